What follows belongs to an exercise in optimizing a design on an open flow for small area and a short achievable clock period; a production flow would make more cautious choices.
At most, simulation tests tie the RTL to the original design; equivalence was not proved.
Order is by start time. A run may have started before the one above it ended, and the first run may already hold edits.
Not every run is shown, and edits may drop behaviour that the tests do not exercise.
No functional check of the RTL was part of runs 2 to 7.

===== flow/design.v =====
module Float8Mac16_3stage #(
    parameter int unsigned N_WAY  = 16,
    parameter int unsigned PADBIT = 10
)(
    input  logic               clk,
    input  logic               rst_n,
    input  logic [8*N_WAY-1:0] din_X,
    input  logic [8*N_WAY-1:0] din_W,
    input  logic               din_valid,
    output logic [15:0]        dout,
    output logic               dout_valid
);
    localparam int unsigned S_BIT       = PADBIT + 9;
    localparam int unsigned F_BIT       = S_BIT + $clog2(N_WAY);
    localparam int unsigned FIRST_BIT   = $clog2(F_BIT);
    localparam int unsigned ROUND_BIT   = (F_BIT-1)-8;
    logic        i_sign[N_WAY-1:0];
    logic [7:0]  i_exp [N_WAY-1:0];
    logic [7:0]  i_man [N_WAY-1:0];
    logic        zero_x[N_WAY-1:0];
    logic        zero_w[N_WAY-1:0];
    logic        sub_normal_flag_X[N_WAY-1:0];
    logic        sub_normal_flag_W[N_WAY-1:0];
    logic [3:0]  first[N_WAY-1:0];
    logic [7:0]  m_exp[N_WAY-1:0];
    logic [7:0]  m_man[N_WAY-1:0];
    logic [7:0]  max;
    logic        f_sign;
    logic [7:0]  f_exp;
    logic [FIRST_BIT-1:0]   f_first;
    logic signed [S_BIT-1:0] s_man [N_WAY-1:0];
    logic signed [F_BIT-1:0] f_man;
    logic         dout_valid_buf;
    logic         i_sign_buf[N_WAY-1:0];
    logic [7:0]  i_exp_buf [N_WAY-1:0];
    logic [7:0]  i_man_buf [N_WAY-1:0];
    logic         zero_x_buf[N_WAY-1:0];
    logic         zero_w_buf[N_WAY-1:0];
    logic signed [S_BIT-1:0] s_man_buf [N_WAY-1:0];
    logic         dout_valid_buf_1;
    logic [7:0]  max_buf;
    logic [15:0] dout_buf;
    genvar K;
    generate 
        for (K = 0; K < N_WAY; K = K + 1) begin : gen_mul
            assign sub_normal_flag_X[K] = (din_X[8*K+6:8*K+3] == 4'd0 & din_X[8*K+2:8*K] != 3'd0) ? 1'b1 : 1'b0;  
            assign sub_normal_flag_W[K] = (din_W[8*K+6:8*K+3] == 4'd0 & din_W[8*K+2:8*K] != 3'd0) ? 1'b1 : 1'b0;  
            assign zero_x[K] = (din_X[8*K+6:8*K] == 7'd0 | din_valid == 1'b0) ? 1'b1 : 1'b0;   
            assign zero_w[K] = (din_W[8*K+6:8*K] == 7'd0 | din_valid == 1'b0) ? 1'b1 : 1'b0;   
            assign i_sign[K] = (din_X[8*K+7] ^ din_W[8*K+7]);
            assign i_exp[K]  = (sub_normal_flag_X[K] | sub_normal_flag_W[K]) ? (sub_normal_flag_X[K] & sub_normal_flag_W[K]) ?
            (din_X[8*K+6:8*K+3] + din_W[8*K+6:8*K+3] - 'd7 + 'd2 + 'd120) :  
            (din_X[8*K+6:8*K+3] + din_W[8*K+6:8*K+3] - 'd7 + 'd1 + 'd120) :  
            (din_X[8*K+6:8*K+3] + din_W[8*K+6:8*K+3] - 'd7 + 'd120);         
            assign i_man[K]  = {|{din_X[8*K+6:8*K+3]},din_X[8*K+2:8*K]} * {|{din_W[8*K+6:8*K+3]},din_W[8*K+2:8*K]};
        end
    endgenerate
    generate
        for (K = 0; K < N_WAY; K = K + 1) begin : gen_first
            always_comb begin
                first[K] = 'd0;
                for (int unsigned i = 0; i < 8; i = i + 1) begin
                    if (i_man_buf[K][i]) begin
                        first[K] = i;
                    end
                end
                if (zero_x_buf[K] | zero_w_buf[K]) begin
                    m_exp[K] = 'd0;
                    m_man[K] = 'd0;
                end
                else begin
                    m_exp[K] = i_exp_buf[K] + first[K] - 'd6;
                    m_man[K] = i_man_buf[K] << ('d7 - first[K]);
                end
            end
        end
    endgenerate
    always_comb begin   
        max = 'd0;
        for (int unsigned i = 0; i < N_WAY; i = i + 1) begin
            if (m_exp[i] > max) begin
                max = m_exp[i];
            end
        end
    end
    generate 
        for (K = 0; K < N_WAY; K = K + 1) begin : gen_s_man
            always_comb begin
                s_man[K] = ({|{m_exp[K]},m_man[K][6:0],{PADBIT{1'b0}}} >> (max - m_exp[K]));
                if (i_sign_buf[K]) begin
                    s_man[K] = -s_man[K];
                end
            end
        end
    endgenerate
    always_comb begin
        f_man   = 'd0;
        f_first = 'd0;
        for (int unsigned i = 0; i < N_WAY; i = i + 1) begin
            f_man = f_man + s_man_buf[i];
        end
        if (f_man < 0) begin
            f_sign = 1'b1;
            f_man  = -f_man;
        end
        else begin
            f_sign = 1'b0;
        end
        for (int unsigned i = 0; i < F_BIT; i = i + 1) begin
            if (f_man[i]) begin
                f_first = i;
            end
        end
        f_man = f_man << ((F_BIT-1) - f_first);
        if (f_man == {F_BIT{1'b0}}) begin
            f_exp = 8'd0;
        end else begin
            f_exp = max_buf + f_first - ((F_BIT-1)-($clog2(N_WAY)+1));
        end
        if (f_man[ROUND_BIT]) begin
            if (|f_man[ROUND_BIT-1:0]) begin
                if (&f_man[ROUND_BIT+7:ROUND_BIT+1]) begin
                    f_man[ROUND_BIT+8:ROUND_BIT+1] = 8'b10000000;  
                    f_exp = f_exp + 1; 
                end
                else begin
                    f_man[ROUND_BIT+8:ROUND_BIT+1] = f_man[ROUND_BIT+8:ROUND_BIT+1] + 1'b1;
                end
            end
            else begin
                if (f_man[ROUND_BIT+1]) begin
                    if (&f_man[ROUND_BIT+7:ROUND_BIT+1]) begin
                        f_man[ROUND_BIT+8:ROUND_BIT+1] = 8'b10000000;
                        f_exp = f_exp + 1;
                    end
                    else begin
                        f_man[ROUND_BIT+8:ROUND_BIT+1] = f_man[ROUND_BIT+8:ROUND_BIT+1] + 1'b1;
                    end
                end
            end
        end
    end
    assign dout_buf = {f_sign, f_exp, f_man[ROUND_BIT+7:ROUND_BIT+1]};
    always_ff @(posedge clk or negedge rst_n) begin 
        if (rst_n == 1'b0) begin
            dout_valid_buf    <= 1'b0;
            for (int unsigned i = 0; i < N_WAY; i = i + 1) begin
                i_sign_buf[i] <= 1'b0;
                i_exp_buf[i]  <= 'd0;
                i_man_buf[i]  <= 'd0;
                zero_x_buf[i] <= 1'b0;
                zero_w_buf[i] <= 1'b0;
            end
        end
        else begin
            dout_valid_buf    <= din_valid;
            for (int unsigned i = 0; i < N_WAY; i = i + 1) begin
                i_sign_buf[i] <= i_sign[i];
                i_exp_buf[i]  <= i_exp[i];
                i_man_buf[i]  <= i_man[i];
                zero_x_buf[i] <= zero_x[i];
                zero_w_buf[i] <= zero_w[i];
            end
        end
    end
    always_ff @(posedge clk or negedge rst_n) begin 
        if (rst_n == 1'b0) begin
            dout_valid_buf_1  <= 1'b0;
            max_buf           <= 'd0;
            for (int unsigned i = 0; i < N_WAY; i = i + 1) begin
                s_man_buf[i]  <= 'd0;
            end
        end
        else begin
            dout_valid_buf_1  <= dout_valid_buf;
            max_buf           <= max;
            for (int unsigned i = 0; i < N_WAY; i = i + 1) begin
                s_man_buf[i]  <= s_man[i];
            end
        end 
    end
    always_ff @(posedge clk or negedge rst_n) begin 
        if (rst_n == 1'b0) begin
            dout_valid <= 1'b0;
            dout       <= 16'd0;
        end
        else begin
            dout_valid <= dout_valid_buf_1;
            dout       <= dout_buf;
        end
    end
endmodule

===== flow/run.sh =====
#!/bin/bash
# synth_recipe.tcl (not shown) runs the flow's synth.tcl, then flattens the netlist and writes it again
# the make line also repeats each setting of config.mk as NAME=value (left out here)
make -C /OpenROAD-flow-scripts/flow DESIGN_CONFIG=/design/flow/config.mk WORK_HOME=/design/flow/orfs CLKGATE_MAP_FILE= SYNTH_SCRIPT=/design/flow/synth_recipe.tcl finish

===== flow/config.mk =====
export PLATFORM = sky130hd
export DESIGN_NAME = Float8Mac16_3stage
export DESIGN_NICKNAME = Float8Mac16_3stage
export VERILOG_FILES = /design/flow/design.v
export SDC_FILE = /design/flow/constraint.sdc
export NUM_CORES = 4
export LEC_CHECK = 0
export CAP_MARGIN = 20
export CORE_MARGIN = 2
export CORE_UTILIZATION = 40
export PLACE_DENSITY = 0.6
export SLEW_MARGIN = 20

===== flow/constraint.sdc =====
create_clock -name core_clock -period 44.0 [get_ports {clk}]
set_input_delay 8.8000 -clock core_clock [delete_from_list [all_inputs] [get_ports {clk}]]
set_output_delay 8.8000 -clock core_clock [all_outputs]
set_load 0.01 [all_outputs]

==> results of run 1 <==
through the flow:
step / util (%) / worst slack (ps) / hold slack (ps) / area, µm²
CTS: 44.51 / 2648 / 349.0 / 84460
floorplan: - / 7211 / 331.2 / 76190
global route: 44.54 / 135.1 / 366.9 / 84530
global placement: 43.06 / 3812 / 332.0 / 81720
finish: 44.55 / 3002 / 346.5 / 84540
detailed placement: 43.06 / 2854 / 336.4 / 81720
repair_timing:
| action | CTS | global route |
|---|---|---|
| resized for setup | 0 | 6 |
| setup endpoints to repair | 0 | 159 |
| setup buffers | 0 | 0 |
kinds of logic after synthesis:
| group | share of synthesized area [%] |
|---|---|
| DFF | 20.85 |
| AOI/OAI and AO/OA | 18.13 |
| muxes | 3.785 |
| adders and majority gates | 23.76 |
| buffers and inverters | 6.401 |
| and+or+nand+nor | 18.87 |
| xor gates and xnor gates | 8.196 |
state kept, by name (all words and copies together) (netlist names):
register / cells
dout: 16
dout_valid: 1
dout_valid_buf: 1
dout_valid_buf_1: 1
i_exp_buf: 128
i_man_buf: 128
i_sign_buf: 16
max_buf: 8
s_man_buf: 304
zero_w_buf: 16
zero_x_buf: 16
cell usage in the layout, fill, tap and decap left out, types with 31 or more instances in the layout:
cell type        count
inv_1             1054
nand2_1            954
ha_1               828
nor2_1             742
dfrtp_1            635
a21oi_1            519
o21ai_0            506
xnor2_1            417
fa_1               387
xor2_1             293
clkdlybuf4s50_1    273
a21o_1             231
and2_1             229
nor3_1             223
nand3_1            182
mux2i_1            169
nand2b_1           117
a31oi_1            105
mux2_2              97
nor2b_1             87
clkbuf_16           82
o22ai_1             78
nor4_1              73
o211ai_1            70
o31ai_1             68
or3_1               57
nand4_1             53
o21bai_1            53
buf_4               53
o21ai_1             49
and3_1              49
a211oi_1            46
or4_1               44
or2_2               36
o41ai_1             36
a32oi_1             35
o21a_1              31
per-layer routing:
layer  global-route usage (%)  up-vias  part of all wire, %
li1                         -    32300                    -
met1                    33.86    32190                   46
met2                    38.72     1974                   44
met3                    4.458      366                  6.9
met4                    7.239        2                  3.2
met5                        0        -               0.0054
worst register-to-register path, delay by kind of cell, from the launching register on:
kind,cells,cell delay (ps)
AO/OA/AOI/OAI,74,19600
AND/OR/NAND/NOR,57,10370
adder cells (fa/ha/maj),20,6140
multiplexers,11,3450
buffers and inverters,3,540
XOR/XNOR,2,420
flip-flops,1,380
cell type report:
| type | instances | share of cell area, % |
|---|---|---|
| tap | 2511 | 3.716 |
| timing repair buffer | 329 | 3.750 |
| sequential | 635 | 18.80 |
| clock inverter | 42 | 0.6083 |
| multi-input combinational | 7323 | 65.75 |
| clock buffer | 104 | 2.643 |
| inverter | 1065 | 4.729 |
| antenna | 2 | 0.005920 |
worst paths after layout:
path	cells after the start	endpoint
worst min-delay path	0	dout_valid_buf_1$_DFF_PN0_
worst min register to register	0	dout_valid_buf_1$_DFF_PN0_
worst max register to register	167	s_man_buf[13][15]$_DFF_PN0_
max in group asynchronous	3	i_man_buf[4][0]$_DFF_PN0_
min in group asynchronous	1	i_sign_buf[10]$_DFF_PN0_
worst max-delay path	167	s_man_buf[13][15]$_DFF_PN0_
==> impl_metrics.ini, run 1 <==
[grt]
antenna_found_initial = 3
grt_usage_pct = 24.45
grt-ovfl-total = 0
grt_max_degree = 149
grt_pass1_wl_mm = 370.8
grt_pass1_vias = 64510

[cts]
clock-sinks = 635
cts-root-buf = clkbuf_16
clk_latency_ps = 740
clkSlewWorstSetupHoldPaths_ps = 60
postCtsHoldBufs = 0
cts_tree = yes
cts_buffer_depth = 3
htreeDepth = 3
numCtsBuffers = 80

[sta]
period_share_pct = 93.18
clock_skew_ps = 39.42
fin_tns_setup_ps = 0
timing.fmax_ghz = 0.02439
setup_violations = 0
hold_viol_final = 0
drv_slew = 0
worst_pin_slew_ps = 1252
rsz0062_at_grt = no
relSlewSlack_pct = 16.53
layout_min_cycle_time_ps = 41000

[cells_and_area]
stdcell_count = 12010
area_delta_synth_final_pct = 10.95
seqCellArea_um2 = 15890
nets = 10910
n_fill_cell = 18890
multi_input_area_um2 = 55590
drive_gt1_share_pct = 4.622

[die]
core_um2 = 189800
row_count = 160
initial_core_util_pct = 40.15
die_h_um = 440.4
pin_count = 276
die_x_um = 440.4
dieArea_um2 = 194000

[detailed_routing]
wl_per_cell_um = 20.07
drc = 0
detail_route.first_pass.iterations = 8
vias = 66840
finalWirelength_mm = 241.0
ant_nets = 0
drt_iter0_drc = 5521
viasPerCell = 5.565

[min_path]
hp-class = register to register
min_from = dout_valid_buf$_DFF_PN0_

[placement]
port-buffer-count = 275
gp_congestion = 1.003
dp_hpwl_mm = 198.1
place_inst = 11860

[logic_synthesis]
synthTopCellsByArea = dfrtp_1 (21%), ha_1 (14%), fa_1 (10%)
synth_top_cell_by_area = dfrtp_1
synth_edf_count = 0
synth.most_common_cell = inv_1
yosys.area.top_type_share_pct = 20.85
synth_common_cells = inv_1 (1054), nand2_1 (955), ha_1 (828)
ys_types = 128
synth.avg_cell_area_um2 = 8.241
synth_seq_cells = 635
synth_area_um2 = 76190
yosys_warnings = 18
async_flop_share_pct = 100.0
ys_seq_area_share_pct = 20.85
synthCells = 9246
synthesis.nets = 10720
ys.flop_type = dfrtp_1

[worst_setup_path]
timing.critical_path.buf_inv = 3
startpoint_type = register
critPathMaxFanout = 16
crit_slowest_cell = a21boi_0
crit_family = compound AO/OA/AOI/OAI gates
r2r_start = i_man_buf[0][2]$_DFF_PN0_
cp-end-kind = register
cp-startpoint = i_man_buf[0][2]$_DFF_PN0_
max_stage_delay_ps = 760
worst_path_most_repeated_cell = ha_1
critPathKind = register to register
crit_arrival_ps = 41580
required_ps = 44580
reg2reg_slack_ps = 3000

[outcome]
status = finished clean

[flow_run]
maxCapViolCount = 0
Power of run 1 is left out: the tool's default activity adds up to more than one toggle a clock period on the data nets, which glitch-free logic cannot reach.
==> inputs of run 2 (changes only) <==
==> flow/design.v (replaced) <==
module Float8Mac16_3stage #(
    parameter int unsigned N_WAY  = 16,
    parameter int unsigned PADBIT = 10
)(
    input  logic               clk,
    input  logic               rst_n,
    input  logic [8*N_WAY-1:0] din_X,
    input  logic [8*N_WAY-1:0] din_W,
    input  logic               din_valid,
    output logic [15:0]        dout,
    output logic               dout_valid
);
    logic [7:0] p   [N_WAY-1:0];    
    logic [4:0] e   [N_WAY-1:0];    
    logic       sg  [N_WAY-1:0];    
    logic [5:0] g   [N_WAY-1:0];    
    genvar K;
    generate
        for (K = 0; K < N_WAY; K = K + 1) begin : gen_lane
            wire [3:0] ex = din_X[8*K+6:8*K+3];
            wire [3:0] ew = din_W[8*K+6:8*K+3];
            wire       hx = |ex;
            wire       hw = |ew;
            assign p[K]  = {hx, din_X[8*K+2:8*K]} * {hw, din_W[8*K+2:8*K]};
            assign e[K]  = {1'b0, ex[3:1], ex[0] | ~hx} + {1'b0, ew[3:1], ew[0] | ~hw};
            assign sg[K] = din_X[8*K+7] ^ din_W[8*K+7];
        end
    endgenerate
    logic [7:0] p_r  [N_WAY-1:0];
    logic [4:0] e_r  [N_WAY-1:0];
    logic       sg_r [N_WAY-1:0];
    logic       v1;
    always_ff @(posedge clk) begin
        for (int i = 0; i < N_WAY; i = i + 1) begin
            p_r[i]  <= p[i];
            e_r[i]  <= e[i];
            sg_r[i] <= sg[i];
        end
    end
    always_ff @(posedge clk or negedge rst_n) begin
        if (!rst_n) v1 <= 1'b0;
        else        v1 <= din_valid;
    end
    generate
        for (K = 0; K < N_WAY; K = K + 1) begin : gen_g
            always_comb begin
                logic [2:0] f;
                f = 3'd0;
                for (int i = 0; i < 8; i = i + 1)
                    if (p_r[K][i]) f = i[2:0];
                g[K] = (|p_r[K]) ? ({1'b0, e_r[K]} + {3'b0, f}) : 6'd0;
            end
        end
    endgenerate
    logic [5:0] mt [2*N_WAY-2:0];
    generate
        for (K = 0; K < N_WAY; K = K + 1) begin : gen_mleaf
            assign mt[N_WAY-1+K] = g[K];
        end
        for (K = N_WAY-2; K >= 0; K = K - 1) begin : gen_mnode
            assign mt[K] = (mt[2*K+1] > mt[2*K+2]) ? mt[2*K+1] : mt[2*K+2];
        end
    endgenerate
    logic [5:0] mx;
    assign mx = mt[0];
    logic [17:0] a  [N_WAY-1:0];
    logic [18:0] r  [N_WAY-1:0];
    logic [4:0]  nneg;
    logic [22:0] sum;
    always_comb begin
        for (int i = 0; i < N_WAY; i = i + 1) begin
            logic [6:0]  t;
            logic [31:0] sh;
            t = {2'b0, e_r[i]} + 7'd24 - {1'b0, mx};
            sh = {24'd0, p_r[i]} << t[4:0];
            a[i] = t[6] ? 18'd0 : sh[24:7];
            r[i] = {~sg_r[i], a[i] ^ {18{sg_r[i]}}};
        end
    end
    assign sum = r[0] + r[1] + r[2] + r[3] + r[4] + r[5] + r[6] + r[7]
               + r[8] + r[9] + r[10] + r[11] + r[12] + r[13] + r[14] + r[15]
               + sg_r[0] + sg_r[1] + sg_r[2] + sg_r[3] + sg_r[4] + sg_r[5] + sg_r[6] + sg_r[7]
               + sg_r[8] + sg_r[9] + sg_r[10] + sg_r[11] + sg_r[12] + sg_r[13] + sg_r[14] + sg_r[15]
               + 23'h400000;
    logic [22:0] sum_r;
    logic [5:0]  mx_r;
    logic        v2;
    always_ff @(posedge clk) begin
        sum_r <= sum;
        mx_r  <= mx;
    end
    always_ff @(posedge clk or negedge rst_n) begin
        if (!rst_n) v2 <= 1'b0;
        else        v2 <= v1;
    end
    logic        f_sign;
    logic [21:0] mag;
    logic [4:0]  lead;
    logic [21:0] nrm;
    logic [14:0] em;
    logic        rnd;
    always_comb begin
        f_sign = sum_r[22];
        mag    = f_sign ? -sum_r[21:0] : sum_r[21:0];
        lead   = 5'd0;
        for (int i = 0; i < 22; i = i + 1)
            if (mag[i]) lead = i[4:0];
        nrm = mag << (5'd21 - lead);
        rnd = nrm[13] & ((|nrm[12:0]) | nrm[14]);
        em  = {({2'b0, mx_r} + 8'd90 + {3'b0, lead}), nrm[20:14]} + {14'd0, rnd};
        dout = (|mag) ? {f_sign, em} : 16'd0;
    end
    assign dout_valid = v2;
endmodule
==> impl_metrics.ini, run 2 <==
[outcome]
status = finished clean

[grt]
grt_pass1_wl_mm = 202.9
grt_pass1_vias = 38270
grt_max_degree = 35
grt_usage_pct = 21.18
antenna_found_initial = 1
grt-ovfl-total = 0

[cts]
cts_buffer_depth = 3
clock-sinks = 255
clkSlewWorstSetupHoldPaths_ps = 70
cts_resized = 0
cts-root-buf = clkbuf_16
cts_setup_buffers = 0
cts_tree = yes
clk_latency_ps = 640
numCtsBuffers = 31
htreeDepth = 1
postCtsHoldBufs = 0

[die]
die_h_um = 344.1
pin_count = 276
initial_core_util_pct = 40.42
row_count = 124
dieArea_um2 = 118400
die_x_um = 344.1
core_um2 = 114500

[cells_and_area]
area_delta_synth_final_pct = 11.49
nets = 7167
regMostFlops = p_r
drive_gt1_share_pct = 3.540
final_cell_mix = inv_1 (779), ha_1 (584), nor2_1 (514)
mostFrequentLayoutCell = inv_1
largest_register_ffs = 128
reg_top3 = p_r: 128 flops, e_r: 80 flops, sum_r: 23 flops
final_area_um2 = 51600
stdcell_count = 7472
antennaDiodeCount = 0

[logic_synthesis]
ys.flop_type = dfxtp_1
ys_types = 89
synth_seq_cells = 255
ys_seq_area_share_pct = 11.05
synth_edf_count = 0
synthTopCellsByArea = fa_1 (17%), ha_1 (16%), dfxtp_1 (11%)
synth_common_cells = inv_1 (779), ha_1 (584), nor2_1 (514)
synth.most_common_cell = inv_1
synthCells = 5760
synthesis.nets = 6992
yosys_warnings = 11
synth_top_cell_by_area = fa_1
synth_area_um2 = 46280
yosys.area.top_type_share_pct = 16.83
synth.avg_cell_area_um2 = 8.035
async_flop_share_pct = 0.7843

[worst_setup_path]
timing.critical_path.buf_inv = 10
startpoint_type = register
crit_arrival_ps = 19920
reg2reg_slack_ps = 24590
cp-end-kind = register
required_ps = 44510
crit_slowest_cell = xnor2_1
critPathKind = register to register
max_stage_delay_ps = 820
crit_family = compound AO/OA/AOI/OAI gates
critPathMaxFanout = 29

[min_path]
hp-class = register to register

[sta]
clock_skew_ps = 33.54
whs_ps = 353.9
rsz0062_at_grt = no
timing.fmax_ghz = 0.05152
fin_tns_setup_ps = 0
hold_viol_final = 0
relSlewSlack_pct = 20.09
layout_min_cycle_time_ps = 19410
worst_pin_slew_ps = 1199
drv_slew = 0
setup_violations = 0
period_share_pct = 44.11

[detailed_routing]
vias = 39010
drt_iter0_drc = 2437
drc = 0
finalWirelength_mm = 126.4
viasPerCell = 5.221
detail_route.first_pass.iterations = 6
wl_per_cell_um = 16.92
ant_nets = 0

[placement]
port-buffer-count = 275
placed_area_um2 = 50550
dp_hpwl_mm = 107.6
gp_congestion = 0.9608
place_inst = 7414

[flow_run]
maxCapViolCount = 0
run 2: cell types whose count changed in the layout (fill, tap and decap cells not counted), sizes merged, moves of 135 or more:
cell,previous run,this run
a21o,231,96
a21oi,525,330
dfrtp,635,2
dfxtp,0,253
ha,828,584
inv,1065,795
nand2,956,394
nor2,745,514
o21ai,559,216
run 2: worst paths after layout:
check / to / startpoint / cells past startpoint
worst min register to register: v2$_DFF_PN0_ / v1$_DFF_PN0_ / 0
worst max register to register: sum_r[20]$_DFF_P_ / p_r[9][1]$_DFF_P_ / 81
worst max-delay path: sum_r[20]$_DFF_P_ / p_r[9][1]$_DFF_P_ / 81
min in group asynchronous: v1$_DFF_PN0_ / rst_n / 1
worst min-delay path: v2$_DFF_PN0_ / v1$_DFF_PN0_ / 0
max in group asynchronous: v1$_DFF_PN0_ / rst_n / 1
run 2: worst reg2reg max path: cells and delay by family (launching register included):
family                   cells  cell delay (ps)
flip-flops                   1              430
multiplexers                 1              550
AND/OR/NAND/NOR             19             1920
AO/OA/AOI/OAI               32             7480
adder cells (fa/ha/maj)     15             6220
XOR/XNOR                     4             1300
buffers and inverters       10             1400
run 2: metrics by stage:
stage / util [%] / setup WS [ps]
2_1_floorplan: - / 27420
3_3_place_gp: 44.15 / 25250
3_5_place_dp: 44.15 / 24810
4_1_cts: 45.04 / 24760
5_1_grt: 45.06 / 23070
6_report: 45.06 / 24590
run 2: routing by layer:
layer / share of wire [%] / routed length [µm] / vias to the layer above / global-route usage, %
met4: 2.4 / 3001 / 0 / 5.045
met3: 5.8 / 7379 / 134 / 3.368
li1: - / - / 19630 / -
met5: 0 / 0 / - / 0
met1: 47 / 59110 / 18320 / 29.11
met2: 45 / 56910 / 932 / 34.73
run 2: layout make-up:
class | instances | area [µm²]
sequential | 255 | 5115
clock inverter | 15 | 133.9
inverter | 788 | 2958
tap | 1512 | 1892
multi-input combinational | 4559 | 37670
timing repair buffer | 300 | 2940
clock buffer | 43 | 890.9
fill | 11550 | 62900
run 2: kinds of logic (layout without fill, tap and decap cells):
logic type / after synthesis / after routing / share of synthesized area (%)
simple gates: 1752 / 1752 / 18.48
compound gates: 1043 / 1043 / 14.18
fa+ha+maj: 976 / 976 / 32.68
buf+inv: 946 / 1146 / 7.724
xor+xnor: 574 / 574 / 10.86
flops: 255 / 255 / 11.05
mux: 214 / 214 / 5.012
Power of run 2 is left out for the same reason.
==> inputs of run 3 (changes only) <==
==> flow/design.v (replaced) <==
module Float8Mac16_3stage #(
    parameter int unsigned N_WAY  = 16,
    parameter int unsigned PADBIT = 10
)(
    input  logic               clk,
    input  logic               rst_n,
    input  logic [8*N_WAY-1:0] din_X,
    input  logic [8*N_WAY-1:0] din_W,
    input  logic               din_valid,
    output logic [15:0]        dout,
    output logic               dout_valid
);
    logic [2:0] vld;
    always_ff @(posedge clk or negedge rst_n) begin
        if (!rst_n) vld <= '0;
        else        vld <= {vld[1:0], din_valid};
    end
    assign dout_valid = vld[2];
    logic [7:0] pa [N_WAY-1:0];
    logic [4:0] ea [N_WAY-1:0];
    logic       sa [N_WAY-1:0];
    genvar K;
    generate
        for (K = 0; K < N_WAY; K = K + 1) begin : gen_front
            wire [3:0] ex = din_X[8*K+6:8*K+3];
            wire [3:0] ew = din_W[8*K+6:8*K+3];
            wire       hx = |ex;
            wire       hw = |ew;
            assign pa[K] = {hx, din_X[8*K+2:8*K]} * {hw, din_W[8*K+2:8*K]};
            assign ea[K] = {1'b0, ex[3:1], ex[0] | ~hx} + {1'b0, ew[3:1], ew[0] | ~hw};
            assign sa[K] = din_X[8*K+7] ^ din_W[8*K+7];
        end
    endgenerate
    logic [7:0] pb [15:0];
    always_ff @(posedge clk) for (int i = 0; i < 16; i = i + 1) pb[i] <= pa[i];
    logic [4:0] eb [15:0];
    always_ff @(posedge clk) for (int i = 0; i < 16; i = i + 1) eb[i] <= ea[i];
    logic [N_WAY-1:0] sb;
    always_ff @(posedge clk) for (int i = 0; i < N_WAY; i = i + 1) sb[i] <= sa[i];
    logic [5:0] g [N_WAY-1:0];
    generate
        for (K = 0; K < N_WAY; K = K + 1) begin : gen_g
            always_comb begin
                logic [2:0] f;
                f = 3'd0;
                for (int i = 0; i < 8; i = i + 1)
                    if (pb[K][i]) f = i[2:0];
                g[K] = (|pb[K]) ? ({1'b0, eb[K]} + {3'b0, f}) : 6'd0;
            end
        end
    endgenerate
    logic [5:0] mx;
    always_comb begin
        logic [N_WAY-1:0] cand;
        cand = '1;
        for (int b = 5; b >= 0; b = b - 1) begin
            mx[b] = 1'b0;
            for (int k = 0; k < N_WAY; k = k + 1) mx[b] = mx[b] | (cand[k] & g[k][b]);
            for (int k = 0; k < N_WAY; k = k + 1) cand[k] = cand[k] & (g[k][b] | ~mx[b]);
        end
    end
    logic [6:0]  cm;
    assign cm = 7'd24 - {1'b0, mx};
    logic [18:0] r [N_WAY-1:0];
    generate
        for (K = 0; K < N_WAY; K = K + 1) begin : gen_align
            wire [6:0]  t  = {2'b0, eb[K]} + cm;
            wire [7:0]  q  = t[6] ? 8'd0 : pb[K];
            wire [8:0]  s0 = t[0] ? {q, 1'b0}   : {1'b0, q};
            wire [10:0] s1 = t[1] ? {s0, 2'b0}  : {2'b0, s0};
            wire [14:0] s2 = t[2] ? {s1, 4'b0}  : {4'b0, s1};
            wire [22:0] s3 = t[3] ? {s2, 8'b0}  : {8'b0, s2};
            wire [38:0] s4 = t[4] ? {s3, 16'b0} : {16'b0, s3};
            assign r[K] = {~sb[K], s4[24:7] ^ {18{sb[K]}}};
        end
    endgenerate
    wire cs_s1;
    wire cs_c2;
    wire cs_s3;
    wire cs_c4;
    wire cs_s5;
    wire cs_c6;
    wire cs_s7;
    wire cs_c8;
    wire cs_s9;
    wire cs_c10;
    wire cs_s11;
    wire cs_c12;
    wire cs_s13;
    wire cs_c14;
    wire cs_s15;
    wire cs_c16;
    wire cs_s17;
    wire cs_c18;
    wire cs_s19;
    wire cs_c20;
    wire cs_s21;
    wire cs_c22;
    wire cs_s23;
    wire cs_c24;
    wire cs_s25;
    wire cs_c26;
    wire cs_s27;
    wire cs_c28;
    wire cs_s29;
    wire cs_c30;
    wire cs_s31;
    wire cs_c32;
    wire cs_s33;
    wire cs_c34;
    wire cs_s35;
    wire cs_c36;
    wire cs_s37;
    wire cs_c38;
    wire cs_s39;
    wire cs_c40;
    wire cs_s41;
    wire cs_c42;
    wire cs_s43;
    wire cs_c44;
    wire cs_s45;
    wire cs_c46;
    wire cs_s47;
    wire cs_c48;
    wire cs_s49;
    wire cs_c50;
    wire cs_s51;
    wire cs_c52;
    wire cs_s53;
    wire cs_c54;
    wire cs_s55;
    wire cs_c56;
    wire cs_s57;
    wire cs_c58;
    wire cs_s59;
    wire cs_c60;
    wire cs_s61;
    wire cs_c62;
    wire cs_s63;
    wire cs_c64;
    wire cs_s65;
    wire cs_c66;
    wire cs_s67;
    wire cs_c68;
    wire cs_s69;
    wire cs_c70;
    wire cs_s71;
    wire cs_c72;
    wire cs_s73;
    wire cs_c74;
    wire cs_s75;
    wire cs_c76;
    wire cs_s77;
    wire cs_c78;
    wire cs_s79;
    wire cs_c80;
    wire cs_s81;
    wire cs_c82;
    wire cs_s83;
    wire cs_c84;
    wire cs_s85;
    wire cs_c86;
    wire cs_s87;
    wire cs_c88;
    wire cs_s89;
    wire cs_c90;
    wire cs_s91;
    wire cs_c92;
    wire cs_s93;
    wire cs_c94;
    wire cs_s95;
    wire cs_c96;
    wire cs_s97;
    wire cs_c98;
    wire cs_s99;
    wire cs_c100;
    wire cs_s101;
    wire cs_c102;
    wire cs_s103;
    wire cs_c104;
    wire cs_s105;
    wire cs_c106;
    wire cs_s107;
    wire cs_c108;
    wire cs_s109;
    wire cs_c110;
    wire cs_s111;
    wire cs_c112;
    wire cs_s113;
    wire cs_c114;
    wire cs_s115;
    wire cs_c116;
    wire cs_s117;
    wire cs_c118;
    wire cs_s119;
    wire cs_c120;
    wire cs_s121;
    wire cs_c122;
    wire cs_s123;
    wire cs_c124;
    wire cs_s125;
    wire cs_c126;
    wire cs_s127;
    wire cs_c128;
    wire cs_s129;
    wire cs_c130;
    wire cs_s131;
    wire cs_c132;
    wire cs_s133;
    wire cs_c134;
    wire cs_s135;
    wire cs_c136;
    wire cs_s137;
    wire cs_c138;
    wire cs_s139;
    wire cs_c140;
    wire cs_s141;
    wire cs_c142;
    wire cs_s143;
    wire cs_c144;
    wire cs_s145;
    wire cs_c146;
    wire cs_s147;
    wire cs_c148;
    wire cs_s149;
    wire cs_c150;
    wire cs_s151;
    wire cs_c152;
    wire cs_s153;
    wire cs_c154;
    wire cs_s155;
    wire cs_c156;
    wire cs_s157;
    wire cs_c158;
    wire cs_s159;
    wire cs_c160;
    wire cs_s161;
    wire cs_c162;
    wire cs_s163;
    wire cs_c164;
    wire cs_s165;
    wire cs_c166;
    wire cs_s167;
    wire cs_c168;
    wire cs_s169;
    wire cs_c170;
    wire cs_s171;
    wire cs_c172;
    wire cs_s173;
    wire cs_c174;
    wire cs_s175;
    wire cs_c176;
    wire cs_s177;
    wire cs_c178;
    wire cs_s179;
    wire cs_c180;
    wire cs_s181;
    wire cs_c182;
    wire cs_s183;
    wire cs_c184;
    wire cs_s185;
    wire cs_c186;
    wire cs_s187;
    wire cs_c188;
    wire cs_s189;
    wire cs_c190;
    wire cs_s191;
    wire cs_c192;
    wire cs_s193;
    wire cs_c194;
    wire cs_s195;
    wire cs_c196;
    wire cs_s197;
    wire cs_c198;
    wire cs_s199;
    wire cs_c200;
    wire cs_s201;
    wire cs_c202;
    wire cs_s203;
    wire cs_c204;
    wire cs_s205;
    wire cs_c206;
    wire cs_s207;
    wire cs_c208;
    wire cs_s209;
    wire cs_c210;
    wire cs_s211;
    wire cs_c212;
    wire cs_s213;
    wire cs_c214;
    wire cs_s215;
    wire cs_c216;
    wire cs_s217;
    wire cs_c218;
    wire cs_s219;
    wire cs_c220;
    wire cs_s221;
    wire cs_c222;
    wire cs_s223;
    wire cs_c224;
    wire cs_s225;
    wire cs_c226;
    wire cs_s227;
    wire cs_c228;
    wire cs_s229;
    wire cs_c230;
    wire cs_s231;
    wire cs_c232;
    wire cs_s233;
    wire cs_c234;
    wire cs_s235;
    wire cs_c236;
    wire cs_s237;
    wire cs_c238;
    wire cs_s239;
    wire cs_c240;
    wire cs_s241;
    wire cs_c242;
    wire cs_s243;
    wire cs_c244;
    wire cs_s245;
    wire cs_c246;
    wire cs_s247;
    wire cs_c248;
    wire cs_s249;
    wire cs_c250;
    wire cs_s251;
    wire cs_c252;
    wire cs_s253;
    wire cs_c254;
    wire cs_s255;
    wire cs_c256;
    wire cs_s257;
    wire cs_c258;
    wire cs_s259;
    wire cs_c260;
    wire cs_s261;
    wire cs_c262;
    wire cs_s263;
    wire cs_c264;
    wire cs_s265;
    wire cs_c266;
    wire cs_s267;
    wire cs_c268;
    wire cs_s269;
    wire cs_c270;
    wire cs_s271;
    wire cs_c272;
    wire cs_s273;
    wire cs_c274;
    wire cs_s275;
    wire cs_c276;
    wire cs_s277;
    wire cs_c278;
    wire cs_s279;
    wire cs_c280;
    wire cs_s281;
    wire cs_c282;
    wire cs_s283;
    wire cs_c284;
    wire cs_s285;
    wire cs_c286;
    wire cs_s287;
    wire cs_c288;
    wire cs_s289;
    wire cs_c290;
    wire cs_s291;
    wire cs_c292;
    wire cs_s293;
    wire cs_c294;
    wire cs_s295;
    wire cs_c296;
    wire cs_s297;
    wire cs_c298;
    wire cs_s299;
    wire cs_c300;
    wire cs_s301;
    wire cs_c302;
    wire cs_s303;
    wire cs_c304;
    wire cs_s305;
    wire cs_c306;
    wire cs_s307;
    wire cs_c308;
    wire cs_s309;
    wire cs_c310;
    wire cs_s311;
    wire cs_c312;
    wire cs_s313;
    wire cs_c314;
    wire cs_s315;
    wire cs_c316;
    wire cs_s317;
    wire cs_c318;
    wire cs_s319;
    wire cs_c320;
    wire cs_s321;
    wire cs_c322;
    wire cs_s323;
    wire cs_c324;
    wire cs_s325;
    wire cs_c326;
    wire cs_s327;
    wire cs_c328;
    wire cs_s329;
    wire cs_c330;
    wire cs_s331;
    wire cs_c332;
    wire cs_s333;
    wire cs_c334;
    wire cs_s335;
    wire cs_c336;
    wire cs_s337;
    wire cs_c338;
    wire cs_s339;
    wire cs_c340;
    wire cs_s341;
    wire cs_c342;
    wire cs_s343;
    wire cs_c344;
    wire cs_s345;
    wire cs_c346;
    wire cs_s347;
    wire cs_c348;
    wire cs_s349;
    wire cs_c350;
    wire cs_s351;
    wire cs_c352;
    wire cs_s353;
    wire cs_c354;
    wire cs_s355;
    wire cs_c356;
    wire cs_s357;
    wire cs_c358;
    wire cs_s359;
    wire cs_c360;
    wire cs_s361;
    wire cs_c362;
    wire cs_s363;
    wire cs_c364;
    wire cs_s365;
    wire cs_c366;
    wire cs_s367;
    wire cs_c368;
    wire cs_s369;
    wire cs_c370;
    wire cs_s371;
    wire cs_c372;
    wire cs_s373;
    wire cs_c374;
    wire cs_s375;
    wire cs_c376;
    wire cs_s377;
    wire cs_c378;
    wire cs_s379;
    wire cs_c380;
    wire cs_s381;
    wire cs_c382;
    wire cs_s383;
    wire cs_c384;
    wire cs_s385;
    wire cs_c386;
    wire cs_s387;
    wire cs_c388;
    wire cs_s389;
    wire cs_c390;
    wire cs_s391;
    wire cs_c392;
    wire cs_s393;
    wire cs_c394;
    wire cs_s395;
    wire cs_c396;
    wire cs_s397;
    wire cs_c398;
    wire cs_s399;
    wire cs_c400;
    wire cs_s401;
    wire cs_c402;
    wire cs_s403;
    wire cs_c404;
    wire cs_s405;
    wire cs_c406;
    wire cs_s407;
    wire cs_c408;
    wire cs_s409;
    wire cs_c410;
    wire cs_s411;
    wire cs_c412;
    wire cs_s413;
    wire cs_c414;
    wire cs_s415;
    wire cs_c416;
    wire cs_s417;
    wire cs_c418;
    wire cs_s419;
    wire cs_c420;
    wire cs_s421;
    wire cs_c422;
    wire cs_s423;
    wire cs_c424;
    wire cs_s425;
    wire cs_c426;
    wire cs_s427;
    wire cs_c428;
    wire cs_s429;
    wire cs_c430;
    wire cs_s431;
    wire cs_c432;
    wire cs_s433;
    wire cs_c434;
    wire cs_s435;
    wire cs_c436;
    wire cs_s437;
    wire cs_c438;
    wire cs_s439;
    wire cs_c440;
    wire cs_s441;
    wire cs_c442;
    wire cs_s443;
    wire cs_c444;
    wire cs_s445;
    wire cs_c446;
    wire cs_s447;
    wire cs_c448;
    wire cs_s449;
    wire cs_c450;
    wire cs_s451;
    wire cs_c452;
    wire cs_s453;
    wire cs_c454;
    wire cs_s455;
    wire cs_c456;
    wire cs_s457;
    wire cs_c458;
    wire cs_s459;
    wire cs_c460;
    wire cs_s461;
    wire cs_c462;
    wire cs_s463;
    wire cs_c464;
    wire cs_s465;
    wire cs_c466;
    wire cs_s467;
    wire cs_c468;
    wire cs_s469;
    wire cs_c470;
    wire cs_s471;
    wire cs_c472;
    wire cs_s473;
    wire cs_c474;
    wire cs_s475;
    wire cs_c476;
    wire cs_s477;
    wire cs_c478;
    wire cs_s479;
    wire cs_c480;
    wire cs_s481;
    wire cs_c482;
    wire cs_s483;
    wire cs_c484;
    wire cs_s485;
    wire cs_c486;
    wire cs_s487;
    wire cs_c488;
    wire cs_s489;
    wire cs_c490;
    wire cs_s491;
    wire cs_c492;
    wire cs_s493;
    wire cs_c494;
    wire cs_s495;
    wire cs_c496;
    wire cs_s497;
    wire cs_c498;
    wire cs_s499;
    wire cs_c500;
    wire cs_s501;
    wire cs_c502;
    wire cs_s503;
    wire cs_c504;
    wire cs_s505;
    wire cs_c506;
    wire cs_s507;
    wire cs_c508;
    wire cs_s509;
    wire cs_c510;
    wire cs_s511;
    wire cs_c512;
    wire cs_s513;
    wire cs_c514;
    wire cs_s515;
    wire cs_c516;
    wire cs_s517;
    wire cs_c518;
    wire cs_s519;
    wire cs_c520;
    wire cs_s521;
    wire cs_c522;
    wire cs_s523;
    wire cs_c524;
    wire cs_s525;
    wire cs_c526;
    wire cs_s527;
    wire cs_c528;
    wire cs_s529;
    wire cs_c530;
    wire cs_s531;
    wire cs_c532;
    wire cs_s533;
    wire cs_c534;
    wire cs_s535;
    wire cs_c536;
    wire cs_s537;
    wire cs_c538;
    wire cs_s539;
    wire cs_c540;
    wire cs_s541;
    wire cs_c542;
    wire cs_s543;
    wire cs_c544;
    wire cs_s545;
    wire cs_c546;
    wire cs_s547;
    wire cs_c548;
    wire cs_s549;
    wire cs_c550;
    wire cs_s551;
    wire cs_c552;
    wire cs_s553;
    wire cs_c554;
    wire cs_s555;
    wire cs_c556;
    wire cs_s557;
    wire cs_c558;
    wire cs_s559;
    wire cs_c560;
    wire cs_s561;
    wire cs_c562;
    wire cs_s563;
    wire cs_c564;
    wire cs_s565;
    wire cs_c566;
    wire cs_s567;
    wire cs_c568;
    wire cs_s569;
    wire cs_c570;
    wire cs_s571;
    wire cs_c572;
    wire cs_s573;
    wire cs_c574;
    wire cs_s575;
    wire cs_c576;
    wire cs_s577;
    wire cs_c578;
    wire cs_s579;
    wire cs_c580;
    wire cs_s581;
    wire cs_c582;
    wire cs_s583;
    wire cs_c584;
    wire cs_s585;
    wire cs_c586;
    wire cs_s587;
    wire cs_c588;
    wire cs_s589;
    wire cs_c590;
    wire cs_s591;
    wire cs_c592;
    wire cs_s593;
    wire cs_c594;
    wire cs_s595;
    wire cs_c596;
    wire cs_s597;
    wire cs_c598;
    wire cs_s599;
    wire cs_c600;
    wire cs_s601;
    wire cs_c602;
    assign cs_s1 = r[0][0] ^ r[1][0] ^ r[2][0];
    assign cs_c2 = (r[0][0] & r[1][0]) | (r[2][0] & (r[0][0] ^ r[1][0]));
    assign cs_s3 = r[3][0] ^ r[4][0] ^ r[5][0];
    assign cs_c4 = (r[3][0] & r[4][0]) | (r[5][0] & (r[3][0] ^ r[4][0]));
    assign cs_s5 = cs_s1 ^ cs_s3 ^ r[6][0];
    assign cs_c6 = (cs_s1 & cs_s3) | (r[6][0] & (cs_s1 ^ cs_s3));
    assign cs_s7 = r[7][0] ^ r[8][0] ^ r[9][0];
    assign cs_c8 = (r[7][0] & r[8][0]) | (r[9][0] & (r[7][0] ^ r[8][0]));
    assign cs_s9 = r[10][0] ^ r[11][0] ^ r[12][0];
    assign cs_c10 = (r[10][0] & r[11][0]) | (r[12][0] & (r[10][0] ^ r[11][0]));
    assign cs_s11 = r[13][0] ^ r[14][0] ^ r[15][0];
    assign cs_c12 = (r[13][0] & r[14][0]) | (r[15][0] & (r[13][0] ^ r[14][0]));
    assign cs_s13 = sb[0] ^ sb[1];
    assign cs_c14 = sb[0] & sb[1];
    assign cs_s15 = r[0][1] ^ r[1][1] ^ r[2][1];
    assign cs_c16 = (r[0][1] & r[1][1]) | (r[2][1] & (r[0][1] ^ r[1][1]));
    assign cs_s17 = r[3][1] ^ r[4][1] ^ r[5][1];
    assign cs_c18 = (r[3][1] & r[4][1]) | (r[5][1] & (r[3][1] ^ r[4][1]));
    assign cs_s19 = cs_s5 ^ cs_s7 ^ cs_s9;
    assign cs_c20 = (cs_s5 & cs_s7) | (cs_s9 & (cs_s5 ^ cs_s7));
    assign cs_s21 = cs_s11 ^ cs_s13 ^ sb[2];
    assign cs_c22 = (cs_s11 & cs_s13) | (sb[2] & (cs_s11 ^ cs_s13));
    assign cs_s23 = sb[3] ^ sb[4] ^ sb[5];
    assign cs_c24 = (sb[3] & sb[4]) | (sb[5] & (sb[3] ^ sb[4]));
    assign cs_s25 = cs_s15 ^ cs_s17 ^ r[6][1];
    assign cs_c26 = (cs_s15 & cs_s17) | (r[6][1] & (cs_s15 ^ cs_s17));
    assign cs_s27 = r[7][1] ^ r[8][1] ^ r[9][1];
    assign cs_c28 = (r[7][1] & r[8][1]) | (r[9][1] & (r[7][1] ^ r[8][1]));
    assign cs_s29 = r[10][1] ^ r[11][1] ^ r[12][1];
    assign cs_c30 = (r[10][1] & r[11][1]) | (r[12][1] & (r[10][1] ^ r[11][1]));
    assign cs_s31 = r[13][1] ^ r[14][1] ^ r[15][1];
    assign cs_c32 = (r[13][1] & r[14][1]) | (r[15][1] & (r[13][1] ^ r[14][1]));
    assign cs_s33 = cs_c2 ^ cs_c4;
    assign cs_c34 = cs_c2 & cs_c4;
    assign cs_s35 = r[0][2] ^ r[1][2] ^ r[2][2];
    assign cs_c36 = (r[0][2] & r[1][2]) | (r[2][2] & (r[0][2] ^ r[1][2]));
    assign cs_s37 = r[3][2] ^ r[4][2] ^ r[5][2];
    assign cs_c38 = (r[3][2] & r[4][2]) | (r[5][2] & (r[3][2] ^ r[4][2]));
    assign cs_s39 = r[6][2] ^ r[7][2] ^ r[8][2];
    assign cs_c40 = (r[6][2] & r[7][2]) | (r[8][2] & (r[6][2] ^ r[7][2]));
    assign cs_s41 = r[9][2] ^ r[10][2] ^ r[11][2];
    assign cs_c42 = (r[9][2] & r[10][2]) | (r[11][2] & (r[9][2] ^ r[10][2]));
    assign cs_s43 = r[12][2] ^ r[13][2] ^ r[14][2];
    assign cs_c44 = (r[12][2] & r[13][2]) | (r[14][2] & (r[12][2] ^ r[13][2]));
    assign cs_s45 = r[0][3] ^ r[1][3] ^ r[2][3];
    assign cs_c46 = (r[0][3] & r[1][3]) | (r[2][3] & (r[0][3] ^ r[1][3]));
    assign cs_s47 = r[3][3] ^ r[4][3] ^ r[5][3];
    assign cs_c48 = (r[3][3] & r[4][3]) | (r[5][3] & (r[3][3] ^ r[4][3]));
    assign cs_s49 = r[6][3] ^ r[7][3] ^ r[8][3];
    assign cs_c50 = (r[6][3] & r[7][3]) | (r[8][3] & (r[6][3] ^ r[7][3]));
    assign cs_s51 = r[9][3] ^ r[10][3] ^ r[11][3];
    assign cs_c52 = (r[9][3] & r[10][3]) | (r[11][3] & (r[9][3] ^ r[10][3]));
    assign cs_s53 = r[0][4] ^ r[1][4] ^ r[2][4];
    assign cs_c54 = (r[0][4] & r[1][4]) | (r[2][4] & (r[0][4] ^ r[1][4]));
    assign cs_s55 = r[3][4] ^ r[4][4] ^ r[5][4];
    assign cs_c56 = (r[3][4] & r[4][4]) | (r[5][4] & (r[3][4] ^ r[4][4]));
    assign cs_s57 = r[6][4] ^ r[7][4] ^ r[8][4];
    assign cs_c58 = (r[6][4] & r[7][4]) | (r[8][4] & (r[6][4] ^ r[7][4]));
    assign cs_s59 = r[9][4] ^ r[10][4];
    assign cs_c60 = r[9][4] & r[10][4];
    assign cs_s61 = r[0][5] ^ r[1][5] ^ r[2][5];
    assign cs_c62 = (r[0][5] & r[1][5]) | (r[2][5] & (r[0][5] ^ r[1][5]));
    assign cs_s63 = r[3][5] ^ r[4][5] ^ r[5][5];
    assign cs_c64 = (r[3][5] & r[4][5]) | (r[5][5] & (r[3][5] ^ r[4][5]));
    assign cs_s65 = r[6][5] ^ r[7][5] ^ r[8][5];
    assign cs_c66 = (r[6][5] & r[7][5]) | (r[8][5] & (r[6][5] ^ r[7][5]));
    assign cs_s67 = r[9][5] ^ r[10][5];
    assign cs_c68 = r[9][5] & r[10][5];
    assign cs_s69 = r[0][6] ^ r[1][6] ^ r[2][6];
    assign cs_c70 = (r[0][6] & r[1][6]) | (r[2][6] & (r[0][6] ^ r[1][6]));
    assign cs_s71 = r[3][6] ^ r[4][6] ^ r[5][6];
    assign cs_c72 = (r[3][6] & r[4][6]) | (r[5][6] & (r[3][6] ^ r[4][6]));
    assign cs_s73 = r[6][6] ^ r[7][6] ^ r[8][6];
    assign cs_c74 = (r[6][6] & r[7][6]) | (r[8][6] & (r[6][6] ^ r[7][6]));
    assign cs_s75 = r[9][6] ^ r[10][6];
    assign cs_c76 = r[9][6] & r[10][6];
    assign cs_s77 = r[0][7] ^ r[1][7] ^ r[2][7];
    assign cs_c78 = (r[0][7] & r[1][7]) | (r[2][7] & (r[0][7] ^ r[1][7]));
    assign cs_s79 = r[3][7] ^ r[4][7] ^ r[5][7];
    assign cs_c80 = (r[3][7] & r[4][7]) | (r[5][7] & (r[3][7] ^ r[4][7]));
    assign cs_s81 = r[6][7] ^ r[7][7] ^ r[8][7];
    assign cs_c82 = (r[6][7] & r[7][7]) | (r[8][7] & (r[6][7] ^ r[7][7]));
    assign cs_s83 = r[9][7] ^ r[10][7];
    assign cs_c84 = r[9][7] & r[10][7];
    assign cs_s85 = r[0][8] ^ r[1][8] ^ r[2][8];
    assign cs_c86 = (r[0][8] & r[1][8]) | (r[2][8] & (r[0][8] ^ r[1][8]));
    assign cs_s87 = r[3][8] ^ r[4][8] ^ r[5][8];
    assign cs_c88 = (r[3][8] & r[4][8]) | (r[5][8] & (r[3][8] ^ r[4][8]));
    assign cs_s89 = r[6][8] ^ r[7][8] ^ r[8][8];
    assign cs_c90 = (r[6][8] & r[7][8]) | (r[8][8] & (r[6][8] ^ r[7][8]));
    assign cs_s91 = r[9][8] ^ r[10][8];
    assign cs_c92 = r[9][8] & r[10][8];
    assign cs_s93 = r[0][9] ^ r[1][9] ^ r[2][9];
    assign cs_c94 = (r[0][9] & r[1][9]) | (r[2][9] & (r[0][9] ^ r[1][9]));
    assign cs_s95 = r[3][9] ^ r[4][9] ^ r[5][9];
    assign cs_c96 = (r[3][9] & r[4][9]) | (r[5][9] & (r[3][9] ^ r[4][9]));
    assign cs_s97 = r[6][9] ^ r[7][9] ^ r[8][9];
    assign cs_c98 = (r[6][9] & r[7][9]) | (r[8][9] & (r[6][9] ^ r[7][9]));
    assign cs_s99 = r[9][9] ^ r[10][9];
    assign cs_c100 = r[9][9] & r[10][9];
    assign cs_s101 = r[0][10] ^ r[1][10] ^ r[2][10];
    assign cs_c102 = (r[0][10] & r[1][10]) | (r[2][10] & (r[0][10] ^ r[1][10]));
    assign cs_s103 = r[3][10] ^ r[4][10] ^ r[5][10];
    assign cs_c104 = (r[3][10] & r[4][10]) | (r[5][10] & (r[3][10] ^ r[4][10]));
    assign cs_s105 = r[6][10] ^ r[7][10] ^ r[8][10];
    assign cs_c106 = (r[6][10] & r[7][10]) | (r[8][10] & (r[6][10] ^ r[7][10]));
    assign cs_s107 = r[9][10] ^ r[10][10];
    assign cs_c108 = r[9][10] & r[10][10];
    assign cs_s109 = r[0][11] ^ r[1][11] ^ r[2][11];
    assign cs_c110 = (r[0][11] & r[1][11]) | (r[2][11] & (r[0][11] ^ r[1][11]));
    assign cs_s111 = r[3][11] ^ r[4][11] ^ r[5][11];
    assign cs_c112 = (r[3][11] & r[4][11]) | (r[5][11] & (r[3][11] ^ r[4][11]));
    assign cs_s113 = r[6][11] ^ r[7][11] ^ r[8][11];
    assign cs_c114 = (r[6][11] & r[7][11]) | (r[8][11] & (r[6][11] ^ r[7][11]));
    assign cs_s115 = r[9][11] ^ r[10][11];
    assign cs_c116 = r[9][11] & r[10][11];
    assign cs_s117 = r[0][12] ^ r[1][12] ^ r[2][12];
    assign cs_c118 = (r[0][12] & r[1][12]) | (r[2][12] & (r[0][12] ^ r[1][12]));
    assign cs_s119 = r[3][12] ^ r[4][12] ^ r[5][12];
    assign cs_c120 = (r[3][12] & r[4][12]) | (r[5][12] & (r[3][12] ^ r[4][12]));
    assign cs_s121 = r[6][12] ^ r[7][12] ^ r[8][12];
    assign cs_c122 = (r[6][12] & r[7][12]) | (r[8][12] & (r[6][12] ^ r[7][12]));
    assign cs_s123 = r[9][12] ^ r[10][12];
    assign cs_c124 = r[9][12] & r[10][12];
    assign cs_s125 = r[0][13] ^ r[1][13] ^ r[2][13];
    assign cs_c126 = (r[0][13] & r[1][13]) | (r[2][13] & (r[0][13] ^ r[1][13]));
    assign cs_s127 = r[3][13] ^ r[4][13] ^ r[5][13];
    assign cs_c128 = (r[3][13] & r[4][13]) | (r[5][13] & (r[3][13] ^ r[4][13]));
    assign cs_s129 = r[6][13] ^ r[7][13] ^ r[8][13];
    assign cs_c130 = (r[6][13] & r[7][13]) | (r[8][13] & (r[6][13] ^ r[7][13]));
    assign cs_s131 = r[9][13] ^ r[10][13];
    assign cs_c132 = r[9][13] & r[10][13];
    assign cs_s133 = r[0][14] ^ r[1][14] ^ r[2][14];
    assign cs_c134 = (r[0][14] & r[1][14]) | (r[2][14] & (r[0][14] ^ r[1][14]));
    assign cs_s135 = r[3][14] ^ r[4][14] ^ r[5][14];
    assign cs_c136 = (r[3][14] & r[4][14]) | (r[5][14] & (r[3][14] ^ r[4][14]));
    assign cs_s137 = r[6][14] ^ r[7][14] ^ r[8][14];
    assign cs_c138 = (r[6][14] & r[7][14]) | (r[8][14] & (r[6][14] ^ r[7][14]));
    assign cs_s139 = r[9][14] ^ r[10][14];
    assign cs_c140 = r[9][14] & r[10][14];
    assign cs_s141 = r[0][15] ^ r[1][15] ^ r[2][15];
    assign cs_c142 = (r[0][15] & r[1][15]) | (r[2][15] & (r[0][15] ^ r[1][15]));
    assign cs_s143 = r[3][15] ^ r[4][15] ^ r[5][15];
    assign cs_c144 = (r[3][15] & r[4][15]) | (r[5][15] & (r[3][15] ^ r[4][15]));
    assign cs_s145 = r[6][15] ^ r[7][15] ^ r[8][15];
    assign cs_c146 = (r[6][15] & r[7][15]) | (r[8][15] & (r[6][15] ^ r[7][15]));
    assign cs_s147 = r[9][15] ^ r[10][15];
    assign cs_c148 = r[9][15] & r[10][15];
    assign cs_s149 = r[0][16] ^ r[1][16] ^ r[2][16];
    assign cs_c150 = (r[0][16] & r[1][16]) | (r[2][16] & (r[0][16] ^ r[1][16]));
    assign cs_s151 = r[3][16] ^ r[4][16] ^ r[5][16];
    assign cs_c152 = (r[3][16] & r[4][16]) | (r[5][16] & (r[3][16] ^ r[4][16]));
    assign cs_s153 = r[6][16] ^ r[7][16] ^ r[8][16];
    assign cs_c154 = (r[6][16] & r[7][16]) | (r[8][16] & (r[6][16] ^ r[7][16]));
    assign cs_s155 = r[9][16] ^ r[10][16];
    assign cs_c156 = r[9][16] & r[10][16];
    assign cs_s157 = r[0][17] ^ r[1][17] ^ r[2][17];
    assign cs_c158 = (r[0][17] & r[1][17]) | (r[2][17] & (r[0][17] ^ r[1][17]));
    assign cs_s159 = r[3][17] ^ r[4][17] ^ r[5][17];
    assign cs_c160 = (r[3][17] & r[4][17]) | (r[5][17] & (r[3][17] ^ r[4][17]));
    assign cs_s161 = r[6][17] ^ r[7][17] ^ r[8][17];
    assign cs_c162 = (r[6][17] & r[7][17]) | (r[8][17] & (r[6][17] ^ r[7][17]));
    assign cs_s163 = r[9][17] ^ r[10][17];
    assign cs_c164 = r[9][17] & r[10][17];
    assign cs_s165 = r[0][18] ^ r[1][18] ^ r[2][18];
    assign cs_c166 = (r[0][18] & r[1][18]) | (r[2][18] & (r[0][18] ^ r[1][18]));
    assign cs_s167 = r[3][18] ^ r[4][18] ^ r[5][18];
    assign cs_c168 = (r[3][18] & r[4][18]) | (r[5][18] & (r[3][18] ^ r[4][18]));
    assign cs_s169 = r[6][18] ^ r[7][18] ^ r[8][18];
    assign cs_c170 = (r[6][18] & r[7][18]) | (r[8][18] & (r[6][18] ^ r[7][18]));
    assign cs_s171 = r[9][18] ^ r[10][18];
    assign cs_c172 = r[9][18] & r[10][18];
    assign cs_s173 = cs_s19 ^ cs_s21 ^ cs_s23;
    assign cs_c174 = (cs_s19 & cs_s21) | (cs_s23 & (cs_s19 ^ cs_s21));
    assign cs_s175 = sb[6] ^ sb[7] ^ sb[8];
    assign cs_c176 = (sb[6] & sb[7]) | (sb[8] & (sb[6] ^ sb[7]));
    assign cs_s177 = cs_s25 ^ cs_s27 ^ cs_s29;
    assign cs_c178 = (cs_s25 & cs_s27) | (cs_s29 & (cs_s25 ^ cs_s27));
    assign cs_s179 = cs_s31 ^ cs_s33 ^ cs_c6;
    assign cs_c180 = (cs_s31 & cs_s33) | (cs_c6 & (cs_s31 ^ cs_s33));
    assign cs_s181 = cs_c8 ^ cs_c10 ^ cs_c12;
    assign cs_c182 = (cs_c8 & cs_c10) | (cs_c12 & (cs_c8 ^ cs_c10));
    assign cs_s183 = cs_s35 ^ cs_s37 ^ cs_s39;
    assign cs_c184 = (cs_s35 & cs_s37) | (cs_s39 & (cs_s35 ^ cs_s37));
    assign cs_s185 = cs_s41 ^ cs_s43 ^ r[15][2];
    assign cs_c186 = (cs_s41 & cs_s43) | (r[15][2] & (cs_s41 ^ cs_s43));
    assign cs_s187 = cs_c16 ^ cs_c18 ^ cs_c26;
    assign cs_c188 = (cs_c16 & cs_c18) | (cs_c26 & (cs_c16 ^ cs_c18));
    assign cs_s189 = cs_c28 ^ cs_c30;
    assign cs_c190 = cs_c28 & cs_c30;
    assign cs_s191 = cs_s45 ^ cs_s47 ^ cs_s49;
    assign cs_c192 = (cs_s45 & cs_s47) | (cs_s49 & (cs_s45 ^ cs_s47));
    assign cs_s193 = cs_s51 ^ r[12][3] ^ r[13][3];
    assign cs_c194 = (cs_s51 & r[12][3]) | (r[13][3] & (cs_s51 ^ r[12][3]));
    assign cs_s195 = r[14][3] ^ r[15][3] ^ cs_c36;
    assign cs_c196 = (r[14][3] & r[15][3]) | (cs_c36 & (r[14][3] ^ r[15][3]));
    assign cs_s197 = cs_c38 ^ cs_c40 ^ cs_c42;
    assign cs_c198 = (cs_c38 & cs_c40) | (cs_c42 & (cs_c38 ^ cs_c40));
    assign cs_s199 = cs_s53 ^ cs_s55 ^ cs_s57;
    assign cs_c200 = (cs_s53 & cs_s55) | (cs_s57 & (cs_s53 ^ cs_s55));
    assign cs_s201 = cs_s59 ^ r[11][4] ^ r[12][4];
    assign cs_c202 = (cs_s59 & r[11][4]) | (r[12][4] & (cs_s59 ^ r[11][4]));
    assign cs_s203 = r[13][4] ^ r[14][4] ^ r[15][4];
    assign cs_c204 = (r[13][4] & r[14][4]) | (r[15][4] & (r[13][4] ^ r[14][4]));
    assign cs_s205 = cs_c46 ^ cs_c48 ^ cs_c50;
    assign cs_c206 = (cs_c46 & cs_c48) | (cs_c50 & (cs_c46 ^ cs_c48));
    assign cs_s207 = cs_s61 ^ cs_s63 ^ cs_s65;
    assign cs_c208 = (cs_s61 & cs_s63) | (cs_s65 & (cs_s61 ^ cs_s63));
    assign cs_s209 = cs_s67 ^ r[11][5] ^ r[12][5];
    assign cs_c210 = (cs_s67 & r[11][5]) | (r[12][5] & (cs_s67 ^ r[11][5]));
    assign cs_s211 = r[13][5] ^ r[14][5] ^ r[15][5];
    assign cs_c212 = (r[13][5] & r[14][5]) | (r[15][5] & (r[13][5] ^ r[14][5]));
    assign cs_s213 = cs_c54 ^ cs_c56 ^ cs_c58;
    assign cs_c214 = (cs_c54 & cs_c56) | (cs_c58 & (cs_c54 ^ cs_c56));
    assign cs_s215 = cs_s69 ^ cs_s71 ^ cs_s73;
    assign cs_c216 = (cs_s69 & cs_s71) | (cs_s73 & (cs_s69 ^ cs_s71));
    assign cs_s217 = cs_s75 ^ r[11][6] ^ r[12][6];
    assign cs_c218 = (cs_s75 & r[11][6]) | (r[12][6] & (cs_s75 ^ r[11][6]));
    assign cs_s219 = r[13][6] ^ r[14][6] ^ r[15][6];
    assign cs_c220 = (r[13][6] & r[14][6]) | (r[15][6] & (r[13][6] ^ r[14][6]));
    assign cs_s221 = cs_c62 ^ cs_c64 ^ cs_c66;
    assign cs_c222 = (cs_c62 & cs_c64) | (cs_c66 & (cs_c62 ^ cs_c64));
    assign cs_s223 = cs_s77 ^ cs_s79 ^ cs_s81;
    assign cs_c224 = (cs_s77 & cs_s79) | (cs_s81 & (cs_s77 ^ cs_s79));
    assign cs_s225 = cs_s83 ^ r[11][7] ^ r[12][7];
    assign cs_c226 = (cs_s83 & r[11][7]) | (r[12][7] & (cs_s83 ^ r[11][7]));
    assign cs_s227 = r[13][7] ^ r[14][7] ^ r[15][7];
    assign cs_c228 = (r[13][7] & r[14][7]) | (r[15][7] & (r[13][7] ^ r[14][7]));
    assign cs_s229 = cs_c70 ^ cs_c72 ^ cs_c74;
    assign cs_c230 = (cs_c70 & cs_c72) | (cs_c74 & (cs_c70 ^ cs_c72));
    assign cs_s231 = cs_s85 ^ cs_s87 ^ cs_s89;
    assign cs_c232 = (cs_s85 & cs_s87) | (cs_s89 & (cs_s85 ^ cs_s87));
    assign cs_s233 = cs_s91 ^ r[11][8] ^ r[12][8];
    assign cs_c234 = (cs_s91 & r[11][8]) | (r[12][8] & (cs_s91 ^ r[11][8]));
    assign cs_s235 = r[13][8] ^ r[14][8] ^ r[15][8];
    assign cs_c236 = (r[13][8] & r[14][8]) | (r[15][8] & (r[13][8] ^ r[14][8]));
    assign cs_s237 = cs_c78 ^ cs_c80 ^ cs_c82;
    assign cs_c238 = (cs_c78 & cs_c80) | (cs_c82 & (cs_c78 ^ cs_c80));
    assign cs_s239 = cs_s93 ^ cs_s95 ^ cs_s97;
    assign cs_c240 = (cs_s93 & cs_s95) | (cs_s97 & (cs_s93 ^ cs_s95));
    assign cs_s241 = cs_s99 ^ r[11][9] ^ r[12][9];
    assign cs_c242 = (cs_s99 & r[11][9]) | (r[12][9] & (cs_s99 ^ r[11][9]));
    assign cs_s243 = r[13][9] ^ r[14][9] ^ r[15][9];
    assign cs_c244 = (r[13][9] & r[14][9]) | (r[15][9] & (r[13][9] ^ r[14][9]));
    assign cs_s245 = cs_c86 ^ cs_c88 ^ cs_c90;
    assign cs_c246 = (cs_c86 & cs_c88) | (cs_c90 & (cs_c86 ^ cs_c88));
    assign cs_s247 = cs_s101 ^ cs_s103 ^ cs_s105;
    assign cs_c248 = (cs_s101 & cs_s103) | (cs_s105 & (cs_s101 ^ cs_s103));
    assign cs_s249 = cs_s107 ^ r[11][10] ^ r[12][10];
    assign cs_c250 = (cs_s107 & r[11][10]) | (r[12][10] & (cs_s107 ^ r[11][10]));
    assign cs_s251 = r[13][10] ^ r[14][10] ^ r[15][10];
    assign cs_c252 = (r[13][10] & r[14][10]) | (r[15][10] & (r[13][10] ^ r[14][10]));
    assign cs_s253 = cs_c94 ^ cs_c96 ^ cs_c98;
    assign cs_c254 = (cs_c94 & cs_c96) | (cs_c98 & (cs_c94 ^ cs_c96));
    assign cs_s255 = cs_s109 ^ cs_s111 ^ cs_s113;
    assign cs_c256 = (cs_s109 & cs_s111) | (cs_s113 & (cs_s109 ^ cs_s111));
    assign cs_s257 = cs_s115 ^ r[11][11] ^ r[12][11];
    assign cs_c258 = (cs_s115 & r[11][11]) | (r[12][11] & (cs_s115 ^ r[11][11]));
    assign cs_s259 = r[13][11] ^ r[14][11] ^ r[15][11];
    assign cs_c260 = (r[13][11] & r[14][11]) | (r[15][11] & (r[13][11] ^ r[14][11]));
    assign cs_s261 = cs_c102 ^ cs_c104 ^ cs_c106;
    assign cs_c262 = (cs_c102 & cs_c104) | (cs_c106 & (cs_c102 ^ cs_c104));
    assign cs_s263 = cs_s117 ^ cs_s119 ^ cs_s121;
    assign cs_c264 = (cs_s117 & cs_s119) | (cs_s121 & (cs_s117 ^ cs_s119));
    assign cs_s265 = cs_s123 ^ r[11][12] ^ r[12][12];
    assign cs_c266 = (cs_s123 & r[11][12]) | (r[12][12] & (cs_s123 ^ r[11][12]));
    assign cs_s267 = r[13][12] ^ r[14][12] ^ r[15][12];
    assign cs_c268 = (r[13][12] & r[14][12]) | (r[15][12] & (r[13][12] ^ r[14][12]));
    assign cs_s269 = cs_c110 ^ cs_c112 ^ cs_c114;
    assign cs_c270 = (cs_c110 & cs_c112) | (cs_c114 & (cs_c110 ^ cs_c112));
    assign cs_s271 = cs_s125 ^ cs_s127 ^ cs_s129;
    assign cs_c272 = (cs_s125 & cs_s127) | (cs_s129 & (cs_s125 ^ cs_s127));
    assign cs_s273 = cs_s131 ^ r[11][13] ^ r[12][13];
    assign cs_c274 = (cs_s131 & r[11][13]) | (r[12][13] & (cs_s131 ^ r[11][13]));
    assign cs_s275 = r[13][13] ^ r[14][13] ^ r[15][13];
    assign cs_c276 = (r[13][13] & r[14][13]) | (r[15][13] & (r[13][13] ^ r[14][13]));
    assign cs_s277 = cs_c118 ^ cs_c120 ^ cs_c122;
    assign cs_c278 = (cs_c118 & cs_c120) | (cs_c122 & (cs_c118 ^ cs_c120));
    assign cs_s279 = cs_s133 ^ cs_s135 ^ cs_s137;
    assign cs_c280 = (cs_s133 & cs_s135) | (cs_s137 & (cs_s133 ^ cs_s135));
    assign cs_s281 = cs_s139 ^ r[11][14] ^ r[12][14];
    assign cs_c282 = (cs_s139 & r[11][14]) | (r[12][14] & (cs_s139 ^ r[11][14]));
    assign cs_s283 = r[13][14] ^ r[14][14] ^ r[15][14];
    assign cs_c284 = (r[13][14] & r[14][14]) | (r[15][14] & (r[13][14] ^ r[14][14]));
    assign cs_s285 = cs_c126 ^ cs_c128 ^ cs_c130;
    assign cs_c286 = (cs_c126 & cs_c128) | (cs_c130 & (cs_c126 ^ cs_c128));
    assign cs_s287 = cs_s141 ^ cs_s143 ^ cs_s145;
    assign cs_c288 = (cs_s141 & cs_s143) | (cs_s145 & (cs_s141 ^ cs_s143));
    assign cs_s289 = cs_s147 ^ r[11][15] ^ r[12][15];
    assign cs_c290 = (cs_s147 & r[11][15]) | (r[12][15] & (cs_s147 ^ r[11][15]));
    assign cs_s291 = r[13][15] ^ r[14][15] ^ r[15][15];
    assign cs_c292 = (r[13][15] & r[14][15]) | (r[15][15] & (r[13][15] ^ r[14][15]));
    assign cs_s293 = cs_c134 ^ cs_c136 ^ cs_c138;
    assign cs_c294 = (cs_c134 & cs_c136) | (cs_c138 & (cs_c134 ^ cs_c136));
    assign cs_s295 = cs_s149 ^ cs_s151 ^ cs_s153;
    assign cs_c296 = (cs_s149 & cs_s151) | (cs_s153 & (cs_s149 ^ cs_s151));
    assign cs_s297 = cs_s155 ^ r[11][16] ^ r[12][16];
    assign cs_c298 = (cs_s155 & r[11][16]) | (r[12][16] & (cs_s155 ^ r[11][16]));
    assign cs_s299 = r[13][16] ^ r[14][16] ^ r[15][16];
    assign cs_c300 = (r[13][16] & r[14][16]) | (r[15][16] & (r[13][16] ^ r[14][16]));
    assign cs_s301 = cs_c142 ^ cs_c144 ^ cs_c146;
    assign cs_c302 = (cs_c142 & cs_c144) | (cs_c146 & (cs_c142 ^ cs_c144));
    assign cs_s303 = cs_s157 ^ cs_s159 ^ cs_s161;
    assign cs_c304 = (cs_s157 & cs_s159) | (cs_s161 & (cs_s157 ^ cs_s159));
    assign cs_s305 = cs_s163 ^ r[11][17] ^ r[12][17];
    assign cs_c306 = (cs_s163 & r[11][17]) | (r[12][17] & (cs_s163 ^ r[11][17]));
    assign cs_s307 = r[13][17] ^ r[14][17] ^ r[15][17];
    assign cs_c308 = (r[13][17] & r[14][17]) | (r[15][17] & (r[13][17] ^ r[14][17]));
    assign cs_s309 = cs_c150 ^ cs_c152 ^ cs_c154;
    assign cs_c310 = (cs_c150 & cs_c152) | (cs_c154 & (cs_c150 ^ cs_c152));
    assign cs_s311 = cs_s165 ^ cs_s167 ^ cs_s169;
    assign cs_c312 = (cs_s165 & cs_s167) | (cs_s169 & (cs_s165 ^ cs_s167));
    assign cs_s313 = cs_s171 ^ r[11][18] ^ r[12][18];
    assign cs_c314 = (cs_s171 & r[11][18]) | (r[12][18] & (cs_s171 ^ r[11][18]));
    assign cs_s315 = r[13][18] ^ r[14][18] ^ r[15][18];
    assign cs_c316 = (r[13][18] & r[14][18]) | (r[15][18] & (r[13][18] ^ r[14][18]));
    assign cs_s317 = cs_c158 ^ cs_c160 ^ cs_c162;
    assign cs_c318 = (cs_c158 & cs_c160) | (cs_c162 & (cs_c158 ^ cs_c160));
    assign cs_s319 = cs_s173 ^ cs_s175 ^ sb[9];
    assign cs_c320 = (cs_s173 & cs_s175) | (sb[9] & (cs_s173 ^ cs_s175));
    assign cs_s321 = sb[10] ^ sb[11];
    assign cs_c322 = sb[10] & sb[11];
    assign cs_s323 = cs_s177 ^ cs_s179 ^ cs_s181;
    assign cs_c324 = (cs_s177 & cs_s179) | (cs_s181 & (cs_s177 ^ cs_s179));
    assign cs_s325 = cs_c14 ^ cs_c20 ^ cs_c22;
    assign cs_c326 = (cs_c14 & cs_c20) | (cs_c22 & (cs_c14 ^ cs_c20));
    assign cs_s327 = cs_c24 ^ cs_c174;
    assign cs_c328 = cs_c24 & cs_c174;
    assign cs_s329 = cs_s183 ^ cs_s185 ^ cs_s187;
    assign cs_c330 = (cs_s183 & cs_s185) | (cs_s187 & (cs_s183 ^ cs_s185));
    assign cs_s331 = cs_s189 ^ cs_c32 ^ cs_c34;
    assign cs_c332 = (cs_s189 & cs_c32) | (cs_c34 & (cs_s189 ^ cs_c32));
    assign cs_s333 = cs_c178 ^ cs_c180 ^ cs_c182;
    assign cs_c334 = (cs_c178 & cs_c180) | (cs_c182 & (cs_c178 ^ cs_c180));
    assign cs_s335 = cs_s191 ^ cs_s193 ^ cs_s195;
    assign cs_c336 = (cs_s191 & cs_s193) | (cs_s195 & (cs_s191 ^ cs_s193));
    assign cs_s337 = cs_s197 ^ cs_c44 ^ cs_c184;
    assign cs_c338 = (cs_s197 & cs_c44) | (cs_c184 & (cs_s197 ^ cs_c44));
    assign cs_s339 = cs_c186 ^ cs_c188 ^ cs_c190;
    assign cs_c340 = (cs_c186 & cs_c188) | (cs_c190 & (cs_c186 ^ cs_c188));
    assign cs_s341 = cs_s199 ^ cs_s201 ^ cs_s203;
    assign cs_c342 = (cs_s199 & cs_s201) | (cs_s203 & (cs_s199 ^ cs_s201));
    assign cs_s343 = cs_s205 ^ cs_c52 ^ cs_c192;
    assign cs_c344 = (cs_s205 & cs_c52) | (cs_c192 & (cs_s205 ^ cs_c52));
    assign cs_s345 = cs_c194 ^ cs_c196 ^ cs_c198;
    assign cs_c346 = (cs_c194 & cs_c196) | (cs_c198 & (cs_c194 ^ cs_c196));
    assign cs_s347 = cs_s207 ^ cs_s209 ^ cs_s211;
    assign cs_c348 = (cs_s207 & cs_s209) | (cs_s211 & (cs_s207 ^ cs_s209));
    assign cs_s349 = cs_s213 ^ cs_c60 ^ cs_c200;
    assign cs_c350 = (cs_s213 & cs_c60) | (cs_c200 & (cs_s213 ^ cs_c60));
    assign cs_s351 = cs_c202 ^ cs_c204 ^ cs_c206;
    assign cs_c352 = (cs_c202 & cs_c204) | (cs_c206 & (cs_c202 ^ cs_c204));
    assign cs_s353 = cs_s215 ^ cs_s217 ^ cs_s219;
    assign cs_c354 = (cs_s215 & cs_s217) | (cs_s219 & (cs_s215 ^ cs_s217));
    assign cs_s355 = cs_s221 ^ cs_c68 ^ cs_c208;
    assign cs_c356 = (cs_s221 & cs_c68) | (cs_c208 & (cs_s221 ^ cs_c68));
    assign cs_s357 = cs_c210 ^ cs_c212 ^ cs_c214;
    assign cs_c358 = (cs_c210 & cs_c212) | (cs_c214 & (cs_c210 ^ cs_c212));
    assign cs_s359 = cs_s223 ^ cs_s225 ^ cs_s227;
    assign cs_c360 = (cs_s223 & cs_s225) | (cs_s227 & (cs_s223 ^ cs_s225));
    assign cs_s361 = cs_s229 ^ cs_c76 ^ cs_c216;
    assign cs_c362 = (cs_s229 & cs_c76) | (cs_c216 & (cs_s229 ^ cs_c76));
    assign cs_s363 = cs_c218 ^ cs_c220 ^ cs_c222;
    assign cs_c364 = (cs_c218 & cs_c220) | (cs_c222 & (cs_c218 ^ cs_c220));
    assign cs_s365 = cs_s231 ^ cs_s233 ^ cs_s235;
    assign cs_c366 = (cs_s231 & cs_s233) | (cs_s235 & (cs_s231 ^ cs_s233));
    assign cs_s367 = cs_s237 ^ cs_c84 ^ cs_c224;
    assign cs_c368 = (cs_s237 & cs_c84) | (cs_c224 & (cs_s237 ^ cs_c84));
    assign cs_s369 = cs_c226 ^ cs_c228 ^ cs_c230;
    assign cs_c370 = (cs_c226 & cs_c228) | (cs_c230 & (cs_c226 ^ cs_c228));
    assign cs_s371 = cs_s239 ^ cs_s241 ^ cs_s243;
    assign cs_c372 = (cs_s239 & cs_s241) | (cs_s243 & (cs_s239 ^ cs_s241));
    assign cs_s373 = cs_s245 ^ cs_c92 ^ cs_c232;
    assign cs_c374 = (cs_s245 & cs_c92) | (cs_c232 & (cs_s245 ^ cs_c92));
    assign cs_s375 = cs_c234 ^ cs_c236 ^ cs_c238;
    assign cs_c376 = (cs_c234 & cs_c236) | (cs_c238 & (cs_c234 ^ cs_c236));
    assign cs_s377 = cs_s247 ^ cs_s249 ^ cs_s251;
    assign cs_c378 = (cs_s247 & cs_s249) | (cs_s251 & (cs_s247 ^ cs_s249));
    assign cs_s379 = cs_s253 ^ cs_c100 ^ cs_c240;
    assign cs_c380 = (cs_s253 & cs_c100) | (cs_c240 & (cs_s253 ^ cs_c100));
    assign cs_s381 = cs_c242 ^ cs_c244 ^ cs_c246;
    assign cs_c382 = (cs_c242 & cs_c244) | (cs_c246 & (cs_c242 ^ cs_c244));
    assign cs_s383 = cs_s255 ^ cs_s257 ^ cs_s259;
    assign cs_c384 = (cs_s255 & cs_s257) | (cs_s259 & (cs_s255 ^ cs_s257));
    assign cs_s385 = cs_s261 ^ cs_c108 ^ cs_c248;
    assign cs_c386 = (cs_s261 & cs_c108) | (cs_c248 & (cs_s261 ^ cs_c108));
    assign cs_s387 = cs_c250 ^ cs_c252 ^ cs_c254;
    assign cs_c388 = (cs_c250 & cs_c252) | (cs_c254 & (cs_c250 ^ cs_c252));
    assign cs_s389 = cs_s263 ^ cs_s265 ^ cs_s267;
    assign cs_c390 = (cs_s263 & cs_s265) | (cs_s267 & (cs_s263 ^ cs_s265));
    assign cs_s391 = cs_s269 ^ cs_c116 ^ cs_c256;
    assign cs_c392 = (cs_s269 & cs_c116) | (cs_c256 & (cs_s269 ^ cs_c116));
    assign cs_s393 = cs_c258 ^ cs_c260 ^ cs_c262;
    assign cs_c394 = (cs_c258 & cs_c260) | (cs_c262 & (cs_c258 ^ cs_c260));
    assign cs_s395 = cs_s271 ^ cs_s273 ^ cs_s275;
    assign cs_c396 = (cs_s271 & cs_s273) | (cs_s275 & (cs_s271 ^ cs_s273));
    assign cs_s397 = cs_s277 ^ cs_c124 ^ cs_c264;
    assign cs_c398 = (cs_s277 & cs_c124) | (cs_c264 & (cs_s277 ^ cs_c124));
    assign cs_s399 = cs_c266 ^ cs_c268 ^ cs_c270;
    assign cs_c400 = (cs_c266 & cs_c268) | (cs_c270 & (cs_c266 ^ cs_c268));
    assign cs_s401 = cs_s279 ^ cs_s281 ^ cs_s283;
    assign cs_c402 = (cs_s279 & cs_s281) | (cs_s283 & (cs_s279 ^ cs_s281));
    assign cs_s403 = cs_s285 ^ cs_c132 ^ cs_c272;
    assign cs_c404 = (cs_s285 & cs_c132) | (cs_c272 & (cs_s285 ^ cs_c132));
    assign cs_s405 = cs_c274 ^ cs_c276 ^ cs_c278;
    assign cs_c406 = (cs_c274 & cs_c276) | (cs_c278 & (cs_c274 ^ cs_c276));
    assign cs_s407 = cs_s287 ^ cs_s289 ^ cs_s291;
    assign cs_c408 = (cs_s287 & cs_s289) | (cs_s291 & (cs_s287 ^ cs_s289));
    assign cs_s409 = cs_s293 ^ cs_c140 ^ cs_c280;
    assign cs_c410 = (cs_s293 & cs_c140) | (cs_c280 & (cs_s293 ^ cs_c140));
    assign cs_s411 = cs_c282 ^ cs_c284 ^ cs_c286;
    assign cs_c412 = (cs_c282 & cs_c284) | (cs_c286 & (cs_c282 ^ cs_c284));
    assign cs_s413 = cs_s295 ^ cs_s297 ^ cs_s299;
    assign cs_c414 = (cs_s295 & cs_s297) | (cs_s299 & (cs_s295 ^ cs_s297));
    assign cs_s415 = cs_s301 ^ cs_c148 ^ cs_c288;
    assign cs_c416 = (cs_s301 & cs_c148) | (cs_c288 & (cs_s301 ^ cs_c148));
    assign cs_s417 = cs_c290 ^ cs_c292 ^ cs_c294;
    assign cs_c418 = (cs_c290 & cs_c292) | (cs_c294 & (cs_c290 ^ cs_c292));
    assign cs_s419 = cs_s303 ^ cs_s305 ^ cs_s307;
    assign cs_c420 = (cs_s303 & cs_s305) | (cs_s307 & (cs_s303 ^ cs_s305));
    assign cs_s421 = cs_s309 ^ cs_c156 ^ cs_c296;
    assign cs_c422 = (cs_s309 & cs_c156) | (cs_c296 & (cs_s309 ^ cs_c156));
    assign cs_s423 = cs_c298 ^ cs_c300 ^ cs_c302;
    assign cs_c424 = (cs_c298 & cs_c300) | (cs_c302 & (cs_c298 ^ cs_c300));
    assign cs_s425 = cs_s311 ^ cs_s313 ^ cs_s315;
    assign cs_c426 = (cs_s311 & cs_s313) | (cs_s315 & (cs_s311 ^ cs_s313));
    assign cs_s427 = cs_s317 ^ cs_c164 ^ cs_c304;
    assign cs_c428 = (cs_s317 & cs_c164) | (cs_c304 & (cs_s317 ^ cs_c164));
    assign cs_s429 = cs_c306 ^ cs_c308 ^ cs_c310;
    assign cs_c430 = (cs_c306 & cs_c308) | (cs_c310 & (cs_c306 ^ cs_c308));
    assign cs_s431 = cs_c166 ^ cs_c168 ^ cs_c170;
    assign cs_c432 = (cs_c166 & cs_c168) | (cs_c170 & (cs_c166 ^ cs_c168));
    assign cs_s433 = cs_c172 ^ cs_c312 ^ cs_c314;
    assign cs_c434 = (cs_c172 & cs_c312) | (cs_c314 & (cs_c172 ^ cs_c312));
    assign cs_s435 = cs_c316 ^ cs_c318;
    assign cs_c436 = cs_c316 & cs_c318;
    assign cs_s437 = cs_s319 ^ cs_s321 ^ sb[12];
    assign cs_c438 = (cs_s319 & cs_s321) | (sb[12] & (cs_s319 ^ cs_s321));
    assign cs_s439 = cs_s323 ^ cs_s325 ^ cs_s327;
    assign cs_c440 = (cs_s323 & cs_s325) | (cs_s327 & (cs_s323 ^ cs_s325));
    assign cs_s441 = cs_c176 ^ cs_c320;
    assign cs_c442 = cs_c176 & cs_c320;
    assign cs_s443 = cs_s329 ^ cs_s331 ^ cs_s333;
    assign cs_c444 = (cs_s329 & cs_s331) | (cs_s333 & (cs_s329 ^ cs_s331));
    assign cs_s445 = cs_c324 ^ cs_c326 ^ cs_c328;
    assign cs_c446 = (cs_c324 & cs_c326) | (cs_c328 & (cs_c324 ^ cs_c326));
    assign cs_s447 = cs_s335 ^ cs_s337 ^ cs_s339;
    assign cs_c448 = (cs_s335 & cs_s337) | (cs_s339 & (cs_s335 ^ cs_s337));
    assign cs_s449 = cs_c330 ^ cs_c332 ^ cs_c334;
    assign cs_c450 = (cs_c330 & cs_c332) | (cs_c334 & (cs_c330 ^ cs_c332));
    assign cs_s451 = cs_s341 ^ cs_s343 ^ cs_s345;
    assign cs_c452 = (cs_s341 & cs_s343) | (cs_s345 & (cs_s341 ^ cs_s343));
    assign cs_s453 = cs_c336 ^ cs_c338 ^ cs_c340;
    assign cs_c454 = (cs_c336 & cs_c338) | (cs_c340 & (cs_c336 ^ cs_c338));
    assign cs_s455 = cs_s347 ^ cs_s349 ^ cs_s351;
    assign cs_c456 = (cs_s347 & cs_s349) | (cs_s351 & (cs_s347 ^ cs_s349));
    assign cs_s457 = cs_c342 ^ cs_c344 ^ cs_c346;
    assign cs_c458 = (cs_c342 & cs_c344) | (cs_c346 & (cs_c342 ^ cs_c344));
    assign cs_s459 = cs_s353 ^ cs_s355 ^ cs_s357;
    assign cs_c460 = (cs_s353 & cs_s355) | (cs_s357 & (cs_s353 ^ cs_s355));
    assign cs_s461 = cs_c348 ^ cs_c350 ^ cs_c352;
    assign cs_c462 = (cs_c348 & cs_c350) | (cs_c352 & (cs_c348 ^ cs_c350));
    assign cs_s463 = cs_s359 ^ cs_s361 ^ cs_s363;
    assign cs_c464 = (cs_s359 & cs_s361) | (cs_s363 & (cs_s359 ^ cs_s361));
    assign cs_s465 = cs_c354 ^ cs_c356 ^ cs_c358;
    assign cs_c466 = (cs_c354 & cs_c356) | (cs_c358 & (cs_c354 ^ cs_c356));
    assign cs_s467 = cs_s365 ^ cs_s367 ^ cs_s369;
    assign cs_c468 = (cs_s365 & cs_s367) | (cs_s369 & (cs_s365 ^ cs_s367));
    assign cs_s469 = cs_c360 ^ cs_c362 ^ cs_c364;
    assign cs_c470 = (cs_c360 & cs_c362) | (cs_c364 & (cs_c360 ^ cs_c362));
    assign cs_s471 = cs_s371 ^ cs_s373 ^ cs_s375;
    assign cs_c472 = (cs_s371 & cs_s373) | (cs_s375 & (cs_s371 ^ cs_s373));
    assign cs_s473 = cs_c366 ^ cs_c368 ^ cs_c370;
    assign cs_c474 = (cs_c366 & cs_c368) | (cs_c370 & (cs_c366 ^ cs_c368));
    assign cs_s475 = cs_s377 ^ cs_s379 ^ cs_s381;
    assign cs_c476 = (cs_s377 & cs_s379) | (cs_s381 & (cs_s377 ^ cs_s379));
    assign cs_s477 = cs_c372 ^ cs_c374 ^ cs_c376;
    assign cs_c478 = (cs_c372 & cs_c374) | (cs_c376 & (cs_c372 ^ cs_c374));
    assign cs_s479 = cs_s383 ^ cs_s385 ^ cs_s387;
    assign cs_c480 = (cs_s383 & cs_s385) | (cs_s387 & (cs_s383 ^ cs_s385));
    assign cs_s481 = cs_c378 ^ cs_c380 ^ cs_c382;
    assign cs_c482 = (cs_c378 & cs_c380) | (cs_c382 & (cs_c378 ^ cs_c380));
    assign cs_s483 = cs_s389 ^ cs_s391 ^ cs_s393;
    assign cs_c484 = (cs_s389 & cs_s391) | (cs_s393 & (cs_s389 ^ cs_s391));
    assign cs_s485 = cs_c384 ^ cs_c386 ^ cs_c388;
    assign cs_c486 = (cs_c384 & cs_c386) | (cs_c388 & (cs_c384 ^ cs_c386));
    assign cs_s487 = cs_s395 ^ cs_s397 ^ cs_s399;
    assign cs_c488 = (cs_s395 & cs_s397) | (cs_s399 & (cs_s395 ^ cs_s397));
    assign cs_s489 = cs_c390 ^ cs_c392 ^ cs_c394;
    assign cs_c490 = (cs_c390 & cs_c392) | (cs_c394 & (cs_c390 ^ cs_c392));
    assign cs_s491 = cs_s401 ^ cs_s403 ^ cs_s405;
    assign cs_c492 = (cs_s401 & cs_s403) | (cs_s405 & (cs_s401 ^ cs_s403));
    assign cs_s493 = cs_c396 ^ cs_c398 ^ cs_c400;
    assign cs_c494 = (cs_c396 & cs_c398) | (cs_c400 & (cs_c396 ^ cs_c398));
    assign cs_s495 = cs_s407 ^ cs_s409 ^ cs_s411;
    assign cs_c496 = (cs_s407 & cs_s409) | (cs_s411 & (cs_s407 ^ cs_s409));
    assign cs_s497 = cs_c402 ^ cs_c404 ^ cs_c406;
    assign cs_c498 = (cs_c402 & cs_c404) | (cs_c406 & (cs_c402 ^ cs_c404));
    assign cs_s499 = cs_s413 ^ cs_s415 ^ cs_s417;
    assign cs_c500 = (cs_s413 & cs_s415) | (cs_s417 & (cs_s413 ^ cs_s415));
    assign cs_s501 = cs_c408 ^ cs_c410 ^ cs_c412;
    assign cs_c502 = (cs_c408 & cs_c410) | (cs_c412 & (cs_c408 ^ cs_c410));
    assign cs_s503 = cs_s419 ^ cs_s421 ^ cs_s423;
    assign cs_c504 = (cs_s419 & cs_s421) | (cs_s423 & (cs_s419 ^ cs_s421));
    assign cs_s505 = cs_c414 ^ cs_c416 ^ cs_c418;
    assign cs_c506 = (cs_c414 & cs_c416) | (cs_c418 & (cs_c414 ^ cs_c416));
    assign cs_s507 = cs_s425 ^ cs_s427 ^ cs_s429;
    assign cs_c508 = (cs_s425 & cs_s427) | (cs_s429 & (cs_s425 ^ cs_s427));
    assign cs_s509 = cs_c420 ^ cs_c422 ^ cs_c424;
    assign cs_c510 = (cs_c420 & cs_c422) | (cs_c424 & (cs_c420 ^ cs_c422));
    assign cs_s511 = cs_s431 ^ cs_s433 ^ cs_s435;
    assign cs_c512 = (cs_s431 & cs_s433) | (cs_s435 & (cs_s431 ^ cs_s433));
    assign cs_s513 = cs_c426 ^ cs_c428 ^ cs_c430;
    assign cs_c514 = (cs_c426 & cs_c428) | (cs_c430 & (cs_c426 ^ cs_c428));
    assign cs_s515 = cs_c432 ^ cs_c434;
    assign cs_c516 = cs_c432 & cs_c434;
    assign cs_s517 = cs_s437 ^ sb[13];
    assign cs_c518 = cs_s437 & sb[13];
    assign cs_s519 = cs_s439 ^ cs_s441 ^ cs_c322;
    assign cs_c520 = (cs_s439 & cs_s441) | (cs_c322 & (cs_s439 ^ cs_s441));
    assign cs_s521 = cs_s443 ^ cs_s445 ^ cs_c440;
    assign cs_c522 = (cs_s443 & cs_s445) | (cs_c440 & (cs_s443 ^ cs_s445));
    assign cs_s523 = cs_s447 ^ cs_s449 ^ cs_c444;
    assign cs_c524 = (cs_s447 & cs_s449) | (cs_c444 & (cs_s447 ^ cs_s449));
    assign cs_s525 = cs_s451 ^ cs_s453 ^ cs_c448;
    assign cs_c526 = (cs_s451 & cs_s453) | (cs_c448 & (cs_s451 ^ cs_s453));
    assign cs_s527 = cs_s455 ^ cs_s457 ^ cs_c452;
    assign cs_c528 = (cs_s455 & cs_s457) | (cs_c452 & (cs_s455 ^ cs_s457));
    assign cs_s529 = cs_s459 ^ cs_s461 ^ cs_c456;
    assign cs_c530 = (cs_s459 & cs_s461) | (cs_c456 & (cs_s459 ^ cs_s461));
    assign cs_s531 = cs_s463 ^ cs_s465 ^ cs_c460;
    assign cs_c532 = (cs_s463 & cs_s465) | (cs_c460 & (cs_s463 ^ cs_s465));
    assign cs_s533 = cs_s467 ^ cs_s469 ^ cs_c464;
    assign cs_c534 = (cs_s467 & cs_s469) | (cs_c464 & (cs_s467 ^ cs_s469));
    assign cs_s535 = cs_s471 ^ cs_s473 ^ cs_c468;
    assign cs_c536 = (cs_s471 & cs_s473) | (cs_c468 & (cs_s471 ^ cs_s473));
    assign cs_s537 = cs_s475 ^ cs_s477 ^ cs_c472;
    assign cs_c538 = (cs_s475 & cs_s477) | (cs_c472 & (cs_s475 ^ cs_s477));
    assign cs_s539 = cs_s479 ^ cs_s481 ^ cs_c476;
    assign cs_c540 = (cs_s479 & cs_s481) | (cs_c476 & (cs_s479 ^ cs_s481));
    assign cs_s541 = cs_s483 ^ cs_s485 ^ cs_c480;
    assign cs_c542 = (cs_s483 & cs_s485) | (cs_c480 & (cs_s483 ^ cs_s485));
    assign cs_s543 = cs_s487 ^ cs_s489 ^ cs_c484;
    assign cs_c544 = (cs_s487 & cs_s489) | (cs_c484 & (cs_s487 ^ cs_s489));
    assign cs_s545 = cs_s491 ^ cs_s493 ^ cs_c488;
    assign cs_c546 = (cs_s491 & cs_s493) | (cs_c488 & (cs_s491 ^ cs_s493));
    assign cs_s547 = cs_s495 ^ cs_s497 ^ cs_c492;
    assign cs_c548 = (cs_s495 & cs_s497) | (cs_c492 & (cs_s495 ^ cs_s497));
    assign cs_s549 = cs_s499 ^ cs_s501 ^ cs_c496;
    assign cs_c550 = (cs_s499 & cs_s501) | (cs_c496 & (cs_s499 ^ cs_s501));
    assign cs_s551 = cs_s503 ^ cs_s505 ^ cs_c500;
    assign cs_c552 = (cs_s503 & cs_s505) | (cs_c500 & (cs_s503 ^ cs_s505));
    assign cs_s553 = cs_s507 ^ cs_s509 ^ cs_c504;
    assign cs_c554 = (cs_s507 & cs_s509) | (cs_c504 & (cs_s507 ^ cs_s509));
    assign cs_s555 = cs_s511 ^ cs_s513 ^ cs_c508;
    assign cs_c556 = (cs_s511 & cs_s513) | (cs_c508 & (cs_s511 ^ cs_s513));
    assign cs_s557 = cs_s515 ^ cs_c436 ^ cs_c512;
    assign cs_c558 = (cs_s515 & cs_c436) | (cs_c512 & (cs_s515 ^ cs_c436));
    assign cs_s559 = cs_s517 ^ sb[14];
    assign cs_c560 = cs_s517 & sb[14];
    assign cs_s561 = cs_s519 ^ cs_c438 ^ cs_c518;
    assign cs_c562 = (cs_s519 & cs_c438) | (cs_c518 & (cs_s519 ^ cs_c438));
    assign cs_s563 = cs_s521 ^ cs_c442 ^ cs_c520;
    assign cs_c564 = (cs_s521 & cs_c442) | (cs_c520 & (cs_s521 ^ cs_c442));
    assign cs_s565 = cs_s523 ^ cs_c446 ^ cs_c522;
    assign cs_c566 = (cs_s523 & cs_c446) | (cs_c522 & (cs_s523 ^ cs_c446));
    assign cs_s567 = cs_s525 ^ cs_c450 ^ cs_c524;
    assign cs_c568 = (cs_s525 & cs_c450) | (cs_c524 & (cs_s525 ^ cs_c450));
    assign cs_s569 = cs_s527 ^ cs_c454 ^ cs_c526;
    assign cs_c570 = (cs_s527 & cs_c454) | (cs_c526 & (cs_s527 ^ cs_c454));
    assign cs_s571 = cs_s529 ^ cs_c458 ^ cs_c528;
    assign cs_c572 = (cs_s529 & cs_c458) | (cs_c528 & (cs_s529 ^ cs_c458));
    assign cs_s573 = cs_s531 ^ cs_c462 ^ cs_c530;
    assign cs_c574 = (cs_s531 & cs_c462) | (cs_c530 & (cs_s531 ^ cs_c462));
    assign cs_s575 = cs_s533 ^ cs_c466 ^ cs_c532;
    assign cs_c576 = (cs_s533 & cs_c466) | (cs_c532 & (cs_s533 ^ cs_c466));
    assign cs_s577 = cs_s535 ^ cs_c470 ^ cs_c534;
    assign cs_c578 = (cs_s535 & cs_c470) | (cs_c534 & (cs_s535 ^ cs_c470));
    assign cs_s579 = cs_s537 ^ cs_c474 ^ cs_c536;
    assign cs_c580 = (cs_s537 & cs_c474) | (cs_c536 & (cs_s537 ^ cs_c474));
    assign cs_s581 = cs_s539 ^ cs_c478 ^ cs_c538;
    assign cs_c582 = (cs_s539 & cs_c478) | (cs_c538 & (cs_s539 ^ cs_c478));
    assign cs_s583 = cs_s541 ^ cs_c482 ^ cs_c540;
    assign cs_c584 = (cs_s541 & cs_c482) | (cs_c540 & (cs_s541 ^ cs_c482));
    assign cs_s585 = cs_s543 ^ cs_c486 ^ cs_c542;
    assign cs_c586 = (cs_s543 & cs_c486) | (cs_c542 & (cs_s543 ^ cs_c486));
    assign cs_s587 = cs_s545 ^ cs_c490 ^ cs_c544;
    assign cs_c588 = (cs_s545 & cs_c490) | (cs_c544 & (cs_s545 ^ cs_c490));
    assign cs_s589 = cs_s547 ^ cs_c494 ^ cs_c546;
    assign cs_c590 = (cs_s547 & cs_c494) | (cs_c546 & (cs_s547 ^ cs_c494));
    assign cs_s591 = cs_s549 ^ cs_c498 ^ cs_c548;
    assign cs_c592 = (cs_s549 & cs_c498) | (cs_c548 & (cs_s549 ^ cs_c498));
    assign cs_s593 = cs_s551 ^ cs_c502 ^ cs_c550;
    assign cs_c594 = (cs_s551 & cs_c502) | (cs_c550 & (cs_s551 ^ cs_c502));
    assign cs_s595 = cs_s553 ^ cs_c506 ^ cs_c552;
    assign cs_c596 = (cs_s553 & cs_c506) | (cs_c552 & (cs_s553 ^ cs_c506));
    assign cs_s597 = cs_s555 ^ cs_c510 ^ cs_c554;
    assign cs_c598 = (cs_s555 & cs_c510) | (cs_c554 & (cs_s555 ^ cs_c510));
    assign cs_s599 = cs_s557 ^ cs_c514 ^ cs_c556;
    assign cs_c600 = (cs_s557 & cs_c514) | (cs_c556 & (cs_s557 ^ cs_c514));
    assign cs_s601 = cs_c516 ^ cs_c558;
    assign cs_c602 = cs_c516 & cs_c558;
    wire [22:0] ua = {1'b1, cs_s601, cs_s599, cs_s597, cs_s595, cs_s593, cs_s591, cs_s589, cs_s587, cs_s585, cs_s583, cs_s581, cs_s579, cs_s577, cs_s575, cs_s573, cs_s571, cs_s569, cs_s567, cs_s565, cs_s563, cs_s561, cs_s559};
    wire [22:0] va = {cs_c602, cs_c600, cs_c598, cs_c596, cs_c594, cs_c592, cs_c590, cs_c588, cs_c586, cs_c584, cs_c582, cs_c580, cs_c578, cs_c576, cs_c574, cs_c572, cs_c570, cs_c568, cs_c566, cs_c564, cs_c562, cs_c560, sb[15]};
    logic [22:0] ub;
    always_ff @(posedge clk) ub <= ua;
    logic [22:0] vb;
    always_ff @(posedge clk) vb <= va;
    logic [5:0] mb;
    always_ff @(posedge clk) mb <= mx;
    logic [22:0] sum;
    logic        sgn_a;
    logic [21:0] mag_a;
    logic [4:0]  lead_a;
    always_comb begin
        sum    = ub + vb;
        sgn_a  = sum[22];
        mag_a  = sgn_a ? -sum[21:0] : sum[21:0];
        lead_a = 5'd0;
        for (int i = 0; i < 22; i = i + 1)
            if (mag_a[i]) lead_a = i[4:0];
    end
    logic [0:0] sgn_b;
    always_ff @(posedge clk) sgn_b <= sgn_a;
    logic [21:0] mag_b;
    always_ff @(posedge clk) mag_b <= mag_a;
    logic [4:0] lead_b;
    always_ff @(posedge clk) lead_b <= lead_a;
    logic [5:0] mc;
    always_ff @(posedge clk) mc <= mb;
    logic [21:0] nrm;
    logic        rnd;
    logic [14:0] em;
    always_comb begin
        nrm  = mag_b << (5'd21 - lead_b);
        rnd  = nrm[13] & ((|nrm[12:0]) | nrm[14]);
        em   = {({2'b0, mc} + 8'd90 + {3'b0, lead_b}), nrm[20:14]} + {14'd0, rnd};
        dout = (|mag_b) ? {sgn_b, em} : 16'd0;
    end
endmodule
==> impl_metrics.ini, run 3 <==
[cells_and_area]
area_delta_synth_final_pct = 12.70
drive_gt1_share_pct = 4.545
final_area_um2 = 50580
largest_register_ffs = 128
stdcell_count = 7126
multi_input_area_um2 = 36000
nets = 6696
mostFrequentLayoutCell = inv_1
regMostFlops = pb
n_fill_cell = 10980
seqCellArea_um2 = 6261
reg_top3 = pb: 128 flops, eb: 80 flops, vb: 23 flops
final_cell_mix = inv_1 (513), nand2_1 (470), ha_1 (447)

[logic_synthesis]
ys_types = 100
async_flop_share_pct = 0.9615
synth_seq_cells = 312
synthesis.nets = 6497
synthCells = 5403
synth_top_cell_by_area = fa_1
yosys.area.top_type_share_pct = 17.31
synth.most_common_cell = inv_1
ys_seq_area_share_pct = 13.95
synth_edf_count = 0
yosys_warnings = 8
synth_area_um2 = 44880
ys.flop_type = dfxtp_1
synth.avg_cell_area_um2 = 8.307
synth_common_cells = inv_1 (513), nand2_1 (472), ha_1 (447)
synthTopCellsByArea = fa_1 (17%), dfxtp_1 (14%), ha_1 (12%)

[detailed_routing]
wl_per_cell_um = 22.66
viasPerCell = 5.537
detail_route.first_pass.iterations = 6
drc = 0
ant_nets = 0
drt_iter0_drc = 3299
vias = 39460
finalWirelength_mm = 161.5

[cts]
cts_setup_buffers = 0
clkSlewWorstSetupHoldPaths_ps = 60
cts_buffer_depth = 3
cts-root-buf = clkbuf_16
postCtsHoldBufs = 0
cts_tree = yes
clock-sinks = 312
clk_latency_ps = 630
htreeDepth = 2
cts_resized = 0
numCtsBuffers = 41

[die]
pin_count = 276
die_x_um = 339.0
core_um2 = 111000
die_h_um = 339.0
row_count = 122
initial_core_util_pct = 40.44
dieArea_um2 = 114900

[sta]
rsz0062_at_grt = no
fin_tns_setup_ps = 0
layout_min_cycle_time_ps = 16100
drv_slew = 0
relSlewSlack_pct = 24.45
timing.fmax_ghz = 0.06212
hold_viol_final = 0
clock_skew_ps = 36.04
setup_violations = 0
period_share_pct = 36.59
worst_pin_slew_ps = 1125

[min_path]
holdPathEnd = mc[0]$_DFF_P_
hp-class = register to register
holdPathStages = 0
min_from = mb[0]$_DFF_P_

[outcome]
status = finished clean

[placement]
gp_congestion = 1.108
placed_area_um2 = 49180
dp_hpwl_mm = 137.9
place_inst = 7047
port-buffer-count = 275

[grt]
grt_pass1_vias = 38850
antenna_found_initial = 5
grt-ovfl-total = 0
grt_max_degree = 40
grt_pass1_wl_mm = 239.5
grt_usage_pct = 27.48

[worst_setup_path]
worst_path_most_repeated_cell = fa_1
startpoint_type = register
rr_worst_depth = 42
max_stage_delay_ps = 790
critPathKind = register to register
r2r_end = ub[1]$_DFF_P_
r2r_start = pb[1][6]$_DFF_P_
critPathMaxFanout = 31
required_ps = 44500
cp-end-kind = register
crit_arrival_ps = 16590
reg2reg_slack_ps = 27900
cp-startpoint = pb[1][6]$_DFF_P_
crit_slowest_cell = nor3_2

[flow_run]
maxCapViolCount = 0
==> run 3: through the flow <==
step | utilization (%) | worst slack (ps) | hold slack, ps
final | 45.58 | 27900 | 324.0
after global routing | 45.57 | 27610 | 328.9
after CTS | 45.56 | 28440 | 324.6
after detailed placement | 44.31 | 28530 | 312.1
after global placement | 44.30 | 28770 | 313.2
after floorplan | - | 31700 | 309.6
==> run 3: per-layer routing <==
metal	track usage, %	vias to the layer above	share of wire (%)
li1	-	18780	-
met1	34.43	18880	41
met2	45.02	1434	46
met3	5.361	368	8.0
met4	13.59	4	5.4
met5	0	-	0.0099
==> run 3: area by class of cell <==
class                      instances  share of cell area, %
multi-input combinational       4400                  71.18
sequential                       312                  12.38
timing repair buffer             317                  6.065
inverter                         530                  3.933
tap                             1488                  3.681
clock buffer                      53                  2.380
clock inverter                    21                 0.3587
antenna                            5                0.02474
==> run 3: worst max-delay path: cells and delay by family, from the launching register on <==
kind	cells	cell delay [ps]
and+or+nand+nor	14	5680
adders and majority gates	10	4950
AOI/OAI and AO/OA	12	3520
buffers and inverters	5	1200
DFF	1	350
xor gates and xnor gates	1	210
==> run 3: cell families after synthesis <==
logic type      count (synthesis)  share of synthesized area [%]
xor+xnor                      574                          11.20
buf+inv                       691                          5.958
flops                         312                          13.95
simple gates                 1801                          20.16
mux                           232                          5.397
fa+ha+maj                     836                          29.79
compound gates                957                          13.55
==> run 3: worst max-delay path by stage <==
stage / end
final: ub[1]$_DFF_P_
after detailed placement: ub[1]$_DFF_P_
after global routing: ub[1]$_DFF_P_
after floorplan: ub[1]$_DFF_P_
after CTS: ub[1]$_DFF_P_
after global placement: ub[1]$_DFF_P_
Power of run 3 is left out for the same reason.
==> inputs of run 4 (changes only) <==
==> flow/design.v (replaced) <==
module Float8Mac16_3stage #(
    parameter int unsigned N_WAY  = 16,
    parameter int unsigned PADBIT = 10
)(
    input  logic               clk,
    input  logic               rst_n,
    input  logic [8*N_WAY-1:0] din_X,
    input  logic [8*N_WAY-1:0] din_W,
    input  logic               din_valid,
    output logic [15:0]        dout,
    output logic               dout_valid
);
    logic [2:0] vld;
    always_ff @(posedge clk or negedge rst_n) begin
        if (!rst_n) vld <= 3'd0;
        else        vld <= {vld[1:0], din_valid};
    end
    assign dout_valid = vld[2];
    logic [7:0] pa [N_WAY-1:0];
    logic [4:0] ea [N_WAY-1:0];
    logic [5:0] ga [N_WAY-1:0];
    logic [N_WAY-1:0] sa;
    genvar K;
    generate
        for (K = 0; K < N_WAY; K = K + 1) begin : gen_front
            wire [3:0] ex = din_X[8*K+6:8*K+3];
            wire [3:0] ew = din_W[8*K+6:8*K+3];
            wire [2:0] fx = din_X[8*K+2:8*K];
            wire [2:0] fw = din_W[8*K+2:8*K];
            wire       hx = |ex;
            wire       hw = |ew;
            assign pa[K] = {hx, fx} * {hw, fw};
            assign ea[K] = {1'b0, ex[3:1], ex[0] | ~hx} + {1'b0, ew[3:1], ew[0] | ~hw};
            assign sa[K] = din_X[8*K+7] ^ din_W[8*K+7];
            logic [4:0] nx, nw;
            logic [2:0] ax, aw;
            always_comb begin
                if (hx)         begin nx = {1'b0, ex} + 5'd3; ax = fx;                end
                else if (fx[2]) begin nx = 5'd3;              ax = {fx[1:0], 1'b0};   end
                else if (fx[1]) begin nx = 5'd2;              ax = {fx[0], 2'b00};    end
                else            begin nx = 5'd1;              ax = 3'b000;            end
                if (hw)         begin nw = {1'b0, ew} + 5'd3; aw = fw;                end
                else if (fw[2]) begin nw = 5'd3;              aw = {fw[1:0], 1'b0};   end
                else if (fw[1]) begin nw = 5'd2;              aw = {fw[0], 2'b00};    end
                else            begin nw = 5'd1;              aw = 3'b000;            end
            end
            wire [7:0] pn = {1'b1, ax} * {1'b1, aw};
            wire       nz = (hx | (|fx)) & (hw | (|fw));
            assign ga[K] = nz ? ({1'b0, nx} + {1'b0, nw} + {5'd0, pn[7]}) : 6'd0;
        end
    endgenerate
    logic [7:0] pb [N_WAY-1:0];
    logic [4:0] eb [N_WAY-1:0];
    logic [5:0] gb [N_WAY-1:0];
    logic [N_WAY-1:0] sb;
    always_ff @(posedge clk) begin
        for (int i = 0; i < N_WAY; i = i + 1) begin
            pb[i] <= pa[i];
            eb[i] <= ea[i];
            gb[i] <= ga[i];
        end
        sb <= sa;
    end
    logic [5:0] mx;
    always_comb begin
        logic [N_WAY-1:0] cand;
        cand = '1;
        for (int b = 5; b >= 0; b = b - 1) begin
            mx[b] = 1'b0;
            for (int k = 0; k < N_WAY; k = k + 1) mx[b] = mx[b] | (cand[k] & gb[k][b]);
            for (int k = 0; k < N_WAY; k = k + 1) cand[k] = cand[k] & (gb[k][b] | ~mx[b]);
        end
    end
    logic [6:0]  cm;
    assign cm = 7'd24 - {1'b0, mx};
    logic [17:0] r [N_WAY-1:0];
    generate
        for (K = 0; K < N_WAY; K = K + 1) begin : gen_align
            wire [6:0]  t  = {2'b0, eb[K]} + cm;
            wire [7:0]  q  = t[6] ? 8'd0 : pb[K];
            wire [8:0]  s0 = t[0] ? {q, 1'b0}   : {1'b0, q};
            wire [10:0] s1 = t[1] ? {s0, 2'b0}  : {2'b0, s0};
            wire [14:0] s2 = t[2] ? {s1, 4'b0}  : {4'b0, s1};
            wire [22:0] s3 = t[3] ? {s2, 8'b0}  : {8'b0, s2};
            wire [38:0] s4 = t[4] ? {s3, 16'b0} : {16'b0, s3};
            assign r[K] = s4[24:7] ^ {18{sb[K]}};
        end
    endgenerate
    logic [4:0] nneg, nneg_m;
    always_comb begin
        nneg = 5'd0;
        for (int k = 0; k < N_WAY; k = k + 1) nneg = nneg + {4'd0, sb[k]};
        nneg_m = -nneg;
    end
    wire tas1;
    wire tac2;
    wire tas3;
    wire tac4;
    wire tas5;
    wire tac6;
    wire tas7;
    wire tac8;
    wire tas9;
    wire tac10;
    wire tas11;
    wire tac12;
    wire tas13;
    wire tac14;
    wire tas15;
    wire tac16;
    wire tas17;
    wire tac18;
    wire tas19;
    wire tac20;
    wire tas21;
    wire tac22;
    wire tas23;
    wire tac24;
    wire tas25;
    wire tac26;
    wire tas27;
    wire tac28;
    wire tas29;
    wire tac30;
    wire tas31;
    wire tac32;
    wire tas33;
    wire tac34;
    wire tas35;
    wire tac36;
    wire tas37;
    wire tac38;
    wire tas39;
    wire tac40;
    wire tas41;
    wire tac42;
    wire tas43;
    wire tac44;
    wire tas45;
    wire tac46;
    wire tas47;
    wire tac48;
    wire tas49;
    wire tac50;
    wire tas51;
    wire tac52;
    wire tas53;
    wire tac54;
    wire tas55;
    wire tac56;
    wire tas57;
    wire tac58;
    wire tas59;
    wire tac60;
    wire tas61;
    wire tac62;
    wire tas63;
    wire tac64;
    wire tas65;
    wire tac66;
    wire tas67;
    wire tac68;
    wire tas69;
    wire tac70;
    wire tas71;
    wire tac72;
    wire tas73;
    wire tac74;
    wire tas75;
    wire tac76;
    wire tas77;
    wire tac78;
    wire tas79;
    wire tac80;
    wire tas81;
    wire tac82;
    wire tas83;
    wire tac84;
    wire tas85;
    wire tac86;
    wire tas87;
    wire tac88;
    wire tas89;
    wire tac90;
    wire tas91;
    wire tac92;
    wire tas93;
    wire tac94;
    wire tas95;
    wire tac96;
    wire tas97;
    wire tac98;
    wire tas99;
    wire tac100;
    wire tas101;
    wire tac102;
    wire tas103;
    wire tac104;
    wire tas105;
    wire tac106;
    wire tas107;
    wire tac108;
    wire tas109;
    wire tac110;
    wire tas111;
    wire tac112;
    wire tas113;
    wire tac114;
    wire tas115;
    wire tac116;
    wire tas117;
    wire tac118;
    wire tas119;
    wire tac120;
    wire tas121;
    wire tac122;
    wire tas123;
    wire tac124;
    wire tas125;
    wire tac126;
    wire tas127;
    wire tac128;
    wire tas129;
    wire tac130;
    wire tas131;
    wire tac132;
    wire tas133;
    wire tac134;
    wire tas135;
    wire tac136;
    wire tas137;
    wire tac138;
    wire tas139;
    wire tac140;
    wire tas141;
    wire tac142;
    wire tas143;
    wire tac144;
    wire tas145;
    wire tac146;
    wire tas147;
    wire tac148;
    wire tas149;
    wire tac150;
    wire tas151;
    wire tac152;
    wire tas153;
    wire tac154;
    wire tas155;
    wire tac156;
    wire tas157;
    wire tac158;
    wire tas159;
    wire tac160;
    wire tas161;
    wire tac162;
    wire tas163;
    wire tac164;
    wire tas165;
    wire tac166;
    wire tas167;
    wire tac168;
    wire tas169;
    wire tac170;
    wire tas171;
    wire tac172;
    wire tas173;
    wire tac174;
    wire tas175;
    wire tac176;
    wire tas177;
    wire tac178;
    wire tas179;
    wire tac180;
    wire tas181;
    wire tac182;
    wire tas183;
    wire tac184;
    wire tas185;
    wire tac186;
    wire tas187;
    wire tac188;
    wire tas189;
    wire tac190;
    wire tas191;
    wire tac192;
    wire tas193;
    wire tac194;
    wire tas195;
    wire tac196;
    wire tas197;
    wire tac198;
    wire tas199;
    wire tac200;
    wire tas201;
    wire tac202;
    wire tas203;
    wire tac204;
    wire tas205;
    wire tac206;
    wire tas207;
    wire tac208;
    wire tas209;
    wire tac210;
    wire tas211;
    wire tac212;
    wire tas213;
    wire tac214;
    wire tas215;
    wire tac216;
    wire tas217;
    wire tac218;
    wire tas219;
    wire tac220;
    wire tas221;
    wire tac222;
    wire tas223;
    wire tac224;
    wire tas225;
    wire tac226;
    wire tas227;
    wire tac228;
    wire tas229;
    wire tac230;
    wire tas231;
    wire tac232;
    wire tas233;
    wire tac234;
    wire tas235;
    wire tac236;
    wire tas237;
    wire tac238;
    wire tas239;
    wire tac240;
    wire tas241;
    wire tac242;
    wire tas243;
    wire tac244;
    wire tas245;
    wire tac246;
    wire tas247;
    wire tac248;
    wire tas249;
    wire tac250;
    wire tas251;
    wire tac252;
    wire tas253;
    wire tac254;
    wire tas255;
    wire tac256;
    wire tas257;
    wire tac258;
    wire tas259;
    wire tac260;
    wire tas261;
    wire tac262;
    wire tas263;
    wire tac264;
    wire tas265;
    wire tac266;
    wire tas267;
    wire tac268;
    wire tas269;
    wire tac270;
    wire tas271;
    wire tac272;
    wire tas273;
    wire tac274;
    wire tas275;
    wire tac276;
    wire tas277;
    wire tac278;
    wire tas279;
    wire tac280;
    wire tas281;
    wire tac282;
    wire tas283;
    wire tac284;
    wire tas285;
    wire tac286;
    wire tas287;
    wire tac288;
    wire tas289;
    wire tac290;
    wire tas291;
    wire tac292;
    wire tas293;
    wire tac294;
    wire tas295;
    wire tac296;
    wire tas297;
    wire tac298;
    wire tas299;
    wire tac300;
    wire tas301;
    wire tac302;
    wire tas303;
    wire tac304;
    wire tas305;
    wire tac306;
    wire tas307;
    wire tac308;
    wire tas309;
    wire tac310;
    wire tas311;
    wire tac312;
    wire tas313;
    wire tac314;
    wire tas315;
    wire tac316;
    wire tas317;
    wire tac318;
    wire tas319;
    wire tac320;
    wire tas321;
    wire tac322;
    wire tas323;
    wire tac324;
    wire tas325;
    wire tac326;
    wire tas327;
    wire tac328;
    wire tas329;
    wire tac330;
    wire tas331;
    wire tac332;
    wire tas333;
    wire tac334;
    wire tas335;
    wire tac336;
    wire tas337;
    wire tac338;
    wire tas339;
    wire tac340;
    wire tas341;
    wire tac342;
    wire tas343;
    wire tac344;
    wire tas345;
    wire tac346;
    wire tas347;
    wire tac348;
    wire tas349;
    wire tac350;
    wire tas351;
    wire tac352;
    wire tas353;
    wire tac354;
    wire tas355;
    wire tac356;
    wire tas357;
    wire tac358;
    wire tas359;
    wire tac360;
    wire tas361;
    wire tac362;
    wire tas363;
    wire tac364;
    wire tas365;
    wire tac366;
    wire tas367;
    wire tac368;
    wire tas369;
    wire tac370;
    wire tas371;
    wire tac372;
    wire tas373;
    wire tac374;
    wire tas375;
    wire tac376;
    wire tas377;
    wire tac378;
    wire tas379;
    wire tac380;
    wire tas381;
    wire tac382;
    wire tas383;
    wire tac384;
    wire tas385;
    wire tac386;
    wire tas387;
    wire tac388;
    wire tas389;
    wire tac390;
    wire tas391;
    wire tac392;
    wire tas393;
    wire tac394;
    wire tas395;
    wire tac396;
    wire tas397;
    wire tac398;
    wire tas399;
    wire tac400;
    wire tas401;
    wire tac402;
    wire tas403;
    wire tac404;
    wire tas405;
    wire tac406;
    wire tas407;
    wire tac408;
    wire tas409;
    wire tac410;
    wire tas411;
    wire tac412;
    wire tas413;
    wire tac414;
    wire tas415;
    wire tac416;
    wire tas417;
    wire tac418;
    wire tas419;
    wire tac420;
    wire tas421;
    wire tac422;
    wire tas423;
    wire tac424;
    wire tas425;
    wire tac426;
    wire tas427;
    wire tac428;
    wire tas429;
    wire tac430;
    wire tas431;
    wire tac432;
    wire tas433;
    wire tac434;
    wire tas435;
    wire tac436;
    wire tas437;
    wire tac438;
    wire tas439;
    wire tac440;
    wire tas441;
    wire tac442;
    wire tas443;
    wire tac444;
    wire tas445;
    wire tac446;
    wire tas447;
    wire tac448;
    wire tas449;
    wire tac450;
    wire tas451;
    wire tac452;
    wire tas453;
    wire tac454;
    wire tas455;
    wire tac456;
    wire tas457;
    wire tac458;
    wire tas459;
    wire tac460;
    wire tas461;
    wire tac462;
    wire tas463;
    wire tac464;
    assign tas1 = r[0][0] ^ r[1][0] ^ r[2][0];
    assign tac2 = (r[0][0] & r[1][0]) | (r[2][0] & (r[0][0] ^ r[1][0]));
    assign tas3 = r[3][0] ^ r[4][0] ^ r[5][0];
    assign tac4 = (r[3][0] & r[4][0]) | (r[5][0] & (r[3][0] ^ r[4][0]));
    assign tas5 = r[0][1] ^ r[1][1] ^ r[2][1];
    assign tac6 = (r[0][1] & r[1][1]) | (r[2][1] & (r[0][1] ^ r[1][1]));
    assign tas7 = r[3][1] ^ r[4][1] ^ r[5][1];
    assign tac8 = (r[3][1] & r[4][1]) | (r[5][1] & (r[3][1] ^ r[4][1]));
    assign tas9 = r[6][1] ^ r[7][1] ^ r[8][1];
    assign tac10 = (r[6][1] & r[7][1]) | (r[8][1] & (r[6][1] ^ r[7][1]));
    assign tas11 = r[0][2] ^ r[1][2] ^ r[2][2];
    assign tac12 = (r[0][2] & r[1][2]) | (r[2][2] & (r[0][2] ^ r[1][2]));
    assign tas13 = r[3][2] ^ r[4][2] ^ r[5][2];
    assign tac14 = (r[3][2] & r[4][2]) | (r[5][2] & (r[3][2] ^ r[4][2]));
    assign tas15 = r[6][2] ^ r[7][2] ^ r[8][2];
    assign tac16 = (r[6][2] & r[7][2]) | (r[8][2] & (r[6][2] ^ r[7][2]));
    assign tas17 = r[9][2] ^ r[10][2];
    assign tac18 = r[9][2] & r[10][2];
    assign tas19 = r[0][3] ^ r[1][3] ^ r[2][3];
    assign tac20 = (r[0][3] & r[1][3]) | (r[2][3] & (r[0][3] ^ r[1][3]));
    assign tas21 = r[3][3] ^ r[4][3] ^ r[5][3];
    assign tac22 = (r[3][3] & r[4][3]) | (r[5][3] & (r[3][3] ^ r[4][3]));
    assign tas23 = r[6][3] ^ r[7][3] ^ r[8][3];
    assign tac24 = (r[6][3] & r[7][3]) | (r[8][3] & (r[6][3] ^ r[7][3]));
    assign tas25 = r[9][3] ^ r[10][3] ^ r[11][3];
    assign tac26 = (r[9][3] & r[10][3]) | (r[11][3] & (r[9][3] ^ r[10][3]));
    assign tas27 = r[0][4] ^ r[1][4] ^ r[2][4];
    assign tac28 = (r[0][4] & r[1][4]) | (r[2][4] & (r[0][4] ^ r[1][4]));
    assign tas29 = r[3][4] ^ r[4][4] ^ r[5][4];
    assign tac30 = (r[3][4] & r[4][4]) | (r[5][4] & (r[3][4] ^ r[4][4]));
    assign tas31 = r[6][4] ^ r[7][4] ^ r[8][4];
    assign tac32 = (r[6][4] & r[7][4]) | (r[8][4] & (r[6][4] ^ r[7][4]));
    assign tas33 = r[9][4] ^ r[10][4] ^ r[11][4];
    assign tac34 = (r[9][4] & r[10][4]) | (r[11][4] & (r[9][4] ^ r[10][4]));
    assign tas35 = r[0][5] ^ r[1][5] ^ r[2][5];
    assign tac36 = (r[0][5] & r[1][5]) | (r[2][5] & (r[0][5] ^ r[1][5]));
    assign tas37 = r[3][5] ^ r[4][5] ^ r[5][5];
    assign tac38 = (r[3][5] & r[4][5]) | (r[5][5] & (r[3][5] ^ r[4][5]));
    assign tas39 = r[6][5] ^ r[7][5] ^ r[8][5];
    assign tac40 = (r[6][5] & r[7][5]) | (r[8][5] & (r[6][5] ^ r[7][5]));
    assign tas41 = r[9][5] ^ r[10][5];
    assign tac42 = r[9][5] & r[10][5];
    assign tas43 = r[0][6] ^ r[1][6] ^ r[2][6];
    assign tac44 = (r[0][6] & r[1][6]) | (r[2][6] & (r[0][6] ^ r[1][6]));
    assign tas45 = r[3][6] ^ r[4][6] ^ r[5][6];
    assign tac46 = (r[3][6] & r[4][6]) | (r[5][6] & (r[3][6] ^ r[4][6]));
    assign tas47 = r[6][6] ^ r[7][6] ^ r[8][6];
    assign tac48 = (r[6][6] & r[7][6]) | (r[8][6] & (r[6][6] ^ r[7][6]));
    assign tas49 = r[9][6] ^ r[10][6];
    assign tac50 = r[9][6] & r[10][6];
    assign tas51 = r[0][7] ^ r[1][7] ^ r[2][7];
    assign tac52 = (r[0][7] & r[1][7]) | (r[2][7] & (r[0][7] ^ r[1][7]));
    assign tas53 = r[3][7] ^ r[4][7] ^ r[5][7];
    assign tac54 = (r[3][7] & r[4][7]) | (r[5][7] & (r[3][7] ^ r[4][7]));
    assign tas55 = r[6][7] ^ r[7][7] ^ r[8][7];
    assign tac56 = (r[6][7] & r[7][7]) | (r[8][7] & (r[6][7] ^ r[7][7]));
    assign tas57 = r[9][7] ^ r[10][7];
    assign tac58 = r[9][7] & r[10][7];
    assign tas59 = r[0][8] ^ r[1][8] ^ r[2][8];
    assign tac60 = (r[0][8] & r[1][8]) | (r[2][8] & (r[0][8] ^ r[1][8]));
    assign tas61 = r[3][8] ^ r[4][8] ^ r[5][8];
    assign tac62 = (r[3][8] & r[4][8]) | (r[5][8] & (r[3][8] ^ r[4][8]));
    assign tas63 = r[6][8] ^ r[7][8] ^ r[8][8];
    assign tac64 = (r[6][8] & r[7][8]) | (r[8][8] & (r[6][8] ^ r[7][8]));
    assign tas65 = r[9][8] ^ r[10][8];
    assign tac66 = r[9][8] & r[10][8];
    assign tas67 = r[0][9] ^ r[1][9] ^ r[2][9];
    assign tac68 = (r[0][9] & r[1][9]) | (r[2][9] & (r[0][9] ^ r[1][9]));
    assign tas69 = r[3][9] ^ r[4][9] ^ r[5][9];
    assign tac70 = (r[3][9] & r[4][9]) | (r[5][9] & (r[3][9] ^ r[4][9]));
    assign tas71 = r[6][9] ^ r[7][9] ^ r[8][9];
    assign tac72 = (r[6][9] & r[7][9]) | (r[8][9] & (r[6][9] ^ r[7][9]));
    assign tas73 = r[9][9] ^ r[10][9];
    assign tac74 = r[9][9] & r[10][9];
    assign tas75 = r[0][10] ^ r[1][10] ^ r[2][10];
    assign tac76 = (r[0][10] & r[1][10]) | (r[2][10] & (r[0][10] ^ r[1][10]));
    assign tas77 = r[3][10] ^ r[4][10] ^ r[5][10];
    assign tac78 = (r[3][10] & r[4][10]) | (r[5][10] & (r[3][10] ^ r[4][10]));
    assign tas79 = r[6][10] ^ r[7][10] ^ r[8][10];
    assign tac80 = (r[6][10] & r[7][10]) | (r[8][10] & (r[6][10] ^ r[7][10]));
    assign tas81 = r[9][10] ^ r[10][10];
    assign tac82 = r[9][10] & r[10][10];
    assign tas83 = r[0][11] ^ r[1][11] ^ r[2][11];
    assign tac84 = (r[0][11] & r[1][11]) | (r[2][11] & (r[0][11] ^ r[1][11]));
    assign tas85 = r[3][11] ^ r[4][11] ^ r[5][11];
    assign tac86 = (r[3][11] & r[4][11]) | (r[5][11] & (r[3][11] ^ r[4][11]));
    assign tas87 = r[6][11] ^ r[7][11] ^ r[8][11];
    assign tac88 = (r[6][11] & r[7][11]) | (r[8][11] & (r[6][11] ^ r[7][11]));
    assign tas89 = r[9][11] ^ r[10][11];
    assign tac90 = r[9][11] & r[10][11];
    assign tas91 = r[0][12] ^ r[1][12] ^ r[2][12];
    assign tac92 = (r[0][12] & r[1][12]) | (r[2][12] & (r[0][12] ^ r[1][12]));
    assign tas93 = r[3][12] ^ r[4][12] ^ r[5][12];
    assign tac94 = (r[3][12] & r[4][12]) | (r[5][12] & (r[3][12] ^ r[4][12]));
    assign tas95 = r[6][12] ^ r[7][12] ^ r[8][12];
    assign tac96 = (r[6][12] & r[7][12]) | (r[8][12] & (r[6][12] ^ r[7][12]));
    assign tas97 = r[9][12] ^ r[10][12];
    assign tac98 = r[9][12] & r[10][12];
    assign tas99 = r[0][13] ^ r[1][13] ^ r[2][13];
    assign tac100 = (r[0][13] & r[1][13]) | (r[2][13] & (r[0][13] ^ r[1][13]));
    assign tas101 = r[3][13] ^ r[4][13] ^ r[5][13];
    assign tac102 = (r[3][13] & r[4][13]) | (r[5][13] & (r[3][13] ^ r[4][13]));
    assign tas103 = r[6][13] ^ r[7][13] ^ r[8][13];
    assign tac104 = (r[6][13] & r[7][13]) | (r[8][13] & (r[6][13] ^ r[7][13]));
    assign tas105 = r[9][13] ^ r[10][13];
    assign tac106 = r[9][13] & r[10][13];
    assign tas107 = r[0][14] ^ r[1][14] ^ r[2][14];
    assign tac108 = (r[0][14] & r[1][14]) | (r[2][14] & (r[0][14] ^ r[1][14]));
    assign tas109 = r[3][14] ^ r[4][14] ^ r[5][14];
    assign tac110 = (r[3][14] & r[4][14]) | (r[5][14] & (r[3][14] ^ r[4][14]));
    assign tas111 = r[6][14] ^ r[7][14] ^ r[8][14];
    assign tac112 = (r[6][14] & r[7][14]) | (r[8][14] & (r[6][14] ^ r[7][14]));
    assign tas113 = r[9][14] ^ r[10][14];
    assign tac114 = r[9][14] & r[10][14];
    assign tas115 = r[0][15] ^ r[1][15] ^ r[2][15];
    assign tac116 = (r[0][15] & r[1][15]) | (r[2][15] & (r[0][15] ^ r[1][15]));
    assign tas117 = r[3][15] ^ r[4][15] ^ r[5][15];
    assign tac118 = (r[3][15] & r[4][15]) | (r[5][15] & (r[3][15] ^ r[4][15]));
    assign tas119 = r[6][15] ^ r[7][15] ^ r[8][15];
    assign tac120 = (r[6][15] & r[7][15]) | (r[8][15] & (r[6][15] ^ r[7][15]));
    assign tas121 = r[9][15] ^ r[10][15];
    assign tac122 = r[9][15] & r[10][15];
    assign tas123 = r[0][16] ^ r[1][16] ^ r[2][16];
    assign tac124 = (r[0][16] & r[1][16]) | (r[2][16] & (r[0][16] ^ r[1][16]));
    assign tas125 = r[3][16] ^ r[4][16] ^ r[5][16];
    assign tac126 = (r[3][16] & r[4][16]) | (r[5][16] & (r[3][16] ^ r[4][16]));
    assign tas127 = r[6][16] ^ r[7][16] ^ r[8][16];
    assign tac128 = (r[6][16] & r[7][16]) | (r[8][16] & (r[6][16] ^ r[7][16]));
    assign tas129 = r[9][16] ^ r[10][16];
    assign tac130 = r[9][16] & r[10][16];
    assign tas131 = r[0][17] ^ r[1][17] ^ r[2][17];
    assign tac132 = (r[0][17] & r[1][17]) | (r[2][17] & (r[0][17] ^ r[1][17]));
    assign tas133 = r[3][17] ^ r[4][17] ^ r[5][17];
    assign tac134 = (r[3][17] & r[4][17]) | (r[5][17] & (r[3][17] ^ r[4][17]));
    assign tas135 = r[6][17] ^ r[7][17] ^ r[8][17];
    assign tac136 = (r[6][17] & r[7][17]) | (r[8][17] & (r[6][17] ^ r[7][17]));
    assign tas137 = r[9][17] ^ r[10][17];
    assign tac138 = r[9][17] & r[10][17];
    assign tas139 = r[6][0] ^ r[7][0] ^ r[8][0];
    assign tac140 = (r[6][0] & r[7][0]) | (r[8][0] & (r[6][0] ^ r[7][0]));
    assign tas141 = r[9][0] ^ r[10][0] ^ r[11][0];
    assign tac142 = (r[9][0] & r[10][0]) | (r[11][0] & (r[9][0] ^ r[10][0]));
    assign tas143 = r[9][1] ^ r[10][1] ^ r[11][1];
    assign tac144 = (r[9][1] & r[10][1]) | (r[11][1] & (r[9][1] ^ r[10][1]));
    assign tas145 = r[12][1] ^ r[13][1] ^ r[14][1];
    assign tac146 = (r[12][1] & r[13][1]) | (r[14][1] & (r[12][1] ^ r[13][1]));
    assign tas147 = r[15][1] ^ nneg[1] ^ tas5;
    assign tac148 = (r[15][1] & nneg[1]) | (tas5 & (r[15][1] ^ nneg[1]));
    assign tas149 = r[11][2] ^ r[12][2] ^ r[13][2];
    assign tac150 = (r[11][2] & r[12][2]) | (r[13][2] & (r[11][2] ^ r[12][2]));
    assign tas151 = r[14][2] ^ r[15][2] ^ nneg[2];
    assign tac152 = (r[14][2] & r[15][2]) | (nneg[2] & (r[14][2] ^ r[15][2]));
    assign tas153 = tas11 ^ tas13 ^ tas15;
    assign tac154 = (tas11 & tas13) | (tas15 & (tas11 ^ tas13));
    assign tas155 = tas17 ^ tac6;
    assign tac156 = tas17 & tac6;
    assign tas157 = r[12][3] ^ r[13][3] ^ r[14][3];
    assign tac158 = (r[12][3] & r[13][3]) | (r[14][3] & (r[12][3] ^ r[13][3]));
    assign tas159 = r[15][3] ^ nneg[3] ^ tas19;
    assign tac160 = (r[15][3] & nneg[3]) | (tas19 & (r[15][3] ^ nneg[3]));
    assign tas161 = tas21 ^ tas23 ^ tas25;
    assign tac162 = (tas21 & tas23) | (tas25 & (tas21 ^ tas23));
    assign tas163 = tac12 ^ tac14 ^ tac16;
    assign tac164 = (tac12 & tac14) | (tac16 & (tac12 ^ tac14));
    assign tas165 = r[12][4] ^ r[13][4] ^ r[14][4];
    assign tac166 = (r[12][4] & r[13][4]) | (r[14][4] & (r[12][4] ^ r[13][4]));
    assign tas167 = r[15][4] ^ nneg[4] ^ tas27;
    assign tac168 = (r[15][4] & nneg[4]) | (tas27 & (r[15][4] ^ nneg[4]));
    assign tas169 = tas29 ^ tas31 ^ tas33;
    assign tac170 = (tas29 & tas31) | (tas33 & (tas29 ^ tas31));
    assign tas171 = tac20 ^ tac22 ^ tac24;
    assign tac172 = (tac20 & tac22) | (tac24 & (tac20 ^ tac22));
    assign tas173 = r[11][5] ^ r[12][5] ^ r[13][5];
    assign tac174 = (r[11][5] & r[12][5]) | (r[13][5] & (r[11][5] ^ r[12][5]));
    assign tas175 = r[14][5] ^ r[15][5] ^ tas35;
    assign tac176 = (r[14][5] & r[15][5]) | (tas35 & (r[14][5] ^ r[15][5]));
    assign tas177 = tas37 ^ tas39 ^ tas41;
    assign tac178 = (tas37 & tas39) | (tas41 & (tas37 ^ tas39));
    assign tas179 = tac28 ^ tac30 ^ tac32;
    assign tac180 = (tac28 & tac30) | (tac32 & (tac28 ^ tac30));
    assign tas181 = r[11][6] ^ r[12][6] ^ r[13][6];
    assign tac182 = (r[11][6] & r[12][6]) | (r[13][6] & (r[11][6] ^ r[12][6]));
    assign tas183 = r[14][6] ^ r[15][6] ^ tas43;
    assign tac184 = (r[14][6] & r[15][6]) | (tas43 & (r[14][6] ^ r[15][6]));
    assign tas185 = tas45 ^ tas47 ^ tas49;
    assign tac186 = (tas45 & tas47) | (tas49 & (tas45 ^ tas47));
    assign tas187 = tac36 ^ tac38 ^ tac40;
    assign tac188 = (tac36 & tac38) | (tac40 & (tac36 ^ tac38));
    assign tas189 = r[11][7] ^ r[12][7] ^ r[13][7];
    assign tac190 = (r[11][7] & r[12][7]) | (r[13][7] & (r[11][7] ^ r[12][7]));
    assign tas191 = r[14][7] ^ r[15][7] ^ tas51;
    assign tac192 = (r[14][7] & r[15][7]) | (tas51 & (r[14][7] ^ r[15][7]));
    assign tas193 = tas53 ^ tas55 ^ tas57;
    assign tac194 = (tas53 & tas55) | (tas57 & (tas53 ^ tas55));
    assign tas195 = tac44 ^ tac46 ^ tac48;
    assign tac196 = (tac44 & tac46) | (tac48 & (tac44 ^ tac46));
    assign tas197 = r[11][8] ^ r[12][8] ^ r[13][8];
    assign tac198 = (r[11][8] & r[12][8]) | (r[13][8] & (r[11][8] ^ r[12][8]));
    assign tas199 = r[14][8] ^ r[15][8] ^ tas59;
    assign tac200 = (r[14][8] & r[15][8]) | (tas59 & (r[14][8] ^ r[15][8]));
    assign tas201 = tas61 ^ tas63 ^ tas65;
    assign tac202 = (tas61 & tas63) | (tas65 & (tas61 ^ tas63));
    assign tas203 = tac52 ^ tac54 ^ tac56;
    assign tac204 = (tac52 & tac54) | (tac56 & (tac52 ^ tac54));
    assign tas205 = r[11][9] ^ r[12][9] ^ r[13][9];
    assign tac206 = (r[11][9] & r[12][9]) | (r[13][9] & (r[11][9] ^ r[12][9]));
    assign tas207 = r[14][9] ^ r[15][9] ^ tas67;
    assign tac208 = (r[14][9] & r[15][9]) | (tas67 & (r[14][9] ^ r[15][9]));
    assign tas209 = tas69 ^ tas71 ^ tas73;
    assign tac210 = (tas69 & tas71) | (tas73 & (tas69 ^ tas71));
    assign tas211 = tac60 ^ tac62 ^ tac64;
    assign tac212 = (tac60 & tac62) | (tac64 & (tac60 ^ tac62));
    assign tas213 = r[11][10] ^ r[12][10] ^ r[13][10];
    assign tac214 = (r[11][10] & r[12][10]) | (r[13][10] & (r[11][10] ^ r[12][10]));
    assign tas215 = r[14][10] ^ r[15][10] ^ tas75;
    assign tac216 = (r[14][10] & r[15][10]) | (tas75 & (r[14][10] ^ r[15][10]));
    assign tas217 = tas77 ^ tas79 ^ tas81;
    assign tac218 = (tas77 & tas79) | (tas81 & (tas77 ^ tas79));
    assign tas219 = tac68 ^ tac70 ^ tac72;
    assign tac220 = (tac68 & tac70) | (tac72 & (tac68 ^ tac70));
    assign tas221 = r[11][11] ^ r[12][11] ^ r[13][11];
    assign tac222 = (r[11][11] & r[12][11]) | (r[13][11] & (r[11][11] ^ r[12][11]));
    assign tas223 = r[14][11] ^ r[15][11] ^ tas83;
    assign tac224 = (r[14][11] & r[15][11]) | (tas83 & (r[14][11] ^ r[15][11]));
    assign tas225 = tas85 ^ tas87 ^ tas89;
    assign tac226 = (tas85 & tas87) | (tas89 & (tas85 ^ tas87));
    assign tas227 = tac76 ^ tac78 ^ tac80;
    assign tac228 = (tac76 & tac78) | (tac80 & (tac76 ^ tac78));
    assign tas229 = r[11][12] ^ r[12][12] ^ r[13][12];
    assign tac230 = (r[11][12] & r[12][12]) | (r[13][12] & (r[11][12] ^ r[12][12]));
    assign tas231 = r[14][12] ^ r[15][12] ^ tas91;
    assign tac232 = (r[14][12] & r[15][12]) | (tas91 & (r[14][12] ^ r[15][12]));
    assign tas233 = tas93 ^ tas95 ^ tas97;
    assign tac234 = (tas93 & tas95) | (tas97 & (tas93 ^ tas95));
    assign tas235 = tac84 ^ tac86 ^ tac88;
    assign tac236 = (tac84 & tac86) | (tac88 & (tac84 ^ tac86));
    assign tas237 = r[11][13] ^ r[12][13] ^ r[13][13];
    assign tac238 = (r[11][13] & r[12][13]) | (r[13][13] & (r[11][13] ^ r[12][13]));
    assign tas239 = r[14][13] ^ r[15][13] ^ tas99;
    assign tac240 = (r[14][13] & r[15][13]) | (tas99 & (r[14][13] ^ r[15][13]));
    assign tas241 = tas101 ^ tas103 ^ tas105;
    assign tac242 = (tas101 & tas103) | (tas105 & (tas101 ^ tas103));
    assign tas243 = tac92 ^ tac94 ^ tac96;
    assign tac244 = (tac92 & tac94) | (tac96 & (tac92 ^ tac94));
    assign tas245 = r[11][14] ^ r[12][14] ^ r[13][14];
    assign tac246 = (r[11][14] & r[12][14]) | (r[13][14] & (r[11][14] ^ r[12][14]));
    assign tas247 = r[14][14] ^ r[15][14] ^ tas107;
    assign tac248 = (r[14][14] & r[15][14]) | (tas107 & (r[14][14] ^ r[15][14]));
    assign tas249 = tas109 ^ tas111 ^ tas113;
    assign tac250 = (tas109 & tas111) | (tas113 & (tas109 ^ tas111));
    assign tas251 = tac100 ^ tac102 ^ tac104;
    assign tac252 = (tac100 & tac102) | (tac104 & (tac100 ^ tac102));
    assign tas253 = r[11][15] ^ r[12][15] ^ r[13][15];
    assign tac254 = (r[11][15] & r[12][15]) | (r[13][15] & (r[11][15] ^ r[12][15]));
    assign tas255 = r[14][15] ^ r[15][15] ^ tas115;
    assign tac256 = (r[14][15] & r[15][15]) | (tas115 & (r[14][15] ^ r[15][15]));
    assign tas257 = tas117 ^ tas119 ^ tas121;
    assign tac258 = (tas117 & tas119) | (tas121 & (tas117 ^ tas119));
    assign tas259 = tac108 ^ tac110 ^ tac112;
    assign tac260 = (tac108 & tac110) | (tac112 & (tac108 ^ tac110));
    assign tas261 = r[11][16] ^ r[12][16] ^ r[13][16];
    assign tac262 = (r[11][16] & r[12][16]) | (r[13][16] & (r[11][16] ^ r[12][16]));
    assign tas263 = r[14][16] ^ r[15][16] ^ tas123;
    assign tac264 = (r[14][16] & r[15][16]) | (tas123 & (r[14][16] ^ r[15][16]));
    assign tas265 = tas125 ^ tas127 ^ tas129;
    assign tac266 = (tas125 & tas127) | (tas129 & (tas125 ^ tas127));
    assign tas267 = tac116 ^ tac118 ^ tac120;
    assign tac268 = (tac116 & tac118) | (tac120 & (tac116 ^ tac118));
    assign tas269 = r[11][17] ^ r[12][17] ^ r[13][17];
    assign tac270 = (r[11][17] & r[12][17]) | (r[13][17] & (r[11][17] ^ r[12][17]));
    assign tas271 = r[14][17] ^ r[15][17] ^ tas131;
    assign tac272 = (r[14][17] & r[15][17]) | (tas131 & (r[14][17] ^ r[15][17]));
    assign tas273 = tas133 ^ tas135 ^ tas137;
    assign tac274 = (tas133 & tas135) | (tas137 & (tas133 ^ tas135));
    assign tas275 = tac124 ^ tac126 ^ tac128;
    assign tac276 = (tac124 & tac126) | (tac128 & (tac124 ^ tac126));
    assign tas277 = r[12][0] ^ r[13][0] ^ r[14][0];
    assign tac278 = (r[12][0] & r[13][0]) | (r[14][0] & (r[12][0] ^ r[13][0]));
    assign tas279 = r[15][0] ^ nneg[0];
    assign tac280 = r[15][0] & nneg[0];
    assign tas281 = tas7 ^ tas9 ^ tac2;
    assign tac282 = (tas7 & tas9) | (tac2 & (tas7 ^ tas9));
    assign tas283 = tac4 ^ tas143 ^ tas145;
    assign tac284 = (tac4 & tas143) | (tas145 & (tac4 ^ tas143));
    assign tas285 = tas147 ^ tac140;
    assign tac286 = tas147 & tac140;
    assign tas287 = tac8 ^ tac10 ^ tas149;
    assign tac288 = (tac8 & tac10) | (tas149 & (tac8 ^ tac10));
    assign tas289 = tas151 ^ tas153 ^ tas155;
    assign tac290 = (tas151 & tas153) | (tas155 & (tas151 ^ tas153));
    assign tas291 = tac144 ^ tac146 ^ tac148;
    assign tac292 = (tac144 & tac146) | (tac148 & (tac144 ^ tac146));
    assign tas293 = tac18 ^ tas157 ^ tas159;
    assign tac294 = (tac18 & tas157) | (tas159 & (tac18 ^ tas157));
    assign tas295 = tas161 ^ tas163 ^ tac150;
    assign tac296 = (tas161 & tas163) | (tac150 & (tas161 ^ tas163));
    assign tas297 = tac152 ^ tac154 ^ tac156;
    assign tac298 = (tac152 & tac154) | (tac156 & (tac152 ^ tac154));
    assign tas299 = tac26 ^ tas165 ^ tas167;
    assign tac300 = (tac26 & tas165) | (tas167 & (tac26 ^ tas165));
    assign tas301 = tas169 ^ tas171 ^ tac158;
    assign tac302 = (tas169 & tas171) | (tac158 & (tas169 ^ tas171));
    assign tas303 = tac160 ^ tac162 ^ tac164;
    assign tac304 = (tac160 & tac162) | (tac164 & (tac160 ^ tac162));
    assign tas305 = tac34 ^ tas173 ^ tas175;
    assign tac306 = (tac34 & tas173) | (tas175 & (tac34 ^ tas173));
    assign tas307 = tas177 ^ tas179 ^ tac166;
    assign tac308 = (tas177 & tas179) | (tac166 & (tas177 ^ tas179));
    assign tas309 = tac168 ^ tac170 ^ tac172;
    assign tac310 = (tac168 & tac170) | (tac172 & (tac168 ^ tac170));
    assign tas311 = tac42 ^ tas181 ^ tas183;
    assign tac312 = (tac42 & tas181) | (tas183 & (tac42 ^ tas181));
    assign tas313 = tas185 ^ tas187 ^ tac174;
    assign tac314 = (tas185 & tas187) | (tac174 & (tas185 ^ tas187));
    assign tas315 = tac176 ^ tac178 ^ tac180;
    assign tac316 = (tac176 & tac178) | (tac180 & (tac176 ^ tac178));
    assign tas317 = tac50 ^ tas189 ^ tas191;
    assign tac318 = (tac50 & tas189) | (tas191 & (tac50 ^ tas189));
    assign tas319 = tas193 ^ tas195 ^ tac182;
    assign tac320 = (tas193 & tas195) | (tac182 & (tas193 ^ tas195));
    assign tas321 = tac184 ^ tac186 ^ tac188;
    assign tac322 = (tac184 & tac186) | (tac188 & (tac184 ^ tac186));
    assign tas323 = tac58 ^ tas197 ^ tas199;
    assign tac324 = (tac58 & tas197) | (tas199 & (tac58 ^ tas197));
    assign tas325 = tas201 ^ tas203 ^ tac190;
    assign tac326 = (tas201 & tas203) | (tac190 & (tas201 ^ tas203));
    assign tas327 = tac192 ^ tac194 ^ tac196;
    assign tac328 = (tac192 & tac194) | (tac196 & (tac192 ^ tac194));
    assign tas329 = tac66 ^ tas205 ^ tas207;
    assign tac330 = (tac66 & tas205) | (tas207 & (tac66 ^ tas205));
    assign tas331 = tas209 ^ tas211 ^ tac198;
    assign tac332 = (tas209 & tas211) | (tac198 & (tas209 ^ tas211));
    assign tas333 = tac200 ^ tac202 ^ tac204;
    assign tac334 = (tac200 & tac202) | (tac204 & (tac200 ^ tac202));
    assign tas335 = tac74 ^ tas213 ^ tas215;
    assign tac336 = (tac74 & tas213) | (tas215 & (tac74 ^ tas213));
    assign tas337 = tas217 ^ tas219 ^ tac206;
    assign tac338 = (tas217 & tas219) | (tac206 & (tas217 ^ tas219));
    assign tas339 = tac208 ^ tac210 ^ tac212;
    assign tac340 = (tac208 & tac210) | (tac212 & (tac208 ^ tac210));
    assign tas341 = tac82 ^ tas221 ^ tas223;
    assign tac342 = (tac82 & tas221) | (tas223 & (tac82 ^ tas221));
    assign tas343 = tas225 ^ tas227 ^ tac214;
    assign tac344 = (tas225 & tas227) | (tac214 & (tas225 ^ tas227));
    assign tas345 = tac216 ^ tac218 ^ tac220;
    assign tac346 = (tac216 & tac218) | (tac220 & (tac216 ^ tac218));
    assign tas347 = tac90 ^ tas229 ^ tas231;
    assign tac348 = (tac90 & tas229) | (tas231 & (tac90 ^ tas229));
    assign tas349 = tas233 ^ tas235 ^ tac222;
    assign tac350 = (tas233 & tas235) | (tac222 & (tas233 ^ tas235));
    assign tas351 = tac224 ^ tac226 ^ tac228;
    assign tac352 = (tac224 & tac226) | (tac228 & (tac224 ^ tac226));
    assign tas353 = tac98 ^ tas237 ^ tas239;
    assign tac354 = (tac98 & tas237) | (tas239 & (tac98 ^ tas237));
    assign tas355 = tas241 ^ tas243 ^ tac230;
    assign tac356 = (tas241 & tas243) | (tac230 & (tas241 ^ tas243));
    assign tas357 = tac232 ^ tac234 ^ tac236;
    assign tac358 = (tac232 & tac234) | (tac236 & (tac232 ^ tac234));
    assign tas359 = tac106 ^ tas245 ^ tas247;
    assign tac360 = (tac106 & tas245) | (tas247 & (tac106 ^ tas245));
    assign tas361 = tas249 ^ tas251 ^ tac238;
    assign tac362 = (tas249 & tas251) | (tac238 & (tas249 ^ tas251));
    assign tas363 = tac240 ^ tac242 ^ tac244;
    assign tac364 = (tac240 & tac242) | (tac244 & (tac240 ^ tac242));
    assign tas365 = tac114 ^ tas253 ^ tas255;
    assign tac366 = (tac114 & tas253) | (tas255 & (tac114 ^ tas253));
    assign tas367 = tas257 ^ tas259 ^ tac246;
    assign tac368 = (tas257 & tas259) | (tac246 & (tas257 ^ tas259));
    assign tas369 = tac248 ^ tac250 ^ tac252;
    assign tac370 = (tac248 & tac250) | (tac252 & (tac248 ^ tac250));
    assign tas371 = tac122 ^ tas261 ^ tas263;
    assign tac372 = (tac122 & tas261) | (tas263 & (tac122 ^ tas261));
    assign tas373 = tas265 ^ tas267 ^ tac254;
    assign tac374 = (tas265 & tas267) | (tac254 & (tas265 ^ tas267));
    assign tas375 = tac256 ^ tac258 ^ tac260;
    assign tac376 = (tac256 & tac258) | (tac260 & (tac256 ^ tac258));
    assign tas377 = tac130 ^ tas269 ^ tas271;
    assign tac378 = (tac130 & tas269) | (tas271 & (tac130 ^ tas269));
    assign tas379 = tas273 ^ tas275 ^ tac262;
    assign tac380 = (tas273 & tas275) | (tac262 & (tas273 ^ tas275));
    assign tas381 = tac264 ^ tac266 ^ tac268;
    assign tac382 = (tac264 & tac266) | (tac268 & (tac264 ^ tac266));
    assign tas383 = nneg_m[0] ^ tac132 ^ tac134;
    assign tac384 = (nneg_m[0] & tac132) | (tac134 & (nneg_m[0] ^ tac132));
    assign tas385 = tac136 ^ tac138 ^ tac270;
    assign tac386 = (tac136 & tac138) | (tac270 & (tac136 ^ tac138));
    assign tas387 = tac272 ^ tac274 ^ tac276;
    assign tac388 = (tac272 & tac274) | (tac276 & (tac272 ^ tac274));
    assign tas389 = tas1 ^ tas3 ^ tas139;
    assign tac390 = (tas1 & tas3) | (tas139 & (tas1 ^ tas3));
    assign tas391 = tac142 ^ tas281 ^ tas283;
    assign tac392 = (tac142 & tas281) | (tas283 & (tac142 ^ tas281));
    assign tas393 = tas285 ^ tac278;
    assign tac394 = tas285 & tac278;
    assign tas395 = tas287 ^ tas289 ^ tas291;
    assign tac396 = (tas287 & tas289) | (tas291 & (tas287 ^ tas289));
    assign tas397 = tac282 ^ tac284 ^ tac286;
    assign tac398 = (tac282 & tac284) | (tac286 & (tac282 ^ tac284));
    assign tas399 = tas293 ^ tas295 ^ tas297;
    assign tac400 = (tas293 & tas295) | (tas297 & (tas293 ^ tas295));
    assign tas401 = tac288 ^ tac290 ^ tac292;
    assign tac402 = (tac288 & tac290) | (tac292 & (tac288 ^ tac290));
    assign tas403 = tas299 ^ tas301 ^ tas303;
    assign tac404 = (tas299 & tas301) | (tas303 & (tas299 ^ tas301));
    assign tas405 = tac294 ^ tac296 ^ tac298;
    assign tac406 = (tac294 & tac296) | (tac298 & (tac294 ^ tac296));
    assign tas407 = tas305 ^ tas307 ^ tas309;
    assign tac408 = (tas305 & tas307) | (tas309 & (tas305 ^ tas307));
    assign tas409 = tac300 ^ tac302 ^ tac304;
    assign tac410 = (tac300 & tac302) | (tac304 & (tac300 ^ tac302));
    assign tas411 = tas311 ^ tas313 ^ tas315;
    assign tac412 = (tas311 & tas313) | (tas315 & (tas311 ^ tas313));
    assign tas413 = tac306 ^ tac308 ^ tac310;
    assign tac414 = (tac306 & tac308) | (tac310 & (tac306 ^ tac308));
    assign tas415 = tas317 ^ tas319 ^ tas321;
    assign tac416 = (tas317 & tas319) | (tas321 & (tas317 ^ tas319));
    assign tas417 = tac312 ^ tac314 ^ tac316;
    assign tac418 = (tac312 & tac314) | (tac316 & (tac312 ^ tac314));
    assign tas419 = tas323 ^ tas325 ^ tas327;
    assign tac420 = (tas323 & tas325) | (tas327 & (tas323 ^ tas325));
    assign tas421 = tac318 ^ tac320 ^ tac322;
    assign tac422 = (tac318 & tac320) | (tac322 & (tac318 ^ tac320));
    assign tas423 = tas329 ^ tas331 ^ tas333;
    assign tac424 = (tas329 & tas331) | (tas333 & (tas329 ^ tas331));
    assign tas425 = tac324 ^ tac326 ^ tac328;
    assign tac426 = (tac324 & tac326) | (tac328 & (tac324 ^ tac326));
    assign tas427 = tas335 ^ tas337 ^ tas339;
    assign tac428 = (tas335 & tas337) | (tas339 & (tas335 ^ tas337));
    assign tas429 = tac330 ^ tac332 ^ tac334;
    assign tac430 = (tac330 & tac332) | (tac334 & (tac330 ^ tac332));
    assign tas431 = tas341 ^ tas343 ^ tas345;
    assign tac432 = (tas341 & tas343) | (tas345 & (tas341 ^ tas343));
    assign tas433 = tac336 ^ tac338 ^ tac340;
    assign tac434 = (tac336 & tac338) | (tac340 & (tac336 ^ tac338));
    assign tas435 = tas347 ^ tas349 ^ tas351;
    assign tac436 = (tas347 & tas349) | (tas351 & (tas347 ^ tas349));
    assign tas437 = tac342 ^ tac344 ^ tac346;
    assign tac438 = (tac342 & tac344) | (tac346 & (tac342 ^ tac344));
    assign tas439 = tas353 ^ tas355 ^ tas357;
    assign tac440 = (tas353 & tas355) | (tas357 & (tas353 ^ tas355));
    assign tas441 = tac348 ^ tac350 ^ tac352;
    assign tac442 = (tac348 & tac350) | (tac352 & (tac348 ^ tac350));
    assign tas443 = tas359 ^ tas361 ^ tas363;
    assign tac444 = (tas359 & tas361) | (tas363 & (tas359 ^ tas361));
    assign tas445 = tac354 ^ tac356 ^ tac358;
    assign tac446 = (tac354 & tac356) | (tac358 & (tac354 ^ tac356));
    assign tas447 = tas365 ^ tas367 ^ tas369;
    assign tac448 = (tas365 & tas367) | (tas369 & (tas365 ^ tas367));
    assign tas449 = tac360 ^ tac362 ^ tac364;
    assign tac450 = (tac360 & tac362) | (tac364 & (tac360 ^ tac362));
    assign tas451 = tas371 ^ tas373 ^ tas375;
    assign tac452 = (tas371 & tas373) | (tas375 & (tas371 ^ tas373));
    assign tas453 = tac366 ^ tac368 ^ tac370;
    assign tac454 = (tac366 & tac368) | (tac370 & (tac366 ^ tac368));
    assign tas455 = tas377 ^ tas379 ^ tas381;
    assign tac456 = (tas377 & tas379) | (tas381 & (tas377 ^ tas379));
    assign tas457 = tac372 ^ tac374 ^ tac376;
    assign tac458 = (tac372 & tac374) | (tac376 & (tac372 ^ tac374));
    assign tas459 = tas383 ^ tas385 ^ tas387;
    assign tac460 = (tas383 & tas385) | (tas387 & (tas383 ^ tas385));
    assign tas461 = tac378 ^ tac380 ^ tac382;
    assign tac462 = (tac378 & tac380) | (tac382 & (tac378 ^ tac380));
    assign tas463 = nneg_m[1] ^ tac384 ^ tac386;
    assign tac464 = (nneg_m[1] & tac384) | (tac386 & (nneg_m[1] ^ tac384));
    logic [83:0] tr_a, tr_b;
    assign tr_a = {nneg_m[4], nneg_m[3], tac464, nneg_m[2], tac462, tac460, tas463, tac388, tac458, tac456, tas461, tas459, tac454, tac452, tas457, tas455, tac450, tac448, tas453, tas451, tac446, tac444, tas449, tas447, tac442, tac440, tas445, tas443, tac438, tac436, tas441, tas439, tac434, tac432, tas437, tas435, tac430, tac428, tas433, tas431, tac426, tac424, tas429, tas427, tac422, tac420, tas425, tas423, tac418, tac416, tas421, tas419, tac414, tac412, tas417, tas415, tac410, tac408, tas413, tas411, tac406, tac404, tas409, tas407, tac402, tac400, tas405, tas403, tac398, tac396, tas401, tas399, tac394, tac392, tas397, tas395, tac390, tas393, tas391, tac280, tas389, tas279, tas277, tas141};
    logic [5:0] mb;
    always_ff @(posedge clk) begin
        tr_b <= tr_a;
        mb   <= mx;
    end
    wire tbs1;
    wire tbc2;
    wire tbs3;
    wire tbc4;
    wire tbs5;
    wire tbc6;
    wire tbs7;
    wire tbc8;
    wire tbs9;
    wire tbc10;
    wire tbs11;
    wire tbc12;
    wire tbs13;
    wire tbc14;
    wire tbs15;
    wire tbc16;
    wire tbs17;
    wire tbc18;
    wire tbs19;
    wire tbc20;
    wire tbs21;
    wire tbc22;
    wire tbs23;
    wire tbc24;
    wire tbs25;
    wire tbc26;
    wire tbs27;
    wire tbc28;
    wire tbs29;
    wire tbc30;
    wire tbs31;
    wire tbc32;
    wire tbs33;
    wire tbc34;
    wire tbs35;
    wire tbc36;
    wire tbs37;
    wire tbc38;
    wire tbs39;
    wire tbc40;
    wire tbs41;
    wire tbc42;
    wire tbs43;
    wire tbc44;
    wire tbs45;
    wire tbc46;
    wire tbs47;
    wire tbc48;
    wire tbs49;
    wire tbc50;
    wire tbs51;
    wire tbc52;
    wire tbs53;
    wire tbc54;
    wire tbs55;
    wire tbc56;
    wire tbs57;
    wire tbc58;
    wire tbs59;
    wire tbc60;
    wire tbs61;
    wire tbc62;
    wire tbs63;
    wire tbc64;
    wire tbs65;
    wire tbc66;
    wire tbs67;
    wire tbc68;
    wire tbs69;
    wire tbc70;
    wire tbs71;
    wire tbc72;
    wire tbs73;
    wire tbc74;
    wire tbs75;
    wire tbc76;
    wire tbs77;
    wire tbc78;
    wire tbs79;
    wire tbc80;
    wire tbs81;
    wire tbc82;
    assign tbs1 = tr_b[0] ^ tr_b[1];
    assign tbc2 = tr_b[0] & tr_b[1];
    assign tbs3 = tr_b[4] ^ tr_b[5] ^ tr_b[6];
    assign tbc4 = (tr_b[4] & tr_b[5]) | (tr_b[6] & (tr_b[4] ^ tr_b[5]));
    assign tbs5 = tr_b[8] ^ tr_b[9] ^ tr_b[10];
    assign tbc6 = (tr_b[8] & tr_b[9]) | (tr_b[10] & (tr_b[8] ^ tr_b[9]));
    assign tbs7 = tr_b[12] ^ tr_b[13] ^ tr_b[14];
    assign tbc8 = (tr_b[12] & tr_b[13]) | (tr_b[14] & (tr_b[12] ^ tr_b[13]));
    assign tbs9 = tr_b[16] ^ tr_b[17] ^ tr_b[18];
    assign tbc10 = (tr_b[16] & tr_b[17]) | (tr_b[18] & (tr_b[16] ^ tr_b[17]));
    assign tbs11 = tr_b[20] ^ tr_b[21] ^ tr_b[22];
    assign tbc12 = (tr_b[20] & tr_b[21]) | (tr_b[22] & (tr_b[20] ^ tr_b[21]));
    assign tbs13 = tr_b[24] ^ tr_b[25] ^ tr_b[26];
    assign tbc14 = (tr_b[24] & tr_b[25]) | (tr_b[26] & (tr_b[24] ^ tr_b[25]));
    assign tbs15 = tr_b[28] ^ tr_b[29] ^ tr_b[30];
    assign tbc16 = (tr_b[28] & tr_b[29]) | (tr_b[30] & (tr_b[28] ^ tr_b[29]));
    assign tbs17 = tr_b[32] ^ tr_b[33] ^ tr_b[34];
    assign tbc18 = (tr_b[32] & tr_b[33]) | (tr_b[34] & (tr_b[32] ^ tr_b[33]));
    assign tbs19 = tr_b[36] ^ tr_b[37] ^ tr_b[38];
    assign tbc20 = (tr_b[36] & tr_b[37]) | (tr_b[38] & (tr_b[36] ^ tr_b[37]));
    assign tbs21 = tr_b[40] ^ tr_b[41] ^ tr_b[42];
    assign tbc22 = (tr_b[40] & tr_b[41]) | (tr_b[42] & (tr_b[40] ^ tr_b[41]));
    assign tbs23 = tr_b[44] ^ tr_b[45] ^ tr_b[46];
    assign tbc24 = (tr_b[44] & tr_b[45]) | (tr_b[46] & (tr_b[44] ^ tr_b[45]));
    assign tbs25 = tr_b[48] ^ tr_b[49] ^ tr_b[50];
    assign tbc26 = (tr_b[48] & tr_b[49]) | (tr_b[50] & (tr_b[48] ^ tr_b[49]));
    assign tbs27 = tr_b[52] ^ tr_b[53] ^ tr_b[54];
    assign tbc28 = (tr_b[52] & tr_b[53]) | (tr_b[54] & (tr_b[52] ^ tr_b[53]));
    assign tbs29 = tr_b[56] ^ tr_b[57] ^ tr_b[58];
    assign tbc30 = (tr_b[56] & tr_b[57]) | (tr_b[58] & (tr_b[56] ^ tr_b[57]));
    assign tbs31 = tr_b[60] ^ tr_b[61] ^ tr_b[62];
    assign tbc32 = (tr_b[60] & tr_b[61]) | (tr_b[62] & (tr_b[60] ^ tr_b[61]));
    assign tbs33 = tr_b[64] ^ tr_b[65] ^ tr_b[66];
    assign tbc34 = (tr_b[64] & tr_b[65]) | (tr_b[66] & (tr_b[64] ^ tr_b[65]));
    assign tbs35 = tr_b[68] ^ tr_b[69] ^ tr_b[70];
    assign tbc36 = (tr_b[68] & tr_b[69]) | (tr_b[70] & (tr_b[68] ^ tr_b[69]));
    assign tbs37 = tr_b[72] ^ tr_b[73] ^ tr_b[74];
    assign tbc38 = (tr_b[72] & tr_b[73]) | (tr_b[74] & (tr_b[72] ^ tr_b[73]));
    assign tbs39 = tr_b[76] ^ tr_b[77] ^ tr_b[78];
    assign tbc40 = (tr_b[76] & tr_b[77]) | (tr_b[78] & (tr_b[76] ^ tr_b[77]));
    assign tbs41 = tr_b[2] ^ tr_b[3];
    assign tbc42 = tr_b[2] & tr_b[3];
    assign tbs43 = tr_b[7] ^ tbs3 ^ tbc2;
    assign tbc44 = (tr_b[7] & tbs3) | (tbc2 & (tr_b[7] ^ tbs3));
    assign tbs45 = tr_b[11] ^ tbs5 ^ tbc4;
    assign tbc46 = (tr_b[11] & tbs5) | (tbc4 & (tr_b[11] ^ tbs5));
    assign tbs47 = tr_b[15] ^ tbs7 ^ tbc6;
    assign tbc48 = (tr_b[15] & tbs7) | (tbc6 & (tr_b[15] ^ tbs7));
    assign tbs49 = tr_b[19] ^ tbs9 ^ tbc8;
    assign tbc50 = (tr_b[19] & tbs9) | (tbc8 & (tr_b[19] ^ tbs9));
    assign tbs51 = tr_b[23] ^ tbs11 ^ tbc10;
    assign tbc52 = (tr_b[23] & tbs11) | (tbc10 & (tr_b[23] ^ tbs11));
    assign tbs53 = tr_b[27] ^ tbs13 ^ tbc12;
    assign tbc54 = (tr_b[27] & tbs13) | (tbc12 & (tr_b[27] ^ tbs13));
    assign tbs55 = tr_b[31] ^ tbs15 ^ tbc14;
    assign tbc56 = (tr_b[31] & tbs15) | (tbc14 & (tr_b[31] ^ tbs15));
    assign tbs57 = tr_b[35] ^ tbs17 ^ tbc16;
    assign tbc58 = (tr_b[35] & tbs17) | (tbc16 & (tr_b[35] ^ tbs17));
    assign tbs59 = tr_b[39] ^ tbs19 ^ tbc18;
    assign tbc60 = (tr_b[39] & tbs19) | (tbc18 & (tr_b[39] ^ tbs19));
    assign tbs61 = tr_b[43] ^ tbs21 ^ tbc20;
    assign tbc62 = (tr_b[43] & tbs21) | (tbc20 & (tr_b[43] ^ tbs21));
    assign tbs63 = tr_b[47] ^ tbs23 ^ tbc22;
    assign tbc64 = (tr_b[47] & tbs23) | (tbc22 & (tr_b[47] ^ tbs23));
    assign tbs65 = tr_b[51] ^ tbs25 ^ tbc24;
    assign tbc66 = (tr_b[51] & tbs25) | (tbc24 & (tr_b[51] ^ tbs25));
    assign tbs67 = tr_b[55] ^ tbs27 ^ tbc26;
    assign tbc68 = (tr_b[55] & tbs27) | (tbc26 & (tr_b[55] ^ tbs27));
    assign tbs69 = tr_b[59] ^ tbs29 ^ tbc28;
    assign tbc70 = (tr_b[59] & tbs29) | (tbc28 & (tr_b[59] ^ tbs29));
    assign tbs71 = tr_b[63] ^ tbs31 ^ tbc30;
    assign tbc72 = (tr_b[63] & tbs31) | (tbc30 & (tr_b[63] ^ tbs31));
    assign tbs73 = tr_b[67] ^ tbs33 ^ tbc32;
    assign tbc74 = (tr_b[67] & tbs33) | (tbc32 & (tr_b[67] ^ tbs33));
    assign tbs75 = tr_b[71] ^ tbs35 ^ tbc34;
    assign tbc76 = (tr_b[71] & tbs35) | (tbc34 & (tr_b[71] ^ tbs35));
    assign tbs77 = tr_b[75] ^ tbs37 ^ tbc36;
    assign tbc78 = (tr_b[75] & tbs37) | (tbc36 & (tr_b[75] ^ tbs37));
    assign tbs79 = tr_b[79] ^ tbs39 ^ tbc38;
    assign tbc80 = (tr_b[79] & tbs39) | (tbc38 & (tr_b[79] ^ tbs39));
    assign tbs81 = tr_b[80] ^ tr_b[81] ^ tbc40;
    assign tbc82 = (tr_b[80] & tr_b[81]) | (tbc40 & (tr_b[80] ^ tr_b[81]));
    wire [22:0] ua = {tr_b[83], tr_b[82], tbs81, tbs79, tbs77, tbs75, tbs73, tbs71, tbs69, tbs67, tbs65, tbs63, tbs61, tbs59, tbs57, tbs55, tbs53, tbs51, tbs49, tbs47, tbs45, tbs43, tbs1};
    wire [22:0] va = {1'b0, tbc82, tbc80, tbc78, tbc76, tbc74, tbc72, tbc70, tbc68, tbc66, tbc64, tbc62, tbc60, tbc58, tbc56, tbc54, tbc52, tbc50, tbc48, tbc46, tbc44, tbc42, tbs41};
    logic [22:0] sum;
    logic        sgn_a, nz_a, rb_a, st_a;
    logic [21:0] mag, nrm;
    logic [4:0]  lead;
    logic [7:0]  ex_a;
    logic [6:0]  mt_a;
    always_comb begin
        sum   = ua + va;
        sgn_a = sum[22];
        mag   = sgn_a ? -sum[21:0] : sum[21:0];
        lead  = 5'd0;
        for (int i = 0; i < 22; i = i + 1)
            if (mag[i]) lead = i[4:0];
        nrm   = mag << (5'd21 - lead);
        nz_a  = |mag;
        mt_a  = nrm[20:14];
        rb_a  = nrm[13];
        st_a  = |nrm[12:0];
        ex_a  = {2'b0, mb} + 8'd90 + {3'b0, lead};
    end
    logic        sgn_c, nz_c, rb_c, st_c;
    logic [7:0]  ex_c;
    logic [6:0]  mt_c;
    always_ff @(posedge clk) begin
        sgn_c <= sgn_a;
        nz_c  <= nz_a;
        rb_c  <= rb_a;
        st_c  <= st_a;
        ex_c  <= ex_a;
        mt_c  <= mt_a;
    end
    logic [14:0] em;
    always_comb begin
        em   = {ex_c, mt_c} + {14'd0, rb_c & (st_c | mt_c[0])};
        dout = nz_c ? {sgn_c, em} : 16'd0;
    end
endmodule
==> impl_metrics.ini, run 4 <==
[worst_setup_path]
cp-end-kind = register
critPathMaxFanout = 14
r2r_start = gb[13][5]$_SDFF_PN0_
startpoint_type = input pin
required_ps = 44510
timing.critical_path.buf_inv = 3
max_stage_delay_ps = 560
crit_slowest_cell = or3b_1
worst_path_most_repeated_cell = fa_1
critPathKind = input pin to register
cp-startpoint = din_X[68]
crit_family = adder cells
crit_arrival_ps = 14220
path_cells = clkdlybuf4s50_1, inv_1, ha_1, or3b_1, o21ai_0, nand2_1, fa_1, fa_1, inv_1, ha_1, and4_1, o21ai_0, nand2b_1, a21oi_1, nor2_1, nor2_1, xnor2_1, fa_1, fa_1, a21o_1, a21oi_1, xor2_1, nor2_1

[cells_and_area]
regMostFlops = pb
reg_top3 = pb: 128 flops, gb: 96 flops, tr_b: 84 flops
mostFrequentLayoutCell = inv_1
nets = 8282
area_delta_synth_final_pct = 10.78
final_cell_mix = inv_1 (764), ha_1 (638), nand2_1 (553)
largest_register_ffs = 128
drive_gt1_share_pct = 3.646

[logic_synthesis]
synth.avg_cell_area_um2 = 8.254
yosys_warnings = 8
synth_common_cells = inv_1 (764), ha_1 (638), nand2_1 (553)
synthTopCellsByArea = fa_1 (16%), dfxtp_1 (15%), ha_1 (14%)
synth.most_common_cell = inv_1
ys.flop_type = dfxtp_1
synth_edf_count = 0
ys_types = 108
synth_seq_cells = 432
synth_area_um2 = 56370
yosys.area.top_type_share_pct = 16.23
synthCells = 6829
async_flop_share_pct = 0.6944
synthesis.nets = 8183
ys_seq_area_share_pct = 15.37
synth_top_cell_by_area = fa_1

[die]
dieArea_um2 = 143900
row_count = 137
initial_core_util_pct = 40.35
die_h_um = 379.4
pin_count = 276
core_um2 = 139700
die_x_um = 379.4

[sta]
clock_skew_ps = 34.24
period_share_pct = 31.15
relSlewSlack_pct = 28.35
layout_min_cycle_time_ps = 13710
timing.fmax_ghz = 0.07296
hold_viol_final = 0
fin_tns_setup_ps = 0
drv_slew = 0
setup_violations = 0
rsz0062_at_grt = no
worst_pin_slew_ps = 1073

[cts]
postCtsHoldBufs = 0
htreeDepth = 2
cts_resized = 0
cts-root-buf = clkbuf_16
clk_latency_ps = 650
cts_buffer_depth = 3
cts_setup_buffers = 0
clock-sinks = 432
numCtsBuffers = 52
clkSlewWorstSetupHoldPaths_ps = 60
cts_tree = yes

[grt]
grt_pass1_vias = 46860
grt_max_degree = 96
grt_usage_pct = 24.35
grt-ovfl-total = 0
antenna_found_initial = 7
grt_pass1_wl_mm = 271.6

[detailed_routing]
vias = 47590
finalWirelength_mm = 177.4
drc = 0
viasPerCell = 5.380
detail_route.first_pass.iterations = 6
ant_nets = 0
wl_per_cell_um = 20.06
drt_iter0_drc = 3275

[flow_run]
maxCapViolCount = 0

[min_path]
min_from = vld[1]$_DFF_PN0_
hp-class = register to register

[placement]
port-buffer-count = 275
gp_congestion = 1.024
dp_hpwl_mm = 150.3

[outcome]
status = finished clean
run 4: final cells by class:
class,instances,area [µm²]
clock inverter,27,294.0
antenna,1,2.502
inverter,773,2902
fill,13810,77260
sequential,432,8665
clock buffer,66,1455
timing repair buffer,307,2998
multi-input combinational,5362,43780
tap,1876,2347
run 4: final timing paths:
path                                        to  slack, ps  depth (start not counted)
min                           vld[2]$_DFF_PN0_        360                          0
min in group asynchronous     vld[1]$_DFF_PN0_       8330                          1
max in group asynchronous     vld[0]$_DFF_PN0_      35530                          1
max reg2reg                   tr_b[60]$_DFF_P_      31720                         36
min reg2reg                   vld[2]$_DFF_PN0_        360                          0
max                        gb[8][4]$_SDFF_PN0_      30290                         23
run 4: routing by layer:
layer | vias up | part of all wire, % | global-route usage [%]
li1 | 23290 | - | -
met1 | 22790 | 44 | 31.79
met2 | 1239 | 46 | 40.82
met3 | 260 | 4.9 | 2.694
met4 | 6 | 4.4 | 10.03
met5 | - | 0.020 | 0
run 4: kinds of logic after synthesis:
| family | count (synthesis) | synth area share (%) |
|---|---|---|
| AND/OR/NAND/NOR | 2156 | 19.09 |
| AO/OA/AOI/OAI | 1254 | 14.08 |
| adder cells (fa/ha/maj) | 1095 | 30.39 |
| buffers and inverters | 1035 | 7.123 |
| XOR/XNOR | 648 | 10.07 |
| flip-flops | 432 | 15.37 |
| multiplexers | 209 | 3.880 |
run 4: per-stage QoR:
stage	hold slack [ps]	utilization, %	area [µm²]	worst slack (ps)	std cells
floorplan	331.2	-	56370	30440	6829
global placement	335.6	43.40	60630	29710	8748
detailed placement	346.6	43.41	60640	29610	8749
CTS	361.1	44.66	62390	30310	8842
global route	364.0	44.70	62440	29820	8843
finish	355.9	44.70	62440	30290	8844
Power of run 4 is left out for the same reason.
==> inputs of run 5 (changes only) <==
==> flow/design.v (replaced) <==
module Float8Mac16_3stage #(
    parameter int unsigned N_WAY  = 16,
    parameter int unsigned PADBIT = 10
)(
    input  logic               clk,
    input  logic               rst_n,
    input  logic [8*N_WAY-1:0] din_X,
    input  logic [8*N_WAY-1:0] din_W,
    input  logic               din_valid,
    output logic [15:0]        dout,
    output logic               dout_valid
);
    logic [3:0] vld;
    always_ff @(posedge clk or negedge rst_n) begin
        if (!rst_n) vld <= 4'd0;
        else        vld <= {vld[2:0], din_valid};
    end
    assign dout_valid = vld[3];
    logic [8*N_WAY-1:0] xq, wq;
    always_ff @(posedge clk) begin
        xq <= din_X;
        wq <= din_W;
    end
    logic [7:0] pa [N_WAY-1:0];
    logic [4:0] ea [N_WAY-1:0];
    logic [5:0] ga [N_WAY-1:0];
    logic [N_WAY-1:0] sa;
    genvar K;
    generate
        for (K = 0; K < N_WAY; K = K + 1) begin : gen_front
            wire [3:0] ex = xq[8*K+6:8*K+3];
            wire [3:0] ew = wq[8*K+6:8*K+3];
            wire [2:0] fx = xq[8*K+2:8*K];
            wire [2:0] fw = wq[8*K+2:8*K];
            wire       hx = |ex;
            wire       hw = |ew;
            assign pa[K] = {hx, fx} * {hw, fw};
            assign ea[K] = {1'b0, ex[3:1], ex[0] | ~hx} + {1'b0, ew[3:1], ew[0] | ~hw};
            assign sa[K] = xq[8*K+7] ^ wq[8*K+7];
            logic [1:0] lx, lw;
            logic [2:0] ax, aw;
            always_comb begin
                if (hx)         begin lx = 2'd3; ax = fx;              end
                else if (fx[2]) begin lx = 2'd2; ax = {fx[1:0], 1'b0}; end
                else if (fx[1]) begin lx = 2'd1; ax = {fx[0], 2'b00};  end
                else            begin lx = 2'd0; ax = 3'b000;          end
                if (hw)         begin lw = 2'd3; aw = fw;              end
                else if (fw[2]) begin lw = 2'd2; aw = {fw[1:0], 1'b0}; end
                else if (fw[1]) begin lw = 2'd1; aw = {fw[0], 2'b00};  end
                else            begin lw = 2'd0; aw = 3'b000;          end
            end
            localparam logic [63:0] CARRY = 64'hfefcfcf8f0e08000;
            wire       c  = CARRY[{ax, aw}];
            wire [2:0] f  = {1'b0, lx} + {1'b0, lw} + {2'b0, c};
            wire       nz = (hx | (|fx)) & (hw | (|fw));
            assign ga[K] = nz ? ({1'b0, ea[K]} + {3'b0, f}) : 6'd0;
        end
    endgenerate
    logic [5:0] mx;
    always_comb begin
        logic [N_WAY-1:0] cand;
        cand = '1;
        for (int b = 5; b >= 0; b = b - 1) begin
            mx[b] = 1'b0;
            for (int k = 0; k < N_WAY; k = k + 1) mx[b] = mx[b] | (cand[k] & ga[k][b]);
            for (int k = 0; k < N_WAY; k = k + 1) cand[k] = cand[k] & (ga[k][b] | ~mx[b]);
        end
    end
    logic [6:0] cm;
    assign cm = 7'd24 - {1'b0, mx};
    logic [6:0] ta [N_WAY-1:0];
    always_comb for (int i = 0; i < N_WAY; i = i + 1) ta[i] = {2'b0, ea[i]} + cm;
    logic [7:0] pb [N_WAY-1:0];
    logic [4:0] tb [N_WAY-1:0];
    logic [N_WAY-1:0] kb, sb;
    logic [5:0] mb;
    always_ff @(posedge clk) begin
        for (int i = 0; i < N_WAY; i = i + 1) begin
            pb[i] <= pa[i];
            tb[i] <= ta[i][4:0];
            kb[i] <= ta[i][6];
        end
        sb <= sa;
        mb <= mx;
    end
    logic [17:0] r [N_WAY-1:0];
    generate
        for (K = 0; K < N_WAY; K = K + 1) begin : gen_align
            wire [4:0]  t  = tb[K];
            wire [7:0]  q  = kb[K] ? 8'd0 : pb[K];
            wire [8:0]  s0 = t[0] ? {q, 1'b0}   : {1'b0, q};
            wire [10:0] s1 = t[1] ? {s0, 2'b0}  : {2'b0, s0};
            wire [14:0] s2 = t[2] ? {s1, 4'b0}  : {4'b0, s1};
            wire [22:0] s3 = t[3] ? {s2, 8'b0}  : {8'b0, s2};
            wire [38:0] s4 = t[4] ? {s3, 16'b0} : {16'b0, s3};
            assign r[K] = s4[24:7] ^ {18{sb[K]}};
        end
    endgenerate
    logic [4:0] nneg, nneg_m;
    always_comb begin
        nneg = 5'd0;
        for (int k = 0; k < N_WAY; k = k + 1) nneg = nneg + {4'd0, sb[k]};
        nneg_m = -nneg;
    end
    wire tss1;
    wire tsc2;
    wire tss3;
    wire tsc4;
    wire tss5;
    wire tsc6;
    wire tss7;
    wire tsc8;
    wire tss9;
    wire tsc10;
    wire tss11;
    wire tsc12;
    wire tss13;
    wire tsc14;
    wire tss15;
    wire tsc16;
    wire tss17;
    wire tsc18;
    wire tss19;
    wire tsc20;
    wire tss21;
    wire tsc22;
    wire tss23;
    wire tsc24;
    wire tss25;
    wire tsc26;
    wire tss27;
    wire tsc28;
    wire tss29;
    wire tsc30;
    wire tss31;
    wire tsc32;
    wire tss33;
    wire tsc34;
    wire tss35;
    wire tsc36;
    wire tss37;
    wire tsc38;
    wire tss39;
    wire tsc40;
    wire tss41;
    wire tsc42;
    wire tss43;
    wire tsc44;
    wire tss45;
    wire tsc46;
    wire tss47;
    wire tsc48;
    wire tss49;
    wire tsc50;
    wire tss51;
    wire tsc52;
    wire tss53;
    wire tsc54;
    wire tss55;
    wire tsc56;
    wire tss57;
    wire tsc58;
    wire tss59;
    wire tsc60;
    wire tss61;
    wire tsc62;
    wire tss63;
    wire tsc64;
    wire tss65;
    wire tsc66;
    wire tss67;
    wire tsc68;
    wire tss69;
    wire tsc70;
    wire tss71;
    wire tsc72;
    wire tss73;
    wire tsc74;
    wire tss75;
    wire tsc76;
    wire tss77;
    wire tsc78;
    wire tss79;
    wire tsc80;
    wire tss81;
    wire tsc82;
    wire tss83;
    wire tsc84;
    wire tss85;
    wire tsc86;
    wire tss87;
    wire tsc88;
    wire tss89;
    wire tsc90;
    wire tss91;
    wire tsc92;
    wire tss93;
    wire tsc94;
    wire tss95;
    wire tsc96;
    wire tss97;
    wire tsc98;
    wire tss99;
    wire tsc100;
    wire tss101;
    wire tsc102;
    wire tss103;
    wire tsc104;
    wire tss105;
    wire tsc106;
    wire tss107;
    wire tsc108;
    wire tss109;
    wire tsc110;
    wire tss111;
    wire tsc112;
    wire tss113;
    wire tsc114;
    wire tss115;
    wire tsc116;
    wire tss117;
    wire tsc118;
    wire tss119;
    wire tsc120;
    wire tss121;
    wire tsc122;
    wire tss123;
    wire tsc124;
    wire tss125;
    wire tsc126;
    wire tss127;
    wire tsc128;
    wire tss129;
    wire tsc130;
    wire tss131;
    wire tsc132;
    wire tss133;
    wire tsc134;
    wire tss135;
    wire tsc136;
    wire tss137;
    wire tsc138;
    wire tss139;
    wire tsc140;
    wire tss141;
    wire tsc142;
    wire tss143;
    wire tsc144;
    wire tss145;
    wire tsc146;
    wire tss147;
    wire tsc148;
    wire tss149;
    wire tsc150;
    wire tss151;
    wire tsc152;
    wire tss153;
    wire tsc154;
    wire tss155;
    wire tsc156;
    wire tss157;
    wire tsc158;
    wire tss159;
    wire tsc160;
    wire tss161;
    wire tsc162;
    wire tss163;
    wire tsc164;
    wire tss165;
    wire tsc166;
    wire tss167;
    wire tsc168;
    wire tss169;
    wire tsc170;
    wire tss171;
    wire tsc172;
    wire tss173;
    wire tsc174;
    wire tss175;
    wire tsc176;
    wire tss177;
    wire tsc178;
    wire tss179;
    wire tsc180;
    wire tss181;
    wire tsc182;
    wire tss183;
    wire tsc184;
    wire tss185;
    wire tsc186;
    wire tss187;
    wire tsc188;
    wire tss189;
    wire tsc190;
    wire tss191;
    wire tsc192;
    wire tss193;
    wire tsc194;
    wire tss195;
    wire tsc196;
    wire tss197;
    wire tsc198;
    wire tss199;
    wire tsc200;
    wire tss201;
    wire tsc202;
    wire tss203;
    wire tsc204;
    wire tss205;
    wire tsc206;
    wire tss207;
    wire tsc208;
    wire tss209;
    wire tsc210;
    wire tss211;
    wire tsc212;
    wire tss213;
    wire tsc214;
    wire tss215;
    wire tsc216;
    wire tss217;
    wire tsc218;
    wire tss219;
    wire tsc220;
    wire tss221;
    wire tsc222;
    wire tss223;
    wire tsc224;
    wire tss225;
    wire tsc226;
    wire tss227;
    wire tsc228;
    wire tss229;
    wire tsc230;
    wire tss231;
    wire tsc232;
    wire tss233;
    wire tsc234;
    wire tss235;
    wire tsc236;
    wire tss237;
    wire tsc238;
    wire tss239;
    wire tsc240;
    wire tss241;
    wire tsc242;
    wire tss243;
    wire tsc244;
    wire tss245;
    wire tsc246;
    wire tss247;
    wire tsc248;
    wire tss249;
    wire tsc250;
    wire tss251;
    wire tsc252;
    wire tss253;
    wire tsc254;
    wire tss255;
    wire tsc256;
    wire tss257;
    wire tsc258;
    wire tss259;
    wire tsc260;
    wire tss261;
    wire tsc262;
    wire tss263;
    wire tsc264;
    wire tss265;
    wire tsc266;
    wire tss267;
    wire tsc268;
    wire tss269;
    wire tsc270;
    wire tss271;
    wire tsc272;
    wire tss273;
    wire tsc274;
    wire tss275;
    wire tsc276;
    wire tss277;
    wire tsc278;
    wire tss279;
    wire tsc280;
    wire tss281;
    wire tsc282;
    wire tss283;
    wire tsc284;
    wire tss285;
    wire tsc286;
    wire tss287;
    wire tsc288;
    wire tss289;
    wire tsc290;
    wire tss291;
    wire tsc292;
    wire tss293;
    wire tsc294;
    wire tss295;
    wire tsc296;
    wire tss297;
    wire tsc298;
    wire tss299;
    wire tsc300;
    wire tss301;
    wire tsc302;
    wire tss303;
    wire tsc304;
    wire tss305;
    wire tsc306;
    wire tss307;
    wire tsc308;
    wire tss309;
    wire tsc310;
    wire tss311;
    wire tsc312;
    wire tss313;
    wire tsc314;
    wire tss315;
    wire tsc316;
    wire tss317;
    wire tsc318;
    wire tss319;
    wire tsc320;
    wire tss321;
    wire tsc322;
    wire tss323;
    wire tsc324;
    wire tss325;
    wire tsc326;
    wire tss327;
    wire tsc328;
    wire tss329;
    wire tsc330;
    wire tss331;
    wire tsc332;
    wire tss333;
    wire tsc334;
    wire tss335;
    wire tsc336;
    wire tss337;
    wire tsc338;
    wire tss339;
    wire tsc340;
    wire tss341;
    wire tsc342;
    wire tss343;
    wire tsc344;
    wire tss345;
    wire tsc346;
    wire tss347;
    wire tsc348;
    wire tss349;
    wire tsc350;
    wire tss351;
    wire tsc352;
    wire tss353;
    wire tsc354;
    wire tss355;
    wire tsc356;
    wire tss357;
    wire tsc358;
    wire tss359;
    wire tsc360;
    wire tss361;
    wire tsc362;
    wire tss363;
    wire tsc364;
    wire tss365;
    wire tsc366;
    wire tss367;
    wire tsc368;
    wire tss369;
    wire tsc370;
    wire tss371;
    wire tsc372;
    wire tss373;
    wire tsc374;
    wire tss375;
    wire tsc376;
    wire tss377;
    wire tsc378;
    wire tss379;
    wire tsc380;
    wire tss381;
    wire tsc382;
    wire tss383;
    wire tsc384;
    wire tss385;
    wire tsc386;
    wire tss387;
    wire tsc388;
    wire tss389;
    wire tsc390;
    wire tss391;
    wire tsc392;
    wire tss393;
    wire tsc394;
    wire tss395;
    wire tsc396;
    wire tss397;
    wire tsc398;
    wire tss399;
    wire tsc400;
    wire tss401;
    wire tsc402;
    wire tss403;
    wire tsc404;
    wire tss405;
    wire tsc406;
    wire tss407;
    wire tsc408;
    wire tss409;
    wire tsc410;
    wire tss411;
    wire tsc412;
    wire tss413;
    wire tsc414;
    wire tss415;
    wire tsc416;
    wire tss417;
    wire tsc418;
    wire tss419;
    wire tsc420;
    wire tss421;
    wire tsc422;
    wire tss423;
    wire tsc424;
    wire tss425;
    wire tsc426;
    wire tss427;
    wire tsc428;
    wire tss429;
    wire tsc430;
    wire tss431;
    wire tsc432;
    wire tss433;
    wire tsc434;
    wire tss435;
    wire tsc436;
    wire tss437;
    wire tsc438;
    wire tss439;
    wire tsc440;
    wire tss441;
    wire tsc442;
    wire tss443;
    wire tsc444;
    wire tss445;
    wire tsc446;
    wire tss447;
    wire tsc448;
    wire tss449;
    wire tsc450;
    wire tss451;
    wire tsc452;
    wire tss453;
    wire tsc454;
    wire tss455;
    wire tsc456;
    wire tss457;
    wire tsc458;
    wire tss459;
    wire tsc460;
    wire tss461;
    wire tsc462;
    wire tss463;
    wire tsc464;
    wire tss465;
    wire tsc466;
    wire tss467;
    wire tsc468;
    wire tss469;
    wire tsc470;
    wire tss471;
    wire tsc472;
    wire tss473;
    wire tsc474;
    wire tss475;
    wire tsc476;
    wire tss477;
    wire tsc478;
    wire tss479;
    wire tsc480;
    wire tss481;
    wire tsc482;
    wire tss483;
    wire tsc484;
    wire tss485;
    wire tsc486;
    wire tss487;
    wire tsc488;
    wire tss489;
    wire tsc490;
    wire tss491;
    wire tsc492;
    wire tss493;
    wire tsc494;
    wire tss495;
    wire tsc496;
    wire tss497;
    wire tsc498;
    wire tss499;
    wire tsc500;
    wire tss501;
    wire tsc502;
    wire tss503;
    wire tsc504;
    wire tss505;
    wire tsc506;
    wire tss507;
    wire tsc508;
    wire tss509;
    wire tsc510;
    wire tss511;
    wire tsc512;
    wire tss513;
    wire tsc514;
    wire tss515;
    wire tsc516;
    wire tss517;
    wire tsc518;
    wire tss519;
    wire tsc520;
    wire tss521;
    wire tsc522;
    wire tss523;
    wire tsc524;
    wire tss525;
    wire tsc526;
    wire tss527;
    wire tsc528;
    wire tss529;
    wire tsc530;
    wire tss531;
    wire tsc532;
    wire tss533;
    wire tsc534;
    wire tss535;
    wire tsc536;
    wire tss537;
    wire tsc538;
    wire tss539;
    wire tsc540;
    wire tss541;
    wire tsc542;
    wire tss543;
    wire tsc544;
    wire tss545;
    wire tsc546;
    assign tss1 = r[0][0] ^ r[1][0] ^ r[2][0];
    assign tsc2 = (r[0][0] & r[1][0]) | (r[2][0] & (r[0][0] ^ r[1][0]));
    assign tss3 = r[3][0] ^ r[4][0] ^ r[5][0];
    assign tsc4 = (r[3][0] & r[4][0]) | (r[5][0] & (r[3][0] ^ r[4][0]));
    assign tss5 = r[0][1] ^ r[1][1] ^ r[2][1];
    assign tsc6 = (r[0][1] & r[1][1]) | (r[2][1] & (r[0][1] ^ r[1][1]));
    assign tss7 = r[3][1] ^ r[4][1] ^ r[5][1];
    assign tsc8 = (r[3][1] & r[4][1]) | (r[5][1] & (r[3][1] ^ r[4][1]));
    assign tss9 = r[6][1] ^ r[7][1] ^ r[8][1];
    assign tsc10 = (r[6][1] & r[7][1]) | (r[8][1] & (r[6][1] ^ r[7][1]));
    assign tss11 = r[0][2] ^ r[1][2] ^ r[2][2];
    assign tsc12 = (r[0][2] & r[1][2]) | (r[2][2] & (r[0][2] ^ r[1][2]));
    assign tss13 = r[3][2] ^ r[4][2] ^ r[5][2];
    assign tsc14 = (r[3][2] & r[4][2]) | (r[5][2] & (r[3][2] ^ r[4][2]));
    assign tss15 = r[6][2] ^ r[7][2] ^ r[8][2];
    assign tsc16 = (r[6][2] & r[7][2]) | (r[8][2] & (r[6][2] ^ r[7][2]));
    assign tss17 = r[9][2] ^ r[10][2];
    assign tsc18 = r[9][2] & r[10][2];
    assign tss19 = r[0][3] ^ r[1][3] ^ r[2][3];
    assign tsc20 = (r[0][3] & r[1][3]) | (r[2][3] & (r[0][3] ^ r[1][3]));
    assign tss21 = r[3][3] ^ r[4][3] ^ r[5][3];
    assign tsc22 = (r[3][3] & r[4][3]) | (r[5][3] & (r[3][3] ^ r[4][3]));
    assign tss23 = r[6][3] ^ r[7][3] ^ r[8][3];
    assign tsc24 = (r[6][3] & r[7][3]) | (r[8][3] & (r[6][3] ^ r[7][3]));
    assign tss25 = r[9][3] ^ r[10][3] ^ r[11][3];
    assign tsc26 = (r[9][3] & r[10][3]) | (r[11][3] & (r[9][3] ^ r[10][3]));
    assign tss27 = r[0][4] ^ r[1][4] ^ r[2][4];
    assign tsc28 = (r[0][4] & r[1][4]) | (r[2][4] & (r[0][4] ^ r[1][4]));
    assign tss29 = r[3][4] ^ r[4][4] ^ r[5][4];
    assign tsc30 = (r[3][4] & r[4][4]) | (r[5][4] & (r[3][4] ^ r[4][4]));
    assign tss31 = r[6][4] ^ r[7][4] ^ r[8][4];
    assign tsc32 = (r[6][4] & r[7][4]) | (r[8][4] & (r[6][4] ^ r[7][4]));
    assign tss33 = r[9][4] ^ r[10][4] ^ r[11][4];
    assign tsc34 = (r[9][4] & r[10][4]) | (r[11][4] & (r[9][4] ^ r[10][4]));
    assign tss35 = r[0][5] ^ r[1][5] ^ r[2][5];
    assign tsc36 = (r[0][5] & r[1][5]) | (r[2][5] & (r[0][5] ^ r[1][5]));
    assign tss37 = r[3][5] ^ r[4][5] ^ r[5][5];
    assign tsc38 = (r[3][5] & r[4][5]) | (r[5][5] & (r[3][5] ^ r[4][5]));
    assign tss39 = r[6][5] ^ r[7][5] ^ r[8][5];
    assign tsc40 = (r[6][5] & r[7][5]) | (r[8][5] & (r[6][5] ^ r[7][5]));
    assign tss41 = r[9][5] ^ r[10][5];
    assign tsc42 = r[9][5] & r[10][5];
    assign tss43 = r[0][6] ^ r[1][6] ^ r[2][6];
    assign tsc44 = (r[0][6] & r[1][6]) | (r[2][6] & (r[0][6] ^ r[1][6]));
    assign tss45 = r[3][6] ^ r[4][6] ^ r[5][6];
    assign tsc46 = (r[3][6] & r[4][6]) | (r[5][6] & (r[3][6] ^ r[4][6]));
    assign tss47 = r[6][6] ^ r[7][6] ^ r[8][6];
    assign tsc48 = (r[6][6] & r[7][6]) | (r[8][6] & (r[6][6] ^ r[7][6]));
    assign tss49 = r[9][6] ^ r[10][6];
    assign tsc50 = r[9][6] & r[10][6];
    assign tss51 = r[0][7] ^ r[1][7] ^ r[2][7];
    assign tsc52 = (r[0][7] & r[1][7]) | (r[2][7] & (r[0][7] ^ r[1][7]));
    assign tss53 = r[3][7] ^ r[4][7] ^ r[5][7];
    assign tsc54 = (r[3][7] & r[4][7]) | (r[5][7] & (r[3][7] ^ r[4][7]));
    assign tss55 = r[6][7] ^ r[7][7] ^ r[8][7];
    assign tsc56 = (r[6][7] & r[7][7]) | (r[8][7] & (r[6][7] ^ r[7][7]));
    assign tss57 = r[9][7] ^ r[10][7];
    assign tsc58 = r[9][7] & r[10][7];
    assign tss59 = r[0][8] ^ r[1][8] ^ r[2][8];
    assign tsc60 = (r[0][8] & r[1][8]) | (r[2][8] & (r[0][8] ^ r[1][8]));
    assign tss61 = r[3][8] ^ r[4][8] ^ r[5][8];
    assign tsc62 = (r[3][8] & r[4][8]) | (r[5][8] & (r[3][8] ^ r[4][8]));
    assign tss63 = r[6][8] ^ r[7][8] ^ r[8][8];
    assign tsc64 = (r[6][8] & r[7][8]) | (r[8][8] & (r[6][8] ^ r[7][8]));
    assign tss65 = r[9][8] ^ r[10][8];
    assign tsc66 = r[9][8] & r[10][8];
    assign tss67 = r[0][9] ^ r[1][9] ^ r[2][9];
    assign tsc68 = (r[0][9] & r[1][9]) | (r[2][9] & (r[0][9] ^ r[1][9]));
    assign tss69 = r[3][9] ^ r[4][9] ^ r[5][9];
    assign tsc70 = (r[3][9] & r[4][9]) | (r[5][9] & (r[3][9] ^ r[4][9]));
    assign tss71 = r[6][9] ^ r[7][9] ^ r[8][9];
    assign tsc72 = (r[6][9] & r[7][9]) | (r[8][9] & (r[6][9] ^ r[7][9]));
    assign tss73 = r[9][9] ^ r[10][9];
    assign tsc74 = r[9][9] & r[10][9];
    assign tss75 = r[0][10] ^ r[1][10] ^ r[2][10];
    assign tsc76 = (r[0][10] & r[1][10]) | (r[2][10] & (r[0][10] ^ r[1][10]));
    assign tss77 = r[3][10] ^ r[4][10] ^ r[5][10];
    assign tsc78 = (r[3][10] & r[4][10]) | (r[5][10] & (r[3][10] ^ r[4][10]));
    assign tss79 = r[6][10] ^ r[7][10] ^ r[8][10];
    assign tsc80 = (r[6][10] & r[7][10]) | (r[8][10] & (r[6][10] ^ r[7][10]));
    assign tss81 = r[9][10] ^ r[10][10];
    assign tsc82 = r[9][10] & r[10][10];
    assign tss83 = r[0][11] ^ r[1][11] ^ r[2][11];
    assign tsc84 = (r[0][11] & r[1][11]) | (r[2][11] & (r[0][11] ^ r[1][11]));
    assign tss85 = r[3][11] ^ r[4][11] ^ r[5][11];
    assign tsc86 = (r[3][11] & r[4][11]) | (r[5][11] & (r[3][11] ^ r[4][11]));
    assign tss87 = r[6][11] ^ r[7][11] ^ r[8][11];
    assign tsc88 = (r[6][11] & r[7][11]) | (r[8][11] & (r[6][11] ^ r[7][11]));
    assign tss89 = r[9][11] ^ r[10][11];
    assign tsc90 = r[9][11] & r[10][11];
    assign tss91 = r[0][12] ^ r[1][12] ^ r[2][12];
    assign tsc92 = (r[0][12] & r[1][12]) | (r[2][12] & (r[0][12] ^ r[1][12]));
    assign tss93 = r[3][12] ^ r[4][12] ^ r[5][12];
    assign tsc94 = (r[3][12] & r[4][12]) | (r[5][12] & (r[3][12] ^ r[4][12]));
    assign tss95 = r[6][12] ^ r[7][12] ^ r[8][12];
    assign tsc96 = (r[6][12] & r[7][12]) | (r[8][12] & (r[6][12] ^ r[7][12]));
    assign tss97 = r[9][12] ^ r[10][12];
    assign tsc98 = r[9][12] & r[10][12];
    assign tss99 = r[0][13] ^ r[1][13] ^ r[2][13];
    assign tsc100 = (r[0][13] & r[1][13]) | (r[2][13] & (r[0][13] ^ r[1][13]));
    assign tss101 = r[3][13] ^ r[4][13] ^ r[5][13];
    assign tsc102 = (r[3][13] & r[4][13]) | (r[5][13] & (r[3][13] ^ r[4][13]));
    assign tss103 = r[6][13] ^ r[7][13] ^ r[8][13];
    assign tsc104 = (r[6][13] & r[7][13]) | (r[8][13] & (r[6][13] ^ r[7][13]));
    assign tss105 = r[9][13] ^ r[10][13];
    assign tsc106 = r[9][13] & r[10][13];
    assign tss107 = r[0][14] ^ r[1][14] ^ r[2][14];
    assign tsc108 = (r[0][14] & r[1][14]) | (r[2][14] & (r[0][14] ^ r[1][14]));
    assign tss109 = r[3][14] ^ r[4][14] ^ r[5][14];
    assign tsc110 = (r[3][14] & r[4][14]) | (r[5][14] & (r[3][14] ^ r[4][14]));
    assign tss111 = r[6][14] ^ r[7][14] ^ r[8][14];
    assign tsc112 = (r[6][14] & r[7][14]) | (r[8][14] & (r[6][14] ^ r[7][14]));
    assign tss113 = r[9][14] ^ r[10][14];
    assign tsc114 = r[9][14] & r[10][14];
    assign tss115 = r[0][15] ^ r[1][15] ^ r[2][15];
    assign tsc116 = (r[0][15] & r[1][15]) | (r[2][15] & (r[0][15] ^ r[1][15]));
    assign tss117 = r[3][15] ^ r[4][15] ^ r[5][15];
    assign tsc118 = (r[3][15] & r[4][15]) | (r[5][15] & (r[3][15] ^ r[4][15]));
    assign tss119 = r[6][15] ^ r[7][15] ^ r[8][15];
    assign tsc120 = (r[6][15] & r[7][15]) | (r[8][15] & (r[6][15] ^ r[7][15]));
    assign tss121 = r[9][15] ^ r[10][15];
    assign tsc122 = r[9][15] & r[10][15];
    assign tss123 = r[0][16] ^ r[1][16] ^ r[2][16];
    assign tsc124 = (r[0][16] & r[1][16]) | (r[2][16] & (r[0][16] ^ r[1][16]));
    assign tss125 = r[3][16] ^ r[4][16] ^ r[5][16];
    assign tsc126 = (r[3][16] & r[4][16]) | (r[5][16] & (r[3][16] ^ r[4][16]));
    assign tss127 = r[6][16] ^ r[7][16] ^ r[8][16];
    assign tsc128 = (r[6][16] & r[7][16]) | (r[8][16] & (r[6][16] ^ r[7][16]));
    assign tss129 = r[9][16] ^ r[10][16];
    assign tsc130 = r[9][16] & r[10][16];
    assign tss131 = r[0][17] ^ r[1][17] ^ r[2][17];
    assign tsc132 = (r[0][17] & r[1][17]) | (r[2][17] & (r[0][17] ^ r[1][17]));
    assign tss133 = r[3][17] ^ r[4][17] ^ r[5][17];
    assign tsc134 = (r[3][17] & r[4][17]) | (r[5][17] & (r[3][17] ^ r[4][17]));
    assign tss135 = r[6][17] ^ r[7][17] ^ r[8][17];
    assign tsc136 = (r[6][17] & r[7][17]) | (r[8][17] & (r[6][17] ^ r[7][17]));
    assign tss137 = r[9][17] ^ r[10][17];
    assign tsc138 = r[9][17] & r[10][17];
    assign tss139 = r[6][0] ^ r[7][0] ^ r[8][0];
    assign tsc140 = (r[6][0] & r[7][0]) | (r[8][0] & (r[6][0] ^ r[7][0]));
    assign tss141 = r[9][0] ^ r[10][0] ^ r[11][0];
    assign tsc142 = (r[9][0] & r[10][0]) | (r[11][0] & (r[9][0] ^ r[10][0]));
    assign tss143 = r[9][1] ^ r[10][1] ^ r[11][1];
    assign tsc144 = (r[9][1] & r[10][1]) | (r[11][1] & (r[9][1] ^ r[10][1]));
    assign tss145 = r[12][1] ^ r[13][1] ^ r[14][1];
    assign tsc146 = (r[12][1] & r[13][1]) | (r[14][1] & (r[12][1] ^ r[13][1]));
    assign tss147 = r[15][1] ^ nneg[1] ^ tss5;
    assign tsc148 = (r[15][1] & nneg[1]) | (tss5 & (r[15][1] ^ nneg[1]));
    assign tss149 = r[11][2] ^ r[12][2] ^ r[13][2];
    assign tsc150 = (r[11][2] & r[12][2]) | (r[13][2] & (r[11][2] ^ r[12][2]));
    assign tss151 = r[14][2] ^ r[15][2] ^ nneg[2];
    assign tsc152 = (r[14][2] & r[15][2]) | (nneg[2] & (r[14][2] ^ r[15][2]));
    assign tss153 = tss11 ^ tss13 ^ tss15;
    assign tsc154 = (tss11 & tss13) | (tss15 & (tss11 ^ tss13));
    assign tss155 = tss17 ^ tsc6;
    assign tsc156 = tss17 & tsc6;
    assign tss157 = r[12][3] ^ r[13][3] ^ r[14][3];
    assign tsc158 = (r[12][3] & r[13][3]) | (r[14][3] & (r[12][3] ^ r[13][3]));
    assign tss159 = r[15][3] ^ nneg[3] ^ tss19;
    assign tsc160 = (r[15][3] & nneg[3]) | (tss19 & (r[15][3] ^ nneg[3]));
    assign tss161 = tss21 ^ tss23 ^ tss25;
    assign tsc162 = (tss21 & tss23) | (tss25 & (tss21 ^ tss23));
    assign tss163 = tsc12 ^ tsc14 ^ tsc16;
    assign tsc164 = (tsc12 & tsc14) | (tsc16 & (tsc12 ^ tsc14));
    assign tss165 = r[12][4] ^ r[13][4] ^ r[14][4];
    assign tsc166 = (r[12][4] & r[13][4]) | (r[14][4] & (r[12][4] ^ r[13][4]));
    assign tss167 = r[15][4] ^ nneg[4] ^ tss27;
    assign tsc168 = (r[15][4] & nneg[4]) | (tss27 & (r[15][4] ^ nneg[4]));
    assign tss169 = tss29 ^ tss31 ^ tss33;
    assign tsc170 = (tss29 & tss31) | (tss33 & (tss29 ^ tss31));
    assign tss171 = tsc20 ^ tsc22 ^ tsc24;
    assign tsc172 = (tsc20 & tsc22) | (tsc24 & (tsc20 ^ tsc22));
    assign tss173 = r[11][5] ^ r[12][5] ^ r[13][5];
    assign tsc174 = (r[11][5] & r[12][5]) | (r[13][5] & (r[11][5] ^ r[12][5]));
    assign tss175 = r[14][5] ^ r[15][5] ^ tss35;
    assign tsc176 = (r[14][5] & r[15][5]) | (tss35 & (r[14][5] ^ r[15][5]));
    assign tss177 = tss37 ^ tss39 ^ tss41;
    assign tsc178 = (tss37 & tss39) | (tss41 & (tss37 ^ tss39));
    assign tss179 = tsc28 ^ tsc30 ^ tsc32;
    assign tsc180 = (tsc28 & tsc30) | (tsc32 & (tsc28 ^ tsc30));
    assign tss181 = r[11][6] ^ r[12][6] ^ r[13][6];
    assign tsc182 = (r[11][6] & r[12][6]) | (r[13][6] & (r[11][6] ^ r[12][6]));
    assign tss183 = r[14][6] ^ r[15][6] ^ tss43;
    assign tsc184 = (r[14][6] & r[15][6]) | (tss43 & (r[14][6] ^ r[15][6]));
    assign tss185 = tss45 ^ tss47 ^ tss49;
    assign tsc186 = (tss45 & tss47) | (tss49 & (tss45 ^ tss47));
    assign tss187 = tsc36 ^ tsc38 ^ tsc40;
    assign tsc188 = (tsc36 & tsc38) | (tsc40 & (tsc36 ^ tsc38));
    assign tss189 = r[11][7] ^ r[12][7] ^ r[13][7];
    assign tsc190 = (r[11][7] & r[12][7]) | (r[13][7] & (r[11][7] ^ r[12][7]));
    assign tss191 = r[14][7] ^ r[15][7] ^ tss51;
    assign tsc192 = (r[14][7] & r[15][7]) | (tss51 & (r[14][7] ^ r[15][7]));
    assign tss193 = tss53 ^ tss55 ^ tss57;
    assign tsc194 = (tss53 & tss55) | (tss57 & (tss53 ^ tss55));
    assign tss195 = tsc44 ^ tsc46 ^ tsc48;
    assign tsc196 = (tsc44 & tsc46) | (tsc48 & (tsc44 ^ tsc46));
    assign tss197 = r[11][8] ^ r[12][8] ^ r[13][8];
    assign tsc198 = (r[11][8] & r[12][8]) | (r[13][8] & (r[11][8] ^ r[12][8]));
    assign tss199 = r[14][8] ^ r[15][8] ^ tss59;
    assign tsc200 = (r[14][8] & r[15][8]) | (tss59 & (r[14][8] ^ r[15][8]));
    assign tss201 = tss61 ^ tss63 ^ tss65;
    assign tsc202 = (tss61 & tss63) | (tss65 & (tss61 ^ tss63));
    assign tss203 = tsc52 ^ tsc54 ^ tsc56;
    assign tsc204 = (tsc52 & tsc54) | (tsc56 & (tsc52 ^ tsc54));
    assign tss205 = r[11][9] ^ r[12][9] ^ r[13][9];
    assign tsc206 = (r[11][9] & r[12][9]) | (r[13][9] & (r[11][9] ^ r[12][9]));
    assign tss207 = r[14][9] ^ r[15][9] ^ tss67;
    assign tsc208 = (r[14][9] & r[15][9]) | (tss67 & (r[14][9] ^ r[15][9]));
    assign tss209 = tss69 ^ tss71 ^ tss73;
    assign tsc210 = (tss69 & tss71) | (tss73 & (tss69 ^ tss71));
    assign tss211 = tsc60 ^ tsc62 ^ tsc64;
    assign tsc212 = (tsc60 & tsc62) | (tsc64 & (tsc60 ^ tsc62));
    assign tss213 = r[11][10] ^ r[12][10] ^ r[13][10];
    assign tsc214 = (r[11][10] & r[12][10]) | (r[13][10] & (r[11][10] ^ r[12][10]));
    assign tss215 = r[14][10] ^ r[15][10] ^ tss75;
    assign tsc216 = (r[14][10] & r[15][10]) | (tss75 & (r[14][10] ^ r[15][10]));
    assign tss217 = tss77 ^ tss79 ^ tss81;
    assign tsc218 = (tss77 & tss79) | (tss81 & (tss77 ^ tss79));
    assign tss219 = tsc68 ^ tsc70 ^ tsc72;
    assign tsc220 = (tsc68 & tsc70) | (tsc72 & (tsc68 ^ tsc70));
    assign tss221 = r[11][11] ^ r[12][11] ^ r[13][11];
    assign tsc222 = (r[11][11] & r[12][11]) | (r[13][11] & (r[11][11] ^ r[12][11]));
    assign tss223 = r[14][11] ^ r[15][11] ^ tss83;
    assign tsc224 = (r[14][11] & r[15][11]) | (tss83 & (r[14][11] ^ r[15][11]));
    assign tss225 = tss85 ^ tss87 ^ tss89;
    assign tsc226 = (tss85 & tss87) | (tss89 & (tss85 ^ tss87));
    assign tss227 = tsc76 ^ tsc78 ^ tsc80;
    assign tsc228 = (tsc76 & tsc78) | (tsc80 & (tsc76 ^ tsc78));
    assign tss229 = r[11][12] ^ r[12][12] ^ r[13][12];
    assign tsc230 = (r[11][12] & r[12][12]) | (r[13][12] & (r[11][12] ^ r[12][12]));
    assign tss231 = r[14][12] ^ r[15][12] ^ tss91;
    assign tsc232 = (r[14][12] & r[15][12]) | (tss91 & (r[14][12] ^ r[15][12]));
    assign tss233 = tss93 ^ tss95 ^ tss97;
    assign tsc234 = (tss93 & tss95) | (tss97 & (tss93 ^ tss95));
    assign tss235 = tsc84 ^ tsc86 ^ tsc88;
    assign tsc236 = (tsc84 & tsc86) | (tsc88 & (tsc84 ^ tsc86));
    assign tss237 = r[11][13] ^ r[12][13] ^ r[13][13];
    assign tsc238 = (r[11][13] & r[12][13]) | (r[13][13] & (r[11][13] ^ r[12][13]));
    assign tss239 = r[14][13] ^ r[15][13] ^ tss99;
    assign tsc240 = (r[14][13] & r[15][13]) | (tss99 & (r[14][13] ^ r[15][13]));
    assign tss241 = tss101 ^ tss103 ^ tss105;
    assign tsc242 = (tss101 & tss103) | (tss105 & (tss101 ^ tss103));
    assign tss243 = tsc92 ^ tsc94 ^ tsc96;
    assign tsc244 = (tsc92 & tsc94) | (tsc96 & (tsc92 ^ tsc94));
    assign tss245 = r[11][14] ^ r[12][14] ^ r[13][14];
    assign tsc246 = (r[11][14] & r[12][14]) | (r[13][14] & (r[11][14] ^ r[12][14]));
    assign tss247 = r[14][14] ^ r[15][14] ^ tss107;
    assign tsc248 = (r[14][14] & r[15][14]) | (tss107 & (r[14][14] ^ r[15][14]));
    assign tss249 = tss109 ^ tss111 ^ tss113;
    assign tsc250 = (tss109 & tss111) | (tss113 & (tss109 ^ tss111));
    assign tss251 = tsc100 ^ tsc102 ^ tsc104;
    assign tsc252 = (tsc100 & tsc102) | (tsc104 & (tsc100 ^ tsc102));
    assign tss253 = r[11][15] ^ r[12][15] ^ r[13][15];
    assign tsc254 = (r[11][15] & r[12][15]) | (r[13][15] & (r[11][15] ^ r[12][15]));
    assign tss255 = r[14][15] ^ r[15][15] ^ tss115;
    assign tsc256 = (r[14][15] & r[15][15]) | (tss115 & (r[14][15] ^ r[15][15]));
    assign tss257 = tss117 ^ tss119 ^ tss121;
    assign tsc258 = (tss117 & tss119) | (tss121 & (tss117 ^ tss119));
    assign tss259 = tsc108 ^ tsc110 ^ tsc112;
    assign tsc260 = (tsc108 & tsc110) | (tsc112 & (tsc108 ^ tsc110));
    assign tss261 = r[11][16] ^ r[12][16] ^ r[13][16];
    assign tsc262 = (r[11][16] & r[12][16]) | (r[13][16] & (r[11][16] ^ r[12][16]));
    assign tss263 = r[14][16] ^ r[15][16] ^ tss123;
    assign tsc264 = (r[14][16] & r[15][16]) | (tss123 & (r[14][16] ^ r[15][16]));
    assign tss265 = tss125 ^ tss127 ^ tss129;
    assign tsc266 = (tss125 & tss127) | (tss129 & (tss125 ^ tss127));
    assign tss267 = tsc116 ^ tsc118 ^ tsc120;
    assign tsc268 = (tsc116 & tsc118) | (tsc120 & (tsc116 ^ tsc118));
    assign tss269 = r[11][17] ^ r[12][17] ^ r[13][17];
    assign tsc270 = (r[11][17] & r[12][17]) | (r[13][17] & (r[11][17] ^ r[12][17]));
    assign tss271 = r[14][17] ^ r[15][17] ^ tss131;
    assign tsc272 = (r[14][17] & r[15][17]) | (tss131 & (r[14][17] ^ r[15][17]));
    assign tss273 = tss133 ^ tss135 ^ tss137;
    assign tsc274 = (tss133 & tss135) | (tss137 & (tss133 ^ tss135));
    assign tss275 = tsc124 ^ tsc126 ^ tsc128;
    assign tsc276 = (tsc124 & tsc126) | (tsc128 & (tsc124 ^ tsc126));
    assign tss277 = r[12][0] ^ r[13][0] ^ r[14][0];
    assign tsc278 = (r[12][0] & r[13][0]) | (r[14][0] & (r[12][0] ^ r[13][0]));
    assign tss279 = r[15][0] ^ nneg[0];
    assign tsc280 = r[15][0] & nneg[0];
    assign tss281 = tss7 ^ tss9 ^ tsc2;
    assign tsc282 = (tss7 & tss9) | (tsc2 & (tss7 ^ tss9));
    assign tss283 = tsc4 ^ tss143 ^ tss145;
    assign tsc284 = (tsc4 & tss143) | (tss145 & (tsc4 ^ tss143));
    assign tss285 = tss147 ^ tsc140;
    assign tsc286 = tss147 & tsc140;
    assign tss287 = tsc8 ^ tsc10 ^ tss149;
    assign tsc288 = (tsc8 & tsc10) | (tss149 & (tsc8 ^ tsc10));
    assign tss289 = tss151 ^ tss153 ^ tss155;
    assign tsc290 = (tss151 & tss153) | (tss155 & (tss151 ^ tss153));
    assign tss291 = tsc144 ^ tsc146 ^ tsc148;
    assign tsc292 = (tsc144 & tsc146) | (tsc148 & (tsc144 ^ tsc146));
    assign tss293 = tsc18 ^ tss157 ^ tss159;
    assign tsc294 = (tsc18 & tss157) | (tss159 & (tsc18 ^ tss157));
    assign tss295 = tss161 ^ tss163 ^ tsc150;
    assign tsc296 = (tss161 & tss163) | (tsc150 & (tss161 ^ tss163));
    assign tss297 = tsc152 ^ tsc154 ^ tsc156;
    assign tsc298 = (tsc152 & tsc154) | (tsc156 & (tsc152 ^ tsc154));
    assign tss299 = tsc26 ^ tss165 ^ tss167;
    assign tsc300 = (tsc26 & tss165) | (tss167 & (tsc26 ^ tss165));
    assign tss301 = tss169 ^ tss171 ^ tsc158;
    assign tsc302 = (tss169 & tss171) | (tsc158 & (tss169 ^ tss171));
    assign tss303 = tsc160 ^ tsc162 ^ tsc164;
    assign tsc304 = (tsc160 & tsc162) | (tsc164 & (tsc160 ^ tsc162));
    assign tss305 = tsc34 ^ tss173 ^ tss175;
    assign tsc306 = (tsc34 & tss173) | (tss175 & (tsc34 ^ tss173));
    assign tss307 = tss177 ^ tss179 ^ tsc166;
    assign tsc308 = (tss177 & tss179) | (tsc166 & (tss177 ^ tss179));
    assign tss309 = tsc168 ^ tsc170 ^ tsc172;
    assign tsc310 = (tsc168 & tsc170) | (tsc172 & (tsc168 ^ tsc170));
    assign tss311 = tsc42 ^ tss181 ^ tss183;
    assign tsc312 = (tsc42 & tss181) | (tss183 & (tsc42 ^ tss181));
    assign tss313 = tss185 ^ tss187 ^ tsc174;
    assign tsc314 = (tss185 & tss187) | (tsc174 & (tss185 ^ tss187));
    assign tss315 = tsc176 ^ tsc178 ^ tsc180;
    assign tsc316 = (tsc176 & tsc178) | (tsc180 & (tsc176 ^ tsc178));
    assign tss317 = tsc50 ^ tss189 ^ tss191;
    assign tsc318 = (tsc50 & tss189) | (tss191 & (tsc50 ^ tss189));
    assign tss319 = tss193 ^ tss195 ^ tsc182;
    assign tsc320 = (tss193 & tss195) | (tsc182 & (tss193 ^ tss195));
    assign tss321 = tsc184 ^ tsc186 ^ tsc188;
    assign tsc322 = (tsc184 & tsc186) | (tsc188 & (tsc184 ^ tsc186));
    assign tss323 = tsc58 ^ tss197 ^ tss199;
    assign tsc324 = (tsc58 & tss197) | (tss199 & (tsc58 ^ tss197));
    assign tss325 = tss201 ^ tss203 ^ tsc190;
    assign tsc326 = (tss201 & tss203) | (tsc190 & (tss201 ^ tss203));
    assign tss327 = tsc192 ^ tsc194 ^ tsc196;
    assign tsc328 = (tsc192 & tsc194) | (tsc196 & (tsc192 ^ tsc194));
    assign tss329 = tsc66 ^ tss205 ^ tss207;
    assign tsc330 = (tsc66 & tss205) | (tss207 & (tsc66 ^ tss205));
    assign tss331 = tss209 ^ tss211 ^ tsc198;
    assign tsc332 = (tss209 & tss211) | (tsc198 & (tss209 ^ tss211));
    assign tss333 = tsc200 ^ tsc202 ^ tsc204;
    assign tsc334 = (tsc200 & tsc202) | (tsc204 & (tsc200 ^ tsc202));
    assign tss335 = tsc74 ^ tss213 ^ tss215;
    assign tsc336 = (tsc74 & tss213) | (tss215 & (tsc74 ^ tss213));
    assign tss337 = tss217 ^ tss219 ^ tsc206;
    assign tsc338 = (tss217 & tss219) | (tsc206 & (tss217 ^ tss219));
    assign tss339 = tsc208 ^ tsc210 ^ tsc212;
    assign tsc340 = (tsc208 & tsc210) | (tsc212 & (tsc208 ^ tsc210));
    assign tss341 = tsc82 ^ tss221 ^ tss223;
    assign tsc342 = (tsc82 & tss221) | (tss223 & (tsc82 ^ tss221));
    assign tss343 = tss225 ^ tss227 ^ tsc214;
    assign tsc344 = (tss225 & tss227) | (tsc214 & (tss225 ^ tss227));
    assign tss345 = tsc216 ^ tsc218 ^ tsc220;
    assign tsc346 = (tsc216 & tsc218) | (tsc220 & (tsc216 ^ tsc218));
    assign tss347 = tsc90 ^ tss229 ^ tss231;
    assign tsc348 = (tsc90 & tss229) | (tss231 & (tsc90 ^ tss229));
    assign tss349 = tss233 ^ tss235 ^ tsc222;
    assign tsc350 = (tss233 & tss235) | (tsc222 & (tss233 ^ tss235));
    assign tss351 = tsc224 ^ tsc226 ^ tsc228;
    assign tsc352 = (tsc224 & tsc226) | (tsc228 & (tsc224 ^ tsc226));
    assign tss353 = tsc98 ^ tss237 ^ tss239;
    assign tsc354 = (tsc98 & tss237) | (tss239 & (tsc98 ^ tss237));
    assign tss355 = tss241 ^ tss243 ^ tsc230;
    assign tsc356 = (tss241 & tss243) | (tsc230 & (tss241 ^ tss243));
    assign tss357 = tsc232 ^ tsc234 ^ tsc236;
    assign tsc358 = (tsc232 & tsc234) | (tsc236 & (tsc232 ^ tsc234));
    assign tss359 = tsc106 ^ tss245 ^ tss247;
    assign tsc360 = (tsc106 & tss245) | (tss247 & (tsc106 ^ tss245));
    assign tss361 = tss249 ^ tss251 ^ tsc238;
    assign tsc362 = (tss249 & tss251) | (tsc238 & (tss249 ^ tss251));
    assign tss363 = tsc240 ^ tsc242 ^ tsc244;
    assign tsc364 = (tsc240 & tsc242) | (tsc244 & (tsc240 ^ tsc242));
    assign tss365 = tsc114 ^ tss253 ^ tss255;
    assign tsc366 = (tsc114 & tss253) | (tss255 & (tsc114 ^ tss253));
    assign tss367 = tss257 ^ tss259 ^ tsc246;
    assign tsc368 = (tss257 & tss259) | (tsc246 & (tss257 ^ tss259));
    assign tss369 = tsc248 ^ tsc250 ^ tsc252;
    assign tsc370 = (tsc248 & tsc250) | (tsc252 & (tsc248 ^ tsc250));
    assign tss371 = tsc122 ^ tss261 ^ tss263;
    assign tsc372 = (tsc122 & tss261) | (tss263 & (tsc122 ^ tss261));
    assign tss373 = tss265 ^ tss267 ^ tsc254;
    assign tsc374 = (tss265 & tss267) | (tsc254 & (tss265 ^ tss267));
    assign tss375 = tsc256 ^ tsc258 ^ tsc260;
    assign tsc376 = (tsc256 & tsc258) | (tsc260 & (tsc256 ^ tsc258));
    assign tss377 = tsc130 ^ tss269 ^ tss271;
    assign tsc378 = (tsc130 & tss269) | (tss271 & (tsc130 ^ tss269));
    assign tss379 = tss273 ^ tss275 ^ tsc262;
    assign tsc380 = (tss273 & tss275) | (tsc262 & (tss273 ^ tss275));
    assign tss381 = tsc264 ^ tsc266 ^ tsc268;
    assign tsc382 = (tsc264 & tsc266) | (tsc268 & (tsc264 ^ tsc266));
    assign tss383 = nneg_m[0] ^ tsc132 ^ tsc134;
    assign tsc384 = (nneg_m[0] & tsc132) | (tsc134 & (nneg_m[0] ^ tsc132));
    assign tss385 = tsc136 ^ tsc138 ^ tsc270;
    assign tsc386 = (tsc136 & tsc138) | (tsc270 & (tsc136 ^ tsc138));
    assign tss387 = tsc272 ^ tsc274 ^ tsc276;
    assign tsc388 = (tsc272 & tsc274) | (tsc276 & (tsc272 ^ tsc274));
    assign tss389 = tss1 ^ tss3 ^ tss139;
    assign tsc390 = (tss1 & tss3) | (tss139 & (tss1 ^ tss3));
    assign tss391 = tsc142 ^ tss281 ^ tss283;
    assign tsc392 = (tsc142 & tss281) | (tss283 & (tsc142 ^ tss281));
    assign tss393 = tss285 ^ tsc278;
    assign tsc394 = tss285 & tsc278;
    assign tss395 = tss287 ^ tss289 ^ tss291;
    assign tsc396 = (tss287 & tss289) | (tss291 & (tss287 ^ tss289));
    assign tss397 = tsc282 ^ tsc284 ^ tsc286;
    assign tsc398 = (tsc282 & tsc284) | (tsc286 & (tsc282 ^ tsc284));
    assign tss399 = tss293 ^ tss295 ^ tss297;
    assign tsc400 = (tss293 & tss295) | (tss297 & (tss293 ^ tss295));
    assign tss401 = tsc288 ^ tsc290 ^ tsc292;
    assign tsc402 = (tsc288 & tsc290) | (tsc292 & (tsc288 ^ tsc290));
    assign tss403 = tss299 ^ tss301 ^ tss303;
    assign tsc404 = (tss299 & tss301) | (tss303 & (tss299 ^ tss301));
    assign tss405 = tsc294 ^ tsc296 ^ tsc298;
    assign tsc406 = (tsc294 & tsc296) | (tsc298 & (tsc294 ^ tsc296));
    assign tss407 = tss305 ^ tss307 ^ tss309;
    assign tsc408 = (tss305 & tss307) | (tss309 & (tss305 ^ tss307));
    assign tss409 = tsc300 ^ tsc302 ^ tsc304;
    assign tsc410 = (tsc300 & tsc302) | (tsc304 & (tsc300 ^ tsc302));
    assign tss411 = tss311 ^ tss313 ^ tss315;
    assign tsc412 = (tss311 & tss313) | (tss315 & (tss311 ^ tss313));
    assign tss413 = tsc306 ^ tsc308 ^ tsc310;
    assign tsc414 = (tsc306 & tsc308) | (tsc310 & (tsc306 ^ tsc308));
    assign tss415 = tss317 ^ tss319 ^ tss321;
    assign tsc416 = (tss317 & tss319) | (tss321 & (tss317 ^ tss319));
    assign tss417 = tsc312 ^ tsc314 ^ tsc316;
    assign tsc418 = (tsc312 & tsc314) | (tsc316 & (tsc312 ^ tsc314));
    assign tss419 = tss323 ^ tss325 ^ tss327;
    assign tsc420 = (tss323 & tss325) | (tss327 & (tss323 ^ tss325));
    assign tss421 = tsc318 ^ tsc320 ^ tsc322;
    assign tsc422 = (tsc318 & tsc320) | (tsc322 & (tsc318 ^ tsc320));
    assign tss423 = tss329 ^ tss331 ^ tss333;
    assign tsc424 = (tss329 & tss331) | (tss333 & (tss329 ^ tss331));
    assign tss425 = tsc324 ^ tsc326 ^ tsc328;
    assign tsc426 = (tsc324 & tsc326) | (tsc328 & (tsc324 ^ tsc326));
    assign tss427 = tss335 ^ tss337 ^ tss339;
    assign tsc428 = (tss335 & tss337) | (tss339 & (tss335 ^ tss337));
    assign tss429 = tsc330 ^ tsc332 ^ tsc334;
    assign tsc430 = (tsc330 & tsc332) | (tsc334 & (tsc330 ^ tsc332));
    assign tss431 = tss341 ^ tss343 ^ tss345;
    assign tsc432 = (tss341 & tss343) | (tss345 & (tss341 ^ tss343));
    assign tss433 = tsc336 ^ tsc338 ^ tsc340;
    assign tsc434 = (tsc336 & tsc338) | (tsc340 & (tsc336 ^ tsc338));
    assign tss435 = tss347 ^ tss349 ^ tss351;
    assign tsc436 = (tss347 & tss349) | (tss351 & (tss347 ^ tss349));
    assign tss437 = tsc342 ^ tsc344 ^ tsc346;
    assign tsc438 = (tsc342 & tsc344) | (tsc346 & (tsc342 ^ tsc344));
    assign tss439 = tss353 ^ tss355 ^ tss357;
    assign tsc440 = (tss353 & tss355) | (tss357 & (tss353 ^ tss355));
    assign tss441 = tsc348 ^ tsc350 ^ tsc352;
    assign tsc442 = (tsc348 & tsc350) | (tsc352 & (tsc348 ^ tsc350));
    assign tss443 = tss359 ^ tss361 ^ tss363;
    assign tsc444 = (tss359 & tss361) | (tss363 & (tss359 ^ tss361));
    assign tss445 = tsc354 ^ tsc356 ^ tsc358;
    assign tsc446 = (tsc354 & tsc356) | (tsc358 & (tsc354 ^ tsc356));
    assign tss447 = tss365 ^ tss367 ^ tss369;
    assign tsc448 = (tss365 & tss367) | (tss369 & (tss365 ^ tss367));
    assign tss449 = tsc360 ^ tsc362 ^ tsc364;
    assign tsc450 = (tsc360 & tsc362) | (tsc364 & (tsc360 ^ tsc362));
    assign tss451 = tss371 ^ tss373 ^ tss375;
    assign tsc452 = (tss371 & tss373) | (tss375 & (tss371 ^ tss373));
    assign tss453 = tsc366 ^ tsc368 ^ tsc370;
    assign tsc454 = (tsc366 & tsc368) | (tsc370 & (tsc366 ^ tsc368));
    assign tss455 = tss377 ^ tss379 ^ tss381;
    assign tsc456 = (tss377 & tss379) | (tss381 & (tss377 ^ tss379));
    assign tss457 = tsc372 ^ tsc374 ^ tsc376;
    assign tsc458 = (tsc372 & tsc374) | (tsc376 & (tsc372 ^ tsc374));
    assign tss459 = tss383 ^ tss385 ^ tss387;
    assign tsc460 = (tss383 & tss385) | (tss387 & (tss383 ^ tss385));
    assign tss461 = tsc378 ^ tsc380 ^ tsc382;
    assign tsc462 = (tsc378 & tsc380) | (tsc382 & (tsc378 ^ tsc380));
    assign tss463 = nneg_m[1] ^ tsc384 ^ tsc386;
    assign tsc464 = (nneg_m[1] & tsc384) | (tsc386 & (nneg_m[1] ^ tsc384));
    assign tss465 = tss141 ^ tss277;
    assign tsc466 = tss141 & tss277;
    assign tss467 = tsc280 ^ tss391 ^ tss393;
    assign tsc468 = (tsc280 & tss391) | (tss393 & (tsc280 ^ tss391));
    assign tss469 = tss395 ^ tss397 ^ tsc392;
    assign tsc470 = (tss395 & tss397) | (tsc392 & (tss395 ^ tss397));
    assign tss471 = tss399 ^ tss401 ^ tsc396;
    assign tsc472 = (tss399 & tss401) | (tsc396 & (tss399 ^ tss401));
    assign tss473 = tss403 ^ tss405 ^ tsc400;
    assign tsc474 = (tss403 & tss405) | (tsc400 & (tss403 ^ tss405));
    assign tss475 = tss407 ^ tss409 ^ tsc404;
    assign tsc476 = (tss407 & tss409) | (tsc404 & (tss407 ^ tss409));
    assign tss477 = tss411 ^ tss413 ^ tsc408;
    assign tsc478 = (tss411 & tss413) | (tsc408 & (tss411 ^ tss413));
    assign tss479 = tss415 ^ tss417 ^ tsc412;
    assign tsc480 = (tss415 & tss417) | (tsc412 & (tss415 ^ tss417));
    assign tss481 = tss419 ^ tss421 ^ tsc416;
    assign tsc482 = (tss419 & tss421) | (tsc416 & (tss419 ^ tss421));
    assign tss483 = tss423 ^ tss425 ^ tsc420;
    assign tsc484 = (tss423 & tss425) | (tsc420 & (tss423 ^ tss425));
    assign tss485 = tss427 ^ tss429 ^ tsc424;
    assign tsc486 = (tss427 & tss429) | (tsc424 & (tss427 ^ tss429));
    assign tss487 = tss431 ^ tss433 ^ tsc428;
    assign tsc488 = (tss431 & tss433) | (tsc428 & (tss431 ^ tss433));
    assign tss489 = tss435 ^ tss437 ^ tsc432;
    assign tsc490 = (tss435 & tss437) | (tsc432 & (tss435 ^ tss437));
    assign tss491 = tss439 ^ tss441 ^ tsc436;
    assign tsc492 = (tss439 & tss441) | (tsc436 & (tss439 ^ tss441));
    assign tss493 = tss443 ^ tss445 ^ tsc440;
    assign tsc494 = (tss443 & tss445) | (tsc440 & (tss443 ^ tss445));
    assign tss495 = tss447 ^ tss449 ^ tsc444;
    assign tsc496 = (tss447 & tss449) | (tsc444 & (tss447 ^ tss449));
    assign tss497 = tss451 ^ tss453 ^ tsc448;
    assign tsc498 = (tss451 & tss453) | (tsc448 & (tss451 ^ tss453));
    assign tss499 = tss455 ^ tss457 ^ tsc452;
    assign tsc500 = (tss455 & tss457) | (tsc452 & (tss455 ^ tss457));
    assign tss501 = tss459 ^ tss461 ^ tsc456;
    assign tsc502 = (tss459 & tss461) | (tsc456 & (tss459 ^ tss461));
    assign tss503 = tsc388 ^ tss463 ^ tsc460;
    assign tsc504 = (tsc388 & tss463) | (tsc460 & (tsc388 ^ tss463));
    assign tss505 = tss279 ^ tss389;
    assign tsc506 = tss279 & tss389;
    assign tss507 = tsc390 ^ tss467 ^ tsc466;
    assign tsc508 = (tsc390 & tss467) | (tsc466 & (tsc390 ^ tss467));
    assign tss509 = tsc394 ^ tss469 ^ tsc468;
    assign tsc510 = (tsc394 & tss469) | (tsc468 & (tsc394 ^ tss469));
    assign tss511 = tsc398 ^ tss471 ^ tsc470;
    assign tsc512 = (tsc398 & tss471) | (tsc470 & (tsc398 ^ tss471));
    assign tss513 = tsc402 ^ tss473 ^ tsc472;
    assign tsc514 = (tsc402 & tss473) | (tsc472 & (tsc402 ^ tss473));
    assign tss515 = tsc406 ^ tss475 ^ tsc474;
    assign tsc516 = (tsc406 & tss475) | (tsc474 & (tsc406 ^ tss475));
    assign tss517 = tsc410 ^ tss477 ^ tsc476;
    assign tsc518 = (tsc410 & tss477) | (tsc476 & (tsc410 ^ tss477));
    assign tss519 = tsc414 ^ tss479 ^ tsc478;
    assign tsc520 = (tsc414 & tss479) | (tsc478 & (tsc414 ^ tss479));
    assign tss521 = tsc418 ^ tss481 ^ tsc480;
    assign tsc522 = (tsc418 & tss481) | (tsc480 & (tsc418 ^ tss481));
    assign tss523 = tsc422 ^ tss483 ^ tsc482;
    assign tsc524 = (tsc422 & tss483) | (tsc482 & (tsc422 ^ tss483));
    assign tss525 = tsc426 ^ tss485 ^ tsc484;
    assign tsc526 = (tsc426 & tss485) | (tsc484 & (tsc426 ^ tss485));
    assign tss527 = tsc430 ^ tss487 ^ tsc486;
    assign tsc528 = (tsc430 & tss487) | (tsc486 & (tsc430 ^ tss487));
    assign tss529 = tsc434 ^ tss489 ^ tsc488;
    assign tsc530 = (tsc434 & tss489) | (tsc488 & (tsc434 ^ tss489));
    assign tss531 = tsc438 ^ tss491 ^ tsc490;
    assign tsc532 = (tsc438 & tss491) | (tsc490 & (tsc438 ^ tss491));
    assign tss533 = tsc442 ^ tss493 ^ tsc492;
    assign tsc534 = (tsc442 & tss493) | (tsc492 & (tsc442 ^ tss493));
    assign tss535 = tsc446 ^ tss495 ^ tsc494;
    assign tsc536 = (tsc446 & tss495) | (tsc494 & (tsc446 ^ tss495));
    assign tss537 = tsc450 ^ tss497 ^ tsc496;
    assign tsc538 = (tsc450 & tss497) | (tsc496 & (tsc450 ^ tss497));
    assign tss539 = tsc454 ^ tss499 ^ tsc498;
    assign tsc540 = (tsc454 & tss499) | (tsc498 & (tsc454 ^ tss499));
    assign tss541 = tsc458 ^ tss501 ^ tsc500;
    assign tsc542 = (tsc458 & tss501) | (tsc500 & (tsc458 ^ tss501));
    assign tss543 = tsc462 ^ tss503 ^ tsc502;
    assign tsc544 = (tsc462 & tss503) | (tsc502 & (tsc462 ^ tss503));
    assign tss545 = nneg_m[2] ^ tsc464 ^ tsc504;
    assign tsc546 = (nneg_m[2] & tsc464) | (tsc504 & (nneg_m[2] ^ tsc464));
    wire [22:0] ua = {nneg_m[4], nneg_m[3], tss545, tss543, tss541, tss539, tss537, tss535, tss533, tss531, tss529, tss527, tss525, tss523, tss521, tss519, tss517, tss515, tss513, tss511, tss509, tss507, tss465};
    wire [22:0] va = {1'b0, tsc546, tsc544, tsc542, tsc540, tsc538, tsc536, tsc534, tsc532, tsc530, tsc528, tsc526, tsc524, tsc522, tsc520, tsc518, tsc516, tsc514, tsc512, tsc510, tsc508, tsc506, tss505};
    logic [22:0] sum_c;
    logic [5:0]  mc;
    always_ff @(posedge clk) begin
        sum_c <= ua + va;
        mc    <= mb;
    end
    logic        sgn;
    logic [21:0] mag, nrm;
    logic [4:0]  lead;
    logic [14:0] em;
    logic [15:0] res;
    always_comb begin
        sgn  = sum_c[22];
        mag  = sgn ? -sum_c[21:0] : sum_c[21:0];
        lead = 5'd0;
        for (int i = 0; i < 22; i = i + 1)
            if (mag[i]) lead = i[4:0];
        nrm  = mag << (5'd21 - lead);
        em   = {({2'b0, mc} + 8'd90 + {3'b0, lead}), nrm[20:14]}
             + {14'd0, nrm[13] & ((|nrm[12:0]) | nrm[14])};
        res  = (|mag) ? {sgn, em} : 16'd0;
    end
    always_ff @(posedge clk) dout <= res;
endmodule
==> impl_metrics.ini, run 5 <==
[outcome]
status = finished clean

[cts]
clkSlewWorstSetupHoldPaths_ps = 60
clk_latency_ps = 700
cts_buffer_depth = 3
clock-sinks = 551
cts_resized = 0
cts-root-buf = clkbuf_16
numCtsBuffers = 72
htreeDepth = 3
postCtsHoldBufs = 0
cts_tree = yes
cts_setup_buffers = 0

[sta]
worst_pin_slew_ps = 1114
setup_violations = 0
layout_min_cycle_time_ps = 11910
drv_slew = 0
relSlewSlack_pct = 25.71
rsz0062_at_grt = no
hold_viol_final = 0
fin_tns_setup_ps = 0
period_share_pct = 27.07
timing.fmax_ghz = 0.08395
clock_skew_ps = 48.93

[placement]
dp_hpwl_mm = 151.9
gp_congestion = 1.016
port-buffer-count = 275
place_inst = 7953

[logic_synthesis]
yosys.area.top_type_share_pct = 20.61
ys_seq_area_share_pct = 20.80
synthCells = 6187
yosys_warnings = 8
synthTopCellsByArea = dfxtp_1 (21%), fa_1 (15%), ha_1 (11%)
synth_common_cells = dfxtp_1 (547), inv_1 (547), nor2_1 (501)
synth.avg_cell_area_um2 = 8.586
synth_seq_cells = 551
ys.flop_type = dfxtp_1
synth_area_um2 = 53120
synth_edf_count = 0
ys_types = 110
synth_top_cell_by_area = dfxtp_1
synthesis.nets = 7302
async_flop_share_pct = 0.7260

[grt]
grt-ovfl-total = 0
grt_max_degree = 53
met3_usage_pct = 4.146
antenna_found_initial = 7
grt_pass1_vias = 44160
grt_pass1_wl_mm = 273.6
met2_usage_pct = 43.36
grt.busiest_layer = met2
grt_usage_pct = 26.47
grt_use_met1_pct = 34.45

[detailed_routing]
vias = 45310
drt_iter0_drc = 3858
wl_per_cell_um = 22.62
detail_route.first_pass.iterations = 6
ant_nets = 0
finalWirelength_mm = 182.7
viasPerCell = 5.609
drc = 0

[die]
die_h_um = 368.4
row_count = 133
initial_core_util_pct = 40.36
die_x_um = 368.4
dieArea_um2 = 135700
pin_count = 276
core_um2 = 131600

[min_path]
hp-class = register to register

[worst_setup_path]
required_ps = 44530
startpoint_type = register
crit_slowest_cell = nor4b_1
crit_arrival_ps = 12440
worst_path_most_repeated_cell = buf_4
reg2reg_slack_ps = 32090
max_stage_delay_ps = 950
critPathMaxFanout = 52
cp-end-kind = register
critPathKind = register to register

[cells_and_area]
final_cell_mix = dfxtp_1 (547), inv_1 (546), nor2_1 (501)
reg_top3 = pb: 128 flops, wq: 128 flops, xq: 128 flops
mostFrequentLayoutCell = dfxtp_1
nets = 7387
drive_gt1_share_pct = 4.303
area_delta_synth_final_pct = 12.46
stdcell_count = 8078

[flow_run]
maxCapViolCount = 0
[run 5: changes by cell type in the layout (fill, tap and decap cells not counted), moves of 48 or more]
cell     change
fa_1        -48
ha_1       -191
o21ai_0    -146
and2_1      -55
dfxtp_1    +119
nand3_1    -114
nor3_1      -75
nand2_1    -121
inv_1      -218
nand4_1     -49
xnor2_1     -90
a211o_1     +57
a22oi_1     +74
[run 5: layout make-up]
| class | instances | area (µm²) |
|---|---|---|
| repair buffers | 325 | 3126 |
| diodes | 2 | 5.005 |
| well taps | 1755 | 2196 |
| fillers | 12920 | 71890 |
| clock buffers | 89 | 1957 |
| inverters | 557 | 2093 |
| flip-flops and latches | 551 | 11050 |
| multi-input cells | 4765 | 38800 |
| clock inverters | 34 | 519.2 |
[run 5: kinds of logic after synthesis]
logic type	synth area share, %
flip-flops	20.80
buffers and inverters	6.324
adder cells (fa/ha/maj)	25.98
AND/OR/NAND/NOR	17.37
multiplexers	3.403
XOR/XNOR	9.150
AO/OA/AOI/OAI	16.97
[run 5: worst paths after layout]
kind / cells past startpoint / endpoint / from
worst max-delay path: 38 / kb[6]$_DFF_P_ / xq[76]$_DFF_P_
worst min-delay path: 0 / mc[0]$_DFF_P_ / mb[0]$_DFF_P_
worst min register to register: 0 / mc[0]$_DFF_P_ / mb[0]$_DFF_P_
max in group asynchronous: 1 / vld[1]$_DFF_PN0_ / rst_n
min in group asynchronous: 1 / vld[0]$_DFF_PN0_ / rst_n
worst max register to register: 38 / kb[6]$_DFF_P_ / xq[76]$_DFF_P_
[run 5: stage by stage]
stage	worst slack (ps)	hold slack [ps]	instance area, µm²	util, %
5_1_grt	31590	330.6	59740	45.38
2_1_floorplan	34600	309.6	53120	-
4_1_cts	32370	326.6	59720	45.37
3_3_place_gp	32570	335.6	57240	43.49
3_5_place_dp	32390	314.7	57250	43.49
6_report	32090	324.8	59740	45.39
[run 5: layer usage]
layer,up-vias,share of wire (%)
met5,-,0
met4,0,4.7
met3,355,6.5
met2,1614,46
met1,21850,43
li1,21490,-
[run 5: worst max-delay path, delay by kind of cell (launching register included)]
family                   cells  cell delay (ps)
AND/OR/NAND/NOR             12             3790
buffers and inverters        9             2580
adder cells (fa/ha/maj)      6             1990
flip-flops                   1              350
AO/OA/AOI/OAI               11             2940
Power of run 5 is left out for the same reason.
==> inputs of run 6 (changes only) <==
--- a/flow/design.v
+++ b/flow/design.v
@@ -72,4 +72,11 @@
     always_comb for (int i = 0; i < N_WAY; i = i + 1) ta[i] = {2'b0, ea[i]} + cm;
+    logic [4:0] na, na_m;
+    always_comb begin
+        na = 5'd0;
+        for (int k = 0; k < N_WAY; k = k + 1) na = na + {4'd0, sa[k]};
+        na_m = -na;
+    end
     logic [7:0] pb [N_WAY-1:0];
     logic [4:0] tb [N_WAY-1:0];
+    logic [4:0] nneg, nneg_m;
     logic [N_WAY-1:0] kb, sb;
@@ -84,2 +91,4 @@
         mb <= mx;
+        nneg   <= na;
+        nneg_m <= na_m;
     end
@@ -98,8 +107,2 @@
     endgenerate
-    logic [4:0] nneg, nneg_m;
-    always_comb begin
-        nneg = 5'd0;
-        for (int k = 0; k < N_WAY; k = k + 1) nneg = nneg + {4'd0, sb[k]};
-        nneg_m = -nneg;
-    end
     wire tss1;
==> impl_metrics.ini, run 6 <==
[outcome]
status = finished clean

[grt]
grt_pass1_wl_mm = 272.8
antenna_found_initial = 8
grt_pass1_vias = 44010
grt_usage_pct = 26.36
grt_max_degree = 28
grt-ovfl-total = 0

[detailed_routing]
ant_nets = 0
viasPerCell = 5.591
met3WireLength_mm = 9.877
vias = 45170
wl_met2_mm = 84.02
detail_route.first_pass.iterations = 6
wl_per_cell_um = 22.48
drt_iter0_drc = 3468
finalWirelength_mm = 181.6
drc = 0
dr.max_layer_used = met5
wl_met1_mm = 80.15

[cts]
clk_latency_ps = 710
htreeDepth = 3
cts-root-buf = clkbuf_16
postCtsHoldBufs = 0
numCtsBuffers = 71
cts_resized = 0
clkSlewWorstSetupHoldPaths_ps = 60
cts_buffer_depth = 3
cts_setup_buffers = 0
clock-sinks = 560
cts_tree = yes

[cells_and_area]
antennaDiodeCount = 0
nets = 7383
final_cell_mix = inv_1 (561), dfxtp_1 (556), nor2_1 (551)
reg_top3 = pb: 128 flops, wq: 128 flops, xq: 128 flops
post-route-util_pct = 45.43
drive_gt1_share_pct = 4.617
area_delta_synth_final_pct = 12.65
mostFrequentLayoutCell = inv_1
final_area_um2 = 59800

[worst_setup_path]
r2r_start = xq[124]$_DFF_P_
rr_worst_depth = 34
crit_slowest_cell = xnor2_4
required_ps = 44620
max_stage_delay_ps = 1000
startpoint_type = register
crit_arrival_ps = 12400
reg2reg_slack_ps = 32220
crit_family = simple AND/OR/NAND/NOR gates
cp-startpoint = xq[124]$_DFF_P_
r2r_end = kb[0]$_DFF_P_
critPathKind = register to register
timing.critical_path.buf_inv = 7
worst_path_most_repeated_cell = inv_1
cp-end-kind = register
critPathMaxFanout = 27

[logic_synthesis]
synthCells = 6161
synth_seq_cells = 560
synthTopCellsByArea = dfxtp_1 (21%), fa_1 (15%), ha_1 (11%)
async_flop_share_pct = 0.7143
ys_seq_area_share_pct = 21.15
synth_edf_count = 0
synthesis.nets = 7276
ys_types = 98
ys.flop_type = dfxtp_1
synth_common_cells = inv_1 (561), dfxtp_1 (556), nor2_1 (553)
synth_area_um2 = 53090
yosys.area.top_type_share_pct = 20.97
synth_top_cell_by_area = dfxtp_1
yosys_warnings = 8
synth.most_common_cell = inv_1
synth.avg_cell_area_um2 = 8.617

[sta]
timing.fmax_ghz = 0.08489
worst_pin_slew_ps = 1167
layout_min_cycle_time_ps = 11780
clock_skew_ps = 49.47
drv_slew = 0
setup_violations = 0
final.setup.worst_slack_ps = 32220
relSlewSlack_pct = 22.22
period_share_pct = 26.77
fin_tns_setup_ps = 0
hold_viol_final = 0
rsz0062_at_grt = no

[min_path]
holdPathStages = 0
hp-class = register to register
holdPathEnd = mc[3]$_DFF_P_
min_from = mb[3]$_DFF_P_

[die]
dieArea_um2 = 135700
core_um2 = 131600
pin_count = 276
row_count = 133
die_h_um = 368.3
initial_core_util_pct = 40.33
die_x_um = 368.3

[placement]
dp_hpwl_mm = 151.3
port-buffer-count = 275
preCtsSetupSlack_ps = 32110
gp_congestion = 0.9980
placed_area_um2 = 57340

[flow_run]
maxCapViolCount = 0
[run 6: changes by cell type in the layout (fill, tap and decap cells not counted), sizes merged, moves of 13 or more]
cell    before  now
a22oi       96   83
a31oi       51   26
nand2      433  353
nand3       84  107
nand4       21   43
nor2       502  554
nor2b      124  108
o221ai       8   24
o22ai       53   68
or3         54   27
xnor2      334  245
xor2       221  287
[run 6: worst max-delay path by stage]
| stage | depth (start not counted) | slack (ps) | endpoint |
|---|---|---|---|
| 2_1_floorplan | 36 | 34730 | kb[11]$_DFF_P_ |
| 3_3_place_gp | 37 | 32370 | kb[15]$_DFF_P_ |
| 3_5_place_dp | 37 | 32110 | kb[11]$_DFF_P_ |
| 4_1_cts | 37 | 32070 | kb[11]$_DFF_P_ |
| 5_1_grt | 35 | 31880 | kb[5]$_DFF_P_ |
| 6_report | 34 | 32220 | kb[0]$_DFF_P_ |
[run 6: cells by family (layout without fill, tap and decap cells)]
kind of cell,after synthesis,in the layout,share of synthesized area [%]
compound gates,1335,1335,17.02
xor+xnor,533,533,8.819
fa+ha+maj,856,856,25.96
buf+inv,865,1028,6.194
flops,560,560,21.15
mux,188,188,3.674
simple gates,1824,1824,17.18
[run 6: area by class of cell]
| class | instances | area, µm² |
|---|---|---|
| Multi-Input combinational cell | 4736 | 38660 |
| Inverter | 571 | 2143 |
| Timing Repair Buffer | 328 | 3152 |
| Sequential cell | 560 | 11230 |
| Clock buffer | 94 | 2036 |
| Clock inverter | 35 | 380.4 |
| Tap cell | 1755 | 2196 |
| Fill cell | 12870 | 71830 |
[run 6: per-stage QoR]
step / instances / hold WS (ps)
CTS: 8077 / 303.8
finish: 8079 / 318.2
global placement: 7948 / 322.8
detailed placement: 7948 / 329.6
global route: 8079 / 313.8
floorplan: 6161 / 309.6
[run 6: worst register-to-register path: cells and delay by family, from the launching register on]
kind / cells / cell delay, ps
buf+inv: 7 / 1300
fa+ha+maj: 6 / 1820
compound gates: 10 / 3500
flops: 1 / 350
simple gates: 10 / 3730
xor+xnor: 1 / 1000
[run 6: routing by layer]
layer | vias up | GRT usage [%]
li1 | 21540 | -
met1 | 21890 | 35.13
met2 | 1449 | 43.28
met3 | 286 | 3.536
met4 | 4 | 10.06
met5 | - | 0
Power of run 6 is left out for the same reason.
==> inputs of run 7 (changes only) <==
--- a/flow/design.v
+++ b/flow/design.v
@@ -68,6 +68,4 @@
     end
-    logic [6:0] cm;
-    assign cm = 7'd24 - {1'b0, mx};
-    logic [6:0] ta [N_WAY-1:0];
-    always_comb for (int i = 0; i < N_WAY; i = i + 1) ta[i] = {2'b0, ea[i]} + cm;
+    logic [6:0] cma;
+    assign cma = 7'd24 - {1'b0, mx};
     logic [4:0] na, na_m;
@@ -79,5 +77,6 @@
     logic [7:0] pb [N_WAY-1:0];
-    logic [4:0] tb [N_WAY-1:0];
+    logic [4:0] eb [N_WAY-1:0];
     logic [4:0] nneg, nneg_m;
-    logic [N_WAY-1:0] kb, sb;
+    logic [6:0] cm;
+    logic [N_WAY-1:0] sb;
     logic [5:0] mb;
@@ -86,4 +85,3 @@
             pb[i] <= pa[i];
-            tb[i] <= ta[i][4:0];
-            kb[i] <= ta[i][6];
+            eb[i] <= ea[i];
         end
@@ -91,2 +89,3 @@
         mb <= mx;
+        cm <= cma;
         nneg   <= na;
@@ -97,4 +96,4 @@
         for (K = 0; K < N_WAY; K = K + 1) begin : gen_align
-            wire [4:0]  t  = tb[K];
-            wire [7:0]  q  = kb[K] ? 8'd0 : pb[K];
+            wire [6:0]  t  = {2'b0, eb[K]} + cm;
+            wire [7:0]  q  = t[6] ? 8'd0 : pb[K];
             wire [8:0]  s0 = t[0] ? {q, 1'b0}   : {1'b0, q};
@@ -1201,8 +1200,10 @@
     wire [22:0] va = {1'b0, tsc546, tsc544, tsc542, tsc540, tsc538, tsc536, tsc534, tsc532, tsc530, tsc528, tsc526, tsc524, tsc522, tsc520, tsc518, tsc516, tsc514, tsc512, tsc510, tsc508, tsc506, tss505};
-    logic [22:0] sum_c;
+    logic [22:0] uc, vc;
     logic [5:0]  mc;
     always_ff @(posedge clk) begin
-        sum_c <= ua + va;
-        mc    <= mb;
+        uc <= ua;
+        vc <= va;
+        mc <= mb;
     end
+    logic [22:0] sum_c;
     logic        sgn;
@@ -1213,2 +1214,3 @@
     always_comb begin
+        sum_c = uc + vc;
         sgn  = sum_c[22];
==> impl_metrics.ini, run 7 <==
[outcome]
status = finished clean

[cts]
htreeDepth = 3
clock-sinks = 572
clkSlewWorstSetupHoldPaths_ps = 60
cts-root-buf = clkbuf_16
numCtsBuffers = 70
clk_latency_ps = 700
cts_resized = 0
postCtsHoldBufs = 0
cts_buffer_depth = 3
cts_tree = yes
cts_setup_buffers = 0

[logic_synthesis]
yosys_warnings = 7
synth.most_common_cell = dfxtp_1
synth.avg_cell_area_um2 = 8.531
ys_types = 109
synth_seq_cells = 572
synthCells = 6341
synth_edf_count = 0
ys.flop_type = dfxtp_1
synth_top_cell_by_area = dfxtp_1
ys_seq_area_share_pct = 21.20
synthTopCellsByArea = dfxtp_1 (21%), fa_1 (15%), ha_1 (10%)
synth_area_um2 = 54100
synth_common_cells = dfxtp_1 (568), nand2_1 (561), nor2_1 (551)
async_flop_share_pct = 0.6993
synthesis.nets = 7455
yosys.area.top_type_share_pct = 21.02

[detailed_routing]
detail_route.first_pass.iterations = 8
finalWirelength_mm = 174.8
viasPerCell = 5.526
ant_nets = 0
vias = 45630
drc = 0
drt_iter0_drc = 3852
wl_per_cell_um = 21.17

[worst_setup_path]
reg2reg_slack_ps = 34310
critPathMaxFanout = 1
r2r_start = wq[92]$_DFF_P_
rr_worst_depth = 31
required_ps = 35200
max_stage_delay_ps = 540
critPathKind = register to output port
timing.critical_path.buf_inv = 1
cp-end-kind = output port
r2r_end = cm[6]$_DFF_P_
crit_family = buffers and inverters
path_cells = clkdlybuf4s50_1
crit_slowest_cell = clkdlybuf4s50_1
startpoint_type = register
crit_arrival_ps = 1540
crit_cells = 1

[cells_and_area]
final_area_um2 = 60680
area_delta_synth_final_pct = 12.17
post-route-util_pct = 45.35
reg_top3 = pb: 128 flops, wq: 128 flops, xq: 128 flops
nets = 7547
mostFrequentLayoutCell = dfxtp_1
drive_gt1_share_pct = 4.624
final_cell_mix = dfxtp_1 (564), nand2_1 (561), nor2_1 (551)

[sta]
worst_pin_slew_ps = 1178
clock_skew_ps = 40.46
rsz0062_at_grt = no
relSlewSlack_pct = 19.24
drv_slew = 0
setup_violations = 0
layout_min_cycle_time_ps = 10340
fin_tns_setup_ps = 0
period_share_pct = 23.50
timing.fmax_ghz = 0.09670
hold_viol_final = 0

[die]
die_x_um = 371.8
row_count = 134
initial_core_util_pct = 40.43
core_um2 = 133800
pin_count = 276
dieArea_um2 = 138200
die_h_um = 371.8

[min_path]
holdPathStages = 0
holdPathEnd = uc[21]$_DFF_P_
min_from = nneg_m[3]$_DFF_P_
hp-class = register to register

[grt]
grt_usage_pct = 24.95
grt_pass1_wl_mm = 265.5
grt_pass1_vias = 44390
grt-ovfl-total = 0
grt_max_degree = 28
antenna_found_initial = 4

[placement]
port-buffer-count = 275
placed_area_um2 = 58140
dp_hpwl_mm = 145.4
gp_congestion = 1.035

[flow_run]
maxCapViolCount = 0
-- run 7: worst register-to-register path, delay by kind of cell (launching register included) --
kind | cells | cell delay (ps)
buffers and inverters | 3 | 480
AO/OA/AOI/OAI | 13 | 3340
AND/OR/NAND/NOR | 10 | 3880
flip-flops | 1 | 340
adder cells (fa/ha/maj) | 5 | 1500
-- run 7: area by class of cell --
class	instances	area (µm²)
sequential	572	11480
inverter	506	1899
clock buffer	86	1913
clock inverter	41	549.3
timing repair buffer	296	2910
multi-input combinational	4987	39720
fill	13050	73110
tap	1768	2212
antenna	1	2.502
-- run 7: cell families after synthesis --
logic type / after synthesis / share of synthesized area, %
buffers and inverters: 782 / 5.535
muxes: 212 / 4.492
and+or+nand+nor: 1943 / 17.30
AOI/OAI and AO/OA: 1369 / 15.92
adders and majority gates: 855 / 25.45
DFF: 572 / 21.20
xor gates and xnor gates: 608 / 10.10
-- run 7: through the flow --
step	setup WS [ps]	hold WS [ps]	instances
2_1_floorplan	34820	309.6	6341
3_3_place_gp	34370	310.6	8129
3_5_place_dp	34360	321.3	8129
4_1_cts	33600	330.6	8256
5_1_grt	33580	344.7	8257
6_report	33660	331.3	8257
-- run 7: per-layer routing --
layer / GRT usage (%) / part of all wire (%)
met5: 0 / 0.022
met1: 32.54 / 44
met2: 40.42 / 46
met3: 3.936 / 5.7
met4: 11.60 / 5.2
-- run 7: worst max-delay path by stage --
stage | from | endpoint | slack, ps
final | vld[3]$_DFF_PN0_ | dout_valid | 33660
after global routing | vld[3]$_DFF_PN0_ | dout_valid | 33580
after CTS | dout[14]$_SDFF_PN0_ | dout[14] | 33600
after detailed placement | vld[3]$_DFF_PN0_ | dout_valid | 34360
after global placement | vld[3]$_DFF_PN0_ | dout_valid | 34370
after floorplan | vld[3]$_DFF_PN0_ | dout_valid | 34820
Power of run 7 is left out for the same reason.
==> inputs of run 8 (changes only) <==
--- a/flow/design.v
+++ b/flow/design.v
@@ -36,3 +36,18 @@
             wire       hw = |ew;
-            assign pa[K] = {hx, fx} * {hw, fw};
+            wire [3:0] ma = {hx, fx}, mb = {hw, fw};
+            wire [3:0] pp0 = ma & {4{mb[0]}}, pp1 = ma & {4{mb[1]}};
+            wire [3:0] pp2 = ma & {4{mb[2]}}, pp3 = ma & {4{mb[3]}};
+            wire s10 = pp0[1] ^ pp1[0], c10 = pp0[1] & pp1[0];
+            wire s11 = pp0[2] ^ pp1[1] ^ c10, c11 = (pp0[2] & pp1[1]) | (c10 & (pp0[2] ^ pp1[1]));
+            wire s12 = pp0[3] ^ pp1[2] ^ c11, c12 = (pp0[3] & pp1[2]) | (c11 & (pp0[3] ^ pp1[2]));
+            wire s13 = pp1[3] ^ c12,          c13 = pp1[3] & c12;
+            wire s20 = s11 ^ pp2[0],          c20 = s11 & pp2[0];
+            wire s21 = s12 ^ pp2[1] ^ c20,    c21 = (s12 & pp2[1]) | (c20 & (s12 ^ pp2[1]));
+            wire s22 = s13 ^ pp2[2] ^ c21,    c22 = (s13 & pp2[2]) | (c21 & (s13 ^ pp2[2]));
+            wire s23 = c13 ^ pp2[3] ^ c22,    c23 = (c13 & pp2[3]) | (c22 & (c13 ^ pp2[3]));
+            wire s30 = s21 ^ pp3[0],          c30 = s21 & pp3[0];
+            wire s31 = s22 ^ pp3[1] ^ c30,    c31 = (s22 & pp3[1]) | (c30 & (s22 ^ pp3[1]));
+            wire s32 = s23 ^ pp3[2] ^ c31,    c32 = (s23 & pp3[2]) | (c31 & (s23 ^ pp3[2]));
+            wire s33 = c23 ^ pp3[3] ^ c32,    c33 = (c23 & pp3[3]) | (c32 & (c23 ^ pp3[3]));
+            assign pa[K] = {c33, s33, s32, s31, s30, s20, s10, pp0[0]};
             assign ea[K] = {1'b0, ex[3:1], ex[0] | ~hx} + {1'b0, ew[3:1], ew[0] | ~hw};
--- a/flow/config.mk
+++ b/flow/config.mk
@@ -7,2 +7,3 @@
 export LEC_CHECK = 0
+export ABC_AREA = 1
 export CAP_MARGIN = 20
==> impl_metrics.ini, run 8 <==
[outcome]
status = finished clean

[grt]
grt_pass1_wl_mm = 234.3
antenna_found_initial = 2
grt-ovfl-total = 0
grt_max_degree = 25
grt_usage_pct = 23.66
grt_pass1_vias = 41790

[sta]
layout_min_cycle_time_ps = 10370
clock_skew_ps = 40.17
rsz0062_at_grt = no
timing.fmax_ghz = 0.09646
worst_pin_slew_ps = 1069
hold_viol_final = 0
fin_tns_setup_ps = 0
drv_slew = 0
setup_violations = 0
period_share_pct = 23.56
relSlewSlack_pct = 28.18

[worst_setup_path]
path_cells = clkdlybuf4s50_1
crit_arrival_ps = 1570
required_ps = 35200
reg2reg_slack_ps = 34850
max_stage_delay_ps = 530
r2r_end = cm[4]$_DFF_P_
cp-end-kind = output port
crit_family = buffers and inverters
startpoint_type = register
rr_worst_depth = 51
crit_slowest_cell = clkdlybuf4s50_1
r2r_start = xq[92]$_DFF_P_
critPathKind = register to output port
critPathMaxFanout = 1
timing.critical_path.buf_inv = 1

[logic_synthesis]
synth_area_um2 = 50220
synth.most_common_cell = nand2_1
ys.flop_type = dfxtp_1
synth_edf_count = 0
synth_seq_cells = 572
synthCells = 6647
synth_top_cell_by_area = dfxtp_1
synth_common_cells = nand2_1 (1458), inv_1 (1142), dfxtp_1 (568)
yosys_warnings = 7
async_flop_share_pct = 0.6993
ys_seq_area_share_pct = 22.84
ys_types = 59
synth.avg_cell_area_um2 = 7.555
synthesis.nets = 7697
synthTopCellsByArea = dfxtp_1 (23%), fa_1 (19%), nand2_1 (11%)
yosys.area.top_type_share_pct = 22.64

[cells_and_area]
mostFrequentLayoutCell = nand2_1
nets = 7898
final_cell_mix = nand2_1 (1458), inv_1 (1142), dfxtp_1 (563)
area_delta_synth_final_pct = 13.18
antennaDiodeCount = 0
drive_gt1_share_pct = 3.389
reg_top3 = pb: 128 flops, wq: 128 flops, xq: 128 flops

[detailed_routing]
finalWirelength_mm = 152.5
drt_iter0_drc = 3386
drc = 0
viasPerCell = 5.102
wl_per_cell_um = 17.82
detail_route.first_pass.iterations = 6
vias = 43650
ant_nets = 0

[cts]
cts-root-buf = clkbuf_16
cts_resized = 0
cts_setup_buffers = 0
htreeDepth = 3
postCtsHoldBufs = 0
numCtsBuffers = 72
clock-sinks = 572
clkSlewWorstSetupHoldPaths_ps = 60
cts_tree = yes
clk_latency_ps = 700
cts_buffer_depth = 3

[die]
die_x_um = 358.3
core_um2 = 125100
pin_count = 276
initial_core_util_pct = 40.15
dieArea_um2 = 128400
row_count = 130
die_h_um = 358.3

[min_path]
min_from = mb[1]$_DFF_P_
holdPathStages = 0
hp-class = register to register
holdPathEnd = mc[1]$_DFF_P_

[flow_run]
maxCapViolCount = 0

[placement]
dp_hpwl_mm = 129.5
gp_congestion = 1.035
port-buffer-count = 275
-- run 8: changes by cell type in the layout (fill, tap and decap cells not counted), moves of 103 or more --
| cell | before | now |
|---|---|---|
| xnor2_1 | 294 | 49 |
| a21o_1 | 125 | 22 |
| and2_1 | 160 | 4 |
| nand3_1 | 136 | 363 |
| inv_1 | 502 | 1142 |
| ha_1 | 446 | 318 |
| nand2_1 | 561 | 1458 |
| o21ai_0 | 241 | 355 |
| a21oi_1 | 499 | 212 |
| o22ai_1 | 66 | 229 |
-- run 8: layout make-up --
| cell class | instances | area (µm²) |
|---|---|---|
| multi-input cells | 4722 | 33570 |
| well taps | 1650 | 2064 |
| flip-flops and latches | 572 | 11480 |
| fillers | 12410 | 68240 |
| clock buffers | 92 | 2019 |
| clock inverters | 38 | 406.6 |
| inverters | 1198 | 4497 |
| repair buffers | 282 | 2805 |
-- run 8: kinds of logic after synthesis --
family | synth area share, %
compound gates | 10.80
xor+xnor | 7.704
flops | 22.84
buf+inv | 10.32
mux | 0.6976
simple gates | 20.85
fa+ha+maj | 26.78
-- run 8: worst max path at each step --
stage,cells past startpoint,slack (ps),endpoint,startpoint
after global placement,1,34340,dout_valid,vld[3]$_DFF_PN0_
after CTS,1,33560,dout[12],dout[12]$_SDFF_PN0_
final,1,33630,dout_valid,vld[3]$_DFF_PN0_
after floorplan,0,34820,dout_valid,vld[3]$_DFF_PN0_
after global routing,1,33580,dout[12],dout[12]$_SDFF_PN0_
after detailed placement,1,34340,dout[12],dout[12]$_SDFF_PN0_
-- run 8: worst register-to-register path: cells and delay by family, from the launching register on --
family	cells	cell delay, ps
buffers and inverters	5	750
AOI/OAI and AO/OA	2	440
adders and majority gates	5	1630
xor gates and xnor gates	1	190
DFF	1	380
and+or+nand+nor	38	5670
-- run 8: metal layers --
metal  vias to the layer above  GRT usage [%]  part of all wire [%]
met5                         -              0                     0
met4                         0          9.582                   4.1
met3                       269          3.609                   6.9
met2                      1403          38.21                    45
met1                     20600          31.66                    44
li1                      21380              -                     -
-- run 8: stage by stage --
step	hold slack [ps]	util (%)	setup WS, ps	cells	cell area, µm²
after floorplan	309.6	-	34820	6647	50220
after global placement	311.8	43.49	34340	8423	54400
after detailed placement	313.6	43.50	34340	8424	54410
after CTS	327.4	45.44	33560	8554	56830
after global routing	331.4	45.44	33580	8554	56840
final	325.6	45.44	33630	8554	56840
Power of run 8 is left out for the same reason.
==> inputs of run 9 (changes only) <==
==> flow/flow/run.sh (new file) <==
#!/bin/bash
# The standard layout, with the port buffers made of sky130_fd_sc_hd__buf_2
# instead of the cell buffer_ports picks by default (clkdlybuf4s50_1, a delay cell).
set -euo pipefail
echo 'export BUFFER_PORTS_ARGS = -buffer_cell sky130_fd_sc_hd__buf_2' >> config.mk
bash standard.sh > flow.log 2>&1
==> flow/standard.sh (new file) <==
#!/bin/bash
# synth_recipe.tcl (not shown) runs the flow's synth.tcl, then flattens the netlist and writes it again
# the make line also repeats each setting of config.mk as NAME=value (left out here)
make -C /OpenROAD-flow-scripts/flow DESIGN_CONFIG=/design/flow/config.mk WORK_HOME=/design/flow/orfs CLKGATE_MAP_FILE= SYNTH_SCRIPT=/design/flow/synth_recipe.tcl "${@:-finish}"
--- a/flow/config.mk
+++ b/flow/config.mk
@@ -13 +13,2 @@
 export SLEW_MARGIN = 20
+export BUFFER_PORTS_ARGS = -buffer_cell sky130_fd_sc_hd__buf_2
removed: flow/run.sh
==> impl_metrics.ini, run 9 <==
[cells_and_area]
drive_gt1_share_pct = 7.331
area_delta_synth_final_pct = 10.64
antennaDiodeCount = 0
final_cell_mix = nand2_1 (1458), inv_1 (1142), dfxtp_1 (563)
mostFrequentLayoutCell = nand2_1
final_area_um2 = 55560
reg_top3 = pb: 128 flops, wq: 128 flops, xq: 128 flops
nets = 7896

[logic_synthesis]
synthesis.nets = 7697
synth_edf_count = 0
ys.flop_type = dfxtp_1
synth_seq_cells = 572
yosys.area.top_type_share_pct = 22.64
yosys_warnings = 7
synth_top_cell_by_area = dfxtp_1
synthCells = 6647
ys_types = 59
ys_seq_area_share_pct = 22.84
synth_area_um2 = 50220
synthTopCellsByArea = dfxtp_1 (23%), fa_1 (19%), nand2_1 (11%)
synth.avg_cell_area_um2 = 7.555
synth.most_common_cell = nand2_1
async_flop_share_pct = 0.6993
synth_common_cells = nand2_1 (1458), inv_1 (1142), dfxtp_1 (568)

[die]
dieArea_um2 = 128400
die_h_um = 358.3
pin_count = 276
row_count = 130
core_um2 = 125100
initial_core_util_pct = 40.15
die_x_um = 358.3

[cts]
cts_tree = yes
cts_setup_buffers = 0
clk_latency_ps = 700
numCtsBuffers = 71
clock-sinks = 572
postCtsHoldBufs = 0
clkSlewWorstSetupHoldPaths_ps = 60
htreeDepth = 3
cts_resized = 0
cts-root-buf = clkbuf_16
cts_buffer_depth = 3

[detailed_routing]
finalWirelength_mm = 152.4
detail_route.first_pass.iterations = 8
drc = 0
drt_iter0_drc = 3529
wl_per_cell_um = 17.82
viasPerCell = 5.066
vias = 43320
ant_nets = 0

[worst_setup_path]
critPathMaxFanout = 1
cp-end-kind = output port
crit_family = flip-flops
crit_arrival_ps = 1160
required_ps = 35200
path_cells = buf_2
max_stage_delay_ps = 350
startpoint_type = register
timing.critical_path.buf_inv = 1
critPathKind = register to output port
crit_slowest_cell = dfrtp_1

[sta]
fin_tns_setup_ps = 0
relSlewSlack_pct = 13.80
drv_slew = 0
period_share_pct = 22.64
clock_skew_ps = 39.15
layout_min_cycle_time_ps = 9963
timing.fmax_ghz = 0.1004
hold_viol_final = 0
setup_violations = 0
worst_pin_slew_ps = 1283
rsz0062_at_grt = no

[grt]
grt-ovfl-total = 0
grt_usage_pct = 23.64
antenna_found_initial = 4
grt_pass1_wl_mm = 233.6
grt_max_degree = 25
grt_pass1_vias = 41230

[outcome]
status = finished clean

[placement]
gp_congestion = 1.016
placed_area_um2 = 53020
port-buffer-count = 275
dp_hpwl_mm = 128.4

[flow_run]
maxCapViolCount = 0

[min_path]
hp-class = register to register
run 9: changes by cell type in the layout (fill, tap and decap cells not counted), moves of 4 or more:
cell,change
buf_2,+275
clkdlybuf4s50_1,-275
bufinv_16,+5
inv_6,-4
run 9: area by class of cell:
| cell class | count | area [µm²] |
|---|---|---|
| Tap cell | 1650 | 2064 |
| Sequential cell | 572 | 11480 |
| Clock buffer | 94 | 2069 |
| Multi-Input combinational cell | 4722 | 33560 |
| Fill cell | 12620 | 69520 |
| Clock inverter | 35 | 470.5 |
| Inverter | 1198 | 4497 |
| Timing Repair Buffer | 281 | 1421 |
run 9: worst reg2reg max path, delay by kind of cell (launching register included):
family                   cells  cell delay [ps]
flip-flops                   1              320
AO/OA/AOI/OAI                2              250
buffers and inverters        5              460
adder cells (fa/ha/maj)      5             1700
XOR/XNOR                     1              190
AND/OR/NAND/NOR             38             5930
run 9: metal layers:
layer	wire (µm)	vias to the layer above	GRT usage, %	share of wire (%)
met5	0	-	0	0
met2	68780	1434	38.07	45
li1	-	21380	-	-
met3	9309	210	3.015	6.1
met1	68910	20300	32.46	45
met4	5390	0	8.695	3.5
run 9: metrics by stage:
stage / worst slack (ps) / utilization [%] / std cells / hold WS [ps]
3_5_place_dp: 34740 / 42.39 / 8423 / 312.1
3_3_place_gp: 34720 / 42.39 / 8423 / 313.0
4_1_cts: 33970 / 44.42 / 8552 / 328.0
5_1_grt: 33990 / 44.42 / 8552 / 346.9
6_report: 34040 / 44.42 / 8552 / 327.0
2_1_floorplan: 34820 / - / 6647 / 309.6
run 9: final timing paths:
kind	startpoint	to	slack, ps	depth (start not counted)
max	vld[3]$_DFF_PN0_	dout_valid	34040	1
min	nneg_m[3]$_DFF_P_	uc[21]$_DFF_P_	330	0
max reg2reg	wq[36]$_DFF_P_	cm[4]$_DFF_P_	35050	51
min reg2reg	nneg_m[3]$_DFF_P_	uc[21]$_DFF_P_	330	0
max in group asynchronous	rst_n	vld[0]$_DFF_PN0_	35980	1
min in group asynchronous	rst_n	vld[3]$_DFF_PN0_	7910	1
run 9: cells by family after synthesis:
group / count (synthesis) / share of synthesized area, %
adders and majority gates: 791 / 26.78
buffers and inverters: 1353 / 10.32
muxes: 35 / 0.6976
xor gates and xnor gates: 437 / 7.704
AOI/OAI and AO/OA: 949 / 10.80
DFF: 572 / 22.84
and+or+nand+nor: 2510 / 20.85
Power of run 9 is left out for the same reason.
==> inputs of run 10 (changes only) <==
--- a/flow/design.v
+++ b/flow/design.v
@@ -18,6 +18,21 @@
     assign dout_valid = vld[3];
-    logic [8*N_WAY-1:0] xq, wq;
+    logic [4:0] e1 [N_WAY-1:0];
+    logic [2:0] fx1 [N_WAY-1:0];
+    logic [2:0] fw1 [N_WAY-1:0];
+    logic [N_WAY-1:0] hx1, hw1, s1;
     always_ff @(posedge clk) begin
-        xq <= din_X;
-        wq <= din_W;
+        for (int i = 0; i < N_WAY; i = i + 1) begin
+            logic [3:0] ex, ew;
+            logic       hx, hw;
+            ex = din_X[8*i+3 +: 4];
+            ew = din_W[8*i+3 +: 4];
+            hx = |ex;
+            hw = |ew;
+            e1[i]  <= {1'b0, ex[3:1], ex[0] | ~hx} + {1'b0, ew[3:1], ew[0] | ~hw};
+            hx1[i] <= hx;
+            hw1[i] <= hw;
+            fx1[i] <= din_X[8*i +: 3];
+            fw1[i] <= din_W[8*i +: 3];
+            s1[i]  <= din_X[8*i+7] ^ din_W[8*i+7];
+        end
     end
@@ -26,3 +41,3 @@
     logic [5:0] ga [N_WAY-1:0];
-    logic [N_WAY-1:0] sa;
+    logic [N_WAY-1:0] sa, ca;
     genvar K;
@@ -30,8 +45,8 @@
         for (K = 0; K < N_WAY; K = K + 1) begin : gen_front
-            wire [3:0] ex = xq[8*K+6:8*K+3];
-            wire [3:0] ew = wq[8*K+6:8*K+3];
-            wire [2:0] fx = xq[8*K+2:8*K];
-            wire [2:0] fw = wq[8*K+2:8*K];
-            wire       hx = |ex;
-            wire       hw = |ew;
+            wire [2:0] fx = fx1[K];
+            wire [2:0] fw = fw1[K];
+            wire       hx = hx1[K];
+            wire       hw = hw1[K];
+            assign ea[K] = e1[K];
+            assign sa[K] = s1[K];
             wire [3:0] ma = {hx, fx}, mb = {hw, fw};
@@ -52,24 +67,12 @@
             assign pa[K] = {c33, s33, s32, s31, s30, s20, s10, pp0[0]};
-            assign ea[K] = {1'b0, ex[3:1], ex[0] | ~hx} + {1'b0, ew[3:1], ew[0] | ~hw};
-            assign sa[K] = xq[8*K+7] ^ wq[8*K+7];
-            logic [1:0] lx, lw;
-            logic [2:0] ax, aw;
-            always_comb begin
-                if (hx)         begin lx = 2'd3; ax = fx;              end
-                else if (fx[2]) begin lx = 2'd2; ax = {fx[1:0], 1'b0}; end
-                else if (fx[1]) begin lx = 2'd1; ax = {fx[0], 2'b00};  end
-                else            begin lx = 2'd0; ax = 3'b000;          end
-                if (hw)         begin lw = 2'd3; aw = fw;              end
-                else if (fw[2]) begin lw = 2'd2; aw = {fw[1:0], 1'b0}; end
-                else if (fw[1]) begin lw = 2'd1; aw = {fw[0], 2'b00};  end
-                else            begin lw = 2'd0; aw = 3'b000;          end
-            end
-            localparam logic [63:0] CARRY = 64'hfefcfcf8f0e08000;
-            wire       c  = CARRY[{ax, aw}];
-            wire [2:0] f  = {1'b0, lx} + {1'b0, lw} + {2'b0, c};
+            wire [1:0] lx = hx ? 2'd3 : fx[2] ? 2'd2 : fx[1] ? 2'd1 : 2'd0;
+            wire [1:0] lw = hw ? 2'd3 : fw[2] ? 2'd2 : fw[1] ? 2'd1 : 2'd0;
+            wire [2:0] l  = {1'b0, lx} + {1'b0, lw};
             wire       nz = (hx | (|fx)) & (hw | (|fw));
-            assign ga[K] = nz ? ({1'b0, ea[K]} + {3'b0, f}) : 6'd0;
+            assign ga[K] = nz ? ({1'b0, ea[K]} + {3'b0, l}) : 6'd0;
+            assign ca[K] = pa[K][l + 3'd1];
         end
     endgenerate
-    logic [5:0] mx;
+    logic [5:0] mq;
+    logic       minc;
     always_comb begin
@@ -78,7 +81,10 @@
         for (int b = 5; b >= 0; b = b - 1) begin
-            mx[b] = 1'b0;
-            for (int k = 0; k < N_WAY; k = k + 1) mx[b] = mx[b] | (cand[k] & ga[k][b]);
-            for (int k = 0; k < N_WAY; k = k + 1) cand[k] = cand[k] & (ga[k][b] | ~mx[b]);
+            mq[b] = 1'b0;
+            for (int k = 0; k < N_WAY; k = k + 1) mq[b] = mq[b] | (cand[k] & ga[k][b]);
+            for (int k = 0; k < N_WAY; k = k + 1) cand[k] = cand[k] & (ga[k][b] | ~mq[b]);
         end
+        minc = |(cand & ca);
     end
+    logic [5:0] mx;
+    assign mx = mq + {5'd0, minc};
     logic [6:0] cma;
==> impl_metrics.ini, run 10 <==
[cts]
cts-root-buf = clkbuf_16
numCtsBuffers = 70
cts_resized = 0
cts_tree = yes
cts_setup_buffers = 0
htreeDepth = 3
postCtsHoldBufs = 0
clock-sinks = 540
clkSlewWorstSetupHoldPaths_ps = 60
clk_latency_ps = 660
cts_buffer_depth = 3

[detailed_routing]
drc = 0
wl_met2_mm = 70.28
dr.max_layer_used = met4
ant_nets = 0
met3WireLength_mm = 10.25
drt_iter0_drc = 3240
finalWirelength_mm = 154.1
wl_met1_mm = 66.72
wl_per_cell_um = 18.17
vias = 42490
detail_route.first_pass.iterations = 6
viasPerCell = 5.010

[sta]
layout_min_cycle_time_ps = 9924
relSlewSlack_pct = 30.62
timing.fmax_ghz = 0.1008
clock_skew_ps = 35.95
hold_viol_final = 0
rsz0062_at_grt = no
fin_tns_setup_ps = 0
setup_violations = 0
worst_pin_slew_ps = 1041
period_share_pct = 22.55
drv_slew = 0

[worst_setup_path]
cp-end-kind = output port
required_ps = 35200
path_cells = buf_2
crit_cells = 1
crit_slowest_cell = dfrtp_1
crit_family = flip-flops
max_stage_delay_ps = 360
startpoint_type = register
rr_worst_depth = 53
critPathKind = register to output port
r2r_start = fx1[7][1]$_DFF_P_
crit_arrival_ps = 1120
critPathMaxFanout = 1
cp-startpoint = vld[3]$_DFF_PN0_
timing.critical_path.buf_inv = 1

[logic_synthesis]
synthesis.nets = 7633
synthCells = 6562
synth.most_common_cell = nand2_1
synthAdderAreaFrac_pct = 27.53
synth_edf_count = 0
synth_top_family_by_area = adder cells
synth_top_cell_by_area = dfxtp_1
synth_compound_area_share_pct = 10.37
synth.avg_cell_area_um2 = 7.523
synth.area.mux_share_pct = 1.014
synth_area_um2 = 49370
async_flop_share_pct = 0.7407
synth-simple-area-share_pct = 20.39
ys_seq_area_share_pct = 21.94
synth_common_cells = nand2_1 (1568), inv_1 (1167), dfxtp_1 (536)
yosys_warnings = 10
synthXorXnorAreaFrac_pct = 8.351
synthTopCellsByArea = dfxtp_1 (22%), fa_1 (19%), nand2_1 (12%)
synth_seq_cells = 540
ys.flop_type = dfxtp_1
ys_types = 54
yosys.area.top_type_share_pct = 21.74

[cells_and_area]
largest_register_ffs = 128
mostFrequentLayoutCell = nand2_1
antennaDiodeCount = 0
reg_top3 = pb: 128 flops, e1: 80 flops, eb: 80 flops
stdcell_count = 8480
area_delta_synth_final_pct = 10.95
nets = 7870
final_cell_mix = nand2_1 (1568), inv_1 (1167), dfxtp_1 (530)
regMostFlops = pb
drive_gt1_share_pct = 8.140

[placement]
port-buffer-count = 275
dp_hpwl_mm = 131.1
place_inst = 8352
gp_congestion = 1.067

[die]
core_um2 = 122200
die_h_um = 355.3
pin_count = 276
dieArea_um2 = 126200
initial_core_util_pct = 40.40
row_count = 128
die_x_um = 355.3

[grt]
grt_pass1_vias = 41250
grt_max_degree = 34
antenna_found_initial = 2
grt-ovfl-total = 0
grt_pass1_wl_mm = 236.0
grt_usage_pct = 24.26

[min_path]
holdPathStages = 0
min_from = nneg_m[3]$_DFF_P_
hp-class = register to register

[outcome]
status = finished clean

[flow_run]
maxCapViolCount = 0
-- run 10: changes by cell type in the layout (fill, tap and decap cells not counted), moves of 30 or more --
cell and change:
nand2_2 +30, dfxtp_1 -33, nor3_1 -49, nor2_1 -136
nand2_1 +110, ha_1 +37
-- run 10: area by class of cell --
class	count	area, µm²
timing repair buffer	277	1391
inverter	1239	4651
sequential	540	10840
clock buffer	87	1999
tap	1625	2033
clock inverter	41	456.7
fill	12290	67430
multi-input combinational	4671	33400
-- run 10: path summary, 6_finish.rpt --
kind                               endpoint  slack (ps)
hold reg to reg              uc[21]$_DFF_P_         330
max in group asynchronous  vld[0]$_DFF_PN0_       35930
hold / removal               uc[21]$_DFF_P_         330
setup reg to reg              cm[5]$_DFF_P_       34430
min in group asynchronous  vld[1]$_DFF_PN0_        7960
setup / recovery                 dout_valid       34080
-- run 10: metrics by stage --
step	cell area, µm²	setup WS, ps	hold slack [ps]	util (%)
after floorplan	49370	34160	309.6	-
after global placement	52320	33830	313.8	42.81
after detailed placement	52320	33820	312.1	42.81
after CTS	54770	34030	325.4	44.82
after global routing	54770	34040	336.9	44.82
final	54770	34080	325.1	44.82
-- run 10: cells by family (layout without fill, tap and decap cells) --
logic type / Yosys count / count (layout)
adder cells (fa/ha/maj): 812 / 812
flip-flops: 540 / 540
AND/OR/NAND/NOR: 2422 / 2422
XOR/XNOR: 469 / 469
multiplexers: 50 / 50
buffers and inverters: 1351 / 1644
AO/OA/AOI/OAI: 918 / 918
-- run 10: routing by layer --
| metal | GRT usage (%) | vias up |
|---|---|---|
| li1 | - | 21060 |
| met1 | 31.68 | 19790 |
| met3 | 3.944 | 312 |
| met5 | 0 | - |
| met4 | 9.686 | 0 |
| met2 | 39.98 | 1323 |
Power of run 10 is left out for the same reason.
==> inputs of run 11 (changes only) <==
--- a/flow/config.mk
+++ b/flow/config.mk
@@ -11,2 +11,5 @@
 export CORE_UTILIZATION = 40
+export CTS_BUF_LIST = sky130_fd_sc_hd__clkbuf_8
+export CTS_CLUSTER_DIAMETER = 60
+export CTS_CLUSTER_SIZE = 16
 export PLACE_DENSITY = 0.6
==> impl_metrics.ini, run 11 <==
[logic_synthesis]
synthTopCellsByArea = dfxtp_1 (22%), fa_1 (19%), nand2_1 (12%)
synth_edf_count = 0
ys.flop_type = dfxtp_1
yosys.area.top_type_share_pct = 21.74
synth_area_um2 = 49370
async_flop_share_pct = 0.7407
ys_types = 54
ys_seq_area_share_pct = 21.94
synth_seq_cells = 540
synthesis.nets = 7633
yosys_warnings = 10
synth.most_common_cell = nand2_1
synthCells = 6562
synth_top_cell_by_area = dfxtp_1
synth.avg_cell_area_um2 = 7.523
synth_common_cells = nand2_1 (1568), inv_1 (1167), dfxtp_1 (536)

[flow_run]
maxCapViolCount = 0

[sta]
worst_pin_slew_ps = 1046
fin_tns_setup_ps = 0
timing.fmax_ghz = 0.09976
setup_violations = 0
final.setup.worst_slack_ps = 33980
period_share_pct = 22.78
whs_ps = 333.6
hold_viol_final = 0
drv_slew = 0
relSlewSlack_pct = 30.25
layout_min_cycle_time_ps = 10020
rsz0062_at_grt = no
clock_skew_ps = 35.45

[cts]
cts-root-buf = clkbuf_8
cts_buffer_depth = 3
postCtsHoldBufs = 0
cts_resized = 0
clock-sinks = 540
clkSlewWorstSetupHoldPaths_ps = 90
clk_latency_ps = 760
numCtsBuffers = 66
htreeDepth = 3
cts_tree = yes
cts_setup_buffers = 0

[grt]
grt_usage_pct = 24.11
grt_pass1_wl_mm = 234.8
grt_max_degree = 34
grt-ovfl-total = 0
grt_pass1_vias = 41120
antenna_found_initial = 3

[detailed_routing]
viasPerCell = 4.990
drt_iter0_drc = 3353
vias = 42290
finalWirelength_mm = 153.2
wl_per_cell_um = 18.08
ant_nets = 0
detail_route.first_pass.iterations = 9
drc = 0

[worst_setup_path]
rr_worst_depth = 53
max_stage_delay_ps = 360
startpoint_type = register
critPathMaxFanout = 1
crit_arrival_ps = 1220
timing.critical_path.buf_inv = 1
crit_cells = 1
critPathKind = register to output port
required_ps = 35200
cp-end-kind = output port
path_cells = buf_2
crit_family = flip-flops
crit_slowest_cell = dfxtp_1

[cells_and_area]
largest_register_ffs = 128
drive_gt1_share_pct = 8.018
n_fill_cell = 12380
area_delta_synth_final_pct = 9.160
reg_top3 = pb: 128 flops, e1: 80 flops, eb: 80 flops
final_cell_mix = nand2_1 (1568), inv_1 (1170), dfxtp_1 (530)
mostFrequentLayoutCell = nand2_1
nets = 7866
regMostFlops = pb

[min_path]
hp-class = register to register
holdPathStages = 0

[die]
initial_core_util_pct = 40.40
dieArea_um2 = 126200
die_x_um = 355.3
core_um2 = 122200
die_h_um = 355.3
row_count = 128
pin_count = 276

[placement]
gp_congestion = 1.067
preCtsSetupSlack_ps = 33820
dp_hpwl_mm = 131.1
port-buffer-count = 275

[outcome]
status = finished clean
==> run 11: changes by cell type in the layout (fill, tap and decap cells not counted) <==
cell        change
clkbuf_16      -73
clkbuf_8       +59
clkinv_2       -12
clkinv_8        +6
inv_8           +6
inv_12          +5
clkinv_4        +4
bufinv_16       -3
clkinvlp_4      -3
inv_1           +3
clkbuf_1        -2
diode_2         +2
inv_4           +1
inv_6           +1
==> run 11: through the flow <==
step                      instances  instance area [µm²]  util, %
after floorplan                6562                49370        -
after global placement         8352                52320    42.81
after detailed placement       8352                52320    42.81
after CTS                      8472                53880    44.10
after global routing           8474                53890    44.10
final                          8474                53890    44.10
==> run 11: final cells by class <==
class                   count  area, µm²  area share, %
clock buffers              71      977.2          1.813
repair buffers            277       1391          2.582
clock inverters            49      591.8          1.098
diodes                      2      5.005       0.009287
inverters                1239       4651          8.630
multi-input cells        4671      33400          61.98
flip-flops and latches    540      10840          20.11
well taps                1625       2033          3.773
==> run 11: logic make-up after synthesis <==
| kind of cell | share of synthesized area (%) |
|---|---|
| AOI/OAI and AO/OA | 10.37 |
| xor gates and xnor gates | 8.351 |
| adders and majority gates | 27.53 |
| buffers and inverters | 10.40 |
| DFF | 21.94 |
| muxes | 1.014 |
| and+or+nand+nor | 20.39 |
==> run 11: layer usage <==
layer	vias to the layer above	track usage, %	part of all wire [%]
li1	21060	-	-
met1	19650	31.56	44
met3	294	4.154	6.4
met4	0	9.525	4.5
met2	1280	39.53	45
met5	-	0	0
==> run 11: path summary, 6_finish.rpt <==
path / startpoint / end / slack [ps]
max reg2reg: fx1[7][1]$_DFF_P_ / cm[5]$_DFF_P_ / 34490
min in group asynchronous: rst_n / vld[1]$_DFF_PN0_ / 7860
max in group asynchronous: rst_n / vld[0]$_DFF_PN0_ / 36030
min reg2reg: nneg_m[3]$_DFF_P_ / uc[21]$_DFF_P_ / 330
max: dout[12]$_SDFF_PN0_ / dout[12] / 33980
min: nneg_m[3]$_DFF_P_ / uc[21]$_DFF_P_ / 330
Power of run 11 is left out for the same reason.
==> inputs of run 12 (changes only) <==
--- a/flow/config.mk
+++ b/flow/config.mk
@@ -10,7 +10,4 @@
 export CORE_MARGIN = 2
-export CORE_UTILIZATION = 40
-export CTS_BUF_LIST = sky130_fd_sc_hd__clkbuf_8
-export CTS_CLUSTER_DIAMETER = 60
-export CTS_CLUSTER_SIZE = 16
-export PLACE_DENSITY = 0.6
+export CORE_UTILIZATION = 60
+export PLACE_DENSITY = 0.75
 export SLEW_MARGIN = 20
==> impl_metrics.ini, run 12 <==
[outcome]
status = finished clean

[sta]
rsz0062_at_grt = no
timing.fmax_ghz = 0.1007
relSlewSlack_pct = 32.23
setup_violations = 0
worst_pin_slew_ps = 1013
hold_viol_final = 0
period_share_pct = 22.57
clock_skew_ps = 32.07
layout_min_cycle_time_ps = 9929
fin_tns_setup_ps = 0
drv_slew = 0

[cts]
clk_latency_ps = 650
clkSlewWorstSetupHoldPaths_ps = 70
cts_resized = 0
clock-sinks = 540
cts_buffer_depth = 3
cts_tree = yes
cts-root-buf = clkbuf_16
cts_setup_buffers = 0
postCtsHoldBufs = 0
numCtsBuffers = 59
htreeDepth = 2

[logic_synthesis]
synth.most_common_cell = nand2_1
synth_area_um2 = 49370
yosys_warnings = 10
synth_top_cell_by_area = dfxtp_1
synthesis.nets = 7633
yosys.area.top_type_share_pct = 21.74
ys_types = 54
ys.flop_type = dfxtp_1
async_flop_share_pct = 0.7407
synth_common_cells = nand2_1 (1568), inv_1 (1167), dfxtp_1 (536)
synth.avg_cell_area_um2 = 7.523
synth_seq_cells = 540
synthCells = 6562
ys_seq_area_share_pct = 21.94
synthTopCellsByArea = dfxtp_1 (22%), fa_1 (19%), nand2_1 (12%)
synth_edf_count = 0

[placement]
place_inst = 7802
port-buffer-count = 275
dp_hpwl_mm = 126.6
placed_area_um2 = 51660
gp_congestion = 1.058

[worst_setup_path]
crit_family = flip-flops
critPathMaxFanout = 1
crit_arrival_ps = 1130
required_ps = 35200
critPathKind = register to output port
timing.critical_path.buf_inv = 1
path_cells = buf_2
crit_slowest_cell = dfrtp_1
cp-end-kind = output port
max_stage_delay_ps = 360
startpoint_type = register

[die]
initial_core_util_pct = 60.41
die_h_um = 290.8
die_x_um = 290.8
pin_count = 276
dieArea_um2 = 84590
row_count = 105
core_um2 = 81720

[detailed_routing]
drc = 0
detail_route.first_pass.iterations = 7
drt_iter0_drc = 3526
ant_nets = 0
finalWirelength_mm = 149.3
wl_per_cell_um = 18.88
viasPerCell = 5.468
vias = 43260

[min_path]
hp-class = register to register

[flow_run]
maxCapViolCount = 0

[grt]
grt-ovfl-total = 0
grt_pass1_wl_mm = 230.9
grt_usage_pct = 35.18
antenna_found_initial = 3
grt_max_degree = 34
grt_pass1_vias = 41660

[cells_and_area]
stdcell_count = 7911
nets = 7864
area_delta_synth_final_pct = 8.754
mostFrequentLayoutCell = nand2_1
largest_register_ffs = 128
antennaDiodeCount = 0
regMostFlops = pb
final_cell_mix = nand2_1 (1568), inv_1 (1167), dfxtp_1 (531)
drive_gt1_share_pct = 7.791
reg_top3 = pb: 128 flops, e1: 80 flops, eb: 80 flops
final_area_um2 = 53690
==> run 12: cell counts after synthesis <==
Identical to the previous run, type by type.
==> run 12: logic make-up (layout without fill, tap and decap cells) <==
group                    after synthesis  count (layout)  synth area share, %
XOR/XNOR                             469             469                8.351
AND/OR/NAND/NOR                     2422            2422                20.39
buffers and inverters               1351            1630                10.40
multiplexers                          50              50                1.014
adder cells (fa/ha/maj)              812             812                27.53
flip-flops                           540             540                21.94
AO/OA/AOI/OAI                        918             918                10.37
==> run 12: per-stage QoR <==
stage | setup slack, ps | hold slack [ps] | util [%]
floorplan | 34160 | 309.6 | -
global placement | 33790 | 318.1 | 63.22
detailed placement | 33810 | 315.7 | 63.22
CTS | 34040 | 327.7 | 65.70
global route | 33900 | 344.0 | 65.70
finish | 34070 | 325.9 | 65.70
==> run 12: worst reg2reg max path: cells and delay by family, from the launching register on <==
| kind | cells | cell delay (ps) |
|---|---|---|
| XOR/XNOR | 1 | 430 |
| buffers and inverters | 3 | 140 |
| AND/OR/NAND/NOR | 41 | 6570 |
| adder cells (fa/ha/maj) | 4 | 1240 |
| flip-flops | 1 | 420 |
| AO/OA/AOI/OAI | 4 | 740 |
==> run 12: area by class of cell <==
class	count	area (µm²)
Clock buffer	86	1750
Clock inverter	23	281.5
Fill cell	7201	28030
Inverter	1239	4651
Multi-Input combinational cell	4671	33400
Sequential cell	540	10840
Tap cell	1070	1339
Timing Repair Buffer	282	1429
==> run 12: worst paths after layout <==
kind / from / slack [ps] / end / cells past startpoint
min: mb[3]$_DFF_P_ / 330 / mc[3]$_DFF_P_ / 0
max reg2reg: fx1[3][1]$_DFF_P_ / 34350 / cm[5]$_DFF_P_ / 53
max: vld[3]$_DFF_PN0_ / 34070 / dout_valid / 1
min reg2reg: mb[3]$_DFF_P_ / 330 / mc[3]$_DFF_P_ / 0
min in group asynchronous: rst_n / 7960 / vld[0]$_DFF_PN0_ / 1
max in group asynchronous: rst_n / 35900 / vld[1]$_DFF_PN0_ / 1
==> run 12: per-layer routing <==
metal	wire length, µm	track usage [%]	vias up
met5	0	0	-
met4	7074	14.10	0
met3	11970	6.248	332
met2	66450	56.65	1674
met1	63840	47.04	20190
li1	-	-	21060
Power of run 12 is left out for the same reason.
==> inputs of run 13 (changes only) <==
--- a/flow/config.mk
+++ b/flow/config.mk
@@ -10,4 +10,7 @@
 export CORE_MARGIN = 2
-export CORE_UTILIZATION = 60
-export PLACE_DENSITY = 0.75
+export CORE_UTILIZATION = 40
+export CTS_BUF_LIST = sky130_fd_sc_hd__clkbuf_16
+export CTS_CLUSTER_DIAMETER = 120
+export CTS_CLUSTER_SIZE = 32
+export PLACE_DENSITY = 0.6
 export SLEW_MARGIN = 20
==> impl_metrics.ini, run 13 <==
[sta]
clock_skew_ps = 27.93
rsz0062_at_grt = no
worst_pin_slew_ps = 1021
setup_violations = 0
whs_ps = 329.7
period_share_pct = 22.60
fin_tns_setup_ps = 0
layout_min_cycle_time_ps = 9944
hold_viol_final = 0
relSlewSlack_pct = 31.93
timing.fmax_ghz = 0.1006
drv_slew = 0

[cts]
htreeDepth = 1
cts_buffer_depth = 3
numCtsBuffers = 27
cts_resized = 0
clock-sinks = 540
postCtsHoldBufs = 0
cts-root-buf = clkbuf_16
cts_tree = yes
clkSlewWorstSetupHoldPaths_ps = 120
clk_latency_ps = 660
cts_setup_buffers = 0

[outcome]
status = finished clean

[detailed_routing]
finalWirelength_mm = 152.4
detail_route.first_pass.iterations = 6
viasPerCell = 5.014
drc = 0
ant_nets = 0
drt_iter0_drc = 3223
wl_per_cell_um = 18.15
vias = 42100

[worst_setup_path]
crit_slowest_cell = dfrtp_1
cp-end-kind = output port
timing.critical_path.buf_inv = 1
path_cells = buf_2
required_ps = 35200
critPathMaxFanout = 1
max_stage_delay_ps = 380
critPathKind = register to output port
crit_family = flip-flops
startpoint_type = register
crit_arrival_ps = 1140

[cells_and_area]
nets = 7827
final_cell_mix = nand2_1 (1568), inv_1 (1167), dfxtp_1 (530)
drive_gt1_share_pct = 6.988
area_delta_synth_final_pct = 7.897
mostFrequentLayoutCell = nand2_1
reg_top3 = pb: 128 flops, e1: 80 flops, eb: 80 flops
regMostFlops = pb
stdcell_count = 8395
final_area_um2 = 53270
largest_register_ffs = 128

[logic_synthesis]
synth_edf_count = 0
synthCells = 6562
synth_area_um2 = 49370
ys_seq_area_share_pct = 21.94
synth_top_cell_by_area = dfxtp_1
synth.most_common_cell = nand2_1
yosys.area.top_type_share_pct = 21.74
yosys_warnings = 10
ys.flop_type = dfxtp_1
async_flop_share_pct = 0.7407
synth_common_cells = nand2_1 (1568), inv_1 (1167), dfxtp_1 (536)
synth_seq_cells = 540
ys_types = 54
synthesis.nets = 7633
synthTopCellsByArea = dfxtp_1 (22%), fa_1 (19%), nand2_1 (12%)
synth.avg_cell_area_um2 = 7.523

[die]
dieArea_um2 = 126200
initial_core_util_pct = 40.40
die_h_um = 355.3
core_um2 = 122200
row_count = 128
die_x_um = 355.3
pin_count = 276

[grt]
antenna_found_initial = 2
grt_pass1_vias = 40720
grt_pass1_wl_mm = 233.7
grt_usage_pct = 23.85
grt_max_degree = 34
grt-ovfl-total = 0

[placement]
gp_congestion = 1.067
placed_area_um2 = 52320
port-buffer-count = 275
dp_hpwl_mm = 131.1
place_inst = 8352

[min_path]
hp-class = register to register

[flow_run]
maxCapViolCount = 0
## run 13: kinds of logic (layout without fill, tap and decap cells)
logic type               after synthesis  in the layout  synth area share, %
XOR/XNOR                             469            469                8.351
AND/OR/NAND/NOR                     2422           2422                20.39
flip-flops                           540            540                21.94
buffers and inverters               1351           1558                10.40
multiplexers                          50             50                1.014
AO/OA/AOI/OAI                        918            918                10.37
other                                  0              1                    0
adder cells (fa/ha/maj)              812            812                27.53
## run 13: worst paths after layout
kind	start	endpoint	slack, ps	depth (start not counted)
max reg2reg	fx1[7][1]$_DFF_P_	cm[5]$_DFF_P_	34500	53
min in group asynchronous	rst_n	vld[1]$_DFF_PN0_	7940	1
max in group asynchronous	rst_n	vld[0]$_DFF_PN0_	35950	1
min	mb[3]$_DFF_P_	mc[3]$_DFF_P_	330	0
min reg2reg	mb[3]$_DFF_P_	mc[3]$_DFF_P_	330	0
max	vld[3]$_DFF_PN0_	dout_valid	34060	1
## run 13: metrics by stage
stage	utilization, %	setup WS [ps]
global placement	42.81	33830
detailed placement	42.81	33820
floorplan	-	34160
global route	43.59	34000
CTS	43.59	33990
finish	43.59	34060
## run 13: area by class of cell
type,instances,area [µm²]
Fill cell,12440,68930
Multi-Input combinational cell,4671,33400
Sequential cell,540,10840
Inverter,1239,4651
Tap cell,1625,2033
Timing Repair Buffer,277,1391
Clock buffer,27,675.6
Clock inverter,15,272.8
Antenna cell,1,2.502
## run 13: routing by layer
layer	vias up	routed length (µm)	track usage [%]
met5	-	0	0
met4	0	6023	8.161
met3	255	9769	3.333
met2	1279	69820	39.75
met1	19620	66740	31.65
li1	20940	-	-
Power of run 13 is left out for the same reason.
==> inputs of run 14 (changes only) <==
--- a/flow/design.v
+++ b/flow/design.v
@@ -72,3 +72,3 @@
             assign ga[K] = nz ? ({1'b0, ea[K]} + {3'b0, l}) : 6'd0;
-            assign ca[K] = pa[K][l + 3'd1];
+            assign ca[K] = |(pa[K][7:1] & {1'b1, l <= 3'd5, l <= 3'd4, l <= 3'd3, l <= 3'd2, l <= 3'd1, l == 3'd0});
         end
@@ -87,6 +87,4 @@
     end
-    logic [5:0] mx;
-    assign mx = mq + {5'd0, minc};
     logic [6:0] cma;
-    assign cma = 7'd24 - {1'b0, mx};
+    assign cma = 7'd23 - {1'b0, mq};
     logic [4:0] na, na_m;
@@ -101,2 +99,3 @@
     logic [6:0] cm;
+    logic       mi;
     logic [N_WAY-1:0] sb;
@@ -109,3 +108,4 @@
         sb <= sa;
-        mb <= mx;
+        mb <= mq;
+        mi <= minc;
         cm <= cma;
@@ -117,3 +117,3 @@
         for (K = 0; K < N_WAY; K = K + 1) begin : gen_align
-            wire [6:0]  t  = {2'b0, eb[K]} + cm;
+            wire [6:0]  t  = {2'b0, eb[K]} + cm + {6'd0, ~mi};
             wire [7:0]  q  = t[6] ? 8'd0 : pb[K];
@@ -1226,3 +1226,3 @@
         vc <= va;
-        mc <= mb;
+        mc <= mb + {5'd0, mi};
     end
--- a/flow/config.mk
+++ b/flow/config.mk
@@ -10,7 +10,4 @@
 export CORE_MARGIN = 2
-export CORE_UTILIZATION = 40
-export CTS_BUF_LIST = sky130_fd_sc_hd__clkbuf_16
-export CTS_CLUSTER_DIAMETER = 120
-export CTS_CLUSTER_SIZE = 32
-export PLACE_DENSITY = 0.6
+export CORE_UTILIZATION = 60
+export PLACE_DENSITY = 0.75
 export SLEW_MARGIN = 20
==> impl_metrics.ini, run 14 <==
[outcome]
status = finished clean

[sta]
period_share_pct = 22.60
hold_viol_final = 0
fin_tns_setup_ps = 0
worst_pin_slew_ps = 1134
layout_min_cycle_time_ps = 9944
setup_violations = 0
clock_skew_ps = 27.39
drv_slew = 0
relSlewSlack_pct = 23.62
timing.fmax_ghz = 0.1006
rsz0062_at_grt = no

[placement]
port-buffer-count = 275
gp_congestion = 1.092
dp_hpwl_mm = 120.8

[cells_and_area]
area_delta_synth_final_pct = 8.978
n_fill_cell = 7023
seqCellArea_um2 = 10860
multi_input_area_um2 = 32700
antennaDiodeCount = 0
largest_register_ffs = 128
nets = 7817
drive_gt1_share_pct = 7.177
regMostFlops = pb
final_cell_mix = nand2_1 (1531), inv_1 (1227), dfxtp_1 (533)
mostFrequentLayoutCell = nand2_1
reg_top3 = pb: 128 flops, e1: 80 flops, eb: 80 flops

[min_path]
hp-class = register to register

[worst_setup_path]
max_stage_delay_ps = 360
path_cells = buf_2
critPathMaxFanout = 1
critPathKind = register to output port
reg2reg_slack_ps = 35260
required_ps = 35200
crit_slowest_cell = dfrtp_1
cp-end-kind = output port
startpoint_type = register
timing.critical_path.buf_inv = 1
crit_family = flip-flops
crit_arrival_ps = 1140

[cts]
postCtsHoldBufs = 0
clock-sinks = 541
htreeDepth = 2
numCtsBuffers = 61
cts_buffer_depth = 3
clk_latency_ps = 670
cts_resized = 0
cts_tree = yes
cts_setup_buffers = 0
clkSlewWorstSetupHoldPaths_ps = 70
cts-root-buf = clkbuf_16

[grt]
grt_pass1_wl_mm = 221.9
antenna_found_initial = 3
grt_use_met1_pct = 44.72
met3_usage_pct = 6.654
grt.busiest_layer = met2
grt_max_degree = 36
grt_usage_pct = 34.36
grt-ovfl-total = 0
grt_pass1_vias = 40980
met2_usage_pct = 54.94

[logic_synthesis]
yosys.area.top_type_share_pct = 22.00
synthCells = 6521
ys.flop_type = dfxtp_1
synth_top_cell_by_area = dfxtp_1
synthesis.nets = 7576
synth_area_um2 = 48870
async_flop_share_pct = 0.7394
ys_seq_area_share_pct = 22.20
synth_edf_count = 0
synth.most_common_cell = nand2_1
ys_types = 49
synth.avg_cell_area_um2 = 7.495
synth_common_cells = nand2_1 (1531), inv_1 (1228), dfxtp_1 (537)
yosys_warnings = 10
synthTopCellsByArea = dfxtp_1 (22%), fa_1 (19%), nand2_1 (12%)
synth_seq_cells = 541

[detailed_routing]
drc = 0
ant_nets = 0
vias = 42910
drt_iter0_drc = 3437
detail_route.first_pass.iterations = 6
viasPerCell = 5.451
wl_per_cell_um = 18.24
finalWirelength_mm = 143.6

[die]
pin_count = 276
core_um2 = 80550
die_h_um = 289.4
row_count = 104
dieArea_um2 = 83750
die_x_um = 289.4
initial_core_util_pct = 60.67

[flow_run]
maxCapViolCount = 0
==> run 14: metrics by stage <==
step / setup WS (ps) / area, µm² / instances / hold slack, ps / util [%]
floorplan: 34160 / 48870 / 6521 / 309.6 / -
global placement: 33900 / 51180 / 7759 / 311.7 / 63.54
detailed placement: 33880 / 51190 / 7759 / 313.6 / 63.55
CTS: 34030 / 53250 / 7873 / 328.9 / 66.11
global route: 34020 / 53260 / 7873 / 337.6 / 66.12
finish: 34060 / 53260 / 7873 / 328.3 / 66.12
==> run 14: cell type report <==
type	instances	area share, %
multi-input cells	4575	61.39
flip-flops and latches	541	20.38
inverters	1299	9.155
clock buffers	87	3.258
repair buffers	284	2.711
well taps	1060	2.490
clock inverters	27	0.6155
==> run 14: cell families after synthesis <==
logic type	count (synthesis)	synth area share [%]
and+or+nand+nor	2369	19.91
adders and majority gates	796	27.64
buffers and inverters	1405	10.93
AOI/OAI and AO/OA	921	10.47
DFF	541	22.20
muxes	32	0.6554
xor gates and xnor gates	457	8.190
==> run 14: final timing paths <==
path                              startpoint                to  depth (start not counted)
max in group asynchronous              rst_n  vld[0]$_DFF_PN0_                          1
min in group asynchronous              rst_n  vld[2]$_DFF_PN0_                          1
max                         vld[3]$_DFF_PN0_        dout_valid                          1
min                        nneg_m[3]$_DFF_P_    uc[21]$_DFF_P_                          0
min reg2reg                nneg_m[3]$_DFF_P_    uc[21]$_DFF_P_                          0
max reg2reg                fx1[9][1]$_DFF_P_        mi$_DFF_P_                         51
==> run 14: routing by layer <==
metal  part of all wire (%)  routed length [µm]  vias to the layer above
li1                       -                   -                    20840
met2                     45               64010                     1763
met4                    5.5                7903                        4
met3                    9.0               12850                      404
met1                     41               58820                    19900
met5                  0.013                  19                        -
Power of run 14 is left out for the same reason.
==> inputs of run 15 (changes only) <==
--- a/flow/config.mk
+++ b/flow/config.mk
@@ -11,2 +11,5 @@
 export CORE_UTILIZATION = 60
+export CTS_BUF_LIST = sky130_fd_sc_hd__clkbuf_16
+export CTS_CLUSTER_DIAMETER = 120
+export CTS_CLUSTER_SIZE = 32
 export PLACE_DENSITY = 0.75
==> impl_metrics.ini, run 15 <==
[outcome]
status = finished clean

[cells_and_area]
area_delta_synth_final_pct = 6.418
largest_register_ffs = 128
n_fill_cell = 7196
multi_input_area_um2 = 32690
mostFrequentLayoutCell = nand2_1
nets = 7780
stdcell_count = 7796
drive_gt1_share_pct = 6.295
final_cell_mix = nand2_1 (1531), inv_1 (1228), dfxtp_1 (533)
reg_top3 = pb: 128 flops, e1: 80 flops, eb: 80 flops
regMostFlops = pb
seqCellArea_um2 = 10860

[die]
pin_count = 276
initial_core_util_pct = 60.67
die_x_um = 289.4
dieArea_um2 = 83750
row_count = 104
die_h_um = 289.4
core_um2 = 80550

[grt]
grt_pass1_wl_mm = 219.1
grt_pass1_vias = 40330
grt-ovfl-total = 0
antenna_found_initial = 4
grt_usage_pct = 33.79
grt_max_degree = 36

[sta]
layout_min_cycle_time_ps = 9947
worst_pin_slew_ps = 1167
relSlewSlack_pct = 21.75
fin_tns_setup_ps = 0
clock_skew_ps = 28.82
timing.fmax_ghz = 0.1005
hold_viol_final = 0
drv_slew = 0
rsz0062_at_grt = no
period_share_pct = 22.61
setup_violations = 0

[logic_synthesis]
async_flop_share_pct = 0.7394
synthXorXnorAreaFrac_pct = 8.190
synth.area.mux_share_pct = 0.6554
synthTopCellsByArea = dfxtp_1 (22%), fa_1 (19%), nand2_1 (12%)
synth.most_common_cell = nand2_1
synthesis.nets = 7576
synth_compound_area_share_pct = 10.47
yosys_warnings = 10
ys_seq_area_share_pct = 22.20
ys_types = 49
synthCells = 6521
synth_top_family_by_area = adder cells
synth_seq_cells = 541
synthAdderAreaFrac_pct = 27.64
synth_edf_count = 0
synth.avg_cell_area_um2 = 7.495
synth_area_um2 = 48870
synth-simple-area-share_pct = 19.91
synth_top_cell_by_area = dfxtp_1
synth_common_cells = nand2_1 (1531), inv_1 (1228), dfxtp_1 (537)
ys.flop_type = dfxtp_1
yosys.area.top_type_share_pct = 22.00

[worst_setup_path]
required_ps = 35200
reg2reg_slack_ps = 35250
cp-end-kind = output port
crit_family = flip-flops
crit_arrival_ps = 1150
timing.critical_path.buf_inv = 1
path_cells = buf_2
critPathKind = register to output port
crit_slowest_cell = dfrtp_1
critPathMaxFanout = 1
max_stage_delay_ps = 380
startpoint_type = register

[placement]
dp_hpwl_mm = 120.8
gp_congestion = 1.092
place_inst = 7759
port-buffer-count = 275

[cts]
clkSlewWorstSetupHoldPaths_ps = 120
cts_resized = 0
cts_setup_buffers = 0
numCtsBuffers = 24
postCtsHoldBufs = 0
clk_latency_ps = 630
cts_buffer_depth = 3
cts-root-buf = clkbuf_16
cts_tree = yes
htreeDepth = 1
clock-sinks = 541

[detailed_routing]
detail_route.first_pass.iterations = 6
vias = 42530
wl_per_cell_um = 18.14
drc = 0
drt_iter0_drc = 3409
viasPerCell = 5.455
finalWirelength_mm = 141.4
ant_nets = 0

[flow_run]
maxCapViolCount = 0

[min_path]
hp-class = register to register
[run 15: cell counts after synthesis]
No cell type changed its count.
[run 15: layout make-up]
class | count | area share [%]
multi-input combinational | 4575 | 62.86
sequential | 541 | 20.87
inverter | 1299 | 9.375
timing repair buffer | 284 | 2.776
tap | 1060 | 2.550
clock buffer | 25 | 1.203
clock inverter | 11 | 0.3633
antenna | 1 | 0.004812
[run 15: layer usage]
layer / wire length, µm / track usage [%] / vias up
met3: 12130 / 5.417 / 358
met2: 62870 / 54.42 / 1683
met5: 46 / 0 / -
met1: 58650 / 44.96 / 19740
li1: - / - / 20740
met4: 7721 / 15.00 / 8
[run 15: cell families after synthesis]
logic type      count (synthesis)
buf+inv                      1405
mux                            32
xor+xnor                      457
fa+ha+maj                     796
compound gates                921
simple gates                 2369
flops                         541
[run 15: metrics by stage]
step	area, µm²	utilization, %	hold slack (ps)	worst slack (ps)
CTS	52000	64.56	341.4	34020
finish	52010	64.57	340.8	34050
global route	52010	64.57	350.0	34020
detailed placement	51190	63.55	313.6	33880
global placement	51180	63.54	311.7	33900
floorplan	48870	-	309.6	34160
[run 15: worst paths after layout]
kind                                    from          endpoint  depth (start not counted)
hold reg to reg            nneg_m[3]$_DFF_P_    uc[21]$_DFF_P_                          0
min in group asynchronous              rst_n  vld[2]$_DFF_PN0_                          1
hold / removal             nneg_m[3]$_DFF_P_    uc[21]$_DFF_P_                          0
max in group asynchronous              rst_n  vld[0]$_DFF_PN0_                          1
setup reg to reg           fx1[9][1]$_DFF_P_        mi$_DFF_P_                         51
setup / recovery            vld[3]$_DFF_PN0_        dout_valid                          1
[run 15: worst register-to-register path, delay by kind of cell, from the launching register on]
kind	cells	cell delay, ps
flops	1	440
compound gates	2	370
simple gates	38	6010
buf+inv	8	800
fa+ha+maj	3	1000
Power of run 15 is left out for the same reason.
==> inputs of run 16 (changes only) <==
--- a/flow/config.mk
+++ b/flow/config.mk
@@ -10,7 +10,7 @@
 export CORE_MARGIN = 2
-export CORE_UTILIZATION = 60
+export CORE_UTILIZATION = 40
 export CTS_BUF_LIST = sky130_fd_sc_hd__clkbuf_16
-export CTS_CLUSTER_DIAMETER = 120
-export CTS_CLUSTER_SIZE = 32
-export PLACE_DENSITY = 0.75
+export CTS_CLUSTER_DIAMETER = 100
+export CTS_CLUSTER_SIZE = 24
+export PLACE_DENSITY = 0.6
 export SLEW_MARGIN = 20
==> impl_metrics.ini, run 16 <==
[worst_setup_path]
crit_family = flip-flops
timing.critical_path.buf_inv = 1
reg2reg_slack_ps = 34820
path_cells = buf_2
r2r_end = mi$_DFF_P_
cp-end-kind = output port
startpoint_type = register
crit_arrival_ps = 1150
crit_cells = 1
crit_end = dout_valid
rr_worst_depth = 51
critPathMaxFanout = 1
required_ps = 35200
cp-startpoint = vld[3]$_DFF_PN0_
max_stage_delay_ps = 370
r2r_start = fx1[11][1]$_DFF_P_
crit_slowest_cell = dfrtp_1
critPathKind = register to output port

[cts]
htreeDepth = 2
postCtsHoldBufs = 0
clock-sinks = 541
cts-root-buf = clkbuf_16
cts_setup_buffers = 0
cts_tree = yes
clkSlewWorstSetupHoldPaths_ps = 90
cts_buffer_depth = 3
cts_resized = 0
numCtsBuffers = 37
clk_latency_ps = 640

[placement]
dp_hpwl_mm = 132.5
gp_congestion = 1.072
port-buffer-count = 275

[sta]
fin_tns_setup_ps = 0
worst_pin_slew_ps = 1067
setup_violations = 0
period_share_pct = 22.61
timing.fmax_ghz = 0.1005
layout_min_cycle_time_ps = 9946
hold_viol_final = 0
rsz0062_at_grt = no
drv_slew = 0
relSlewSlack_pct = 28.38
clock_skew_ps = 38.88

[logic_synthesis]
synth.most_common_cell = nand2_1
synth_area_um2 = 48870
ys.flop_type = dfxtp_1
synthTopCellsByArea = dfxtp_1 (22%), fa_1 (19%), nand2_1 (12%)
yosys_warnings = 10
yosys.area.top_type_share_pct = 22.00
synth.avg_cell_area_um2 = 7.495
ys_seq_area_share_pct = 22.20
synth_common_cells = nand2_1 (1531), inv_1 (1228), dfxtp_1 (537)
synthesis.nets = 7576
async_flop_share_pct = 0.7394
synth_seq_cells = 541
ys_types = 49
synth_edf_count = 0
synthCells = 6521
synth_top_cell_by_area = dfxtp_1

[detailed_routing]
ant_nets = 0
detail_route.first_pass.iterations = 6
drc = 0
wl_per_cell_um = 18.49
vias = 42230
finalWirelength_mm = 155.1
drt_iter0_drc = 2914
viasPerCell = 5.034

[die]
initial_core_util_pct = 40.21
row_count = 128
pin_count = 276
die_h_um = 353.5
dieArea_um2 = 125000
core_um2 = 121600
die_x_um = 353.5

[grt]
grt_pass1_vias = 41240
grt_usage_pct = 24.59
grt_max_degree = 36
grt-ovfl-total = 0
grt_pass1_wl_mm = 237.3
antenna_found_initial = 4

[cells_and_area]
nets = 7794
antennaDiodeCount = 0
multi_input_area_um2 = 32700
reg_top3 = pb: 128 flops, e1: 80 flops, eb: 80 flops
mostFrequentLayoutCell = nand2_1
final_cell_mix = nand2_1 (1531), inv_1 (1230), dfxtp_1 (533)
area_delta_synth_final_pct = 8.871
n_fill_cell = 12420
seqCellArea_um2 = 10860
regMostFlops = pb
largest_register_ffs = 128
drive_gt1_share_pct = 6.669

[outcome]
status = finished clean

[min_path]
hp-class = register to register

[flow_run]
maxCapViolCount = 0
## run 16: cell types whose count changed in the layout (fill, tap and decap cells not counted), sizes merged
cell	before	now
clkinvlp	0	1
inv	1269	1281
clkbuf	25	39
diode	1	0
buf	284	285
## run 16: per-stage QoR
stage	setup slack (ps)	instances	area, µm²	hold WS, ps	util (%)
2_1_floorplan	34160	6521	48870	309.6	-
3_3_place_gp	33800	8325	51900	315.3	42.70
3_5_place_dp	33780	8325	51910	315.8	42.71
4_1_cts	34000	8388	53210	337.3	43.77
5_1_grt	33980	8388	53210	349.3	43.77
6_report	34050	8388	53210	336.6	43.77
## run 16: cells by family after synthesis
| logic type | after synthesis | synth area share, % |
|---|---|---|
| xor gates and xnor gates | 457 | 8.190 |
| AOI/OAI and AO/OA | 921 | 10.47 |
| muxes | 32 | 0.6554 |
| DFF | 541 | 22.20 |
| and+or+nand+nor | 2369 | 19.91 |
| buffers and inverters | 1405 | 10.93 |
| adders and majority gates | 796 | 27.64 |
## run 16: how the worst min path moves through the flow
stage                           to               from  depth (start not counted)  slack (ps)
detailed placement  uc[21]$_DFF_P_  nneg_m[3]$_DFF_P_                          0         320
CTS                 uc[21]$_DFF_P_  nneg_m[3]$_DFF_P_                          0         340
floorplan           uc[21]$_DFF_P_  nneg_m[3]$_DFF_P_                          0         310
global placement    uc[21]$_DFF_P_  nneg_m[3]$_DFF_P_                          0         320
finish              uc[21]$_DFF_P_  nneg_m[3]$_DFF_P_                          0         340
global route        uc[21]$_DFF_P_  nneg_m[3]$_DFF_P_                          0         350
## run 16: final cells by class
| cell class | instances | area share [%] |
|---|---|---|
| Multi-Input combinational cell | 4575 | 61.45 |
| Sequential cell | 541 | 20.40 |
| Inverter | 1299 | 9.164 |
| Tap cell | 1625 | 3.821 |
| Timing Repair Buffer | 285 | 2.728 |
| Clock buffer | 39 | 1.834 |
| Clock inverter | 24 | 0.6020 |
## run 16: per-layer routing
layer | global-route usage [%] | share of wire (%) | up-vias
met5 | 0 | 0.021 | -
met4 | 9.915 | 4.6 | 6
met3 | 3.098 | 5.8 | 267
met2 | 40.21 | 45 | 1295
met1 | 32.95 | 44 | 19890
li1 | - | - | 20770
Power of run 16 is left out for the same reason.
==> inputs of run 17 (changes only) <==
--- a/flow/design.v
+++ b/flow/design.v
@@ -117,3 +117,10 @@
         for (K = 0; K < N_WAY; K = K + 1) begin : gen_align
-            wire [6:0]  t  = {2'b0, eb[K]} + cm + {6'd0, ~mi};
+            wire [6:0]  t;
+            wire [7:0]  tc;
+            assign tc[0] = ~mi;
+            for (genvar j = 0; j < 7; j = j + 1) begin : gen_t
+                wire ej = (j < 5) ? eb[K][j] : 1'b0;
+                assign t[j]    = ej ^ cm[j] ^ tc[j];
+                assign tc[j+1] = (ej & cm[j]) | (tc[j] & (ej ^ cm[j]));
+            end
             wire [7:0]  q  = t[6] ? 8'd0 : pb[K];
==> impl_metrics.ini, run 17 <==
[cts]
postCtsHoldBufs = 0
cts_resized = 0
clk_latency_ps = 660
cts-root-buf = clkbuf_16
cts_buffer_depth = 3
htreeDepth = 2
cts_setup_buffers = 0
clkSlewWorstSetupHoldPaths_ps = 90
clock-sinks = 541
cts_tree = yes
numCtsBuffers = 39

[logic_synthesis]
yosys.area.top_type_share_pct = 22.11
synth_top_cell_by_area = dfxtp_1
ys.flop_type = dfxtp_1
synth_common_cells = nand2_1 (1536), inv_1 (1305), dfxtp_1 (537)
synth_seq_cells = 541
synthAdderAreaFrac_pct = 28.12
synth_edf_count = 0
ys_seq_area_share_pct = 22.32
synthesis.nets = 7532
synth.area.mux_share_pct = 0.6588
synth_top_family_by_area = adder cells
synthXorXnorAreaFrac_pct = 7.420
synthTopCellsByArea = dfxtp_1 (22%), fa_1 (21%), nand2_1 (12%)
ys_types = 50
synth.most_common_cell = nand2_1
synth.avg_cell_area_um2 = 7.488
yosys_warnings = 10
synth_area_um2 = 48620
synthCells = 6493
synth_compound_area_share_pct = 9.015
synth-simple-area-share_pct = 20.79
async_flop_share_pct = 0.7394

[worst_setup_path]
crit_slowest_cell = dfrtp_1
reg2reg_slack_ps = 35530
max_stage_delay_ps = 390
crit_end = dout_valid
rr_worst_depth = 28
path_cells = buf_2
r2r_end = uc[8]$_DFF_P_
r2r_start = cm[0]$_DFF_P_
cp-startpoint = vld[3]$_DFF_PN0_
cp-end-kind = output port
required_ps = 35200
timing.critical_path.buf_inv = 1
crit_arrival_ps = 1180
critPathMaxFanout = 1
crit_cells = 1
crit_family = flip-flops
startpoint_type = register
critPathKind = register to output port

[sta]
period_share_pct = 22.67
whs_ps = 343.1
fin_tns_setup_ps = 0
relSlewSlack_pct = 28.30
worst_pin_slew_ps = 1069
final.setup.worst_slack_ps = 34020
setup_violations = 0
timing.fmax_ghz = 0.1002
clock_skew_ps = 42.11
layout_min_cycle_time_ps = 9977
rsz0062_at_grt = no
drv_slew = 0
hold_viol_final = 0

[detailed_routing]
vias = 40970
ant_nets = 0
drt_iter0_drc = 3425
viasPerCell = 4.936
wl_per_cell_um = 17.97
detail_route.first_pass.iterations = 11
drc = 0
finalWirelength_mm = 149.1

[outcome]
status = finished clean

[grt]
grt_max_degree = 26
antenna_found_initial = 4
grt-ovfl-total = 0
grt_usage_pct = 23.96
grt_pass1_wl_mm = 230.7
grt_pass1_vias = 39960

[placement]
preCtsSetupSlack_ps = 33760
gp_congestion = 1.048
port-buffer-count = 275
dp_hpwl_mm = 127.7

[cells_and_area]
reg_top3 = pb: 128 flops, e1: 80 flops, eb: 80 flops
antennaDiodeCount = 0
area_delta_synth_final_pct = 8.575
regMostFlops = pb
drive_gt1_share_pct = 6.848
largest_register_ffs = 128
mostFrequentLayoutCell = nand2_1
final_cell_mix = nand2_1 (1536), inv_1 (1303), dfxtp_1 (536)
post-route-util_pct = 43.88
nets = 7703

[min_path]
hp-class = register to register

[flow_run]
maxCapViolCount = 0

[die]
die_h_um = 352.6
die_x_um = 352.6
initial_core_util_pct = 40.42
core_um2 = 120300
pin_count = 276
dieArea_um2 = 124300
row_count = 127
## run 17: cell types whose count changed in the layout (fill, tap and decap cells not counted), moves of 33 or more
cell      change
fa_1         +48
clkinv_1     -33
a21oi_1      -86
nor2_1       +60
inv_1        +73
o21ai_0      -49
ha_1         -64
## run 17: per-stage QoR
stage          cells  cell area (µm²)
2_1_floorplan   6493            48620
3_5_place_dp    8235            51420
4_1_cts         8300            52790
3_3_place_gp    8235            51420
5_1_grt         8300            52790
6_report        8300            52790
## run 17: final cells by class
class                      count  area (µm²)
clock inverter                25       362.8
tap                         1612        2017
sequential                   541       10850
timing repair buffer         284        1444
clock buffer                  40        1001
inverter                    1338        5022
fill                       12200       67500
multi-input combinational   4460       32090
## run 17: worst min path at each step
stage / to / cells after the start / slack, ps / startpoint
global route: uc[22]$_DFF_P_ / 0 / 350 / nneg_m[4]$_DFF_P_
global placement: uc[22]$_DFF_P_ / 0 / 310 / nneg_m[4]$_DFF_P_
detailed placement: uc[22]$_DFF_P_ / 0 / 320 / nneg_m[4]$_DFF_P_
floorplan: uc[21]$_DFF_P_ / 0 / 310 / nneg_m[3]$_DFF_P_
finish: uc[22]$_DFF_P_ / 0 / 340 / nneg_m[4]$_DFF_P_
CTS: uc[22]$_DFF_P_ / 0 / 340 / nneg_m[4]$_DFF_P_
## run 17: worst register-to-register path, delay by kind of cell (launching register included)
family / cells / cell delay, ps
flip-flops: 1 / 310
XOR/XNOR: 2 / 380
adder cells (fa/ha/maj): 11 / 4920
AO/OA/AOI/OAI: 3 / 1140
AND/OR/NAND/NOR: 5 / 570
buffers and inverters: 7 / 1030
## run 17: logic make-up after synthesis
family                     count (synthesis)
and+or+nand+nor                         2459
xor gates and xnor gates                 411
adders and majority gates                780
AOI/OAI and AO/OA                        778
muxes                                     32
DFF                                      541
buffers and inverters                   1492
## run 17: routing by layer
layer / vias to the layer above / global-route usage (%) / wire, µm / part of all wire [%]
li1: 20300 / - / - / -
met1: 19160 / 32.24 / 66250 / 44
met2: 1266 / 38.26 / 65430 / 44
met3: 239 / 3.793 / 10070 / 6.8
met4: 4 / 9.957 / 7342 / 4.9
met5: - / 0 / 47 / 0.032
Power of run 17 is left out for the same reason.
==> inputs of run 18 (changes only) <==
--- a/flow/design.v
+++ b/flow/design.v
@@ -117,10 +117,3 @@
         for (K = 0; K < N_WAY; K = K + 1) begin : gen_align
-            wire [6:0]  t;
-            wire [7:0]  tc;
-            assign tc[0] = ~mi;
-            for (genvar j = 0; j < 7; j = j + 1) begin : gen_t
-                wire ej = (j < 5) ? eb[K][j] : 1'b0;
-                assign t[j]    = ej ^ cm[j] ^ tc[j];
-                assign tc[j+1] = (ej & cm[j]) | (tc[j] & (ej ^ cm[j]));
-            end
+            wire [6:0]  t  = {2'b0, eb[K]} + cm + {6'd0, ~mi};
             wire [7:0]  q  = t[6] ? 8'd0 : pb[K];
--- a/flow/config.mk
+++ b/flow/config.mk
@@ -10,7 +10,7 @@
 export CORE_MARGIN = 2
-export CORE_UTILIZATION = 40
+export CORE_UTILIZATION = 60
 export CTS_BUF_LIST = sky130_fd_sc_hd__clkbuf_16
-export CTS_CLUSTER_DIAMETER = 100
-export CTS_CLUSTER_SIZE = 24
-export PLACE_DENSITY = 0.6
+export CTS_CLUSTER_DIAMETER = 90
+export CTS_CLUSTER_SIZE = 22
+export PLACE_DENSITY = 0.75
 export SLEW_MARGIN = 20
==> impl_metrics.ini, run 18 <==
[sta]
drv_slew = 0
setup_violations = 0
layout_min_cycle_time_ps = 9901
fin_tns_setup_ps = 0
hold_viol_final = 0
timing.fmax_ghz = 0.1010
relSlewSlack_pct = 13.58
period_share_pct = 22.50
rsz0062_at_grt = no
worst_pin_slew_ps = 1288
clock_skew_ps = 34.50

[flow_run]
maxCapViolCount = 0

[cells_and_area]
mostFrequentLayoutCell = nand2_1
nets = 7794
reg_top3 = pb: 128 flops, e1: 80 flops, eb: 80 flops
area_delta_synth_final_pct = 7.286
regMostFlops = pb
largest_register_ffs = 128
n_fill_cell = 7147
final_cell_mix = nand2_1 (1531), inv_1 (1230), dfxtp_1 (533)
drive_gt1_share_pct = 6.569

[logic_synthesis]
synthTopCellsByArea = dfxtp_1 (22%), fa_1 (19%), nand2_1 (12%)
synth_seq_cells = 541
synth.most_common_cell = nand2_1
synth_area_um2 = 48870
synth_top_cell_by_area = dfxtp_1
synthesis.nets = 7576
synth_common_cells = nand2_1 (1531), inv_1 (1228), dfxtp_1 (537)
ys.flop_type = dfxtp_1
yosys_warnings = 10
synthCells = 6521
synth_edf_count = 0
ys_seq_area_share_pct = 22.20
synth.avg_cell_area_um2 = 7.495
yosys.area.top_type_share_pct = 22.00
ys_types = 49
async_flop_share_pct = 0.7394

[worst_setup_path]
cp-end-kind = output port
r2r_end = mi$_DFF_P_
r2r_start = fx1[7][1]$_DFF_P_
reg2reg_slack_ps = 35300
rr_worst_depth = 51
path_cells = buf_2
crit_family = flip-flops
critPathKind = register to output port
startpoint_type = register
timing.critical_path.buf_inv = 1
critPathMaxFanout = 1
max_stage_delay_ps = 370
required_ps = 35200
crit_arrival_ps = 1100
crit_slowest_cell = dfrtp_1

[detailed_routing]
detail_route.first_pass.iterations = 6
vias = 42760
ant_nets = 0
wl_per_cell_um = 18.19
viasPerCell = 5.468
drt_iter0_drc = 3424
drc = 0
finalWirelength_mm = 142.3

[cts]
numCtsBuffers = 38
cts_resized = 0
postCtsHoldBufs = 0
clkSlewWorstSetupHoldPaths_ps = 90
clock-sinks = 541
htreeDepth = 2
cts_setup_buffers = 0
clk_latency_ps = 610
cts_tree = yes
cts-root-buf = clkbuf_16
cts_buffer_depth = 3

[die]
die_h_um = 289.4
pin_count = 276
dieArea_um2 = 83750
initial_core_util_pct = 60.67
core_um2 = 80550
die_x_um = 289.4
row_count = 104

[outcome]
status = finished clean

[min_path]
hp-class = register to register
min_from = nneg_m[3]$_DFF_P_
holdPathStages = 0
holdPathEnd = uc[21]$_DFF_P_

[placement]
gp_congestion = 1.092
port-buffer-count = 275
dp_hpwl_mm = 120.8

[grt]
grt-ovfl-total = 0
grt_max_degree = 36
grt_usage_pct = 34.09
antenna_found_initial = 0
grt_pass1_wl_mm = 220.3
grt_pass1_vias = 40530
[run 18: cell types whose count changed in the layout (fill, tap and decap cells not counted), moves of 15 or more]
cell      before   now
a31oi_1       66    36
o21ai_0      330   379
nand4_1       11    26
xor2_1       381   406
ha_1         259   323
inv_1       1303  1230
o22ai_1      196   211
clkinv_1       2    38
nand3_1      389   359
a21oi_1      120   206
nor2_1       396   336
fa_1         521   473
xnor2_1       29    51
[run 18: how the worst max path moves through the flow]
| stage | start | cells past startpoint | to |
|---|---|---|---|
| global route | vld[3]$_DFF_PN0_ | 1 | dout_valid |
| floorplan | din_X[4] | 7 | e1[0][2]$_DFF_P_ |
| finish | vld[3]$_DFF_PN0_ | 1 | dout_valid |
| CTS | vld[3]$_DFF_PN0_ | 1 | dout_valid |
| detailed placement | din_W[92] | 8 | e1[11][4]$_DFF_P_ |
| global placement | din_W[94] | 8 | e1[11][4]$_DFF_P_ |
[run 18: per-stage QoR]
stage                     instance area [µm²]  hold slack (ps)  std cells  worst slack [ps]  util, %
after floorplan                         48870            309.6       6521             34160        -
after global placement                  51180            311.7       7759             33900    63.54
after detailed placement                51190            313.6       7759             33880    63.55
after CTS                               52430            332.7       7819             34070    65.09
after global routing                    52430            341.5       7819             34050    65.09
final                                   52430            330.9       7820             34100    65.10
[run 18: final cells by class]
class,count,area (µm²),share of cell area (%)
timing repair buffer,284,1444,2.754
sequential,541,10860,20.70
clock inverter,21,262.8,0.5011
antenna,1,2.502,0.004773
clock buffer,39,975.9,1.861
tap,1060,1326,2.529
multi-input combinational,4575,32690,62.35
inverter,1299,4876,9.299
[run 18: per-layer routing]
layer  routed length [µm]  vias to the layer above  GRT usage [%]
met5                    0                        -              0
met4                 7317                        0          15.72
met3                12480                      356          6.055
met2                63630                     1730          54.71
met1                58850                    19900          44.91
li1                     -                    20770              -
[run 18: cell families after synthesis]
kind of cell,Yosys count,share of synthesized area [%]
AO/OA/AOI/OAI,921,10.47
XOR/XNOR,457,8.190
adder cells (fa/ha/maj),796,27.64
buffers and inverters,1405,10.93
flip-flops,541,22.20
multiplexers,32,0.6554
AND/OR/NAND/NOR,2369,19.91
Power of run 18 is left out for the same reason.
==> inputs of run 19 (changes only) <==
--- a/flow/design.v
+++ b/flow/design.v
@@ -117,3 +117,10 @@
         for (K = 0; K < N_WAY; K = K + 1) begin : gen_align
-            wire [6:0]  t  = {2'b0, eb[K]} + cm + {6'd0, ~mi};
+            wire [6:0]  t;
+            wire [7:0]  tc;
+            assign tc[0] = ~mi;
+            for (genvar j = 0; j < 7; j = j + 1) begin : gen_t
+                wire ej = (j < 5) ? eb[K][j] : 1'b0;
+                assign t[j]    = ej ^ cm[j] ^ tc[j];
+                assign tc[j+1] = (ej & cm[j]) | (tc[j] & (ej ^ cm[j]));
+            end
             wire [7:0]  q  = t[6] ? 8'd0 : pb[K];
==> impl_metrics.ini, run 19 <==
[outcome]
status = finished clean

[cts]
clkSlewWorstSetupHoldPaths_ps = 90
clock-sinks = 541
cts_resized = 0
clk_latency_ps = 610
cts_setup_buffers = 0
cts-root-buf = clkbuf_16
numCtsBuffers = 38
postCtsHoldBufs = 0
htreeDepth = 2
cts_buffer_depth = 3
cts_tree = yes

[logic_synthesis]
ys.flop_type = dfxtp_1
async_flop_share_pct = 0.7394
synthXorXnorAreaFrac_pct = 7.420
synth-simple-area-share_pct = 20.79
synth.avg_cell_area_um2 = 7.488
synthAdderAreaFrac_pct = 28.12
synthTopCellsByArea = dfxtp_1 (22%), fa_1 (21%), nand2_1 (12%)
synth_compound_area_share_pct = 9.015
synth_seq_cells = 541
synth_top_family_by_area = adder cells
yosys_warnings = 10
yosys.area.top_type_share_pct = 22.11
synthesis.nets = 7532
ys_seq_area_share_pct = 22.32
synth_common_cells = nand2_1 (1536), inv_1 (1305), dfxtp_1 (537)
synth.most_common_cell = nand2_1
synth_top_cell_by_area = dfxtp_1
ys_types = 50
synthCells = 6493
synth_edf_count = 0
synth.area.mux_share_pct = 0.6588
synth_area_um2 = 48620

[cells_and_area]
largest_register_ffs = 128
nets = 7701
regMostFlops = pb
final_cell_mix = nand2_1 (1536), inv_1 (1307), dfxtp_1 (535)
n_fill_cell = 7128
drive_gt1_share_pct = 6.735
stdcell_count = 7743
mostFrequentLayoutCell = nand2_1
area_delta_synth_final_pct = 6.998
post-route-util_pct = 64.69
reg_top3 = pb: 128 flops, e1: 80 flops, eb: 80 flops

[sta]
rsz0062_at_grt = no
clock_skew_ps = 29.45
layout_min_cycle_time_ps = 9887
drv_slew = 0
timing.fmax_ghz = 0.1011
setup_violations = 0
relSlewSlack_pct = 27.70
hold_viol_final = 0
whs_ps = 355.0
period_share_pct = 22.47
worst_pin_slew_ps = 1084
fin_tns_setup_ps = 0

[die]
pin_count = 276
dieArea_um2 = 83320
core_um2 = 80420
row_count = 104
die_h_um = 288.7
die_x_um = 288.7
initial_core_util_pct = 60.46

[worst_setup_path]
required_ps = 35200
max_stage_delay_ps = 360
path_cells = buf_2
crit_slowest_cell = dfrtp_1
critPathKind = register to output port
crit_family = flip-flops
cp-end-kind = output port
crit_arrival_ps = 1090
critPathMaxFanout = 1
startpoint_type = register
timing.critical_path.buf_inv = 1

[placement]
place_inst = 7682
gp_congestion = 1.062
dp_hpwl_mm = 121.2
port-buffer-count = 275

[grt]
grt_pass1_vias = 39620
grt_usage_pct = 34.31
grt_pass1_wl_mm = 219.0
grt-ovfl-total = 0
antenna_found_initial = 6
grt_max_degree = 26

[detailed_routing]
wl_per_cell_um = 18.38
detail_route.first_pass.iterations = 9
ant_nets = 0
drt_iter0_drc = 3598
drc = 0
viasPerCell = 5.384
finalWirelength_mm = 142.3
vias = 41690

[flow_run]
maxCapViolCount = 0

[min_path]
hp-class = register to register
==> run 19: changes by cell type after synthesis, moves of 22 or more <==
cell / before / now
clkinv_1: 35 / 1
clkbuf_1: 73 / 138
xnor2_1: 51 / 29
ha_1: 323 / 259
nor2_1: 336 / 396
a31oi_1: 36 / 66
a21oi_1: 206 / 120
nand3_1: 359 / 389
inv_1: 1228 / 1305
o21ai_0: 379 / 330
xor2_1: 406 / 381
fa_1: 473 / 521
==> run 19: worst reg2reg max path, delay by kind of cell, from the launching register on <==
family	cells	cell delay [ps]
AOI/OAI and AO/OA	3	1090
xor gates and xnor gates	2	440
adders and majority gates	11	4890
and+or+nand+nor	5	520
buffers and inverters	7	1400
DFF	1	310
==> run 19: final cells by class <==
type / instances / area (µm²) / area share, %
diodes: 1 / 2.502 / 0.004811
clock inverters: 21 / 315.3 / 0.6061
clock buffers: 39 / 975.9 / 1.876
repair buffers: 283 / 1436 / 2.761
multi-input cells: 4460 / 32090 / 61.68
inverters: 1338 / 5022 / 9.655
well taps: 1060 / 1326 / 2.550
flip-flops and latches: 541 / 10850 / 20.86
==> run 19: cell families after synthesis <==
group / Yosys count
and+or+nand+nor: 2459
xor gates and xnor gates: 411
AOI/OAI and AO/OA: 778
muxes: 32
adders and majority gates: 780
buffers and inverters: 1492
DFF: 541
==> run 19: per-layer routing <==
layer,global-route usage [%],up-vias,routed length [µm]
met3,5.427,287,12130
met5,0,-,30
li1,-,20320,-
met1,46.59,19390,60130
met2,54.55,1687,62720
met4,14.81,4,7311
==> run 19: worst paths after layout <==
kind / startpoint / endpoint / slack, ps / depth (start not counted)
worst max register to register: cm[0]$_DFF_P_ / uc[16]$_DFF_P_ / 35200 / 28
worst min-delay path: vld[2]$_DFF_PN0_ / vld[3]$_DFF_PN0_ / 360 / 0
worst max-delay path: vld[3]$_DFF_PN0_ / dout_valid / 34110 / 1
worst min register to register: vld[2]$_DFF_PN0_ / vld[3]$_DFF_PN0_ / 360 / 0
min in group asynchronous: rst_n / vld[2]$_DFF_PN0_ / 7990 / 1
max in group asynchronous: rst_n / vld[0]$_DFF_PN0_ / 35900 / 1
==> run 19: stage by stage <==
| step | instance area (µm²) | setup slack, ps |
|---|---|---|
| final | 52020 | 34110 |
| after global routing | 52020 | 34070 |
| after CTS | 52020 | 34090 |
| after detailed placement | 50720 | 33850 |
| after global placement | 50720 | 33900 |
| after floorplan | 48620 | 34160 |
Power of run 19 is left out for the same reason.
==> inputs of run 20 (changes only) <==
--- a/flow/config.mk
+++ b/flow/config.mk
@@ -14,2 +14,4 @@
 export CTS_CLUSTER_SIZE = 22
+export GPL_ROUTABILITY_DRIVEN = 0
+export GPL_TIMING_DRIVEN = 0
 export PLACE_DENSITY = 0.75
==> impl_metrics.ini, run 20 <==
[outcome]
status = finished clean

[detailed_routing]
ant_nets = 0
drt_iter0_drc = 4326
drc = 0
finalWirelength_mm = 135.6
viasPerCell = 5.382
vias = 42520
detail_route.first_pass.iterations = 7
wl_per_cell_um = 17.16

[sta]
relSlewSlack_pct = 39.91
period_share_pct = 22.48
setup_violations = 0
hold_viol_final = 0
rsz0062_at_grt = no
worst_pin_slew_ps = 895.9
fin_tns_setup_ps = 0
drv_slew = 0
clock_skew_ps = 31.64
timing.fmax_ghz = 0.1011
layout_min_cycle_time_ps = 9890

[logic_synthesis]
synthTopCellsByArea = dfxtp_1 (22%), fa_1 (21%), nand2_1 (12%)
synthesis.nets = 7532
synthCells = 6493
synth_common_cells = nand2_1 (1536), inv_1 (1305), dfxtp_1 (537)
ys_types = 50
synth.most_common_cell = nand2_1
synth_seq_cells = 541
synth_edf_count = 0
synth.avg_cell_area_um2 = 7.488
synth_area_um2 = 48620
ys.flop_type = dfxtp_1
synth_top_cell_by_area = dfxtp_1
yosys.area.top_type_share_pct = 22.11
async_flop_share_pct = 0.7394
yosys_warnings = 10
ys_seq_area_share_pct = 22.32

[worst_setup_path]
startpoint_type = register
critPathMaxFanout = 1
max_stage_delay_ps = 360
cp-end-kind = output port
r2r_end = mi$_DFF_P_
crit_slowest_cell = dfrtp_1
rr_worst_depth = 54
path_cells = buf_2
crit_family = flip-flops
crit_cells = 1
reg2reg_slack_ps = 34210
critPathKind = register to output port
crit_arrival_ps = 1090
timing.critical_path.buf_inv = 1
required_ps = 35200
r2r_start = fw1[9][1]$_DFF_P_

[grt]
grt-ovfl-total = 0
grt_max_degree = 23
grt_pass1_wl_mm = 213.6
grt_usage_pct = 32.92
grt_pass1_vias = 40320
antenna_found_initial = 5

[cts]
postCtsHoldBufs = 0
clk_latency_ps = 620
cts_resized = 0
clkSlewWorstSetupHoldPaths_ps = 80
clock-sinks = 541
htreeDepth = 2
numCtsBuffers = 40
cts_tree = yes
cts_buffer_depth = 3
cts-root-buf = clkbuf_16
cts_setup_buffers = 0

[placement]
dp_hpwl_mm = 112.9
port-buffer-count = 275

[cells_and_area]
regMostFlops = pb
seqCellArea_um2 = 10850
post-route-util_pct = 65.67
multi_input_area_um2 = 32090
final_cell_mix = nand2_1 (1536), inv_1 (1301), dfxtp_1 (535)
largest_register_ffs = 128
area_delta_synth_final_pct = 8.624
nets = 7855
drive_gt1_share_pct = 6.888
mostFrequentLayoutCell = nand2_1
n_fill_cell = 6968
reg_top3 = pb: 128 flops, e1: 80 flops, eb: 80 flops

[die]
die_h_um = 288.7
row_count = 104
pin_count = 276
initial_core_util_pct = 60.46
die_x_um = 288.7
core_um2 = 80420
dieArea_um2 = 83320

[min_path]
holdPathEnd = uc[21]$_DFF_P_
hp-class = register to register
min_from = nneg_m[3]$_DFF_P_
holdPathStages = 0

[flow_run]
maxCapViolCount = 0
[run 20: cell counts after synthesis]
Identical to the previous run, type by type.
[run 20: cell families (layout without fill, tap and decap cells)]
kind of cell               Yosys count  count (layout)  share of synthesized area, %
AOI/OAI and AO/OA                  778             778                         9.015
and+or+nand+nor                   2459            2459                         20.79
DFF                                541             541                         22.32
adders and majority gates          780             780                         28.12
xor gates and xnor gates           411             411                         7.420
other                                0               1                             0
muxes                               32              32                        0.6588
buffers and inverters             1492            1837                         11.68
[run 20: worst max-delay path by stage]
stage                                 from           endpoint
after floorplan                  din_X[12]   e1[1][2]$_DFF_P_
after global placement          din_X[110]  e1[13][2]$_DFF_P_
after detailed placement        din_X[110]  e1[13][4]$_DFF_P_
after CTS                 vld[3]$_DFF_PN0_         dout_valid
after global routing      vld[3]$_DFF_PN0_         dout_valid
final                     vld[3]$_DFF_PN0_         dout_valid
[run 20: final cells by class]
cell class	count	area share, %
Multi-Input combinational cell	4460	60.76
Sequential cell	541	20.55
Inverter	1338	9.510
Timing Repair Buffer	281	2.862
Tap cell	1060	2.511
Clock buffer	41	1.943
Buffer	154	1.249
Clock inverter	23	0.6089
Antenna cell	1	0.004739
[run 20: layer usage]
metal	vias to the layer above	global-route usage (%)	share of wire (%)
met5	-	0	0.018
met4	4	18.45	6.9
met3	373	7.251	11
met2	1922	50.62	43
met1	19590	43.17	40
li1	20630	-	-
[run 20: stage by stage]
step | instances | hold slack [ps] | cell area, µm² | worst slack [ps]
finish | 7899 | 333.1 | 52810 | 34110
global route | 7898 | 337.4 | 52810 | 34070
CTS | 7898 | 332.4 | 52810 | 34080
detailed placement | 7834 | 312.1 | 51460 | 33870
global placement | 7828 | 311.9 | 51320 | 33890
floorplan | 6493 | 309.6 | 48620 | 34160
[run 20: worst reg2reg max path, delay by kind of cell (launching register included)]
kind / cells / cell delay, ps
buffers and inverters: 10 / 2050
AOI/OAI and AO/OA: 1 / 170
adders and majority gates: 3 / 1050
and+or+nand+nor: 40 / 5990
DFF: 1 / 450
Power of run 20 is left out for the same reason.

-- re-timing with driven ports --
Ports are ideal in the flow. The routed layouts listed here were re-timed in OpenROAD.
Step 1: set_driving_cell puts a clkbuf_16 on clk and a buf_2 on each other input, an assumption about the parent block.
Step 2 times the ports against the registers' clock, not the clock port: input delays grow and output delays shrink by t, the midpoint of the rising clock arrivals with the driver on.
a / b / c = ideal / step 1 / step 2; a / b = the first two.
run | t (ns) | slack for setup (ns) | worst setup path after step 2 | pins driven straight from the clock port
run 1 | 0.811 | 3.002 / 3.002 / 3.002 | register to register | 1
run 2 | 0.699 | 24.590 / 24.590 / 24.590 | register to register | 1
run 3 | 0.690 | 27.902 / 27.902 / 27.902 | register to register | 1
run 4 | 0.720 | 30.294 / 30.353 / 29.634 | input to register | 1
run 5 | 0.752 | 32.088 / 32.088 / 32.088 | register to register | 1
run 6 | 0.762 | 32.220 / 32.220 / 32.220 | register to register | 1
run 7 | 0.760 | 33.659 / 33.580 / 34.308 | register to register | 1
run 8 | 0.763 | 33.633 / 33.553 / 34.316 | register to output | 1
run 9 | 0.752 | 34.037 / 33.962 / 34.714 | register to output | 1
run 10 | 0.725 | 34.076 / 33.996 / 33.840 | input to register | 1
run 11 | 0.810 | 33.976 / 33.901 / 33.843 | input to register | 1
run 12 | 0.704 | 34.071 / 33.998 / 33.717 | input to register | 1
run 13 | 0.724 | 34.056 / 33.977 / 33.856 | input to register | 1
run 14 | 0.725 | 34.056 / 33.985 / 33.875 | input to register | 1
run 15 | 0.689 | 34.054 / 33.986 / 33.881 | input to register | 1
run 16 | 0.695 | 34.054 / 33.984 / 33.769 | input to register | 1
run 17 | 0.712 | 34.023 / 33.949 / 33.659 | input to register | 1
run 18 | 0.665 | 34.099 / 34.027 / 33.866 | input to register | 1
run 19 | 0.666 | 34.113 / 34.040 / 33.846 | input to register | 1
run 20 | 0.676 | 34.110 / 34.040 / 33.862 | input to register | 1
After both steps every run listed still meets setup and hold. For run 4, which loses most, drivers alone change the setup slack by +0.059 ns; drivers and shift together by -0.660 ns.
